Source: an optimization exercise on an open RTL-to-GDS flow (aim: small area). Production flows keep margins and buffers that such runs may drop.
At most, simulation tests tie the RTL to the original design; equivalence was not proved.
The runs stand in the order in which they began. Some may have run side by side, so a run need not build on the results above it, and the first need not be the original design.
The series may have gaps, and a smaller design here may also do less where the tests do not look.
Function not checked in runs 2 and 19: the RTL went through the layout flow alone.
Power and IR drop assume default switching activity.

### run.sh
#!/bin/bash
# synth_recipe.tcl (not shown) runs the flow's synth.tcl, then flattens the netlist and writes it again
# the make line also repeats each setting of config.mk as NAME=value (left out here)
make -C /OpenROAD-flow-scripts/flow DESIGN_CONFIG=/design/flow/config.mk WORK_HOME=/design/flow/orfs CLKGATE_MAP_FILE= SYNTH_SCRIPT=/design/flow/synth_recipe.tcl finish
### config.mk
export PLATFORM = sky130hd
export DESIGN_NAME = PWM_Generator
export DESIGN_NICKNAME = PWM_Generator
export VERILOG_FILES = /design/flow/design.v
export SDC_FILE = /design/flow/constraint.sdc
export NUM_CORES = 4
export LEC_CHECK = 0
export CAP_MARGIN = 20
export CORE_MARGIN = 2
export CORE_UTILIZATION = 40
export SLEW_MARGIN = 20
### constraint.sdc
create_clock -name core_clock -period 7.0 [get_ports {clk}]
set_input_delay 1.4000 -clock core_clock [delete_from_list [all_inputs] [get_ports {clk}]]
set_output_delay 1.4000 -clock core_clock [all_outputs]
set_load 0.01 [all_outputs]
### design.v
module PWM_Generator (
	input clk,
	input rst,
	input [7:0] DUTY_CYCLE,
	input [15:0] ADC,
	input [9:0] PWM_PERIOD, DEAD_TIME,
	output reg PWM_UP, PWM_DOWN, Complete, ADC_Test
);
	reg [9:0] counter;
	reg [17:0] up_time;
	reg [9:0] high_end;
	reg [17:0] product;
	reg [15:0] ADC_cycle;
	reg Fault;
	reg next_UP, next_DOWN;
	always@(posedge clk)begin 
		if(rst)begin
			counter <= 10'd0;
			up_time <= 18'd0;
			high_end <= 10'd0;
			ADC_cycle <= 16'd0;
			Fault <= 1'b0;
			next_UP <= 1'b0;
			next_DOWN <= 1'b0;
			PWM_UP <= 1'b0;
			PWM_DOWN <= 1'b0;
			Complete <= 1'b0;
			ADC_Test <= 1'b0;
		end
		else begin
		next_UP <= 0;
		next_DOWN <= 0;
		if(!Fault)begin
			if(counter < PWM_PERIOD -1)begin
				counter <= counter + 1;
				Complete <= 0;
			end
			else begin
				counter <= 0;
				Complete <= 1;
				up_time <= (PWM_PERIOD * DUTY_CYCLE) >> 8;
				ADC_cycle <= ADC;
			end
			if(up_time > (DEAD_TIME / 2))
				high_end <= up_time - (DEAD_TIME/2);
			else
				high_end <= 9'd0;
			if((counter < high_end) && (counter >= (DEAD_TIME / 2)))
				next_UP <= 1;
			else next_UP <= 0;
			if((counter >= ((up_time) + (DEAD_TIME / 2))) && (counter < (PWM_PERIOD - (DEAD_TIME /2))))
				next_DOWN <= 1;
			else next_DOWN <= 0;
			if(16'd10 < ADC_cycle)begin
				ADC_Test <= 1;
			end		
			else 
				ADC_Test <= 0;
			PWM_UP <= next_UP;
			PWM_DOWN <= next_DOWN;
			if(next_UP && next_DOWN)begin
				Fault <= 1;
			end
		end
		else begin
			PWM_UP <= 0;
			PWM_DOWN <= 0;
		end
		end
	end
endmodule 
==> impl_metrics.csv, run 1 <==
group,metric,value,unit
setup_path,r2r_setup_slack,4090,ps
power,power.sequential.fraction,0.251,
setup_path,cp-start-kind,"primary input",
setup_path,timing_worst_setup_path_type,"primary input to flip-flop",
grt,grt_max_degree,45,
setup_path,cp.arrival,6310,ps
final_layout,multi_input_area,5190,um^2
setup_path,path_max_fanout,13,
grt,grt_pass1_wl,26.1,mm
setup_path,worst_setup_path_endpoint,"up_time[8]",
synthesis,synthFlopType,"sky130_fd_sc_hd__dfxtp_1",
power,power.density_cell_area,162,nW/um^2
setup_path,r2r_end,"next_DOWN",
setup_path,cp_cell_sequence,"clkdlybuf4s50_1 -> nand2_1 -> fa_1 -> fa_1 -> inv_1 -> fa_1 -> fa_1 -> ha_1 -> nor4_1 -> o21ai_1 -> nand4_1 -> a32oi_1 -> o311ai_1 -> mux2_1 -> o22ai_1",
floorplanning,core-area,16500,um^2
synthesis,number_of_enable_flip_flop_cells_after_synthesis,0,
synthesis,synth_adder_area_share,0.352,
grt,met2_global_route_usage,0.308,
setup_path,cp_data_required_time,7220,ps
setup_path,worst_path_max_stage_delay,840,ps
power,share_comb_of_total_power,0.541,
floorplanning,top_level_ports,50,
place,dp_hpwl,12.4,mm
synthesis,synth_compound_gate_area_share,0.134,
grt,grt_overflow_total,0,
setup_path,cp_common_cell,"sky130_fd_sc_hd__fa_1",
synthesis,synth_warnings,1,
clocking,cts_setup_buffers,0,
power,ir_drop,0.000103,V
synthesis,proportion_of_synthesized_chip_area_in_sequential_cells,0.157,
final_layout,antenna_cells,0,
synthesis,synth_largest_type_area_fraction,0.204,
grt,gr-usage-met3,0.0212,
synthesis,synth.area.mux_share,0.0328,
detailed_routing,num_vias,5243,
detailed_routing,avgViaCountPerCell,5.03,
final_layout,syn_to_final_growth,12.3,%
setup_path,r2r_cells,14,
clocking,tritoncts_clock_tree,"built",
power,p_int,0.738,mW
timing,finalHoldWorstSlack,456,ps
outcome,run_status,"complete, no violations",
timing,setup-tns-final,0,ps
floorplanning,die_height,134,um
timing,fmax,164,MHz
detailed_routing,drc,0,
synthesis,synth.distinct_cells,62,
final_layout,finish.net_count,1027,
final_layout,fin_util,0.459,
synthesis,netlist.top_cell.by_area,"sky130_fd_sc_hd__ha_1",
grt,grt_usage,0.180,
clocking,htree_levels,2,
job,max_cap_violations,0,
place,place.port_buffers,48,
grt,number_of_global_route_vias_before_repair,5306,
synthesis,post_synth_and_or_nand_nor_area_fraction,0.193,
synthesis,synth.avg_cell_area,8.56,um^2
clocking,cts_hold_buf,0,
synthesis,synth_cells,789,
clocking,clock_tree.root_cell,"sky130_fd_sc_hd__clkbuf_16",
final_layout,layout-drive-gt1-share,0.0414,
setup_path,startpoint,"PWM_PERIOD[3]",
setup_path,worstSetupEndpointType,"flip-flop",
detailed_routing,initialDrtViolationCount,238,
timing,report.final.setup_viol,0,
clocking,cts_sinks,53,
place,routabilityCongestion,0.813,
grt,grt_busiest_layer,"met2",
clocking,worstSkewPairLatency,300,ps
clocking,clock_path_buffers,2,
timing,max_slew.worst_pin.slew,982,ps
timing,final_max_slew_viol_count,0,
setup_path,crit_path_top_delay_cell,"sky130_fd_sc_hd__clkdlybuf4s50_1",
synthesis,combinational_family_with_the_most_area_after_synthesis,"adder cells",
floorplanning,initial_core_utilization,0.409,
clocking,cts_repair_resize_count,0,
power,clkPwrFrac,0.208,
grt,initial_antenna_violation_count,0,
timing,max_slew_margin,0.344,
synthesis,async_flop_share,0,
clocking,tritoncts.num_buffers,5,
floorplanning,fp.dieArea,17900,um^2
synthesis,synth_xor_xnor_area_share,0.0571,
worst_hold_path,hold_class,"flip-flop to flip-flop",
floorplanning,placement_rows,47,
timing,layout_worst_path_cycle_share,0.870,
setup_path,regToRegStartpoint,"up_time[1]",
detailed_routing,route.antenna.remaining_nets,0,
clocking,cts.reportedPaths.clkPinSlew,70,ps
detailed_routing,wl_per_cell,14.7,um
synthesis,netlist_top_cells_area,"sky130_fd_sc_hd__ha_1 20%, sky130_fd_sc_hd__dfxtp_1 16%, sky130_fd_sc_hd__fa_1 15%",
power,p_sw,0.487,mW
timing,final-hold-violation-count,0,
floorplanning,chipWidth,134,um
grt,grt_use_met1,0.251,
power,leakage,3.44,nW
timing,period_needed,6090,ps
detailed_routing,wirelength,15.3,mm
final_layout,fillers,1628,
detailed_routing,dr.pass1.iters,5,
synthesis,synth.ff_latch_count,53,
timing,finalClockSkew,7.60,ps
final_layout,layout.area.seq,1060,um^2
timing,unrepaired_setup_endpoints_after_global_routing,"false",
synthesis,synthesis.area,6750,um^2
power,power_switching_share,0.398,
## cell usage in the layout (no fill, tap or decap), types with 12 or more instances in the layout
cell,Yosys,layout
sky130_fd_sc_hd__nor2b_1,14,14
sky130_fd_sc_hd__a21oi_1,29,29
sky130_fd_sc_hd__mux2i_1,21,21
sky130_fd_sc_hd__ha_1,110,110
sky130_fd_sc_hd__xor2_1,15,15
sky130_fd_sc_hd__nand2b_1,15,15
sky130_fd_sc_hd__nor3_1,12,12
sky130_fd_sc_hd__inv_1,95,95
sky130_fd_sc_hd__clkdlybuf4s50_1,0,48
sky130_fd_sc_hd__o21ai_0,27,27
sky130_fd_sc_hd__nor2_1,71,71
sky130_fd_sc_hd__xnor2_1,29,29
sky130_fd_sc_hd__dfxtp_1,53,53
sky130_fd_sc_hd__and2_1,56,56
sky130_fd_sc_hd__a21o_1,12,12
sky130_fd_sc_hd__nand2_1,43,43
sky130_fd_sc_hd__fa_1,50,50
## layer usage
metal  up-vias  wire [um]
met5         -          0
met4         0         87
met3         7        567
met2        78       7190
met1      2455       7480
li1       2703          -
## power groups by stage
stage	clock network, mW	logic (mW)	registers (mW)
after CTS	0.263	0.678	0.308
final	0.254	0.663	0.308
after floorplan	0	0.511	0.313
after global routing	0.271	0.774	0.308
after detailed placement	0	0.672	0.315
after global placement	0	0.667	0.315
## worst min-delay path by stage
stage	start	end	slack, ps	depth (start not counted)
after global routing	next_UP	PWM_UP	480	1
after CTS	next_UP	PWM_UP	460	1
after detailed placement	next_UP	PWM_UP	450	1
after floorplan	next_UP	PWM_UP	430	1
after global placement	next_UP	PWM_UP	440	1
final	next_UP	PWM_UP	460	1
## worst max-delay path, delay by kind of cell
| kind | cells | cell delay, ps |
|---|---|---|
| AOI/OAI and AO/OA | 4 | 830 |
| adders and majority gates | 5 | 2260 |
| buffers and inverters | 2 | 900 |
| and+or+nand+nor | 3 | 560 |
| muxes | 1 | 360 |
## cell type report
type | count | share of cell area
Multi-Input combinational cell | 609 | 0.685
Sequential cell | 53 | 0.140
Timing Repair Buffer | 57 | 0.0723
Inverter | 95 | 0.0470
Tap cell | 220 | 0.0363
Clock buffer | 5 | 0.0165
Clock inverter | 3 | 0.00346
## synthesized netlist by cell type (all sizes together), types with 21 or more instances
cell type	instances
dfxtp	53
nand2	43
xnor2	29
fa	50
and2	56
inv	95
ha	110
nor2	72
a21oi	31
mux2i	21
o21ai	30
clkbuf	23
## state kept, by name (all words and copies together), names as in the netlist
register / count
ADC_Test: 1
ADC_cycle: 16
Complete: 1
Fault: 1
PWM_DOWN: 1
PWM_UP: 1
counter: 10
high_end: 10
next_DOWN: 1
next_UP: 1
up_time: 10
## cell families after synthesis
| family | Yosys count |
|---|---|
| DFF | 53 |
| buffers and inverters | 127 |
| and+or+nand+nor | 254 |
| muxes | 22 |
| adders and majority gates | 160 |
| AOI/OAI and AO/OA | 129 |
| xor gates and xnor gates | 44 |
## stage by stage
| step | power [mW] | std cells | setup slack [ps] | area (um^2) |
|---|---|---|---|---|
| final | 1.23 | 1042 | 908 | 7580 |
| after global routing | 1.35 | 1042 | 605 | 7580 |
| after CTS | 1.25 | 1042 | 905 | 7580 |
| after detailed placement | 0.988 | 1034 | 626 | 7430 |
| after global placement | 0.982 | 1034 | 631 | 7430 |
| after floorplan | 0.824 | 789 | 1540 | 6750 |
==> run 2: changes to the inputs <==
==> design.v (replaced) <==
module PWM_Generator (
	input clk,
	input rst,
	input [7:0] DUTY_CYCLE,
	input [15:0] ADC,
	input [9:0] PWM_PERIOD, DEAD_TIME,
	output reg PWM_UP, PWM_DOWN, Complete, ADC_Test
);
	reg [9:0] counter;
	reg [9:0] up_time;
	reg lt;
	reg adc_gt;
	reg Fault;
	reg next_UP, next_DOWN;
	wire n1 = counter[1] ^ counter[0];
	wire n2 = counter[1] & counter[0];
	wire n3 = counter[2] ^ n2;
	wire n4 = counter[2] & n2;
	wire n5 = counter[3] ^ n4;
	wire n6 = counter[3] & n4;
	wire n7 = counter[4] ^ n6;
	wire n8 = counter[4] & n6;
	wire n9 = counter[5] ^ n8;
	wire n10 = counter[5] & n8;
	wire n11 = counter[6] ^ n10;
	wire n12 = counter[6] & n10;
	wire n13 = counter[7] ^ n12;
	wire n14 = counter[7] & n12;
	wire n15 = counter[8] ^ n14;
	wire n16 = counter[8] & n14;
	wire n17 = counter[9] ^ n16;
	wire n18 = counter[9] & n16;
	wire [10:0] cinc;
	assign cinc[0] = ~counter[0];
	assign cinc[1] = n1;
	assign cinc[2] = n3;
	assign cinc[3] = n5;
	assign cinc[4] = n7;
	assign cinc[5] = n9;
	assign cinc[6] = n11;
	assign cinc[7] = n13;
	assign cinc[8] = n15;
	assign cinc[9] = n17;
	assign cinc[10] = n18;
	wire n19 = ~cinc[0] & PWM_PERIOD[0];
	wire m20;
	pwm_maj u_m20(.a(~cinc[1]), .b(PWM_PERIOD[1]), .c(n19), .y(m20));
	wire m21;
	pwm_maj u_m21(.a(~cinc[2]), .b(PWM_PERIOD[2]), .c(m20), .y(m21));
	wire m22;
	pwm_maj u_m22(.a(~cinc[3]), .b(PWM_PERIOD[3]), .c(m21), .y(m22));
	wire m23;
	pwm_maj u_m23(.a(~cinc[4]), .b(PWM_PERIOD[4]), .c(m22), .y(m23));
	wire m24;
	pwm_maj u_m24(.a(~cinc[5]), .b(PWM_PERIOD[5]), .c(m23), .y(m24));
	wire m25;
	pwm_maj u_m25(.a(~cinc[6]), .b(PWM_PERIOD[6]), .c(m24), .y(m25));
	wire m26;
	pwm_maj u_m26(.a(~cinc[7]), .b(PWM_PERIOD[7]), .c(m25), .y(m26));
	wire m27;
	pwm_maj u_m27(.a(~cinc[8]), .b(PWM_PERIOD[8]), .c(m26), .y(m27));
	wire m28;
	pwm_maj u_m28(.a(~cinc[9]), .b(PWM_PERIOD[9]), .c(m27), .y(m28));
	wire n29 = ~cinc[10] & m28;
	wire n30 = ~(PWM_PERIOD[0] & DUTY_CYCLE[0]);
	wire n31 = ~(PWM_PERIOD[0] & DUTY_CYCLE[1]);
	wire n32 = ~(PWM_PERIOD[0] & DUTY_CYCLE[2]);
	wire n33 = ~(PWM_PERIOD[0] & DUTY_CYCLE[3]);
	wire n34 = ~(PWM_PERIOD[0] & DUTY_CYCLE[4]);
	wire n35 = ~(PWM_PERIOD[0] & DUTY_CYCLE[5]);
	wire n36 = ~(PWM_PERIOD[0] & DUTY_CYCLE[6]);
	wire n37 = ~(PWM_PERIOD[0] & DUTY_CYCLE[7]);
	wire n38 = ~(PWM_PERIOD[1] & DUTY_CYCLE[0]);
	wire n39 = ~(PWM_PERIOD[1] & DUTY_CYCLE[1]);
	wire n40 = ~(PWM_PERIOD[1] & DUTY_CYCLE[2]);
	wire n41 = ~(PWM_PERIOD[1] & DUTY_CYCLE[3]);
	wire n42 = ~(PWM_PERIOD[1] & DUTY_CYCLE[4]);
	wire n43 = ~(PWM_PERIOD[1] & DUTY_CYCLE[5]);
	wire n44 = ~(PWM_PERIOD[1] & DUTY_CYCLE[6]);
	wire n45 = ~(PWM_PERIOD[1] & DUTY_CYCLE[7]);
	wire n46 = ~(PWM_PERIOD[2] & DUTY_CYCLE[0]);
	wire n47 = ~(PWM_PERIOD[2] & DUTY_CYCLE[1]);
	wire n48 = ~(PWM_PERIOD[2] & DUTY_CYCLE[2]);
	wire n49 = ~(PWM_PERIOD[2] & DUTY_CYCLE[3]);
	wire n50 = ~(PWM_PERIOD[2] & DUTY_CYCLE[4]);
	wire n51 = ~(PWM_PERIOD[2] & DUTY_CYCLE[5]);
	wire n52 = ~(PWM_PERIOD[2] & DUTY_CYCLE[6]);
	wire n53 = ~(PWM_PERIOD[2] & DUTY_CYCLE[7]);
	wire n54 = ~(PWM_PERIOD[3] & DUTY_CYCLE[0]);
	wire n55 = ~(PWM_PERIOD[3] & DUTY_CYCLE[1]);
	wire n56 = ~(PWM_PERIOD[3] & DUTY_CYCLE[2]);
	wire n57 = ~(PWM_PERIOD[3] & DUTY_CYCLE[3]);
	wire n58 = ~(PWM_PERIOD[3] & DUTY_CYCLE[4]);
	wire n59 = ~(PWM_PERIOD[3] & DUTY_CYCLE[5]);
	wire n60 = ~(PWM_PERIOD[3] & DUTY_CYCLE[6]);
	wire n61 = ~(PWM_PERIOD[3] & DUTY_CYCLE[7]);
	wire n62 = ~(PWM_PERIOD[4] & DUTY_CYCLE[0]);
	wire n63 = ~(PWM_PERIOD[4] & DUTY_CYCLE[1]);
	wire n64 = ~(PWM_PERIOD[4] & DUTY_CYCLE[2]);
	wire n65 = ~(PWM_PERIOD[4] & DUTY_CYCLE[3]);
	wire n66 = ~(PWM_PERIOD[4] & DUTY_CYCLE[4]);
	wire n67 = ~(PWM_PERIOD[4] & DUTY_CYCLE[5]);
	wire n68 = ~(PWM_PERIOD[4] & DUTY_CYCLE[6]);
	wire n69 = ~(PWM_PERIOD[4] & DUTY_CYCLE[7]);
	wire n70 = ~(PWM_PERIOD[5] & DUTY_CYCLE[0]);
	wire n71 = ~(PWM_PERIOD[5] & DUTY_CYCLE[1]);
	wire n72 = ~(PWM_PERIOD[5] & DUTY_CYCLE[2]);
	wire n73 = ~(PWM_PERIOD[5] & DUTY_CYCLE[3]);
	wire n74 = ~(PWM_PERIOD[5] & DUTY_CYCLE[4]);
	wire n75 = ~(PWM_PERIOD[5] & DUTY_CYCLE[5]);
	wire n76 = ~(PWM_PERIOD[5] & DUTY_CYCLE[6]);
	wire n77 = ~(PWM_PERIOD[5] & DUTY_CYCLE[7]);
	wire n78 = ~(PWM_PERIOD[6] & DUTY_CYCLE[0]);
	wire n79 = ~(PWM_PERIOD[6] & DUTY_CYCLE[1]);
	wire n80 = ~(PWM_PERIOD[6] & DUTY_CYCLE[2]);
	wire n81 = ~(PWM_PERIOD[6] & DUTY_CYCLE[3]);
	wire n82 = ~(PWM_PERIOD[6] & DUTY_CYCLE[4]);
	wire n83 = ~(PWM_PERIOD[6] & DUTY_CYCLE[5]);
	wire n84 = ~(PWM_PERIOD[6] & DUTY_CYCLE[6]);
	wire n85 = ~(PWM_PERIOD[6] & DUTY_CYCLE[7]);
	wire n86 = ~(PWM_PERIOD[7] & DUTY_CYCLE[0]);
	wire n87 = ~(PWM_PERIOD[7] & DUTY_CYCLE[1]);
	wire n88 = ~(PWM_PERIOD[7] & DUTY_CYCLE[2]);
	wire n89 = ~(PWM_PERIOD[7] & DUTY_CYCLE[3]);
	wire n90 = ~(PWM_PERIOD[7] & DUTY_CYCLE[4]);
	wire n91 = ~(PWM_PERIOD[7] & DUTY_CYCLE[5]);
	wire n92 = ~(PWM_PERIOD[7] & DUTY_CYCLE[6]);
	wire n93 = ~(PWM_PERIOD[7] & DUTY_CYCLE[7]);
	wire n94 = ~(PWM_PERIOD[8] & DUTY_CYCLE[0]);
	wire n95 = ~(PWM_PERIOD[8] & DUTY_CYCLE[1]);
	wire n96 = ~(PWM_PERIOD[8] & DUTY_CYCLE[2]);
	wire n97 = ~(PWM_PERIOD[8] & DUTY_CYCLE[3]);
	wire n98 = ~(PWM_PERIOD[8] & DUTY_CYCLE[4]);
	wire n99 = ~(PWM_PERIOD[8] & DUTY_CYCLE[5]);
	wire n100 = ~(PWM_PERIOD[8] & DUTY_CYCLE[6]);
	wire n101 = ~(PWM_PERIOD[8] & DUTY_CYCLE[7]);
	wire n102 = ~(PWM_PERIOD[9] & DUTY_CYCLE[0]);
	wire n103 = ~(PWM_PERIOD[9] & DUTY_CYCLE[1]);
	wire n104 = ~(PWM_PERIOD[9] & DUTY_CYCLE[2]);
	wire n105 = ~(PWM_PERIOD[9] & DUTY_CYCLE[3]);
	wire n106 = ~(PWM_PERIOD[9] & DUTY_CYCLE[4]);
	wire n107 = ~(PWM_PERIOD[9] & DUTY_CYCLE[5]);
	wire n108 = ~(PWM_PERIOD[9] & DUTY_CYCLE[6]);
	wire n109 = ~(PWM_PERIOD[9] & DUTY_CYCLE[7]);
	wire n110 = n36 ^ n43;
	wire n111 = ~n36 & ~n43;
	wire s112, c113;
	pwm_fa u_s112(.a(n37), .b(n44), .c(n51), .s(s112), .co(c113));
	wire n114 = n58 ^ n65;
	wire n115 = ~n58 & ~n65;
	wire s116, c117;
	pwm_fa u_s116(.a(n45), .b(n52), .c(n59), .s(s116), .co(c117));
	wire s118, c119;
	pwm_fa u_s118(.a(n66), .b(n73), .c(n80), .s(s118), .co(c119));
	wire s120, c121;
	pwm_fa u_s120(.a(n53), .b(n60), .c(n67), .s(s120), .co(c121));
	wire s122, c123;
	pwm_fa u_s122(.a(n74), .b(n81), .c(n88), .s(s122), .co(c123));
	wire s124, c125;
	pwm_fa u_s124(.a(n61), .b(n68), .c(n75), .s(s124), .co(c125));
	wire n126 = n82 ^ n89;
	wire n127 = ~n82 & ~n89;
	wire s128, c129;
	pwm_fa u_s128(.a(n69), .b(n76), .c(n83), .s(s128), .co(c129));
	wire n130 = n34 ^ n41;
	wire n131 = ~n34 & ~n41;
	wire s132, c133;
	pwm_fa u_s132(.a(n35), .b(n42), .c(n49), .s(s132), .co(c133));
	wire n134 = n56 ^ n63;
	wire n135 = ~n56 & ~n63;
	wire s136, c137;
	pwm_fa u_s136(.a(~n110), .b(n50), .c(n57), .s(s136), .co(c137));
	wire s138, c139;
	pwm_fa u_s138(.a(n64), .b(n71), .c(n78), .s(s138), .co(c139));
	wire s140, c141;
	pwm_fa u_s140(.a(~n111), .b(s112), .c(~n114), .s(s140), .co(c141));
	wire s142, c143;
	pwm_fa u_s142(.a(n72), .b(n79), .c(n86), .s(s142), .co(c143));
	wire s144, c145;
	pwm_fa u_s144(.a(c113), .b(~n115), .c(s116), .s(s144), .co(c145));
	wire s146, c147;
	pwm_fa u_s146(.a(s118), .b(n87), .c(n94), .s(s146), .co(c147));
	wire s148, c149;
	pwm_fa u_s148(.a(c117), .b(c119), .c(s120), .s(s148), .co(c149));
	wire s150, c151;
	pwm_fa u_s150(.a(s122), .b(n95), .c(n102), .s(s150), .co(c151));
	wire s152, c153;
	pwm_fa u_s152(.a(c121), .b(c123), .c(s124), .s(s152), .co(c153));
	wire s154, c155;
	pwm_fa u_s154(.a(~n126), .b(n96), .c(n103), .s(s154), .co(c155));
	wire s156, c157;
	pwm_fa u_s156(.a(c125), .b(~n127), .c(s128), .s(s156), .co(c157));
	wire s158, c159;
	pwm_fa u_s158(.a(n90), .b(n97), .c(n104), .s(s158), .co(c159));
	wire s160, c161;
	pwm_fa u_s160(.a(c129), .b(n77), .c(n84), .s(s160), .co(c161));
	wire s162, c163;
	pwm_fa u_s162(.a(n91), .b(n98), .c(n105), .s(s162), .co(c163));
	wire s164, c165;
	pwm_fa u_s164(.a(n85), .b(n92), .c(n99), .s(s164), .co(c165));
	wire n166 = n33 ^ n40;
	wire n167 = ~n33 & ~n40;
	wire s168, c169;
	pwm_fa u_s168(.a(~n130), .b(n48), .c(n55), .s(s168), .co(c169));
	wire s170, c171;
	pwm_fa u_s170(.a(~n131), .b(s132), .c(~n134), .s(s170), .co(c171));
	wire s172, c173;
	pwm_fa u_s172(.a(c133), .b(~n135), .c(s136), .s(s172), .co(c173));
	wire s174, c175;
	pwm_fa u_s174(.a(c137), .b(c139), .c(s140), .s(s174), .co(c175));
	wire s176, c177;
	pwm_fa u_s176(.a(c141), .b(c143), .c(s144), .s(s176), .co(c177));
	wire s178, c179;
	pwm_fa u_s178(.a(c145), .b(c147), .c(s148), .s(s178), .co(c179));
	wire s180, c181;
	pwm_fa u_s180(.a(c149), .b(c151), .c(s152), .s(s180), .co(c181));
	wire s182, c183;
	pwm_fa u_s182(.a(c153), .b(c155), .c(s156), .s(s182), .co(c183));
	wire s184, c185;
	pwm_fa u_s184(.a(c157), .b(c159), .c(s160), .s(s184), .co(c185));
	wire s186, c187;
	pwm_fa u_s186(.a(c161), .b(c163), .c(s164), .s(s186), .co(c187));
	wire s188, c189;
	pwm_fa u_s188(.a(c165), .b(n93), .c(n100), .s(s188), .co(c189));
	wire n190 = n32 ^ n39;
	wire n191 = ~n32 & ~n39;
	wire s192, c193;
	pwm_fa u_s192(.a(~n166), .b(n47), .c(n54), .s(s192), .co(c193));
	wire s194, c195;
	pwm_fa u_s194(.a(~n167), .b(s168), .c(n62), .s(s194), .co(c195));
	wire s196, c197;
	pwm_fa u_s196(.a(c169), .b(s170), .c(n70), .s(s196), .co(c197));
	wire s198, c199;
	pwm_fa u_s198(.a(c171), .b(s172), .c(s138), .s(s198), .co(c199));
	wire s200, c201;
	pwm_fa u_s200(.a(c173), .b(s174), .c(s142), .s(s200), .co(c201));
	wire s202, c203;
	pwm_fa u_s202(.a(c175), .b(s176), .c(s146), .s(s202), .co(c203));
	wire s204, c205;
	pwm_fa u_s204(.a(c177), .b(s178), .c(s150), .s(s204), .co(c205));
	wire s206, c207;
	pwm_fa u_s206(.a(c179), .b(s180), .c(s154), .s(s206), .co(c207));
	wire s208, c209;
	pwm_fa u_s208(.a(c181), .b(s182), .c(s158), .s(s208), .co(c209));
	wire s210, c211;
	pwm_fa u_s210(.a(c183), .b(s184), .c(s162), .s(s210), .co(c211));
	wire s212, c213;
	pwm_fa u_s212(.a(c185), .b(s186), .c(n106), .s(s212), .co(c213));
	wire s214, c215;
	pwm_fa u_s214(.a(c187), .b(s188), .c(n107), .s(s214), .co(c215));
	wire s216, c217;
	pwm_fa u_s216(.a(c189), .b(n101), .c(n108), .s(s216), .co(c217));
	wire n218 = ~n31 & ~n38;
	wire m219;
	pwm_maj u_m219(.a(n190), .b(~n46), .c(n218), .y(m219));
	wire m220;
	pwm_maj u_m220(.a(n191), .b(~s192), .c(m219), .y(m220));
	wire m221;
	pwm_maj u_m221(.a(c193), .b(s194), .c(~m220), .y(m221));
	wire m222;
	pwm_maj u_m222(.a(c195), .b(s196), .c(m221), .y(m222));
	wire m223;
	pwm_maj u_m223(.a(c197), .b(s198), .c(m222), .y(m223));
	wire m224;
	pwm_maj u_m224(.a(c199), .b(s200), .c(m223), .y(m224));
	wire s225, c226;
	pwm_fa u_s225(.a(c201), .b(s202), .c(m224), .s(s225), .co(c226));
	wire s227, c228;
	pwm_fa u_s227(.a(c203), .b(s204), .c(c226), .s(s227), .co(c228));
	wire s229, c230;
	pwm_fa u_s229(.a(c205), .b(s206), .c(c228), .s(s229), .co(c230));
	wire s231, c232;
	pwm_fa u_s231(.a(c207), .b(s208), .c(c230), .s(s231), .co(c232));
	wire s233, c234;
	pwm_fa u_s233(.a(c209), .b(s210), .c(c232), .s(s233), .co(c234));
	wire s235, c236;
	pwm_fa u_s235(.a(c211), .b(s212), .c(c234), .s(s235), .co(c236));
	wire s237, c238;
	pwm_fa u_s237(.a(c213), .b(s214), .c(c236), .s(s237), .co(c238));
	wire s239, c240;
	pwm_fa u_s239(.a(c215), .b(s216), .c(c238), .s(s239), .co(c240));
	wire s241, c242;
	pwm_fa u_s241(.a(c217), .b(n109), .c(c240), .s(s241), .co(c242));
	wire [9:0] prod;
	assign prod[0] = ~s225;
	assign prod[1] = ~s227;
	assign prod[2] = ~s229;
	assign prod[3] = ~s231;
	assign prod[4] = ~s233;
	assign prod[5] = ~s235;
	assign prod[6] = ~s237;
	assign prod[7] = ~s239;
	assign prod[8] = ~s241;
	assign prod[9] = ~c242;
	wire n243 = cinc[0] ^ DEAD_TIME[1];
	wire n244 = cinc[0] & DEAD_TIME[1];
	wire s245, c246;
	pwm_fa u_s245(.a(cinc[1]), .b(DEAD_TIME[2]), .c(~up_time[1]), .s(s245), .co(c246));
	wire s247, c248;
	pwm_fa u_s247(.a(cinc[2]), .b(DEAD_TIME[3]), .c(~up_time[2]), .s(s247), .co(c248));
	wire s249, c250;
	pwm_fa u_s249(.a(cinc[3]), .b(DEAD_TIME[4]), .c(~up_time[3]), .s(s249), .co(c250));
	wire s251, c252;
	pwm_fa u_s251(.a(cinc[4]), .b(DEAD_TIME[5]), .c(~up_time[4]), .s(s251), .co(c252));
	wire s253, c254;
	pwm_fa u_s253(.a(cinc[5]), .b(DEAD_TIME[6]), .c(~up_time[5]), .s(s253), .co(c254));
	wire s255, c256;
	pwm_fa u_s255(.a(cinc[6]), .b(DEAD_TIME[7]), .c(~up_time[6]), .s(s255), .co(c256));
	wire s257, c258;
	pwm_fa u_s257(.a(cinc[7]), .b(DEAD_TIME[8]), .c(~up_time[7]), .s(s257), .co(c258));
	wire s259, c260;
	pwm_fa u_s259(.a(cinc[8]), .b(DEAD_TIME[9]), .c(~up_time[8]), .s(s259), .co(c260));
	wire n261 = cinc[9] ^ up_time[9];
	wire n262 = cinc[9] & ~up_time[9];
	wire n263 = ~n243 & up_time[0];
	wire m264;
	pwm_maj u_m264(.a(n244), .b(s245), .c(~n263), .y(m264));
	wire m265;
	pwm_maj u_m265(.a(c246), .b(s247), .c(m264), .y(m265));
	wire m266;
	pwm_maj u_m266(.a(c248), .b(s249), .c(m265), .y(m266));
	wire m267;
	pwm_maj u_m267(.a(c250), .b(s251), .c(m266), .y(m267));
	wire m268;
	pwm_maj u_m268(.a(c252), .b(s253), .c(m267), .y(m268));
	wire m269;
	pwm_maj u_m269(.a(c254), .b(s255), .c(m268), .y(m269));
	wire m270;
	pwm_maj u_m270(.a(c256), .b(s257), .c(m269), .y(m270));
	wire m271;
	pwm_maj u_m271(.a(c258), .b(s259), .c(m270), .y(m271));
	wire m272;
	pwm_maj u_m272(.a(c260), .b(~n261), .c(m271), .y(m272));
	wire n273 = ~n262 & ~m272;
	wire n274 = ~DEAD_TIME[1] & up_time[0];
	wire m275;
	pwm_maj u_m275(.a(~DEAD_TIME[2]), .b(up_time[1]), .c(n274), .y(m275));
	wire m276;
	pwm_maj u_m276(.a(~DEAD_TIME[3]), .b(up_time[2]), .c(m275), .y(m276));
	wire m277;
	pwm_maj u_m277(.a(~DEAD_TIME[4]), .b(up_time[3]), .c(m276), .y(m277));
	wire m278;
	pwm_maj u_m278(.a(~DEAD_TIME[5]), .b(up_time[4]), .c(m277), .y(m278));
	wire m279;
	pwm_maj u_m279(.a(~DEAD_TIME[6]), .b(up_time[5]), .c(m278), .y(m279));
	wire m280;
	pwm_maj u_m280(.a(~DEAD_TIME[7]), .b(up_time[6]), .c(m279), .y(m280));
	wire m281;
	pwm_maj u_m281(.a(~DEAD_TIME[8]), .b(up_time[7]), .c(m280), .y(m281));
	wire m282;
	pwm_maj u_m282(.a(~DEAD_TIME[9]), .b(up_time[8]), .c(m281), .y(m282));
	wire n283 = ~up_time[9] & ~m282;
	wire n284 = counter[0] ^ DEAD_TIME[1];
	wire n285 = ~counter[0] & DEAD_TIME[1];
	wire s286, c287;
	pwm_fa u_s286(.a(~counter[1]), .b(DEAD_TIME[2]), .c(n285), .s(s286), .co(c287));
	wire s288, c289;
	pwm_fa u_s288(.a(~counter[2]), .b(DEAD_TIME[3]), .c(c287), .s(s288), .co(c289));
	wire s290, c291;
	pwm_fa u_s290(.a(~counter[3]), .b(DEAD_TIME[4]), .c(c289), .s(s290), .co(c291));
	wire s292, c293;
	pwm_fa u_s292(.a(~counter[4]), .b(DEAD_TIME[5]), .c(c291), .s(s292), .co(c293));
	wire s294, c295;
	pwm_fa u_s294(.a(~counter[5]), .b(DEAD_TIME[6]), .c(c293), .s(s294), .co(c295));
	wire s296, c297;
	pwm_fa u_s296(.a(~counter[6]), .b(DEAD_TIME[7]), .c(c295), .s(s296), .co(c297));
	wire s298, c299;
	pwm_fa u_s298(.a(~counter[7]), .b(DEAD_TIME[8]), .c(c297), .s(s298), .co(c299));
	wire s300, c301;
	pwm_fa u_s300(.a(~counter[8]), .b(DEAD_TIME[9]), .c(c299), .s(s300), .co(c301));
	wire n302 = counter[9] ^ c301;
	wire n303 = ~counter[9] & c301;
	wire [10:0] s;
	assign s[0] = n284;
	assign s[1] = ~s286;
	assign s[2] = ~s288;
	assign s[3] = ~s290;
	assign s[4] = ~s292;
	assign s[5] = ~s294;
	assign s[6] = ~s296;
	assign s[7] = ~s298;
	assign s[8] = ~s300;
	assign s[9] = n302;
	assign s[10] = n303;
	wire n304 = ~s[0] & up_time[0];
	wire m305;
	pwm_maj u_m305(.a(~s[1]), .b(up_time[1]), .c(n304), .y(m305));
	wire m306;
	pwm_maj u_m306(.a(~s[2]), .b(up_time[2]), .c(m305), .y(m306));
	wire m307;
	pwm_maj u_m307(.a(~s[3]), .b(up_time[3]), .c(m306), .y(m307));
	wire m308;
	pwm_maj u_m308(.a(~s[4]), .b(up_time[4]), .c(m307), .y(m308));
	wire m309;
	pwm_maj u_m309(.a(~s[5]), .b(up_time[5]), .c(m308), .y(m309));
	wire m310;
	pwm_maj u_m310(.a(~s[6]), .b(up_time[6]), .c(m309), .y(m310));
	wire m311;
	pwm_maj u_m311(.a(~s[7]), .b(up_time[7]), .c(m310), .y(m311));
	wire m312;
	pwm_maj u_m312(.a(~s[8]), .b(up_time[8]), .c(m311), .y(m312));
	wire m313;
	pwm_maj u_m313(.a(~s[9]), .b(up_time[9]), .c(m312), .y(m313));
	wire n314 = PWM_PERIOD[0] ^ DEAD_TIME[1];
	wire n315 = ~PWM_PERIOD[0] & DEAD_TIME[1];
	wire s316, c317;
	pwm_fa u_s316(.a(~PWM_PERIOD[1]), .b(DEAD_TIME[2]), .c(n315), .s(s316), .co(c317));
	wire s318, c319;
	pwm_fa u_s318(.a(~PWM_PERIOD[2]), .b(DEAD_TIME[3]), .c(c317), .s(s318), .co(c319));
	wire s320, c321;
	pwm_fa u_s320(.a(~PWM_PERIOD[3]), .b(DEAD_TIME[4]), .c(c319), .s(s320), .co(c321));
	wire s322, c323;
	pwm_fa u_s322(.a(~PWM_PERIOD[4]), .b(DEAD_TIME[5]), .c(c321), .s(s322), .co(c323));
	wire s324, c325;
	pwm_fa u_s324(.a(~PWM_PERIOD[5]), .b(DEAD_TIME[6]), .c(c323), .s(s324), .co(c325));
	wire s326, c327;
	pwm_fa u_s326(.a(~PWM_PERIOD[6]), .b(DEAD_TIME[7]), .c(c325), .s(s326), .co(c327));
	wire s328, c329;
	pwm_fa u_s328(.a(~PWM_PERIOD[7]), .b(DEAD_TIME[8]), .c(c327), .s(s328), .co(c329));
	wire s330, c331;
	pwm_fa u_s330(.a(~PWM_PERIOD[8]), .b(DEAD_TIME[9]), .c(c329), .s(s330), .co(c331));
	wire n332 = PWM_PERIOD[9] ^ c331;
	wire n333 = ~PWM_PERIOD[9] & c331;
	wire [10:0] ph;
	assign ph[0] = n314;
	assign ph[1] = ~s316;
	assign ph[2] = ~s318;
	assign ph[3] = ~s320;
	assign ph[4] = ~s322;
	assign ph[5] = ~s324;
	assign ph[6] = ~s326;
	assign ph[7] = ~s328;
	assign ph[8] = ~s330;
	assign ph[9] = n332;
	assign ph[10] = n333;
	wire n334 = ~counter[0] & ph[0];
	wire m335;
	pwm_maj u_m335(.a(~counter[1]), .b(ph[1]), .c(n334), .y(m335));
	wire m336;
	pwm_maj u_m336(.a(~counter[2]), .b(ph[2]), .c(m335), .y(m336));
	wire m337;
	pwm_maj u_m337(.a(~counter[3]), .b(ph[3]), .c(m336), .y(m337));
	wire m338;
	pwm_maj u_m338(.a(~counter[4]), .b(ph[4]), .c(m337), .y(m338));
	wire m339;
	pwm_maj u_m339(.a(~counter[5]), .b(ph[5]), .c(m338), .y(m339));
	wire m340;
	pwm_maj u_m340(.a(~counter[6]), .b(ph[6]), .c(m339), .y(m340));
	wire m341;
	pwm_maj u_m341(.a(~counter[7]), .b(ph[7]), .c(m340), .y(m341));
	wire m342;
	pwm_maj u_m342(.a(~counter[8]), .b(ph[8]), .c(m341), .y(m342));
	wire m343;
	pwm_maj u_m343(.a(~counter[9]), .b(ph[9]), .c(m342), .y(m343));
	wire n344 = ~ph[10] & ~m343;
	wire wrap = (|PWM_PERIOD) & ~(n29);
	wire ge_h = ~s[10];
	always @(posedge clk) begin
		if (rst) begin
			counter <= 10'd0;
			up_time <= 10'd0;
			lt <= 1'b0;
			adc_gt <= 1'b0;
			Fault <= 1'b0;
			next_UP <= 1'b0;
			next_DOWN <= 1'b0;
			PWM_UP <= 1'b0;
			PWM_DOWN <= 1'b0;
			Complete <= 1'b0;
			ADC_Test <= 1'b0;
		end else begin
			counter <= wrap ? 10'd0 : cinc[9:0];
			if (wrap) begin
				up_time <= prod;
				adc_gt <= ADC > 16'd10;
			end
			lt <= wrap ? (~n283) : (n273);
			next_UP <= lt & ge_h;
			next_DOWN <= ge_h & ~(m313) & (~n344);
			if (!Fault) begin
				Complete <= wrap;
				ADC_Test <= adc_gt;
			end
			PWM_UP <= next_UP & ~Fault;
			PWM_DOWN <= next_DOWN & ~Fault;
			Fault <= Fault | (next_UP & next_DOWN);
		end
	end
endmodule
module pwm_fa(input a, input b, input c, output s, output co);
	assign s = a ^ b ^ c;
	assign co = (a & b) | (a & c) | (b & c);
endmodule
module pwm_maj(input a, input b, input c, output y);
	assign y = (a & b) | (a & c) | (b & c);
endmodule
--- a/config.mk
+++ b/config.mk
@@ -11 +11,3 @@
 export SLEW_MARGIN = 20
+export SYNTH_HIERARCHICAL = 1
+export SYNTH_MINIMUM_KEEP_SIZE = 0
==> run 2 against run 1 <==
Net effect: now fails the layout checks on negative setup slack; largest cell class unchanged; global-route usage up 0.36 points; sequential share of layout area down 2.7 points; critical path depth up 7; via count down 41%; combinational power down 38%; synthesized cell count down 46%; clock skew down 1.4 ps; design area down 32%; hold slack better by 4.0 ps; non-clock buffer count up 24.
==> impl_metrics.csv, run 2 <==
group,metric,value,unit
outcome,run_status,"finished with violations",
outcome,so_faults,"negative setup slack",
power,ir_drop,0.0000738,V
synthesis,proportion_of_synthesized_chip_area_in_sequential_cells,0.139,
timing,max_slew_margin,0.620,
clocking,cts_hold_buf,0,
timing,final-hold-violation-count,0,
setup_path,path_max_fanout,4,
setup_path,cp-start-kind,"primary input",
synthesis,synth_warnings,7,
synthesis,synth.distinct_cells,29,
timing,finalHoldWorstSlack,460,ps
place,detailedPlace.worstSlack,-1260,ps
setup_path,r2r_setup_slack,2160,ps
synthesis,combinational_family_with_the_most_area_after_synthesis,"adder cells",
setup_path,cp_data_required_time,7160,ps
synthesis,synth.ff_latch_count,29,
grt,grt_overflow_total,0,
timing,report.final.setup_viol,3,
setup_path,worst_path_max_stage_delay,540,ps
setup_path,worstSetupEndpointType,"flip-flop",
floorplanning,top_level_ports,50,
worst_hold_path,hold_class,"flip-flop to flip-flop",
floorplanning,fp.dieArea,11300,um^2
timing,max_slew.worst_pin.slew,562,ps
synthesis,yosys-top-cells-count,"80 x sky130_fd_sc_hd__fa_1, 70 x sky130_fd_sc_hd__inv_1, 63 x sky130_fd_sc_hd__nand2_1",
power,leakage,1.98,nW
synthesis,synth_compound_gate_area_share,0.0478,
clocking,worstSkewPairLatency,280,ps
detailed_routing,wl_per_cell,15.1,um
place,dp_hpwl,8.10,mm
timing,postLayoutSetupSlackWorst,-512,ps
grt,grt_pass1_wl,16.7,mm
final_layout,mostFrequentLayoutCell,"sky130_fd_sc_hd__fa_1",
timing,period_needed,7510,ps
synthesis,synth_cells,428,
final_layout,syn_to_final_growth,22.8,%
detailed_routing,avgViaCountPerCell,4.94,
timing,fmax,133,MHz
synthesis,synth.avg_cell_area,9.79,um^2
place,placed_cells,617,
grt,initial_antenna_violation_count,0,
detailed_routing,drc,0,
synthesis,number_of_enable_flip_flop_cells_after_synthesis,0,
synthesis,netlist.top_cell.by_area,"sky130_fd_sc_hd__fa_1",
timing,setup-tns-final,-1050,ps
clocking,tritoncts.num_buffers,5,
final_layout,final_cell_mix,"71 x sky130_fd_sc_hd__fa_1, 68 x sky130_fd_sc_hd__inv_1, 63 x sky130_fd_sc_hd__nand2_1",
timing,unrepaired_setup_endpoints_after_global_routing,"true",
detailed_routing,initialDrtViolationCount,76,
synthesis,netlist_top_cells_area,"sky130_fd_sc_hd__fa_1 38%, sky130_fd_sc_hd__dfxtp_1 14%, sky130_fd_sc_hd__maj3_2 13%",
clocking,clock_tree.root_cell,"sky130_fd_sc_hd__clkbuf_8",
synthesis,async_flop_share,0,
detailed_routing,num_vias,3095,
final_layout,final_cells,627,
place,routabilityCongestion,0.832,
floorplanning,die_height,106,um
setup_path,crit_path_top_delay_cell,"sky130_fd_sc_hd__fa_2",
place,place.port_buffers,48,
final_layout,antenna_cells,0,
grt,grt_max_degree,40,
final_layout,layout-drive-gt1-share,0.251,
setup_path,timing_worst_setup_path_type,"primary input to flip-flop",
grt,grt_usage,0.184,
job,max_cap_violations,0,
timing,finalClockSkew,6.19,ps
setup_path,cp_cell_sequence,"buf_8 -> and2_4 -> ha_4 -> inv_2 -> fa_1 -> fa_1 -> maj3_2 -> maj3_2 -> maj3_2 -> maj3_2 -> fa_2 -> fa_2 -> fa_2 -> fa_2 -> fa_2 -> fa_2 -> fa_2 -> fa_2 -> fa_2 -> nor2_2 -> o311ai_2 -> o31ai_1",
final_layout,stdcell_area,5140,um^2
grt,number_of_global_route_vias_before_repair,3457,
synthesis,post_synth_and_or_nand_nor_area_fraction,0.136,
timing,layout_worst_path_cycle_share,1.07,
clocking,cts.reportedPaths.clkPinSlew,70,ps
detailed_routing,route.antenna.remaining_nets,0,
power,power.total,0.714,mW
clocking,htree_levels,2,
floorplanning,initial_core_utilization,0.410,
final_layout,layout_top_registers,"counter: 10 flops, up_time: 10 flops",
clocking,cts_sinks,29,
synthesis,post-synth-top-count-cell,"sky130_fd_sc_hd__fa_1",
power,power.density_cell_area,139,nW/um^2
floorplanning,chipWidth,106,um
floorplanning,placement_rows,37,
place,post_dp_cell_area,5000,um^2
setup_path,cp_common_cell,"sky130_fd_sc_hd__fa_2",
timing,final_max_slew_viol_count,0,
synthesis,synth.area.mux_share,0.00776,
synthesis,synthesis.area,4190,um^2
synthesis,synth_largest_type_area_fraction,0.382,
final_layout,fin_util,0.503,
synthesis,synth_adder_area_share,0.579,
clocking,tritoncts_clock_tree,"built",
floorplanning,core-area,10200,um^2
detailed_routing,wirelength,9.44,mm
detailed_routing,dr.pass1.iters,5,
synthesis,synth_xor_xnor_area_share,0,
final_layout,finish.net_count,637,
setup_path,cp.arrival,7670,ps
synthesis,synthFlopType,"sky130_fd_sc_hd__dfxtp_1",
clocking,clock_path_buffers,2,
## run 2: repair_timing
| action | 4_1_cts | 5_1_grt |
|---|---|---|
| resized for setup | 47 | 5 |
| endpoints found under the hold margin | 0 | 0 |
| buffers inserted | 1 | 1 |
| pin swaps | 9 | 1 |
| setup endpoints to repair | 5 | 4 |
## run 2: cells by family after synthesis
group                    Yosys count
AO/OA/AOI/OAI                     24
flip-flops                        29
buffers and inverters             96
AND/OR/NAND/NOR                  125
multiplexers                       3
adder cells (fa/ha/maj)          151
## run 2: cell type report
cell class	count	area (um^2)
fill	964	5090
multi-input combinational	303	3290
timing repair buffer	81	752
sequential	29	581
inverter	70	263
tap	136	170
clock buffer	5	68.8
clock inverter	3	17.5
## run 2: path summary, 6_finish.rpt
| check | from | endpoint | cells past startpoint |
|---|---|---|---|
| hold / removal | next_DOWN | PWM_DOWN | 1 |
| setup / recovery | PWM_PERIOD[1] | up_time[8] | 22 |
| hold reg to reg | next_DOWN | PWM_DOWN | 1 |
| setup reg to reg | counter[0] | next_DOWN | 13 |
## run 2: per-module statistics from Yosys, one instance, submodules excluded
module | flops+latches | cells
pwm_fa | 0 | 1
PWM_Generator | 29 | 298
pwm_maj | 0 | 1
## run 2: where the power goes
group | total (mW) | internal (mW) | leakage (nW) | switching (mW)
logic | 0.411 | 0.207 | 1.70 | 0.203
clock network | 0.135 | 0.0684 | 0.0439 | 0.0662
registers | 0.169 | 0.167 | 0.234 | 0.00148
total | 0.714 | 0.443 | 1.98 | 0.271
## run 2: worst max-delay path: cells and delay by family
kind | cells | cell delay (ps)
adder cells (fa/ha/maj) | 16 | 5750
buffers and inverters | 2 | 130
AND/OR/NAND/NOR | 2 | 190
AO/OA/AOI/OAI | 2 | 190
## run 2: layer usage
metal / track usage / up-vias / wire [um]
met1: 0.254 / 1561 / 4360
li1: - / 1477 / -
met3: 0.0135 / 4 / 316
met4: 0.0329 / 0 / 51
met2: 0.321 / 53 / 4710
met5: 0 / - / 0
==> run 3: changes to the inputs <==
--- a/design.v
+++ b/design.v
@@ -10,2 +10,3 @@
 	reg [9:0] up_time;
+	reg up_cin;
 	reg lt;
@@ -265,6 +266,6 @@
 	pwm_maj u_m224(.a(c199), .b(s200), .c(m223), .y(m224));
-	wire s225, c226;
-	pwm_fa u_s225(.a(c201), .b(s202), .c(m224), .s(s225), .co(c226));
+	wire n225 = c201 ^ s202;
+	wire n226 = ~c201 & ~s202;
 	wire s227, c228;
-	pwm_fa u_s227(.a(c203), .b(s204), .c(c226), .s(s227), .co(c228));
+	pwm_fa u_s227(.a(c203), .b(s204), .c(~n226), .s(s227), .co(c228));
 	wire s229, c230;
@@ -284,3 +285,3 @@
 	wire [9:0] prod;
-	assign prod[0] = ~s225;
+	assign prod[0] = n225;
 	assign prod[1] = ~s227;
@@ -294,4 +295,4 @@
 	assign prod[9] = ~c242;
-	wire n243 = cinc[0] ^ DEAD_TIME[1];
-	wire n244 = cinc[0] & DEAD_TIME[1];
+	wire n243 = DEAD_TIME[1] ^ up_time[0];
+	wire n244 = DEAD_TIME[1] & ~up_time[0];
 	wire s245, c246;
@@ -314,5 +315,6 @@
 	wire n262 = cinc[9] & ~up_time[9];
-	wire n263 = ~n243 & up_time[0];
+	wire m263;
+	pwm_maj u_m263(.a(~cinc[0]), .b(n243), .c(up_cin), .y(m263));
 	wire m264;
-	pwm_maj u_m264(.a(n244), .b(s245), .c(~n263), .y(m264));
+	pwm_maj u_m264(.a(n244), .b(s245), .c(~m263), .y(m264));
 	wire m265;
@@ -334,5 +336,6 @@
 	wire n273 = ~n262 & ~m272;
-	wire n274 = ~DEAD_TIME[1] & up_time[0];
+	wire m274;
+	pwm_maj u_m274(.a(~DEAD_TIME[1]), .b(up_time[0]), .c(up_cin), .y(m274));
 	wire m275;
-	pwm_maj u_m275(.a(~DEAD_TIME[2]), .b(up_time[1]), .c(n274), .y(m275));
+	pwm_maj u_m275(.a(~DEAD_TIME[2]), .b(up_time[1]), .c(m274), .y(m275));
 	wire m276;
@@ -384,5 +387,6 @@
 	assign s[10] = n303;
-	wire n304 = ~s[0] & up_time[0];
+	wire m304;
+	pwm_maj u_m304(.a(~s[0]), .b(up_time[0]), .c(up_cin), .y(m304));
 	wire m305;
-	pwm_maj u_m305(.a(~s[1]), .b(up_time[1]), .c(n304), .y(m305));
+	pwm_maj u_m305(.a(~s[1]), .b(up_time[1]), .c(m304), .y(m305));
 	wire m306;
@@ -461,2 +465,3 @@
 			up_time <= 10'd0;
+			up_cin <= 1'b0;
 			lt <= 1'b0;
@@ -474,2 +479,3 @@
 				up_time <= prod;
+				up_cin <= ~m224;
 				adc_gt <= ADC > 16'd10;
==> run 3 against run 2 <==
Net effect: the run now finishes clean; hold slack lost 4.2 ps; maximum frequency grew 9.8%; worst setup slack gained 670 ps; critical path type unchanged; critical endpoint unchanged; largest power group unchanged.
==> impl_metrics.csv, run 3 <==
group,metric,value,unit
place,dp_hpwl,8.34,mm
timing,fmax,146,MHz
synthesis,post-synth-top-count-cell,"sky130_fd_sc_hd__fa_1",
synthesis,async_flop_share,0,
power,power.density_cell_area,139,nW/um^2
power,ir_drop,0.0000718,V
synthesis,number_of_enable_flip_flop_cells_after_synthesis,0,
setup_path,timing_worst_setup_path_type,"primary input to flip-flop",
floorplanning,die_height,108,um
timing,unrepaired_setup_endpoints_after_global_routing,"false",
floorplanning,placement_rows,38,
synthesis,netlist.top_cell.by_area,"sky130_fd_sc_hd__fa_1",
detailed_routing,initialDrtViolationCount,89,
setup_path,critical_path_buf_inv_count,3,
power,leakage,2.08,nW
timing,final_max_slew_viol_count,0,
grt,grt_pass1_wl,17.1,mm
timing,max_slew_margin,0.657,
clocking,tritoncts.num_buffers,5,
detailed_routing,dr.pass1.iters,4,
synthesis,synthesis.area,4340,um^2
setup_path,worst_path_max_stage_delay,560,ps
grt,number_of_global_route_vias_before_repair,3558,
synthesis,synth_largest_type_area_fraction,0.364,
place,place.port_buffers,48,
detailed_routing,num_vias,3055,
clocking,cts.reportedPaths.clkPinSlew,60,ps
floorplanning,initial_core_utilization,0.406,
worst_hold_path,hold-path-endpoint,"PWM_DOWN",
detailed_routing,route.antenna.remaining_nets,0,
final_layout,fillers,1008,
place,routabilityCongestion,0.858,
clocking,clock_tree.root_cell,"sky130_fd_sc_hd__clkbuf_8",
timing,setup-tns-final,0,ps
grt,grt_busiest_layer,"met2",
synthesis,synth.distinct_cells,31,
outcome,run_status,"complete, no violations",
floorplanning,top_level_ports,50,
setup_path,cp.arrival,7010,ps
floorplanning,chipWidth,108,um
final_layout,layout.area.seq,601,um^2
timing,postLayoutSetupSlackWorst,158,ps
clocking,htree_levels,2,
setup_path,crit_path_top_delay_cell,"sky130_fd_sc_hd__fa_1",
grt,gr-usage-met3,0.0253,
power,power.total,0.735,mW
setup_path,regToRegStartpoint,"counter[0]",
clocking,tritoncts_clock_tree,"built",
synthesis,synth_warnings,7,
job,max_cap_violations,0,
setup_path,r2r_cells,13,
setup_path,startpoint,"DUTY_CYCLE[7]",
floorplanning,fp.dieArea,11700,um^2
setup_path,cp_common_cell,"sky130_fd_sc_hd__fa_2",
synthesis,synth.avg_cell_area,9.96,um^2
synthesis,synthFlopType,"sky130_fd_sc_hd__dfxtp_1",
place,placed_cells,631,
setup_path,path_max_fanout,3,
worst_hold_path,hold_class,"flip-flop to flip-flop",
timing,max_slew.worst_pin.slew,515,ps
detailed_routing,wirelength,10.0,mm
grt,grt_use_met1,0.231,
grt,grt_overflow_total,0,
setup_path,r2r_setup_slack,2100,ps
place,post_dp_cell_area,5120,um^2
setup_path,r2r_end,"next_DOWN",
setup_path,cpLargestDelayFamily,"adder cells",
synthesis,proportion_of_synthesized_chip_area_in_sequential_cells,0.138,
setup_path,worstSetupEndpointType,"flip-flop",
setup_path,cp_cell_sequence,"buf_6 -> nand2_4 -> fa_1 -> fa_1 -> fa_1 -> fa_1 -> inv_1 -> ha_2 -> inv_2 -> fa_2 -> fa_2 -> fa_2 -> fa_2 -> fa_2 -> fa_2 -> fa_2 -> fa_1 -> nor2_1 -> mux2_4",
place,detailedPlace.worstSlack,-731,ps
detailed_routing,avgViaCountPerCell,4.77,
detailed_routing,drc,0,
timing,layout_worst_path_cycle_share,0.977,
final_layout,layout-drive-gt1-share,0.294,
timing,finalClockSkew,13.3,ps
final_layout,stdcell_area,5270,um^2
worst_hold_path,worstHoldPathCells,1,
final_layout,layout_top_registers,"counter: 10 flops, up_time: 10 flops",
synthesis,yosys-top-cells-count,"79 x sky130_fd_sc_hd__fa_1, 77 x sky130_fd_sc_hd__inv_1, 63 x sky130_fd_sc_hd__nand2_1",
timing,report.final.setup_viol,0,
clocking,clock_path_buffers,2,
final_layout,final_cell_mix,"74 x sky130_fd_sc_hd__inv_1, 65 x sky130_fd_sc_hd__fa_1, 59 x sky130_fd_sc_hd__nand2_1",
setup_path,cp-start-kind,"primary input",
final_layout,multi_input_area,3410,um^2
final_layout,final_cells,640,
synthesis,netlist_top_cells_area,"sky130_fd_sc_hd__fa_1 36%, sky130_fd_sc_hd__dfxtp_1 14%, sky130_fd_sc_hd__maj3_2 14%",
detailed_routing,wl_per_cell,15.7,um
grt,grt_max_degree,42,
setup_path,cp_data_required_time,7170,ps
clocking,cts_sinks,30,
final_layout,finish.net_count,647,
clocking,worstSkewPairLatency,290,ps
grt,met2_global_route_usage,0.358,
timing,final-hold-violation-count,0,
grt,initial_antenna_violation_count,0,
grt,grt_usage,0.189,
final_layout,syn_to_final_growth,21.4,%
floorplanning,core-area,10700,um^2
synthesis,synth_cells,436,
final_layout,mostFrequentLayoutCell,"sky130_fd_sc_hd__inv_1",
worst_hold_path,launch_instance_of_the_worst_min_delay_path,"next_DOWN",
clocking,cts_hold_buf,0,
synthesis,synth.ff_latch_count,30,
timing,period_needed,6840,ps
final_layout,antenna_cells,0,
run 3: changes by cell type after synthesis, moves of 2 or more:
cell,change
sky130_fd_sc_hd__nor3_1,-10
sky130_fd_sc_hd__nor3_2,+10
sky130_fd_sc_hd__nor2_1,+9
sky130_fd_sc_hd__o311ai_0,-9
sky130_fd_sc_hd__o31ai_1,-9
sky130_fd_sc_hd__inv_1,+7
sky130_fd_sc_hd__mux2_4,+7
sky130_fd_sc_hd__clkbuf_1,-6
sky130_fd_sc_hd__maj3_2,+3
sky130_fd_sc_hd__ha_1,+2
sky130_fd_sc_hd__mux2_2,+2
run 3: layer usage:
metal	wire, um	share of wire
met5	0	0
met4	70	0.0070
met3	342	0.034
met2	5380	0.54
met1	4240	0.42
run 3: worst reg2reg max path, cell delays in order, from the launching register on:
cell and delay, ps:
sky130_fd_sc_hd__dfxtp_1 430, sky130_fd_sc_hd__inv_1 90, sky130_fd_sc_hd__ha_1 190, sky130_fd_sc_hd__fa_1 400
sky130_fd_sc_hd__fa_1 390, sky130_fd_sc_hd__fa_1 390, sky130_fd_sc_hd__fa_1 390, sky130_fd_sc_hd__fa_1 390
sky130_fd_sc_hd__fa_1 410, sky130_fd_sc_hd__fa_1 400, sky130_fd_sc_hd__fa_1 450, sky130_fd_sc_hd__maj3_2 310
sky130_fd_sc_hd__maj3_2 300, sky130_fd_sc_hd__nor4_1 250
run 3: worst max path at each step:
stage	endpoint	slack (ps)	cells past startpoint
after global placement	up_time[8]	-690	19
final	up_time[8]	160	19
after global routing	up_time[8]	4	19
after detailed placement	up_time[8]	-730	19
after CTS	up_time[8]	-8	21
after floorplan	up_time[8]	-60	19
run 3: Yosys stat by module (local to each module, per instance):
module         times used  cells inside  flops+latches  cell area, um^2
pwm_fa                 79             1              0             20.0
pwm_maj                53             1              0             11.3
PWM_Generator           1           304             30             2160
run 3: stage by stage:
stage,utilization,hold WS [ps]
6_report,0.493,456
4_1_cts,0.488,462
5_1_grt,0.493,478
3_5_place_dp,0.479,447
2_1_floorplan,-,430
3_3_place_gp,0.479,438
run 3: cell type report:
cell class	count	share of cell area
clock buffers	7	0.0164
inverters	77	0.0548
flip-flops and latches	30	0.114
repair buffers	78	0.133
clock inverters	1	0.000949
well taps	140	0.0332
multi-input cells	307	0.647
run 3: cell families (layout without fill, tap and decap cells):
group | Yosys count | after routing | share of synthesized area
compound gates | 6 | 6 | 0.0133
fa+ha+maj | 155 | 155 | 0.568
buf+inv | 99 | 163 | 0.0922
flops | 30 | 30 | 0.138
mux | 13 | 13 | 0.0392
simple gates | 133 | 133 | 0.149
run 3: timing repair:
action / 4_1_cts / 5_1_grt
buffers inserted: 1 / 0
endpoints found under the setup margin: 3 / 1
gates resized for setup: 43 / 25
pin swaps: 14 / 20
run 3: power by group:
part           internal (mW)  switching, mW  leakage, nW  total [mW]
sequential             0.173        0.00164        0.242       0.175
combinational          0.204          0.206         1.79       0.410
clock                 0.0793         0.0709       0.0482       0.150
total                  0.457          0.278         2.08       0.735
==> run 4: changes to the inputs <==
==> design.v (replaced) <==
module PWM_Generator (
	input clk,
	input rst,
	input [7:0] DUTY_CYCLE,
	input [15:0] ADC,
	input [9:0] PWM_PERIOD, DEAD_TIME,
	output reg PWM_UP, PWM_DOWN, Complete, ADC_Test
);
	reg [9:0] counter;
	reg [9:0] up_time_n;
	reg up_cin_n;
	reg lt;
	reg adc_gt;
	reg Fault;
	reg next_UP, next_DOWN;
	wire pp1 = ~(PWM_PERIOD[0] & DUTY_CYCLE[0]);
	wire pp2 = ~(PWM_PERIOD[0] & DUTY_CYCLE[1]);
	wire pp3 = ~(PWM_PERIOD[0] & DUTY_CYCLE[2]);
	wire pp4 = ~(PWM_PERIOD[0] & DUTY_CYCLE[3]);
	wire pp5 = ~(PWM_PERIOD[0] & DUTY_CYCLE[4]);
	wire pp6 = ~(PWM_PERIOD[0] & DUTY_CYCLE[5]);
	wire pp7 = ~(PWM_PERIOD[0] & DUTY_CYCLE[6]);
	wire pp8 = ~(PWM_PERIOD[0] & DUTY_CYCLE[7]);
	wire pp9 = ~(PWM_PERIOD[1] & DUTY_CYCLE[0]);
	wire pp10 = ~(PWM_PERIOD[1] & DUTY_CYCLE[1]);
	wire pp11 = ~(PWM_PERIOD[1] & DUTY_CYCLE[2]);
	wire pp12 = ~(PWM_PERIOD[1] & DUTY_CYCLE[3]);
	wire pp13 = ~(PWM_PERIOD[1] & DUTY_CYCLE[4]);
	wire pp14 = ~(PWM_PERIOD[1] & DUTY_CYCLE[5]);
	wire pp15 = ~(PWM_PERIOD[1] & DUTY_CYCLE[6]);
	wire pp16 = ~(PWM_PERIOD[1] & DUTY_CYCLE[7]);
	wire pp17 = ~(PWM_PERIOD[2] & DUTY_CYCLE[0]);
	wire pp18 = ~(PWM_PERIOD[2] & DUTY_CYCLE[1]);
	wire pp19 = ~(PWM_PERIOD[2] & DUTY_CYCLE[2]);
	wire pp20 = ~(PWM_PERIOD[2] & DUTY_CYCLE[3]);
	wire pp21 = ~(PWM_PERIOD[2] & DUTY_CYCLE[4]);
	wire pp22 = ~(PWM_PERIOD[2] & DUTY_CYCLE[5]);
	wire pp23 = ~(PWM_PERIOD[2] & DUTY_CYCLE[6]);
	wire pp24 = ~(PWM_PERIOD[2] & DUTY_CYCLE[7]);
	wire pp25 = ~(PWM_PERIOD[3] & DUTY_CYCLE[0]);
	wire pp26 = ~(PWM_PERIOD[3] & DUTY_CYCLE[1]);
	wire pp27 = ~(PWM_PERIOD[3] & DUTY_CYCLE[2]);
	wire pp28 = ~(PWM_PERIOD[3] & DUTY_CYCLE[3]);
	wire pp29 = ~(PWM_PERIOD[3] & DUTY_CYCLE[4]);
	wire pp30 = ~(PWM_PERIOD[3] & DUTY_CYCLE[5]);
	wire pp31 = ~(PWM_PERIOD[3] & DUTY_CYCLE[6]);
	wire pp32 = ~(PWM_PERIOD[3] & DUTY_CYCLE[7]);
	wire pp33 = ~(PWM_PERIOD[4] & DUTY_CYCLE[0]);
	wire pp34 = ~(PWM_PERIOD[4] & DUTY_CYCLE[1]);
	wire pp35 = ~(PWM_PERIOD[4] & DUTY_CYCLE[2]);
	wire pp36 = ~(PWM_PERIOD[4] & DUTY_CYCLE[3]);
	wire pp37 = ~(PWM_PERIOD[4] & DUTY_CYCLE[4]);
	wire pp38 = ~(PWM_PERIOD[4] & DUTY_CYCLE[5]);
	wire pp39 = ~(PWM_PERIOD[4] & DUTY_CYCLE[6]);
	wire pp40 = ~(PWM_PERIOD[4] & DUTY_CYCLE[7]);
	wire pp41 = ~(PWM_PERIOD[5] & DUTY_CYCLE[0]);
	wire pp42 = ~(PWM_PERIOD[5] & DUTY_CYCLE[1]);
	wire pp43 = ~(PWM_PERIOD[5] & DUTY_CYCLE[2]);
	wire pp44 = ~(PWM_PERIOD[5] & DUTY_CYCLE[3]);
	wire pp45 = ~(PWM_PERIOD[5] & DUTY_CYCLE[4]);
	wire pp46 = ~(PWM_PERIOD[5] & DUTY_CYCLE[5]);
	wire pp47 = ~(PWM_PERIOD[5] & DUTY_CYCLE[6]);
	wire pp48 = ~(PWM_PERIOD[5] & DUTY_CYCLE[7]);
	wire pp49 = ~(PWM_PERIOD[6] & DUTY_CYCLE[0]);
	wire pp50 = ~(PWM_PERIOD[6] & DUTY_CYCLE[1]);
	wire pp51 = ~(PWM_PERIOD[6] & DUTY_CYCLE[2]);
	wire pp52 = ~(PWM_PERIOD[6] & DUTY_CYCLE[3]);
	wire pp53 = ~(PWM_PERIOD[6] & DUTY_CYCLE[4]);
	wire pp54 = ~(PWM_PERIOD[6] & DUTY_CYCLE[5]);
	wire pp55 = ~(PWM_PERIOD[6] & DUTY_CYCLE[6]);
	wire pp56 = ~(PWM_PERIOD[6] & DUTY_CYCLE[7]);
	wire pp57 = ~(PWM_PERIOD[7] & DUTY_CYCLE[0]);
	wire pp58 = ~(PWM_PERIOD[7] & DUTY_CYCLE[1]);
	wire pp59 = ~(PWM_PERIOD[7] & DUTY_CYCLE[2]);
	wire pp60 = ~(PWM_PERIOD[7] & DUTY_CYCLE[3]);
	wire pp61 = ~(PWM_PERIOD[7] & DUTY_CYCLE[4]);
	wire pp62 = ~(PWM_PERIOD[7] & DUTY_CYCLE[5]);
	wire pp63 = ~(PWM_PERIOD[7] & DUTY_CYCLE[6]);
	wire pp64 = ~(PWM_PERIOD[7] & DUTY_CYCLE[7]);
	wire pp65 = ~(PWM_PERIOD[8] & DUTY_CYCLE[0]);
	wire pp66 = ~(PWM_PERIOD[8] & DUTY_CYCLE[1]);
	wire pp67 = ~(PWM_PERIOD[8] & DUTY_CYCLE[2]);
	wire pp68 = ~(PWM_PERIOD[8] & DUTY_CYCLE[3]);
	wire pp69 = ~(PWM_PERIOD[8] & DUTY_CYCLE[4]);
	wire pp70 = ~(PWM_PERIOD[8] & DUTY_CYCLE[5]);
	wire pp71 = ~(PWM_PERIOD[8] & DUTY_CYCLE[6]);
	wire pp72 = ~(PWM_PERIOD[8] & DUTY_CYCLE[7]);
	wire pp73 = ~(PWM_PERIOD[9] & DUTY_CYCLE[0]);
	wire pp74 = ~(PWM_PERIOD[9] & DUTY_CYCLE[1]);
	wire pp75 = ~(PWM_PERIOD[9] & DUTY_CYCLE[2]);
	wire pp76 = ~(PWM_PERIOD[9] & DUTY_CYCLE[3]);
	wire pp77 = ~(PWM_PERIOD[9] & DUTY_CYCLE[4]);
	wire pp78 = ~(PWM_PERIOD[9] & DUTY_CYCLE[5]);
	wire pp79 = ~(PWM_PERIOD[9] & DUTY_CYCLE[6]);
	wire pp80 = ~(PWM_PERIOD[9] & DUTY_CYCLE[7]);
	wire s81, c82;
	pwm_fa u_s81(.a(pp7), .b(pp14), .c(1'b1), .s(s81), .co(c82));
	wire s83, c84;
	pwm_fa u_s83(.a(pp8), .b(pp15), .c(pp22), .s(s83), .co(c84));
	wire s85, c86;
	pwm_fa u_s85(.a(pp29), .b(pp36), .c(1'b1), .s(s85), .co(c86));
	wire s87, c88;
	pwm_fa u_s87(.a(pp16), .b(pp23), .c(pp30), .s(s87), .co(c88));
	wire s89, c90;
	pwm_fa u_s89(.a(pp37), .b(pp44), .c(pp51), .s(s89), .co(c90));
	wire s91, c92;
	pwm_fa u_s91(.a(pp24), .b(pp31), .c(pp38), .s(s91), .co(c92));
	wire s93, c94;
	pwm_fa u_s93(.a(pp45), .b(pp52), .c(pp59), .s(s93), .co(c94));
	wire s95, c96;
	pwm_fa u_s95(.a(pp32), .b(pp39), .c(pp46), .s(s95), .co(c96));
	wire s97, c98;
	pwm_fa u_s97(.a(pp53), .b(pp60), .c(1'b1), .s(s97), .co(c98));
	wire s99, c100;
	pwm_fa u_s99(.a(pp40), .b(pp47), .c(pp54), .s(s99), .co(c100));
	wire s101, c102;
	pwm_fa u_s101(.a(pp5), .b(pp12), .c(1'b1), .s(s101), .co(c102));
	wire s103, c104;
	pwm_fa u_s103(.a(pp6), .b(pp13), .c(pp20), .s(s103), .co(c104));
	wire s105, c106;
	pwm_fa u_s105(.a(pp27), .b(pp34), .c(1'b1), .s(s105), .co(c106));
	wire s107, c108;
	pwm_fa u_s107(.a(s81), .b(pp21), .c(pp28), .s(s107), .co(c108));
	wire s109, c110;
	pwm_fa u_s109(.a(pp35), .b(pp42), .c(pp49), .s(s109), .co(c110));
	wire s111, c112;
	pwm_fa u_s111(.a(c82), .b(s83), .c(s85), .s(s111), .co(c112));
	wire s113, c114;
	pwm_fa u_s113(.a(pp43), .b(pp50), .c(pp57), .s(s113), .co(c114));
	wire s115, c116;
	pwm_fa u_s115(.a(c84), .b(c86), .c(s87), .s(s115), .co(c116));
	wire s117, c118;
	pwm_fa u_s117(.a(s89), .b(pp58), .c(pp65), .s(s117), .co(c118));
	wire s119, c120;
	pwm_fa u_s119(.a(c88), .b(c90), .c(s91), .s(s119), .co(c120));
	wire s121, c122;
	pwm_fa u_s121(.a(s93), .b(pp66), .c(pp73), .s(s121), .co(c122));
	wire s123, c124;
	pwm_fa u_s123(.a(c92), .b(c94), .c(s95), .s(s123), .co(c124));
	wire s125, c126;
	pwm_fa u_s125(.a(s97), .b(pp67), .c(pp74), .s(s125), .co(c126));
	wire s127, c128;
	pwm_fa u_s127(.a(c96), .b(c98), .c(s99), .s(s127), .co(c128));
	wire s129, c130;
	pwm_fa u_s129(.a(pp61), .b(pp68), .c(pp75), .s(s129), .co(c130));
	wire s131, c132;
	pwm_fa u_s131(.a(c100), .b(pp48), .c(pp55), .s(s131), .co(c132));
	wire s133, c134;
	pwm_fa u_s133(.a(pp62), .b(pp69), .c(pp76), .s(s133), .co(c134));
	wire s135, c136;
	pwm_fa u_s135(.a(pp56), .b(pp63), .c(pp70), .s(s135), .co(c136));
	wire s137, c138;
	pwm_fa u_s137(.a(pp4), .b(pp11), .c(1'b1), .s(s137), .co(c138));
	wire s139, c140;
	pwm_fa u_s139(.a(s101), .b(pp19), .c(pp26), .s(s139), .co(c140));
	wire s141, c142;
	pwm_fa u_s141(.a(c102), .b(s103), .c(s105), .s(s141), .co(c142));
	wire s143, c144;
	pwm_fa u_s143(.a(c104), .b(c106), .c(s107), .s(s143), .co(c144));
	wire s145, c146;
	pwm_fa u_s145(.a(c108), .b(c110), .c(s111), .s(s145), .co(c146));
	wire s147, c148;
	pwm_fa u_s147(.a(c112), .b(c114), .c(s115), .s(s147), .co(c148));
	wire s149, c150;
	pwm_fa u_s149(.a(c116), .b(c118), .c(s119), .s(s149), .co(c150));
	wire s151, c152;
	pwm_fa u_s151(.a(c120), .b(c122), .c(s123), .s(s151), .co(c152));
	wire s153, c154;
	pwm_fa u_s153(.a(c124), .b(c126), .c(s127), .s(s153), .co(c154));
	wire s155, c156;
	pwm_fa u_s155(.a(c128), .b(c130), .c(s131), .s(s155), .co(c156));
	wire s157, c158;
	pwm_fa u_s157(.a(c132), .b(c134), .c(s135), .s(s157), .co(c158));
	wire s159, c160;
	pwm_fa u_s159(.a(c136), .b(pp64), .c(pp71), .s(s159), .co(c160));
	wire s161, c162;
	pwm_fa u_s161(.a(pp3), .b(pp10), .c(1'b1), .s(s161), .co(c162));
	wire s163, c164;
	pwm_fa u_s163(.a(s137), .b(pp18), .c(pp25), .s(s163), .co(c164));
	wire s165, c166;
	pwm_fa u_s165(.a(c138), .b(s139), .c(pp33), .s(s165), .co(c166));
	wire s167, c168;
	pwm_fa u_s167(.a(c140), .b(s141), .c(pp41), .s(s167), .co(c168));
	wire s169, c170;
	pwm_fa u_s169(.a(c142), .b(s143), .c(s109), .s(s169), .co(c170));
	wire s171, c172;
	pwm_fa u_s171(.a(c144), .b(s145), .c(s113), .s(s171), .co(c172));
	wire s173, c174;
	pwm_fa u_s173(.a(c146), .b(s147), .c(s117), .s(s173), .co(c174));
	wire s175, c176;
	pwm_fa u_s175(.a(c148), .b(s149), .c(s121), .s(s175), .co(c176));
	wire s177, c178;
	pwm_fa u_s177(.a(c150), .b(s151), .c(s125), .s(s177), .co(c178));
	wire s179, c180;
	pwm_fa u_s179(.a(c152), .b(s153), .c(s129), .s(s179), .co(c180));
	wire s181, c182;
	pwm_fa u_s181(.a(c154), .b(s155), .c(s133), .s(s181), .co(c182));
	wire s183, c184;
	pwm_fa u_s183(.a(c156), .b(s157), .c(pp77), .s(s183), .co(c184));
	wire s185, c186;
	pwm_fa u_s185(.a(c158), .b(s159), .c(pp78), .s(s185), .co(c186));
	wire s187, c188;
	pwm_fa u_s187(.a(c160), .b(pp72), .c(pp79), .s(s187), .co(c188));
	wire g189 = ~pp2 & ~pp9;
	wire m190;
	pwm_maj u_m190(.a(s161), .b(pp17), .c(~g189), .y(m190));
	wire m191;
	pwm_maj u_m191(.a(c162), .b(s163), .c(m190), .y(m191));
	wire m192;
	pwm_maj u_m192(.a(c164), .b(s165), .c(m191), .y(m192));
	wire m193;
	pwm_maj u_m193(.a(c166), .b(s167), .c(m192), .y(m193));
	wire m194;
	pwm_maj u_m194(.a(c168), .b(s169), .c(m193), .y(m194));
	wire m195;
	pwm_maj u_m195(.a(c170), .b(s171), .c(m194), .y(m195));
	wire s196, c197;
	pwm_fa u_s196(.a(c172), .b(s173), .c(1'b1), .s(s196), .co(c197));
	wire s198, c199;
	pwm_fa u_s198(.a(c174), .b(s175), .c(c197), .s(s198), .co(c199));
	wire s200, c201;
	pwm_fa u_s200(.a(c176), .b(s177), .c(c199), .s(s200), .co(c201));
	wire s202, c203;
	pwm_fa u_s202(.a(c178), .b(s179), .c(c201), .s(s202), .co(c203));
	wire s204, c205;
	pwm_fa u_s204(.a(c180), .b(s181), .c(c203), .s(s204), .co(c205));
	wire s206, c207;
	pwm_fa u_s206(.a(c182), .b(s183), .c(c205), .s(s206), .co(c207));
	wire s208, c209;
	pwm_fa u_s208(.a(c184), .b(s185), .c(c207), .s(s208), .co(c209));
	wire s210, c211;
	pwm_fa u_s210(.a(c186), .b(s187), .c(c209), .s(s210), .co(c211));
	wire s212, c213;
	pwm_fa u_s212(.a(c188), .b(pp80), .c(c211), .s(s212), .co(c213));
	wire hs214 = counter[1] ^ counter[0];
	wire hc215 = counter[1] & counter[0];
	wire hs216 = counter[2] ^ hc215;
	wire hc217 = counter[2] & hc215;
	wire hs218 = counter[3] ^ hc217;
	wire hc219 = counter[3] & hc217;
	wire hs220 = counter[4] ^ hc219;
	wire hc221 = counter[4] & hc219;
	wire hs222 = counter[5] ^ hc221;
	wire hc223 = counter[5] & hc221;
	wire hs224 = counter[6] ^ hc223;
	wire hc225 = counter[6] & hc223;
	wire hs226 = counter[7] ^ hc225;
	wire hc227 = counter[7] & hc225;
	wire hs228 = counter[8] ^ hc227;
	wire hc229 = counter[8] & hc227;
	wire hs230 = counter[9] ^ hc229;
	wire hc231 = counter[9] & hc229;
	wire g232 = ~counter[0] | ~PWM_PERIOD[0];
	wire m233;
	pwm_maj u_m233(.a(hs214), .b(~PWM_PERIOD[1]), .c(g232), .y(m233));
	wire m234;
	pwm_maj u_m234(.a(hs216), .b(~PWM_PERIOD[2]), .c(m233), .y(m234));
	wire m235;
	pwm_maj u_m235(.a(hs218), .b(~PWM_PERIOD[3]), .c(m234), .y(m235));
	wire m236;
	pwm_maj u_m236(.a(hs220), .b(~PWM_PERIOD[4]), .c(m235), .y(m236));
	wire m237;
	pwm_maj u_m237(.a(hs222), .b(~PWM_PERIOD[5]), .c(m236), .y(m237));
	wire m238;
	pwm_maj u_m238(.a(hs224), .b(~PWM_PERIOD[6]), .c(m237), .y(m238));
	wire m239;
	pwm_maj u_m239(.a(hs226), .b(~PWM_PERIOD[7]), .c(m238), .y(m239));
	wire m240;
	pwm_maj u_m240(.a(hs228), .b(~PWM_PERIOD[8]), .c(m239), .y(m240));
	wire m241;
	pwm_maj u_m241(.a(hs230), .b(~PWM_PERIOD[9]), .c(m240), .y(m241));
	wire g242 = hc231 | m241;
	wire hs243 = DEAD_TIME[1] ^ up_time_n[0];
	wire hc244 = DEAD_TIME[1] & up_time_n[0];
	wire s245, c246;
	pwm_fa u_s245(.a(hs214), .b(DEAD_TIME[2]), .c(up_time_n[1]), .s(s245), .co(c246));
	wire s247, c248;
	pwm_fa u_s247(.a(hs216), .b(DEAD_TIME[3]), .c(up_time_n[2]), .s(s247), .co(c248));
	wire s249, c250;
	pwm_fa u_s249(.a(hs218), .b(DEAD_TIME[4]), .c(up_time_n[3]), .s(s249), .co(c250));
	wire s251, c252;
	pwm_fa u_s251(.a(hs220), .b(DEAD_TIME[5]), .c(up_time_n[4]), .s(s251), .co(c252));
	wire s253, c254;
	pwm_fa u_s253(.a(hs222), .b(DEAD_TIME[6]), .c(up_time_n[5]), .s(s253), .co(c254));
	wire s255, c256;
	pwm_fa u_s255(.a(hs224), .b(DEAD_TIME[7]), .c(up_time_n[6]), .s(s255), .co(c256));
	wire s257, c258;
	pwm_fa u_s257(.a(hs226), .b(DEAD_TIME[8]), .c(up_time_n[7]), .s(s257), .co(c258));
	wire s259, c260;
	pwm_fa u_s259(.a(hs228), .b(DEAD_TIME[9]), .c(up_time_n[8]), .s(s259), .co(c260));
	wire hs261 = hs230 ^ up_time_n[9];
	wire hc262 = hs230 & up_time_n[9];
	wire m263;
	pwm_maj u_m263(.a(~counter[0]), .b(hs243), .c(up_cin_n), .y(m263));
	wire m264;
	pwm_maj u_m264(.a(hc244), .b(s245), .c(m263), .y(m264));
	wire m265;
	pwm_maj u_m265(.a(c246), .b(s247), .c(m264), .y(m265));
	wire m266;
	pwm_maj u_m266(.a(c248), .b(s249), .c(m265), .y(m266));
	wire m267;
	pwm_maj u_m267(.a(c250), .b(s251), .c(m266), .y(m267));
	wire m268;
	pwm_maj u_m268(.a(c252), .b(s253), .c(m267), .y(m268));
	wire m269;
	pwm_maj u_m269(.a(c254), .b(s255), .c(m268), .y(m269));
	wire m270;
	pwm_maj u_m270(.a(c256), .b(s257), .c(m269), .y(m270));
	wire m271;
	pwm_maj u_m271(.a(c258), .b(s259), .c(m270), .y(m271));
	wire m272;
	pwm_maj u_m272(.a(c260), .b(hs261), .c(m271), .y(m272));
	wire g273 = hc262 | m272;
	wire m274;
	pwm_maj u_m274(.a(DEAD_TIME[1]), .b(up_time_n[0]), .c(up_cin_n), .y(m274));
	wire m275;
	pwm_maj u_m275(.a(DEAD_TIME[2]), .b(up_time_n[1]), .c(m274), .y(m275));
	wire m276;
	pwm_maj u_m276(.a(DEAD_TIME[3]), .b(up_time_n[2]), .c(m275), .y(m276));
	wire m277;
	pwm_maj u_m277(.a(DEAD_TIME[4]), .b(up_time_n[3]), .c(m276), .y(m277));
	wire m278;
	pwm_maj u_m278(.a(DEAD_TIME[5]), .b(up_time_n[4]), .c(m277), .y(m278));
	wire m279;
	pwm_maj u_m279(.a(DEAD_TIME[6]), .b(up_time_n[5]), .c(m278), .y(m279));
	wire m280;
	pwm_maj u_m280(.a(DEAD_TIME[7]), .b(up_time_n[6]), .c(m279), .y(m280));
	wire m281;
	pwm_maj u_m281(.a(DEAD_TIME[8]), .b(up_time_n[7]), .c(m280), .y(m281));
	wire m282;
	pwm_maj u_m282(.a(DEAD_TIME[9]), .b(up_time_n[8]), .c(m281), .y(m282));
	wire g283 = up_time_n[9] & m282;
	wire s284, c285;
	pwm_fa u_s284(.a(counter[0]), .b(~DEAD_TIME[1]), .c(1'b1), .s(s284), .co(c285));
	wire s286, c287;
	pwm_fa u_s286(.a(counter[1]), .b(~DEAD_TIME[2]), .c(c285), .s(s286), .co(c287));
	wire s288, c289;
	pwm_fa u_s288(.a(counter[2]), .b(~DEAD_TIME[3]), .c(c287), .s(s288), .co(c289));
	wire s290, c291;
	pwm_fa u_s290(.a(counter[3]), .b(~DEAD_TIME[4]), .c(c289), .s(s290), .co(c291));
	wire s292, c293;
	pwm_fa u_s292(.a(counter[4]), .b(~DEAD_TIME[5]), .c(c291), .s(s292), .co(c293));
	wire s294, c295;
	pwm_fa u_s294(.a(counter[5]), .b(~DEAD_TIME[6]), .c(c293), .s(s294), .co(c295));
	wire s296, c297;
	pwm_fa u_s296(.a(counter[6]), .b(~DEAD_TIME[7]), .c(c295), .s(s296), .co(c297));
	wire s298, c299;
	pwm_fa u_s298(.a(counter[7]), .b(~DEAD_TIME[8]), .c(c297), .s(s298), .co(c299));
	wire s300, c301;
	pwm_fa u_s300(.a(counter[8]), .b(~DEAD_TIME[9]), .c(c299), .s(s300), .co(c301));
	wire s302, c303;
	pwm_fa u_s302(.a(counter[9]), .b(c301), .c(1'b1), .s(s302), .co(c303));
	wire m304;
	pwm_maj u_m304(.a(s284), .b(up_time_n[0]), .c(up_cin_n), .y(m304));
	wire m305;
	pwm_maj u_m305(.a(s286), .b(up_time_n[1]), .c(m304), .y(m305));
	wire m306;
	pwm_maj u_m306(.a(s288), .b(up_time_n[2]), .c(m305), .y(m306));
	wire m307;
	pwm_maj u_m307(.a(s290), .b(up_time_n[3]), .c(m306), .y(m307));
	wire m308;
	pwm_maj u_m308(.a(s292), .b(up_time_n[4]), .c(m307), .y(m308));
	wire m309;
	pwm_maj u_m309(.a(s294), .b(up_time_n[5]), .c(m308), .y(m309));
	wire m310;
	pwm_maj u_m310(.a(s296), .b(up_time_n[6]), .c(m309), .y(m310));
	wire m311;
	pwm_maj u_m311(.a(s298), .b(up_time_n[7]), .c(m310), .y(m311));
	wire m312;
	pwm_maj u_m312(.a(s300), .b(up_time_n[8]), .c(m311), .y(m312));
	wire m313;
	pwm_maj u_m313(.a(s302), .b(up_time_n[9]), .c(m312), .y(m313));
	wire hs314 = DEAD_TIME[1] ^ ~PWM_PERIOD[0];
	wire hc315 = DEAD_TIME[1] & ~PWM_PERIOD[0];
	wire s316, c317;
	pwm_fa u_s316(.a(DEAD_TIME[2]), .b(~PWM_PERIOD[1]), .c(hc315), .s(s316), .co(c317));
	wire s318, c319;
	pwm_fa u_s318(.a(DEAD_TIME[3]), .b(~PWM_PERIOD[2]), .c(c317), .s(s318), .co(c319));
	wire s320, c321;
	pwm_fa u_s320(.a(DEAD_TIME[4]), .b(~PWM_PERIOD[3]), .c(c319), .s(s320), .co(c321));
	wire s322, c323;
	pwm_fa u_s322(.a(DEAD_TIME[5]), .b(~PWM_PERIOD[4]), .c(c321), .s(s322), .co(c323));
	wire s324, c325;
	pwm_fa u_s324(.a(DEAD_TIME[6]), .b(~PWM_PERIOD[5]), .c(c323), .s(s324), .co(c325));
	wire s326, c327;
	pwm_fa u_s326(.a(DEAD_TIME[7]), .b(~PWM_PERIOD[6]), .c(c325), .s(s326), .co(c327));
	wire s328, c329;
	pwm_fa u_s328(.a(DEAD_TIME[8]), .b(~PWM_PERIOD[7]), .c(c327), .s(s328), .co(c329));
	wire s330, c331;
	pwm_fa u_s330(.a(DEAD_TIME[9]), .b(~PWM_PERIOD[8]), .c(c329), .s(s330), .co(c331));
	wire hs332 = ~PWM_PERIOD[9] ^ c331;
	wire hc333 = ~PWM_PERIOD[9] & c331;
	wire g334 = counter[0] | hs314;
	wire m335;
	pwm_maj u_m335(.a(counter[1]), .b(s316), .c(g334), .y(m335));
	wire m336;
	pwm_maj u_m336(.a(counter[2]), .b(s318), .c(m335), .y(m336));
	wire m337;
	pwm_maj u_m337(.a(counter[3]), .b(s320), .c(m336), .y(m337));
	wire m338;
	pwm_maj u_m338(.a(counter[4]), .b(s322), .c(m337), .y(m338));
	wire m339;
	pwm_maj u_m339(.a(counter[5]), .b(s324), .c(m338), .y(m339));
	wire m340;
	pwm_maj u_m340(.a(counter[6]), .b(s326), .c(m339), .y(m340));
	wire m341;
	pwm_maj u_m341(.a(counter[7]), .b(s328), .c(m340), .y(m341));
	wire m342;
	pwm_maj u_m342(.a(counter[8]), .b(s330), .c(m341), .y(m342));
	wire m343;
	pwm_maj u_m343(.a(counter[9]), .b(hs332), .c(m342), .y(m343));
	wire g344 = ~hc333 & m343;
	wire [9:0] cinc = {hs230, hs228, hs226, hs224, hs222, hs220, hs218, hs216, hs214, ~counter[0]};
	wire [9:0] prod_n = {c213, s212, s210, s208, s206, s204, s202, s200, s198, s196};
	wire wrap = (|PWM_PERIOD) & ~(~g242);
	wire ge_h = c303;
	always @(posedge clk) begin
		if (rst) begin
			counter <= 10'd0;
			up_time_n <= 10'h3ff;
			up_cin_n <= 1'b1;
			lt <= 1'b0;
			adc_gt <= 1'b0;
			Fault <= 1'b0;
			next_UP <= 1'b0;
			next_DOWN <= 1'b0;
			PWM_UP <= 1'b0;
			PWM_DOWN <= 1'b0;
			Complete <= 1'b0;
			ADC_Test <= 1'b0;
		end else begin
			counter <= wrap ? 10'd0 : cinc;
			if (wrap) begin
				up_time_n <= prod_n;
				up_cin_n <= m195;
				adc_gt <= ADC > 16'd10;
			end
			lt <= wrap ? (~g283) : (~g273);
			next_UP <= lt & ge_h;
			next_DOWN <= ge_h & ~(~m313) & (~g344);
			if (!Fault) begin
				Complete <= wrap;
				ADC_Test <= adc_gt;
			end
			PWM_UP <= next_UP & ~Fault;
			PWM_DOWN <= next_DOWN & ~Fault;
			Fault <= Fault | (next_UP & next_DOWN);
		end
	end
endmodule
module pwm_fa(input a, input b, input c, output s, output co);
	assign s = a ^ b ^ c;
	assign co = (a & b) | (a & c) | (b & c);
endmodule
module pwm_maj(input a, input b, input c, output y);
	assign y = (a & b) | (a & c) | (b & c);
endmodule
==> run 4 against run 3 <==
Net effect: still clean; sequential power about the same; combinational power up 13%; synthesized cell count down 12%; register-to-register slack worse by 90 ps; die area down 2.9%; clock skew down 4.8 ps; global-route usage down 3.0 points; total power up 10%; largest power group unchanged.
==> impl_metrics.csv, run 4 <==
group,metric,value,unit
detailed_routing,route.antenna.remaining_nets,0,
grt,initial_antenna_violation_count,0,
final_layout,multi_input_area,3480,um^2
detailed_routing,wl_per_cell,14.4,um
detailed_routing,num_vias,2855,
synthesis,proportion_of_synthesized_chip_area_in_sequential_cells,0.143,
clocking,tritoncts.num_buffers,5,
setup_path,worstSetupEndpointType,"flip-flop",
detailed_routing,dr.pass1.iters,4,
final_layout,final_cell_mix,"75 x sky130_fd_sc_hd__nand2_1, 71 x sky130_fd_sc_hd__fa_1, 53 x sky130_fd_sc_hd__maj3_2",
synthesis,synthFlopType,"sky130_fd_sc_hd__dfxtp_1",
power,power.total,0.810,mW
setup_path,cp-start-kind,"primary input",
final_layout,fillers,976,
floorplanning,top_level_ports,50,
final_layout,layout_top_registers,"counter: 10 flops, up_time_n: 10 flops",
timing,report.final.setup_viol,0,
floorplanning,placement_rows,37,
clocking,tritoncts_clock_tree,"built",
timing,unrepaired_setup_endpoints_after_global_routing,"false",
outcome,run_status,"complete, no violations",
place,dp_hpwl,7.33,mm
synthesis,yosys-top-cells-count,"89 x sky130_fd_sc_hd__fa_1, 79 x sky130_fd_sc_hd__nand2_1, 53 x sky130_fd_sc_hd__maj3_2",
clocking,htree_levels,2,
floorplanning,core-area,10300,um^2
final_layout,antenna_cells,0,
synthesis,netlist.top_cell.by_area,"sky130_fd_sc_hd__fa_1",
timing,layout_worst_path_cycle_share,0.979,
timing,final_max_slew_viol_count,0,
setup_path,path_max_fanout,2,
timing,final-hold-violation-count,0,
timing,period_needed,6850,ps
synthesis,netlist_top_cells_area,"sky130_fd_sc_hd__fa_1 42%, sky130_fd_sc_hd__dfxtp_1 14%, sky130_fd_sc_hd__maj3_2 14%",
final_layout,layout.area.seq,601,um^2
grt,grt_max_degree,42,
power,leakage,1.94,nW
worst_hold_path,hold_class,"flip-flop to flip-flop",
synthesis,synth.ff_latch_count,30,
synthesis,post-synth-top-count-cell,"sky130_fd_sc_hd__fa_1",
timing,fmax,146,MHz
floorplanning,die_height,107,um
synthesis,synthesis.area,4210,um^2
setup_path,r2r_setup_slack,2010,ps
clocking,cts_sinks,30,
setup_path,startpoint,"DUTY_CYCLE[3]",
floorplanning,chipWidth,107,um
final_layout,mostFrequentLayoutCell,"sky130_fd_sc_hd__nand2_1",
power,power.density_cell_area,158,nW/um^2
setup_path,cp_data_required_time,7130,ps
timing,max_slew.worst_pin.slew,1060,ps
detailed_routing,wirelength,8.45,mm
synthesis,number_of_enable_flip_flop_cells_after_synthesis,0,
final_layout,syn_to_final_growth,21.7,%
timing,finalHoldWorstSlack,461,ps
power,ir_drop,0.0000934,V
synthesis,async_flop_share,0,
final_layout,layout-drive-gt1-share,0.295,
clocking,clock_path_buffers,2,
synthesis,synth.distinct_cells,30,
timing,finalClockSkew,8.48,ps
final_layout,finish.net_count,598,
grt,grt_pass1_wl,14.6,mm
setup_path,cp.arrival,6980,ps
detailed_routing,drc,0,
clocking,worstSkewPairLatency,280,ps
synthesis,synth.avg_cell_area,11.0,um^2
worst_hold_path,launch_instance_of_the_worst_min_delay_path,"Complete",
floorplanning,fp.dieArea,11400,um^2
clocking,clock_tree.root_cell,"sky130_fd_sc_hd__clkbuf_8",
setup_path,regToRegStartpoint,"counter[0]",
job,max_cap_violations,0,
grt,grt_overflow_total,0,
timing,max_slew_margin,0.293,
setup_path,timing_worst_setup_path_type,"primary input to flip-flop",
synthesis,synth_warnings,7,
detailed_routing,initialDrtViolationCount,75,
place,place.port_buffers,48,
grt,number_of_global_route_vias_before_repair,3143,
synthesis,synth_cells,384,
clocking,cts.reportedPaths.clkPinSlew,70,ps
detailed_routing,avgViaCountPerCell,4.86,
clocking,cts_hold_buf,0,
floorplanning,initial_core_utilization,0.410,
grt,grt_usage,0.160,
place,routabilityCongestion,0.791,
synthesis,synth_largest_type_area_fraction,0.423,
## run 4: cell types whose count changed after synthesis, sizes merged, moves of 8 or more
cell,previous run,this run
inv,77,22
mux2,11,1
nor3b,1,9
nor3,11,3
nand2,63,79
mux2i,2,12
ha,23,13
fa,79,89
and2,17,2
## run 4: stage by stage
step,setup TNS (ps),cell area (um^2),setup slack (ps),utilization,cells
6_report,0,5130,149,0.499,587
5_1_grt,0,5130,5.11,0.499,587
3_3_place_gp,-1350,4980,-581,0.485,578
4_1_cts,-24.9,5110,-24.9,0.497,587
2_1_floorplan,0,4290,20.5,-,393
3_5_place_dp,-1440,4980,-611,0.485,578
## run 4: per-layer routing
metal	wire (um)	track usage
met1	3970	0.225
met2	4150	0.268
met3	253	0.0182
met4	80	0.0325
met5	0	0
## run 4: cell families (layout without fill, tap and decap cells)
group / Yosys count / count (layout) / share of synthesized area
fa+ha+maj: 155 / 155 / 0.603
simple gates: 130 / 130 / 0.151
buf+inv: 47 / 105 / 0.0526
flops: 30 / 30 / 0.143
mux: 13 / 13 / 0.0312
compound gates: 8 / 8 / 0.0181
other cells: 1 / 10 / 0.000890
## run 4: power by group
part           leakage (nW)  internal (mW)  total [mW]  switching, mW
clock                0.0579          0.105       0.172         0.0672
sequential            0.243          0.173       0.176        0.00283
combinational          1.64          0.237       0.462          0.225
total                  1.94          0.515       0.810          0.295
## run 4: worst max-delay path: stages
cell and delay (ps):
sky130_fd_sc_hd__clkdlybuf4s15_1 190, sky130_fd_sc_hd__nand2_2 70, sky130_fd_sc_hd__fa_2 580, sky130_fd_sc_hd__fa_2 450
sky130_fd_sc_hd__fa_2 400, sky130_fd_sc_hd__fa_1 520, sky130_fd_sc_hd__fa_2 380, sky130_fd_sc_hd__fa_2 350
sky130_fd_sc_hd__fa_2 350, sky130_fd_sc_hd__fa_2 350, sky130_fd_sc_hd__fa_2 340, sky130_fd_sc_hd__fa_2 340
sky130_fd_sc_hd__fa_2 340, sky130_fd_sc_hd__fa_2 340, sky130_fd_sc_hd__fa_1 430, sky130_fd_sc_hd__nor2_1 90
sky130_fd_sc_hd__mux2i_1 70
## run 4: per-module statistics from Yosys (local to each module, per instance)
module | flops+latches | cells inside
pwm_fa | 0 | 1
PWM_Generator | 30 | 242
pwm_maj | 0 | 1
## run 4: what timing repair did
| action | 4_1_cts | 5_1_grt |
|---|---|---|
| setup endpoints to repair | 3 | 2 |
| hold endpoints to repair | 0 | 0 |
| cloned | 0 | 0 |
| setup buffers | 1 | 0 |
| gates resized for setup | 53 | 7 |
| pin swaps | 21 | 15 |
## run 4: final cells by class
| type | instances | area share |
|---|---|---|
| Multi-Input combinational cell | 316 | 0.679 |
| Timing Repair Buffer | 75 | 0.133 |
| Sequential cell | 30 | 0.117 |
| Tap cell | 136 | 0.0332 |
| Inverter | 22 | 0.0161 |
| Clock buffer | 5 | 0.0134 |
| Clock inverter | 3 | 0.00781 |
## run 4: path summary, 6_finish.rpt
check	endpoint	depth (start not counted)
worst max register to register	next_DOWN	13
worst max-delay path	up_time_n[8]	17
worst min register to register	Complete	2
worst min-delay path	Complete	2
==> run 5: changes to the inputs <==
==> flow/run.sh (new file) <==
#!/bin/bash
cp standard.sh standard_copy.log
export BUFFER_PORTS_ARGS="-buffer_cell sky130_fd_sc_hd__buf_2"
bash standard.sh > standard.log 2>&1
==> standard.sh (new file) <==
#!/bin/bash
# synth_recipe.tcl (not shown) runs the flow's synth.tcl, then flattens the netlist and writes it again
# the make line also repeats each setting of config.mk as NAME=value (left out here)
make -C /OpenROAD-flow-scripts/flow DESIGN_CONFIG=/design/flow/config.mk WORK_HOME=/design/flow/orfs CLKGATE_MAP_FILE= SYNTH_SCRIPT=/design/flow/synth_recipe.tcl "${@:-finish}"
removed: run.sh
==> run 5 against run 4 <==
Net effect: critical path type unchanged; critical endpoint unchanged; worst setup slack better by 24 ps; largest power group unchanged; first-iteration DRC count is 5.3% higher; critical path depth stayed put.
==> impl_metrics.csv, run 5 <==
group,metric,value,unit
outcome,run_status,"complete, no violations",
grt,grt_busiest_layer,"met2",
synthesis,synth_largest_type_area_fraction,0.423,
clocking,clock_path_buffers,2,
detailed_routing,initialDrtViolationCount,79,
detailed_routing,avgViaCountPerCell,4.91,
place,placed_cells,569,
synthesis,synth_warnings,7,
place,detailedPlace.worstSlack,-141,ps
final_layout,layout-drive-gt1-share,0.345,
synthesis,synth.ff_latch_count,30,
detailed_routing,num_vias,2835,
grt,grt_use_met1,0.226,
final_layout,antenna_cells,0,
synthesis,synth_cells,384,
power,ir_drop,0.0000656,V
synthesis,number_of_enable_flip_flop_cells_after_synthesis,0,
grt,met2_global_route_usage,0.263,
detailed_routing,wirelength,8.33,mm
final_layout,final_cell_mix,"79 x sky130_fd_sc_hd__nand2_1, 77 x sky130_fd_sc_hd__fa_1, 53 x sky130_fd_sc_hd__maj3_2",
setup_path,cp_common_cell,"sky130_fd_sc_hd__fa_2",
setup_path,cp_cell_sequence,"buf_2 -> nand2_1 -> fa_1 -> fa_1 -> fa_1 -> fa_1 -> fa_2 -> fa_2 -> fa_2 -> fa_2 -> fa_2 -> fa_2 -> fa_2 -> fa_2 -> fa_1 -> nor2_1 -> mux2i_1",
final_layout,mostFrequentLayoutCell,"sky130_fd_sc_hd__nand2_1",
clocking,worstSkewPairLatency,280,ps
setup_path,worst_path_max_stage_delay,570,ps
clocking,cts_setup_buffers,0,
floorplanning,chipWidth,107,um
clocking,tritoncts.num_buffers,5,
place,post_dp_cell_area,4680,um^2
synthesis,synth.avg_cell_area,11.0,um^2
clocking,cts_sinks,30,
timing,postLayoutSetupSlackWorst,172,ps
timing,final_max_slew_viol_count,0,
clocking,cts.reportedPaths.clkPinSlew,60,ps
floorplanning,die_height,107,um
power,leakage,1.86,nW
power,power_switching_share,0.379,
worst_hold_path,hold_class,"flip-flop to flip-flop",
floorplanning,core-area,10300,um^2
setup_path,r2r_setup_slack,1960,ps
detailed_routing,route.antenna.remaining_nets,0,
clocking,tritoncts_clock_tree,"built",
synthesis,netlist_top_cells_area,"sky130_fd_sc_hd__fa_1 42%, sky130_fd_sc_hd__dfxtp_1 14%, sky130_fd_sc_hd__maj3_2 14%",
synthesis,post-synth-top-count-cell,"sky130_fd_sc_hd__fa_1",
setup_path,cp-start-kind,"primary input",
grt,initial_antenna_violation_count,0,
grt,gr-usage-met3,0.0128,
floorplanning,top_level_ports,50,
timing,unrepaired_setup_endpoints_after_global_routing,"false",
detailed_routing,drc,0,
synthesis,synth.distinct_cells,30,
timing,finalClockSkew,3.76,ps
timing,layout_worst_path_cycle_share,0.975,
timing,fmax,146,MHz
power,p_sw,0.289,mW
power,power.sequential.fraction,0.231,
clocking,cts_hold_buf,0,
grt,grt_pass1_wl,14.3,mm
synthesis,proportion_of_synthesized_chip_area_in_sequential_cells,0.143,
clocking,htree_levels,2,
timing,max_slew_margin,0.325,
power,power.total,0.760,mW
synthesis,synthFlopType,"sky130_fd_sc_hd__dfxtp_1",
final_layout,layout_top_registers,"counter: 10 flops, up_time_n: 10 flops",
setup_path,cp.arrival,6950,ps
setup_path,worstSetupEndpointType,"flip-flop",
timing,final-hold-violation-count,0,
timing,setup-tns-final,0,ps
synthesis,yosys-top-cells-count,"89 x sky130_fd_sc_hd__fa_1, 79 x sky130_fd_sc_hd__nand2_1, 53 x sky130_fd_sc_hd__maj3_2",
setup_path,path_max_fanout,3,
final_layout,syn_to_final_growth,13.2,%
final_layout,stdcell_area,4770,um^2
power,p_int,0.472,mW
grt,grt_overflow_total,0,
power,power.density_cell_area,160,nW/um^2
synthesis,netlist.top_cell.by_area,"sky130_fd_sc_hd__fa_1",
final_layout,final_cells,577,
synthesis,synthesis.area,4210,um^2
timing,report.final.setup_viol,0,
place,place.port_buffers,48,
clocking,clock_tree.root_cell,"sky130_fd_sc_hd__clkbuf_8",
detailed_routing,wl_per_cell,14.4,um
grt,grt_usage,0.158,
synthesis,async_flop_share,0,
grt,number_of_global_route_vias_before_repair,3054,
power,share_comb_of_total_power,0.580,
clocking,cts_repair_resize_count,0,
grt,grt_max_degree,42,
detailed_routing,dr.pass1.iters,5,
timing,finalHoldWorstSlack,465,ps
setup_path,cp_data_required_time,7130,ps
place,dp_hpwl,7.12,mm
final_layout,fin_util,0.464,
job,max_cap_violations,0,
setup_path,timing_worst_setup_path_type,"primary input to flip-flop",
timing,period_needed,6830,ps
final_layout,finish.net_count,588,
power,clkPwrFrac,0.189,
floorplanning,initial_core_utilization,0.410,
floorplanning,placement_rows,37,
timing,max_slew.worst_pin.slew,1010,ps
place,routabilityCongestion,0.795,
setup_path,crit_path_top_delay_cell,"sky130_fd_sc_hd__fa_1",
floorplanning,fp.dieArea,11400,um^2
run 5: cell counts after synthesis:
Identical to the previous run, type by type.
run 5: metal layers:
metal  part of all wire  vias up
met5                  0        -
met2               0.49       60
met1               0.47     1437
met4             0.0089        0
met3              0.031        8
li1                   -     1330
run 5: final timing paths:
check | from | to | cells past startpoint
worst max-delay path | PWM_PERIOD[0] | up_time_n[8] | 17
worst min-delay path | next_DOWN | PWM_DOWN | 1
worst max register to register | counter[0] | next_DOWN | 13
worst min register to register | next_DOWN | PWM_DOWN | 1
run 5: power groups by stage:
stage | logic, mW | registers [mW] | clock network, mW
final | 0.441 | 0.176 | 0.143
after global routing | 0.509 | 0.176 | 0.158
after CTS | 0.453 | 0.176 | 0.149
after detailed placement | 0.451 | 0.180 | 0
after global placement | 0.445 | 0.180 | 0
after floorplan | 0.349 | 0.179 | 0
run 5: worst max-delay path, delay by kind of cell:
family | cells | cell delay [ps]
fa+ha+maj | 13 | 5130
simple gates | 2 | 200
buf+inv | 1 | 120
mux | 1 | 90
run 5: Yosys stat by module (local to each module, per instance):
module,area (um^2),flip-flops and latches,times used
PWM_Generator,1830,30,1
pwm_fa,20.0,0,89
pwm_maj,11.3,0,53
run 5: kinds of logic after synthesis:
family | count (synthesis) | synth area share
adder cells (fa/ha/maj) | 155 | 0.603
AND/OR/NAND/NOR | 130 | 0.151
buffers and inverters | 47 | 0.0526
flip-flops | 30 | 0.143
multiplexers | 13 | 0.0312
AO/OA/AOI/OAI | 8 | 0.0181
other | 1 | 0.000890
run 5: layout make-up:
| class | count | area (um^2) |
|---|---|---|
| flip-flops and latches | 30 | 601 |
| well taps | 136 | 170 |
| inverters | 22 | 82.6 |
| fillers | 1021 | 5510 |
| multi-input cells | 316 | 3450 |
| repair buffers | 65 | 368 |
| clock buffers | 7 | 86.3 |
| clock inverters | 1 | 5.00 |
==> run 6: changes to the inputs <==
==> flow/run.sh (replaced) <==
#!/bin/bash
bash standard.sh BUFFER_PORTS_ARGS="-buffer_cell sky130_fd_sc_hd__buf_2" RECOVER_POWER=100 finish > standard.log 2>&1
--- a/config.mk
+++ b/config.mk
@@ -7,6 +7,6 @@
 export LEC_CHECK = 0
-export CAP_MARGIN = 20
+export CAP_MARGIN = 5
 export CORE_MARGIN = 2
-export CORE_UTILIZATION = 40
-export SLEW_MARGIN = 20
+export CORE_UTILIZATION = 60
+export SLEW_MARGIN = 5
 export SYNTH_HIERARCHICAL = 1
==> run 6 against run 5 <==
Net effect: synthesized area unchanged; via count is 0.53% higher; non-clock buffer count grew 4; hold slack is essentially flat; critical path depth unchanged; critical path type unchanged; critical endpoint unchanged; largest power group unchanged.
==> impl_metrics.csv, run 6 <==
group,metric,value,unit
grt,grt_usage,0.237,
power,clkPwrFrac,0.192,
timing,final-hold-violation-count,0,
clocking,cts_setup_buffers,0,
floorplanning,placement_rows,30,
setup_path,path_max_fanout,5,
power,power.total,0.770,mW
power,p_sw,0.296,mW
clocking,clock_tree.root_cell,"sky130_fd_sc_hd__clkbuf_8",
synthesis,yosys-top-cells-count,"89 x sky130_fd_sc_hd__fa_1, 79 x sky130_fd_sc_hd__nand2_1, 53 x sky130_fd_sc_hd__maj3_2",
clocking,cts_hold_buf,0,
power,power_switching_share,0.384,
clocking,clock_path_buffers,2,
detailed_routing,drc,0,
synthesis,netlist_top_cells_area,"sky130_fd_sc_hd__fa_1 42%, sky130_fd_sc_hd__dfxtp_1 14%, sky130_fd_sc_hd__maj3_2 14%",
job,max_cap_violations,0,
detailed_routing,dr.pass1.iters,4,
synthesis,synth_cells,384,
setup_path,critical_path_buf_inv_count,1,
final_layout,fillers,554,
timing,max_slew_margin,0.389,
timing,fmax,147,MHz
place,placed_cells,533,
clocking,tritoncts.num_buffers,5,
floorplanning,top_level_ports,50,
setup_path,worst_path_max_stage_delay,550,ps
setup_path,regToRegStartpoint,"counter[0]",
timing,final_max_slew_viol_count,0,
synthesis,synth_warnings,7,
timing,layout_worst_path_cycle_share,0.974,
worst_hold_path,worstHoldPathCells,2,
synthesis,synth_largest_type_area_fraction,0.423,
detailed_routing,num_vias,2850,
detailed_routing,wirelength,8.22,mm
final_layout,multi_input_area,3410,um^2
clocking,cts_sinks,30,
synthesis,synth.distinct_cells,30,
detailed_routing,initialDrtViolationCount,90,
setup_path,worstSetupEndpointType,"flip-flop",
power,leakage,1.82,nW
worst_hold_path,hold-path-endpoint,"Complete",
place,dp_hpwl,6.96,mm
power,power.density_cell_area,164,nW/um^2
setup_path,cp_cell_sequence,"clkbuf_4 -> nand2_2 -> fa_1 -> fa_1 -> fa_1 -> fa_1 -> fa_2 -> fa_2 -> fa_2 -> fa_2 -> fa_2 -> fa_2 -> fa_2 -> fa_2 -> fa_1 -> nor2_1 -> mux2i_1",
final_layout,antenna_cells,0,
synthesis,synth.ff_latch_count,30,
detailed_routing,wl_per_cell,15.2,um
floorplanning,fp.dieArea,7710,um^2
final_layout,final_cells,541,
setup_path,crit_path_top_delay_cell,"sky130_fd_sc_hd__fa_1",
final_layout,layout-drive-gt1-share,0.310,
detailed_routing,avgViaCountPerCell,5.27,
setup_path,cp-start-kind,"primary input",
synthesis,number_of_enable_flip_flop_cells_after_synthesis,0,
synthesis,async_flop_share,0,
timing,max_slew.worst_pin.slew,917,ps
setup_path,cpLargestDelayFamily,"adder cells",
grt,grt_pass1_wl,14.0,mm
synthesis,proportion_of_synthesized_chip_area_in_sequential_cells,0.143,
setup_path,r2r_setup_slack,2000,ps
clocking,cts_repair_resize_count,0,
clocking,tritoncts_clock_tree,"built",
timing,finalHoldWorstSlack,465,ps
grt,grt_overflow_total,0,
synthesis,post-synth-top-count-cell,"sky130_fd_sc_hd__fa_1",
setup_path,r2r_cells,13,
clocking,worstSkewPairLatency,290,ps
worst_hold_path,launch_instance_of_the_worst_min_delay_path,"Complete",
worst_hold_path,hold_class,"flip-flop to flip-flop",
setup_path,cp_data_required_time,7140,ps
synthesis,synth.avg_cell_area,11.0,um^2
floorplanning,chipWidth,87.8,um
detailed_routing,route.antenna.remaining_nets,0,
final_layout,layout_top_registers,"counter: 10 flops, up_time_n: 10 flops",
grt,grt_max_degree,42,
grt,initial_antenna_violation_count,0,
final_layout,syn_to_final_growth,11.7,%
power,p_int,0.474,mW
final_layout,mostFrequentLayoutCell,"sky130_fd_sc_hd__nand2_1",
power,ir_drop,0.000117,V
final_layout,finish.net_count,592,
place,routabilityCongestion,0.850,
setup_path,r2r_end,"next_DOWN",
timing,finalClockSkew,8.44,ps
floorplanning,initial_core_utilization,0.620,
synthesis,synthesis.area,4210,um^2
synthesis,synthFlopType,"sky130_fd_sc_hd__dfxtp_1",
timing,period_needed,6820,ps
synthesis,netlist.top_cell.by_area,"sky130_fd_sc_hd__fa_1",
setup_path,cp.arrival,6960,ps
floorplanning,core-area,6790,um^2
power,share_comb_of_total_power,0.579,
clocking,cts.reportedPaths.clkPinSlew,70,ps
power,power.sequential.fraction,0.228,
setup_path,timing_worst_setup_path_type,"primary input to flip-flop",
place,place.port_buffers,48,
timing,unrepaired_setup_endpoints_after_global_routing,"false",
timing,report.final.setup_viol,0,
floorplanning,die_height,87.8,um
setup_path,cp_common_cell,"sky130_fd_sc_hd__fa_2",
clocking,htree_levels,2,
grt,number_of_global_route_vias_before_repair,3057,
final_layout,final_cell_mix,"77 x sky130_fd_sc_hd__nand2_1, 75 x sky130_fd_sc_hd__fa_1, 45 x sky130_fd_sc_hd__maj3_2",
final_layout,layout.area.seq,601,um^2
outcome,run_status,"complete, no violations",
run 6: power groups by stage:
stage / Combinational (mW) / Sequential (mW) / Clock, mW
2_1_floorplan: 0.349 / 0.179 / 0
3_3_place_gp: 0.448 / 0.180 / 0
3_5_place_dp: 0.455 / 0.180 / 0
4_1_cts: 0.458 / 0.176 / 0.152
5_1_grt: 0.511 / 0.176 / 0.160
6_report: 0.446 / 0.176 / 0.148
run 6: per-layer routing:
layer | part of all wire | vias to the layer above | GRT usage
li1 | - | 1342 | -
met3 | 0.046 | 9 | 0.0311
met5 | 0 | - | 0
met4 | 0.0083 | 0 | 0.0350
met1 | 0.42 | 1425 | 0.330
met2 | 0.52 | 74 | 0.410
run 6: cell families after synthesis:
| family | Yosys count | synth area share |
|---|---|---|
| other | 1 | 0.000890 |
| AND/OR/NAND/NOR | 130 | 0.151 |
| multiplexers | 13 | 0.0312 |
| buffers and inverters | 47 | 0.0526 |
| AO/OA/AOI/OAI | 8 | 0.0181 |
| flip-flops | 30 | 0.143 |
| adder cells (fa/ha/maj) | 155 | 0.603 |
run 6: worst max-delay path by stage:
stage,cells past startpoint,startpoint,endpoint,slack [ps]
after detailed placement,17,PWM_PERIOD[2],up_time_n[8],-190
final,17,PWM_PERIOD[1],up_time_n[8],180
after global routing,17,PWM_PERIOD[1],up_time_n[8],8
after CTS,17,PWM_PERIOD[2],up_time_n[8],120
after global placement,17,PWM_PERIOD[0],up_time_n[8],-140
after floorplan,17,DUTY_CYCLE[7],up_time_n[8],20
run 6: area by class of cell:
class                   count  share of cell area
clock inverters             2             0.00266
multi-input cells         316               0.724
inverters                  22              0.0176
flip-flops and latches     30               0.128
well taps                  96              0.0255
repair buffers             69              0.0846
clock buffers               6              0.0176
run 6: worst reg2reg max path: stages, from the launching register on:
cell and delay (ps):
sky130_fd_sc_hd__dfxtp_1 380, sky130_fd_sc_hd__fa_1 450, sky130_fd_sc_hd__fa_1 390, sky130_fd_sc_hd__fa_1 380, sky130_fd_sc_hd__fa_1 390, sky130_fd_sc_hd__fa_1 390, sky130_fd_sc_hd__fa_1 390, sky130_fd_sc_hd__fa_1 400
sky130_fd_sc_hd__fa_1 400, sky130_fd_sc_hd__fa_1 400, sky130_fd_sc_hd__fa_1 470, sky130_fd_sc_hd__maj3_1 330, sky130_fd_sc_hd__nand3b_1 90, sky130_fd_sc_hd__a21oi_1 40
run 6: per-stage QoR:
stage | TNS (ps) | util | instance area (um^2) | worst slack [ps]
2_1_floorplan | 0 | - | 4290 | 20.5
3_3_place_gp | -231 | 0.685 | 4660 | -144
3_5_place_dp | -317 | 0.685 | 4660 | -188
4_1_cts | 0 | 0.699 | 4750 | 118
5_1_grt | 0 | 0.692 | 4700 | 7.59
6_report | 0 | 0.692 | 4700 | 180
run 6: per-module statistics from Yosys, one instance, submodules excluded:
module,flip-flops and latches,times used
pwm_fa,0,89
PWM_Generator,30,1
pwm_maj,0,53
==> run 7: changes to the inputs <==
==> flow/run.sh (replaced) <==
#!/bin/bash
bash standard.sh BUFFER_PORTS_ARGS="-buffer_cell sky130_fd_sc_hd__buf_1" RECOVER_POWER=100 finish > standard.log 2>&1
--- a/config.mk
+++ b/config.mk
@@ -7,6 +7,6 @@
 export LEC_CHECK = 0
-export CAP_MARGIN = 5
+export CAP_MARGIN = 20
 export CORE_MARGIN = 2
-export CORE_UTILIZATION = 60
-export SLEW_MARGIN = 5
+export CORE_UTILIZATION = 40
+export SLEW_MARGIN = 20
 export SYNTH_HIERARCHICAL = 1
==> run 7 against run 6 <==
Net effect: register-to-register slack got worse by 20 ps; design area is 0.53% higher; cell count rose by 7.2%; worst setup slack got worse by 19 ps.
==> impl_metrics.csv, run 7 <==
group,metric,value,unit
synthesis,synth.distinct_cells,30,
timing,final-hold-violation-count,0,
setup_path,cp-start-kind,"primary input",
setup_path,path_max_fanout,3,
outcome,run_status,"complete, no violations",
grt,grt_overflow_total,0,
worst_hold_path,launch_instance_of_the_worst_min_delay_path,"lt",
synthesis,synth.avg_cell_area,11.0,um^2
synthesis,async_flop_share,0,
setup_path,cp.arrival,6980,ps
timing,period_needed,6840,ps
setup_path,regToRegStartpoint,"counter[0]",
floorplanning,top_level_ports,50,
synthesis,synth.ff_latch_count,30,
timing,fmax,146,MHz
timing,max_slew.worst_pin.slew,888,ps
final_layout,finish.net_count,591,
timing,layout_worst_path_cycle_share,0.977,
detailed_routing,initialDrtViolationCount,93,
grt,number_of_global_route_vias_before_repair,3222,
detailed_routing,route.antenna.remaining_nets,0,
synthesis,synthFlopType,"sky130_fd_sc_hd__dfxtp_1",
floorplanning,die_height,107,um
final_layout,layout_top_registers,"counter: 10 flops, up_time_n: 10 flops",
floorplanning,initial_core_utilization,0.410,
floorplanning,chipWidth,107,um
clocking,tritoncts.num_buffers,5,
power,leakage,1.73,nW
detailed_routing,num_vias,2882,
final_layout,stdcell_area,4730,um^2
power,ir_drop,0.0000681,V
setup_path,timing_worst_setup_path_type,"primary input to flip-flop",
synthesis,post-synth-top-count-cell,"sky130_fd_sc_hd__fa_1",
place,place.port_buffers,48,
synthesis,synth_warnings,7,
final_layout,syn_to_final_growth,12.3,%
final_layout,antenna_cells,0,
detailed_routing,wirelength,8.65,mm
clocking,cts_hold_buf,0,
setup_path,r2r_cells,13,
synthesis,synth_cells,384,
final_layout,final_cell_mix,"78 x sky130_fd_sc_hd__nand2_1, 75 x sky130_fd_sc_hd__fa_1, 44 x sky130_fd_sc_hd__maj3_2",
setup_path,worstSetupEndpointType,"flip-flop",
timing,finalHoldWorstSlack,466,ps
clocking,clock_path_buffers,2,
timing,setup-tns-final,0,ps
clocking,worstSkewPairLatency,280,ps
setup_path,cp_data_required_time,7140,ps
timing,max_slew_margin,0.408,
grt,grt_max_degree,42,
setup_path,r2r_end,"next_DOWN",
floorplanning,fp.dieArea,11400,um^2
clocking,cts_repair_resize_count,0,
place,post_dp_cell_area,4660,um^2
detailed_routing,avgViaCountPerCell,4.97,
power,power.density_cell_area,168,nW/um^2
synthesis,netlist.top_cell.by_area,"sky130_fd_sc_hd__fa_1",
floorplanning,core-area,10300,um^2
synthesis,synthesis.area,4210,um^2
timing,finalClockSkew,8.41,ps
clocking,cts_sinks,30,
synthesis,yosys-top-cells-count,"89 x sky130_fd_sc_hd__fa_1, 79 x sky130_fd_sc_hd__nand2_1, 53 x sky130_fd_sc_hd__maj3_2",
clocking,cts_setup_buffers,0,
synthesis,netlist_top_cells_area,"sky130_fd_sc_hd__fa_1 42%, sky130_fd_sc_hd__dfxtp_1 14%, sky130_fd_sc_hd__maj3_2 14%",
clocking,tritoncts_clock_tree,"built",
setup_path,startpoint,"DUTY_CYCLE[7]",
final_layout,layout-drive-gt1-share,0.223,
floorplanning,placement_rows,37,
clocking,cts.reportedPaths.clkPinSlew,70,ps
worst_hold_path,hold-path-endpoint,"next_UP",
place,routabilityCongestion,0.808,
grt,grt_usage,0.168,
synthesis,number_of_enable_flip_flop_cells_after_synthesis,0,
job,max_cap_violations,0,
setup_path,r2r_setup_slack,1980,ps
final_layout,mostFrequentLayoutCell,"sky130_fd_sc_hd__nand2_1",
clocking,clock_tree.root_cell,"sky130_fd_sc_hd__clkbuf_8",
timing,report.final.setup_viol,0,
timing,unrepaired_setup_endpoints_after_global_routing,"false",
synthesis,synth_largest_type_area_fraction,0.423,
worst_hold_path,hold_class,"flip-flop to flip-flop",
detailed_routing,drc,0,
detailed_routing,dr.pass1.iters,4,
synthesis,proportion_of_synthesized_chip_area_in_sequential_cells,0.143,
grt,grt_pass1_wl,15.4,mm
clocking,htree_levels,2,
worst_hold_path,worstHoldPathCells,1,
timing,final_max_slew_viol_count,0,
grt,initial_antenna_violation_count,0,
place,dp_hpwl,7.36,mm
detailed_routing,wl_per_cell,14.9,um
run 7: cell types whose count changed in the layout (fill, tap and decap cells not counted), sizes merged:
cell	before	now
clkbuf	14	13
clkinv	1	2
clkinvlp	1	0
bufinv	0	1
buf	61	60
run 7: logic make-up (layout without fill, tap and decap cells):
group | Yosys count | after routing | share of synthesized area
and+or+nand+nor | 130 | 130 | 0.151
other | 1 | 10 | 0.000890
adders and majority gates | 155 | 155 | 0.603
buffers and inverters | 47 | 98 | 0.0526
DFF | 30 | 30 | 0.143
muxes | 13 | 13 | 0.0312
AOI/OAI and AO/OA | 8 | 8 | 0.0181
run 7: modules after synthesis (local to each module, per instance):
module	times used	flip-flops and latches	area [um^2]
pwm_maj	53	0	11.3
PWM_Generator	1	30	1830
pwm_fa	89	0	20.0
run 7: routing by layer:
metal  vias to the layer above  track usage  share of wire
li1                       1339            -              -
met1                      1477        0.237           0.47
met2                        60        0.282           0.50
met3                         6       0.0188          0.029
met4                         0       0.0343         0.0075
met5                         -            0              0
run 7: where the power goes:
group          internal [mW]  leakage, nW  switching, mW
Sequential             0.173        0.243        0.00293
Clock                  0.105       0.0579         0.0668
Combinational          0.220         1.43          0.226
run 7: through the flow:
step / util / setup WS, ps / total power, mW / instances
finish: 0.460 / 161 / 0.793 / 580
global route: 0.460 / 8.59 / 0.877 / 580
CTS: 0.464 / 52.7 / 0.809 / 580
detailed placement: 0.454 / -258 / 0.635 / 572
global placement: 0.454 / -172 / 0.621 / 572
floorplan: - / 20.5 / 0.528 / 393
run 7: cell type report:
class	instances	area (um^2)
Fill cell	1014	5550
Multi-Input combinational cell	316	3400
Clock buffer	5	68.8
Clock inverter	3	40.0
Sequential cell	30	601
Timing Repair Buffer	68	363
Inverter	22	82.6
Tap cell	136	170
run 7: worst max path at each step:
stage                        end  slack [ps]
CTS                 up_time_n[8]          50
global route        up_time_n[8]           9
finish              up_time_n[8]         160
detailed placement  up_time_n[8]        -260
global placement    up_time_n[8]        -170
floorplan           up_time_n[8]          20
run 7: worst max-delay path, stage by stage:
cell and delay [ps]:
sky130_fd_sc_hd__clkbuf_2 120, sky130_fd_sc_hd__nand2_2 70, sky130_fd_sc_hd__fa_1 550, sky130_fd_sc_hd__fa_1 450, sky130_fd_sc_hd__fa_1 540, sky130_fd_sc_hd__fa_1 460, sky130_fd_sc_hd__fa_2 370, sky130_fd_sc_hd__fa_2 350
sky130_fd_sc_hd__fa_2 350, sky130_fd_sc_hd__fa_2 350, sky130_fd_sc_hd__fa_2 340, sky130_fd_sc_hd__fa_2 340, sky130_fd_sc_hd__fa_2 340, sky130_fd_sc_hd__fa_2 340, sky130_fd_sc_hd__fa_1 430, sky130_fd_sc_hd__nor2_1 110
sky130_fd_sc_hd__mux2i_1 90
==> run 8: changes to the inputs <==
==> flow/run.sh (replaced) <==
#!/bin/bash
bash standard.sh BUFFER_PORTS_ARGS="-buffer_cell sky130_fd_sc_hd__buf_1" RECOVER_POWER=100 \
  CTS_ARGS="-sink_clustering_enable -repair_clock_nets -dont_use_dummy_load" finish > standard.log 2>&1
==> run 8 against run 7 <==
Net effect: largest power group unchanged; global-route usage increased by 0.054 points; wire length decreased by 0.28%; critical path type unchanged; maximum frequency about the same; sequential share of layout area increased by 0.12 points; design area decreased by 0.90%.
==> impl_metrics.csv, run 8 <==
group,metric,value,unit
outcome,run_status,"complete, no violations",
floorplanning,core-area,10300,um^2
setup_path,cp_cell_sequence,"clkbuf_2 -> nand2_2 -> fa_1 -> fa_1 -> fa_1 -> fa_1 -> fa_2 -> fa_2 -> fa_2 -> fa_2 -> fa_2 -> fa_2 -> fa_2 -> fa_2 -> fa_1 -> nor2_1 -> mux2i_1",
detailed_routing,route.antenna.remaining_nets,0,
timing,postLayoutSetupSlackWorst,160,ps
setup_path,critical_path_buf_inv_count,1,
synthesis,async_flop_share,0,
grt,grt_use_met1,0.238,
setup_path,cpLargestDelayFamily,"adder cells",
place,placed_cells,572,
synthesis,proportion_of_synthesized_chip_area_in_sequential_cells,0.143,
detailed_routing,drc,0,
power,ir_drop,0.0000572,V
grt,grt_overflow_total,0,
detailed_routing,num_vias,2895,
setup_path,r2r_end,"next_DOWN",
floorplanning,fp.dieArea,11400,um^2
grt,grt_busiest_layer,"met2",
synthesis,synth.avg_cell_area,11.0,um^2
final_layout,stdcell_area,4690,um^2
timing,period_needed,6840,ps
final_layout,syn_to_final_growth,11.3,%
detailed_routing,initialDrtViolationCount,100,
place,post_dp_cell_area,4660,um^2
final_layout,layout_top_registers,"counter: 10 flops, up_time_n: 10 flops",
grt,grt_max_degree,42,
final_layout,final_cells,577,
clocking,cts_sinks,30,
setup_path,timing_worst_setup_path_type,"primary input to flip-flop",
final_layout,multi_input_area,3400,um^2
clocking,htree_levels,2,
final_layout,fin_util,0.456,
floorplanning,die_height,107,um
setup_path,cp_common_cell,"sky130_fd_sc_hd__fa_2",
timing,fmax,146,MHz
timing,finalHoldWorstSlack,467,ps
setup_path,crit_cells,17,
floorplanning,placement_rows,37,
clocking,worstSkewPairLatency,280,ps
synthesis,netlist_top_cells_area,"sky130_fd_sc_hd__fa_1 42%, sky130_fd_sc_hd__dfxtp_1 14%, sky130_fd_sc_hd__maj3_2 14%",
final_layout,layout.area.seq,601,um^2
grt,gr-usage-met3,0.0207,
final_layout,antenna_cells,0,
clocking,clock_tree.root_cell,"sky130_fd_sc_hd__clkbuf_8",
setup_path,r2r_setup_slack,1990,ps
power,power.total,0.743,mW
power,leakage,1.71,nW
place,place.port_buffers,48,
timing,setup-tns-final,0,ps
detailed_routing,avgViaCountPerCell,5.02,
floorplanning,chipWidth,107,um
timing,max_slew.worst_pin.slew,881,ps
detailed_routing,wl_per_cell,15.0,um
clocking,tritoncts.num_buffers,5,
final_layout,layout-drive-gt1-share,0.218,
job,max_cap_violations,0,
setup_path,cp-start-kind,"primary input",
timing,unrepaired_setup_endpoints_after_global_routing,"false",
setup_path,startpoint,"PWM_PERIOD[1]",
synthesis,number_of_enable_flip_flop_cells_after_synthesis,0,
grt,number_of_global_route_vias_before_repair,3218,
final_layout,finish.net_count,591,
final_layout,fillers,1019,
clocking,cts.reportedPaths.clkPinSlew,70,ps
synthesis,synth_warnings,7,
setup_path,worst_setup_path_endpoint,"up_time_n[8]",
setup_path,worstSetupEndpointType,"flip-flop",
detailed_routing,wirelength,8.63,mm
timing,finalClockSkew,19.1,ps
setup_path,path_max_fanout,4,
clocking,clock_path_buffers,2,
setup_path,worst_path_max_stage_delay,550,ps
grt,grt_pass1_wl,15.4,mm
final_layout,mostFrequentLayoutCell,"sky130_fd_sc_hd__nand2_1",
setup_path,cp_data_required_time,7140,ps
synthesis,netlist.top_cell.by_area,"sky130_fd_sc_hd__fa_1",
power,power.density_cell_area,158,nW/um^2
timing,layout_worst_path_cycle_share,0.977,
timing,final-hold-violation-count,0,
setup_path,r2r_cells,13,
synthesis,synth_largest_type_area_fraction,0.423,
grt,initial_antenna_violation_count,0,
detailed_routing,dr.pass1.iters,4,
place,routabilityCongestion,0.808,
synthesis,synth.distinct_cells,30,
synthesis,synthesis.area,4210,um^2
timing,final_max_slew_viol_count,0,
setup_path,regToRegStartpoint,"counter[0]",
place,detailedPlace.worstSlack,-258,ps
clocking,tritoncts_clock_tree,"built",
worst_hold_path,hold_class,"flip-flop to flip-flop",
synthesis,synth.ff_latch_count,30,
floorplanning,initial_core_utilization,0.410,
synthesis,post-synth-top-count-cell,"sky130_fd_sc_hd__fa_1",
place,dp_hpwl,7.36,mm
timing,max_slew_margin,0.413,
grt,grt_usage,0.169,
synthesis,synthFlopType,"sky130_fd_sc_hd__dfxtp_1",
grt,met2_global_route_usage,0.280,
timing,report.final.setup_viol,0,
setup_path,crit_path_top_delay_cell,"sky130_fd_sc_hd__fa_1",
setup_path,cp.arrival,6980,ps
floorplanning,top_level_ports,50,
synthesis,yosys-top-cells-count,"89 x sky130_fd_sc_hd__fa_1, 79 x sky130_fd_sc_hd__nand2_1, 53 x sky130_fd_sc_hd__maj3_2",
final_layout,final_cell_mix,"78 x sky130_fd_sc_hd__nand2_1, 75 x sky130_fd_sc_hd__fa_1, 44 x sky130_fd_sc_hd__maj3_2",
synthesis,synth_cells,384,
clocking,cts_hold_buf,0,
-- run 8: metal layers --
metal / vias to the layer above / part of all wire
met5: - / 0
met4: 0 / 0.010
met3: 7 / 0.037
met2: 70 / 0.50
met1: 1480 / 0.45
li1: 1338 / -
-- run 8: logic make-up after synthesis --
logic type / count (synthesis) / synth area share
buffers and inverters: 47 / 0.0526
adders and majority gates: 155 / 0.603
and+or+nand+nor: 130 / 0.151
DFF: 30 / 0.143
other: 1 / 0.000890
muxes: 13 / 0.0312
AOI/OAI and AO/OA: 8 / 0.0181
-- run 8: what timing repair did --
| item | 4_1_cts | 5_1_grt |
|---|---|---|
| setup endpoints to repair | 0 | 2 |
| setup buffers | 0 | 0 |
| resized for setup | 0 | 10 |
-- run 8: report_power, final --
group / internal, mW / switching, mW / leakage (nW)
clock network: 0.0638 / 0.0582 / 0.0359
logic: 0.220 / 0.225 / 1.43
registers: 0.173 / 0.00294 / 0.243
-- run 8: Yosys stat by module (local to each module, per instance) --
module | area [um^2] | flip-flops and latches
pwm_maj | 11.3 | 0
pwm_fa | 20.0 | 0
PWM_Generator | 1830 | 30
-- run 8: worst min path at each step --
stage,start,endpoint,depth (start not counted)
floorplan,next_DOWN,PWM_DOWN,1
global placement,next_DOWN,PWM_DOWN,1
detailed placement,next_DOWN,PWM_DOWN,1
CTS,Complete,Complete,2
global route,lt,next_UP,1
finish,lt,next_UP,1
-- run 8: area by class of cell --
cell class | count | share of cell area
inverters | 22 | 0.0176
flip-flops and latches | 30 | 0.128
multi-input cells | 316 | 0.726
clock buffers | 5 | 0.0147
repair buffers | 68 | 0.0769
well taps | 136 | 0.0363
==> run 9: changes to the inputs <==
==> flow/run.sh (replaced) <==
#!/bin/bash
set -e
ARGS=(BUFFER_PORTS_ARGS="-buffer_cell sky130_fd_sc_hd__buf_1" RECOVER_POWER=100
      REMOVE_ABC_BUFFERS=1 SKIP_REPAIR_TIE_FANOUT=1
      CTS_ARGS="-sink_clustering_enable -repair_clock_nets -dont_use_dummy_load")
bash standard.sh synth > standard_synth.log 2>&1
DOWNSIZE_ODB=orfs/results/sky130hd/PWM_Generator/base/1_synth.odb \
  openroad -no_init -exit flow/downsize.tcl > downsize.log 2>&1
bash standard.sh "${ARGS[@]}" finish > standard.log 2>&1
==> flow/downsize.tcl (new file) <==
# Resize every combinational cell of the synthesized netlist to the smallest drive strength
# of its own cell family (same function and pins). Flip-flops keep their cell type. The
# later repair steps of the standard flow size up again whatever timing needs.
set odb $::env(DOWNSIZE_ODB)
read_db $odb
set db [ord::get_db]
set block [[$db getChip] getBlock]
set n 0
foreach inst [$block getInsts] {
  set m [$inst getMaster]
  set name [$m getName]
  if {![regexp {^(sky130_fd_sc_hd__)([a-z0-9]+)_([0-9]+)$} $name -> pre fam drive]} { continue }
  if {[string match "df*" $fam] || [string match "*buf*" $fam] || $fam eq "conb"} { continue }
  set best ""
  set best_area 1e9
  foreach d {0 1 2 4} {
    set cand [$db findMaster "${pre}${fam}_$d"]
    if {$cand eq "NULL"} { continue }
    set a [expr {[$cand getWidth] * [$cand getHeight]}]
    if {$a < $best_area} { set best $cand; set best_area $a }
  }
  if {$best ne "" && [$best getName] ne $name} {
    set cur_area [expr {[$m getWidth] * [$m getHeight]}]
    if {$best_area < $cur_area} {
      $inst swapMaster $best
      incr n
    }
  }
}
puts "downsized $n instances"
write_db $odb
==> run 9 against run 8 <==
Net effect: still clean; clock-buffer cell count unchanged; sequential power about the same; synthesized cell count unchanged; utilization up 1.4 points; first-iteration DRC count down 21%; non-clock buffer count up 9; worst setup slack worse by 24 ps; synthesized area down 3.9%; die area down 3.7%; sequential share of layout area up 0.19 points; register-to-register slack better by 20 ps; wire length about the same.
==> impl_metrics.csv, run 9 <==
group,metric,value,unit
final_layout,finish.net_count,591,
power,power.density_cell_area,156,nW/um^2
grt,grt_overflow_total,0,
floorplanning,die_height,105,um
grt,number_of_global_route_vias_before_repair,3158,
outcome,run_status,"complete, no violations",
setup_path,timing_worst_setup_path_type,"primary input to flip-flop",
final_layout,final_cell_mix,"77 x sky130_fd_sc_hd__fa_1, 76 x sky130_fd_sc_hd__nand2_1, 53 x sky130_fd_sc_hd__maj3_1",
power,leakage,1.68,nW
detailed_routing,wirelength,8.63,mm
synthesis,synth_warnings,7,
timing,final_max_slew_viol_count,0,
clocking,cts.reportedPaths.clkPinSlew,70,ps
place,post_dp_cell_area,4480,um^2
clocking,worstSkewPairLatency,290,ps
floorplanning,fp.dieArea,10900,um^2
timing,layout_worst_path_cycle_share,0.981,
timing,max_slew_margin,0.455,
synthesis,synthesis.area,4050,um^2
place,routabilityCongestion,0.860,
timing,period_needed,6860,ps
power,p_sw,0.274,mW
final_layout,layout_top_registers,"counter: 10 flops, up_time_n: 10 flops",
floorplanning,chipWidth,105,um
grt,grt_pass1_wl,15.1,mm
grt,met2_global_route_usage,0.300,
timing,max_slew.worst_pin.slew,811,ps
detailed_routing,drc,0,
timing,fmax,146,MHz
detailed_routing,route.antenna.remaining_nets,0,
final_layout,fillers,1005,
clocking,clock_tree.root_cell,"sky130_fd_sc_hd__clkbuf_8",
power,share_comb_of_total_power,0.587,
final_layout,mostFrequentLayoutCell,"sky130_fd_sc_hd__fa_1",
grt,initial_antenna_violation_count,0,
final_layout,syn_to_final_growth,14.0,%
clocking,cts_sinks,30,
clocking,tritoncts_clock_tree,"built",
setup_path,path_max_fanout,4,
timing,report.final.setup_viol,0,
setup_path,cp-start-kind,"primary input",
timing,setup-tns-final,0,ps
worst_hold_path,hold_class,"flip-flop to flip-flop",
synthesis,synth.avg_cell_area,10.5,um^2
final_layout,layout-drive-gt1-share,0.136,
floorplanning,placement_rows,36,
setup_path,worstSetupEndpointType,"flip-flop",
final_layout,stdcell_area,4620,um^2
clocking,htree_levels,2,
detailed_routing,initialDrtViolationCount,79,
setup_path,cp_data_required_time,7150,ps
floorplanning,top_level_ports,50,
place,place.port_buffers,48,
floorplanning,initial_core_utilization,0.412,
power,ir_drop,0.0000625,V
job,max_cap_violations,0,
detailed_routing,dr.pass1.iters,4,
grt,grt_usage,0.173,
grt,gr-usage-met3,0.0268,
timing,finalClockSkew,21.0,ps
grt,grt_use_met1,0.226,
clocking,tritoncts.num_buffers,5,
final_layout,antenna_cells,0,
synthesis,synth_cells,384,
setup_path,cp.arrival,7020,ps
clocking,cts_hold_buf,0,
detailed_routing,num_vias,2845,
power,p_int,0.447,mW
power,clkPwrFrac,0.169,
place,dp_hpwl,7.36,mm
power,power_switching_share,0.380,
grt,grt_busiest_layer,"met2",
clocking,clock_path_buffers,2,
grt,grt_max_degree,42,
power,power.sequential.fraction,0.244,
detailed_routing,wl_per_cell,15.0,um
timing,unrepaired_setup_endpoints_after_global_routing,"true",
detailed_routing,avgViaCountPerCell,4.96,
floorplanning,core-area,9820,um^2
timing,final-hold-violation-count,0,
==> run 9: final timing paths <==
kind / startpoint / to / slack, ps / cells after the start
setup / recovery: PWM_PERIOD[2] / up_time_n[8] / 140 / 17
hold / removal: lt / next_UP / 460 / 1
setup reg to reg: counter[0] / next_DOWN / 2010 / 13
hold reg to reg: lt / next_UP / 460 / 1
==> run 9: timing repair <==
action,4_1_cts,5_1_grt
pin swaps,2,6
setup endpoints to repair,3,2
setup buffers,0,0
resized for setup,17,14
==> run 9: power groups by stage <==
stage | Clock (mW) | Combinational [mW] | Sequential, mW
after global placement | 0 | 0.404 | 0.179
after global routing | 0.133 | 0.502 | 0.176
final | 0.122 | 0.424 | 0.176
after floorplan | 0 | 0.298 | 0.179
after CTS | 0.125 | 0.432 | 0.176
after detailed placement | 0 | 0.415 | 0.180
==> run 9: worst max-delay path: stages <==
cell and delay [ps]:
sky130_fd_sc_hd__clkbuf_4 140, sky130_fd_sc_hd__nand2_2 60, sky130_fd_sc_hd__fa_1 480, sky130_fd_sc_hd__fa_1 520, sky130_fd_sc_hd__fa_1 520, sky130_fd_sc_hd__fa_1 510, sky130_fd_sc_hd__fa_2 360, sky130_fd_sc_hd__fa_2 340
sky130_fd_sc_hd__fa_2 340, sky130_fd_sc_hd__fa_2 340, sky130_fd_sc_hd__fa_2 350, sky130_fd_sc_hd__fa_2 340, sky130_fd_sc_hd__fa_2 340, sky130_fd_sc_hd__fa_2 350, sky130_fd_sc_hd__fa_1 450, sky130_fd_sc_hd__nor2_1 90
sky130_fd_sc_hd__mux2i_1 80
==> run 9: routing by layer <==
metal	routed length [um]	vias up
met4	137	0
li1	-	1347
met1	3790	1421
met2	4320	65
met5	0	-
met3	381	12
==> run 9: per-stage QoR <==
stage / cells / hold WS (ps) / power (mW) / setup WS (ps) / utilization
final: 574 / 463 / 0.721 / 136 / 0.470
after global routing: 574 / 497 / 0.811 / -89.2 / 0.470
after CTS: 574 / 467 / 0.733 / 18.1 / 0.467
after detailed placement: 569 / 451 / 0.594 / -717 / 0.457
after global placement: 569 / 450 / 0.583 / -599 / 0.457
after floorplan: 359 / 430 / 0.477 / -228 / -
==> run 9: area by class of cell <==
type                       count  area [um^2]  share of cell area
multi-input combinational    307         3270               0.709
sequential                    30          601               0.130
timing repair buffer          77          427              0.0924
tap                          133          166              0.0360
inverter                      22         82.6              0.0179
clock buffer                   5         68.8              0.0149
==> run 10: changes to the inputs <==
--- a/config.mk
+++ b/config.mk
@@ -10,2 +10,3 @@
 export CORE_UTILIZATION = 40
+export GPL_TIMING_DRIVEN = 0
 export SLEW_MARGIN = 20
==> run 10 against run 9 <==
Net effect: the layout now fails its checks (max-capacitance violations, max-slew violations); sequential share of layout area is 0.37 points higher; synthesized cell count stayed put; maximum frequency is 1.2% higher; clock power hardly changed; critical path depth stayed put; wire length is 2.6% lower; design area is 2.8% lower; largest power group unchanged; highest routed layer unchanged.
==> impl_metrics.csv, run 10 <==
group,metric,value,unit
grt,grt_usage,0.168,
grt,grt_max_degree,42,
clocking,tritoncts_clock_tree,"built",
grt,number_of_global_route_vias_before_repair,3030,
floorplanning,core-area,9820,um^2
timing,finalHoldWorstSlack,462,ps
setup_path,cp_cell_sequence,"buf_12 -> nand2_2 -> fa_1 -> fa_1 -> fa_1 -> fa_1 -> fa_2 -> fa_2 -> fa_2 -> fa_2 -> fa_2 -> fa_2 -> fa_2 -> fa_2 -> fa_1 -> nor2_1 -> mux2i_1",
grt,met2_global_route_usage,0.301,
clocking,cts.reportedPaths.clkPinSlew,60,ps
final_layout,antenna_cells,0,
final_layout,layout_top_registers,"counter: 10 flops, up_time_n: 10 flops",
detailed_routing,wl_per_cell,15.4,um
detailed_routing,initialDrtViolationCount,88,
timing,report.final.setup_viol,0,
detailed_routing,route.antenna.remaining_nets,0,
timing,unrepaired_setup_endpoints_after_global_routing,"false",
grt,initial_antenna_violation_count,0,
grt,grt_use_met1,0.211,
final_layout,syn_to_final_growth,10.8,%
timing,period_needed,6780,ps
detailed_routing,drc,0,
floorplanning,placement_rows,36,
final_layout,finish.net_count,563,
place,place.port_buffers,48,
grt,gr-usage-met3,0.0312,
clocking,clock_tree.root_cell,"sky130_fd_sc_hd__clkbuf_8",
timing,final_max_slew_viol_count,10,
timing,finalClockSkew,19.6,ps
grt,grt_overflow_total,0,
clocking,htree_levels,2,
setup_path,timing_worst_setup_path_type,"primary input to flip-flop",
synthesis,synthesis.area,4050,um^2
final_layout,layout-drive-gt1-share,0.0969,
final_layout,final_cells,546,
clocking,tritoncts.num_buffers,5,
clocking,cts_setup_buffers,0,
setup_path,worst_path_max_stage_delay,550,ps
timing,max_slew.worst_pin.slew,1560,ps
setup_path,cp_data_required_time,7210,ps
setup_path,cp-start-kind,"primary input",
detailed_routing,wirelength,8.40,mm
floorplanning,initial_core_utilization,0.412,
job,max_cap_violations,1,
floorplanning,die_height,105,um
timing,final-hold-violation-count,0,
power,power.density_cell_area,160,nW/um^2
grt,grt_busiest_layer,"met2",
outcome,run_status,"finished with violations",
final_layout,final_cell_mix,"75 x sky130_fd_sc_hd__nand2_1, 75 x sky130_fd_sc_hd__fa_1, 53 x sky130_fd_sc_hd__maj3_1",
synthesis,synth_warnings,7,
floorplanning,fp.dieArea,10900,um^2
place,routabilityCongestion,0.786,
clocking,clock_path_buffers,2,
detailed_routing,avgViaCountPerCell,5.06,
synthesis,synth_cells,384,
floorplanning,chipWidth,105,um
detailed_routing,dr.pass1.iters,4,
power,leakage,1.59,nW
place,dp_hpwl,6.93,mm
place,placed_cells,541,
grt,grt_pass1_wl,14.7,mm
timing,layout_worst_path_cycle_share,0.969,
clocking,cts_hold_buf,0,
setup_path,cp_common_cell,"sky130_fd_sc_hd__fa_2",
setup_path,cp.arrival,7000,ps
worst_hold_path,hold_class,"flip-flop to flip-flop",
outcome,so_faults,"max-capacitance violations, max-slew violations",
setup_path,path_max_fanout,10,
setup_path,worstSetupEndpointType,"flip-flop",
timing,fmax,147,MHz
clocking,cts_sinks,30,
timing,max_slew_margin,-0.0421,
setup_path,crit_path_top_delay_cell,"sky130_fd_sc_hd__fa_1",
detailed_routing,num_vias,2763,
clocking,worstSkewPairLatency,280,ps
power,ir_drop,0.0000711,V
synthesis,synth.avg_cell_area,10.5,um^2
floorplanning,top_level_ports,50,
==> run 10: worst paths after layout <==
check                 from           end  slack, ps  depth (start not counted)
max          PWM_PERIOD[1]  up_time_n[8]        220                         17
min               Complete      Complete        460                          2
max reg2reg     counter[0]        adc_gt       1720                         14
min reg2reg       Complete      Complete        460                          2
==> run 10: stage by stage <==
| step | instance area (um^2) | setup WS [ps] | TNS, ps | power, mW | utilization |
|---|---|---|---|---|---|
| 2_1_floorplan | 3910 | -228 | -385 | 0.477 | - |
| 3_3_place_gp | 4260 | -953 | -2620 | 0.569 | 0.434 |
| 3_5_place_dp | 4300 | -969 | -2620 | 0.581 | 0.438 |
| 4_1_cts | 4440 | 28.1 | 0 | 0.725 | 0.452 |
| 5_1_grt | 4490 | 1.25 | 0 | 0.808 | 0.457 |
| 6_report | 4490 | 217 | 0 | 0.720 | 0.457 |
==> run 10: where the power goes <==
group | leakage [nW] | switching, mW | internal [mW]
Sequential | 0.243 | 0.00262 | 0.173
Clock | 0.0359 | 0.0578 | 0.0636
Combinational | 1.31 | 0.216 | 0.207
Total | 1.59 | 0.276 | 0.444
==> run 10: final cells by class <==
type,instances,area (um^2)
repair buffers,49,298
multi-input cells,307,3270
inverters,22,82.6
fillers,958,5330
clock buffers,5,68.8
flip-flops and latches,30,601
well taps,133,166
==> run 10: per-layer routing <==
| layer | part of all wire | vias up |
|---|---|---|
| li1 | - | 1291 |
| met1 | 0.43 | 1394 |
| met2 | 0.52 | 66 |
| met3 | 0.041 | 12 |
| met4 | 0.010 | 0 |
| met5 | 0 | - |
==> run 10: what timing repair did <==
| item | 4_1_cts | 5_1_grt |
|---|---|---|
| resized for setup | 33 | 20 |
| endpoints found under the hold margin | 0 | 0 |
| setup endpoints to repair | 3 | 2 |
| pin swaps | 3 | 4 |
| cloned | 0 | 0 |
==> run 10: critical path: cells and delay by family <==
family | cells | cell delay [ps]
adders and majority gates | 13 | 5230
and+or+nand+nor | 2 | 110
buffers and inverters | 1 | 110
muxes | 1 | 140
==> run 11: changes to the inputs <==
--- a/flow/run.sh
+++ b/flow/run.sh
@@ -6,3 +6,3 @@
 bash standard.sh synth > standard_synth.log 2>&1
-DOWNSIZE_ODB=orfs/results/sky130hd/PWM_Generator/base/1_synth.odb \
+DOWNSIZE_MAX_FANOUT=4 DOWNSIZE_ODB=orfs/results/sky130hd/PWM_Generator/base/1_synth.odb \
   openroad -no_init -exit flow/downsize.tcl > downsize.log 2>&1
--- a/flow/downsize.tcl
+++ b/flow/downsize.tcl
@@ -1,2 +1,2 @@
-# Resize every combinational cell of the synthesized netlist to the smallest drive strength
+# Resize every combinational cell with at most DOWNSIZE_MAX_FANOUT loads of the synthesized netlist to the smallest drive strength
 # of its own cell family (same function and pins). Flip-flops keep their cell type. The
@@ -13,2 +13,11 @@
   if {[string match "df*" $fam] || [string match "*buf*" $fam] || $fam eq "conb"} { continue }
+  # keep the synthesized size of cells driving many loads
+  set fanout 0
+  foreach it [$inst getITerms] {
+    if {[$it isOutputSignal]} {
+      set net [$it getNet]
+      if {$net ne "NULL"} { set fanout [expr {$fanout + [llength [$net getITerms]] - 1}] }
+    }
+  }
+  if {$fanout > $::env(DOWNSIZE_MAX_FANOUT)} { continue }
   set best ""
==> run 11 against run 10 <==
Net effect: clock power is essentially flat; now clean on timing, DRC and antenna; total power decreased by 0.92%; synthesized area up 0.37%; hold slack improved by 8.2 ps; design area is 0.39% lower; critical endpoint unchanged; clock-buffer cell count unchanged; critical path type unchanged; clock skew fell by 2.9 ps; register-to-register slack better by 260 ps; sequential share of layout area is 0.052 points higher; worst setup slack got worse by 58 ps.
==> impl_metrics.csv, run 11 <==
group,metric,value,unit
outcome,run_status,"complete, no violations",
job,max_cap_violations,0,
floorplanning,core-area,9820,um^2
floorplanning,placement_rows,36,
timing,period_needed,6840,ps
place,dp_hpwl,6.59,mm
timing,report.final.setup_viol,0,
final_layout,fin_util,0.455,
grt,grt_usage,0.166,
detailed_routing,route.antenna.remaining_nets,0,
grt,grt_max_degree,42,
timing,finalClockSkew,16.7,ps
final_layout,layout_top_registers,"counter: 10 flops, up_time_n: 10 flops",
synthesis,synth.avg_cell_area,10.6,um^2
synthesis,synthesis.area,4070,um^2
setup_path,path_max_fanout,10,
floorplanning,initial_core_utilization,0.414,
place,routabilityCongestion,0.787,
detailed_routing,wirelength,8.14,mm
worst_hold_path,hold_class,"flip-flop to flip-flop",
floorplanning,chipWidth,105,um
timing,final_max_slew_viol_count,0,
power,power.density_cell_area,160,nW/um^2
clocking,cts.reportedPaths.clkPinSlew,70,ps
timing,setup-tns-final,0,ps
grt,grt_pass1_wl,14.6,mm
clocking,clock_path_buffers,2,
setup_path,cp-start-kind,"primary input",
power,ir_drop,0.0000799,V
timing,layout_worst_path_cycle_share,0.977,
detailed_routing,dr.pass1.iters,4,
floorplanning,die_height,105,um
clocking,tritoncts.num_buffers,5,
final_layout,antenna_cells,0,
synthesis,synth_warnings,7,
setup_path,cpLargestDelayFamily,"adder cells",
final_layout,fillers,978,
final_layout,layout-drive-gt1-share,0.0874,
setup_path,crit_path_top_delay_cell,"sky130_fd_sc_hd__fa_1",
setup_path,cp.arrival,6980,ps
timing,final-hold-violation-count,0,
timing,unrepaired_setup_endpoints_after_global_routing,"true",
detailed_routing,drc,0,
detailed_routing,initialDrtViolationCount,68,
final_layout,syn_to_final_growth,10.0,%
setup_path,critical_path_buf_inv_count,1,
final_layout,final_cell_mix,"77 x sky130_fd_sc_hd__nand2_1, 76 x sky130_fd_sc_hd__fa_1, 53 x sky130_fd_sc_hd__maj3_1",
floorplanning,top_level_ports,50,
setup_path,cp_common_cell,"sky130_fd_sc_hd__fa_2",
clocking,worstSkewPairLatency,280,ps
clocking,tritoncts_clock_tree,"built",
clocking,htree_levels,2,
setup_path,worst_path_max_stage_delay,540,ps
detailed_routing,num_vias,2749,
power,leakage,1.58,nW
setup_path,worstSetupEndpointType,"flip-flop",
setup_path,cp_cell_sequence,"buf_12 -> nand2_2 -> fa_1 -> fa_1 -> fa_1 -> fa_1 -> fa_2 -> fa_2 -> fa_2 -> fa_2 -> fa_2 -> fa_2 -> fa_2 -> fa_2 -> fa_1 -> nor2_1 -> mux2i_1",
clocking,clock_tree.root_cell,"sky130_fd_sc_hd__clkbuf_8",
setup_path,timing_worst_setup_path_type,"primary input to flip-flop",
clocking,cts_sinks,30,
synthesis,synth_cells,384,
timing,max_slew.worst_pin.slew,891,ps
place,place.port_buffers,48,
final_layout,finish.net_count,562,
final_layout,mostFrequentLayoutCell,"sky130_fd_sc_hd__nand2_1",
grt,grt_overflow_total,0,
timing,fmax,146,MHz
floorplanning,fp.dieArea,11000,um^2
grt,number_of_global_route_vias_before_repair,3009,
detailed_routing,avgViaCountPerCell,5.04,
timing,max_slew_margin,0.406,
detailed_routing,wl_per_cell,14.9,um
grt,initial_antenna_violation_count,0,
setup_path,cp_data_required_time,7140,ps
## run 11: what timing repair did
| item | CTS | global route |
|---|---|---|
| setup buffers | 0 | 0 |
| gates resized for setup | 31 | 20 |
| pin swaps | 2 | 5 |
| hold buffers | 0 | 0 |
| setup endpoints to repair | 3 | 2 |
## run 11: path summary, 6_finish.rpt
check	startpoint	endpoint	cells past startpoint	slack (ps)
worst min register to register	lt	next_UP	1	470
worst max-delay path	PWM_PERIOD[1]	up_time_n[8]	17	160
worst max register to register	counter[0]	adc_gt	13	1980
worst min-delay path	lt	next_UP	1	470
## run 11: area by class of cell
cell class                      instances  area, um^2  share of cell area
Sequential cell                        30         601               0.134
Tap cell                              133         166              0.0372
Multi-Input combinational cell        307        3280               0.734
Timing Repair Buffer                   48         273              0.0610
Inverter                               22        82.6              0.0185
Clock buffer                            5        68.8              0.0154
## run 11: worst register-to-register path, stage by stage, from the launching register on
cell	delay (ps)
sky130_fd_sc_hd__dfxtp_1	450
sky130_fd_sc_hd__ha_1	320
sky130_fd_sc_hd__maj3_1	350
sky130_fd_sc_hd__maj3_1	370
sky130_fd_sc_hd__maj3_1	370
sky130_fd_sc_hd__maj3_1	370
sky130_fd_sc_hd__maj3_1	370
sky130_fd_sc_hd__maj3_1	370
sky130_fd_sc_hd__maj3_1	370
sky130_fd_sc_hd__maj3_1	370
sky130_fd_sc_hd__maj3_1	370
sky130_fd_sc_hd__nor2_1	200
sky130_fd_sc_hd__a31oi_4	180
sky130_fd_sc_hd__a2111oi_0	460
## run 11: per-stage QoR
| step | std cells | instance area, um^2 | hold slack [ps] | total power [mW] | setup slack, ps |
|---|---|---|---|---|---|
| after floorplan | 359 | 3930 | 430 | 0.478 | -182 |
| after detailed placement | 540 | 4270 | 454 | 0.578 | -974 |
| after global placement | 540 | 4270 | 449 | 0.570 | -874 |
| after CTS | 545 | 4410 | 471 | 0.725 | 26.6 |
| final | 545 | 4470 | 470 | 0.714 | 159 |
| after global routing | 545 | 4470 | 497 | 0.803 | -26.8 |
## run 11: layer usage
| metal | part of all wire | up-vias | GRT usage |
|---|---|---|---|
| met4 | 0.0063 | 0 | 0.0314 |
| met5 | 0 | - | 0 |
| met2 | 0.52 | 55 | 0.294 |
| met3 | 0.036 | 4 | 0.0243 |
| met1 | 0.44 | 1401 | 0.218 |
| li1 | - | 1289 | - |
## run 11: where the power goes
part / switching [mW] / total, mW / leakage (nW) / internal [mW]
registers: 0.00264 / 0.176 / 0.243 / 0.173
clock network: 0.0601 / 0.124 / 0.0359 / 0.0638
logic: 0.210 / 0.414 / 1.30 / 0.204
==> run 12: changes to the inputs <==
--- a/config.mk
+++ b/config.mk
@@ -9,3 +9,3 @@
 export CORE_MARGIN = 2
-export CORE_UTILIZATION = 40
+export CORE_UTILIZATION = 65
 export GPL_TIMING_DRIVEN = 0
==> run 12 against run 11 <==
Net effect: still clean; hold slack got worse by 12 ps; sequential share of layout area increased by 0.19 points; cell count down 11%; total power is 2.4% higher; synthesized cell count unchanged; critical path depth is the same; non-clock buffer count did not move; sequential power barely moved; via count grew 1.3%; critical path type unchanged; critical endpoint unchanged; highest routed layer unchanged.
==> impl_metrics.csv, run 12 <==
group,metric,value,unit
floorplanning,initial_core_utilization,0.679,
setup_path,cpLargestDelayFamily,"adder cells",
setup_path,r2r_setup_slack,1940,ps
detailed_routing,num_vias,2784,
power,power.sequential.fraction,0.241,
clocking,cts_sinks,30,
floorplanning,fp.dieArea,6900,um^2
place,detailedPlace.worstSlack,-970,ps
worst_hold_path,hold_class,"flip-flop to flip-flop",
synthesis,synthesis.area,4070,um^2
final_layout,final_cell_mix,"76 x sky130_fd_sc_hd__nand2_1, 75 x sky130_fd_sc_hd__fa_1, 53 x sky130_fd_sc_hd__maj3_1",
timing,max_slew_margin,0.396,
detailed_routing,route.antenna.remaining_nets,0,
timing,unrepaired_setup_endpoints_after_global_routing,"true",
setup_path,critical_path_buf_inv_count,1,
place,placed_cells,482,
timing,period_needed,6870,ps
grt,initial_antenna_violation_count,0,
floorplanning,core-area,5990,um^2
detailed_routing,drc,0,
setup_path,cp_cell_sequence,"buf_12 -> nand2_2 -> fa_1 -> fa_1 -> fa_1 -> fa_1 -> fa_2 -> fa_2 -> fa_2 -> fa_2 -> fa_2 -> fa_2 -> fa_2 -> fa_2 -> fa_1 -> nor2_1 -> mux2i_1",
place,place.port_buffers,48,
grt,grt_pass1_wl,14.7,mm
grt,grt_max_degree,42,
final_layout,antenna_cells,0,
floorplanning,placement_rows,28,
synthesis,synth_warnings,7,
worst_hold_path,worstHoldPathCells,2,
floorplanning,chipWidth,83.1,um
timing,postLayoutSetupSlackWorst,134,ps
power,power_switching_share,0.386,
setup_path,timing_worst_setup_path_type,"primary input to flip-flop",
grt,grt_usage,0.265,
floorplanning,top_level_ports,50,
detailed_routing,wl_per_cell,16.9,um
outcome,run_status,"complete, no violations",
timing,report.final.setup_viol,0,
setup_path,cp_data_required_time,7200,ps
clocking,clock_path_buffers,2,
timing,fmax,146,MHz
clocking,htree_levels,2,
power,p_sw,0.282,mW
final_layout,syn_to_final_growth,8.46,%
setup_path,cp.arrival,7070,ps
final_layout,finish.net_count,562,
synthesis,synth_cells,384,
grt,grt_overflow_total,0,
clocking,cts_hold_buf,0,
setup_path,regToRegStartpoint,"counter[0]",
power,power.total,0.731,mW
timing,layout_worst_path_cycle_share,0.981,
setup_path,cp-start-kind,"primary input",
timing,final_max_slew_viol_count,0,
power,power.density_cell_area,166,nW/um^2
worst_hold_path,launch_instance_of_the_worst_min_delay_path,"Complete",
power,clkPwrFrac,0.169,
worst_hold_path,hold-path-endpoint,"Complete",
setup_path,r2r_end,"adc_gt",
timing,final-hold-violation-count,0,
setup_path,worst_path_max_stage_delay,550,ps
grt,number_of_global_route_vias_before_repair,3117,
final_layout,layout_top_registers,"counter: 10 flops, up_time_n: 10 flops",
final_layout,mostFrequentLayoutCell,"sky130_fd_sc_hd__nand2_1",
final_layout,fillers,469,
final_layout,layout-drive-gt1-share,0.0947,
setup_path,crit_path_top_delay_cell,"sky130_fd_sc_hd__fa_1",
detailed_routing,initialDrtViolationCount,132,
detailed_routing,dr.pass1.iters,4,
setup_path,path_max_fanout,10,
timing,finalClockSkew,17.0,ps
final_layout,final_cells,487,
clocking,worstSkewPairLatency,280,ps
clocking,tritoncts_clock_tree,"built",
detailed_routing,wirelength,8.21,mm
detailed_routing,avgViaCountPerCell,5.72,
power,ir_drop,0.000124,V
place,dp_hpwl,6.44,mm
clocking,clock_tree.root_cell,"sky130_fd_sc_hd__clkbuf_8",
setup_path,worstSetupEndpointType,"flip-flop",
setup_path,cp_common_cell,"sky130_fd_sc_hd__fa_2",
place,routabilityCongestion,0.788,
power,p_int,0.449,mW
clocking,tritoncts.num_buffers,5,
floorplanning,die_height,83.1,um
setup_path,r2r_cells,13,
power,share_comb_of_total_power,0.590,
power,leakage,1.58,nW
timing,max_slew.worst_pin.slew,906,ps
timing,setup-tns-final,0,ps
clocking,cts.reportedPaths.clkPinSlew,70,ps
job,max_cap_violations,0,
synthesis,synth.avg_cell_area,10.6,um^2
[run 12: how the worst max path moves through the flow]
stage | start | endpoint | slack [ps] | depth (start not counted)
2_1_floorplan | DUTY_CYCLE[7] | up_time_n[8] | -180 | 16
3_3_place_gp | PWM_PERIOD[0] | up_time_n[8] | -890 | 17
3_5_place_dp | PWM_PERIOD[0] | up_time_n[8] | -970 | 17
4_1_cts | PWM_PERIOD[2] | up_time_n[8] | 8 | 17
5_1_grt | DUTY_CYCLE[5] | up_time_n[8] | -10 | 17
6_report | DUTY_CYCLE[5] | up_time_n[8] | 130 | 17
[run 12: layer usage]
metal / track usage / wire [um] / vias to the layer above
met5: 0 / 0 / -
met2: 0.463 / 4340 / 67
met1: 0.350 / 3430 / 1418
met4: 0.0566 / 74 / 0
li1: - / - / 1291
met3: 0.0447 / 361 / 8
[run 12: cell type report]
class / count / area (um^2) / area share
flip-flops and latches: 30 / 601 / 0.136
well taps: 75 / 93.8 / 0.0213
clock buffers: 5 / 68.8 / 0.0156
inverters: 22 / 82.6 / 0.0187
multi-input cells: 307 / 3290 / 0.745
repair buffers: 48 / 278 / 0.0630
[run 12: tightest hold or removal path: stages, from the launching register on]
cell and delay (ps):
sky130_fd_sc_hd__dfxtp_1 310, sky130_fd_sc_hd__nand2_1 50, sky130_fd_sc_hd__o2bb2ai_1 60
[run 12: repair_timing]
action                                  in CTS  in global routing
resized for setup                           33                 22
gates cloned                                 0                  0
endpoints found under the setup margin       3                  2
pin swaps                                    5                  7
buffers inserted                             0                  0
[run 12: power groups by stage]
stage	combinational, mW	clock [mW]	sequential [mW]
after floorplan	0.299	0	0.179
after global placement	0.390	0	0.180
after detailed placement	0.398	0	0.180
after CTS	0.422	0.126	0.176
after global routing	0.503	0.136	0.176
final	0.431	0.124	0.176
[run 12: stage by stage]
| step | util | cell area, um^2 | hold WS, ps |
|---|---|---|---|
| floorplan | - | 3930 | 430 |
| global placement | 0.701 | 4200 | 447 |
| detailed placement | 0.701 | 4200 | 448 |
| CTS | 0.725 | 4340 | 462 |
| global route | 0.736 | 4410 | 472 |
| finish | 0.736 | 4410 | 458 |
==> run 13: changes to the inputs <==
--- a/flow/run.sh
+++ b/flow/run.sh
@@ -4,3 +4,3 @@
       REMOVE_ABC_BUFFERS=1 SKIP_REPAIR_TIE_FANOUT=1
-      CTS_ARGS="-sink_clustering_enable -repair_clock_nets -dont_use_dummy_load")
+      CTS_ARGS="-sink_clustering_enable -repair_clock_nets -dont_use_dummy_load -buf_list {sky130_fd_sc_hd__clkbuf_2 sky130_fd_sc_hd__clkbuf_4}")
 bash standard.sh synth > standard_synth.log 2>&1
--- a/config.mk
+++ b/config.mk
@@ -9,3 +9,3 @@
 export CORE_MARGIN = 2
-export CORE_UTILIZATION = 65
+export CORE_UTILIZATION = 40
 export GPL_TIMING_DRIVEN = 0
==> run 13 against run 12 <==
Net effect: still clean on timing, DRC and antenna; clock skew grew 5.1 ps; sequential power about the same; synthesized cell count did not move; design area is essentially flat; die area increased by 59%; via count decreased by 1.1%; clock-buffer cell count unchanged; maximum frequency rose by 0.77%; cell count grew 12%; critical path depth stayed put; sequential cell count unchanged; non-clock buffer count did not move; largest cell class unchanged; largest power group unchanged.
==> impl_metrics.csv, run 13 <==
group,metric,value,unit
setup_path,startpoint,"PWM_PERIOD[1]",
place,dp_hpwl,6.59,mm
timing,final-hold-violation-count,0,
final_layout,syn_to_final_growth,8.43,%
place,placed_cells,540,
timing,postLayoutSetupSlackWorst,187,ps
final_layout,layout_top_registers,"counter: 10 flops, up_time_n: 10 flops",
setup_path,cpLargestDelayFamily,"adder cells",
synthesis,synth_warnings,7,
floorplanning,core-area,9820,um^2
timing,fmax,147,MHz
detailed_routing,initialDrtViolationCount,75,
power,power.total,0.678,mW
power,power.density_cell_area,154,nW/um^2
timing,report.final.setup_viol,0,
final_layout,layout-drive-gt1-share,0.0825,
setup_path,worstSetupEndpointType,"flip-flop",
detailed_routing,avgViaCountPerCell,5.05,
final_layout,final_cells,545,
setup_path,cp_common_cell,"sky130_fd_sc_hd__fa_2",
power,ir_drop,0.0000848,V
final_layout,mostFrequentLayoutCell,"sky130_fd_sc_hd__nand2_1",
floorplanning,chipWidth,105,um
detailed_routing,num_vias,2753,
final_layout,antenna_cells,0,
job,max_cap_violations,0,
clocking,cts_hold_buf,0,
place,detailedPlace.worstSlack,-974,ps
detailed_routing,dr.pass1.iters,4,
timing,max_slew.worst_pin.slew,886,ps
detailed_routing,wirelength,8.14,mm
setup_path,regToRegStartpoint,"counter[0]",
clocking,worstSkewPairLatency,330,ps
setup_path,path_max_fanout,10,
place,place.port_buffers,48,
detailed_routing,wl_per_cell,14.9,um
grt,initial_antenna_violation_count,0,
setup_path,r2r_setup_slack,1980,ps
timing,max_slew_margin,0.410,
floorplanning,initial_core_utilization,0.414,
setup_path,crit_path_top_delay_cell,"sky130_fd_sc_hd__fa_1",
grt,grt_pass1_wl,14.6,mm
clocking,htree_levels,2,
floorplanning,top_level_ports,50,
final_layout,final_cell_mix,"78 x sky130_fd_sc_hd__nand2_1, 76 x sky130_fd_sc_hd__fa_1, 53 x sky130_fd_sc_hd__maj3_1",
synthesis,synth.avg_cell_area,10.6,um^2
setup_path,r2r_cells,13,
setup_path,cp.arrival,7010,ps
synthesis,synthesis.area,4070,um^2
clocking,tritoncts_clock_tree,"built",
grt,grt_overflow_total,0,
detailed_routing,route.antenna.remaining_nets,0,
worst_hold_path,hold_class,"flip-flop to flip-flop",
timing,setup-tns-final,0,ps
timing,finalHoldWorstSlack,478,ps
setup_path,cp-start-kind,"primary input",
clocking,clock_tree.root_cell,"sky130_fd_sc_hd__clkbuf_4",
clocking,cts_sinks,30,
floorplanning,fp.dieArea,11000,um^2
final_layout,finish.net_count,562,
place,routabilityCongestion,0.787,
timing,layout_worst_path_cycle_share,0.973,
synthesis,synth_cells,384,
clocking,tritoncts.num_buffers,5,
clocking,clock_path_buffers,2,
final_layout,fillers,985,
grt,grt_usage,0.166,
setup_path,worst_setup_path_endpoint,"up_time_n[8]",
outcome,run_status,"complete, no violations",
grt,number_of_global_route_vias_before_repair,3014,
setup_path,timing_worst_setup_path_type,"primary input to flip-flop",
floorplanning,placement_rows,36,
timing,finalClockSkew,22.1,ps
clocking,cts.reportedPaths.clkPinSlew,100,ps
timing,unrepaired_setup_endpoints_after_global_routing,"false",
detailed_routing,drc,0,
setup_path,critical_path_buf_inv_count,1,
grt,grt_max_degree,42,
setup_path,crit_cells,17,
timing,period_needed,6810,ps
setup_path,cp_data_required_time,7190,ps
clocking,cts_setup_buffers,0,
final_layout,multi_input_area,3280,um^2
power,leakage,1.55,nW
setup_path,cp_cell_sequence,"buf_6 -> nand2_2 -> fa_1 -> fa_1 -> fa_1 -> fa_1 -> fa_2 -> fa_2 -> fa_2 -> fa_2 -> fa_2 -> fa_2 -> fa_2 -> fa_2 -> fa_1 -> nor2_1 -> mux2i_1",
setup_path,r2r_end,"adc_gt",
final_layout,layout.area.seq,601,um^2
floorplanning,die_height,105,um
setup_path,worst_path_max_stage_delay,550,ps
timing,final_max_slew_viol_count,0,
run 13: worst min path at each step:
stage                to  cells past startpoint  startpoint  slack, ps
2_1_floorplan  PWM_DOWN                      1   next_DOWN        430
3_3_place_gp   Complete                      2    Complete        450
3_5_place_dp   PWM_DOWN                      1   next_DOWN        450
4_1_cts        PWM_DOWN                      1   next_DOWN        480
5_1_grt         next_UP                      1          lt        510
6_report        next_UP                      1          lt        480
run 13: layout make-up:
type | count | area share
clock buffer | 5 | 0.00852
inverter | 22 | 0.0187
multi-input combinational | 307 | 0.744
sequential | 30 | 0.136
tap | 133 | 0.0378
timing repair buffer | 48 | 0.0551
run 13: what timing repair did:
item	in CTS	in global routing
setup endpoints to repair	3	2
gates resized for setup	29	12
pin swaps	2	5
run 13: layer usage:
metal	vias up	global-route usage	wire (um)
met1	1408	0.219	3620
li1	1290	-	-
met4	0	0.0257	48
met5	-	0	0
met3	4	0.0243	253
met2	51	0.295	4220
run 13: stage by stage:
stage                     utilization  instance area (um^2)
after floorplan                     -                  3930
after global placement          0.435                  4270
after detailed placement        0.435                  4270
after CTS                       0.445                  4370
after global routing            0.449                  4410
final                           0.449                  4410
run 13: worst register-to-register path, cell delays in order (launching register included):
cell and delay, ps:
sky130_fd_sc_hd__dfxtp_1 460, sky130_fd_sc_hd__ha_1 320, sky130_fd_sc_hd__maj3_1 350, sky130_fd_sc_hd__maj3_1 370
sky130_fd_sc_hd__maj3_1 370, sky130_fd_sc_hd__maj3_1 370, sky130_fd_sc_hd__maj3_1 370, sky130_fd_sc_hd__maj3_1 370
sky130_fd_sc_hd__maj3_1 370, sky130_fd_sc_hd__maj3_1 370, sky130_fd_sc_hd__maj3_1 370, sky130_fd_sc_hd__nor2_1 200
sky130_fd_sc_hd__a31oi_4 180, sky130_fd_sc_hd__a2111oi_0 460
run 13: report_power, final:
| part | leakage [nW] | switching (mW) | internal, mW |
|---|---|---|---|
| combinational | 1.29 | 0.210 | 0.203 |
| clock | 0.0230 | 0.0569 | 0.0335 |
| sequential | 0.243 | 0.00263 | 0.173 |
| total | 1.55 | 0.269 | 0.409 |
==> run 14: changes to the inputs <==
==> design.v (replaced) <==
module PWM_Generator (
	input clk,
	input rst,
	input [7:0] DUTY_CYCLE,
	input [15:0] ADC,
	input [9:0] PWM_PERIOD, DEAD_TIME,
	output reg PWM_UP, PWM_DOWN, Complete, ADC_Test
);
	reg [9:0] counter;
	reg [9:0] up_time_n;
	reg up_cin_n;
	reg lt;
	reg adc_gt;
	reg Fault;
	reg next_UP, next_DOWN;
	wire pp1 = ~(PWM_PERIOD[0] & DUTY_CYCLE[0]);
	wire pp2 = ~(PWM_PERIOD[0] & DUTY_CYCLE[1]);
	wire pp3 = ~(PWM_PERIOD[0] & DUTY_CYCLE[2]);
	wire pp4 = ~(PWM_PERIOD[0] & DUTY_CYCLE[3]);
	wire pp5 = ~(PWM_PERIOD[0] & DUTY_CYCLE[4]);
	wire pp6 = ~(PWM_PERIOD[0] & DUTY_CYCLE[5]);
	wire pp7 = ~(PWM_PERIOD[0] & DUTY_CYCLE[6]);
	wire pp8 = ~(PWM_PERIOD[0] & DUTY_CYCLE[7]);
	wire pp9 = ~(PWM_PERIOD[1] & DUTY_CYCLE[0]);
	wire pp10 = ~(PWM_PERIOD[1] & DUTY_CYCLE[1]);
	wire pp11 = ~(PWM_PERIOD[1] & DUTY_CYCLE[2]);
	wire pp12 = ~(PWM_PERIOD[1] & DUTY_CYCLE[3]);
	wire pp13 = ~(PWM_PERIOD[1] & DUTY_CYCLE[4]);
	wire pp14 = ~(PWM_PERIOD[1] & DUTY_CYCLE[5]);
	wire pp15 = ~(PWM_PERIOD[1] & DUTY_CYCLE[6]);
	wire pp16 = ~(PWM_PERIOD[1] & DUTY_CYCLE[7]);
	wire pp17 = ~(PWM_PERIOD[2] & DUTY_CYCLE[0]);
	wire pp18 = ~(PWM_PERIOD[2] & DUTY_CYCLE[1]);
	wire pp19 = ~(PWM_PERIOD[2] & DUTY_CYCLE[2]);
	wire pp20 = ~(PWM_PERIOD[2] & DUTY_CYCLE[3]);
	wire pp21 = ~(PWM_PERIOD[2] & DUTY_CYCLE[4]);
	wire pp22 = ~(PWM_PERIOD[2] & DUTY_CYCLE[5]);
	wire pp23 = ~(PWM_PERIOD[2] & DUTY_CYCLE[6]);
	wire pp24 = ~(PWM_PERIOD[2] & DUTY_CYCLE[7]);
	wire pp25 = ~(PWM_PERIOD[3] & DUTY_CYCLE[0]);
	wire pp26 = ~(PWM_PERIOD[3] & DUTY_CYCLE[1]);
	wire pp27 = ~(PWM_PERIOD[3] & DUTY_CYCLE[2]);
	wire pp28 = ~(PWM_PERIOD[3] & DUTY_CYCLE[3]);
	wire pp29 = ~(PWM_PERIOD[3] & DUTY_CYCLE[4]);
	wire pp30 = ~(PWM_PERIOD[3] & DUTY_CYCLE[5]);
	wire pp31 = ~(PWM_PERIOD[3] & DUTY_CYCLE[6]);
	wire pp32 = ~(PWM_PERIOD[3] & DUTY_CYCLE[7]);
	wire pp33 = ~(PWM_PERIOD[4] & DUTY_CYCLE[0]);
	wire pp34 = ~(PWM_PERIOD[4] & DUTY_CYCLE[1]);
	wire pp35 = ~(PWM_PERIOD[4] & DUTY_CYCLE[2]);
	wire pp36 = ~(PWM_PERIOD[4] & DUTY_CYCLE[3]);
	wire pp37 = ~(PWM_PERIOD[4] & DUTY_CYCLE[4]);
	wire pp38 = ~(PWM_PERIOD[4] & DUTY_CYCLE[5]);
	wire pp39 = ~(PWM_PERIOD[4] & DUTY_CYCLE[6]);
	wire pp40 = ~(PWM_PERIOD[4] & DUTY_CYCLE[7]);
	wire pp41 = ~(PWM_PERIOD[5] & DUTY_CYCLE[0]);
	wire pp42 = ~(PWM_PERIOD[5] & DUTY_CYCLE[1]);
	wire pp43 = ~(PWM_PERIOD[5] & DUTY_CYCLE[2]);
	wire pp44 = ~(PWM_PERIOD[5] & DUTY_CYCLE[3]);
	wire pp45 = ~(PWM_PERIOD[5] & DUTY_CYCLE[4]);
	wire pp46 = ~(PWM_PERIOD[5] & DUTY_CYCLE[5]);
	wire pp47 = ~(PWM_PERIOD[5] & DUTY_CYCLE[6]);
	wire pp48 = ~(PWM_PERIOD[5] & DUTY_CYCLE[7]);
	wire pp49 = ~(PWM_PERIOD[6] & DUTY_CYCLE[0]);
	wire pp50 = ~(PWM_PERIOD[6] & DUTY_CYCLE[1]);
	wire pp51 = ~(PWM_PERIOD[6] & DUTY_CYCLE[2]);
	wire pp52 = ~(PWM_PERIOD[6] & DUTY_CYCLE[3]);
	wire pp53 = ~(PWM_PERIOD[6] & DUTY_CYCLE[4]);
	wire pp54 = ~(PWM_PERIOD[6] & DUTY_CYCLE[5]);
	wire pp55 = ~(PWM_PERIOD[6] & DUTY_CYCLE[6]);
	wire pp56 = ~(PWM_PERIOD[6] & DUTY_CYCLE[7]);
	wire pp57 = ~(PWM_PERIOD[7] & DUTY_CYCLE[0]);
	wire pp58 = ~(PWM_PERIOD[7] & DUTY_CYCLE[1]);
	wire pp59 = ~(PWM_PERIOD[7] & DUTY_CYCLE[2]);
	wire pp60 = ~(PWM_PERIOD[7] & DUTY_CYCLE[3]);
	wire pp61 = ~(PWM_PERIOD[7] & DUTY_CYCLE[4]);
	wire pp62 = ~(PWM_PERIOD[7] & DUTY_CYCLE[5]);
	wire pp63 = ~(PWM_PERIOD[7] & DUTY_CYCLE[6]);
	wire pp64 = ~(PWM_PERIOD[7] & DUTY_CYCLE[7]);
	wire pp65 = ~(PWM_PERIOD[8] & DUTY_CYCLE[0]);
	wire pp66 = ~(PWM_PERIOD[8] & DUTY_CYCLE[1]);
	wire pp67 = ~(PWM_PERIOD[8] & DUTY_CYCLE[2]);
	wire pp68 = ~(PWM_PERIOD[8] & DUTY_CYCLE[3]);
	wire pp69 = ~(PWM_PERIOD[8] & DUTY_CYCLE[4]);
	wire pp70 = ~(PWM_PERIOD[8] & DUTY_CYCLE[5]);
	wire pp71 = ~(PWM_PERIOD[8] & DUTY_CYCLE[6]);
	wire pp72 = ~(PWM_PERIOD[8] & DUTY_CYCLE[7]);
	wire pp73 = ~(PWM_PERIOD[9] & DUTY_CYCLE[0]);
	wire pp74 = ~(PWM_PERIOD[9] & DUTY_CYCLE[1]);
	wire pp75 = ~(PWM_PERIOD[9] & DUTY_CYCLE[2]);
	wire pp76 = ~(PWM_PERIOD[9] & DUTY_CYCLE[3]);
	wire pp77 = ~(PWM_PERIOD[9] & DUTY_CYCLE[4]);
	wire pp78 = ~(PWM_PERIOD[9] & DUTY_CYCLE[5]);
	wire pp79 = ~(PWM_PERIOD[9] & DUTY_CYCLE[6]);
	wire pp80 = ~(PWM_PERIOD[9] & DUTY_CYCLE[7]);
	wire s81, c82;
	pwm_fa u_s81(.a(pp7), .b(pp14), .c(1'b1), .s(s81), .co(c82));
	wire s83, c84;
	pwm_fa u_s83(.a(pp8), .b(pp15), .c(pp22), .s(s83), .co(c84));
	wire s85, c86;
	pwm_fa u_s85(.a(pp29), .b(pp36), .c(1'b1), .s(s85), .co(c86));
	wire s87, c88;
	pwm_fa u_s87(.a(pp16), .b(pp23), .c(pp30), .s(s87), .co(c88));
	wire s89, c90;
	pwm_fa u_s89(.a(pp37), .b(pp44), .c(pp51), .s(s89), .co(c90));
	wire s91, c92;
	pwm_fa u_s91(.a(pp24), .b(pp31), .c(pp38), .s(s91), .co(c92));
	wire s93, c94;
	pwm_fa u_s93(.a(pp45), .b(pp52), .c(pp59), .s(s93), .co(c94));
	wire s95, c96;
	pwm_fa u_s95(.a(pp32), .b(pp39), .c(pp46), .s(s95), .co(c96));
	wire s97, c98;
	pwm_fa u_s97(.a(pp53), .b(pp60), .c(1'b1), .s(s97), .co(c98));
	wire s99, c100;
	pwm_fa u_s99(.a(pp40), .b(pp47), .c(pp54), .s(s99), .co(c100));
	wire s101, c102;
	pwm_fa u_s101(.a(pp5), .b(pp12), .c(1'b1), .s(s101), .co(c102));
	wire s103, c104;
	pwm_fa u_s103(.a(pp6), .b(pp13), .c(pp20), .s(s103), .co(c104));
	wire s105, c106;
	pwm_fa u_s105(.a(pp27), .b(pp34), .c(1'b1), .s(s105), .co(c106));
	wire s107, c108;
	pwm_fa u_s107(.a(pp21), .b(pp28), .c(pp35), .s(s107), .co(c108));
	wire s109, c110;
	pwm_fa u_s109(.a(pp42), .b(pp49), .c(s81), .s(s109), .co(c110));
	wire s111, c112;
	pwm_fa u_s111(.a(pp43), .b(pp50), .c(pp57), .s(s111), .co(c112));
	wire s113, c114;
	pwm_fa u_s113(.a(c82), .b(s83), .c(s85), .s(s113), .co(c114));
	wire s115, c116;
	pwm_fa u_s115(.a(pp58), .b(pp65), .c(c84), .s(s115), .co(c116));
	wire s117, c118;
	pwm_fa u_s117(.a(c86), .b(s87), .c(s89), .s(s117), .co(c118));
	wire s119, c120;
	pwm_fa u_s119(.a(pp66), .b(pp73), .c(c88), .s(s119), .co(c120));
	wire s121, c122;
	pwm_fa u_s121(.a(c90), .b(s91), .c(s93), .s(s121), .co(c122));
	wire s123, c124;
	pwm_fa u_s123(.a(pp67), .b(pp74), .c(c92), .s(s123), .co(c124));
	wire s125, c126;
	pwm_fa u_s125(.a(c94), .b(s95), .c(s97), .s(s125), .co(c126));
	wire s127, c128;
	pwm_fa u_s127(.a(pp61), .b(pp68), .c(pp75), .s(s127), .co(c128));
	wire s129, c130;
	pwm_fa u_s129(.a(c96), .b(c98), .c(s99), .s(s129), .co(c130));
	wire s131, c132;
	pwm_fa u_s131(.a(pp48), .b(pp55), .c(pp62), .s(s131), .co(c132));
	wire s133, c134;
	pwm_fa u_s133(.a(pp69), .b(pp76), .c(c100), .s(s133), .co(c134));
	wire s135, c136;
	pwm_fa u_s135(.a(pp56), .b(pp63), .c(pp70), .s(s135), .co(c136));
	wire s137, c138;
	pwm_fa u_s137(.a(pp4), .b(pp11), .c(1'b1), .s(s137), .co(c138));
	wire s139, c140;
	pwm_fa u_s139(.a(pp19), .b(pp26), .c(pp33), .s(s139), .co(c140));
	wire s141, c142;
	pwm_fa u_s141(.a(pp41), .b(c102), .c(s103), .s(s141), .co(c142));
	wire s143, c144;
	pwm_fa u_s143(.a(c104), .b(c106), .c(s107), .s(s143), .co(c144));
	wire s145, c146;
	pwm_fa u_s145(.a(c108), .b(s111), .c(c110), .s(s145), .co(c146));
	wire s147, c148;
	pwm_fa u_s147(.a(c112), .b(s115), .c(c114), .s(s147), .co(c148));
	wire s149, c150;
	pwm_fa u_s149(.a(c116), .b(s119), .c(c118), .s(s149), .co(c150));
	wire s151, c152;
	pwm_fa u_s151(.a(c120), .b(s123), .c(c122), .s(s151), .co(c152));
	wire s153, c154;
	pwm_fa u_s153(.a(s127), .b(c124), .c(c126), .s(s153), .co(c154));
	wire s155, c156;
	pwm_fa u_s155(.a(c128), .b(s131), .c(s133), .s(s155), .co(c156));
	wire s157, c158;
	pwm_fa u_s157(.a(pp77), .b(c132), .c(s135), .s(s157), .co(c158));
	wire s159, c160;
	pwm_fa u_s159(.a(pp64), .b(pp71), .c(pp78), .s(s159), .co(c160));
	wire s161, c162;
	pwm_fa u_s161(.a(pp3), .b(pp10), .c(1'b1), .s(s161), .co(c162));
	wire s163, c164;
	pwm_fa u_s163(.a(pp18), .b(pp25), .c(s137), .s(s163), .co(c164));
	wire s165, c166;
	pwm_fa u_s165(.a(c138), .b(s139), .c(s101), .s(s165), .co(c166));
	wire s167, c168;
	pwm_fa u_s167(.a(c140), .b(s105), .c(s141), .s(s167), .co(c168));
	wire s169, c170;
	pwm_fa u_s169(.a(c142), .b(s143), .c(s109), .s(s169), .co(c170));
	wire s171, c172;
	pwm_fa u_s171(.a(c144), .b(s113), .c(s145), .s(s171), .co(c172));
	wire s173, c174;
	pwm_fa u_s173(.a(s117), .b(c146), .c(s147), .s(s173), .co(c174));
	wire s175, c176;
	pwm_fa u_s175(.a(s121), .b(c148), .c(s149), .s(s175), .co(c176));
	wire s177, c178;
	pwm_fa u_s177(.a(s125), .b(c150), .c(s151), .s(s177), .co(c178));
	wire s179, c180;
	pwm_fa u_s179(.a(s129), .b(c152), .c(s153), .s(s179), .co(c180));
	wire s181, c182;
	pwm_fa u_s181(.a(c130), .b(s155), .c(c154), .s(s181), .co(c182));
	wire s183, c184;
	pwm_fa u_s183(.a(c134), .b(s157), .c(c156), .s(s183), .co(c184));
	wire s185, c186;
	pwm_fa u_s185(.a(c136), .b(s159), .c(c158), .s(s185), .co(c186));
	wire s187, c188;
	pwm_fa u_s187(.a(pp72), .b(pp79), .c(c160), .s(s187), .co(c188));
	wire g189 = ~pp2 & ~pp9;
	wire m190;
	pwm_maj u_m190(.a(pp17), .b(~g189), .c(s161), .y(m190));
	wire m191;
	pwm_maj u_m191(.a(c162), .b(m190), .c(s163), .y(m191));
	wire m192;
	pwm_maj u_m192(.a(c164), .b(s165), .c(m191), .y(m192));
	wire m193;
	pwm_maj u_m193(.a(c166), .b(s167), .c(m192), .y(m193));
	wire m194;
	pwm_maj u_m194(.a(c168), .b(s169), .c(m193), .y(m194));
	wire m195;
	pwm_maj u_m195(.a(c170), .b(s171), .c(m194), .y(m195));
	wire s196, c197;
	pwm_fa u_s196(.a(c172), .b(s173), .c(1'b1), .s(s196), .co(c197));
	wire s198, c199;
	pwm_fa u_s198(.a(c174), .b(s175), .c(c197), .s(s198), .co(c199));
	wire s200, c201;
	pwm_fa u_s200(.a(c176), .b(s177), .c(c199), .s(s200), .co(c201));
	wire s202, c203;
	pwm_fa u_s202(.a(c178), .b(s179), .c(c201), .s(s202), .co(c203));
	wire s204, c205;
	pwm_fa u_s204(.a(c180), .b(s181), .c(c203), .s(s204), .co(c205));
	wire s206, c207;
	pwm_fa u_s206(.a(s183), .b(c182), .c(c205), .s(s206), .co(c207));
	wire s208, c209;
	pwm_fa u_s208(.a(s185), .b(c184), .c(c207), .s(s208), .co(c209));
	wire s210, c211;
	pwm_fa u_s210(.a(s187), .b(c186), .c(c209), .s(s210), .co(c211));
	wire s212, c213;
	pwm_fa u_s212(.a(pp80), .b(c188), .c(c211), .s(s212), .co(c213));
	wire hs214 = counter[1] ^ counter[0];
	wire hc215 = counter[1] & counter[0];
	wire hs216 = counter[2] ^ hc215;
	wire hc217 = counter[2] & hc215;
	wire hs218 = counter[3] ^ hc217;
	wire hc219 = counter[3] & hc217;
	wire hs220 = counter[4] ^ hc219;
	wire hc221 = counter[4] & hc219;
	wire hs222 = counter[5] ^ hc221;
	wire hc223 = counter[5] & hc221;
	wire hs224 = counter[6] ^ hc223;
	wire hc225 = counter[6] & hc223;
	wire hs226 = counter[7] ^ hc225;
	wire hc227 = counter[7] & hc225;
	wire hs228 = counter[8] ^ hc227;
	wire hc229 = counter[8] & hc227;
	wire hs230 = counter[9] ^ hc229;
	wire hc231 = counter[9] & hc229;
	wire g232 = ~counter[0] | ~PWM_PERIOD[0];
	wire m233;
	pwm_maj u_m233(.a(~PWM_PERIOD[1]), .b(g232), .c(hs214), .y(m233));
	wire m234;
	pwm_maj u_m234(.a(~PWM_PERIOD[2]), .b(hs216), .c(m233), .y(m234));
	wire m235;
	pwm_maj u_m235(.a(~PWM_PERIOD[3]), .b(hs218), .c(m234), .y(m235));
	wire m236;
	pwm_maj u_m236(.a(~PWM_PERIOD[4]), .b(hs220), .c(m235), .y(m236));
	wire m237;
	pwm_maj u_m237(.a(~PWM_PERIOD[5]), .b(hs222), .c(m236), .y(m237));
	wire m238;
	pwm_maj u_m238(.a(~PWM_PERIOD[6]), .b(hs224), .c(m237), .y(m238));
	wire m239;
	pwm_maj u_m239(.a(~PWM_PERIOD[7]), .b(hs226), .c(m238), .y(m239));
	wire m240;
	pwm_maj u_m240(.a(~PWM_PERIOD[8]), .b(hs228), .c(m239), .y(m240));
	wire m241;
	pwm_maj u_m241(.a(~PWM_PERIOD[9]), .b(hs230), .c(m240), .y(m241));
	wire g242 = hc231 | m241;
	wire hs243 = ~counter[0] ^ DEAD_TIME[1];
	wire hc244 = ~counter[0] & DEAD_TIME[1];
	wire s245, c246;
	pwm_fa u_s245(.a(DEAD_TIME[2]), .b(hc244), .c(hs214), .s(s245), .co(c246));
	wire s247, c248;
	pwm_fa u_s247(.a(DEAD_TIME[3]), .b(hs216), .c(c246), .s(s247), .co(c248));
	wire s249, c250;
	pwm_fa u_s249(.a(DEAD_TIME[4]), .b(hs218), .c(c248), .s(s249), .co(c250));
	wire s251, c252;
	pwm_fa u_s251(.a(DEAD_TIME[5]), .b(hs220), .c(c250), .s(s251), .co(c252));
	wire s253, c254;
	pwm_fa u_s253(.a(DEAD_TIME[6]), .b(hs222), .c(c252), .s(s253), .co(c254));
	wire s255, c256;
	pwm_fa u_s255(.a(DEAD_TIME[7]), .b(hs224), .c(c254), .s(s255), .co(c256));
	wire s257, c258;
	pwm_fa u_s257(.a(DEAD_TIME[8]), .b(hs226), .c(c256), .s(s257), .co(c258));
	wire s259, c260;
	pwm_fa u_s259(.a(DEAD_TIME[9]), .b(hs228), .c(c258), .s(s259), .co(c260));
	wire hs261 = hs230 ^ c260;
	wire hc262 = hs230 & c260;
	wire hs263 = hc231 ^ hc262;
	wire hc264 = hc231 & hc262;
	wire m265;
	pwm_maj u_m265(.a(up_time_n[0]), .b(up_cin_n), .c(hs243), .y(m265));
	wire m266;
	pwm_maj u_m266(.a(up_time_n[1]), .b(m265), .c(s245), .y(m266));
	wire m267;
	pwm_maj u_m267(.a(up_time_n[2]), .b(s247), .c(m266), .y(m267));
	wire m268;
	pwm_maj u_m268(.a(up_time_n[3]), .b(m267), .c(s249), .y(m268));
	wire m269;
	pwm_maj u_m269(.a(up_time_n[4]), .b(m268), .c(s251), .y(m269));
	wire m270;
	pwm_maj u_m270(.a(up_time_n[5]), .b(m269), .c(s253), .y(m270));
	wire m271;
	pwm_maj u_m271(.a(up_time_n[6]), .b(m270), .c(s255), .y(m271));
	wire m272;
	pwm_maj u_m272(.a(up_time_n[7]), .b(m271), .c(s257), .y(m272));
	wire m273;
	pwm_maj u_m273(.a(up_time_n[8]), .b(m272), .c(s259), .y(m273));
	wire m274;
	pwm_maj u_m274(.a(up_time_n[9]), .b(hs261), .c(m273), .y(m274));
	wire g275 = hs263 | m274;
	wire g276 = hc264 | g275;
	wire m277;
	pwm_maj u_m277(.a(DEAD_TIME[1]), .b(up_time_n[0]), .c(up_cin_n), .y(m277));
	wire m278;
	pwm_maj u_m278(.a(DEAD_TIME[2]), .b(up_time_n[1]), .c(m277), .y(m278));
	wire m279;
	pwm_maj u_m279(.a(DEAD_TIME[3]), .b(up_time_n[2]), .c(m278), .y(m279));
	wire m280;
	pwm_maj u_m280(.a(DEAD_TIME[4]), .b(up_time_n[3]), .c(m279), .y(m280));
	wire m281;
	pwm_maj u_m281(.a(DEAD_TIME[5]), .b(up_time_n[4]), .c(m280), .y(m281));
	wire m282;
	pwm_maj u_m282(.a(DEAD_TIME[6]), .b(up_time_n[5]), .c(m281), .y(m282));
	wire m283;
	pwm_maj u_m283(.a(DEAD_TIME[7]), .b(up_time_n[6]), .c(m282), .y(m283));
	wire m284;
	pwm_maj u_m284(.a(DEAD_TIME[8]), .b(up_time_n[7]), .c(m283), .y(m284));
	wire m285;
	pwm_maj u_m285(.a(DEAD_TIME[9]), .b(up_time_n[8]), .c(m284), .y(m285));
	wire g286 = up_time_n[9] & m285;
	wire s287, c288;
	pwm_fa u_s287(.a(counter[0]), .b(~DEAD_TIME[1]), .c(1'b1), .s(s287), .co(c288));
	wire s289, c290;
	pwm_fa u_s289(.a(counter[1]), .b(~DEAD_TIME[2]), .c(c288), .s(s289), .co(c290));
	wire s291, c292;
	pwm_fa u_s291(.a(counter[2]), .b(~DEAD_TIME[3]), .c(c290), .s(s291), .co(c292));
	wire s293, c294;
	pwm_fa u_s293(.a(counter[3]), .b(~DEAD_TIME[4]), .c(c292), .s(s293), .co(c294));
	wire s295, c296;
	pwm_fa u_s295(.a(counter[4]), .b(~DEAD_TIME[5]), .c(c294), .s(s295), .co(c296));
	wire s297, c298;
	pwm_fa u_s297(.a(counter[5]), .b(~DEAD_TIME[6]), .c(c296), .s(s297), .co(c298));
	wire s299, c300;
	pwm_fa u_s299(.a(counter[6]), .b(~DEAD_TIME[7]), .c(c298), .s(s299), .co(c300));
	wire s301, c302;
	pwm_fa u_s301(.a(counter[7]), .b(~DEAD_TIME[8]), .c(c300), .s(s301), .co(c302));
	wire s303, c304;
	pwm_fa u_s303(.a(counter[8]), .b(~DEAD_TIME[9]), .c(c302), .s(s303), .co(c304));
	wire s305, c306;
	pwm_fa u_s305(.a(counter[9]), .b(c304), .c(1'b1), .s(s305), .co(c306));
	wire m307;
	pwm_maj u_m307(.a(up_time_n[0]), .b(up_cin_n), .c(s287), .y(m307));
	wire m308;
	pwm_maj u_m308(.a(up_time_n[1]), .b(s289), .c(m307), .y(m308));
	wire m309;
	pwm_maj u_m309(.a(up_time_n[2]), .b(m308), .c(s291), .y(m309));
	wire m310;
	pwm_maj u_m310(.a(up_time_n[3]), .b(m309), .c(s293), .y(m310));
	wire m311;
	pwm_maj u_m311(.a(up_time_n[4]), .b(m310), .c(s295), .y(m311));
	wire m312;
	pwm_maj u_m312(.a(up_time_n[5]), .b(m311), .c(s297), .y(m312));
	wire m313;
	pwm_maj u_m313(.a(up_time_n[6]), .b(m312), .c(s299), .y(m313));
	wire m314;
	pwm_maj u_m314(.a(up_time_n[7]), .b(m313), .c(s301), .y(m314));
	wire m315;
	pwm_maj u_m315(.a(up_time_n[8]), .b(m314), .c(s303), .y(m315));
	wire m316;
	pwm_maj u_m316(.a(up_time_n[9]), .b(m315), .c(s305), .y(m316));
	wire g317 = PWM_PERIOD[0] | ~hs243;
	wire m318;
	pwm_maj u_m318(.a(~PWM_PERIOD[1]), .b(~g317), .c(s245), .y(m318));
	wire m319;
	pwm_maj u_m319(.a(~PWM_PERIOD[2]), .b(s247), .c(m318), .y(m319));
	wire m320;
	pwm_maj u_m320(.a(~PWM_PERIOD[3]), .b(m319), .c(s249), .y(m320));
	wire m321;
	pwm_maj u_m321(.a(~PWM_PERIOD[4]), .b(m320), .c(s251), .y(m321));
	wire m322;
	pwm_maj u_m322(.a(~PWM_PERIOD[5]), .b(m321), .c(s253), .y(m322));
	wire m323;
	pwm_maj u_m323(.a(~PWM_PERIOD[6]), .b(m322), .c(s255), .y(m323));
	wire m324;
	pwm_maj u_m324(.a(~PWM_PERIOD[7]), .b(m323), .c(s257), .y(m324));
	wire m325;
	pwm_maj u_m325(.a(~PWM_PERIOD[8]), .b(m324), .c(s259), .y(m325));
	wire m326;
	pwm_maj u_m326(.a(~PWM_PERIOD[9]), .b(hs261), .c(m325), .y(m326));
	wire g327 = ~hs263 & ~m326;
	wire g328 = ~hc264 & g327;
	wire g329 = PWM_PERIOD[0] | ~DEAD_TIME[1];
	wire m330;
	pwm_maj u_m330(.a(PWM_PERIOD[1]), .b(~DEAD_TIME[2]), .c(g329), .y(m330));
	wire m331;
	pwm_maj u_m331(.a(PWM_PERIOD[2]), .b(~DEAD_TIME[3]), .c(m330), .y(m331));
	wire m332;
	pwm_maj u_m332(.a(PWM_PERIOD[3]), .b(~DEAD_TIME[4]), .c(m331), .y(m332));
	wire m333;
	pwm_maj u_m333(.a(PWM_PERIOD[4]), .b(~DEAD_TIME[5]), .c(m332), .y(m333));
	wire m334;
	pwm_maj u_m334(.a(PWM_PERIOD[5]), .b(~DEAD_TIME[6]), .c(m333), .y(m334));
	wire m335;
	pwm_maj u_m335(.a(PWM_PERIOD[6]), .b(~DEAD_TIME[7]), .c(m334), .y(m335));
	wire m336;
	pwm_maj u_m336(.a(PWM_PERIOD[7]), .b(~DEAD_TIME[8]), .c(m335), .y(m336));
	wire m337;
	pwm_maj u_m337(.a(PWM_PERIOD[8]), .b(~DEAD_TIME[9]), .c(m336), .y(m337));
	wire g338 = PWM_PERIOD[9] | m337;
	wire g339 = g328 | ~g338;
	wire [9:0] cinc = {hs230, hs228, hs226, hs224, hs222, hs220, hs218, hs216, hs214, ~counter[0]};
	wire [9:0] prod_n = {c213, s212, s210, s208, s206, s204, s202, s200, s198, s196};
	wire wrap = (|PWM_PERIOD) & ~(~g242);
	wire ge_h = c306;
	wire cinc_c = hc231;
	always @(posedge clk) begin
		if (rst) begin
			counter <= 10'd0;
			up_time_n <= 10'h3ff;
			up_cin_n <= 1'b1;
			lt <= 1'b0;
			adc_gt <= 1'b0;
			Fault <= 1'b0;
			next_UP <= 1'b0;
			next_DOWN <= 1'b0;
			PWM_UP <= 1'b0;
			PWM_DOWN <= 1'b0;
			Complete <= 1'b0;
			ADC_Test <= 1'b0;
		end else begin
			counter <= wrap ? 10'd0 : cinc;
			if (wrap) begin
				up_time_n <= prod_n;
				up_cin_n <= m195;
				adc_gt <= ADC > 16'd10;
			end
			lt <= (wrap | cinc_c) ? (~g286) : (~g276);
			next_UP <= lt & ge_h;
			next_DOWN <= ge_h & ~(~m316) & (g339);
			if (!Fault) begin
				Complete <= wrap;
				ADC_Test <= adc_gt;
			end
			PWM_UP <= next_UP & ~Fault;
			PWM_DOWN <= next_DOWN & ~Fault;
			Fault <= Fault | (next_UP & next_DOWN);
		end
	end
endmodule
module pwm_fa(input a, input b, input c, output s, output co);
	assign s = a ^ b ^ c;
	assign co = (a & b) | (a & c) | (b & c);
endmodule
module pwm_maj(input a, input b, input c, output y);
	assign y = (a & b) | (a & c) | (b & c);
endmodule
==> run 14 against run 13 <==
Net effect: global-route usage up 0.16 points; hold slack worse by 9.5 ps; maximum frequency rose by 0.18%; sequential power is essentially flat; sequential cell count did not move; wire length grew 3.5%; register-to-register slack worse by 220 ps; critical path depth unchanged; largest cell class unchanged; largest power group unchanged.
==> impl_metrics.csv, run 14 <==
group,metric,value,unit
final_layout,final_cells,549,
final_layout,finish.net_count,558,
power,power.density_cell_area,150,nW/um^2
detailed_routing,dr.pass1.iters,4,
detailed_routing,wirelength,8.42,mm
setup_path,cp-start-kind,"primary input",
grt,number_of_global_route_vias_before_repair,2965,
detailed_routing,drc,0,
clocking,tritoncts.num_buffers,5,
place,placed_cells,544,
clocking,cts.reportedPaths.clkPinSlew,100,ps
clocking,clock_tree.root_cell,"sky130_fd_sc_hd__clkbuf_4",
clocking,htree_levels,2,
final_layout,fillers,973,
grt,grt_usage,0.167,
timing,report.final.setup_viol,0,
power,power.total,0.649,mW
detailed_routing,wl_per_cell,15.3,um
floorplanning,fp.dieArea,10900,um^2
setup_path,worstSetupEndpointType,"flip-flop",
timing,max_slew_margin,0.145,
job,max_cap_violations,0,
final_layout,layout_top_registers,"counter: 10 flops, up_time_n: 10 flops",
final_layout,final_cell_mix,"79 x sky130_fd_sc_hd__nand2_1, 75 x sky130_fd_sc_hd__fa_1, 61 x sky130_fd_sc_hd__maj3_1",
detailed_routing,num_vias,2774,
final_layout,multi_input_area,3210,um^2
detailed_routing,avgViaCountPerCell,5.05,
final_layout,layout-drive-gt1-share,0.0649,
timing,final-hold-violation-count,0,
clocking,clock_path_buffers,2,
clocking,cts_hold_buf,0,
power,leakage,1.53,nW
detailed_routing,initialDrtViolationCount,83,
setup_path,path_max_fanout,11,
synthesis,synth_warnings,7,
final_layout,syn_to_final_growth,7.34,%
synthesis,synthesis.area,4040,um^2
timing,layout_worst_path_cycle_share,0.972,
floorplanning,chipWidth,104,um
floorplanning,initial_core_utilization,0.413,
place,place.port_buffers,48,
floorplanning,top_level_ports,50,
power,ir_drop,0.000101,V
clocking,tritoncts_clock_tree,"built",
clocking,cts_sinks,30,
timing,unrepaired_setup_endpoints_after_global_routing,"false",
detailed_routing,route.antenna.remaining_nets,0,
grt,grt_pass1_wl,14.6,mm
final_layout,layout.area.seq,601,um^2
floorplanning,core-area,9770,um^2
setup_path,cp_data_required_time,7260,ps
worst_hold_path,hold_class,"flip-flop to flip-flop",
timing,max_slew.worst_pin.slew,1280,ps
place,routabilityCongestion,0.853,
grt,grt_overflow_total,0,
grt,grt_max_degree,44,
grt,initial_antenna_violation_count,0,
outcome,run_status,"complete, no violations",
final_layout,mostFrequentLayoutCell,"sky130_fd_sc_hd__nand2_1",
floorplanning,placement_rows,36,
setup_path,cp.arrival,7060,ps
setup_path,timing_worst_setup_path_type,"primary input to flip-flop",
synthesis,synth_cells,387,
timing,period_needed,6800,ps
place,dp_hpwl,6.78,mm
synthesis,synth.avg_cell_area,10.4,um^2
timing,finalClockSkew,24.9,ps
floorplanning,die_height,104,um
clocking,worstSkewPairLatency,320,ps
timing,final_max_slew_viol_count,0,
final_layout,antenna_cells,0,
timing,fmax,147,MHz
==> run 14: cell count changes in the layout (fill, tap and decap cells not counted), sizes merged, moves of 2 or more <==
cell,change
a41oi,+2
fa,-7
maj3,+8
nor2b,+2
nor3,-2
==> run 14: final timing paths <==
kind / start / to / slack [ps] / depth (start not counted)
worst max-delay path: PWM_PERIOD[4] / up_time_n[8] / 200 / 17
worst min-delay path: lt / next_UP / 470 / 1
worst max register to register: counter[0] / next_DOWN / 1760 / 13
worst min register to register: lt / next_UP / 470 / 1
==> run 14: timing repair <==
action / in CTS / in global routing
pin swaps: 0 / 1
endpoints found under the setup margin: 3 / 2
gates resized for setup: 24 / 6
buffers inserted: 0 / 0
hold endpoints to repair: 0 / 0
==> run 14: stage by stage <==
stage	TNS [ps]	hold WS [ps]	instance area, um^2	setup slack, ps	util
3_5_place_dp	-2160	453	4250	-849	0.435
5_1_grt	0	494	4330	18.9	0.443
2_1_floorplan	-206	430	3870	-138	-
6_report	0	468	4330	199	0.443
4_1_cts	0	474	4340	22.7	0.444
3_3_place_gp	-2360	449	4220	-895	0.432
==> run 14: worst max-delay path, cell delays in order <==
cell and delay (ps):
sky130_fd_sc_hd__buf_4 190, sky130_fd_sc_hd__nand2_1 110, sky130_fd_sc_hd__fa_1 500, sky130_fd_sc_hd__fa_2 360, sky130_fd_sc_hd__fa_1 500, sky130_fd_sc_hd__fa_1 440
sky130_fd_sc_hd__fa_2 370, sky130_fd_sc_hd__fa_2 340, sky130_fd_sc_hd__fa_2 340, sky130_fd_sc_hd__fa_2 350, sky130_fd_sc_hd__fa_2 340, sky130_fd_sc_hd__fa_1 380
sky130_fd_sc_hd__fa_1 390, sky130_fd_sc_hd__fa_1 390, sky130_fd_sc_hd__fa_1 480, sky130_fd_sc_hd__nor2_1 40, sky130_fd_sc_hd__mux2i_1 140
==> run 14: report_power, final <==
part	internal, mW	leakage [nW]	switching [mW]
Sequential	0.173	0.243	0.00210
Clock	0.0335	0.0230	0.0544
Combinational	0.187	1.26	0.200
Total	0.393	1.53	0.256
==> run 14: layer usage <==
metal | GRT usage | vias to the layer above | routed length (um)
met1 | 0.233 | 1388 | 3820
met3 | 0.0288 | 4 | 380
met5 | 0 | - | 0
met4 | 0.0241 | 0 | 31
li1 | - | 1315 | -
met2 | 0.279 | 67 | 4190
==> run 14: cell type report <==
cell class                      instances  share of cell area
Sequential cell                        30               0.139
Timing Repair Buffer                   49              0.0554
Tap cell                              133              0.0384
Clock buffer                            5             0.00866
Multi-Input combinational cell        311               0.741
Inverter                               21              0.0182
==> run 15: changes to the inputs <==
--- a/design.v
+++ b/design.v
@@ -12,2 +12,3 @@
 	reg lt;
+	reg uz;           
 	reg adc_gt;
@@ -423,4 +424,3 @@
 			counter <= 10'd0;
-			up_time_n <= 10'h3ff;
-			up_cin_n <= 1'b1;
+			uz <= 1'b1;
 			lt <= 1'b0;
@@ -437,9 +437,8 @@
 			if (wrap) begin
-				up_time_n <= prod_n;
-				up_cin_n <= m195;
+				uz <= 1'b0;
 				adc_gt <= ADC > 16'd10;
 			end
-			lt <= (wrap | cinc_c) ? (~g286) : (~g276);
+			lt <= ~uz & ((wrap | cinc_c) ? (~g286) : (~g276));
 			next_UP <= lt & ge_h;
-			next_DOWN <= ge_h & ~(~m316) & (g339);
+			next_DOWN <= ge_h & ~(~uz & (~m316)) & (g339);
 			if (!Fault) begin
@@ -453,2 +452,7 @@
 	end
+	always @(posedge clk)
+		if (wrap) begin
+			up_time_n <= prod_n;
+			up_cin_n <= m195;
+		end
 endmodule
==> run 15 against run 14 <==
Net effect: the layout now fails its checks (max-capacitance violations, max-slew violations); die area shrank 2.1%; sequential share of layout area grew 3.1 points; wire length shrank 1.7%; synthesized area shrank 2.2%; total power grew 5.0%.
==> impl_metrics.csv, run 15 <==
group,metric,value,unit
outcome,run_status,"finished with violations",
outcome,so_faults,"max-capacitance violations, max-slew violations",
power,share_comb_of_total_power,0.546,
setup_path,regToRegStartpoint,"counter[0]",
grt,grt_max_degree,24,
power,ir_drop,0.0000657,V
clocking,clock_tree.root_cell,"sky130_fd_sc_hd__clkbuf_4",
detailed_routing,wl_per_cell,15.8,um
power,power.sequential.fraction,0.322,
final_layout,final_cell_mix,"79 x sky130_fd_sc_hd__nand2_1, 76 x sky130_fd_sc_hd__fa_1, 61 x sky130_fd_sc_hd__maj3_1",
power,clkPwrFrac,0.131,
clocking,tritoncts_clock_tree,"built",
detailed_routing,initialDrtViolationCount,55,
floorplanning,core-area,9680,um^2
place,dp_hpwl,6.63,mm
grt,number_of_global_route_vias_before_repair,2828,
timing,final_max_slew_viol_count,24,
clocking,cts.reportedPaths.clkPinSlew,100,ps
setup_path,critical_path_buf_inv_count,1,
final_layout,layout_top_registers,"counter: 10 flops, up_time_n: 10 flops",
place,post_dp_cell_area,4210,um^2
timing,finalClockSkew,20.9,ps
clocking,tritoncts.num_buffers,5,
setup_path,cp_common_cell,"sky130_fd_sc_hd__fa_1",
final_layout,finish.net_count,533,
detailed_routing,route.antenna.remaining_nets,0,
worst_hold_path,launch_instance_of_the_worst_min_delay_path,"Complete",
power,leakage,1.57,nW
final_layout,layout.area.seq,731,um^2
timing,final-hold-violation-count,0,
timing,finalHoldWorstSlack,468,ps
grt,grt_pass1_wl,13.9,mm
detailed_routing,dr.pass1.iters,4,
timing,max_slew_margin,-0.594,
synthesis,synth.avg_cell_area,11.0,um^2
place,placed_cells,519,
floorplanning,top_level_ports,50,
floorplanning,chipWidth,103,um
detailed_routing,avgViaCountPerCell,5.06,
final_layout,fillers,945,
place,detailedPlace.worstSlack,-814,ps
final_layout,layout-drive-gt1-share,0.0665,
synthesis,synth_warnings,7,
setup_path,path_max_fanout,11,
synthesis,synthesis.area,3950,um^2
floorplanning,fp.dieArea,10700,um^2
clocking,cts_sinks,31,
final_layout,stdcell_area,4320,um^2
detailed_routing,drc,0,
power,p_sw,0.250,mW
final_layout,antenna_cells,0,
clocking,clock_path_buffers,2,
grt,grt_overflow_total,0,
grt,grt_usage,0.169,
final_layout,syn_to_final_growth,9.41,%
setup_path,crit_path_top_delay_cell,"sky130_fd_sc_hd__fa_1",
detailed_routing,wirelength,8.28,mm
power,power_switching_share,0.367,
worst_hold_path,worstHoldPathCells,2,
place,routabilityCongestion,0.773,
place,place.port_buffers,48,
setup_path,crit_cells,15,
timing,period_needed,6840,ps
setup_path,timing_worst_setup_path_type,"primary input to flip-flop",
setup_path,worst_path_max_stage_delay,530,ps
timing,max_slew.worst_pin.slew,2380,ps
timing,unrepaired_setup_endpoints_after_global_routing,"false",
power,power.total,0.682,mW
timing,report.final.setup_viol,0,
final_layout,mostFrequentLayoutCell,"sky130_fd_sc_hd__nand2_1",
job,max_cap_violations,1,
power,power.density_cell_area,158,nW/um^2
clocking,worstSkewPairLatency,320,ps
setup_path,cp-start-kind,"primary input",
timing,postLayoutSetupSlackWorst,161,ps
setup_path,cp_data_required_time,7080,ps
grt,initial_antenna_violation_count,0,
clocking,cts_setup_buffers,0,
detailed_routing,num_vias,2649,
timing,layout_worst_path_cycle_share,0.977,
floorplanning,placement_rows,36,
worst_hold_path,hold_class,"flip-flop to flip-flop",
power,p_int,0.432,mW
synthesis,synth_cells,359,
floorplanning,die_height,103,um
setup_path,cp_cell_sequence,"buf_6 -> nand2_1 -> fa_2 -> fa_1 -> fa_1 -> fa_1 -> fa_2 -> fa_2 -> fa_2 -> fa_1 -> fa_1 -> fa_1 -> fa_1 -> fa_1 -> fa_1",
timing,fmax,146,MHz
final_layout,final_cells,524,
setup_path,r2r_cells,12,
floorplanning,initial_core_utilization,0.408,
setup_path,cp.arrival,6910,ps
setup_path,worstSetupEndpointType,"flip-flop",
final_layout,multi_input_area,3040,um^2
clocking,htree_levels,2,
setup_path,cpLargestDelayFamily,"adder cells",
setup_path,startpoint,"PWM_PERIOD[0]",
-- run 15: routing by layer --
metal,track usage,vias to the layer above,routed length (um)
met3,0.0228,4,192
met1,0.218,1364,3610
li1,-,1237,-
met5,0,-,0
met2,0.308,44,4440
met4,0.0253,0,39
-- run 15: worst paths after layout --
path	end	slack [ps]
worst max-delay path	up_time_n[8]	160
worst min-delay path	Complete	470
worst min register to register	Complete	470
worst max register to register	up_time_n[2]	1710
-- run 15: cell type report --
| type | count | area share |
|---|---|---|
| Multi-Input combinational cell | 281 | 0.704 |
| Sequential cell | 31 | 0.169 |
| Inverter | 26 | 0.0226 |
| Clock buffer | 5 | 0.00869 |
| Tap cell | 133 | 0.0385 |
| Timing Repair Buffer | 48 | 0.0576 |
-- run 15: power groups by stage --
stage,registers [mW],logic [mW],clock network (mW)
global route,0.220,0.437,0.105
CTS,0.220,0.378,0.0962
floorplan,0.223,0.269,0
detailed placement,0.224,0.372,0
global placement,0.224,0.360,0
finish,0.220,0.373,0.0896
-- run 15: timing repair --
action,4_1_cts,5_1_grt
pin swaps,0,2
resized for setup,22,16
hold buffers,0,0
setup endpoints to repair,3,2
-- run 15: stage by stage --
stage                     TNS [ps]   util
after detailed placement     -2020  0.435
final                            0  0.446
after global placement       -1770  0.433
after CTS                        0  0.443
after floorplan              -49.6      -
after global routing             0  0.446
-- run 15: tightest hold or removal path, stage by stage, from the launching register on --
cell and delay (ps):
sky130_fd_sc_hd__dfxtp_1 320, sky130_fd_sc_hd__nand2_1 50, sky130_fd_sc_hd__o2bb2ai_1 60
==> run 16: changes to the inputs <==
--- a/flow/downsize.tcl
+++ b/flow/downsize.tcl
@@ -1,2 +1,3 @@
-# Resize every combinational cell with at most DOWNSIZE_MAX_FANOUT loads of the synthesized netlist to the smallest drive strength
+# Resize every combinational cell with at most DOWNSIZE_MAX_FANOUT loads to the smallest drive
+# strength of its family; one with 8 or more loads to drive strength 4 (when the family has it) of the synthesized netlist to the smallest drive strength
 # of its own cell family (same function and pins). Flip-flops keep their cell type. The
@@ -21,3 +22,10 @@
   }
-  if {$fanout > $::env(DOWNSIZE_MAX_FANOUT)} { continue }
+  if {$fanout > $::env(DOWNSIZE_MAX_FANOUT)} {
+    # a cell driving many loads gets at least drive strength 4 when its family has it
+    if {$fanout >= 8 && $drive < 4} {
+      set cand [$db findMaster "${pre}${fam}_4"]
+      if {$cand ne "NULL"} { $inst swapMaster $cand; incr n }
+    }
+    continue
+  }
   set best ""
==> run 16 against run 15 <==
Net effect: critical path type unchanged; maximum frequency is the same; still fails the layout checks on max-capacitance violations, max-slew violations; first-iteration DRC count is the same; highest routed layer unchanged; clock-buffer cell count is the same; via count is the same; total power is the same; wire length is the same; die area is the same; design area is the same; synthesized cell count is the same.
==> impl_metrics.csv, run 16 <==
group,metric,value,unit
setup_path,cp.arrival,6910,ps
worst_hold_path,hold_class,"flip-flop to flip-flop",
grt,grt_overflow_total,0,
place,post_dp_cell_area,4210,um^2
outcome,run_status,"finished with violations",
setup_path,cp-start-kind,"primary input",
job,max_cap_violations,1,
detailed_routing,wl_per_cell,15.8,um
timing,setup-tns-final,0,ps
clocking,tritoncts.num_buffers,5,
detailed_routing,dr.pass1.iters,4,
setup_path,worst_setup_path_endpoint,"up_time_n[8]",
final_layout,layout-drive-gt1-share,0.0665,
power,power.total,0.682,mW
grt,initial_antenna_violation_count,0,
timing,finalClockSkew,20.9,ps
final_layout,layout_top_registers,"counter: 10 flops, up_time_n: 10 flops",
grt,grt_pass1_wl,13.9,mm
place,place.port_buffers,48,
synthesis,synthesis.area,3950,um^2
timing,max_slew.worst_pin.slew,2380,ps
power,ir_drop,0.0000657,V
detailed_routing,route.antenna.remaining_nets,0,
final_layout,final_cells,524,
detailed_routing,drc,0,
clocking,tritoncts_clock_tree,"built",
grt,grt_max_degree,24,
setup_path,r2r_cells,12,
setup_path,cp_data_required_time,7080,ps
clocking,cts_setup_buffers,0,
setup_path,path_max_fanout,11,
detailed_routing,wirelength,8.28,mm
outcome,so_faults,"max-capacitance violations, max-slew violations",
final_layout,syn_to_final_growth,9.41,%
clocking,worstSkewPairLatency,320,ps
floorplanning,placement_rows,36,
timing,unrepaired_setup_endpoints_after_global_routing,"false",
power,leakage,1.57,nW
floorplanning,chipWidth,103,um
power,power.density_cell_area,158,nW/um^2
place,dp_hpwl,6.63,mm
detailed_routing,initialDrtViolationCount,55,
floorplanning,core-area,9680,um^2
timing,period_needed,6840,ps
clocking,cts_sinks,31,
clocking,clock_path_buffers,2,
clocking,cts_hold_buf,0,
synthesis,synth.avg_cell_area,11.0,um^2
timing,fmax,146,MHz
clocking,clock_tree.root_cell,"sky130_fd_sc_hd__clkbuf_4",
final_layout,finish.net_count,533,
timing,max_slew_margin,-0.594,
synthesis,synth_cells,359,
detailed_routing,num_vias,2649,
worst_hold_path,launch_instance_of_the_worst_min_delay_path,"Complete",
clocking,cts.reportedPaths.clkPinSlew,100,ps
setup_path,regToRegStartpoint,"counter[0]",
setup_path,startpoint,"PWM_PERIOD[0]",
timing,final_max_slew_viol_count,24,
final_layout,final_cell_mix,"79 x sky130_fd_sc_hd__nand2_1, 76 x sky130_fd_sc_hd__fa_1, 61 x sky130_fd_sc_hd__maj3_1",
setup_path,worstSetupEndpointType,"flip-flop",
floorplanning,die_height,103,um
floorplanning,top_level_ports,50,
detailed_routing,avgViaCountPerCell,5.06,
final_layout,stdcell_area,4320,um^2
setup_path,r2r_end,"up_time_n[2]",
setup_path,timing_worst_setup_path_type,"primary input to flip-flop",
synthesis,synth_warnings,7,
timing,layout_worst_path_cycle_share,0.977,
floorplanning,initial_core_utilization,0.408,
final_layout,mostFrequentLayoutCell,"sky130_fd_sc_hd__nand2_1",
setup_path,r2r_setup_slack,1710,ps
timing,report.final.setup_viol,0,
timing,final-hold-violation-count,0,
final_layout,fillers,945,
grt,number_of_global_route_vias_before_repair,2828,
floorplanning,fp.dieArea,10700,um^2
final_layout,antenna_cells,0,
timing,finalHoldWorstSlack,468,ps
place,routabilityCongestion,0.773,
grt,grt_usage,0.169,
place,placed_cells,519,
clocking,htree_levels,2,
==> run 16: routing by layer <==
| metal | share of wire | GRT usage | vias to the layer above |
|---|---|---|---|
| li1 | - | - | 1237 |
| met1 | 0.44 | 0.218 | 1364 |
| met2 | 0.54 | 0.308 | 44 |
| met3 | 0.023 | 0.0228 | 4 |
| met4 | 0.0047 | 0.0253 | 0 |
| met5 | 0 | 0 | - |
==> run 16: timing repair <==
action                                 4_1_cts  5_1_grt
setup endpoints to repair                    3        2
endpoints found under the hold margin        0        0
gates resized for setup                     22       16
pin swaps                                    0        2
==> run 16: power by group <==
| part | switching, mW | internal [mW] | total [mW] |
|---|---|---|---|
| clock network | 0.0560 | 0.0336 | 0.0896 |
| registers | 0.00221 | 0.218 | 0.220 |
| logic | 0.192 | 0.181 | 0.373 |
| total | 0.250 | 0.432 | 0.682 |
==> run 16: final cells by class <==
type / count / area, um^2 / area share
Tap cell: 133 / 166 / 0.0385
Timing Repair Buffer: 48 / 249 / 0.0576
Clock buffer: 5 / 37.5 / 0.00869
Sequential cell: 31 / 731 / 0.169
Inverter: 26 / 97.6 / 0.0226
Multi-Input combinational cell: 281 / 3040 / 0.704
==> run 16: worst min path at each step <==
| stage | end | slack (ps) | depth (start not counted) |
|---|---|---|---|
| floorplan | PWM_DOWN | 430 | 1 |
| global placement | PWM_DOWN | 440 | 1 |
| detailed placement | PWM_DOWN | 450 | 1 |
| CTS | Complete | 470 | 2 |
| global route | Complete | 490 | 2 |
| finish | Complete | 470 | 2 |
==> run 16: worst max-delay path: stages <==
cell and delay, ps:
sky130_fd_sc_hd__buf_6 130, sky130_fd_sc_hd__nand2_1 90, sky130_fd_sc_hd__fa_2 400, sky130_fd_sc_hd__fa_1 530, sky130_fd_sc_hd__fa_1 440, sky130_fd_sc_hd__fa_1 500
sky130_fd_sc_hd__fa_2 380, sky130_fd_sc_hd__fa_2 340, sky130_fd_sc_hd__fa_2 340, sky130_fd_sc_hd__fa_1 380, sky130_fd_sc_hd__fa_1 390, sky130_fd_sc_hd__fa_1 390
sky130_fd_sc_hd__fa_1 380, sky130_fd_sc_hd__fa_1 380, sky130_fd_sc_hd__fa_1 430
==> run 16: per-stage QoR <==
step / util / setup slack [ps]
6_report: 0.446 / 161
4_1_cts: 0.443 / 14.1
2_1_floorplan: - / -49.6
5_1_grt: 0.446 / 30.4
3_3_place_gp: 0.433 / -740
3_5_place_dp: 0.435 / -814
==> run 17: changes to the inputs <==
--- a/flow/downsize.tcl
+++ b/flow/downsize.tcl
@@ -1,3 +1,2 @@
-# Resize every combinational cell with at most DOWNSIZE_MAX_FANOUT loads to the smallest drive
-# strength of its family; one with 8 or more loads to drive strength 4 (when the family has it) of the synthesized netlist to the smallest drive strength
+# Resize every combinational cell with at most DOWNSIZE_MAX_FANOUT loads of the synthesized netlist to the smallest drive strength
 # of its own cell family (same function and pins). Flip-flops keep their cell type. The
@@ -22,10 +21,3 @@
   }
-  if {$fanout > $::env(DOWNSIZE_MAX_FANOUT)} {
-    # a cell driving many loads gets at least drive strength 4 when its family has it
-    if {$fanout >= 8 && $drive < 4} {
-      set cand [$db findMaster "${pre}${fam}_4"]
-      if {$cand ne "NULL"} { $inst swapMaster $cand; incr n }
-    }
-    continue
-  }
+  if {$fanout > $::env(DOWNSIZE_MAX_FANOUT)} { continue }
   set best ""
--- a/config.mk
+++ b/config.mk
@@ -7,3 +7,3 @@
 export LEC_CHECK = 0
-export CAP_MARGIN = 20
+export CAP_MARGIN = 50
 export CORE_MARGIN = 2
@@ -11,3 +11,3 @@
 export GPL_TIMING_DRIVEN = 0
-export SLEW_MARGIN = 20
+export SLEW_MARGIN = 50
 export SYNTH_HIERARCHICAL = 1
==> run 17 against run 16 <==
Net effect: the run now finishes clean; sequential cell count is the same; critical path depth is the same; largest power group unchanged; non-clock buffer count grew 1; sequential share of layout area about the same; combinational power about the same; first-iteration DRC count increased by 64%; worst setup slack better by 27 ps; cell count grew 0.19%; total power is 0.28% higher.
==> impl_metrics.csv, run 17 <==
group,metric,value,unit
detailed_routing,wirelength,8.31,mm
floorplanning,core-area,9680,um^2
timing,final-hold-violation-count,0,
grt,grt_max_degree,23,
final_layout,antenna_cells,0,
setup_path,path_max_fanout,10,
setup_path,critical_path_buf_inv_count,1,
timing,fmax,147,MHz
timing,final_max_slew_viol_count,0,
setup_path,cp.arrival,6890,ps
synthesis,synth.avg_cell_area,11.0,um^2
timing,report.final.setup_viol,0,
detailed_routing,route.antenna.remaining_nets,0,
synthesis,synth_warnings,7,
power,leakage,1.57,nW
synthesis,synth_cells,359,
place,dp_hpwl,6.72,mm
timing,max_slew.worst_pin.slew,1120,ps
clocking,cts_setup_buffers,0,
floorplanning,top_level_ports,50,
floorplanning,initial_core_utilization,0.408,
grt,grt_usage,0.173,
clocking,cts_sinks,31,
final_layout,fin_util,0.447,
clocking,cts.reportedPaths.clkPinSlew,100,ps
clocking,tritoncts.num_buffers,5,
final_layout,fillers,941,
worst_hold_path,hold-path-endpoint,"Complete",
worst_hold_path,launch_instance_of_the_worst_min_delay_path,"Complete",
grt,initial_antenna_violation_count,0,
detailed_routing,drc,0,
floorplanning,fp.dieArea,10700,um^2
timing,max_slew_margin,0.247,
setup_path,r2r_cells,13,
final_layout,finish.net_count,534,
setup_path,startpoint,"DUTY_CYCLE[4]",
detailed_routing,wl_per_cell,15.8,um
timing,setup-tns-final,0,ps
setup_path,worstSetupEndpointType,"flip-flop",
grt,grt_pass1_wl,14.0,mm
timing,postLayoutSetupSlackWorst,188,ps
timing,finalClockSkew,21.8,ps
final_layout,syn_to_final_growth,9.57,%
clocking,tritoncts_clock_tree,"built",
detailed_routing,avgViaCountPerCell,5.10,
outcome,run_status,"complete, no violations",
setup_path,cp-start-kind,"primary input",
final_layout,layout-drive-gt1-share,0.0663,
timing,unrepaired_setup_endpoints_after_global_routing,"false",
power,ir_drop,0.0000662,V
clocking,worstSkewPairLatency,330,ps
setup_path,regToRegStartpoint,"counter[0]",
setup_path,cp_cell_sequence,"buf_4 -> nand2_1 -> fa_1 -> fa_1 -> fa_1 -> fa_1 -> fa_2 -> fa_2 -> fa_2 -> fa_1 -> fa_1 -> fa_1 -> fa_2 -> fa_1 -> fa_1",
place,routabilityCongestion,0.773,
setup_path,cpLargestDelayFamily,"adder cells",
power,power.density_cell_area,158,nW/um^2
timing,period_needed,6810,ps
place,placed_cells,520,
floorplanning,chipWidth,103,um
power,power.total,0.684,mW
setup_path,cp_common_cell,"sky130_fd_sc_hd__fa_1",
setup_path,crit_path_top_delay_cell,"sky130_fd_sc_hd__fa_1",
clocking,htree_levels,2,
floorplanning,die_height,103,um
clocking,clock_path_buffers,2,
setup_path,r2r_end,"up_time_n[2]",
synthesis,synthesis.area,3950,um^2
final_layout,layout_top_registers,"counter: 10 flops, up_time_n: 10 flops",
job,max_cap_violations,0,
place,place.port_buffers,48,
setup_path,r2r_setup_slack,1660,ps
worst_hold_path,hold_class,"flip-flop to flip-flop",
final_layout,mostFrequentLayoutCell,"sky130_fd_sc_hd__nand2_1",
clocking,clock_tree.root_cell,"sky130_fd_sc_hd__clkbuf_4",
worst_hold_path,worstHoldPathCells,2,
final_layout,multi_input_area,3060,um^2
final_layout,final_cell_mix,"79 x sky130_fd_sc_hd__nand2_1, 76 x sky130_fd_sc_hd__fa_1, 61 x sky130_fd_sc_hd__maj3_1",
detailed_routing,dr.pass1.iters,4,
place,detailedPlace.worstSlack,-827,ps
floorplanning,placement_rows,36,
grt,grt_overflow_total,0,
final_layout,layout.area.seq,731,um^2
detailed_routing,num_vias,2675,
detailed_routing,initialDrtViolationCount,90,
setup_path,cp_data_required_time,7080,ps
setup_path,worst_path_max_stage_delay,520,ps
timing,layout_worst_path_cycle_share,0.973,
final_layout,final_cells,525,
grt,number_of_global_route_vias_before_repair,2885,
setup_path,timing_worst_setup_path_type,"primary input to flip-flop",
run 17: worst max-delay path by stage:
stage / slack (ps) / depth (start not counted) / to
floorplan: -50 / 14 / up_time_n[8]
global placement: -740 / 15 / up_time_n[8]
detailed placement: -830 / 15 / up_time_n[8]
CTS: 40 / 15 / up_time_n[8]
global route: 50 / 15 / up_time_n[8]
finish: 190 / 15 / up_time_n[8]
run 17: repair_timing:
action,4_1_cts,5_1_grt
hold buffers,0,0
endpoints found under the setup margin,3,2
pin swaps,0,2
gates resized for setup,26,7
endpoints found under the hold margin,0,0
run 17: per-stage QoR:
step / hold WS (ps) / cell area, um^2
4_1_cts: 471 / 4330
3_5_place_dp: 452 / 4240
6_report: 469 / 4330
2_1_floorplan: 430 / 3850
5_1_grt: 489 / 4330
3_3_place_gp: 443 / 4190
run 17: final cells by class:
| type | count | share of cell area |
|---|---|---|
| Inverter | 26 | 0.0225 |
| Timing Repair Buffer | 49 | 0.0555 |
| Clock buffer | 5 | 0.00867 |
| Tap cell | 133 | 0.0385 |
| Multi-Input combinational cell | 281 | 0.706 |
| Sequential cell | 31 | 0.169 |
run 17: report_power, final:
group          total [mW]  internal (mW)  switching (mW)
sequential          0.220          0.218         0.00225
clock              0.0905         0.0335          0.0570
combinational       0.373          0.181           0.192
total               0.684          0.432           0.252
run 17: tightest hold or removal path, stage by stage (launching register included):
cell and delay, ps:
sky130_fd_sc_hd__dfxtp_1 320, sky130_fd_sc_hd__nand2_1 50, sky130_fd_sc_hd__o2bb2ai_1 60
run 17: metal layers:
| layer | vias to the layer above | routed length (um) | global-route usage |
|---|---|---|---|
| met5 | - | 0 | 0 |
| met4 | 0 | 34 | 0.0304 |
| met1 | 1364 | 3470 | 0.225 |
| met3 | 4 | 373 | 0.0222 |
| met2 | 66 | 4440 | 0.311 |
| li1 | 1241 | - | - |
==> run 18: changes to the inputs <==
--- a/flow/run.sh
+++ b/flow/run.sh
@@ -6,3 +6,3 @@
 bash standard.sh synth > standard_synth.log 2>&1
-DOWNSIZE_MAX_FANOUT=4 DOWNSIZE_ODB=orfs/results/sky130hd/PWM_Generator/base/1_synth.odb \
+DOWNSIZE_MAX_FANOUT=9 DOWNSIZE_ODB=orfs/results/sky130hd/PWM_Generator/base/1_synth.odb \
   openroad -no_init -exit flow/downsize.tcl > downsize.log 2>&1
==> run 18 against run 17 <==
Net effect: wire length unchanged; total power unchanged; clock skew stayed put; critical path depth unchanged; combinational power about the same; highest routed layer unchanged; critical endpoint unchanged; synthesized cell count did not move; global-route usage stayed put; die area is the same.
==> impl_metrics.csv, run 18 <==
group,metric,value,unit
setup_path,r2r_cells,13,
clocking,clock_path_buffers,2,
floorplanning,top_level_ports,50,
timing,finalHoldWorstSlack,469,ps
synthesis,synth_cells,359,
setup_path,cp.arrival,6890,ps
final_layout,multi_input_area,3060,um^2
timing,unrepaired_setup_endpoints_after_global_routing,"false",
final_layout,layout-drive-gt1-share,0.0663,
detailed_routing,route.antenna.remaining_nets,0,
synthesis,synthesis.area,3950,um^2
setup_path,timing_worst_setup_path_type,"primary input to flip-flop",
final_layout,layout_top_registers,"counter: 10 flops, up_time_n: 10 flops",
setup_path,worstSetupEndpointType,"flip-flop",
final_layout,final_cells,525,
detailed_routing,drc,0,
job,max_cap_violations,0,
worst_hold_path,hold_class,"flip-flop to flip-flop",
detailed_routing,wirelength,8.31,mm
clocking,worstSkewPairLatency,330,ps
worst_hold_path,worstHoldPathCells,2,
final_layout,fillers,941,
clocking,cts_sinks,31,
grt,gr-usage-met3,0.0222,
timing,final_max_slew_viol_count,0,
detailed_routing,num_vias,2675,
setup_path,path_max_fanout,10,
power,leakage,1.57,nW
setup_path,cp_data_required_time,7080,ps
place,post_dp_cell_area,4240,um^2
setup_path,cp-start-kind,"primary input",
grt,grt_use_met1,0.225,
grt,met2_global_route_usage,0.311,
clocking,tritoncts.num_buffers,5,
detailed_routing,initialDrtViolationCount,90,
final_layout,final_cell_mix,"79 x sky130_fd_sc_hd__nand2_1, 76 x sky130_fd_sc_hd__fa_1, 61 x sky130_fd_sc_hd__maj3_1",
place,routabilityCongestion,0.773,
final_layout,syn_to_final_growth,9.57,%
outcome,run_status,"complete, no violations",
power,ir_drop,0.0000662,V
clocking,tritoncts_clock_tree,"built",
clocking,htree_levels,2,
power,power.density_cell_area,158,nW/um^2
synthesis,synth_warnings,7,
detailed_routing,dr.pass1.iters,4,
grt,grt_max_degree,23,
floorplanning,fp.dieArea,10700,um^2
place,detailedPlace.worstSlack,-827,ps
detailed_routing,avgViaCountPerCell,5.10,
clocking,clock_tree.root_cell,"sky130_fd_sc_hd__clkbuf_4",
grt,grt_overflow_total,0,
timing,finalClockSkew,21.8,ps
final_layout,antenna_cells,0,
grt,number_of_global_route_vias_before_repair,2885,
grt,grt_usage,0.173,
floorplanning,placement_rows,36,
grt,grt_pass1_wl,14.0,mm
floorplanning,die_height,103,um
grt,grt_busiest_layer,"met2",
timing,report.final.setup_viol,0,
timing,max_slew.worst_pin.slew,1120,ps
timing,period_needed,6810,ps
floorplanning,initial_core_utilization,0.408,
final_layout,layout.area.seq,731,um^2
place,dp_hpwl,6.72,mm
timing,fmax,147,MHz
timing,postLayoutSetupSlackWorst,188,ps
clocking,cts.reportedPaths.clkPinSlew,100,ps
timing,final-hold-violation-count,0,
timing,max_slew_margin,0.247,
floorplanning,core-area,9680,um^2
detailed_routing,wl_per_cell,15.8,um
final_layout,finish.net_count,534,
floorplanning,chipWidth,103,um
synthesis,synth.avg_cell_area,11.0,um^2
final_layout,mostFrequentLayoutCell,"sky130_fd_sc_hd__nand2_1",
place,place.port_buffers,48,
final_layout,stdcell_area,4330,um^2
grt,initial_antenna_violation_count,0,
timing,layout_worst_path_cycle_share,0.973,
place,placed_cells,520,
run 18: final cells by class:
cell class,count,share of cell area
Sequential cell,31,0.169
Clock buffer,5,0.00867
Timing Repair Buffer,49,0.0555
Tap cell,133,0.0385
Inverter,26,0.0225
Multi-Input combinational cell,281,0.706
run 18: stage by stage:
stage | util | TNS [ps] | total power, mW
after floorplan | - | -49.6 | 0.492
after global placement | 0.433 | -1770 | 0.584
after detailed placement | 0.438 | -2070 | 0.596
after CTS | 0.447 | 0 | 0.697
after global routing | 0.447 | 0 | 0.761
final | 0.447 | 0 | 0.684
run 18: final timing paths:
check	from	endpoint	slack, ps
setup / recovery	DUTY_CYCLE[4]	up_time_n[8]	190
hold / removal	Complete	Complete	470
hold reg to reg	Complete	Complete	470
setup reg to reg	counter[0]	up_time_n[2]	1660
run 18: critical path, stage by stage:
cell and delay (ps):
sky130_fd_sc_hd__buf_4 160, sky130_fd_sc_hd__nand2_1 100, sky130_fd_sc_hd__fa_1 510, sky130_fd_sc_hd__fa_1 400, sky130_fd_sc_hd__fa_1 520, sky130_fd_sc_hd__fa_1 450, sky130_fd_sc_hd__fa_2 380, sky130_fd_sc_hd__fa_2 340
sky130_fd_sc_hd__fa_2 340, sky130_fd_sc_hd__fa_1 380, sky130_fd_sc_hd__fa_1 390, sky130_fd_sc_hd__fa_1 390, sky130_fd_sc_hd__fa_2 340, sky130_fd_sc_hd__fa_1 380, sky130_fd_sc_hd__fa_1 430
run 18: what timing repair did:
item                       4_1_cts  5_1_grt
gates resized for setup         26        7
pin swaps                        0        2
setup buffers                    0        0
hold buffers                     0        0
setup endpoints to repair        3        2
run 18: layer usage:
metal  vias to the layer above  wire length, um  share of wire
met5                         -                0              0
met4                         0               34         0.0041
met3                         4              373          0.045
met2                        66             4440           0.53
met1                      1364             3470           0.42
li1                       1241                -              -
run 18: report_power, final:
group | total (mW) | switching [mW] | internal, mW
sequential | 0.220 | 0.00225 | 0.218
combinational | 0.373 | 0.192 | 0.181
clock | 0.0905 | 0.0570 | 0.0335
total | 0.684 | 0.252 | 0.432
==> run 19: changes to the inputs <==
--- a/design.v
+++ b/design.v
@@ -230,3 +230,3 @@
 	wire s208, c209;
-	pwm_fa u_s208(.a(s185), .b(c184), .c(c207), .s(s208), .co(c209));
+	pwm_fa u_s208(.a(c184), .b(s185), .c(1'b1), .s(s208), .co(c209));
 	wire s210, c211;
@@ -235,188 +235,198 @@
 	pwm_fa u_s212(.a(pp80), .b(c188), .c(c211), .s(s212), .co(c213));
-	wire hs214 = counter[1] ^ counter[0];
-	wire hc215 = counter[1] & counter[0];
-	wire hs216 = counter[2] ^ hc215;
-	wire hc217 = counter[2] & hc215;
-	wire hs218 = counter[3] ^ hc217;
-	wire hc219 = counter[3] & hc217;
-	wire hs220 = counter[4] ^ hc219;
-	wire hc221 = counter[4] & hc219;
-	wire hs222 = counter[5] ^ hc221;
-	wire hc223 = counter[5] & hc221;
-	wire hs224 = counter[6] ^ hc223;
-	wire hc225 = counter[6] & hc223;
-	wire hs226 = counter[7] ^ hc225;
-	wire hc227 = counter[7] & hc225;
-	wire hs228 = counter[8] ^ hc227;
-	wire hc229 = counter[8] & hc227;
-	wire hs230 = counter[9] ^ hc229;
-	wire hc231 = counter[9] & hc229;
-	wire g232 = ~counter[0] | ~PWM_PERIOD[0];
-	wire m233;
-	pwm_maj u_m233(.a(~PWM_PERIOD[1]), .b(g232), .c(hs214), .y(m233));
-	wire m234;
-	pwm_maj u_m234(.a(~PWM_PERIOD[2]), .b(hs216), .c(m233), .y(m234));
-	wire m235;
-	pwm_maj u_m235(.a(~PWM_PERIOD[3]), .b(hs218), .c(m234), .y(m235));
-	wire m236;
-	pwm_maj u_m236(.a(~PWM_PERIOD[4]), .b(hs220), .c(m235), .y(m236));
-	wire m237;
-	pwm_maj u_m237(.a(~PWM_PERIOD[5]), .b(hs222), .c(m236), .y(m237));
-	wire m238;
-	pwm_maj u_m238(.a(~PWM_PERIOD[6]), .b(hs224), .c(m237), .y(m238));
-	wire m239;
-	pwm_maj u_m239(.a(~PWM_PERIOD[7]), .b(hs226), .c(m238), .y(m239));
-	wire m240;
-	pwm_maj u_m240(.a(~PWM_PERIOD[8]), .b(hs228), .c(m239), .y(m240));
-	wire m241;
-	pwm_maj u_m241(.a(~PWM_PERIOD[9]), .b(hs230), .c(m240), .y(m241));
-	wire g242 = hc231 | m241;
-	wire hs243 = ~counter[0] ^ DEAD_TIME[1];
-	wire hc244 = ~counter[0] & DEAD_TIME[1];
-	wire s245, c246;
-	pwm_fa u_s245(.a(DEAD_TIME[2]), .b(hc244), .c(hs214), .s(s245), .co(c246));
-	wire s247, c248;
-	pwm_fa u_s247(.a(DEAD_TIME[3]), .b(hs216), .c(c246), .s(s247), .co(c248));
-	wire s249, c250;
-	pwm_fa u_s249(.a(DEAD_TIME[4]), .b(hs218), .c(c248), .s(s249), .co(c250));
-	wire s251, c252;
-	pwm_fa u_s251(.a(DEAD_TIME[5]), .b(hs220), .c(c250), .s(s251), .co(c252));
-	wire s253, c254;
-	pwm_fa u_s253(.a(DEAD_TIME[6]), .b(hs222), .c(c252), .s(s253), .co(c254));
+	wire hs214 = c184 ^ s185;
+	wire hc215 = c184 & s185;
+	wire s216, c217;
+	pwm_fa u_s216(.a(s187), .b(c186), .c(hc215), .s(s216), .co(c217));
+	wire s218, c219;
+	pwm_fa u_s218(.a(pp80), .b(c188), .c(c217), .s(s218), .co(c219));
+	wire g220 = ~c207 ? hs214 : s208;
+	wire g221 = ~c207 ? s216 : s210;
+	wire g222 = ~c207 ? s218 : s212;
+	wire g223 = ~c207 ? c219 : c213;
+	wire hs224 = counter[1] ^ counter[0];
+	wire hc225 = counter[1] & counter[0];
+	wire hs226 = counter[2] ^ hc225;
+	wire hc227 = counter[2] & hc225;
+	wire hs228 = counter[3] ^ hc227;
+	wire hc229 = counter[3] & hc227;
+	wire hs230 = counter[4] ^ hc229;
+	wire hc231 = counter[4] & hc229;
+	wire hs232 = counter[5] ^ hc231;
+	wire hc233 = counter[5] & hc231;
+	wire hs234 = counter[6] ^ hc233;
+	wire hc235 = counter[6] & hc233;
+	wire hs236 = counter[7] ^ hc235;
+	wire hc237 = counter[7] & hc235;
+	wire hs238 = counter[8] ^ hc237;
+	wire hc239 = counter[8] & hc237;
+	wire hs240 = counter[9] ^ hc239;
+	wire hc241 = counter[9] & hc239;
+	wire g242 = ~counter[0] | ~PWM_PERIOD[0];
+	wire m243;
+	pwm_maj u_m243(.a(~PWM_PERIOD[1]), .b(g242), .c(hs224), .y(m243));
+	wire m244;
+	pwm_maj u_m244(.a(~PWM_PERIOD[2]), .b(hs226), .c(m243), .y(m244));
+	wire m245;
+	pwm_maj u_m245(.a(~PWM_PERIOD[3]), .b(hs228), .c(m244), .y(m245));
+	wire m246;
+	pwm_maj u_m246(.a(~PWM_PERIOD[4]), .b(hs230), .c(m245), .y(m246));
+	wire m247;
+	pwm_maj u_m247(.a(~PWM_PERIOD[5]), .b(hs232), .c(m246), .y(m247));
+	wire m248;
+	pwm_maj u_m248(.a(~PWM_PERIOD[6]), .b(hs234), .c(m247), .y(m248));
+	wire m249;
+	pwm_maj u_m249(.a(~PWM_PERIOD[7]), .b(hs236), .c(m248), .y(m249));
+	wire m250;
+	pwm_maj u_m250(.a(~PWM_PERIOD[8]), .b(hs238), .c(m249), .y(m250));
+	wire m251;
+	pwm_maj u_m251(.a(~PWM_PERIOD[9]), .b(hs240), .c(m250), .y(m251));
+	wire g252 = hc241 | m251;
+	wire hs253 = ~counter[0] ^ DEAD_TIME[1];
+	wire hc254 = ~counter[0] & DEAD_TIME[1];
 	wire s255, c256;
-	pwm_fa u_s255(.a(DEAD_TIME[7]), .b(hs224), .c(c254), .s(s255), .co(c256));
+	pwm_fa u_s255(.a(DEAD_TIME[2]), .b(hc254), .c(hs224), .s(s255), .co(c256));
 	wire s257, c258;
-	pwm_fa u_s257(.a(DEAD_TIME[8]), .b(hs226), .c(c256), .s(s257), .co(c258));
+	pwm_fa u_s257(.a(DEAD_TIME[3]), .b(hs226), .c(c256), .s(s257), .co(c258));
 	wire s259, c260;
-	pwm_fa u_s259(.a(DEAD_TIME[9]), .b(hs228), .c(c258), .s(s259), .co(c260));
-	wire hs261 = hs230 ^ c260;
-	wire hc262 = hs230 & c260;
-	wire hs263 = hc231 ^ hc262;
-	wire hc264 = hc231 & hc262;
-	wire m265;
-	pwm_maj u_m265(.a(up_time_n[0]), .b(up_cin_n), .c(hs243), .y(m265));
-	wire m266;
-	pwm_maj u_m266(.a(up_time_n[1]), .b(m265), .c(s245), .y(m266));
-	wire m267;
-	pwm_maj u_m267(.a(up_time_n[2]), .b(s247), .c(m266), .y(m267));
-	wire m268;
-	pwm_maj u_m268(.a(up_time_n[3]), .b(m267), .c(s249), .y(m268));
-	wire m269;
-	pwm_maj u_m269(.a(up_time_n[4]), .b(m268), .c(s251), .y(m269));
-	wire m270;
-	pwm_maj u_m270(.a(up_time_n[5]), .b(m269), .c(s253), .y(m270));
-	wire m271;
-	pwm_maj u_m271(.a(up_time_n[6]), .b(m270), .c(s255), .y(m271));
-	wire m272;
-	pwm_maj u_m272(.a(up_time_n[7]), .b(m271), .c(s257), .y(m272));
-	wire m273;
-	pwm_maj u_m273(.a(up_time_n[8]), .b(m272), .c(s259), .y(m273));
-	wire m274;
-	pwm_maj u_m274(.a(up_time_n[9]), .b(hs261), .c(m273), .y(m274));
-	wire g275 = hs263 | m274;
-	wire g276 = hc264 | g275;
+	pwm_fa u_s259(.a(DEAD_TIME[4]), .b(hs228), .c(c258), .s(s259), .co(c260));
+	wire s261, c262;
+	pwm_fa u_s261(.a(DEAD_TIME[5]), .b(hs230), .c(c260), .s(s261), .co(c262));
+	wire s263, c264;
+	pwm_fa u_s263(.a(DEAD_TIME[6]), .b(hs232), .c(c262), .s(s263), .co(c264));
+	wire s265, c266;
+	pwm_fa u_s265(.a(DEAD_TIME[7]), .b(hs234), .c(c264), .s(s265), .co(c266));
+	wire s267, c268;
+	pwm_fa u_s267(.a(DEAD_TIME[8]), .b(hs236), .c(c266), .s(s267), .co(c268));
+	wire s269, c270;
+	pwm_fa u_s269(.a(DEAD_TIME[9]), .b(hs238), .c(c268), .s(s269), .co(c270));
+	wire hs271 = hs240 ^ c270;
+	wire hc272 = hs240 & c270;
+	wire hs273 = hc241 ^ hc272;
+	wire hc274 = hc241 & hc272;
+	wire m275;
+	pwm_maj u_m275(.a(up_time_n[0]), .b(up_cin_n), .c(hs253), .y(m275));
+	wire m276;
+	pwm_maj u_m276(.a(up_time_n[1]), .b(m275), .c(s255), .y(m276));
 	wire m277;
-	pwm_maj u_m277(.a(DEAD_TIME[1]), .b(up_time_n[0]), .c(up_cin_n), .y(m277));
+	pwm_maj u_m277(.a(up_time_n[2]), .b(s257), .c(m276), .y(m277));
 	wire m278;
-	pwm_maj u_m278(.a(DEAD_TIME[2]), .b(up_time_n[1]), .c(m277), .y(m278));
+	pwm_maj u_m278(.a(up_time_n[3]), .b(m277), .c(s259), .y(m278));
 	wire m279;
-	pwm_maj u_m279(.a(DEAD_TIME[3]), .b(up_time_n[2]), .c(m278), .y(m279));
+	pwm_maj u_m279(.a(up_time_n[4]), .b(m278), .c(s261), .y(m279));
 	wire m280;
-	pwm_maj u_m280(.a(DEAD_TIME[4]), .b(up_time_n[3]), .c(m279), .y(m280));
+	pwm_maj u_m280(.a(up_time_n[5]), .b(m279), .c(s263), .y(m280));
 	wire m281;
-	pwm_maj u_m281(.a(DEAD_TIME[5]), .b(up_time_n[4]), .c(m280), .y(m281));
+	pwm_maj u_m281(.a(up_time_n[6]), .b(m280), .c(s265), .y(m281));
 	wire m282;
-	pwm_maj u_m282(.a(DEAD_TIME[6]), .b(up_time_n[5]), .c(m281), .y(m282));
+	pwm_maj u_m282(.a(up_time_n[7]), .b(m281), .c(s267), .y(m282));
 	wire m283;
-	pwm_maj u_m283(.a(DEAD_TIME[7]), .b(up_time_n[6]), .c(m282), .y(m283));
+	pwm_maj u_m283(.a(up_time_n[8]), .b(m282), .c(s269), .y(m283));
 	wire m284;
-	pwm_maj u_m284(.a(DEAD_TIME[8]), .b(up_time_n[7]), .c(m283), .y(m284));
-	wire m285;
-	pwm_maj u_m285(.a(DEAD_TIME[9]), .b(up_time_n[8]), .c(m284), .y(m285));
-	wire g286 = up_time_n[9] & m285;
-	wire s287, c288;
-	pwm_fa u_s287(.a(counter[0]), .b(~DEAD_TIME[1]), .c(1'b1), .s(s287), .co(c288));
-	wire s289, c290;
-	pwm_fa u_s289(.a(counter[1]), .b(~DEAD_TIME[2]), .c(c288), .s(s289), .co(c290));
-	wire s291, c292;
-	pwm_fa u_s291(.a(counter[2]), .b(~DEAD_TIME[3]), .c(c290), .s(s291), .co(c292));
-	wire s293, c294;
-	pwm_fa u_s293(.a(counter[3]), .b(~DEAD_TIME[4]), .c(c292), .s(s293), .co(c294));
-	wire s295, c296;
-	pwm_fa u_s295(.a(counter[4]), .b(~DEAD_TIME[5]), .c(c294), .s(s295), .co(c296));
+	pwm_maj u_m284(.a(up_time_n[9]), .b(hs271), .c(m283), .y(m284));
+	wire g285 = hs273 | m284;
+	wire g286 = hc274 | g285;
+	wire m287;
+	pwm_maj u_m287(.a(DEAD_TIME[1]), .b(up_time_n[0]), .c(up_cin_n), .y(m287));
+	wire m288;
+	pwm_maj u_m288(.a(DEAD_TIME[2]), .b(up_time_n[1]), .c(m287), .y(m288));
+	wire m289;
+	pwm_maj u_m289(.a(DEAD_TIME[3]), .b(up_time_n[2]), .c(m288), .y(m289));
+	wire m290;
+	pwm_maj u_m290(.a(DEAD_TIME[4]), .b(up_time_n[3]), .c(m289), .y(m290));
+	wire m291;
+	pwm_maj u_m291(.a(DEAD_TIME[5]), .b(up_time_n[4]), .c(m290), .y(m291));
+	wire m292;
+	pwm_maj u_m292(.a(DEAD_TIME[6]), .b(up_time_n[5]), .c(m291), .y(m292));
+	wire m293;
+	pwm_maj u_m293(.a(DEAD_TIME[7]), .b(up_time_n[6]), .c(m292), .y(m293));
+	wire m294;
+	pwm_maj u_m294(.a(DEAD_TIME[8]), .b(up_time_n[7]), .c(m293), .y(m294));
+	wire m295;
+	pwm_maj u_m295(.a(DEAD_TIME[9]), .b(up_time_n[8]), .c(m294), .y(m295));
+	wire g296 = up_time_n[9] & m295;
 	wire s297, c298;
-	pwm_fa u_s297(.a(counter[5]), .b(~DEAD_TIME[6]), .c(c296), .s(s297), .co(c298));
+	pwm_fa u_s297(.a(counter[0]), .b(~DEAD_TIME[1]), .c(1'b1), .s(s297), .co(c298));
 	wire s299, c300;
-	pwm_fa u_s299(.a(counter[6]), .b(~DEAD_TIME[7]), .c(c298), .s(s299), .co(c300));
+	pwm_fa u_s299(.a(counter[1]), .b(~DEAD_TIME[2]), .c(c298), .s(s299), .co(c300));
 	wire s301, c302;
-	pwm_fa u_s301(.a(counter[7]), .b(~DEAD_TIME[8]), .c(c300), .s(s301), .co(c302));
+	pwm_fa u_s301(.a(counter[2]), .b(~DEAD_TIME[3]), .c(c300), .s(s301), .co(c302));
 	wire s303, c304;
-	pwm_fa u_s303(.a(counter[8]), .b(~DEAD_TIME[9]), .c(c302), .s(s303), .co(c304));
+	pwm_fa u_s303(.a(counter[3]), .b(~DEAD_TIME[4]), .c(c302), .s(s303), .co(c304));
 	wire s305, c306;
-	pwm_fa u_s305(.a(counter[9]), .b(c304), .c(1'b1), .s(s305), .co(c306));
-	wire m307;
-	pwm_maj u_m307(.a(up_time_n[0]), .b(up_cin_n), .c(s287), .y(m307));
-	wire m308;
-	pwm_maj u_m308(.a(up_time_n[1]), .b(s289), .c(m307), .y(m308));
-	wire m309;
-	pwm_maj u_m309(.a(up_time_n[2]), .b(m308), .c(s291), .y(m309));
-	wire m310;
-	pwm_maj u_m310(.a(up_time_n[3]), .b(m309), .c(s293), .y(m310));
-	wire m311;
-	pwm_maj u_m311(.a(up_time_n[4]), .b(m310), .c(s295), .y(m311));
-	wire m312;
-	pwm_maj u_m312(.a(up_time_n[5]), .b(m311), .c(s297), .y(m312));
-	wire m313;
-	pwm_maj u_m313(.a(up_time_n[6]), .b(m312), .c(s299), .y(m313));
-	wire m314;
-	pwm_maj u_m314(.a(up_time_n[7]), .b(m313), .c(s301), .y(m314));
-	wire m315;
-	pwm_maj u_m315(.a(up_time_n[8]), .b(m314), .c(s303), .y(m315));
-	wire m316;
-	pwm_maj u_m316(.a(up_time_n[9]), .b(m315), .c(s305), .y(m316));
-	wire g317 = PWM_PERIOD[0] | ~hs243;
+	pwm_fa u_s305(.a(counter[4]), .b(~DEAD_TIME[5]), .c(c304), .s(s305), .co(c306));
+	wire s307, c308;
+	pwm_fa u_s307(.a(counter[5]), .b(~DEAD_TIME[6]), .c(c306), .s(s307), .co(c308));
+	wire s309, c310;
+	pwm_fa u_s309(.a(counter[6]), .b(~DEAD_TIME[7]), .c(c308), .s(s309), .co(c310));
+	wire s311, c312;
+	pwm_fa u_s311(.a(counter[7]), .b(~DEAD_TIME[8]), .c(c310), .s(s311), .co(c312));
+	wire s313, c314;
+	pwm_fa u_s313(.a(counter[8]), .b(~DEAD_TIME[9]), .c(c312), .s(s313), .co(c314));
+	wire s315, c316;
+	pwm_fa u_s315(.a(counter[9]), .b(c314), .c(1'b1), .s(s315), .co(c316));
+	wire m317;
+	pwm_maj u_m317(.a(up_time_n[0]), .b(up_cin_n), .c(s297), .y(m317));
 	wire m318;
-	pwm_maj u_m318(.a(~PWM_PERIOD[1]), .b(~g317), .c(s245), .y(m318));
+	pwm_maj u_m318(.a(up_time_n[1]), .b(s299), .c(m317), .y(m318));
 	wire m319;
-	pwm_maj u_m319(.a(~PWM_PERIOD[2]), .b(s247), .c(m318), .y(m319));
+	pwm_maj u_m319(.a(up_time_n[2]), .b(m318), .c(s301), .y(m319));
 	wire m320;
-	pwm_maj u_m320(.a(~PWM_PERIOD[3]), .b(m319), .c(s249), .y(m320));
+	pwm_maj u_m320(.a(up_time_n[3]), .b(m319), .c(s303), .y(m320));
 	wire m321;
-	pwm_maj u_m321(.a(~PWM_PERIOD[4]), .b(m320), .c(s251), .y(m321));
+	pwm_maj u_m321(.a(up_time_n[4]), .b(m320), .c(s305), .y(m321));
 	wire m322;
-	pwm_maj u_m322(.a(~PWM_PERIOD[5]), .b(m321), .c(s253), .y(m322));
+	pwm_maj u_m322(.a(up_time_n[5]), .b(m321), .c(s307), .y(m322));
 	wire m323;
-	pwm_maj u_m323(.a(~PWM_PERIOD[6]), .b(m322), .c(s255), .y(m323));
+	pwm_maj u_m323(.a(up_time_n[6]), .b(m322), .c(s309), .y(m323));
 	wire m324;
-	pwm_maj u_m324(.a(~PWM_PERIOD[7]), .b(m323), .c(s257), .y(m324));
+	pwm_maj u_m324(.a(up_time_n[7]), .b(m323), .c(s311), .y(m324));
 	wire m325;
-	pwm_maj u_m325(.a(~PWM_PERIOD[8]), .b(m324), .c(s259), .y(m325));
+	pwm_maj u_m325(.a(up_time_n[8]), .b(m324), .c(s313), .y(m325));
 	wire m326;
-	pwm_maj u_m326(.a(~PWM_PERIOD[9]), .b(hs261), .c(m325), .y(m326));
-	wire g327 = ~hs263 & ~m326;
-	wire g328 = ~hc264 & g327;
-	wire g329 = PWM_PERIOD[0] | ~DEAD_TIME[1];
+	pwm_maj u_m326(.a(up_time_n[9]), .b(m325), .c(s315), .y(m326));
+	wire g327 = PWM_PERIOD[0] | ~hs253;
+	wire m328;
+	pwm_maj u_m328(.a(~PWM_PERIOD[1]), .b(~g327), .c(s255), .y(m328));
+	wire m329;
+	pwm_maj u_m329(.a(~PWM_PERIOD[2]), .b(s257), .c(m328), .y(m329));
 	wire m330;
-	pwm_maj u_m330(.a(PWM_PERIOD[1]), .b(~DEAD_TIME[2]), .c(g329), .y(m330));
+	pwm_maj u_m330(.a(~PWM_PERIOD[3]), .b(m329), .c(s259), .y(m330));
 	wire m331;
-	pwm_maj u_m331(.a(PWM_PERIOD[2]), .b(~DEAD_TIME[3]), .c(m330), .y(m331));
+	pwm_maj u_m331(.a(~PWM_PERIOD[4]), .b(m330), .c(s261), .y(m331));
 	wire m332;
-	pwm_maj u_m332(.a(PWM_PERIOD[3]), .b(~DEAD_TIME[4]), .c(m331), .y(m332));
+	pwm_maj u_m332(.a(~PWM_PERIOD[5]), .b(m331), .c(s263), .y(m332));
 	wire m333;
-	pwm_maj u_m333(.a(PWM_PERIOD[4]), .b(~DEAD_TIME[5]), .c(m332), .y(m333));
+	pwm_maj u_m333(.a(~PWM_PERIOD[6]), .b(m332), .c(s265), .y(m333));
 	wire m334;
-	pwm_maj u_m334(.a(PWM_PERIOD[5]), .b(~DEAD_TIME[6]), .c(m333), .y(m334));
+	pwm_maj u_m334(.a(~PWM_PERIOD[7]), .b(m333), .c(s267), .y(m334));
 	wire m335;
-	pwm_maj u_m335(.a(PWM_PERIOD[6]), .b(~DEAD_TIME[7]), .c(m334), .y(m335));
+	pwm_maj u_m335(.a(~PWM_PERIOD[8]), .b(m334), .c(s269), .y(m335));
 	wire m336;
-	pwm_maj u_m336(.a(PWM_PERIOD[7]), .b(~DEAD_TIME[8]), .c(m335), .y(m336));
-	wire m337;
-	pwm_maj u_m337(.a(PWM_PERIOD[8]), .b(~DEAD_TIME[9]), .c(m336), .y(m337));
-	wire g338 = PWM_PERIOD[9] | m337;
-	wire g339 = g328 | ~g338;
-	wire [9:0] cinc = {hs230, hs228, hs226, hs224, hs222, hs220, hs218, hs216, hs214, ~counter[0]};
-	wire [9:0] prod_n = {c213, s212, s210, s208, s206, s204, s202, s200, s198, s196};
-	wire wrap = (|PWM_PERIOD) & ~(~g242);
-	wire ge_h = c306;
-	wire cinc_c = hc231;
+	pwm_maj u_m336(.a(~PWM_PERIOD[9]), .b(hs271), .c(m335), .y(m336));
+	wire g337 = ~hs273 & ~m336;
+	wire g338 = ~hc274 & g337;
+	wire g339 = PWM_PERIOD[0] | ~DEAD_TIME[1];
+	wire m340;
+	pwm_maj u_m340(.a(PWM_PERIOD[1]), .b(~DEAD_TIME[2]), .c(g339), .y(m340));
+	wire m341;
+	pwm_maj u_m341(.a(PWM_PERIOD[2]), .b(~DEAD_TIME[3]), .c(m340), .y(m341));
+	wire m342;
+	pwm_maj u_m342(.a(PWM_PERIOD[3]), .b(~DEAD_TIME[4]), .c(m341), .y(m342));
+	wire m343;
+	pwm_maj u_m343(.a(PWM_PERIOD[4]), .b(~DEAD_TIME[5]), .c(m342), .y(m343));
+	wire m344;
+	pwm_maj u_m344(.a(PWM_PERIOD[5]), .b(~DEAD_TIME[6]), .c(m343), .y(m344));
+	wire m345;
+	pwm_maj u_m345(.a(PWM_PERIOD[6]), .b(~DEAD_TIME[7]), .c(m344), .y(m345));
+	wire m346;
+	pwm_maj u_m346(.a(PWM_PERIOD[7]), .b(~DEAD_TIME[8]), .c(m345), .y(m346));
+	wire m347;
+	pwm_maj u_m347(.a(PWM_PERIOD[8]), .b(~DEAD_TIME[9]), .c(m346), .y(m347));
+	wire g348 = PWM_PERIOD[9] | m347;
+	wire g349 = g338 | ~g348;
+	wire [9:0] cinc = {hs240, hs238, hs236, hs234, hs232, hs230, hs228, hs226, hs224, ~counter[0]};
+	wire [9:0] prod_n = {g223, g222, g221, g220, s206, s204, s202, s200, s198, s196};
+	wire wrap = (|PWM_PERIOD) & ~(~g252);
+	wire ge_h = c316;
+	wire cinc_c = hc241;
 	always @(posedge clk) begin
@@ -440,5 +450,5 @@
 			end
-			lt <= ~uz & ((wrap | cinc_c) ? (~g286) : (~g276));
+			lt <= ~uz & ((wrap | cinc_c) ? (~g296) : (~g286));
 			next_UP <= lt & ge_h;
-			next_DOWN <= ge_h & ~(~uz & (~m316)) & (g339);
+			next_DOWN <= ge_h & ~(~uz & (~m326)) & (g349);
 			if (!Fault) begin
--- a/flow/run.sh
+++ b/flow/run.sh
@@ -6,3 +6,3 @@
 bash standard.sh synth > standard_synth.log 2>&1
-DOWNSIZE_MAX_FANOUT=9 DOWNSIZE_ODB=orfs/results/sky130hd/PWM_Generator/base/1_synth.odb \
+DOWNSIZE_MAX_FANOUT=4 DOWNSIZE_ODB=orfs/results/sky130hd/PWM_Generator/base/1_synth.odb \
   openroad -no_init -exit flow/downsize.tcl > downsize.log 2>&1
==> run 19 against run 18 <==
Net effect: via count grew 0.71%; maximum frequency grew 3.5%; design area grew 0.61%; critical path depth shrank 2; cell count grew 1.3%; non-clock buffer count is the same; clock-buffer cell count is the same; hold slack lost 3.2 ps; wire length grew 0.87%; clock skew grew 1.5 ps; combinational power grew 5.9%.
==> impl_metrics.csv, run 19 <==
group,metric,value,unit
outcome,run_status,"complete, no violations",
power,ir_drop,0.0000762,V
timing,setup-tns-final,0,ps
setup_path,path_max_fanout,11,
detailed_routing,num_vias,2694,
final_layout,layout_top_registers,"counter: 10 flops, up_time_n: 10 flops",
clocking,clock_tree.root_cell,"sky130_fd_sc_hd__clkbuf_4",
grt,number_of_global_route_vias_before_repair,2920,
final_layout,final_cells,532,
setup_path,cp-start-kind,"primary input",
timing,postLayoutSetupSlackWorst,418,ps
setup_path,r2r_setup_slack,1650,ps
detailed_routing,drc,0,
final_layout,syn_to_final_growth,7.57,%
power,power.density_cell_area,162,nW/um^2
floorplanning,top_level_ports,50,
detailed_routing,avgViaCountPerCell,5.06,
floorplanning,fp.dieArea,10900,um^2
synthesis,synth_cells,366,
setup_path,timing_worst_setup_path_type,"primary input to flip-flop",
grt,grt_max_degree,23,
worst_hold_path,worstHoldPathCells,2,
synthesis,synthesis.area,4050,um^2
timing,period_needed,6580,ps
timing,unrepaired_setup_endpoints_after_global_routing,"false",
final_layout,layout-drive-gt1-share,0.0276,
worst_hold_path,launch_instance_of_the_worst_min_delay_path,"Complete",
place,routabilityCongestion,0.783,
place,dp_hpwl,6.92,mm
clocking,cts_hold_buf,0,
grt,grt_usage,0.164,
detailed_routing,dr.pass1.iters,4,
clocking,worstSkewPairLatency,340,ps
synthesis,synth.avg_cell_area,11.1,um^2
final_layout,final_cell_mix,"84 x sky130_fd_sc_hd__fa_1, 79 x sky130_fd_sc_hd__nand2_1, 61 x sky130_fd_sc_hd__maj3_1",
timing,report.final.setup_viol,0,
timing,layout_worst_path_cycle_share,0.940,
clocking,htree_levels,2,
detailed_routing,route.antenna.remaining_nets,0,
grt,grt_pass1_wl,14.4,mm
clocking,cts_repair_resize_count,0,
final_layout,mostFrequentLayoutCell,"sky130_fd_sc_hd__fa_1",
worst_hold_path,hold-path-endpoint,"Complete",
floorplanning,placement_rows,36,
setup_path,worstSetupEndpointType,"flip-flop",
clocking,tritoncts_clock_tree,"built",
setup_path,cp.arrival,6660,ps
place,place.port_buffers,48,
timing,fmax,152,MHz
setup_path,regToRegStartpoint,"counter[0]",
grt,initial_antenna_violation_count,0,
floorplanning,die_height,105,um
setup_path,cp_data_required_time,7070,ps
final_layout,finish.net_count,544,
final_layout,antenna_cells,0,
timing,final-hold-violation-count,0,
floorplanning,initial_core_utilization,0.412,
detailed_routing,initialDrtViolationCount,73,
detailed_routing,wirelength,8.39,mm
floorplanning,core-area,9820,um^2
clocking,cts_setup_buffers,0,
detailed_routing,wl_per_cell,15.8,um
timing,final_max_slew_viol_count,0,
place,detailedPlace.worstSlack,80.3,ps
timing,finalHoldWorstSlack,466,ps
job,max_cap_violations,0,
clocking,cts.reportedPaths.clkPinSlew,110,ps
clocking,clock_path_buffers,2,
clocking,cts_sinks,31,
place,placed_cells,527,
setup_path,r2r_cells,13,
power,power.total,0.706,mW
clocking,tritoncts.num_buffers,5,
power,leakage,1.55,nW
timing,max_slew_margin,0.147,
setup_path,r2r_end,"up_time_n[2]",
floorplanning,chipWidth,105,um
worst_hold_path,hold_class,"flip-flop to flip-flop",
grt,grt_overflow_total,0,
timing,max_slew.worst_pin.slew,1270,ps
timing,finalClockSkew,23.3,ps
synthesis,synth_warnings,7,
[run 19: final cells by class]
| type | count | area, um^2 |
|---|---|---|
| clock buffer | 5 | 37.5 |
| multi-input combinational | 288 | 3140 |
| sequential | 31 | 731 |
| tap | 133 | 166 |
| inverter | 26 | 97.6 |
| timing repair buffer | 49 | 184 |
| fill | 994 | 5470 |
[run 19: worst max-delay path by stage]
stage                  startpoint            to  slack (ps)  cells after the start
finish              PWM_PERIOD[4]  up_time_n[8]         420                     13
global route        PWM_PERIOD[4]  up_time_n[8]         260                     13
CTS                 PWM_PERIOD[4]  up_time_n[8]         420                     13
detailed placement  PWM_PERIOD[4]  up_time_n[8]          80                     13
global placement    PWM_PERIOD[4]  up_time_n[6]         130                     13
floorplan           DUTY_CYCLE[7]  up_time_n[6]         800                     12
[run 19: metal layers]
layer / global-route usage / part of all wire / up-vias
li1: - / - / 1262
met1: 0.219 / 0.43 / 1344
met2: 0.286 / 0.52 / 75
met3: 0.0256 / 0.038 / 13
met4: 0.0295 / 0.011 / 0
met5: 0 / 0 / -
[run 19: critical path: stages]
cell	delay, ps
sky130_fd_sc_hd__clkbuf_1	520
sky130_fd_sc_hd__nand2_1	160
sky130_fd_sc_hd__fa_1	510
sky130_fd_sc_hd__fa_1	400
sky130_fd_sc_hd__fa_1	520
sky130_fd_sc_hd__fa_1	430
sky130_fd_sc_hd__fa_1	410
sky130_fd_sc_hd__fa_1	380
sky130_fd_sc_hd__fa_1	390
sky130_fd_sc_hd__fa_1	380
sky130_fd_sc_hd__fa_1	380
sky130_fd_sc_hd__fa_1	450
sky130_fd_sc_hd__mux2_2	300
[run 19: power breakdown]
group	total (mW)	internal [mW]	switching, mW	leakage [nW]
clock network	0.0915	0.0335	0.0579	0.0230
logic	0.395	0.193	0.202	1.27
registers	0.220	0.218	0.00218	0.261
[run 19: stage by stage]
step	utilization	instance area, um^2
floorplan	-	3950
global placement	0.437	4290
detailed placement	0.441	4330
CTS	0.445	4370
global route	0.443	4350
finish	0.443	4350
==> run 20: changes to the inputs <==
==> design.v (replaced) <==
module PWM_Generator (
	input clk,
	input rst,
	input [7:0] DUTY_CYCLE,
	input [15:0] ADC,
	input [9:0] PWM_PERIOD, DEAD_TIME,
	output reg PWM_UP, PWM_DOWN, Complete, ADC_Test
);
	reg [9:0] counter;
	reg [9:0] up_time_n;
	reg up_cin_n;
	reg lt;
	reg uz;           
	reg adc_gt;
	reg Fault;
	reg next_UP, next_DOWN;
	wire pp1 = ~(PWM_PERIOD[0] & DUTY_CYCLE[0]);
	wire pp2 = ~(PWM_PERIOD[0] & DUTY_CYCLE[1]);
	wire pp3 = ~(PWM_PERIOD[0] & DUTY_CYCLE[2]);
	wire pp4 = ~(PWM_PERIOD[0] & DUTY_CYCLE[3]);
	wire pp5 = ~(PWM_PERIOD[0] & DUTY_CYCLE[4]);
	wire pp6 = ~(PWM_PERIOD[0] & DUTY_CYCLE[5]);
	wire pp7 = ~(PWM_PERIOD[0] & DUTY_CYCLE[6]);
	wire pp8 = ~(PWM_PERIOD[0] & DUTY_CYCLE[7]);
	wire pp9 = ~(PWM_PERIOD[1] & DUTY_CYCLE[0]);
	wire pp10 = ~(PWM_PERIOD[1] & DUTY_CYCLE[1]);
	wire pp11 = ~(PWM_PERIOD[1] & DUTY_CYCLE[2]);
	wire pp12 = ~(PWM_PERIOD[1] & DUTY_CYCLE[3]);
	wire pp13 = ~(PWM_PERIOD[1] & DUTY_CYCLE[4]);
	wire pp14 = ~(PWM_PERIOD[1] & DUTY_CYCLE[5]);
	wire pp15 = ~(PWM_PERIOD[1] & DUTY_CYCLE[6]);
	wire pp16 = ~(PWM_PERIOD[1] & DUTY_CYCLE[7]);
	wire pp17 = ~(PWM_PERIOD[2] & DUTY_CYCLE[0]);
	wire pp18 = ~(PWM_PERIOD[2] & DUTY_CYCLE[1]);
	wire pp19 = ~(PWM_PERIOD[2] & DUTY_CYCLE[2]);
	wire pp20 = ~(PWM_PERIOD[2] & DUTY_CYCLE[3]);
	wire pp21 = ~(PWM_PERIOD[2] & DUTY_CYCLE[4]);
	wire pp22 = ~(PWM_PERIOD[2] & DUTY_CYCLE[5]);
	wire pp23 = ~(PWM_PERIOD[2] & DUTY_CYCLE[6]);
	wire pp24 = ~(PWM_PERIOD[2] & DUTY_CYCLE[7]);
	wire pp25 = ~(PWM_PERIOD[3] & DUTY_CYCLE[0]);
	wire pp26 = ~(PWM_PERIOD[3] & DUTY_CYCLE[1]);
	wire pp27 = ~(PWM_PERIOD[3] & DUTY_CYCLE[2]);
	wire pp28 = ~(PWM_PERIOD[3] & DUTY_CYCLE[3]);
	wire pp29 = ~(PWM_PERIOD[3] & DUTY_CYCLE[4]);
	wire pp30 = ~(PWM_PERIOD[3] & DUTY_CYCLE[5]);
	wire pp31 = ~(PWM_PERIOD[3] & DUTY_CYCLE[6]);
	wire pp32 = ~(PWM_PERIOD[3] & DUTY_CYCLE[7]);
	wire pp33 = ~(PWM_PERIOD[4] & DUTY_CYCLE[0]);
	wire pp34 = ~(PWM_PERIOD[4] & DUTY_CYCLE[1]);
	wire pp35 = ~(PWM_PERIOD[4] & DUTY_CYCLE[2]);
	wire pp36 = ~(PWM_PERIOD[4] & DUTY_CYCLE[3]);
	wire pp37 = ~(PWM_PERIOD[4] & DUTY_CYCLE[4]);
	wire pp38 = ~(PWM_PERIOD[4] & DUTY_CYCLE[5]);
	wire pp39 = ~(PWM_PERIOD[4] & DUTY_CYCLE[6]);
	wire pp40 = ~(PWM_PERIOD[4] & DUTY_CYCLE[7]);
	wire pp41 = ~(PWM_PERIOD[5] & DUTY_CYCLE[0]);
	wire pp42 = ~(PWM_PERIOD[5] & DUTY_CYCLE[1]);
	wire pp43 = ~(PWM_PERIOD[5] & DUTY_CYCLE[2]);
	wire pp44 = ~(PWM_PERIOD[5] & DUTY_CYCLE[3]);
	wire pp45 = ~(PWM_PERIOD[5] & DUTY_CYCLE[4]);
	wire pp46 = ~(PWM_PERIOD[5] & DUTY_CYCLE[5]);
	wire pp47 = ~(PWM_PERIOD[5] & DUTY_CYCLE[6]);
	wire pp48 = ~(PWM_PERIOD[5] & DUTY_CYCLE[7]);
	wire pp49 = ~(PWM_PERIOD[6] & DUTY_CYCLE[0]);
	wire pp50 = ~(PWM_PERIOD[6] & DUTY_CYCLE[1]);
	wire pp51 = ~(PWM_PERIOD[6] & DUTY_CYCLE[2]);
	wire pp52 = ~(PWM_PERIOD[6] & DUTY_CYCLE[3]);
	wire pp53 = ~(PWM_PERIOD[6] & DUTY_CYCLE[4]);
	wire pp54 = ~(PWM_PERIOD[6] & DUTY_CYCLE[5]);
	wire pp55 = ~(PWM_PERIOD[6] & DUTY_CYCLE[6]);
	wire pp56 = ~(PWM_PERIOD[6] & DUTY_CYCLE[7]);
	wire pp57 = ~(PWM_PERIOD[7] & DUTY_CYCLE[0]);
	wire pp58 = ~(PWM_PERIOD[7] & DUTY_CYCLE[1]);
	wire pp59 = ~(PWM_PERIOD[7] & DUTY_CYCLE[2]);
	wire pp60 = ~(PWM_PERIOD[7] & DUTY_CYCLE[3]);
	wire pp61 = ~(PWM_PERIOD[7] & DUTY_CYCLE[4]);
	wire pp62 = ~(PWM_PERIOD[7] & DUTY_CYCLE[5]);
	wire pp63 = ~(PWM_PERIOD[7] & DUTY_CYCLE[6]);
	wire pp64 = ~(PWM_PERIOD[7] & DUTY_CYCLE[7]);
	wire pp65 = ~(PWM_PERIOD[8] & DUTY_CYCLE[0]);
	wire pp66 = ~(PWM_PERIOD[8] & DUTY_CYCLE[1]);
	wire pp67 = ~(PWM_PERIOD[8] & DUTY_CYCLE[2]);
	wire pp68 = ~(PWM_PERIOD[8] & DUTY_CYCLE[3]);
	wire pp69 = ~(PWM_PERIOD[8] & DUTY_CYCLE[4]);
	wire pp70 = ~(PWM_PERIOD[8] & DUTY_CYCLE[5]);
	wire pp71 = ~(PWM_PERIOD[8] & DUTY_CYCLE[6]);
	wire pp72 = ~(PWM_PERIOD[8] & DUTY_CYCLE[7]);
	wire pp73 = ~(PWM_PERIOD[9] & DUTY_CYCLE[0]);
	wire pp74 = ~(PWM_PERIOD[9] & DUTY_CYCLE[1]);
	wire pp75 = ~(PWM_PERIOD[9] & DUTY_CYCLE[2]);
	wire pp76 = ~(PWM_PERIOD[9] & DUTY_CYCLE[3]);
	wire pp77 = ~(PWM_PERIOD[9] & DUTY_CYCLE[4]);
	wire pp78 = ~(PWM_PERIOD[9] & DUTY_CYCLE[5]);
	wire pp79 = ~(PWM_PERIOD[9] & DUTY_CYCLE[6]);
	wire pp80 = ~(PWM_PERIOD[9] & DUTY_CYCLE[7]);
	wire xs81;
	pwm_xnor u_xs81(.a(pp7), .b(pp14), .y(xs81));
	wire oc82 = pp7 | pp14;
	wire s83, c84;
	pwm_fa u_s83(.a(pp8), .b(pp15), .c(pp22), .s(s83), .co(c84));
	wire xs85;
	pwm_xnor u_xs85(.a(pp29), .b(pp36), .y(xs85));
	wire oc86 = pp29 | pp36;
	wire s87, c88;
	pwm_fa u_s87(.a(pp16), .b(pp23), .c(pp30), .s(s87), .co(c88));
	wire s89, c90;
	pwm_fa u_s89(.a(pp37), .b(pp44), .c(pp51), .s(s89), .co(c90));
	wire s91, c92;
	pwm_fa u_s91(.a(pp24), .b(pp31), .c(pp38), .s(s91), .co(c92));
	wire s93, c94;
	pwm_fa u_s93(.a(pp45), .b(pp52), .c(pp59), .s(s93), .co(c94));
	wire s95, c96;
	pwm_fa u_s95(.a(pp32), .b(pp39), .c(pp46), .s(s95), .co(c96));
	wire xs97;
	pwm_xnor u_xs97(.a(pp53), .b(pp60), .y(xs97));
	wire oc98 = pp53 | pp60;
	wire s99, c100;
	pwm_fa u_s99(.a(pp40), .b(pp47), .c(pp54), .s(s99), .co(c100));
	wire xs101;
	pwm_xnor u_xs101(.a(pp5), .b(pp12), .y(xs101));
	wire oc102 = pp5 | pp12;
	wire s103, c104;
	pwm_fa u_s103(.a(pp6), .b(pp13), .c(pp20), .s(s103), .co(c104));
	wire xs105;
	pwm_xnor u_xs105(.a(pp27), .b(pp34), .y(xs105));
	wire oc106 = pp27 | pp34;
	wire s107, c108;
	pwm_fa u_s107(.a(pp21), .b(pp28), .c(pp35), .s(s107), .co(c108));
	wire s109, c110;
	pwm_fa u_s109(.a(pp42), .b(pp49), .c(xs81), .s(s109), .co(c110));
	wire s111, c112;
	pwm_fa u_s111(.a(pp43), .b(pp50), .c(pp57), .s(s111), .co(c112));
	wire s113, c114;
	pwm_fa u_s113(.a(oc82), .b(xs85), .c(s83), .s(s113), .co(c114));
	wire s115, c116;
	pwm_fa u_s115(.a(pp58), .b(pp65), .c(oc86), .s(s115), .co(c116));
	wire s117, c118;
	pwm_fa u_s117(.a(c84), .b(s87), .c(s89), .s(s117), .co(c118));
	wire s119, c120;
	pwm_fa u_s119(.a(pp66), .b(pp73), .c(c88), .s(s119), .co(c120));
	wire s121, c122;
	pwm_fa u_s121(.a(c90), .b(s91), .c(s93), .s(s121), .co(c122));
	wire s123, c124;
	pwm_fa u_s123(.a(pp67), .b(pp74), .c(xs97), .s(s123), .co(c124));
	wire s125, c126;
	pwm_fa u_s125(.a(c92), .b(c94), .c(s95), .s(s125), .co(c126));
	wire s127, c128;
	pwm_fa u_s127(.a(pp61), .b(pp68), .c(pp75), .s(s127), .co(c128));
	wire s129, c130;
	pwm_fa u_s129(.a(oc98), .b(c96), .c(s99), .s(s129), .co(c130));
	wire s131, c132;
	pwm_fa u_s131(.a(pp48), .b(pp55), .c(pp62), .s(s131), .co(c132));
	wire s133, c134;
	pwm_fa u_s133(.a(pp69), .b(pp76), .c(c100), .s(s133), .co(c134));
	wire s135, c136;
	pwm_fa u_s135(.a(pp56), .b(pp63), .c(pp70), .s(s135), .co(c136));
	wire xs137;
	pwm_xnor u_xs137(.a(pp4), .b(pp11), .y(xs137));
	wire oc138 = pp4 | pp11;
	wire s139, c140;
	pwm_fa u_s139(.a(pp19), .b(pp26), .c(pp33), .s(s139), .co(c140));
	wire s141, c142;
	pwm_fa u_s141(.a(pp41), .b(oc102), .c(xs105), .s(s141), .co(c142));
	wire s143, c144;
	pwm_fa u_s143(.a(oc106), .b(c104), .c(s107), .s(s143), .co(c144));
	wire s145, c146;
	pwm_fa u_s145(.a(c108), .b(s111), .c(c110), .s(s145), .co(c146));
	wire s147, c148;
	pwm_fa u_s147(.a(c112), .b(s115), .c(c114), .s(s147), .co(c148));
	wire s149, c150;
	pwm_fa u_s149(.a(c116), .b(s119), .c(c118), .s(s149), .co(c150));
	wire s151, c152;
	pwm_fa u_s151(.a(s123), .b(c120), .c(c122), .s(s151), .co(c152));
	wire s153, c154;
	pwm_fa u_s153(.a(s127), .b(c124), .c(c126), .s(s153), .co(c154));
	wire s155, c156;
	pwm_fa u_s155(.a(c128), .b(s131), .c(s133), .s(s155), .co(c156));
	wire s157, c158;
	pwm_fa u_s157(.a(pp77), .b(c132), .c(s135), .s(s157), .co(c158));
	wire s159, c160;
	pwm_fa u_s159(.a(pp64), .b(pp71), .c(pp78), .s(s159), .co(c160));
	wire xs161;
	pwm_xnor u_xs161(.a(pp3), .b(pp10), .y(xs161));
	wire oc162 = pp3 | pp10;
	wire s163, c164;
	pwm_fa u_s163(.a(pp18), .b(pp25), .c(xs137), .s(s163), .co(c164));
	wire s165, c166;
	pwm_fa u_s165(.a(oc138), .b(xs101), .c(s139), .s(s165), .co(c166));
	wire s167, c168;
	pwm_fa u_s167(.a(c140), .b(s103), .c(s141), .s(s167), .co(c168));
	wire s169, c170;
	pwm_fa u_s169(.a(c142), .b(s109), .c(s143), .s(s169), .co(c170));
	wire s171, c172;
	pwm_fa u_s171(.a(c144), .b(s113), .c(s145), .s(s171), .co(c172));
	wire s173, c174;
	pwm_fa u_s173(.a(c146), .b(s117), .c(s147), .s(s173), .co(c174));
	wire s175, c176;
	pwm_fa u_s175(.a(s121), .b(c148), .c(s149), .s(s175), .co(c176));
	wire s177, c178;
	pwm_fa u_s177(.a(s125), .b(c150), .c(s151), .s(s177), .co(c178));
	wire s179, c180;
	pwm_fa u_s179(.a(s129), .b(c152), .c(s153), .s(s179), .co(c180));
	wire s181, c182;
	pwm_fa u_s181(.a(c130), .b(c154), .c(s155), .s(s181), .co(c182));
	wire s183, c184;
	pwm_fa u_s183(.a(c134), .b(s157), .c(c156), .s(s183), .co(c184));
	wire s185, c186;
	pwm_fa u_s185(.a(c136), .b(s159), .c(c158), .s(s185), .co(c186));
	wire s187, c188;
	pwm_fa u_s187(.a(pp72), .b(pp79), .c(c160), .s(s187), .co(c188));
	wire g189 = ~pp2 & ~pp9;
	wire m190;
	pwm_maj u_m190(.a(pp17), .b(~g189), .c(xs161), .y(m190));
	wire m191;
	pwm_maj u_m191(.a(oc162), .b(m190), .c(s163), .y(m191));
	wire m192;
	pwm_maj u_m192(.a(c164), .b(s165), .c(m191), .y(m192));
	wire m193;
	pwm_maj u_m193(.a(c166), .b(s167), .c(m192), .y(m193));
	wire m194;
	pwm_maj u_m194(.a(c168), .b(s169), .c(m193), .y(m194));
	wire m195;
	pwm_maj u_m195(.a(c170), .b(s171), .c(m194), .y(m195));
	wire xs196;
	pwm_xnor u_xs196(.a(c172), .b(s173), .y(xs196));
	wire oc197 = c172 | s173;
	wire s198, c199;
	pwm_fa u_s198(.a(c174), .b(s175), .c(oc197), .s(s198), .co(c199));
	wire s200, c201;
	pwm_fa u_s200(.a(c176), .b(s177), .c(c199), .s(s200), .co(c201));
	wire s202, c203;
	pwm_fa u_s202(.a(c178), .b(s179), .c(c201), .s(s202), .co(c203));
	wire s204, c205;
	pwm_fa u_s204(.a(c180), .b(s181), .c(c203), .s(s204), .co(c205));
	wire s206, c207;
	pwm_fa u_s206(.a(s183), .b(c182), .c(c205), .s(s206), .co(c207));
	wire s208, c209;
	pwm_fa u_s208(.a(s185), .b(c184), .c(c207), .s(s208), .co(c209));
	wire s210, c211;
	pwm_fa u_s210(.a(s187), .b(c186), .c(c209), .s(s210), .co(c211));
	wire s212, c213;
	pwm_fa u_s212(.a(pp80), .b(c188), .c(c211), .s(s212), .co(c213));
	wire hs214 = counter[1] ^ counter[0];
	wire hc215 = counter[1] & counter[0];
	wire hs216 = counter[2] ^ hc215;
	wire hc217 = counter[2] & hc215;
	wire hs218 = counter[3] ^ hc217;
	wire hc219 = counter[3] & hc217;
	wire hs220 = counter[4] ^ hc219;
	wire hc221 = counter[4] & hc219;
	wire hs222 = counter[5] ^ hc221;
	wire hc223 = counter[5] & hc221;
	wire hs224 = counter[6] ^ hc223;
	wire hc225 = counter[6] & hc223;
	wire hs226 = counter[7] ^ hc225;
	wire hc227 = counter[7] & hc225;
	wire hs228 = counter[8] ^ hc227;
	wire hc229 = counter[8] & hc227;
	wire hs230 = counter[9] ^ hc229;
	wire hc231 = counter[9] & hc229;
	wire g232 = ~counter[0] | ~PWM_PERIOD[0];
	wire m233;
	pwm_maj u_m233(.a(~PWM_PERIOD[1]), .b(g232), .c(hs214), .y(m233));
	wire m234;
	pwm_maj u_m234(.a(~PWM_PERIOD[2]), .b(hs216), .c(m233), .y(m234));
	wire m235;
	pwm_maj u_m235(.a(~PWM_PERIOD[3]), .b(hs218), .c(m234), .y(m235));
	wire m236;
	pwm_maj u_m236(.a(~PWM_PERIOD[4]), .b(hs220), .c(m235), .y(m236));
	wire m237;
	pwm_maj u_m237(.a(~PWM_PERIOD[5]), .b(hs222), .c(m236), .y(m237));
	wire m238;
	pwm_maj u_m238(.a(~PWM_PERIOD[6]), .b(hs224), .c(m237), .y(m238));
	wire m239;
	pwm_maj u_m239(.a(~PWM_PERIOD[7]), .b(hs226), .c(m238), .y(m239));
	wire m240;
	pwm_maj u_m240(.a(~PWM_PERIOD[8]), .b(hs228), .c(m239), .y(m240));
	wire m241;
	pwm_maj u_m241(.a(~PWM_PERIOD[9]), .b(hs230), .c(m240), .y(m241));
	wire g242 = hc231 | m241;
	wire hs243 = ~counter[0] ^ DEAD_TIME[1];
	wire hc244 = ~counter[0] & DEAD_TIME[1];
	wire s245, c246;
	pwm_fa u_s245(.a(DEAD_TIME[2]), .b(hc244), .c(hs214), .s(s245), .co(c246));
	wire s247, c248;
	pwm_fa u_s247(.a(DEAD_TIME[3]), .b(hs216), .c(c246), .s(s247), .co(c248));
	wire s249, c250;
	pwm_fa u_s249(.a(DEAD_TIME[4]), .b(hs218), .c(c248), .s(s249), .co(c250));
	wire s251, c252;
	pwm_fa u_s251(.a(DEAD_TIME[5]), .b(hs220), .c(c250), .s(s251), .co(c252));
	wire s253, c254;
	pwm_fa u_s253(.a(DEAD_TIME[6]), .b(hs222), .c(c252), .s(s253), .co(c254));
	wire s255, c256;
	pwm_fa u_s255(.a(DEAD_TIME[7]), .b(hs224), .c(c254), .s(s255), .co(c256));
	wire s257, c258;
	pwm_fa u_s257(.a(DEAD_TIME[8]), .b(hs226), .c(c256), .s(s257), .co(c258));
	wire s259, c260;
	pwm_fa u_s259(.a(DEAD_TIME[9]), .b(hs228), .c(c258), .s(s259), .co(c260));
	wire hs261 = hs230 ^ c260;
	wire hc262 = hs230 & c260;
	wire hs263 = hc231 ^ hc262;
	wire hc264 = hc231 & hc262;
	wire m265;
	pwm_maj u_m265(.a(up_time_n[0]), .b(up_cin_n), .c(hs243), .y(m265));
	wire m266;
	pwm_maj u_m266(.a(up_time_n[1]), .b(m265), .c(s245), .y(m266));
	wire m267;
	pwm_maj u_m267(.a(up_time_n[2]), .b(s247), .c(m266), .y(m267));
	wire m268;
	pwm_maj u_m268(.a(up_time_n[3]), .b(m267), .c(s249), .y(m268));
	wire m269;
	pwm_maj u_m269(.a(up_time_n[4]), .b(m268), .c(s251), .y(m269));
	wire m270;
	pwm_maj u_m270(.a(up_time_n[5]), .b(m269), .c(s253), .y(m270));
	wire m271;
	pwm_maj u_m271(.a(up_time_n[6]), .b(m270), .c(s255), .y(m271));
	wire m272;
	pwm_maj u_m272(.a(up_time_n[7]), .b(m271), .c(s257), .y(m272));
	wire m273;
	pwm_maj u_m273(.a(up_time_n[8]), .b(m272), .c(s259), .y(m273));
	wire m274;
	pwm_maj u_m274(.a(up_time_n[9]), .b(hs261), .c(m273), .y(m274));
	wire g275 = hs263 | m274;
	wire g276 = hc264 | g275;
	wire m277;
	pwm_maj u_m277(.a(DEAD_TIME[1]), .b(up_time_n[0]), .c(up_cin_n), .y(m277));
	wire m278;
	pwm_maj u_m278(.a(DEAD_TIME[2]), .b(up_time_n[1]), .c(m277), .y(m278));
	wire m279;
	pwm_maj u_m279(.a(DEAD_TIME[3]), .b(up_time_n[2]), .c(m278), .y(m279));
	wire m280;
	pwm_maj u_m280(.a(DEAD_TIME[4]), .b(up_time_n[3]), .c(m279), .y(m280));
	wire m281;
	pwm_maj u_m281(.a(DEAD_TIME[5]), .b(up_time_n[4]), .c(m280), .y(m281));
	wire m282;
	pwm_maj u_m282(.a(DEAD_TIME[6]), .b(up_time_n[5]), .c(m281), .y(m282));
	wire m283;
	pwm_maj u_m283(.a(DEAD_TIME[7]), .b(up_time_n[6]), .c(m282), .y(m283));
	wire m284;
	pwm_maj u_m284(.a(DEAD_TIME[8]), .b(up_time_n[7]), .c(m283), .y(m284));
	wire m285;
	pwm_maj u_m285(.a(DEAD_TIME[9]), .b(up_time_n[8]), .c(m284), .y(m285));
	wire g286 = up_time_n[9] & m285;
	wire xs287;
	pwm_xnor u_xs287(.a(counter[0]), .b(~DEAD_TIME[1]), .y(xs287));
	wire oc288 = counter[0] | ~DEAD_TIME[1];
	wire s289, c290;
	pwm_fa u_s289(.a(counter[1]), .b(~DEAD_TIME[2]), .c(oc288), .s(s289), .co(c290));
	wire s291, c292;
	pwm_fa u_s291(.a(counter[2]), .b(~DEAD_TIME[3]), .c(c290), .s(s291), .co(c292));
	wire s293, c294;
	pwm_fa u_s293(.a(counter[3]), .b(~DEAD_TIME[4]), .c(c292), .s(s293), .co(c294));
	wire s295, c296;
	pwm_fa u_s295(.a(counter[4]), .b(~DEAD_TIME[5]), .c(c294), .s(s295), .co(c296));
	wire s297, c298;
	pwm_fa u_s297(.a(counter[5]), .b(~DEAD_TIME[6]), .c(c296), .s(s297), .co(c298));
	wire s299, c300;
	pwm_fa u_s299(.a(counter[6]), .b(~DEAD_TIME[7]), .c(c298), .s(s299), .co(c300));
	wire s301, c302;
	pwm_fa u_s301(.a(counter[7]), .b(~DEAD_TIME[8]), .c(c300), .s(s301), .co(c302));
	wire s303, c304;
	pwm_fa u_s303(.a(counter[8]), .b(~DEAD_TIME[9]), .c(c302), .s(s303), .co(c304));
	wire xs305;
	pwm_xnor u_xs305(.a(counter[9]), .b(c304), .y(xs305));
	wire oc306 = counter[9] | c304;
	wire m307;
	pwm_maj u_m307(.a(up_time_n[0]), .b(up_cin_n), .c(xs287), .y(m307));
	wire m308;
	pwm_maj u_m308(.a(up_time_n[1]), .b(m307), .c(s289), .y(m308));
	wire m309;
	pwm_maj u_m309(.a(up_time_n[2]), .b(m308), .c(s291), .y(m309));
	wire m310;
	pwm_maj u_m310(.a(up_time_n[3]), .b(m309), .c(s293), .y(m310));
	wire m311;
	pwm_maj u_m311(.a(up_time_n[4]), .b(m310), .c(s295), .y(m311));
	wire m312;
	pwm_maj u_m312(.a(up_time_n[5]), .b(m311), .c(s297), .y(m312));
	wire m313;
	pwm_maj u_m313(.a(up_time_n[6]), .b(m312), .c(s299), .y(m313));
	wire m314;
	pwm_maj u_m314(.a(up_time_n[7]), .b(m313), .c(s301), .y(m314));
	wire m315;
	pwm_maj u_m315(.a(up_time_n[8]), .b(m314), .c(s303), .y(m315));
	wire m316;
	pwm_maj u_m316(.a(up_time_n[9]), .b(xs305), .c(m315), .y(m316));
	wire g317 = PWM_PERIOD[0] | ~hs243;
	wire m318;
	pwm_maj u_m318(.a(~PWM_PERIOD[1]), .b(~g317), .c(s245), .y(m318));
	wire m319;
	pwm_maj u_m319(.a(~PWM_PERIOD[2]), .b(s247), .c(m318), .y(m319));
	wire m320;
	pwm_maj u_m320(.a(~PWM_PERIOD[3]), .b(m319), .c(s249), .y(m320));
	wire m321;
	pwm_maj u_m321(.a(~PWM_PERIOD[4]), .b(m320), .c(s251), .y(m321));
	wire m322;
	pwm_maj u_m322(.a(~PWM_PERIOD[5]), .b(m321), .c(s253), .y(m322));
	wire m323;
	pwm_maj u_m323(.a(~PWM_PERIOD[6]), .b(m322), .c(s255), .y(m323));
	wire m324;
	pwm_maj u_m324(.a(~PWM_PERIOD[7]), .b(m323), .c(s257), .y(m324));
	wire m325;
	pwm_maj u_m325(.a(~PWM_PERIOD[8]), .b(m324), .c(s259), .y(m325));
	wire m326;
	pwm_maj u_m326(.a(~PWM_PERIOD[9]), .b(hs261), .c(m325), .y(m326));
	wire g327 = ~hs263 & ~m326;
	wire g328 = ~hc264 & g327;
	wire g329 = PWM_PERIOD[0] | ~DEAD_TIME[1];
	wire m330;
	pwm_maj u_m330(.a(PWM_PERIOD[1]), .b(~DEAD_TIME[2]), .c(g329), .y(m330));
	wire m331;
	pwm_maj u_m331(.a(PWM_PERIOD[2]), .b(~DEAD_TIME[3]), .c(m330), .y(m331));
	wire m332;
	pwm_maj u_m332(.a(PWM_PERIOD[3]), .b(~DEAD_TIME[4]), .c(m331), .y(m332));
	wire m333;
	pwm_maj u_m333(.a(PWM_PERIOD[4]), .b(~DEAD_TIME[5]), .c(m332), .y(m333));
	wire m334;
	pwm_maj u_m334(.a(PWM_PERIOD[5]), .b(~DEAD_TIME[6]), .c(m333), .y(m334));
	wire m335;
	pwm_maj u_m335(.a(PWM_PERIOD[6]), .b(~DEAD_TIME[7]), .c(m334), .y(m335));
	wire m336;
	pwm_maj u_m336(.a(PWM_PERIOD[7]), .b(~DEAD_TIME[8]), .c(m335), .y(m336));
	wire m337;
	pwm_maj u_m337(.a(PWM_PERIOD[8]), .b(~DEAD_TIME[9]), .c(m336), .y(m337));
	wire g338 = PWM_PERIOD[9] | m337;
	wire g339 = g328 | ~g338;
	wire [9:0] cinc = {hs230, hs228, hs226, hs224, hs222, hs220, hs218, hs216, hs214, ~counter[0]};
	wire [9:0] prod_n = {c213, s212, s210, s208, s206, s204, s202, s200, s198, xs196};
	wire wrap = (|PWM_PERIOD) & ~(~g242);
	wire ge_h = oc306;
	wire cinc_c = hc231;
	always @(posedge clk) begin
		if (rst) begin
			counter <= 10'd0;
			uz <= 1'b1;
			lt <= 1'b0;
			adc_gt <= 1'b0;
			Fault <= 1'b0;
			next_UP <= 1'b0;
			next_DOWN <= 1'b0;
			PWM_UP <= 1'b0;
			PWM_DOWN <= 1'b0;
			Complete <= 1'b0;
			ADC_Test <= 1'b0;
		end else begin
			counter <= wrap ? 10'd0 : cinc;
			if (wrap) begin
				uz <= 1'b0;
				adc_gt <= ADC > 16'd10;
			end
			lt <= ~uz & ((wrap | cinc_c) ? (~g286) : (~g276));
			next_UP <= lt & ge_h;
			next_DOWN <= ge_h & ~(~uz & (~m316)) & (g339);
			if (!Fault) begin
				Complete <= wrap;
				ADC_Test <= adc_gt;
			end
			PWM_UP <= next_UP & ~Fault;
			PWM_DOWN <= next_DOWN & ~Fault;
			Fault <= Fault | (next_UP & next_DOWN);
		end
	end
	always @(posedge clk)
		if (wrap) begin
			up_time_n <= prod_n;
			up_cin_n <= m195;
		end
endmodule
module pwm_fa(input a, input b, input c, output s, output co);
	assign s = a ^ b ^ c;
	assign co = (a & b) | (a & c) | (b & c);
endmodule
module pwm_xnor(input a, input b, output y);
	assign y = ~(a ^ b);
endmodule
module pwm_maj(input a, input b, input c, output y);
	assign y = (a & b) | (a & c) | (b & c);
endmodule
==> run 20 against run 19 <==
Net effect: still clean; clock skew rose by 2.1 ps; worst setup slack got worse by 290 ps; design area fell by 2.8%; synthesized area fell by 4.0%; maximum frequency fell by 4.2%; sequential power fell by 3%; combinational power fell by 18%; utilization rose by 1.0 points; non-clock buffer count did not move; via count rose by 0.41%; sequential cell count did not move; critical endpoint unchanged; highest routed layer unchanged.
==> impl_metrics.csv, run 20 <==
group,metric,value,unit
timing,max_slew_margin,0.166,
grt,grt_overflow_total,0,
floorplanning,die_height,103,um
timing,report.final.setup_viol,0,
grt,grt_pass1_wl,13.9,mm
clocking,worstSkewPairLatency,340,ps
setup_path,cp_data_required_time,7090,ps
power,ir_drop,0.0000549,V
grt,grt_max_degree,22,
timing,finalHoldWorstSlack,424,ps
detailed_routing,wirelength,8.04,mm
synthesis,synth_warnings,7,
power,power.density_cell_area,149,nW/um^2
synthesis,synth_cells,369,
outcome,run_status,"complete, no violations",
floorplanning,placement_rows,35,
timing,final-hold-violation-count,0,
floorplanning,fp.dieArea,10500,um^2
detailed_routing,dr.pass1.iters,4,
clocking,tritoncts.num_buffers,5,
synthesis,synthesis.area,3880,um^2
final_layout,mostFrequentLayoutCell,"sky130_fd_sc_hd__nand2_1",
clocking,clock_tree.root_cell,"sky130_fd_sc_hd__clkbuf_4",
final_layout,fin_util,0.454,
clocking,tritoncts_clock_tree,"built",
timing,period_needed,6870,ps
timing,max_slew.worst_pin.slew,1240,ps
setup_path,r2r_cells,14,
setup_path,timing_worst_setup_path_type,"primary input to flip-flop",
floorplanning,top_level_ports,50,
timing,layout_worst_path_cycle_share,0.981,
grt,initial_antenna_violation_count,0,
power,leakage,1.51,nW
clocking,htree_levels,2,
detailed_routing,wl_per_cell,15.1,um
detailed_routing,drc,0,
detailed_routing,num_vias,2705,
timing,finalClockSkew,25.5,ps
final_layout,layout_top_registers,"counter: 10 flops, up_time_n: 10 flops",
final_layout,antenna_cells,0,
clocking,clock_path_buffers,2,
grt,grt_usage,0.170,
detailed_routing,route.antenna.remaining_nets,0,
final_layout,finish.net_count,534,
setup_path,worstSetupEndpointType,"flip-flop",
timing,final_max_slew_viol_count,0,
floorplanning,core-area,9330,um^2
timing,fmax,146,MHz
final_layout,layout-drive-gt1-share,0.0547,
clocking,cts.reportedPaths.clkPinSlew,110,ps
floorplanning,chipWidth,103,um
clocking,cts_hold_buf,0,
floorplanning,initial_core_utilization,0.416,
place,routabilityCongestion,0.769,
timing,unrepaired_setup_endpoints_after_global_routing,"false",
setup_path,cp-start-kind,"primary input",
final_layout,syn_to_final_growth,8.96,%
final_layout,final_cell_mix,"79 x sky130_fd_sc_hd__nand2_1, 72 x sky130_fd_sc_hd__fa_1, 61 x sky130_fd_sc_hd__maj3_1",
job,max_cap_violations,0,
worst_hold_path,hold_class,"flip-flop to flip-flop",
place,dp_hpwl,6.47,mm
clocking,cts_setup_buffers,0,
setup_path,cp.arrival,6960,ps
place,place.port_buffers,48,
worst_hold_path,worstHoldPathCells,2,
clocking,cts_sinks,31,
setup_path,path_max_fanout,11,
grt,number_of_global_route_vias_before_repair,2946,
synthesis,synth.avg_cell_area,10.5,um^2
detailed_routing,avgViaCountPerCell,5.09,
detailed_routing,initialDrtViolationCount,67,
==> run 20: final timing paths <==
kind | startpoint | endpoint | slack [ps]
worst max-delay path | PWM_PERIOD[2] | up_time_n[8] | 130
worst max register to register | counter[0] | counter[1] | 1640
worst min register to register | lt | next_UP | 420
worst min-delay path | lt | next_UP | 420
==> run 20: cell type report <==
type | count | area [um^2]
repair buffers | 49 | 224
well taps | 129 | 161
inverters | 28 | 105
fillers | 914 | 5100
clock buffers | 5 | 37.5
multi-input cells | 289 | 2970
flip-flops and latches | 31 | 731
==> run 20: critical path, stage by stage <==
cell	delay (ps)
sky130_fd_sc_hd__clkbuf_4	210
sky130_fd_sc_hd__nand2_1	90
sky130_fd_sc_hd__fa_1	450
sky130_fd_sc_hd__fa_1	400
sky130_fd_sc_hd__fa_1	520
sky130_fd_sc_hd__fa_1	440
sky130_fd_sc_hd__or2_2	320
sky130_fd_sc_hd__fa_1	380
sky130_fd_sc_hd__fa_1	380
sky130_fd_sc_hd__fa_1	380
sky130_fd_sc_hd__fa_1	380
sky130_fd_sc_hd__fa_1	400
sky130_fd_sc_hd__fa_1	390
sky130_fd_sc_hd__fa_1	380
sky130_fd_sc_hd__fa_1	430
==> run 20: stage by stage <==
stage               power [mW]  setup TNS (ps)  instance area (um^2)  std cells  worst slack (ps)
global placement         0.537           -1560                  4130        525              -673
CTS                      0.644               0                  4220        531              12.4
floorplan                0.456               0                  3790        348               102
global route             0.699               0                  4230        531              11.8
detailed placement       0.546           -1650                  4170        526              -704
finish                   0.630               0                  4230        531               132
==> run 20: power breakdown <==
group | internal [mW] | switching, mW
Sequential | 0.212 | 0.00203
Combinational | 0.155 | 0.168
Clock | 0.0335 | 0.0589
Total | 0.401 | 0.229
==> run 20: per-layer routing <==
metal | routed length (um) | GRT usage | vias up
met1 | 3470 | 0.227 | 1358
met4 | 78 | 0.0318 | 0
met3 | 269 | 0.0224 | 10
met5 | 0 | 0 | -
met2 | 4220 | 0.299 | 58
li1 | - | - | 1279
==> run 20: timing repair <==
item                                    4_1_cts  5_1_grt
endpoints found under the setup margin        2        2
resized for setup                            11       12
hold endpoints to repair                      0        0
==> run 21: changes to the inputs <==
--- a/config.mk
+++ b/config.mk
@@ -11,2 +11,3 @@
 export GPL_TIMING_DRIVEN = 0
+export PLACE_DENSITY = 0.75
 export SLEW_MARGIN = 50
==> run 21 against run 20 <==
Net effect: maximum frequency is 0.11% lower; non-clock buffer count stayed put; worst setup slack worse by 7.6 ps; first-iteration DRC count is 110% higher; clock-buffer cell count stayed put; total power is 1.2% higher; global-route usage hardly changed; sequential share of layout area is 0.11 points lower; critical path depth stayed put; clock power is 2% lower; cell count stayed put; still clean; synthesized cell count stayed put.
==> impl_metrics.csv, run 21 <==
group,metric,value,unit
setup_path,worst_path_max_stage_delay,510,ps
clocking,clock_tree.root_cell,"sky130_fd_sc_hd__clkbuf_4",
setup_path,timing_worst_setup_path_type,"primary input to flip-flop",
detailed_routing,drc,0,
final_layout,finish.net_count,534,
detailed_routing,dr.pass1.iters,4,
clocking,cts_hold_buf,0,
place,dp_hpwl,6.60,mm
clocking,cts_setup_buffers,0,
floorplanning,die_height,103,um
synthesis,synth_warnings,7,
detailed_routing,num_vias,2768,
place,routabilityCongestion,0.814,
detailed_routing,initialDrtViolationCount,142,
detailed_routing,wl_per_cell,15.5,um
floorplanning,fp.dieArea,10500,um^2
timing,final-hold-violation-count,0,
worst_hold_path,launch_instance_of_the_worst_min_delay_path,"lt",
detailed_routing,route.antenna.remaining_nets,0,
grt,grt_overflow_total,0,
floorplanning,placement_rows,35,
timing,period_needed,6880,ps
final_layout,syn_to_final_growth,9.63,%
timing,max_slew_margin,0.380,
setup_path,critical_path_buf_inv_count,1,
grt,grt_max_degree,22,
timing,final_max_slew_viol_count,0,
timing,unrepaired_setup_endpoints_after_global_routing,"false",
final_layout,fillers,895,
timing,finalHoldWorstSlack,423,ps
clocking,tritoncts_clock_tree,"built",
timing,report.final.setup_viol,0,
power,power.density_cell_area,150,nW/um^2
outcome,run_status,"complete, no violations",
floorplanning,chipWidth,103,um
synthesis,synth_cells,369,
setup_path,crit_path_top_delay_cell,"sky130_fd_sc_hd__fa_1",
timing,max_slew.worst_pin.slew,930,ps
floorplanning,initial_core_utilization,0.416,
detailed_routing,avgViaCountPerCell,5.21,
synthesis,synthesis.area,3880,um^2
floorplanning,core-area,9330,um^2
timing,layout_worst_path_cycle_share,0.982,
floorplanning,top_level_ports,50,
grt,grt_pass1_wl,14.1,mm
power,ir_drop,0.0000847,V
final_layout,layout_top_registers,"counter: 10 flops, up_time_n: 10 flops",
final_layout,stdcell_area,4260,um^2
final_layout,antenna_cells,0,
setup_path,cp-start-kind,"primary input",
final_layout,mostFrequentLayoutCell,"sky130_fd_sc_hd__nand2_1",
detailed_routing,wirelength,8.21,mm
clocking,worstSkewPairLatency,340,ps
setup_path,cp.arrival,6950,ps
setup_path,cp_data_required_time,7080,ps
synthesis,synth.avg_cell_area,10.5,um^2
setup_path,cp_cell_sequence,"clkbuf_4 -> nand2_1 -> fa_1 -> fa_1 -> fa_1 -> fa_1 -> or2_2 -> fa_1 -> fa_2 -> fa_1 -> fa_1 -> fa_1 -> fa_1 -> fa_1 -> fa_1",
final_layout,fin_util,0.456,
timing,finalClockSkew,38.2,ps
setup_path,path_max_fanout,10,
power,leakage,1.52,nW
setup_path,cpLargestDelayFamily,"adder cells",
grt,grt_usage,0.170,
clocking,cts_repair_resize_count,13,
setup_path,cp_common_cell,"sky130_fd_sc_hd__fa_1",
place,place.port_buffers,48,
place,post_dp_cell_area,4170,um^2
setup_path,startpoint,"DUTY_CYCLE[7]",
clocking,cts.reportedPaths.clkPinSlew,110,ps
final_layout,layout-drive-gt1-share,0.0647,
worst_hold_path,hold_class,"flip-flop to flip-flop",
grt,number_of_global_route_vias_before_repair,3002,
clocking,cts_sinks,31,
final_layout,final_cell_mix,"79 x sky130_fd_sc_hd__nand2_1, 71 x sky130_fd_sc_hd__fa_1, 61 x sky130_fd_sc_hd__maj3_1",
job,max_cap_violations,0,
setup_path,r2r_setup_slack,1940,ps
grt,initial_antenna_violation_count,0,
clocking,clock_path_buffers,2,
clocking,tritoncts.num_buffers,5,
clocking,htree_levels,2,
setup_path,regToRegStartpoint,"counter[0]",
setup_path,worstSetupEndpointType,"flip-flop",
timing,fmax,145,MHz
## run 21: path summary, 6_finish.rpt
kind,end,depth (start not counted)
worst max register to register,lt,14
worst max-delay path,up_time_n[8],15
worst min-delay path,next_UP,2
worst min register to register,next_UP,2
## run 21: layout make-up
cell class / instances / area (um^2) / share of cell area
Inverter: 28 / 105 / 0.0247
Tap cell: 129 / 161 / 0.0379
Multi-Input combinational cell: 289 / 2990 / 0.702
Clock buffer: 5 / 37.5 / 0.00882
Sequential cell: 31 / 731 / 0.172
Timing Repair Buffer: 49 / 233 / 0.0547
## run 21: report_power, final
part           leakage, nW  internal (mW)  total [mW]  switching [mW]
combinational         1.24          0.158       0.333           0.174
clock               0.0230         0.0335      0.0906          0.0570
sequential           0.261          0.212       0.214         0.00197
## run 21: routing by layer
metal	vias up	track usage	routed length, um
met5	-	0	0
met4	0	0.0369	97
met3	12	0.0251	362
met2	75	0.292	4160
met1	1404	0.229	3590
li1	1277	-	-
## run 21: worst register-to-register path, delay by kind of cell, from the launching register on
kind                       cells  cell delay, ps
muxes                          1             170
and+or+nand+nor                1             240
adders and majority gates     11            4130
buffers and inverters          1              70
DFF                            1             430
## run 21: metrics by stage
step / std cells / setup slack [ps] / TNS, ps / total power [mW]
after floorplan: 348 / 102 / 0 / 0.456
after global placement: 525 / -652 / -1500 / 0.526
after detailed placement: 526 / -732 / -1760 / 0.547
after CTS: 531 / 36.7 / 0 / 0.641
after global routing: 531 / 2.63 / 0 / 0.699
final: 531 / 124 / 0 / 0.638

[separate check: timing with driven ports]
Ports are ideal in the flow. The routed layouts listed here were re-timed in OpenROAD.
Step 1 sets driving cells, clkbuf_16 on the clock port and buf_2 on the other inputs (assumed; they add their load-dependent delay and slew).
Step 2 times the ports against the registers' clock, not the clock port: input delays grow and output delays shrink by t, the midpoint of the rising clock arrivals with the driver on.
Three values: ideal ports, drivers, drivers and shift; two values: the first two.
| run | t, ns | setup slack, ns | worst slew at a driven data input, ns | cell pins on the clock port's net |
|---|---|---|---|---|
| run 1 | 0.328 | 0.908 / 0.919 / 0.591 | 0.04 | 1 |
| run 2 | 0.302 | -0.512 / -0.523 / -0.825 | 0.05 | 1 |
| run 3 | 0.315 | 0.158 / 0.143 / -0.172 | 0.04 | 1 |
| run 4 | 0.299 | 0.149 / 0.153 / -0.147 | 0.05 | 1 |
| run 5 | 0.300 | 0.172 / 0.172 / -0.128 | 0.03 | 1 |
| run 6 | 0.308 | 0.180 / 0.181 / -0.127 | 0.03 | 1 |
| run 7 | 0.301 | 0.161 / 0.156 / -0.145 | 0.03 | 1 |
| run 8 | 0.297 | 0.160 / 0.155 / -0.142 | 0.03 | 1 |
| run 9 | 0.304 | 0.136 / 0.138 / -0.166 | 0.04 | 1 |
| run 10 | 0.299 | 0.217 / 0.178 / -0.121 | 0.06 | 1 |
| run 11 | 0.302 | 0.159 / 0.125 / -0.177 | 0.06 | 1 |
| run 12 | 0.301 | 0.134 / 0.095 / -0.207 | 0.06 | 1 |
| run 13 | 0.345 | 0.187 / 0.175 / -0.169 | 0.05 | 1 |
| run 14 | 0.336 | 0.199 / 0.196 / -0.140 | 0.04 | 1 |
| run 15 | 0.335 | 0.161 / 0.141 / -0.193 | 0.05 | 1 |
| run 16 | 0.335 | 0.161 / 0.141 / -0.193 | 0.05 | 1 |
| run 17 | 0.347 | 0.188 / 0.191 / -0.156 | 0.05 | 1 |
| run 18 | 0.347 | 0.188 / 0.191 / -0.156 | 0.05 | 1 |
| run 19 | 0.350 | 0.418 / 0.418 / 0.068 | 0.04 | 1 |
| run 20 | 0.351 | 0.132 / 0.130 / -0.221 | 0.04 | 1 |
| run 21 | 0.340 | 0.124 / 0.117 / -0.223 | 0.04 | 1 |
For run 13, which loses most, drivers alone change the setup slack by -0.012 ns; drivers and shift together by -0.356 ns.
